Source: an optimization exercise on an open RTL-to-GDS flow (aim: small area). Production flows keep margins and buffers that such runs may drop. Function was checked by simulation only, so behaviour that the tests miss may differ from the original. Order is by start time. A run may have started before the one above it ended, and the first run may already hold edits. Not every run is shown, and edits may drop behaviour that the tests do not exercise. In runs 19 to 24 the design's own scripts or RTL, not TritonCTS, make the clock network. The flow treats the clock pin as an ideal source. Dropping or thinning the clock tree relies on that and would not hold on a real chip.

**flow/config.mk**
```make
export PLATFORM = sky130hd
export DESIGN_NAME = Mips
export DESIGN_NICKNAME = Mips
export VERILOG_FILES = /design/flow/design.v
export SDC_FILE = /design/flow/constraint.sdc
export NUM_CORES = 8
export LEC_CHECK = 0
export CAP_MARGIN = 20
export CORE_MARGIN = 2
export CORE_UTILIZATION = 30
export SLEW_MARGIN = 20
```
**flow/constraint.sdc**
```tcl
create_clock -name core_clock -period 15.0 [get_ports {clock}]
set_input_delay 3.0000 -clock core_clock [delete_from_list [all_inputs] [get_ports {clock}]]
set_output_delay 3.0000 -clock core_clock [all_outputs]
set_load 0.01 [all_outputs]
```
**flow/design.v**
```verilog
module Control (
    input     [5:0]    op,
    input     [5:0]    fn,
    output             selwsource,
    output             selregdest,
    output             writereg,
    output             writeov,
    output             selimregb,
    output             selalushift,
    output    [2:0]    aluop,
    output    [1:0]    shiftop,
    output             readmem,
    output             writemem,
    output    [1:0]    selbrjumpz,
    output    [1:0]    selpctype,
    output    [2:0]    compop,
    output             unsig
);
    wire    [12:0]    sel;
    reg     [20:0]    out;
    assign sel = {op,fn};
    assign selimregb = out[20];
    assign selbrjumpz = out[19:18];
    assign selregdest = out[17];
    assign selwsource = out[16];
    assign writereg = out[15];
    assign writeov = out[14];
    assign unsig = out[13];
    assign shiftop = out[12:11];
    assign aluop = out[10:8];
    assign selalushift = out[7];
    assign compop = out[6:4];
    assign selpctype = out[3:2];
    assign readmem = out[1];
    assign writemem = out[0];
    always @(*) begin
        casex (sel)
            12'b000000000100: out <= 21'b000101101000010000000;
            12'b000000000110: out <= 21'b000101100000010000000;
            12'b000000000111: out <= 21'b000101100100010000000;
            12'b000000001000: out <= 21'b001000000000000000100;  
            12'b000000100000: out <= 21'b000101000001000000000;
            12'b000000100001: out <= 21'b000101110001000000000;
            12'b000000100010: out <= 21'b000101000011000000000;
            12'b000000100011: out <= 21'b000101110011000000000;
            12'b000000100100: out <= 21'b000101100000000000000;
            12'b000000100101: out <= 21'b000101100000100000000;
            12'b000000100110: out <= 21'b000101100010100000000;
            12'b000000100111: out <= 21'b000101100010000000000;
            12'b000010XXXXXX: out <= 21'b001000000000000001000;  
            12'b000100XXXXXX: out <= 21'b010000000000000000000;  
            12'b000101XXXXXX: out <= 21'b010000000000001010000;  
            12'b000110XXXXXX: out <= 21'b010000000000000100000;  
            12'b000111XXXXXX: out <= 21'b010000000000000110000;  
            12'b001000XXXXXX: out <= 21'b100001000001000000000;
            12'b001001XXXXXX: out <= 21'b100001110001000000000;
            12'b001100XXXXXX: out <= 21'b100001100000000000000;
            12'b001101XXXXXX: out <= 21'b100001100000100000000;
            12'b001110XXXXXX: out <= 21'b100001100010100000000;
            12'b100011XXXXXX: out <= 21'b100011100001000000010;
            12'b101011XXXXXX: out <= 21'b100100000001000000001;
            12'b000000011000: out <= 21'b000101000000000000000;
            default:          out <= 21'b000000000000000000000;
        endcase
    end
endmodule
module Comparator (
    input     [31:0]    a,
    input     [31:0]    b,
    input     [2:0]     op,
    output              compout
);
    reg compout_reg;
    assign compout = compout_reg;
    always @(*) begin
        case (op)
            3'b000:  compout_reg <= a == b;
            3'b001:  compout_reg <= $signed(a) >= $signed(b);
            3'b010:  compout_reg <= $signed(a) <= $signed(b);
            3'b011:  compout_reg <= $signed(a) > $signed(b);
            3'b100:  compout_reg <= $signed(a) < $signed(b);
            3'b101:  compout_reg <= a !=b;
            default: compout_reg <= 1'b0;
        endcase
    end
endmodule
module Fetch (
    input                   clock,
    input                   reset,
    input                   id_stall,
    output reg    [31:0]    if_id_nextpc,
    output reg    [31:0]    if_id_instruc,
    input                   id_if_selpcsource,
    input         [31:0]    id_if_rega,
    input         [31:0]    id_if_pcimd2ext,
    input         [31:0]    id_if_pcindex,
    input         [1:0]     id_if_selpctype,
    output        [9:0]     imem_addr,
    input         [31:0]    imem_data
);
    reg    [31:0]   pc;
    wire [31:0] instr_data;
    assign imem_addr = pc[11:2];
    assign instr_data = imem_data;
    always @(posedge clock or negedge reset) begin
        if (~reset) begin
            if_id_instruc <= 32'h0000_0000;
            pc <= 32'h0000_0000;
            if_id_nextpc <= 32'h0000_0000;
        end else begin
            if (id_stall) begin
                if_id_nextpc <= pc;
            end else begin
                if_id_instruc <= instr_data;
                if (id_if_selpcsource) begin
                    case (id_if_selpctype)
                        2'b00: pc <= id_if_pcimd2ext;
                        2'b01: pc <= id_if_rega;
                        2'b10: pc <= id_if_pcindex;
                        2'b11: pc <= 32'h0000_0040;
                        default: pc <= 32'h0000_0000;
                    endcase
                    case (id_if_selpctype)
                        2'b00: if_id_nextpc <= id_if_pcimd2ext;
                        2'b01: if_id_nextpc <= id_if_rega;
                        2'b10: if_id_nextpc <= id_if_pcindex;
                        2'b11: if_id_nextpc <= 32'h0000_0040;
                        default: if_id_nextpc <= 32'h0000_0000;
                    endcase
                end else begin
                    if_id_nextpc <= pc + 32'h0000_0004;
                    pc <= pc + 32'h0000_0004;
                end
            end
        end
    end
endmodule
module Decode (
    input                   clock,
    input                   reset,
    input         [31:0]    if_id_instruc,
    input         [31:0]    if_id_nextpc,
    output reg              id_if_selpcsource,
    output        [31:0]    id_if_rega,
    output        [31:0]    id_if_pcimd2ext,
    output        [31:0]    id_if_pcindex,
    output        [1:0]     id_if_selpctype,
    output reg              id_iss_selalushift,
    output reg              id_iss_selimregb,
    output reg    [2:0]     id_iss_aluop,
    output reg              id_iss_unsig,
    output reg    [1:0]     id_iss_shiftop,
    output reg              id_iss_readmem,
    output reg              id_iss_writemem,
    output reg    [31:0]    id_iss_imedext,
    output reg              id_iss_selwsource,
    output reg    [4:0]     id_iss_regdest,   
    output reg              id_iss_writereg,
    output reg              id_iss_writeov,
    output reg              id_iss_selregdest,  
    output reg [5:0] id_iss_op,
    output reg [5:0] id_iss_funct,
    input id_stall,
    input iss_stall,  
    output [4:0] id_reg_addra,
    output [4:0] id_reg_addrb,
    input [31:0] reg_id_ass_dataa,
    input [31:0] reg_id_ass_datab,
    output reg [4:0] id_iss_addra,
    output reg [4:0] id_iss_addrb,
    input wb_reg_en,
    input [4:0] wb_reg_addr,
    input [31:0] wb_reg_data,
    output [31:0] id_iss_dataa,
    output [31:0] id_iss_datab,
    output [4:0] id_hd_ass_addra,
    output id_hd_check_a,
    output [4:0] id_hd_ass_addrb,
    output id_hd_check_b,
    output [4:0] id_ass_waw_write_addr,
    output id_ass_waw_write_writereg
);
    wire    [1:0]    selbrjumpz;
    wire             compout;
    wire    [1:0]    selpctype;
    wire             selalushift;
    wire             selimregb;
    wire    [2:0]    aluop;
    wire             unsig;
    wire    [1:0]    shiftop;
    wire             readmem;
    wire             writemem;
    wire             selwsource;
    wire             selregdest;
    wire             writereg;
    wire             writeov;
    wire    [2:0]    compop;
    reg [31:0] opa_q;
    reg [31:0] opb_q;
    assign id_iss_dataa = (wb_reg_en && wb_reg_addr == id_iss_addra) ? wb_reg_data : opa_q;
    assign id_iss_datab = (wb_reg_en && wb_reg_addr == id_iss_addrb) ? wb_reg_data : opb_q;
    reg discard_instruction;  
    assign id_if_rega = reg_id_ass_dataa;
    assign id_reg_addra = if_id_instruc[25:21];
    assign id_reg_addrb = if_id_instruc[20:16];
    assign id_if_selpctype = selpctype;
    assign id_if_pcindex = {if_id_nextpc[31:28],if_id_instruc[25:0]<<2'b10};
    assign id_if_pcimd2ext = if_id_nextpc + $signed({{16{if_id_instruc[15]}},if_id_instruc[15:0]}<<2'b10);
    assign id_hd_ass_addra = id_reg_addra;
    assign id_hd_ass_addrb = id_reg_addrb;
    assign id_hd_check_a = ~discard_instruction && (selbrjumpz === 2'b10 ||
        selbrjumpz === 2'b01 && selpctype === 2'b01);
    assign id_hd_check_b = ~discard_instruction && selbrjumpz === 2'b10;
    assign id_ass_waw_write_addr = (selregdest) ? if_id_instruc[15:11] : if_id_instruc[20:16];
    assign id_ass_waw_write_writereg = writereg && ~discard_instruction;
    Comparator COMPARATOR(.a(reg_id_ass_dataa),.b(reg_id_ass_datab),.op(compop),.compout(compout));
    Control CONTROL(.op(if_id_instruc[31:26]),.fn(if_id_instruc[5:0]),
                    .selwsource(selwsource),.selregdest(selregdest),.writereg(writereg),
                    .writeov(writeov),.selimregb(selimregb),.selalushift(selalushift),
                    .aluop(aluop),.shiftop(shiftop),.readmem(readmem),.writemem(writemem),
                    .selbrjumpz(selbrjumpz),.selpctype(selpctype),.compop(compop),
                    .unsig(unsig));
    always @(*) begin
        if (discard_instruction)
            id_if_selpcsource <= 1'b0;
        else case (selbrjumpz)
            2'b00:   id_if_selpcsource <= 1'b0;
            2'b01:   id_if_selpcsource <= 1'b1;
            2'b10:   id_if_selpcsource <= compout;
            2'b11:   id_if_selpcsource <= 1'b0;
            default: id_if_selpcsource <= 1'b0;
        endcase
    end
    always @(posedge clock or negedge reset) begin
        if (~reset) begin
            id_iss_selalushift <= 1'b0;
            id_iss_selimregb <= 1'b0;
            id_iss_aluop <= 3'b000;
            id_iss_unsig <= 1'b0;
            id_iss_shiftop <= 2'b00;
            id_iss_readmem <= 1'b0;
            id_iss_writemem <= 1'b0;
            id_iss_selwsource <= 1'b0;
            id_iss_regdest <= 5'b00000;
            id_iss_writereg <= 1'b0;
            id_iss_writeov <= 1'b0;
            id_iss_imedext <= 32'h0000_0000;
            id_iss_selregdest <= 1'b0;
            id_iss_op <= 6'b000000;
            id_iss_funct <= 6'b000000;
            id_iss_addra <= 5'b00000;
            id_iss_addrb <= 5'b00000;
            opa_q <= 32'h0000_0000;
            opb_q <= 32'h0000_0000;
            discard_instruction <= 1'b0;
        end else begin
            if (~id_stall && ~discard_instruction) begin
                id_iss_selalushift <= selalushift;
                id_iss_selimregb <= selimregb;
                id_iss_aluop <= aluop;
                id_iss_unsig <= unsig;
                id_iss_shiftop <= shiftop;
                id_iss_readmem <= readmem;
                id_iss_writemem <= writemem;
                id_iss_selwsource <= selwsource;
                id_iss_regdest <= (selregdest) ? if_id_instruc[15:11] : if_id_instruc[20:16];
                id_iss_writereg <= writereg;
                id_iss_writeov <= writeov;
                id_iss_imedext <= $signed(if_id_instruc[15:0]);
                id_iss_selregdest <= selregdest;
                id_iss_op <= if_id_instruc[31:26];
                id_iss_funct <= if_id_instruc[5:0];
                id_iss_addra <= id_reg_addra;
                id_iss_addrb <= id_reg_addrb;
                opa_q <= reg_id_ass_dataa;
                opb_q <= reg_id_ass_datab;
            end else begin
                opa_q <= id_iss_dataa;
                opb_q <= id_iss_datab;
                if (~iss_stall) begin
                    id_iss_writereg <= 1'b0;
                    id_iss_readmem <= 1'b0;
                    id_iss_writemem <= 1'b0;
                    id_iss_selregdest <= 1'b0;
                    id_iss_op <= 6'b000000;
                    id_iss_funct <= 6'b000000;
                end
            end
            if (~id_stall) begin
                discard_instruction <= id_if_selpcsource;
            end
        end
    end
endmodule
module Scoreboard (
    input            clock,
    input            reset,
    input      [4:0] iss_ass_addr_a,       
    output           iss_ass_pending_a,    
    output     [1:0] iss_ass_unit_a,       
    output     [4:0] iss_ass_row_a,        
    input      [4:0] iss_ass_addr_b,       
    output           iss_ass_pending_b,    
    output     [1:0] iss_ass_unit_b,       
    output     [4:0] iss_ass_row_b,        
    input      [4:0] id_ass_addr_a,       
    output           id_ass_pending_a,    
    output     [1:0] id_ass_unit_a,       
    output     [4:0] id_ass_row_a,        
    input      [4:0] id_ass_addr_b,       
    output           id_ass_pending_b,    
    output     [1:0] id_ass_unit_b,       
    output     [4:0] id_ass_row_b,        
    input [4:0] id_ass_waw_write_addr,
    output           id_ass_waw_write_pending,
    output     [1:0] id_ass_waw_write_unit,
    output     [4:0] id_ass_waw_write_row,
    input      [4:0] writeaddr,      
    input      [1:0] registerunit,   
    input            enablewrite,   
    output [31:0] sb_haz_column
);
    reg [7:0] rows[31:0];
    reg [5:0] i;
    assign iss_ass_pending_a = rows[iss_ass_addr_a][7];
    assign iss_ass_unit_a    = rows[iss_ass_addr_a][6:5];
    assign iss_ass_row_a     = rows[iss_ass_addr_a][4:0];
    assign iss_ass_pending_b = rows[iss_ass_addr_b][7];
    assign iss_ass_unit_b    = rows[iss_ass_addr_b][6:5];
    assign iss_ass_row_b     = rows[iss_ass_addr_b][4:0];
    assign id_ass_pending_a = rows[id_ass_addr_a][7];
    assign id_ass_unit_a    = rows[id_ass_addr_a][6:5];
    assign id_ass_row_a     = rows[id_ass_addr_a][4:0];
    assign id_ass_pending_b = rows[id_ass_addr_b][7];
    assign id_ass_unit_b    = rows[id_ass_addr_b][6:5];
    assign id_ass_row_b     = rows[id_ass_addr_b][4:0];
    assign id_ass_waw_write_pending = rows[id_ass_waw_write_addr][7];
    assign id_ass_waw_write_unit    = rows[id_ass_waw_write_addr][6:5];
    assign id_ass_waw_write_row     = rows[id_ass_waw_write_addr][4:0];
    always @(posedge clock or negedge reset) begin
        if(~reset) begin
            for (i=0; i<32; i=i+1) begin
                rows[i] <= 8'b00000000;
            end
        end else begin
            for (i=0; i<32; i=i+1) begin
                rows[i][4:0] = rows[i][4:0] >> 1;
                if(rows[i][4:0] == 5'b00000) begin
                    rows[i][7:5] = 3'b000;
                end
            end
            if(enablewrite) begin
                rows[writeaddr][7] = 1'b1;
                rows[writeaddr][6:5] = registerunit;
                case (registerunit)
                    2'b00: rows[writeaddr][1] = 1'b1;  
                    2'b01: rows[writeaddr][2] = 1'b1;  
                    2'b10: rows[writeaddr][4] = 1'b1;  
                    2'b11: rows[writeaddr][4] = 1'b1;
                    default: rows[writeaddr][4] = 1'b1;
                endcase
            end
        end
    end
    assign sb_haz_column =
    registerunit === 2'b00 ?
    {
        rows[0][2],
        rows[1][2],
        rows[2][2],
        rows[3][2],
        rows[4][2],
        rows[5][2],
        rows[6][2],
        rows[7][2],
        rows[8][2],
        rows[9][2],
        rows[10][2],
        rows[11][2],
        rows[12][2],
        rows[13][2],
        rows[14][2],
        rows[15][2],
        rows[16][2],
        rows[17][2],
        rows[18][2],
        rows[19][2],
        rows[20][2],
        rows[21][2],
        rows[22][2],
        rows[23][2],
        rows[24][2],
        rows[25][2],
        rows[26][2],
        rows[27][2],
        rows[28][2],
        rows[29][2],
        rows[30][2],
        rows[31][2]
    }  
    : ( registerunit === 2'b01 ?
    {
        rows[0][3],
        rows[1][3],
        rows[2][3],
        rows[3][3],
        rows[4][3],
        rows[5][3],
        rows[6][3],
        rows[7][3],
        rows[8][3],
        rows[9][3],
        rows[10][3],
        rows[11][3],
        rows[12][3],
        rows[13][3],
        rows[14][3],
        rows[15][3],
        rows[16][3],
        rows[17][3],
        rows[18][3],
        rows[19][3],
        rows[20][3],
        rows[21][3],
        rows[22][3],
        rows[23][3],
        rows[24][3],
        rows[25][3],
        rows[26][3],
        rows[27][3],
        rows[28][3],
        rows[29][3],
        rows[30][3],
        rows[31][3]
    } : ( registerunit === 2'b10 ?
        32'h0000_0000 : 32'h0000_0000
    ));
endmodule
module HazardDetector (
    input iss_ass_pending_a,
    input [4:0] iss_ass_row_a,
    input iss_check_a,
    input iss_ass_pending_b,
    input [4:0] iss_ass_row_b,
    input iss_check_b,
    output iss_stalled,
    input [4:0] id_ass_addr_a,
    input id_ass_pending_a,
    input [4:0] id_ass_row_a,
    input id_check_a,  
    input [4:0] id_ass_addr_b,
    input id_ass_pending_b,
    input [4:0] id_ass_row_b,
    input id_check_b,
    input [4:0] iss_ass_writeaddr,
    input iss_ass_writereg,
    input iss_wants_write,  
    input [31:0] sb_haz_column,
    input id_ass_waw_write_pending,
    input [4:0] id_ass_waw_write_row,
    input id_ass_waw_write_check,
    input [4:0] id_ass_waw_write_addr,
    output id_stalled
);
assign iss_stalled =
    iss_check_a &&
    (iss_ass_pending_a && !(iss_ass_row_a[0]) || iss_ass_row_a[4:1] != 0) ||
    iss_check_b &&
    (iss_ass_pending_b && !(iss_ass_row_a[0]) || iss_ass_row_b[4:1] != 0) ||
    iss_wants_write && (sb_haz_column != 0);
assign id_stalled = iss_stalled || (
        iss_ass_writereg && (
            (id_check_a && id_ass_addr_a === iss_ass_writeaddr) ||
            (id_check_b && id_ass_addr_b === iss_ass_writeaddr)
        )
    ) || (
    id_check_a &&
    (id_ass_pending_a && !(id_ass_row_a[0]) || id_ass_row_a[4:1] != 0) ||
    id_check_b &&
    (id_ass_pending_b && !(id_ass_row_b[0]) || id_ass_row_b[4:1] != 0) ||
    id_ass_waw_write_check &&
    (id_ass_waw_write_pending && !(id_ass_waw_write_row[0]) ||
        id_ass_waw_write_row[4:1] != 0 ||
        iss_ass_writereg && id_ass_waw_write_addr === iss_ass_writeaddr)
);
endmodule
module Issue (
    input        clock,
    input        reset,
    input        id_iss_selalushift,
    input        id_iss_selimregb,
    input [2:0]  id_iss_aluop,
    input        id_iss_unsig,
    input [1:0]  id_iss_shiftop,
    input        id_iss_readmem,
    input        id_iss_writemem,
    input [31:0] id_iss_imedext,
    input        id_iss_selwsource,
    input [4:0]  id_iss_regdest,
    input        id_iss_writereg,
    input        id_iss_writeov,
    output reg iss_ex_selalushift,
    output reg iss_ex_selimregb,
    output reg [2:0] iss_ex_aluop,
    output reg iss_ex_unsig,
    output reg [1:0] iss_ex_shiftop,
    output reg [4:0] iss_ex_shiftamt,
    output reg iss_ex_readmem,
    output reg iss_ex_writemem,
    output reg [31:0] iss_ex_imedext,
    output reg iss_ex_selwsource,
    output reg [4:0] iss_ex_regdest,
    output reg iss_ex_writereg,
    output reg iss_ex_writeov,
    input [4:0] id_iss_addra,
    input [4:0] id_iss_addrb,
    output [4:0] iss_reg_addra,
    output [4:0] iss_reg_addrb,
    input [31:0] reg_iss_dataa,
    input [31:0] reg_iss_datab,
    output reg [31:0] iss_ex_rega,
    output reg [31:0] iss_ex_regb,
    input id_iss_selregdest,
    input [5:0] id_iss_op,
    input [5:0] id_iss_funct,
    output iss_am_oper,
    output iss_mem_oper,
    output iss_mul_oper,
    input [4:0] id_hd_ass_addra,
    input id_hd_check_a,
    input [4:0] id_hd_ass_addrb,
    input id_hd_check_b,
    input [4:0] id_ass_waw_write_addr,
    input id_ass_waw_write_writereg,
    output hd_id_stall,
    output iss_stall
);
    wire iss_ass_pending_a;
    wire [1:0] iss_ass_unit_a;
    wire [4:0] iss_ass_row_a;
    wire iss_ass_pending_b;
    wire [1:0] iss_ass_unit_b;
    wire [4:0] iss_ass_row_b;
    wire id_ass_pending_a;
    wire [1:0] id_ass_unit_a;  
    wire [4:0] id_ass_row_a;
    wire id_ass_pending_b;
    wire [1:0] id_ass_unit_b;  
    wire [4:0] id_ass_row_b;
    wire id_ass_waw_write_pending;
    wire [1:0] id_ass_waw_write_unit;
    wire [4:0] id_ass_waw_write_row;
    wire [1:0] registerunit;
    wire [4:0] writeaddr;
    wire       enablewrite;
    wire [31:0] sb_haz_column;
    Scoreboard SB (
        .clock(clock),
        .reset(reset),
        .iss_ass_addr_a(id_iss_addra),
        .iss_ass_pending_a(iss_ass_pending_a),
        .iss_ass_unit_a(iss_ass_unit_a),
        .iss_ass_row_a(iss_ass_row_a),
        .iss_ass_addr_b(id_iss_addrb),
        .iss_ass_pending_b(iss_ass_pending_b),
        .iss_ass_unit_b(iss_ass_unit_b),
        .iss_ass_row_b(iss_ass_row_b),
        .id_ass_addr_a(id_hd_ass_addra),
        .id_ass_pending_a(id_ass_pending_a),
        .id_ass_unit_a(id_ass_unit_a),
        .id_ass_row_a(id_ass_row_a),
        .id_ass_addr_b(id_hd_ass_addrb),
        .id_ass_pending_b(id_ass_pending_b),
        .id_ass_unit_b(id_ass_unit_b),
        .id_ass_row_b(id_ass_row_b),
        .id_ass_waw_write_addr(id_ass_waw_write_addr),
        .id_ass_waw_write_pending(id_ass_waw_write_pending),
        .id_ass_waw_write_unit(id_ass_waw_write_unit),
        .id_ass_waw_write_row(id_ass_waw_write_row),
        .writeaddr(writeaddr),
        .registerunit(registerunit),
        .enablewrite(enablewrite),
        .sb_haz_column(sb_haz_column)
    );
    HazardDetector HDETECTOR (
        .iss_ass_pending_a(iss_ass_pending_a),
        .iss_ass_row_a(iss_ass_row_a),
        .iss_check_a(1'b1),
        .iss_ass_pending_b(iss_ass_pending_b),
        .iss_ass_row_b(iss_ass_row_b),
        .iss_check_b(id_iss_selregdest),
        .iss_stalled(iss_stall),
        .id_ass_addr_a(id_hd_ass_addra),
        .id_ass_pending_a(id_ass_pending_a),
        .id_ass_row_a(id_ass_row_a),
        .id_check_a(id_hd_check_a),
        .id_ass_addr_b(id_hd_ass_addrb),
        .id_ass_pending_b(id_ass_pending_b),
        .id_ass_row_b(id_ass_row_b),
        .id_check_b(id_hd_check_b),
        .iss_ass_writeaddr(writeaddr),
        .iss_ass_writereg(enablewrite),
        .iss_wants_write(wants_write),
        .sb_haz_column(sb_haz_column),
        .id_ass_waw_write_pending(id_ass_waw_write_pending),
        .id_ass_waw_write_row(id_ass_waw_write_row),
        .id_ass_waw_write_check(id_ass_waw_write_writereg),
        .id_ass_waw_write_addr(id_ass_waw_write_addr),
        .id_stalled(hd_id_stall)
    );
    reg [1:0] functional_unit;
    reg prev_stall;
    assign iss_am_oper = functional_unit === 2'b00 && !prev_stall;
    assign iss_mem_oper = functional_unit === 2'b01 && !prev_stall;
    assign iss_mul_oper = functional_unit === 2'b10 && !prev_stall;
    assign iss_reg_addra = id_iss_addra;
    assign iss_reg_addrb = id_iss_addrb;
    assign writeaddr = id_iss_regdest;
    wire wants_write;
    assign wants_write = id_iss_writereg && registerunit !== 2'b11;
    assign enablewrite = wants_write && !iss_stall;
    assign registerunit = (id_iss_op === 6'b000000 && id_iss_funct === 6'b011000) ? 
        2'b10 : (id_iss_op === 6'b101011 || id_iss_op === 6'b100011 ? 2'b01 : (
        2'b00
    ));
    always @(posedge clock or negedge reset) begin
        if (~reset) begin
            iss_ex_selalushift <= 1'b0;
            iss_ex_selimregb <= 1'b0;
            iss_ex_aluop <= 3'b000;
            iss_ex_unsig <= 1'b0;
            iss_ex_shiftop <= 2'b00;
            iss_ex_shiftamt <= 5'b00000;
            iss_ex_readmem <= 1'b0;
            iss_ex_writemem <= 1'b0;
            iss_ex_imedext <= 32'h0000_0000;
            iss_ex_selwsource <= 1'b0;
            iss_ex_regdest <= 5'b00000;
            iss_ex_writereg <= 1'b0;
            iss_ex_writeov <= 1'b0;
            functional_unit <= 2'b11;
            iss_ex_rega <= 32'h0000_0000;
            iss_ex_regb <= 32'h0000_0000;
            prev_stall <= 1'b0;
        end else if (~iss_stall) begin
            iss_ex_selalushift <= id_iss_selalushift;
            iss_ex_selimregb <= id_iss_selimregb;
            iss_ex_aluop <= id_iss_aluop;
            iss_ex_unsig <= id_iss_unsig;
            iss_ex_shiftop <= id_iss_shiftop;
            iss_ex_readmem <= id_iss_readmem;
            iss_ex_writemem <= id_iss_writemem;
            iss_ex_imedext <= id_iss_imedext;
            iss_ex_selwsource <= id_iss_selwsource;
            iss_ex_regdest <= id_iss_regdest;
            iss_ex_writereg <= id_iss_writereg;
            iss_ex_writeov <= id_iss_writeov;
            iss_ex_shiftamt <= reg_iss_dataa;
            iss_ex_rega <= reg_iss_dataa;
            iss_ex_regb <= reg_iss_datab;
            prev_stall <= 1'b0;
            if (id_iss_op === 6'b101011 || id_iss_op === 6'b100011) begin
                functional_unit <= 2'b01;
            end else if (id_iss_op === 6'b000000 && id_iss_funct === 6'b011000) begin
                functional_unit <= 2'b10;
            end else begin
                functional_unit <= 2'b00;
            end
        end else begin
            prev_stall <= 1'b1;
        end
    end
endmodule
module Alu (
    input     [31:0]    a,
    input     [31:0]    b,
    output    [31:0]    aluout,
    input     [2:0]     op,
    input               unsig,
    output              overflow
);
    reg    [31:0]    aluout_reg;
    reg              overflow_reg;
    assign aluout = aluout_reg;
    assign overflow = overflow_reg;
    always @(*) begin
        case (op)
            3'b000:  aluout_reg = a & b;
            3'b001:  aluout_reg = a | b;
            3'b010:  aluout_reg = a + b;
            3'b100:  aluout_reg = ~(a | b);
            3'b101:  aluout_reg = a ^ b;
            3'b110:  aluout_reg = a - b;
            default: aluout_reg = 32'h0000_0000;
        endcase
        if ((op==3'b010 & a[31]==0 & b[31]==0 & aluout_reg[31]==1) ||
            (op==3'b010 & a[31]==1 & b[31]==1 & aluout_reg[31]==0) ||
            (op==3'b110 & a[31]==0 & b[31]==1 & aluout_reg[31]==1) ||
            (op==3'b110 & a[31]==1 & b[31]==0 & aluout_reg[31]==0)) begin
            overflow_reg <= 1'b1;
        end else begin
            overflow_reg <= 1'b0;
        end
    end
endmodule
module Shifter (
    input     [31:0]     in,
    input     [1:0]      shiftop,
    input     [4:0]      shiftamt,
    output    [31:0]     result
);
    reg    [31:0]    result_reg;
    assign result = result_reg;
    always @(*) begin
        case (shiftop)
            2'b00:   result_reg <= in >> shiftamt;
            2'b01:   result_reg <= $signed(in) >>> shiftamt;
            2'b10:   result_reg <= in << shiftamt;
            default: result_reg <= 32'h0000_0000;
        endcase
    end
endmodule
module AluMisc (
    input clock,
    input reset,
    input iss_am_oper,  
    input                   iss_am_selalushift,
    input                   iss_am_selimregb,
    input         [2:0]     iss_am_aluop,
    input                   iss_am_unsig,
    input         [1:0]     iss_am_shiftop,
    input         [4:0]     iss_am_shiftamt,
    input         [31:0]    iss_am_rega,
    input         [31:0]    iss_am_regb,
    input         [31:0]    iss_am_imedext,
    input         [4:0]     iss_am_regdest,
    input                   iss_am_writereg,
    input                   iss_am_writeov, 
    output reg    [4:0]     am_wb_regdest,
    output reg              am_wb_writereg,
    output reg    [31:0]    am_wb_wbvalue,
    output reg am_wb_oper
);
    wire    [31:0]    aluout;
    wire              aluov;
    wire    [31:0]    result;
    wire    [31:0]    mux_imregb;
    assign mux_imregb = (iss_am_selimregb) ? iss_am_imedext : iss_am_regb;
    Alu ALU(.a(iss_am_rega),.b(mux_imregb),.aluout(aluout),.op(iss_am_aluop),.unsig(iss_am_unsig),.overflow(aluov));
    Shifter SHIFTER(.in(iss_am_regb),.shiftop(iss_am_shiftop),.shiftamt(iss_am_shiftamt),.result(result));
    always @(posedge clock or negedge reset) begin
        if (~reset) begin
            am_wb_oper <= 1'b0;  
            am_wb_regdest <= 5'b00000;
            am_wb_writereg <= 1'b0;
            am_wb_wbvalue <= 32'h0000_0000;
        end else if (~iss_am_oper) begin
            am_wb_oper <= 1'b0;  
            am_wb_regdest <= 5'b00000;
            am_wb_writereg <= 1'b0;
            am_wb_wbvalue <= 32'h0000_0000;
        end else begin
            am_wb_oper <= 1'b1;
            am_wb_regdest <= iss_am_regdest;
            am_wb_writereg <= (!aluov | iss_am_writeov) & iss_am_writereg;
            am_wb_wbvalue <= (iss_am_selalushift) ? result : aluout;
        end
    end
endmodule
module Mem_0 (
    input clock,
    input reset,
    input mem_m0_oper,
    input mem_m0_readmem,
    input mem_m0_writemem,
    input [31:0] mem_m0_rega,
    input [31:0] mem_m0_imedext,
    input [31:0] mem_m0_regb,
    input [4:0] mem_m0_regdest,
    input mem_m0_writereg,
    output reg m0_m1_oper,
    output reg m0_m1_readmem,
    output reg m0_m1_writemem,
    output reg [31:0] m0_m1_data_addr,
    output reg [31:0] m0_m1_regb,
    output reg [4:0] m0_m1_regdest,
    output reg m0_m1_writereg
);
    always @(posedge clock or negedge reset) begin
        if (~reset) begin
            m0_m1_oper <= 1'b0;
            m0_m1_readmem <= 1'b0;
            m0_m1_writemem <= 1'b0;
            m0_m1_data_addr <= 32'h0000_0000;
            m0_m1_regb <= 32'h0000_0000;
            m0_m1_regdest <= 5'b00000;
            m0_m1_writereg <= 1'b0;
        end else if (~mem_m0_oper) begin
            m0_m1_oper <= 1'b0;
            m0_m1_readmem <= 1'b0;
            m0_m1_writemem <= 1'b0;
            m0_m1_data_addr <= 32'h0000_0000;
            m0_m1_regb <= 32'h0000_0000;
            m0_m1_regdest <= 5'b00000;
            m0_m1_writereg <= 1'b0;
        end else begin
            m0_m1_oper <= 1'b1;
            m0_m1_readmem <= mem_m0_readmem;
            m0_m1_writemem <= mem_m0_writemem;
            m0_m1_data_addr <= mem_m0_rega + mem_m0_imedext;
            m0_m1_regb <= mem_m0_regb;
            m0_m1_regdest <= mem_m0_regdest;
            m0_m1_writereg <= mem_m0_writereg;
        end
    end
endmodule
module Mem_1 (
    input clock,
    input reset,
    output [9:0] dmem_addr,
    output [31:0] dmem_wdata,
    output dmem_we,
    input [31:0] dmem_rdata,
    input m0_m1_oper,
    input m0_m1_readmem,
    input m0_m1_writemem,
    input [31:0] m0_m1_data_addr,
    input [31:0] m0_m1_regb,
    input [4:0] m0_m1_regdest,
    input m0_m1_writereg,
    output reg [4:0] m1_mem_regdest,
    output reg m1_mem_writereg,
    output reg [31:0] m1_mem_wbvalue
);
    wire [9:0] data_addr;
    assign data_addr = m0_m1_data_addr[11:2];
    wire data_wre;
    assign data_wre = !m0_m1_readmem & m0_m1_writemem;
    wire [31:0] data_data_out;
    assign dmem_addr = data_addr;
    assign dmem_wdata = m0_m1_regb;
    assign dmem_we = data_wre;
    assign data_data_out = dmem_rdata;
    always @(posedge clock or negedge reset) begin
        if (~reset) begin
            m1_mem_regdest <= 5'b00000;
            m1_mem_writereg <= 1'b0;
            m1_mem_wbvalue <= 32'h0000_0000;
        end else if (~m0_m1_oper) begin
            m1_mem_regdest <= 5'b00000;
            m1_mem_writereg <= 1'b0;
            m1_mem_wbvalue <= 32'h0000_0000;
        end else begin
            m1_mem_regdest <= m0_m1_regdest;
            m1_mem_writereg <= m0_m1_writereg;
            m1_mem_wbvalue <= data_data_out;
        end
    end
endmodule
module Mem (
    input clock,
    input reset,
    input iss_mem_oper,
    input iss_mem_readmem,
    input iss_mem_writemem,
    input [31:0] iss_mem_rega,
    input [31:0] iss_mem_imedext,
    input [31:0] iss_mem_regb,
    input [4:0] iss_mem_regdest,
    input iss_mem_writereg,
    output [4:0] mem_wb_regdest,
    output mem_wb_writereg,
    output [31:0] mem_wb_wbvalue,
    output [9:0] dmem_addr,
    output [31:0] dmem_wdata,
    output dmem_we,
    input [31:0] dmem_rdata,
    output mem_wb_oper
);
    assign mem_wb_oper = mem_wb_writereg;
    wire m0_m1_oper;
    wire m0_m1_readmem;
    wire m0_m1_writemem;
    wire m0_m1_writereg;
    wire [31:0] m0_m1_data_addr;
    wire [31:0] m0_m1_regb;
    wire [4:0] m0_m1_regdest;
    Mem_0 MEM_0 (
        .clock(clock),
        .reset(reset),
        .mem_m0_oper(iss_mem_oper),
        .mem_m0_readmem(iss_mem_readmem),
        .mem_m0_writemem(iss_mem_writemem),
        .mem_m0_rega(iss_mem_rega),
        .mem_m0_imedext(iss_mem_imedext),
        .mem_m0_regb(iss_mem_regb),
        .mem_m0_regdest(iss_mem_regdest),
        .mem_m0_writereg(iss_mem_writereg),
        .m0_m1_oper(m0_m1_oper),
        .m0_m1_readmem(m0_m1_readmem),
        .m0_m1_writemem(m0_m1_writemem),
        .m0_m1_data_addr(m0_m1_data_addr),
        .m0_m1_regb(m0_m1_regb),
        .m0_m1_regdest(m0_m1_regdest),
        .m0_m1_writereg(m0_m1_writereg)
    );
    Mem_1 MEM_1 (
        .clock(clock),
        .reset(reset),
        .dmem_addr(dmem_addr),
        .dmem_wdata(dmem_wdata),
        .dmem_we(dmem_we),
        .dmem_rdata(dmem_rdata),
        .m0_m1_oper(m0_m1_oper),
        .m0_m1_readmem(m0_m1_readmem),
        .m0_m1_writemem(m0_m1_writemem),
        .m0_m1_data_addr(m0_m1_data_addr),
        .m0_m1_regb(m0_m1_regb),
        .m0_m1_regdest(m0_m1_regdest),
        .m0_m1_writereg(m0_m1_writereg),
        .m1_mem_regdest(mem_wb_regdest),
        .m1_mem_writereg(mem_wb_writereg),
        .m1_mem_wbvalue(mem_wb_wbvalue)
    );
endmodule
module Mult_0 (
    input clock,
    input reset,
    input mul_m0_oper,
    input [31:0] mul_m0_rega,  
    input [31:0] mul_m0_regb,  
    input [4:0] mul_m0_regdest,
    output reg m0_m1_oper,
    output reg [31:0] m0_m1_rega,
    output reg [31:0] m0_m1_regb,
    output reg [4:0] m0_m1_regdest,
    output reg m0_m1_ispositive,
    output reg m0_m1_iszero
);
always @(posedge clock or negedge reset) begin
    if (~reset) begin
        m0_m1_oper <= 1'b0;
        m0_m1_rega <= 32'h0000_0000;
        m0_m1_regb <= 32'h0000_0000;
        m0_m1_regdest <= 5'b00000;
        m0_m1_ispositive <= 1'b0;
        m0_m1_iszero <= 1'b0;
    end else if (~mul_m0_oper) begin
        m0_m1_oper <= 1'b0;
        m0_m1_rega <= 32'h0000_0000;
        m0_m1_regb <= 32'h0000_0000;
        m0_m1_regdest <= 5'b00000;
        m0_m1_ispositive <= 1'b0;
        m0_m1_iszero <= 1'b0;
    end else begin
        m0_m1_oper <= 1'b1;
        m0_m1_rega <= mul_m0_rega;
        m0_m1_regb <= mul_m0_regb;
        m0_m1_regdest <= mul_m0_regdest;
        if (mul_m0_rega === 32'h0000_0000 || mul_m0_regb === 32'h0000_0000) begin
            m0_m1_iszero <= 1'b1;
        end else begin
            m0_m1_iszero <= 1'b0;
        end
        if (($signed(mul_m0_rega) < 32'sh0000_0000) != ($signed(mul_m0_regb) < 32'sh0000_0000)) begin
            m0_m1_ispositive <= 1'b0;
        end else begin
            m0_m1_ispositive <= 1'b1;
        end
    end
end
endmodule
module Mult_1 (
    input clock,
    input reset,
    input m0_m1_oper,
    input [31:0] m0_m1_rega,  
    input [31:0] m0_m1_regb,  
    input [4:0] m0_m1_regdest,
    input m0_m1_ispositive,
    input m0_m1_iszero,
    output reg m1_m2_oper,
    output reg [31:0] m1_m2_rega,
    output reg [31:0] m1_m2_regb,    
    output reg [4:0] m1_m2_regdest,
    output reg m1_m2_ispositive,
    output reg m1_m2_iszero
);
always @(posedge clock or negedge reset) begin
    if (~reset) begin
        m1_m2_oper <= 1'b0;
        m1_m2_rega <= 32'h0000_0000;
        m1_m2_regb <= 32'h0000_0000;
        m1_m2_regdest <= 5'b00000;
        m1_m2_ispositive <= 1'b0;
        m1_m2_iszero <= 1'b0;
    end else if (~m0_m1_oper) begin
        m1_m2_oper <= 1'b0;
        m1_m2_rega <= 32'h0000_0000;
        m1_m2_regb <= 32'h0000_0000;
        m1_m2_regdest <= 5'b00000;
        m1_m2_ispositive <= 1'b0;
        m1_m2_iszero <= 1'b0;
    end else begin
        m1_m2_oper <= 1'b1;
        m1_m2_regdest <= m0_m1_regdest;
        m1_m2_iszero <= m0_m1_iszero;
        m1_m2_ispositive <= m0_m1_ispositive;
        if ($signed(m0_m1_rega) < 32'sh0000_0000) begin
            m1_m2_rega <= ~m0_m1_rega + 32'h0000_0001;
        end else begin
            m1_m2_rega <= m0_m1_rega;
        end
        if ($signed(m0_m1_regb) < 32'sh0000_0000) begin
            m1_m2_regb <= ~m0_m1_regb + 32'h0000_0001;
        end else begin
            m1_m2_regb <= m0_m1_regb;
        end
    end
end
endmodule
module Mult_2 (
    input clock,
    input reset,
    input m1_m2_oper,
    input [31:0] m1_m2_rega,  
    input [31:0] m1_m2_regb,  
    input [4:0] m1_m2_regdest,
    input m1_m2_ispositive,
    input m1_m2_iszero,
    output reg m2_m3_oper,
    output reg [63:0] m2_m3_multres,
    output reg [4:0] m2_m3_regdest,
    output reg m2_m3_ispositive,
    output reg m2_m3_iszero
);
always @(posedge clock or negedge reset) begin
    if (~reset) begin
        m2_m3_oper <= 1'b0;
        m2_m3_multres <= 64'h00000000_00000000;
        m2_m3_regdest <= 5'b00000;
        m2_m3_ispositive <= 1'b0;
        m2_m3_iszero <= 1'b0;
    end else if (~m1_m2_oper) begin
        m2_m3_oper <= 1'b0;
        m2_m3_multres <= 64'h00000000_00000000;
        m2_m3_regdest <= 5'b00000;
        m2_m3_ispositive <= 1'b0;
        m2_m3_iszero <= 1'b0;
    end else begin
        m2_m3_oper <= 1'b1;
        m2_m3_multres <= m1_m2_rega * m1_m2_regb;
        m2_m3_regdest <= m1_m2_regdest;
        m2_m3_ispositive <= m1_m2_ispositive;
        m2_m3_iszero <= m1_m2_iszero;
    end
end
endmodule
module Mult_3 (
    input clock,
    input reset,
    input m2_m3_oper,
    input [63:0] m2_m3_multres,
    input [4:0] m2_m3_regdest,
    input m2_m3_ispositive,
    input m2_m3_iszero,
    output reg [4:0] m3_mul_regdest,
    output reg m3_mul_writereg,
    output reg [31:0] m3_mul_wbvalue
);
wire [32:0] upper_bits;
wire [31:0] lower_bits;
assign upper_bits = m2_m3_multres[63:31];
assign lower_bits = m2_m3_multres[31:0];
always @(posedge clock or negedge reset) begin
    if (~reset) begin
        m3_mul_regdest <= 5'b00000;
        m3_mul_writereg <= 1'b0;
        m3_mul_wbvalue <= 32'h0000_0000;
    end else if (~m2_m3_oper) begin
        m3_mul_regdest <= 5'b00000;
        m3_mul_writereg <= 1'b0;
        m3_mul_wbvalue <= 32'h0000_0000;
    end else begin
        m3_mul_regdest <= m2_m3_regdest;
        m3_mul_writereg <= 1'b1;
        if (!m2_m3_ispositive) begin
            m3_mul_wbvalue <= ~lower_bits + 1;
        end else begin
            m3_mul_wbvalue <= lower_bits;
        end
    end
end
endmodule
module Mult (
    input clock,
    input reset,
    input iss_mul_oper,  
    input [31:0] iss_mul_rega,  
    input [31:0] iss_mul_regb,  
    input [4:0] iss_mul_regdest,
    output [4:0] mul_wb_regdest,
    output mul_wb_writereg,
    output [31:0] mul_wb_wbvalue,
    output mul_wb_oper
);
assign mul_wb_oper = mul_wb_writereg;
wire m0_m1_oper;
wire m1_m2_oper;
wire m2_m3_oper;
wire m0_m1_ispositive;
wire m1_m2_ispositive;
wire m2_m3_ispositive;
wire m0_m1_iszero;
wire m1_m2_iszero;
wire m2_m3_iszero;
wire [31:0] m0_m1_rega;
wire [31:0] m1_m2_rega;
wire [31:0] m0_m1_regb;
wire [31:0] m1_m2_regb;
wire [4:0] m0_m1_regdest;
wire [4:0] m1_m2_regdest;
wire [4:0] m2_m3_regdest;
wire [63:0] m2_m3_multres;
Mult_0 MULT_0(
    .clock(clock),
    .reset(reset),
    .mul_m0_oper(iss_mul_oper),
    .mul_m0_rega(iss_mul_rega),
    .mul_m0_regb(iss_mul_regb),
    .mul_m0_regdest(iss_mul_regdest),
    .m0_m1_oper(m0_m1_oper),
    .m0_m1_rega(m0_m1_rega),
    .m0_m1_regb(m0_m1_regb),
    .m0_m1_regdest(m0_m1_regdest),
    .m0_m1_ispositive(m0_m1_ispositive),
    .m0_m1_iszero(m0_m1_iszero)
);
Mult_1 MULT_1(
    .clock(clock),
    .reset(reset),
    .m0_m1_oper(m0_m1_oper),
    .m0_m1_rega(m0_m1_rega),
    .m0_m1_regb(m0_m1_regb),
    .m0_m1_regdest(m0_m1_regdest),
    .m0_m1_ispositive(m0_m1_ispositive),
    .m0_m1_iszero(m0_m1_iszero),
    .m1_m2_oper(m1_m2_oper),
    .m1_m2_rega(m1_m2_rega),
    .m1_m2_regb(m1_m2_regb),    
    .m1_m2_regdest(m1_m2_regdest),
    .m1_m2_ispositive(m1_m2_ispositive),
    .m1_m2_iszero(m1_m2_iszero)
);
Mult_2 MULT_2(
    .clock(clock),
    .reset(reset),
    .m1_m2_oper(m1_m2_oper),
    .m1_m2_rega(m1_m2_rega),
    .m1_m2_regb(m1_m2_regb),
    .m1_m2_regdest(m1_m2_regdest),
    .m1_m2_ispositive(m1_m2_ispositive),
    .m1_m2_iszero(m1_m2_iszero),
    .m2_m3_oper(m2_m3_oper),
    .m2_m3_multres(m2_m3_multres),
    .m2_m3_regdest(m2_m3_regdest),
    .m2_m3_ispositive(m2_m3_ispositive),
    .m2_m3_iszero(m2_m3_iszero)
);
Mult_3 MULT_3(
    .clock(clock),
    .reset(reset),
    .m2_m3_oper(m2_m3_oper),
    .m2_m3_multres(m2_m3_multres),
    .m2_m3_regdest(m2_m3_regdest),
    .m2_m3_ispositive(m2_m3_ispositive),
    .m2_m3_iszero(m2_m3_iszero),
    .m3_mul_regdest(mul_wb_regdest),
    .m3_mul_writereg(mul_wb_writereg),
    .m3_mul_wbvalue(mul_wb_wbvalue)
);
endmodule
module Writeback (
    input clock,
    input reset,
    input mul_wb_oper,
    input [4:0] mul_wb_regdest,
    input mul_wb_writereg,
    input [31:0] mul_wb_wbvalue,
    input am_wb_oper,
    input [4:0] am_wb_regdest,
    input am_wb_writereg,
    input [31:0] am_wb_wbvalue,
    input [4:0] mem_wb_regdest,
    input mem_wb_writereg,
    input [31:0] mem_wb_wbvalue,
    input mem_wb_oper,
    output        wb_reg_en,
    output [4:0]  wb_reg_addr,
    output [31:0] wb_reg_data
);
    assign wb_reg_en = mem_wb_oper ? mem_wb_writereg : (
        am_wb_writereg ? am_wb_writereg : (
            mul_wb_oper ? mul_wb_writereg : 1'b0
        )
    );
    assign wb_reg_addr = mem_wb_oper ? mem_wb_regdest : (
        am_wb_writereg ? am_wb_regdest : (
            mul_wb_oper ? mul_wb_regdest : 5'b00000
        )
    );
    assign wb_reg_data = mem_wb_oper ? mem_wb_wbvalue : (
        am_wb_writereg ? am_wb_wbvalue : (
            mul_wb_oper ? mul_wb_wbvalue : 32'h0000_0000
        )
    );
endmodule
module Registers (
    input                   clock,
    input                   reset,
    input         [4:0]     addra,
    output reg    [31:0]    dataa,
    output        [31:0]    ass_dataa,
    input         [4:0]     addrb,
    output reg    [31:0]    datab,
    output        [31:0]    ass_datab,
    input                   enc,
    input         [4:0]     addrc,
    input         [31:0]    datac,
    input         [4:0]     addr_iss_a,
    input         [4:0]     addr_iss_b,
    output        [31:0]    ass_data_iss_a,
    output        [31:0]    ass_data_iss_b
);
    reg [31:0] registers [31:0];
    assign ass_dataa = registers[addra];
    assign ass_datab = registers[addrb];
    assign ass_data_iss_a = registers[addr_iss_a];
    assign ass_data_iss_b = registers[addr_iss_b];
    reg [5:0] i;
    generate
        always @(negedge clock or negedge reset) begin
            if (~reset) begin
                for (i=0; i<32; i=i+1) begin: Reg
                    registers[i] <= 32'h0000_0000;
                end
            end else begin
                dataa <= registers[addra];
                datab <= registers[addrb];
                if (enc) begin
                    registers[addrc] <= datac;
                end
            end
        end
    endgenerate
endmodule
module Mips (
    input clock,
    input reset,
    output [9:0] imem_addr,
    input [31:0] imem_data,
    output [9:0] dmem_addr,
    output [31:0] dmem_wdata,
    output dmem_we,
    input [31:0] dmem_rdata
);
    wire              id_stall;
    wire iss_stall;
    wire    [31:0]    if_id_nextpc;
    wire    [31:0]    if_id_instruc;
    wire              id_if_selpcsource;
    wire    [31:0]    id_if_rega;
    wire    [31:0]    id_if_pcimd2ext;
    wire    [31:0]    id_if_pcindex;
    wire    [1:0]     id_if_selpctype;
    Fetch FETCH(
        .clock(clock),
        .reset(reset),
        .id_stall(id_stall),
        .if_id_nextpc(if_id_nextpc),
        .if_id_instruc(if_id_instruc),
        .id_if_selpcsource(id_if_selpcsource),
        .id_if_rega(id_if_rega),
        .id_if_pcimd2ext(id_if_pcimd2ext),
        .id_if_pcindex(id_if_pcindex),
        .id_if_selpctype(id_if_selpctype),
        .imem_addr(imem_addr),
        .imem_data(imem_data)
    );
    wire id_iss_selalushift;
    wire id_iss_selimregb;
    wire [2:0] id_iss_aluop;
    wire id_iss_unsig;
    wire [1:0] id_iss_shiftop;
    wire id_iss_readmem;
    wire id_iss_writemem;
    wire [31:0] id_iss_imedext;
    wire id_iss_selwsource;
    wire [4:0] id_iss_regdest;
    wire id_iss_writereg;
    wire id_iss_writeov;
    wire id_iss_selregdest;
    wire [5:0] id_iss_op;
    wire [5:0] id_iss_funct;
    wire [4:0] id_reg_addra;
    wire [4:0] id_reg_addrb;
    wire [31:0] reg_id_dataa;
    wire [31:0] reg_id_datab;
    wire [31:0] reg_id_ass_dataa;
    wire [31:0] reg_id_ass_datab;
    wire [4:0] id_iss_addra;
    wire [4:0] id_iss_addrb;
    wire [4:0] id_hd_ass_addra;
    wire id_hd_check_a;
    wire [4:0] id_hd_ass_addrb;
    wire id_hd_check_b;
    wire [4:0] id_ass_waw_write_addr;
    wire id_ass_waw_write_writereg;
    wire wb_reg_en;
    wire [4:0] wb_reg_addr;
    wire [31:0] wb_reg_data;
    wire [31:0] id_iss_dataa;
    wire [31:0] id_iss_datab;
    Decode DECODE(
        .clock(clock),
        .reset(reset),
        .if_id_instruc(if_id_instruc),
        .if_id_nextpc(if_id_nextpc),
        .id_if_selpcsource(id_if_selpcsource),
        .id_if_rega(id_if_rega),
        .id_if_pcimd2ext(id_if_pcimd2ext),
        .id_if_pcindex(id_if_pcindex),
        .id_if_selpctype(id_if_selpctype),
        .id_iss_selalushift(id_iss_selalushift),
        .id_iss_selimregb(id_iss_selimregb),
        .id_iss_aluop(id_iss_aluop),
        .id_iss_unsig(id_iss_unsig),
        .id_iss_shiftop(id_iss_shiftop),
        .id_iss_readmem(id_iss_readmem),
        .id_iss_writemem(id_iss_writemem),
        .id_iss_imedext(id_iss_imedext),
        .id_iss_selwsource(id_iss_selwsource),
        .id_iss_regdest(id_iss_regdest),
        .id_iss_writereg(id_iss_writereg),
        .id_iss_writeov(id_iss_writeov),
        .id_iss_selregdest(id_iss_selregdest),
        .id_iss_op(id_iss_op),
        .id_iss_funct(id_iss_funct),
        .id_stall(id_stall),
        .iss_stall(iss_stall),
        .id_reg_addra(id_reg_addra),
        .id_reg_addrb(id_reg_addrb),
        .reg_id_ass_dataa(reg_id_ass_dataa),
        .reg_id_ass_datab(reg_id_ass_datab),
        .id_iss_addra(id_iss_addra),
        .id_iss_addrb(id_iss_addrb),
        .wb_reg_en(wb_reg_en),
        .wb_reg_addr(wb_reg_addr),
        .wb_reg_data(wb_reg_data),
        .id_iss_dataa(id_iss_dataa),
        .id_iss_datab(id_iss_datab),
        .id_hd_ass_addra(id_hd_ass_addra),
        .id_hd_check_a(id_hd_check_a),
        .id_hd_ass_addrb(id_hd_ass_addrb),
        .id_hd_check_b(id_hd_check_b),
        .id_ass_waw_write_addr(id_ass_waw_write_addr),
        .id_ass_waw_write_writereg(id_ass_waw_write_writereg)
    );
    wire iss_ex_selalushift;
    wire iss_ex_selimregb;
    wire [2:0] iss_ex_aluop;
    wire iss_ex_unsig;
    wire [1:0] iss_ex_shiftop;
    wire [4:0] iss_ex_shiftamt;
    wire iss_ex_readmem;
    wire iss_ex_writemem;
    wire [31:0] iss_ex_imedext;
    wire iss_ex_selwsource;
    wire [4:0] iss_ex_regdest;
    wire iss_ex_writereg;
    wire iss_ex_writeov;
    wire [31:0] iss_ex_rega;
    wire [31:0] iss_ex_regb;
    wire iss_am_oper;
    wire iss_mem_oper;
    wire iss_mul_oper;
    wire [4:0]  iss_reg_addra;
    wire [4:0]  iss_reg_addrb;
    wire [31:0] reg_iss_dataa;
    wire [31:0] reg_iss_datab;
    Issue ISSUE (
        .clock(clock),
        .reset(reset),
        .id_iss_selalushift(id_iss_selalushift),
        .id_iss_selimregb(id_iss_selimregb),
        .id_iss_aluop(id_iss_aluop),
        .id_iss_unsig(id_iss_unsig),
        .id_iss_shiftop(id_iss_shiftop),
        .id_iss_readmem(id_iss_readmem),
        .id_iss_writemem(id_iss_writemem),
        .id_iss_imedext(id_iss_imedext),
        .id_iss_selwsource(id_iss_selwsource),
        .id_iss_regdest(id_iss_regdest),
        .id_iss_writereg(id_iss_writereg),
        .id_iss_writeov(id_iss_writeov),
        .iss_ex_selalushift(iss_ex_selalushift),
        .iss_ex_selimregb(iss_ex_selimregb),
        .iss_ex_aluop(iss_ex_aluop),
        .iss_ex_unsig(iss_ex_unsig),
        .iss_ex_shiftop(iss_ex_shiftop),
        .iss_ex_shiftamt(iss_ex_shiftamt),
        .iss_ex_readmem(iss_ex_readmem),
        .iss_ex_writemem(iss_ex_writemem),
        .iss_ex_imedext(iss_ex_imedext),
        .iss_ex_selwsource(iss_ex_selwsource),
        .iss_ex_regdest(iss_ex_regdest),
        .iss_ex_writereg(iss_ex_writereg),
        .iss_ex_writeov(iss_ex_writeov),
        .id_iss_addra(id_iss_addra),
        .id_iss_addrb(id_iss_addrb),
        .iss_reg_addra(iss_reg_addra),
        .iss_reg_addrb(iss_reg_addrb),
        .reg_iss_dataa(id_iss_dataa),
        .reg_iss_datab(id_iss_datab),
        .iss_ex_rega(iss_ex_rega),
        .iss_ex_regb(iss_ex_regb),
        .id_iss_selregdest(id_iss_selregdest),
        .id_iss_op(id_iss_op),
        .id_iss_funct(id_iss_funct),
        .iss_am_oper(iss_am_oper),
        .iss_mem_oper(iss_mem_oper),
        .iss_mul_oper(iss_mul_oper),
        .id_hd_ass_addra(id_hd_ass_addra),
        .id_hd_check_a(id_hd_check_a),
        .id_hd_ass_addrb(id_hd_ass_addrb),
        .id_hd_check_b(id_hd_check_b),
        .id_ass_waw_write_addr(id_ass_waw_write_addr),
        .id_ass_waw_write_writereg(id_ass_waw_write_writereg),
        .hd_id_stall(id_stall),
        .iss_stall(iss_stall)
    );
    wire [4:0] am_wb_regdest;
    wire am_wb_writereg;
    wire [31:0] am_wb_wbvalue;
    wire am_wb_oper;
    AluMisc ALUMISC (
        .clock(clock),
        .reset(reset),
        .iss_am_oper(iss_am_oper),
        .iss_am_selalushift(iss_ex_selalushift),
        .iss_am_selimregb(iss_ex_selimregb),
        .iss_am_aluop(iss_ex_aluop),
        .iss_am_unsig(iss_ex_unsig),
        .iss_am_shiftop(iss_ex_shiftop),
        .iss_am_shiftamt(iss_ex_shiftamt),
        .iss_am_rega(iss_ex_rega),
        .iss_am_regb(iss_ex_regb),
        .iss_am_imedext(iss_ex_imedext),
        .iss_am_regdest(iss_ex_regdest),
        .iss_am_writereg(iss_ex_writereg),
        .iss_am_writeov(iss_ex_writeov),
        .am_wb_regdest(am_wb_regdest),
        .am_wb_writereg(am_wb_writereg),
        .am_wb_wbvalue(am_wb_wbvalue),
        .am_wb_oper(am_wb_oper)
    );
    wire [4:0] mem_wb_regdest;
    wire mem_wb_writereg;
    wire [31:0] mem_wb_wbvalue;
    wire mem_wb_oper;
    Mem MEM (
        .clock(clock),
        .reset(reset),
        .iss_mem_oper(iss_mem_oper),
        .iss_mem_readmem(iss_ex_readmem),
        .iss_mem_writemem(iss_ex_writemem),
        .iss_mem_rega(iss_ex_rega),
        .iss_mem_imedext(iss_ex_imedext),
        .iss_mem_regb(iss_ex_regb),
        .iss_mem_regdest(iss_ex_regdest),
        .iss_mem_writereg(iss_ex_writereg),
        .mem_wb_regdest(mem_wb_regdest),
        .mem_wb_writereg(mem_wb_writereg),
        .mem_wb_wbvalue(mem_wb_wbvalue),
        .dmem_addr(dmem_addr),
        .dmem_wdata(dmem_wdata),
        .dmem_we(dmem_we),
        .dmem_rdata(dmem_rdata),
        .mem_wb_oper(mem_wb_oper)
    );
    wire [4:0] mul_wb_regdest;
    wire mul_wb_writereg;
    wire [31:0] mul_wb_wbvalue;
    wire mul_wb_oper;
    Mult MULT (
        .clock(clock),
        .reset(reset),
        .iss_mul_oper(iss_mul_oper),
        .iss_mul_rega(iss_ex_rega),
        .iss_mul_regb(iss_ex_regb),
        .iss_mul_regdest(iss_ex_regdest),
        .mul_wb_regdest(mul_wb_regdest),
        .mul_wb_writereg(mul_wb_writereg),
        .mul_wb_wbvalue(mul_wb_wbvalue),
        .mul_wb_oper(mul_wb_oper)
    );
    Writeback WRITEBACK(
        .clock(clock),
        .reset(reset),
        .mul_wb_oper(mul_wb_oper),
        .mul_wb_regdest(mul_wb_regdest),
        .mul_wb_writereg(mul_wb_writereg),
        .mul_wb_wbvalue(mul_wb_wbvalue),
        .am_wb_oper(am_wb_oper),
        .am_wb_regdest(am_wb_regdest),
        .am_wb_writereg(am_wb_writereg),
        .am_wb_wbvalue(am_wb_wbvalue),
        .mem_wb_regdest(mem_wb_regdest),
        .mem_wb_writereg(mem_wb_writereg),
        .mem_wb_wbvalue(mem_wb_wbvalue),
        .mem_wb_oper(mem_wb_oper),
        .wb_reg_en(wb_reg_en),
        .wb_reg_addr(wb_reg_addr),
        .wb_reg_data(wb_reg_data)
    );
    Registers REGISTERS(
        .clock(clock),
        .reset(reset),
        .addra(id_reg_addra),
        .dataa(reg_id_dataa),
        .ass_dataa(reg_id_ass_dataa),
        .addrb(id_reg_addrb),
        .datab(reg_id_datab),
        .ass_datab(reg_id_ass_datab),
        .enc(wb_reg_en),
        .addrc(wb_reg_addr),
        .datac(wb_reg_data),
        .addr_iss_a(iss_reg_addra),
        .ass_data_iss_a(),
        .addr_iss_b(iss_reg_addrb),
        .ass_data_iss_b()
    );
endmodule
```
**flow/run.sh**
```bash
#!/bin/bash
# synth_recipe.tcl (not shown) runs the flow's synth.tcl, then flattens the netlist and writes it again
# the make line also repeats each setting of config.mk as NAME=value (left out here)
make -C /OpenROAD-flow-scripts/flow DESIGN_CONFIG=/design/flow/config.mk WORK_HOME=/design/flow/orfs CLKGATE_MAP_FILE= SYNTH_SCRIPT=/design/flow/synth_recipe.tcl finish
```
==> summary.txt, run 1 <==
Timing
  – Count of endpoints failing setup in the final report: 0
  – Count of endpoints failing hold in the final timing report: 0
  – Setup Total Neg Slack: 0 ns
  – Max Transition Viols Final: 0
  – Worst rel slew slack: 15.43%
  – Slew at the pin with the worst max-slew slack: 1.255 ns
  – Worst clock skew: 0.1094 ns
  – RSZ-0062 raised after global routing: no

Global route
  – First-pass GRT wire length: 825,900 um
  – Total congestion overflow: 0
  – Number of antenna violations at the first check in global routing: 66
  – Number of global-route vias before repair: 102,900
  – GRT Resource Usage Total: 30.42%
  – Largest net degree at the start of global routing: 169

Setup path
  – Cell with the biggest individual delay on the critical path: sky130_fd_sc_hd__o311a_1
  – End point of the critical path: FETCH.if_id_nextpc[10]
  – Maximum single-stage delay on the critical path: 0.84 ns
  – FF-to-FF Start: REGISTERS.registers[11][20]
  – Critical Path Start Type: register
  – Worst Setup End Kind: register
  – Worst setup path class: register to register
  – Highest net fanout along the worst path: 28
  – Launching instance or port of the critical path: REGISTERS.registers[11][20]
  – Cells along the critical path: a22oi_1 -> nand2_1 -> nor4_1 -> a21oi_1 -> ha_1 -> nand2_1 -> o21ai_0 -> nor2_1 -> and4b_1 -> or3_1 -> a21oi_1 -> o311a_1 -> nor2_1 -> nor3_1 -> o22a_1
  – Worst r2r dst: FETCH.if_id_nextpc[10]
  – Reg2reg path depth: 15
  – Slack of the worst reg-to-reg path: 2.29 ns
  – Data required time of the critical path: 15.84 ns
  – Worst path arrival time: 13.55 ns

Logic synthesis
  – Async set or reset register ratio after synthesis: 100.0%
  – Basic-gate share of the synthesized area counting and, or, nand and nor cells: 17.89%
  – Cell area after synthesis: 113,200 sq um
  – Register bit total from synthesis: 1,823
  – Synthesized-area fraction occupied by xor and xnor cells: 1.942%
  – Compound-cell area share of the yosys netlist: 20.40%
  – Yosys synthesis warning count: 18
  – Net count after synthesis: 13,510
  – Number of flops mapped to enable cells by yosys: 0
  – Syn Area/Cell: 8.873 sq um
  – Largest family of logic cells by synthesized area: compound AO/OA/AOI/OAI gates
  – Top_reg_cell synth: sky130_fd_sc_hd__dfrtn_1
  – Count of distinct cell types in the synthesized netlist: 97
  – Sequential cell area fraction in the yosys report: 40.30%
  – Arithmetic-cell share of the synthesized area counting full adders, half adders and majority gates: 10.30%
  – Cell count after synthesis: 12,760
  – Multiplexer area fraction after synthesis: 3.779%

Route
  – Detailed-route wire length: 596,300 um
  – Starting DRT DRC Count: 16,020
  – Vias: 107,700
  – Vias/cell: 6.081
  – Average wire per standard cell: 33.68 um
  – Initial DRT Pass Iterations: 13
  – Number of design rule violations left after detail routing: 0
  – Antenna-violating nets left: 0

Clock network
  – CTS tree: done
  – Worst skew pair latency: 0.96 ns
  – Buffers inserted during post-CTS setup optimization: 0
  – Number of H-tree levels: 4
  – Clock Tree Buf Depth: 4
  – Number of buffers added by the clock tree synthesis step: 204
  – Hold_buf cts: 0
  – Resized Gates After CTS: 0
  – Buffer cell driving the clock tree root: sky130_fd_sc_hd__clkbuf_16
  – Number of clock sinks: 1,823
  – Clock input transition at the sequential cells of the worst setup and hold paths: 0.06 ns

Die
  – Die width: 618.3 um
  – Core area: 375,500 sq um
  – Starting Density: 30.15%
  – Count of pins on the block boundary: 119
  – Vert. Die Dim: 618.3 um
  – Row count: 225
  – Area enclosed by the die boundary: 382,300 sq um

Cells and area
  – Area overhead of the layout relative to synthesis: 13.00%
  – Share of layout cells above drive strength 1: 8.965%
  – Number of nets in the layout: 13,240

Place
  – Number of input and output port buffers inserted: 118
  – DP Wirelength: 390,900 um
  – GPL Wtd Cong: 1.063

Min path
  – Startpoint of the worst hold path: ISSUE.SB.rows[0][4]
  – Class of the worst hold path: register to register

Outcome
  – Outcome: complete, no violations

Run
  – Total of max-cap violations: 0
==> sequential cells by signal, summed over array words and instances, names as in the netlist, 6 cells and up <==
| signal | count |
|---|---|
| REGISTERS.registers | 1024 |
| ISSUE.SB.rows | 192 |
| ALUMISC.am_wb_wbvalue | 32 |
| DECODE.opa_q | 32 |
| DECODE.opb_q | 32 |
| FETCH.if_id_instruc | 32 |
| ISSUE.iss_ex_rega | 32 |
| ISSUE.iss_ex_regb | 32 |
| MEM.MEM_0.m0_m1_regb | 32 |
| MEM.MEM_1.m1_mem_wbvalue | 32 |
| MULT.MULT_0.m0_m1_rega | 32 |
| MULT.MULT_0.m0_m1_regb | 32 |
| MULT.MULT_1.m1_m2_rega | 32 |
| MULT.MULT_1.m1_m2_regb | 32 |
| MULT.MULT_2.m2_m3_multres | 32 |
| MULT.MULT_3.m3_mul_wbvalue | 32 |
| DECODE.id_iss_imedext | 16 |
| ISSUE.iss_ex_imedext | 16 |
| FETCH.if_id_nextpc | 10 |
| MEM.MEM_0.m0_m1_data_addr | 10 |
| DECODE.id_iss_funct | 6 |
| DECODE.id_iss_op | 6 |
==> critical path: cells and delay by family (launching register included) <==
kind | cells | cell delay [ns]
DFF | 1 | 0.37
AOI/OAI and AO/OA | 6 | 2.36
and+or+nand+nor | 8 | 2.00
adders and majority gates | 1 | 0.42
==> worst min-delay path by stage <==
| stage | to | cells past startpoint |
|---|---|---|
| 2_1_floorplan | MULT.MULT_3.m3_mul_writereg | 0 |
| 3_3_place_gp | ISSUE.SB.rows[0][3] | 0 |
| 3_5_place_dp | ISSUE.SB.rows[0][3] | 0 |
| 4_1_cts | ISSUE.SB.rows[0][3] | 0 |
| 5_1_grt | ISSUE.SB.rows[29][0] | 0 |
| 6_report | ISSUE.SB.rows[0][3] | 0 |
==> synthesized netlist by cell type (25+ instances only) <==
master	number	share of area [%]
sky130_fd_sc_hd__a211oi_1	44	0.29
sky130_fd_sc_hd__a21o_1	97	0.64
sky130_fd_sc_hd__a21oi_1	439	1.9
sky130_fd_sc_hd__a221oi_1	64	0.50
sky130_fd_sc_hd__a22o_1	94	0.73
sky130_fd_sc_hd__a22oi_1	1009	6.7
sky130_fd_sc_hd__a31oi_1	47	0.26
sky130_fd_sc_hd__a32oi_1	27	0.21
sky130_fd_sc_hd__and2_1	556	3.1
sky130_fd_sc_hd__and3_1	95	0.52
sky130_fd_sc_hd__buf_1	89	0.30
sky130_fd_sc_hd__buf_2	34	0.15
sky130_fd_sc_hd__clkbuf_1	869	2.9
sky130_fd_sc_hd__dfrtn_1	1024	23
sky130_fd_sc_hd__dfrtp_1	797	18
sky130_fd_sc_hd__fa_1	410	7.3
sky130_fd_sc_hd__ha_1	276	3.1
sky130_fd_sc_hd__inv_1	583	1.9
sky130_fd_sc_hd__mux2_2	143	1.4
sky130_fd_sc_hd__mux2i_1	205	1.8
sky130_fd_sc_hd__nand2_1	2088	6.9
sky130_fd_sc_hd__nand2b_1	77	0.43
sky130_fd_sc_hd__nand3_1	170	0.75
sky130_fd_sc_hd__nand3b_1	25	0.17
sky130_fd_sc_hd__nand4_1	112	0.62
sky130_fd_sc_hd__nor2_1	639	2.1
sky130_fd_sc_hd__nor2b_1	73	0.40
sky130_fd_sc_hd__nor3_1	232	1.0
sky130_fd_sc_hd__nor4_1	120	0.66
sky130_fd_sc_hd__o211ai_1	34	0.23
sky130_fd_sc_hd__o21ai_0	1451	6.4
sky130_fd_sc_hd__o22ai_1	42	0.23
sky130_fd_sc_hd__o31ai_1	51	0.34
sky130_fd_sc_hd__or2_2	30	0.17
sky130_fd_sc_hd__or3_1	50	0.28
sky130_fd_sc_hd__xnor2_1	197	1.5
sky130_fd_sc_hd__xor2_1	54	0.42
==> per-stage QoR <==
stage / instances / worst slack (ns) / utilization, % / area, sq um / hold slack, ns
CTS: 17640 / 2.226 / 34.01 / 127700 / 0.4055
global route: 17650 / 2.205 / 34.03 / 127800 / 0.4278
detailed placement: 17270 / 2.188 / 32.19 / 120900 / 0.3916
global placement: 17270 / 1.946 / 32.19 / 120900 / 0.3985
floorplan: 12760 / 3.800 / - / 113200 / 0.3519
finish: 17700 / 2.289 / 34.06 / 127900 / 0.4088
==> kinds of logic (layout without fill, tap and decap cells) <==
family	after synthesis	count (layout)
simple gates	4370	4370
compound gates	3649	3649
flops	1823	1823
buf+inv	1597	1487
fa+ha+maj	686	686
mux	383	383
xor+xnor	251	251
other cells	0	60
==> metal layers <==
layer / wire length [um] / track usage, % / vias to the layer above
li1: - / - / 44120
met1: 220100 / 37.33 / 52700
met2: 246400 / 44.31 / 8150
met3: 76370 / 10.81 / 2654
met4: 53190 / 21.39 / 34
met5: 232 / 0.08838 / -
==> final cells by class <==
class                      instances  area, sq um
fill                           38820       247600
multi-input combinational       9339        62430
sequential                      1823        45640
tap                             4994         6248
clock buffer                     286         5921
timing repair buffer             527         4398
inverter                         591         2218
clock inverter                    83        914.6
antenna                           60        150.1
==> placed cells by master (no fill, tap or decap), types with 161 or more instances in the layout <==
cell type,netlist,routed
sky130_fd_sc_hd__dfrtp_1,797,786
sky130_fd_sc_hd__nand3_1,170,161
sky130_fd_sc_hd__nor3_1,232,227
sky130_fd_sc_hd__buf_4,7,398
sky130_fd_sc_hd__ha_1,276,276
sky130_fd_sc_hd__a22oi_1,1009,1009
sky130_fd_sc_hd__o21ai_0,1451,1448
sky130_fd_sc_hd__inv_1,583,583
sky130_fd_sc_hd__dfrtn_1,1024,1024
sky130_fd_sc_hd__nand2_1,2088,2068
sky130_fd_sc_hd__and2_1,556,556
sky130_fd_sc_hd__fa_1,410,410
sky130_fd_sc_hd__a21oi_1,439,407
sky130_fd_sc_hd__nor2_1,639,570
sky130_fd_sc_hd__xnor2_1,197,197
sky130_fd_sc_hd__clkbuf_16,0,210
sky130_fd_sc_hd__mux2i_1,205,205
Power of run 1 is not shown: the default activity estimate is doubtful for this run.
==> run 2: changes to the inputs <==
==> flow/design.v (replaced) <==
module Mips (
    input clock,
    input reset,
    output [9:0] imem_addr,
    input [31:0] imem_data,
    output [9:0] dmem_addr,
    output [31:0] dmem_wdata,
    output dmem_we,
    input [31:0] dmem_rdata
);
    reg [4:0] ph;
    wire last = &ph;
    wire first = ~|ph;
    always @(posedge clock or negedge reset)
        if (!reset) ph <= 5'd0;
        else ph <= ph + 5'd1;
    reg init;
    always @(posedge clock or negedge reset)
        if (!reset) init <= 1'b1;
        else if (last) init <= 1'b0;
    wire [31:0] ins = imem_data;
    wire [5:0] op = ins[31:26];
    wire [5:0] fn = ins[5:0];
    wire [4:0] rs = ins[25:21];
    wire [4:0] rt = ins[20:16];
    wire [4:0] rd = ins[15:11];
    wire is_r   = (op == 6'h00);
    wire r_sll  = is_r & (fn == 6'h04);
    wire r_srl  = is_r & (fn == 6'h06);
    wire r_sra  = is_r & (fn == 6'h07);
    wire r_jr   = is_r & (fn == 6'h08);
    wire r_mult = is_r & (fn == 6'h18);
    wire r_addt = is_r & (fn[5:2] == 4'b1000);    
    wire r_logic = is_r & (fn[5:2] == 4'b1001);   
    wire i_j    = (op == 6'h02);
    wire i_br   = (op[5:2] == 4'b0001);           
    wire i_addt = (op[5:1] == 5'b00100);          
    wire i_logic = (op[5:2] == 4'b0011) & ~(op[1] & op[0]);  
    wire i_lw   = (op == 6'h23);
    wire i_sw   = (op == 6'h2b);
    wire use_imm = i_addt | i_logic | i_lw | i_sw;
    wire do_sub  = (r_addt & fn[1]) | i_br;
    wire trap    = (r_addt & ~fn[0]) | (i_addt & ~op[0]);
    wire is_add  = r_addt | i_addt;
    wire alu_wr  = r_addt | r_logic | i_addt | i_logic;
    wire [1:0] lsel = is_r ? fn[1:0] : op[1:0];
    wire shift   = r_sll | r_srl | r_sra;
    wire sb = ph[4] ? ins[15] : ins[ph[3:0]];
    reg cwe;           
    reg [4:0] crd;
    reg cA, cB, cS;    
    reg [4:0] X;       
    reg pend_sw;
    wire C;            
    wire [31:0] rout;
    wire wbit = C & ~init;
    genvar r;
    generate
        for (r = 0; r < 32; r = r + 1) begin : g_rf
            reg [31:0] q;
            wire we = init | (cwe & (crd == r));
            always @(posedge clock)
                q <= {we ? wbit : q[0], q[31:1]};
            assign rout[r] = q[0];
        end
    endgenerate
    wire fwdA = cwe & (crd == rs);
    wire fwdB = cwe & (crd == rt);
    wire a = ~init & (fwdA ? C : rout[rs]);
    wire b = ~init & (fwdB ? C : rout[rt]);
    wire op2 = use_imm ? sb : b;
    wire op2x = op2 ^ do_sub;
    reg cy;
    wire cin = first ? do_sub : cy;
    wire sum = a ^ op2x ^ cin;
    wire cout = (a & op2x) | (a & cin) | (op2x & cin);
    always @(posedge clock) cy <= cout;
    reg lo;
    always @(*)
        case (lsel)
            2'b00: lo = a & op2;
            2'b01: lo = a | op2;
            2'b10: lo = a ^ op2;
            default: lo = ~(a | op2);
        endcase
    wire alu_out = is_add ? sum : lo;
    wire V = alu_wr ? alu_out : b;
    reg neq;
    always @(posedge clock) neq <= (~first & neq) | (a ^ b);
    wire eq = ~(neq | (a ^ b));
    wire lt = a ^ op2x ^ cout;
    wire taken = (op[1:0] == 2'b00) ? eq :
                 (op[1:0] == 2'b01) ? ~eq :
                 (op[1:0] == 2'b10) ? (lt | eq) : ~(lt | eq);
    wire ovf = (a == op2x) & (sum != a);
    reg [9:0] PC;
    reg [9:0] DA;
    wire px = i_br & PC[ph[3:0]];
    reg tc;
    wire tcin = first ? i_br : tc;
    wire tbit = px ^ sb ^ tcin;
    always @(posedge clock) tc <= (px & sb) | (px & tcin) | (sb & tcin);
    wire win_lo = (ph < 5'd10);
    wire win_hi = (ph >= 5'd2) & (ph < 5'd12);
    wire da_en = (win_lo & (i_br | i_j | shift)) | (win_hi & (r_jr | i_lw | i_sw));
    wire din = (i_br | i_j) ? tbit : (i_lw | i_sw) ? sum : a;
    always @(posedge clock)
        if (da_en) DA <= {din, DA[9:1]};
    wire redirect = i_j | r_jr | (i_br & taken);
    always @(posedge clock or negedge reset)
        if (!reset) PC <= 10'd0;
        else if (last) PC <= redirect ? DA : PC + 10'd1;
    reg [31:0] RD;
    always @(posedge clock)
        if (last & i_lw) RD <= dmem_rdata;
        else RD <= {V, RD[31:1]};
    always @(posedge clock or negedge reset)
        if (!reset) begin
            cwe <= 1'b0;
            pend_sw <= 1'b0;
        end else if (last) begin
            cwe <= (alu_wr & ~(trap & ovf)) | i_lw | r_mult | shift;
            pend_sw <= i_sw;
        end
    always @(posedge clock)
        if (last) begin
            crd <= is_r ? rd : rt;
            cA <= r_mult | r_sll;
            cB <= r_srl | r_sra;
            cS <= r_sll | r_sra;
            X <= r_mult ? rs : DA[4:0];
        end
    wire u = cS ? (ph == X) : rout[X];
    wire v = RD[0];
    reg [15:0] MA, MB, R;
    reg [15:0] MAn, MBn, xr, yr;
    integer m;
    always @(*)
        for (m = 0; m < 16; m = m + 1) begin
            MAn[m] = (ph == m) ? u : MA[m];
            MBn[m] = (ph == m) ? v : MB[m];
            xr[m] = u & MB[m] & (ph > m);
            yr[m] = v & MAn[m] & (ph >= m);
        end
    wire [15:0] Rm = first ? 16'd0 : R;
    wire [16:0] tot = {1'b0, Rm} + {1'b0, xr} + {1'b0, yr};
    always @(posedge clock) begin
        MA <= MAn;
        MB <= MBn;
        R <= tot[16:1];
    end
    wire mul_out = tot[0];
    wire inrange = (ph <= ~X);
    reg Cprev;
    wire sh_out = inrange ? RD[X] : (cS & Cprev);
    assign C = cA ? mul_out : cB ? sh_out : RD[0];
    always @(posedge clock) Cprev <= C;
    assign imem_addr = PC;
    assign dmem_addr = DA;
    assign dmem_wdata = RD;
    assign dmem_we = pend_sw & first;
endmodule
==> summary.txt, run 2 <==
Outcome
  – Outcome: complete, no violations

Die
  – Die width: 316.5 um (-49%)
  – Count of pins on the block boundary: 119 (unchanged)
  – Starting Density: 30.30% (+0.16 points)
  – Core area: 96,710 sq um (-74%)
  – Row count: 114 (-49%)
  – Area enclosed by the die boundary: 100,200 sq um (-74%)
  – Vert. Die Dim: 316.5 um (-49%)

Clock network
  – Buffer cell driving the clock tree root: sky130_fd_sc_hd__clkbuf_16
  – Hold_buf cts: 0 (unchanged)
  – Worst skew pair latency: 0.71 ns (-0.25 ns)
  – Resized Gates After CTS: 0 (unchanged)
  – Buffers inserted during post-CTS setup optimization: 0 (unchanged)
  – Clock input transition at the sequential cells of the worst setup and hold paths: 0.06 ns (about the same)
  – CTS tree: done
  – Number of buffers added by the clock tree synthesis step: 103 (-50%)
  – Clock Tree Buf Depth: 3 (-1)
  – Number of clock sinks: 1,149 (-37%)
  – Number of H-tree levels: 3 (-1)

Setup path
  – Worst setup path class: register to register
  – Worst path arrival time: 8.04 ns (-5.51 ns)
  – Worst r2r dst: PC[9]
  – Slack of the worst reg-to-reg path: 7.47 ns (+5.18 ns)
  – Data required time of the critical path: 15.51 ns (-0.33 ns)
  – Highest net fanout along the worst path: 36 (+29%)
  – Cells along the critical path: mux4_2 -> mux4_2 -> mux2i_1 -> o32a_1 -> inv_1 -> nand3_1 -> fa_1 -> nand2b_1 -> nand2_1 -> nor4_1 -> a32o_1 -> buf_4 -> a211o_1 -> mux2i_1 -> xor2_1 -> fa_1 -> a21boi_0 -> nor3b_1 -> a21oi_2 -> nand2_1 -> a311o_1
  – Maximum single-stage delay on the critical path: 0.79 ns (-0.05 ns)
  – Reg2reg path depth: 21 (+6)
  – Cell with the biggest individual delay on the critical path: sky130_fd_sc_hd__o32a_1
  – FF-to-FF Start: X[0]
  – Worst Setup End Kind: register
  – Critical Path Start Type: register

Timing
  – Slew at the pin with the worst max-slew slack: 1.037 ns (-0.2184 ns)
  – Final Critical Period: 7.534 ns
  – Count of endpoints failing hold in the final timing report: 0 (unchanged)
  – Max Transition Viols Final: 0 (unchanged)
  – Min setup slack post-route: 7.466 ns (+5.178 ns)
  – RSZ-0062 raised after global routing: no
  – Worst clock skew: 0.09581 ns (-0.01355 ns)
  – Final period util: 50.22%
  – Count of endpoints failing setup in the final report: 0 (unchanged)
  – Setup Total Neg Slack: 0 ns (unchanged)
  – Worst-case hold slack: 0.2646 ns (-0.1443 ns)
  – Achievable Freq: 132.7 MHz
  – Worst rel slew slack: 30.70% (+15 points)

Global route
  – Number of antenna violations at the first check in global routing: 4 (-94%)
  – Number of global-route vias before repair: 14,490 (-86%)
  – GRT Resource Usage Total: 10.02% (-20 points)
  – Total congestion overflow: 0 (unchanged)
  – First-pass GRT wire length: 79,390 um (-90%)
  – Largest net degree at the start of global routing: 39 (-77%)

Min path
  – Worst Hold Depth: 0 (unchanged)
  – Startpoint of the worst hold path: g_rf[10].q[8]
  – Class of the worst hold path: register to register
  – Hold Path Sink: g_rf[10].q[7]

Logic synthesis
  – Async set or reset register ratio after synthesis: 1.567% (-98 points)
  – Cell with the most instances after synthesis: sky130_fd_sc_hd__dfxtp_1
  – Portion of synthesized cell area occupied by the leading cell type: 74.60% (+52 points)
  – Cell count after synthesis: 1,961 (-85%)
  – Syn Area/Cell: 14.94 sq um (+68%)
  – Yosys synthesis warning count: 1 (-17)
  – Leading cell types by total area after synthesis: sky130_fd_sc_hd__dfxtp_1 (75%), sky130_fd_sc_hd__edfxtp_1 (4.0%), sky130_fd_sc_hd__mux4_2 (2.8%)
  – Cell area after synthesis: 29,300 sq um (-74%)
  – Commonest cells post-synth: sky130_fd_sc_hd__dfxtp_1 (1,092), sky130_fd_sc_hd__nand2_1 (100), sky130_fd_sc_hd__nor2_1 (81)
  – Net count after synthesis: 2,077 (-85%)
  – Sequential cell area fraction in the yosys report: 80.14% (+40 points)
  – Number of flops mapped to enable cells by yosys: 39 (+39)
  – Register bit total from synthesis: 1,149 (-37%)
  – Count of distinct cell types in the synthesized netlist: 73 (-25%)
  – Top_reg_cell synth: sky130_fd_sc_hd__dfxtp_1
  – Cell accounting for the most synthesized area: sky130_fd_sc_hd__dfxtp_1

Route
  – Number of design rule violations left after detail routing: 0 (unchanged)
  – Initial DRT Pass Iterations: 4 (-9)
  – Antenna-violating nets left: 0 (unchanged)
  – Vias/cell: 4.074 (-33%)
  – Average wire per standard cell: 14.35 um (-57%)
  – Detailed-route wire length: 50,220 um (-92%)
  – Vias: 14,250 (-87%)
  – Starting DRT DRC Count: 735 (-95%)

Cells and area
  – Share of layout cells above drive strength 1: 12.31% (+3.3 points)
  – Top library cells by usage in the layout, fill and taps aside: sky130_fd_sc_hd__dfxtp_1 (1,092), sky130_fd_sc_hd__clkdlybuf4s50_1 (117), sky130_fd_sc_hd__clkbuf_16 (106)
  – Area overhead of the layout relative to synthesis: 20.85%
  – End-of-flow core utilization: 36.62% (+2.6 points)
  – Fillers: 9,050 (-77%)
  – Largest Register: g_rf.q
  – Largest register FFs: 1,024 (unchanged)
  – Leading registers by flop count: g_rf.q x1024, RD x32
  – Commonest non-fill, non-tap cell in the layout: sky130_fd_sc_hd__dfxtp_1
  – Number of nets in the layout: 2,251 (-83%)

Place
  – DP Wirelength: 32,350 um (-92%)
  – GPL Wtd Cong: 0.8217 (-23%)
  – Number of input and output port buffers inserted: 118 (unchanged)
  – Setup slack at placement: 7.011 ns (+4.823 ns)

Run
  – Total of max-cap violations: 0 (unchanged)
-- run 2: cell types whose count changed after synthesis, moves of 558 or more --
cell                       before   now
sky130_fd_sc_hd__o21ai_0     1451    34
sky130_fd_sc_hd__nand2_1     2088   100
sky130_fd_sc_hd__nor2_1       639    81
sky130_fd_sc_hd__dfrtn_1     1024     0
sky130_fd_sc_hd__a22oi_1     1009     4
sky130_fd_sc_hd__clkbuf_1     869    39
sky130_fd_sc_hd__dfrtp_1      797    17
sky130_fd_sc_hd__dfxtp_1        0  1092
-- run 2: area by class of cell --
cell class	instances	area [sq um]	share of cell area [%]
clock inverter	38	513.0	1.449
tap	1276	1597	4.509
timing repair buffer	126	1244	3.512
clock buffer	149	3004	8.483
antenna	6	15.01	0.04240
multi-input combinational	686	5296	14.96
inverter	69	259.0	0.7314
sequential	1149	23480	66.32
-- run 2: cell families (layout without fill, tap and decap cells) --
kind of cell               Yosys count  count (layout)  share of synthesized area, %
adders and majority gates           50              50                         2.647
xor gates and xnor gates            29              29                        0.8668
buffers and inverters              126             382                         1.806
and+or+nand+nor                    342             342                         5.670
AOI/OAI and AO/OA                  174             174                         4.018
DFF                               1149            1149                         80.14
other                                0               6                             0
muxes                               91              91                         4.851
-- run 2: metrics by stage --
| step | instance area [sq um] | instances |
|---|---|---|
| after detailed placement | 31870 | 3305 |
| final | 35410 | 3499 |
| after global placement | 31870 | 3305 |
| after global routing | 35400 | 3493 |
| after CTS | 35390 | 3492 |
| after floorplan | 29300 | 1961 |
-- run 2: how the worst max path moves through the flow --
stage / depth (start not counted) / slack [ns] / start / to
4_1_cts: 21 / 6.91 / X[0] / PC[9]
2_1_floorplan: 15 / 8.33 / imem_data[16] / PC[8]
5_1_grt: 21 / 6.85 / X[0] / PC[9]
3_5_place_dp: 21 / 7.01 / X[0] / PC[0]
6_report: 21 / 7.47 / X[0] / PC[9]
3_3_place_gp: 14 / 7.13 / imem_data[16] / PC[9]
-- run 2: worst max-delay path, delay by kind of cell, from the launching register on --
kind	cells	cell delay, ns
buffers and inverters	2	0.63
flip-flops	1	0.73
adder cells (fa/ha/maj)	2	0.69
AO/OA/AOI/OAI	6	2.59
multiplexers	4	1.51
AND/OR/NAND/NOR	6	0.84
XOR/XNOR	1	0.33
-- run 2: layer usage --
metal	GRT usage, %	up-vias	routed length, um
met5	0	-	0
li1	-	6881	-
met1	13.63	6907	23920
met2	15.22	366	21540
met4	3.688	0	1288
met3	2.753	100	3464
Power of run 2 is not shown: the default activity estimate is doubtful for this run.
==> run 3: changes to the inputs <==
--- a/flow/config.mk
+++ b/flow/config.mk
@@ -7,5 +7,8 @@
 export LEC_CHECK = 0
 export CAP_MARGIN = 20
 export CORE_MARGIN = 2
-export CORE_UTILIZATION = 30
+export CORE_UTILIZATION = 55
+export CTS_BUF_LIST = sky130_fd_sc_hd__clkbuf_16
+export CTS_CLUSTER_DIAMETER = 60
+export CTS_CLUSTER_SIZE = 30
 export SLEW_MARGIN = 20
==> summary.txt, run 3 <==
Clock network
  – Hold_buf cts: 0 (unchanged)
  – Number of H-tree levels: 2 (-1)
  – Number of clock sinks: 1,149 (unchanged)
  – Buffers inserted during post-CTS setup optimization: 0 (unchanged)
  – Resized Gates After CTS: 0 (unchanged)
  – CTS tree: done
  – Clock Tree Buf Depth: 3 (unchanged)
  – Worst skew pair latency: 0.62 ns (-0.09 ns)
  – Clock input transition at the sequential cells of the worst setup and hold paths: 0.09 ns (+0.03 ns)
  – Buffer cell driving the clock tree root: sky130_fd_sc_hd__clkbuf_16
  – Number of buffers added by the clock tree synthesis step: 54 (-48%)

Logic synthesis
  – Number of flops mapped to enable cells by yosys: 39 (unchanged)
  – Top_reg_cell synth: sky130_fd_sc_hd__dfxtp_1
  – Net count after synthesis: 2,077 (unchanged)
  – Portion of synthesized cell area occupied by the leading cell type: 74.60% (unchanged)
  – Async set or reset register ratio after synthesis: 1.567% (unchanged)
  – Leading cell types by total area after synthesis: sky130_fd_sc_hd__dfxtp_1 (75%), sky130_fd_sc_hd__edfxtp_1 (4.0%), sky130_fd_sc_hd__mux4_2 (2.8%)
  – Syn Area/Cell: 14.94 sq um (unchanged)
  – Sequential cell area fraction in the yosys report: 80.14% (unchanged)
  – Cell count after synthesis: 1,961 (unchanged)
  – Cell area after synthesis: 29,300 sq um (unchanged)
  – Cell with the most instances after synthesis: sky130_fd_sc_hd__dfxtp_1
  – Yosys synthesis warning count: 1 (unchanged)
  – Count of distinct cell types in the synthesized netlist: 73 (unchanged)
  – Commonest cells post-synth: sky130_fd_sc_hd__dfxtp_1 (1,092), sky130_fd_sc_hd__nand2_1 (100), sky130_fd_sc_hd__nor2_1 (81)
  – Cell accounting for the most synthesized area: sky130_fd_sc_hd__dfxtp_1
  – Register bit total from synthesis: 1,149 (unchanged)

Timing
  – Min setup slack post-route: 7.629 ns (+0.1625 ns)
  – Slew at the pin with the worst max-slew slack: 1.018 ns (-0.01853 ns)
  – Max Transition Viols Final: 0 (unchanged)
  – Final Critical Period: 7.371 ns (-0.1625 ns)
  – Worst rel slew slack: 31.94% (+1.2 points)
  – Achievable Freq: 135.7 MHz (+2.2%)
  – RSZ-0062 raised after global routing: no
  – Worst clock skew: 0.04049 ns (-0.05532 ns)
  – Setup Total Neg Slack: 0 ns (unchanged)
  – Final period util: 49.14% (-1.1 points)
  – Count of endpoints failing setup in the final report: 0 (unchanged)
  – Count of endpoints failing hold in the final timing report: 0 (unchanged)

Min path
  – Startpoint of the worst hold path: g_rf[0].q[1]
  – Worst Hold Depth: 0 (unchanged)
  – Hold Path Sink: g_rf[0].q[0]
  – Class of the worst hold path: register to register

Setup path
  – Worst setup path class: register to register
  – Reg2reg path depth: 21 (unchanged)
  – Launching instance or port of the critical path: X[0]
  – Slack of the worst reg-to-reg path: 7.63 ns (+0.16 ns)
  – Worst r2r dst: PC[0]
  – Worst path arrival time: 7.83 ns (-0.21 ns)
  – Data required time of the critical path: 15.46 ns (-0.05 ns)
  – Critical Path Start Type: register
  – Worst Setup End Kind: register
  – Highest net fanout along the worst path: 36 (unchanged)
  – FF-to-FF Start: X[0]

Run
  – Total of max-cap violations: 0 (unchanged)

Global route
  – Number of global-route vias before repair: 13,430 (-7.3%)
  – GRT Resource Usage Total: 16.55% (+6.5 points)
  – First-pass GRT wire length: 72,740 um (-8.4%)
  – Number of antenna violations at the first check in global routing: 3 (-1)
  – Largest net degree at the start of global routing: 39 (unchanged)
  – Total congestion overflow: 0 (unchanged)

Die
  – Count of pins on the block boundary: 119 (unchanged)
  – Starting Density: 55.65% (+25 points)
  – Core area: 52,660 sq um (-46%)
  – Area enclosed by the die boundary: 55,140 sq um (-45%)
  – Die width: 234.8 um (-26%)
  – Row count: 84 (-26%)
  – Vert. Die Dim: 234.8 um (-26%)

Place
  – Number of input and output port buffers inserted: 118 (unchanged)
  – Cell area after placement: 31,140 sq um (-2.3%)
  – DP Wirelength: 29,940 um (-7.4%)
  – Setup slack at placement: 7.113 ns (+0.1026 ns)
  – GPL Wtd Cong: 0.8406 (+2.3%)

Cells and area
  – Area overhead of the layout relative to synthesis: 11.69%
  – Leading registers by flop count: g_rf.q x1024, RD x32
  – Top library cells by usage in the layout, fill and taps aside: sky130_fd_sc_hd__dfxtp_1 (1,092), sky130_fd_sc_hd__clkdlybuf4s50_1 (118), sky130_fd_sc_hd__nand2_1 (100)
  – Largest Register: g_rf.q
  – Number of nets in the layout: 2,202 (-2.2%)
  – End-of-flow core utilization: 62.15% (+26 points)
  – Commonest non-fill, non-tap cell in the layout: sky130_fd_sc_hd__dfxtp_1
  – Post-route standard cell area excluding fillers: 32,730 sq um (-7.6%)
  – Largest register FFs: 1,024 (unchanged)
  – Share of layout cells above drive strength 1: 8.681% (-3.6 points)

Route
  – Starting DRT DRC Count: 823 (+12%)
  – Initial DRT Pass Iterations: 5 (+1)
  – Number of design rule violations left after detail routing: 0 (unchanged)
  – Antenna-violating nets left: 0 (unchanged)
  – Vias/cell: 4.892 (+20%)
  – Vias: 13,680 (-4.0%)
  – Average wire per standard cell: 16.41 um (+14%)
  – Detailed-route wire length: 45,890 um (-8.6%)

Outcome
  – Outcome: complete, no violations
-- run 3: per-stage QoR --
stage          std cells  hold slack [ns]
2_1_floorplan       1961           0.3096
3_3_place_gp        2718           0.3098
3_5_place_dp        2718           0.3121
4_1_cts             2796           0.2942
5_1_grt             2797           0.2994
6_report            2797           0.2847
-- run 3: cells by family (layout without fill, tap and decap cells) --
group	Yosys count	after routing	share of synthesized area, %
flops	1149	1149	80.14
simple gates	342	342	5.670
compound gates	174	174	4.018
buf+inv	126	273	1.806
mux	91	91	4.851
fa+ha+maj	50	50	2.647
xor+xnor	29	29	0.8668
other cells	0	1	0
-- run 3: cell type report --
cell class / instances / area, sq um
Sequential cell: 1149 / 23480
Fill cell: 4007 / 19930
Multi-Input combinational cell: 686 / 5296
Clock buffer: 55 / 1376
Timing Repair Buffer: 126 / 1241
Tap cell: 688 / 860.8
Inverter: 69 / 259.0
Clock inverter: 23 / 207.7
Antenna cell: 1 / 2.502
-- run 3: worst max path at each step --
stage               endpoint  cells past startpoint
floorplan              PC[8]                     15
global placement       PC[9]                     14
detailed placement     PC[7]                     14
CTS                    PC[5]                     21
global route           PC[9]                     21
finish                 PC[0]                     21
-- run 3: critical path, stage by stage (launching register included) --
cell	delay [ns]
sky130_fd_sc_hd__edfxtp_1	0.66
sky130_fd_sc_hd__mux4_2	0.57
sky130_fd_sc_hd__mux4_2	0.49
sky130_fd_sc_hd__mux2i_1	0.17
sky130_fd_sc_hd__o32a_1	0.77
sky130_fd_sc_hd__inv_1	0.38
sky130_fd_sc_hd__nand3_1	0.22
sky130_fd_sc_hd__fa_1	0.43
sky130_fd_sc_hd__nand2b_1	0.16
sky130_fd_sc_hd__nand2_1	0.08
sky130_fd_sc_hd__nor4_1	0.05
sky130_fd_sc_hd__a32o_1	0.28
sky130_fd_sc_hd__buf_4	0.24
sky130_fd_sc_hd__a211o_1	0.39
sky130_fd_sc_hd__mux2i_1	0.28
sky130_fd_sc_hd__xor2_1	0.33
sky130_fd_sc_hd__fa_1	0.24
sky130_fd_sc_hd__a21boi_0	0.11
sky130_fd_sc_hd__nor3b_1	0.18
sky130_fd_sc_hd__a21oi_2	0.68
sky130_fd_sc_hd__and2_4	0.38
sky130_fd_sc_hd__o221ai_2	0.12
-- run 3: routing by layer --
metal,global-route usage [%],wire length [um]
met5,0,13
met4,5.562,1188
met3,3.301,2151
met2,25.04,20000
met1,23.99,22530
Power of run 3 is not shown: the default activity estimate is doubtful for this run.
==> run 4: changes to the inputs <==
--- a/flow/config.mk
+++ b/flow/config.mk
@@ -8,7 +8,7 @@
 export CAP_MARGIN = 20
 export CORE_MARGIN = 2
 export CORE_UTILIZATION = 55
-export CTS_BUF_LIST = sky130_fd_sc_hd__clkbuf_16
-export CTS_CLUSTER_DIAMETER = 60
-export CTS_CLUSTER_SIZE = 30
+export CTS_BUF_LIST = sky130_fd_sc_hd__clkbuf_8
+export CTS_CLUSTER_DIAMETER = 40
+export CTS_CLUSTER_SIZE = 18
 export SLEW_MARGIN = 20
==> summary.txt, run 4 <==
Logic synthesis
  – Cell area after synthesis: 29,300 sq um (unchanged)
  – Cell count after synthesis: 1,961 (unchanged)
  – Basic-gate share of the synthesized area counting and, or, nand and nor cells: 5.670% (unchanged)
  – Yosys synthesis warning count: 1 (unchanged)
  – Cell accounting for the most synthesized area: sky130_fd_sc_hd__dfxtp_1
  – Top_reg_cell synth: sky130_fd_sc_hd__dfxtp_1
  – Largest family of logic cells by synthesized area: simple AND/OR/NAND/NOR gates
  – Synthesized-area fraction occupied by xor and xnor cells: 0.8668% (unchanged)
  – Async set or reset register ratio after synthesis: 1.567% (unchanged)
  – Arithmetic-cell share of the synthesized area counting full adders, half adders and majority gates: 2.647% (unchanged)
  – Leading cell types by total area after synthesis: sky130_fd_sc_hd__dfxtp_1 (75%), sky130_fd_sc_hd__edfxtp_1 (4.0%), sky130_fd_sc_hd__mux4_2 (2.8%)
  – Count of distinct cell types in the synthesized netlist: 73 (unchanged)
  – Portion of synthesized cell area occupied by the leading cell type: 74.60% (unchanged)
  – Register bit total from synthesis: 1,149 (unchanged)
  – Commonest cells post-synth: sky130_fd_sc_hd__dfxtp_1 (1,092), sky130_fd_sc_hd__nand2_1 (100), sky130_fd_sc_hd__nor2_1 (81)
  – Number of flops mapped to enable cells by yosys: 39 (unchanged)
  – Multiplexer area fraction after synthesis: 4.851% (unchanged)
  – Cell with the most instances after synthesis: sky130_fd_sc_hd__dfxtp_1
  – Sequential cell area fraction in the yosys report: 80.14% (unchanged)
  – Syn Area/Cell: 14.94 sq um (unchanged)
  – Compound-cell area share of the yosys netlist: 4.018% (unchanged)
  – Net count after synthesis: 2,077 (unchanged)

Place
  – Number of input and output port buffers inserted: 118 (unchanged)
  – Setup slack at placement: 7.113 ns (unchanged)
  – GPL Wtd Cong: 0.8406 (unchanged)
  – DP Wirelength: 29,940 um (unchanged)

Global route
  – Number of global-route vias before repair: 14,100 (+5.1%)
  – GRT Resource Usage Total: 16.99% (+0.44 points)
  – Total congestion overflow: 0 (unchanged)
  – Number of antenna violations at the first check in global routing: 4 (+1)
  – First-pass GRT wire length: 74,400 um (+2.3%)
  – Largest net degree at the start of global routing: 39 (unchanged)

Clock network
  – Number of H-tree levels: 3 (+1)
  – Buffer cell driving the clock tree root: sky130_fd_sc_hd__clkbuf_8
  – Worst skew pair latency: 0.72 ns (+0.10 ns)
  – Hold_buf cts: 0 (unchanged)
  – Number of buffers added by the clock tree synthesis step: 106 (+96%)
  – Clock input transition at the sequential cells of the worst setup and hold paths: 0.09 ns (about the same)
  – CTS tree: done
  – Number of clock sinks: 1,149 (unchanged)
  – Clock Tree Buf Depth: 3 (unchanged)
  – Resized Gates After CTS: 0 (unchanged)
  – Buffers inserted during post-CTS setup optimization: 0 (unchanged)

Die
  – Die width: 234.8 um (unchanged)
  – Count of pins on the block boundary: 119 (unchanged)
  – Core area: 52,660 sq um (unchanged)
  – Starting Density: 55.65% (unchanged)
  – Vert. Die Dim: 234.8 um (unchanged)
  – Row count: 84 (unchanged)
  – Area enclosed by the die boundary: 55,140 sq um (unchanged)

Cells and area
  – Largest Register: g_rf.q
  – Commonest non-fill, non-tap cell in the layout: sky130_fd_sc_hd__dfxtp_1
  – Share of layout cells above drive strength 1: 13.40% (+4.7 points)
  – Area overhead of the layout relative to synthesis: 15.10%
  – Largest register FFs: 1,024 (unchanged)
  – Number of nets in the layout: 2,254 (+2.4%)
  – Leading registers by flop count: g_rf.q x1024, RD x32
  – Top library cells by usage in the layout, fill and taps aside: sky130_fd_sc_hd__dfxtp_1 (1,092), sky130_fd_sc_hd__clkdlybuf4s50_1 (118), sky130_fd_sc_hd__clkbuf_8 (115)

Route
  – Number of design rule violations left after detail routing: 0 (unchanged)
  – Starting DRT DRC Count: 866 (+5.2%)
  – Vias/cell: 4.870 (-0.44%)
  – Initial DRT Pass Iterations: 7 (+2)
  – Average wire per standard cell: 16.04 um (-2.2%)
  – Antenna-violating nets left: 0 (unchanged)
  – Vias: 14,200 (+3.8%)
  – Detailed-route wire length: 46,760 um (+1.9%)

Setup path
  – Maximum single-stage delay on the critical path: 0.79 ns (+0.02 ns)
  – Critical Path Start Type: register
  – Highest net fanout along the worst path: 36 (unchanged)
  – Cell family with most CP delay: compound AO/OA/AOI/OAI gates
  – Worst setup path class: register to register
  – Cell with the biggest individual delay on the critical path: sky130_fd_sc_hd__o32a_1
  – Worst path arrival time: 7.93 ns (+0.10 ns)
  – Data required time of the critical path: 15.54 ns (+0.08 ns)
  – Worst Setup End Kind: register
  – Buffer and inverter count on the worst path: 2 (unchanged)
  – Cells along the critical path: mux4_2 -> mux4_2 -> mux2i_1 -> o32a_1 -> inv_1 -> nand3_1 -> fa_1 -> nand2b_1 -> nand2_1 -> nor4_1 -> a32o_1 -> buf_4 -> a211o_1 -> mux2i_1 -> xor2_1 -> fa_1 -> a21boi_0 -> nor3b_1 -> a21oi_2 -> and2_4 -> o221ai_2

Timing
  – Max Transition Viols Final: 0 (unchanged)
  – Worst clock skew: 0.05144 ns (+0.01095 ns)
  – Count of endpoints failing hold in the final timing report: 0 (unchanged)
  – Slew at the pin with the worst max-slew slack: 1.046 ns (+0.02722 ns)
  – Worst rel slew slack: 30.12% (-1.8 points)
  – Achievable Freq: 135.4 MHz (-0.21%)
  – Min setup slack post-route: 7.613 ns (-0.01585 ns)
  – RSZ-0062 raised after global routing: no
  – Count of endpoints failing setup in the final report: 0 (unchanged)
  – Setup Total Neg Slack: 0 ns (unchanged)
  – Final period util: 49.25% (+0.11 points)
  – Final Critical Period: 7.387 ns (+0.01585 ns)

Min path
  – Class of the worst hold path: register to register

Run
  – Total of max-cap violations: 0 (unchanged)

Outcome
  – Outcome: complete, no violations
[run 4: cell counts after synthesis]
Identical to the previous run, type by type.
[run 4: cell families after synthesis]
kind of cell	after synthesis
XOR/XNOR	29
multiplexers	91
adder cells (fa/ha/maj)	50
AND/OR/NAND/NOR	342
AO/OA/AOI/OAI	174
flip-flops	1149
buffers and inverters	126
[run 4: through the flow]
stage / area [sq um] / util (%) / hold WS, ns / cells
5_1_grt: 33720 / 64.05 / 0.3121 / 2914
3_3_place_gp: 31140 / 59.14 / 0.3098 / 2718
4_1_cts: 33720 / 64.04 / 0.3261 / 2912
2_1_floorplan: 29300 / - / 0.3096 / 1961
3_5_place_dp: 31140 / 59.14 / 0.3121 / 2718
6_report: 33730 / 64.05 / 0.3196 / 2915
[run 4: metal layers]
metal	wire length, um	global-route usage (%)
met3	2667	4.500
met2	20160	25.29
met5	17	0
met4	1616	7.077
met1	22300	23.70
[run 4: final cells by class]
cell class / instances / area [sq um]
Sequential cell: 1149 / 23480
Fill cell: 3931 / 18930
Multi-Input combinational cell: 686 / 5296
Clock buffer: 115 / 1583
Timing Repair Buffer: 126 / 1241
Clock inverter: 79 / 996.0
Tap cell: 688 / 860.8
Inverter: 69 / 259.0
Antenna cell: 3 / 7.507
[run 4: final timing paths]
kind	endpoint	slack, ns	startpoint	cells after the start
min in group asynchronous	PC[8]	2.83	reset	1
worst max-delay path	PC[3]	7.61	X[0]	21
max in group asynchronous	ph[4]	11.53	reset	1
worst max register to register	PC[3]	7.61	X[0]	21
worst min register to register	g_rf[12].q[16]	0.32	g_rf[12].q[17]	0
worst min-delay path	g_rf[12].q[16]	0.32	g_rf[12].q[17]	0
Power of run 4 is not shown: the default activity estimate is doubtful for this run.
==> run 5: changes to the inputs <==
==> flow/config.mk (replaced) <==
export PLATFORM = sky130hd
export DESIGN_NAME = Mips
export DESIGN_NICKNAME = Mips
export VERILOG_FILES = /design/flow/design.v
export SDC_FILE = /design/flow/constraint.sdc
export NUM_CORES = 8
export LEC_CHECK = 0
export CAP_MARGIN = 20
export CORE_MARGIN = 2
export CORE_UTILIZATION = 60
export CTS_BUF_LIST = sky130_fd_sc_hd__clkbuf_16
export CTS_CLUSTER_DIAMETER = 60
export CTS_CLUSTER_SIZE = 36
export SLEW_MARGIN = 20
==> summary.txt, run 5 <==
Run
  – Total of max-cap violations: 0 (unchanged)

Min path
  – Class of the worst hold path: register to register
  – Worst Hold Depth: 0 (unchanged)

Die
  – Vert. Die Dim: 225.0 um (-4.2%)
  – Core area: 47,950 sq um (-8.9%)
  – Die width: 225.0 um (-4.2%)
  – Area enclosed by the die boundary: 50,620 sq um (-8.2%)
  – Count of pins on the block boundary: 119 (unchanged)
  – Row count: 80 (-4.8%)
  – Starting Density: 61.12% (+5.5 points)

Timing
  – RSZ-0062 raised after global routing: no
  – Max Transition Viols Final: 0 (unchanged)
  – Worst clock skew: 0.04869 ns (-0.002755 ns)
  – Worst rel slew slack: 28.64% (-1.5 points)
  – Worst-case hold slack: 0.3076 ns (-0.01205 ns)
  – Count of endpoints failing hold in the final timing report: 0 (unchanged)
  – Count of endpoints failing setup in the final report: 0 (unchanged)
  – Final Critical Period: 7.488 ns (+0.1011 ns)
  – Achievable Freq: 133.5 MHz (-1.4%)
  – Final period util: 49.92% (+0.67 points)
  – Slew at the pin with the worst max-slew slack: 1.068 ns (+0.02222 ns)
  – Setup Total Neg Slack: 0 ns (unchanged)

Setup path
  – Highest net fanout along the worst path: 36 (unchanged)
  – FF-to-FF Start: X[0]
  – Cells along the critical path: buf_8 -> mux4_2 -> mux4_2 -> mux2i_1 -> o32a_1 -> inv_1 -> nand3_1 -> fa_1 -> nand2b_1 -> nand2_1 -> nor4_1 -> a32o_1 -> buf_4 -> a211o_1 -> mux2i_1 -> xor2_1 -> fa_1 -> a21boi_0 -> nor3b_1 -> a21oi_2 -> and2_4 -> o221ai_2
  – Launching instance or port of the critical path: X[0]
  – Worst r2r dst: PC[3]
  – Reg2reg path depth: 22 (+4.8%)
  – Maximum single-stage delay on the critical path: 0.74 ns (-0.05 ns)
  – Cell with the biggest individual delay on the critical path: sky130_fd_sc_hd__o32a_1
  – Critical Path Start Type: register
  – Worst path arrival time: 7.95 ns (+0.02 ns)
  – End point of the critical path: PC[3]
  – Data required time of the critical path: 15.46 ns (-0.08 ns)
  – Worst setup path class: register to register
  – Slack of the worst reg-to-reg path: 7.51 ns (-0.10 ns)
  – Worst Setup End Kind: register

Route
  – Detailed-route wire length: 46,560 um (-0.43%)
  – Initial DRT Pass Iterations: 5 (-2)
  – Average wire per standard cell: 17.13 um (+6.8%)
  – Vias/cell: 5.025 (+3.2%)
  – Starting DRT DRC Count: 842 (-2.8%)
  – Number of design rule violations left after detail routing: 0 (unchanged)
  – Antenna-violating nets left: 0 (unchanged)
  – Vias: 13,660 (-3.8%)

Global route
  – Total congestion overflow: 0 (unchanged)
  – Number of antenna violations at the first check in global routing: 2 (-2)
  – GRT Resource Usage Total: 18.78% (+1.8 points)
  – Number of global-route vias before repair: 13,490 (-4.3%)
  – First-pass GRT wire length: 73,750 um (-0.88%)
  – Largest net degree at the start of global routing: 39 (unchanged)

Logic synthesis
  – Yosys synthesis warning count: 1 (unchanged)
  – Cell count after synthesis: 1,961 (unchanged)
  – Register bit total from synthesis: 1,149 (unchanged)
  – Leading cell types by total area after synthesis: sky130_fd_sc_hd__dfxtp_1 (75%), sky130_fd_sc_hd__edfxtp_1 (4.0%), sky130_fd_sc_hd__mux4_2 (2.8%)
  – Cell with the most instances after synthesis: sky130_fd_sc_hd__dfxtp_1
  – Sequential cell area fraction in the yosys report: 80.14% (unchanged)
  – Net count after synthesis: 2,077 (unchanged)
  – Count of distinct cell types in the synthesized netlist: 73 (unchanged)
  – Async set or reset register ratio after synthesis: 1.567% (unchanged)
  – Cell accounting for the most synthesized area: sky130_fd_sc_hd__dfxtp_1
  – Top_reg_cell synth: sky130_fd_sc_hd__dfxtp_1
  – Syn Area/Cell: 14.94 sq um (unchanged)
  – Portion of synthesized cell area occupied by the leading cell type: 74.60% (unchanged)
  – Commonest cells post-synth: sky130_fd_sc_hd__dfxtp_1 (1,092), sky130_fd_sc_hd__nand2_1 (100), sky130_fd_sc_hd__nor2_1 (81)
  – Number of flops mapped to enable cells by yosys: 39 (unchanged)
  – Cell area after synthesis: 29,300 sq um (unchanged)

Cells and area
  – Largest register FFs: 1,024 (unchanged)
  – Share of layout cells above drive strength 1: 8.567% (-4.8 points)
  – Top library cells by usage in the layout, fill and taps aside: sky130_fd_sc_hd__dfxtp_1 (1,092), sky130_fd_sc_hd__clkdlybuf4s50_1 (117), sky130_fd_sc_hd__nand2_1 (100)
  – Fillers: 3,277 (-17%)
  – Largest Register: g_rf.q
  – Non-Filler Instances: 2,718 (-6.8%)
  – Leading registers by flop count: g_rf.q x1024, RD x32
  – Commonest non-fill, non-tap cell in the layout: sky130_fd_sc_hd__dfxtp_1
  – Area overhead of the layout relative to synthesis: 11.40%
  – Number of nets in the layout: 2,196 (-2.6%)

Clock network
  – Number of buffers added by the clock tree synthesis step: 47 (-56%)
  – Clock Tree Buf Depth: 3 (unchanged)
  – Resized Gates After CTS: 0 (unchanged)
  – Buffer cell driving the clock tree root: sky130_fd_sc_hd__clkbuf_16
  – CTS tree: done
  – Hold_buf cts: 0 (unchanged)
  – Clock input transition at the sequential cells of the worst setup and hold paths: 0.10 ns (about the same)
  – Buffers inserted during post-CTS setup optimization: 0 (unchanged)
  – Worst skew pair latency: 0.64 ns (-0.08 ns)
  – Number of H-tree levels: 2 (-1)
  – Number of clock sinks: 1,149 (unchanged)

Outcome
  – Outcome: complete, no violations

Place
  – Post-Place Cells: 2,645 (-2.7%)
  – GPL Wtd Cong: 0.8328 (-0.93%)
  – Number of input and output port buffers inserted: 118 (unchanged)
  – DP Wirelength: 30,460 um (+1.7%)
## run 5: cell counts after synthesis
No cell type changed its count.
## run 5: worst max-delay path, delay by kind of cell, from the launching register on
kind | cells | cell delay (ns)
AOI/OAI and AO/OA | 6 | 2.36
xor gates and xnor gates | 1 | 0.34
adders and majority gates | 2 | 0.68
buffers and inverters | 3 | 0.83
DFF | 1 | 0.57
muxes | 4 | 1.47
and+or+nand+nor | 6 | 1.09
## run 5: logic make-up after synthesis
| family | after synthesis | share of synthesized area, % |
|---|---|---|
| buffers and inverters | 126 | 1.806 |
| AO/OA/AOI/OAI | 174 | 4.018 |
| adder cells (fa/ha/maj) | 50 | 2.647 |
| XOR/XNOR | 29 | 0.8668 |
| flip-flops | 1149 | 80.14 |
| AND/OR/NAND/NOR | 342 | 5.670 |
| multiplexers | 91 | 4.851 |
## run 5: metal layers
layer	share of wire [%]	routed length, um	GRT usage [%]	vias up
li1	-	-	-	6698
met4	2.6	1221	6.238	4
met2	44	20610	28.98	333
met5	0.056	26	0	-
met1	48	22200	27.11	6539
met3	5.4	2508	3.338	83
## run 5: final cells by class
class | instances | area (sq um) | share of cell area, %
Antenna cell | 2 | 5.005 | 0.01533
Clock buffer | 47 | 1176 | 3.603
Clock inverter | 23 | 404.1 | 1.238
Inverter | 69 | 259.0 | 0.7934
Multi-Input combinational cell | 686 | 5296 | 16.22
Sequential cell | 1149 | 23480 | 71.94
Tap cell | 615 | 769.5 | 2.357
Timing Repair Buffer | 127 | 1251 | 3.833
## run 5: worst min-delay path by stage
stage / startpoint / endpoint / slack [ns]
5_1_grt: g_rf[25].q[1] / g_rf[25].q[0] / 0.31
2_1_floorplan: g_rf[0].q[1] / g_rf[0].q[0] / 0.31
3_3_place_gp: g_rf[7].q[23] / g_rf[7].q[22] / 0.31
6_report: g_rf[25].q[1] / g_rf[25].q[0] / 0.31
3_5_place_dp: g_rf[0].q[1] / g_rf[0].q[0] / 0.31
4_1_cts: g_rf[25].q[1] / g_rf[25].q[0] / 0.31
## run 5: through the flow
step           worst slack (ns)  util [%]  instance area, sq um
2_1_floorplan             8.325         -                 29300
3_3_place_gp              7.071     64.76                 31050
3_5_place_dp              6.971     64.76                 31050
4_1_cts                   7.107     68.06                 32630
5_1_grt                   7.037     68.08                 32640
6_report                  7.512     68.09                 32650
Power of run 5 is not shown: the default activity estimate is doubtful for this run.
==> run 6: changes to the inputs <==
--- a/flow/config.mk
+++ b/flow/config.mk
@@ -9,6 +9,6 @@
 export CORE_MARGIN = 2
 export CORE_UTILIZATION = 60
 export CTS_BUF_LIST = sky130_fd_sc_hd__clkbuf_16
-export CTS_CLUSTER_DIAMETER = 60
-export CTS_CLUSTER_SIZE = 36
+export CTS_CLUSTER_DIAMETER = 50
+export CTS_CLUSTER_SIZE = 40
 export SLEW_MARGIN = 20
==> summary.txt, run 6 <==
Cells and area
  – Top library cells by usage in the layout, fill and taps aside: sky130_fd_sc_hd__dfxtp_1 (1,092), sky130_fd_sc_hd__clkdlybuf4s50_1 (117), sky130_fd_sc_hd__nand2_1 (100)
  – Fillers: 3,137 (-4.3%)
  – Non-Filler Instances: 2,766 (+1.8%)
  – Share of layout cells above drive strength 1: 10.51% (+1.9 points)
  – Largest register FFs: 1,024 (unchanged)
  – Largest Register: g_rf.q
  – Leading registers by flop count: g_rf.q x1024, RD x32
  – Area overhead of the layout relative to synthesis: 14.35%
  – End-of-flow core utilization: 69.89% (+1.8 points)
  – Number of nets in the layout: 2,215 (+0.87%)
  – Commonest non-fill, non-tap cell in the layout: sky130_fd_sc_hd__dfxtp_1

Route
  – Antenna-violating nets left: 0 (unchanged)
  – Initial DRT Pass Iterations: 5 (unchanged)
  – Starting DRT DRC Count: 808 (-4.0%)
  – Average wire per standard cell: 17.89 um (+4.4%)
  – Detailed-route wire length: 49,480 um (+6.3%)
  – Vias/cell: 5.027 (about the same)
  – Number of design rule violations left after detail routing: 0 (unchanged)
  – Vias: 13,910 (+1.8%)

Logic synthesis
  – Portion of synthesized cell area occupied by the leading cell type: 74.60% (unchanged)
  – Syn Area/Cell: 14.94 sq um (unchanged)
  – Commonest cells post-synth: sky130_fd_sc_hd__dfxtp_1 (1,092), sky130_fd_sc_hd__nand2_1 (100), sky130_fd_sc_hd__nor2_1 (81)
  – Cell count after synthesis: 1,961 (unchanged)
  – Yosys synthesis warning count: 1 (unchanged)
  – Net count after synthesis: 2,077 (unchanged)
  – Top_reg_cell synth: sky130_fd_sc_hd__dfxtp_1
  – Register bit total from synthesis: 1,149 (unchanged)
  – Number of flops mapped to enable cells by yosys: 39 (unchanged)
  – Async set or reset register ratio after synthesis: 1.567% (unchanged)
  – Cell with the most instances after synthesis: sky130_fd_sc_hd__dfxtp_1
  – Leading cell types by total area after synthesis: sky130_fd_sc_hd__dfxtp_1 (75%), sky130_fd_sc_hd__edfxtp_1 (4.0%), sky130_fd_sc_hd__mux4_2 (2.8%)
  – Cell area after synthesis: 29,300 sq um (unchanged)
  – Cell accounting for the most synthesized area: sky130_fd_sc_hd__dfxtp_1
  – Count of distinct cell types in the synthesized netlist: 73 (unchanged)
  – Sequential cell area fraction in the yosys report: 80.14% (unchanged)

Setup path
  – Highest net fanout along the worst path: 36 (unchanged)
  – Maximum single-stage delay on the critical path: 0.73 ns (about the same)
  – Worst setup path class: register to register
  – Cells along the critical path: buf_8 -> mux4_2 -> mux4_2 -> mux2i_1 -> o32a_1 -> inv_1 -> nand3_1 -> fa_1 -> nand2b_1 -> nand2_1 -> nor4_1 -> a32o_1 -> buf_4 -> a211o_1 -> mux2i_1 -> xor2_1 -> fa_1 -> a21boi_0 -> nor3b_1 -> a21oi_2 -> and2_4 -> o221ai_2
  – Data required time of the critical path: 15.43 ns (-0.03 ns)
  – Critical Path Start Type: register
  – Reg2reg path depth: 22 (unchanged)
  – FF-to-FF Start: X[0]
  – Worst Setup End Kind: register
  – Cell with the biggest individual delay on the critical path: sky130_fd_sc_hd__a21oi_2
  – Worst r2r dst: PC[3]
  – Slack of the worst reg-to-reg path: 7.51 ns (about the same)
  – Worst path arrival time: 7.92 ns (-0.03 ns)

Timing
  – Worst clock skew: 0.07885 ns (+0.03016 ns)
  – Final period util: 49.91% (about the same)
  – Min setup slack post-route: 7.513 ns (+0.001250 ns)
  – Slew at the pin with the worst max-slew slack: 1.095 ns (+0.02749 ns)
  – Count of endpoints failing hold in the final timing report: 0 (unchanged)
  – Count of endpoints failing setup in the final report: 0 (unchanged)
  – Achievable Freq: 133.6 MHz (about the same)
  – RSZ-0062 raised after global routing: no
  – Setup Total Neg Slack: 0 ns (unchanged)
  – Max Transition Viols Final: 0 (unchanged)
  – Final Critical Period: 7.487 ns (-0.001250 ns)
  – Worst rel slew slack: 26.80% (-1.8 points)

Global route
  – Number of global-route vias before repair: 14,200 (+5.2%)
  – Total congestion overflow: 0 (unchanged)
  – Number of antenna violations at the first check in global routing: 5 (+3)
  – Largest net degree at the start of global routing: 41 (+5.1%)
  – First-pass GRT wire length: 78,390 um (+6.3%)
  – GRT Resource Usage Total: 20.17% (+1.4 points)

Place
  – Number of input and output port buffers inserted: 118 (unchanged)
  – DP Wirelength: 30,460 um (unchanged)
  – GPL Wtd Cong: 0.8328 (unchanged)
  – Post-Place Cells: 2,645 (unchanged)
  – Setup slack at placement: 6.971 ns (unchanged)

Min path
  – Startpoint of the worst hold path: g_rf[13].q[2]
  – Worst Hold Depth: 0 (unchanged)
  – Class of the worst hold path: register to register
  – Hold Path Sink: g_rf[13].q[1]

Clock network
  – Number of H-tree levels: 3 (+1)
  – CTS tree: done
  – Worst skew pair latency: 0.64 ns (about the same)
  – Clock input transition at the sequential cells of the worst setup and hold paths: 0.12 ns (+0.02 ns)
  – Buffer cell driving the clock tree root: sky130_fd_sc_hd__clkbuf_16
  – Clock Tree Buf Depth: 3 (unchanged)
  – Number of clock sinks: 1,149 (unchanged)
  – Number of buffers added by the clock tree synthesis step: 66 (+40%)
  – Buffers inserted during post-CTS setup optimization: 0 (unchanged)
  – Resized Gates After CTS: 0 (unchanged)
  – Hold_buf cts: 0 (unchanged)

Die
  – Count of pins on the block boundary: 119 (unchanged)
  – Die width: 225.0 um (unchanged)
  – Vert. Die Dim: 225.0 um (unchanged)
  – Starting Density: 61.12% (unchanged)
  – Core area: 47,950 sq um (unchanged)
  – Area enclosed by the die boundary: 50,620 sq um (unchanged)
  – Row count: 80 (unchanged)

Outcome
  – Outcome: complete, no violations

Run
  – Total of max-cap violations: 0 (unchanged)
run 6: per-layer routing:
layer | up-vias | global-route usage, % | routed length [um]
met3 | 84 | 4.420 | 2728
met5 | - | 0 | 26
li1 | 6778 | - | -
met2 | 337 | 31.78 | 22530
met4 | 4 | 6.729 | 1277
met1 | 6703 | 27.95 | 22920
run 6: cell families (layout without fill, tap and decap cells):
| kind of cell | count (synthesis) | in the layout | synth area share, % |
|---|---|---|---|
| mux | 91 | 91 | 4.851 |
| xor+xnor | 29 | 29 | 0.8668 |
| simple gates | 342 | 342 | 5.670 |
| buf+inv | 126 | 315 | 1.806 |
| compound gates | 174 | 174 | 4.018 |
| fa+ha+maj | 50 | 50 | 2.647 |
| other cells | 0 | 1 | 0 |
| flops | 1149 | 1149 | 80.14 |
run 6: final cells by class:
class | instances | area, sq um | share of cell area (%)
antenna | 1 | 2.502 | 0.007468
clock buffer | 68 | 1702 | 5.078
clock inverter | 51 | 744.5 | 2.222
inverter | 69 | 259.0 | 0.7729
multi-input combinational | 686 | 5296 | 15.81
sequential | 1149 | 23480 | 70.08
tap | 615 | 769.5 | 2.296
timing repair buffer | 127 | 1251 | 3.734
run 6: stage by stage:
step	hold WS (ns)	area, sq um
2_1_floorplan	0.3096	29300
3_3_place_gp	0.3096	31050
3_5_place_dp	0.3121	31050
4_1_cts	0.2956	33500
5_1_grt	0.2998	33510
6_report	0.2897	33510
run 6: worst max-delay path by stage:
stage | start | end | slack, ns | cells after the start
floorplan | imem_data[16] | PC[8] | 8.33 | 15
global placement | imem_data[16] | PC[5] | 7.07 | 14
detailed placement | imem_data[16] | PC[7] | 6.97 | 14
CTS | X[0] | PC[3] | 7.12 | 21
global route | X[0] | PC[0] | 7.05 | 22
finish | X[0] | PC[3] | 7.51 | 22
run 6: critical path, delay by kind of cell, from the launching register on:
kind,cells,cell delay (ns)
AOI/OAI and AO/OA,6,2.35
buffers and inverters,3,0.84
DFF,1,0.57
xor gates and xnor gates,1,0.34
adders and majority gates,2,0.67
muxes,4,1.47
and+or+nand+nor,6,1.09
Power of run 6 is not shown: the default activity estimate is doubtful for this run.
==> run 7: changes to the inputs <==
==> flow/flow/run.sh (new file) <==
#!/bin/bash
set -euo pipefail
export BUFFER_PORTS_ARGS="-buffer_cell sky130_fd_sc_hd__buf_1"
export CTS_ARGS="-sink_clustering_enable -repair_clock_nets -sink_clustering_size 36 -sink_clustering_max_diameter 60 -buf_list sky130_fd_sc_hd__clkbuf_16 -dont_use_dummy_load"
bash standard.sh > standard.log 2>&1
==> flow/standard.sh (new file) <==
#!/bin/bash
# synth_recipe.tcl (not shown) runs the flow's synth.tcl, then flattens the netlist and writes it again
# the make line also repeats each setting of config.mk as NAME=value (left out here)
make -C /OpenROAD-flow-scripts/flow DESIGN_CONFIG=/design/flow/config.mk WORK_HOME=/design/flow/orfs CLKGATE_MAP_FILE= SYNTH_SCRIPT=/design/flow/synth_recipe.tcl "${@:-finish}"
--- a/flow/config.mk
+++ b/flow/config.mk
@@ -8,7 +8,4 @@
 export CAP_MARGIN = 20
 export CORE_MARGIN = 2
 export CORE_UTILIZATION = 60
-export CTS_BUF_LIST = sky130_fd_sc_hd__clkbuf_16
-export CTS_CLUSTER_DIAMETER = 50
-export CTS_CLUSTER_SIZE = 40
 export SLEW_MARGIN = 20
removed: flow/run.sh
==> summary.txt, run 7 <==
Min path
  – Startpoint of the worst hold path: g_rf[28].q[5]
  – Class of the worst hold path: register to register
  – Worst Hold Depth: 0 (unchanged)
  – Hold Path Sink: g_rf[28].q[4]

Die
  – Row count: 80 (unchanged)
  – Die width: 225.0 um (unchanged)
  – Area enclosed by the die boundary: 50,620 sq um (unchanged)
  – Count of pins on the block boundary: 119 (unchanged)
  – Vert. Die Dim: 225.0 um (unchanged)
  – Starting Density: 61.12% (unchanged)
  – Core area: 47,950 sq um (unchanged)

Logic synthesis
  – Yosys synthesis warning count: 1 (unchanged)
  – Count of distinct cell types in the synthesized netlist: 73 (unchanged)
  – Leading cell types by total area after synthesis: sky130_fd_sc_hd__dfxtp_1 (75%), sky130_fd_sc_hd__edfxtp_1 (4.0%), sky130_fd_sc_hd__mux4_2 (2.8%)
  – Portion of synthesized cell area occupied by the leading cell type: 74.60% (unchanged)
  – Register bit total from synthesis: 1,149 (unchanged)
  – Top_reg_cell synth: sky130_fd_sc_hd__dfxtp_1
  – Async set or reset register ratio after synthesis: 1.567% (unchanged)
  – Cell with the most instances after synthesis: sky130_fd_sc_hd__dfxtp_1
  – Cell count after synthesis: 1,961 (unchanged)
  – Cell accounting for the most synthesized area: sky130_fd_sc_hd__dfxtp_1
  – Cell area after synthesis: 29,300 sq um (unchanged)
  – Number of flops mapped to enable cells by yosys: 39 (unchanged)
  – Commonest cells post-synth: sky130_fd_sc_hd__dfxtp_1 (1,092), sky130_fd_sc_hd__nand2_1 (100), sky130_fd_sc_hd__nor2_1 (81)
  – Net count after synthesis: 2,077 (unchanged)
  – Syn Area/Cell: 14.94 sq um (unchanged)
  – Sequential cell area fraction in the yosys report: 80.14% (unchanged)

Route
  – Vias/cell: 5.030 (about the same)
  – Average wire per standard cell: 16.84 um (-5.9%)
  – Number of design rule violations left after detail routing: 0 (unchanged)
  – Detailed-route wire length: 45,400 um (-8.2%)
  – Antenna-violating nets left: 0 (unchanged)
  – Vias: 13,560 (-2.5%)
  – Starting DRT DRC Count: 835 (+3.3%)
  – Initial DRT Pass Iterations: 7 (+2)

Global route
  – GR met2 Demand/Resource: 27.34% (-4.4 points)
  – GRT Resource Usage Total: 18.08% (-2.1 points)
  – GR Layer Usage met1: 26.58% (-1.4 points)
  – Total congestion overflow: 0 (unchanged)
  – Number of antenna violations at the first check in global routing: 6 (+1)
  – Layer with the highest usage: met2
  – Fraction of met3 tracks used by global routing: 3.377% (-1.0 points)
  – First-pass GRT wire length: 71,250 um (-9.1%)
  – Largest net degree at the start of global routing: 39 (-4.9%)
  – Number of global-route vias before repair: 13,090 (-7.8%)

Clock network
  – Buffer cell driving the clock tree root: sky130_fd_sc_hd__clkbuf_16
  – Number of H-tree levels: 2 (-1)
  – CTS tree: done
  – Number of clock sinks: 1,149 (unchanged)
  – Clock input transition at the sequential cells of the worst setup and hold paths: 0.11 ns (about the same)
  – Number of buffers added by the clock tree synthesis step: 47 (-29%)
  – Hold_buf cts: 0 (unchanged)
  – Worst skew pair latency: 0.61 ns (-0.03 ns)
  – Resized Gates After CTS: 0 (unchanged)
  – Clock Tree Buf Depth: 3 (unchanged)
  – Buffers inserted during post-CTS setup optimization: 0 (unchanged)

Setup path
  – Cell with the biggest individual delay on the critical path: sky130_fd_sc_hd__o32a_1
  – Data required time of the critical path: 15.39 ns (-0.04 ns)
  – Buffer and inverter count on the worst path: 2 (-1)
  – Worst path arrival time: 7.77 ns (-0.15 ns)
  – Slack of the worst reg-to-reg path: 7.62 ns (+0.11 ns)
  – Worst setup path class: register to register
  – Worst r2r dst: PC[3]
  – Cells along the critical path: mux4_2 -> mux4_2 -> mux2i_1 -> o32a_1 -> inv_1 -> nand3_1 -> fa_1 -> nand2b_1 -> nand2_1 -> nor4_1 -> a32o_1 -> buf_4 -> a211o_1 -> mux2i_1 -> xor2_1 -> fa_1 -> a21boi_0 -> nor3b_1 -> a21oi_2 -> and2_4 -> o221ai_2
  – Maximum single-stage delay on the critical path: 0.71 ns (-0.02 ns)
  – Highest net fanout along the worst path: 36 (unchanged)
  – Critical Path Start Type: register
  – FF-to-FF Start: X[0]
  – Cell family with most CP delay: compound AO/OA/AOI/OAI gates
  – Reg2reg path depth: 21 (-4.5%)
  – Worst Setup End Kind: register

Cells and area
  – Footprint of the multi-input gates: 5296 sq um (unchanged)
  – Number of nets in the layout: 2,197 (-0.81%)
  – Top library cells by usage in the layout, fill and taps aside: sky130_fd_sc_hd__dfxtp_1 (1,092), sky130_fd_sc_hd__buf_1 (118), sky130_fd_sc_hd__nand2_1 (100)
  – Largest Register: g_rf.q
  – Register area: 23,480 sq um (unchanged)
  – Leading registers by flop count: g_rf.q x1024, RD x32
  – Largest register FFs: 1,024 (unchanged)
  – Share of layout cells above drive strength 1: 7.600% (-2.9 points)
  – Commonest non-fill, non-tap cell in the layout: sky130_fd_sc_hd__dfxtp_1
  – Fillers: 3,477 (+11%)
  – Area overhead of the layout relative to synthesis: 7.549%

Timing
  – Final Critical Period: 7.375 ns (-0.1116 ns)
  – Slew at the pin with the worst max-slew slack: 0.8512 ns (-0.2442 ns)
  – Final period util: 49.17% (-0.74 points)
  – Worst clock skew: 0.09079 ns (+0.01194 ns)
  – Worst rel slew slack: 43.25% (+16 points)
  – Count of endpoints failing setup in the final report: 0 (unchanged)
  – RSZ-0062 raised after global routing: no
  – Achievable Freq: 135.6 MHz (+1.5%)
  – Max Transition Viols Final: 0 (unchanged)
  – Count of endpoints failing hold in the final timing report: 0 (unchanged)
  – Setup Total Neg Slack: 0 ns (unchanged)

Place
  – DP Wirelength: 29,950 um (-1.7%)
  – Number of input and output port buffers inserted: 118 (unchanged)
  – GPL Wtd Cong: 0.8625 (+3.6%)

Outcome
  – Outcome: complete, no violations

Run
  – Total of max-cap violations: 0 (unchanged)
-- run 7: cell types whose count changed in the layout (fill, tap and decap cells not counted), sizes merged --
cell / delta
buf: +118
bufinv: -1
clkbuf: -21
clkdlybuf4s50: -117
clkinv: -18
clkinvlp: -1
diode: +1
inv: -31
-- run 7: layout make-up --
| type | instances | area share, % |
|---|---|---|
| Multi-Input combinational cell | 686 | 16.81 |
| Antenna cell | 2 | 0.01588 |
| Inverter | 69 | 0.8218 |
| Tap cell | 615 | 2.442 |
| Clock buffer | 47 | 3.732 |
| Sequential cell | 1149 | 74.52 |
| Timing Repair Buffer | 128 | 1.667 |
-- run 7: cell families after synthesis --
kind of cell | count (synthesis) | share of synthesized area (%)
compound gates | 174 | 4.018
xor+xnor | 29 | 0.8668
fa+ha+maj | 50 | 2.647
buf+inv | 126 | 1.806
flops | 1149 | 80.14
mux | 91 | 4.851
simple gates | 342 | 5.670
-- run 7: how the worst max path moves through the flow --
stage	start	to	slack, ns	cells after the start
finish	X[0]	PC[3]	7.62	21
global route	X[0]	PC[3]	7.07	21
CTS	X[0]	PC[3]	7.14	21
detailed placement	X[0]	PC[0]	7.22	21
global placement	X[0]	PC[0]	7.36	21
floorplan	imem_data[16]	PC[8]	8.33	15
-- run 7: stage by stage --
step / std cells / instance area [sq um] / setup WS, ns / hold WS [ns] / utilization [%]
CTS: 2693 / 31500 / 7.138 / 0.2675 / 65.69
detailed placement: 2646 / 30320 / 7.220 / 0.3121 / 63.24
global route: 2694 / 31510 / 7.070 / 0.2670 / 65.72
global placement: 2646 / 30320 / 7.360 / 0.3102 / 63.24
floorplan: 1961 / 29300 / 8.325 / 0.3096 / -
finish: 2696 / 31520 / 7.625 / 0.2666 / 65.73
-- run 7: routing by layer --
| metal | vias to the layer above | share of wire, % |
|---|---|---|
| met3 | 68 | 5.2 |
| met5 | - | 0.075 |
| li1 | 6690 | - |
| met1 | 6495 | 49 |
| met2 | 302 | 43 |
| met4 | 6 | 2.3 |
Power of run 7 is not shown: the default activity estimate is doubtful for this run.
==> run 8: changes to the inputs <==
==> flow/flow/run.sh (replaced) <==
#!/bin/bash
# Own layout flow: the standard ORFS flow (standard.sh) with
#  - the standard synthesis script, except that Yosys does not extract full
#    adders and ABC maps with an area-oriented script (flow/area.abc);
#    registers, their names and cells are those of the standard synthesis;
#  - port buffers of the smallest buffer cell;
#  - CTS without dummy loads, with larger sink clusters.
# Every tool's output goes to the ORFS logs under orfs/logs and to own_flow.log.
set -euo pipefail
HERE=$(pwd)
S=$FLOW_HOME/scripts/synth.tcl
sed -e 's|^  extract_fa {\*}\[dont_use_extract_fa_args\]$|  # extract_fa skipped|' \
    -e "s|^  log_cmd abc {\*}\$abc_args\$|  set abc_args [lreplace \$abc_args 1 1 $HERE/flow/area.abc]\n  log_cmd abc {*}\$abc_args|" \
    "$S" > own_synth.tcl
grep -q '# extract_fa skipped' own_synth.tcl
grep -q 'flow/area.abc' own_synth.tcl
sed "s|source \$::env(SCRIPTS_DIR)/synth.tcl|source $HERE/own_synth.tcl|" synth_recipe.tcl > own_synth_recipe.tcl
grep -q own_synth.tcl own_synth_recipe.tcl
sed "s|SYNTH_SCRIPT=[^ ]*|SYNTH_SCRIPT=$HERE/own_synth_recipe.tcl|" standard.sh > own_standard.sh
grep -q own_synth_recipe.tcl own_standard.sh
export BUFFER_PORTS_ARGS="-buffer_cell sky130_fd_sc_hd__buf_1"
export CTS_ARGS="-sink_clustering_enable -repair_clock_nets -sink_clustering_size 36 -sink_clustering_max_diameter 60 -buf_list sky130_fd_sc_hd__clkbuf_16 -dont_use_dummy_load"
bash own_standard.sh > own_flow.log 2>&1
==> flow/flow/area.abc (new file) <==
strash
dch -f
amap
topo
==> summary.txt, run 8 <==
Logic synthesis
  – Commonest cells post-synth: sky130_fd_sc_hd__dfxtp_1 (1,092), sky130_fd_sc_hd__o21ai_0 (133), sky130_fd_sc_hd__nor2_1 (132)
  – Net count after synthesis: 2,100 (+1.1%)
  – Sequential cell area fraction in the yosys report: 83.43% (+3.3 points)
  – Yosys synthesis warning count: 1 (unchanged)
  – Cell with the most instances after synthesis: sky130_fd_sc_hd__dfxtp_1
  – Cell count after synthesis: 2,034 (+3.7%)
  – Register bit total from synthesis: 1,149 (unchanged)
  – Cell area after synthesis: 28,150 sq um (-3.9%)
  – Cell accounting for the most synthesized area: sky130_fd_sc_hd__dfxtp_1
  – Top_reg_cell synth: sky130_fd_sc_hd__dfxtp_1
  – Async set or reset register ratio after synthesis: 1.567% (unchanged)
  – Count of distinct cell types in the synthesized netlist: 45 (-38%)
  – Syn Area/Cell: 13.84 sq um (-7.4%)
  – Portion of synthesized cell area occupied by the leading cell type: 77.67% (+3.1 points)
  – Number of flops mapped to enable cells by yosys: 39 (unchanged)
  – Leading cell types by total area after synthesis: sky130_fd_sc_hd__dfxtp_1 (78%), sky130_fd_sc_hd__edfxtp_1 (4.2%), sky130_fd_sc_hd__o21ai_0 (2.4%)

Setup path
  – Worst path arrival time: 9.00 ns (+1.23 ns)
  – Worst setup path class: register to register
  – Data required time of the critical path: 15.50 ns (+0.11 ns)
  – Slack of the worst reg-to-reg path: 6.50 ns (-1.12 ns)
  – Highest net fanout along the worst path: 35 (-2.8%)
  – Cell with the biggest individual delay on the critical path: sky130_fd_sc_hd__edfxtp_1
  – Worst r2r dst: PC[6]
  – Reg2reg path depth: 30 (+43%)
  – Crit path top cell by count: sky130_fd_sc_hd__a21oi_1
  – Maximum single-stage delay on the critical path: 1.06 ns (+0.35 ns)
  – Worst Setup End Kind: register
  – End point of the critical path: PC[6]
  – Launching instance or port of the critical path: X[0]
  – FF-to-FF Start: X[0]
  – Critical Path Start Type: register

Global route
  – Total congestion overflow: 0 (unchanged)
  – First-pass GRT wire length: 76,890 um (+7.9%)
  – Number of antenna violations at the first check in global routing: 2 (-4)
  – Largest net degree at the start of global routing: 66 (+69%)
  – Number of global-route vias before repair: 13,930 (+6.5%)
  – GRT Resource Usage Total: 20.57% (+2.5 points)

Clock network
  – Clock Tree Buf Depth: 3 (unchanged)
  – Clock input transition at the sequential cells of the worst setup and hold paths: 0.11 ns (about the same)
  – Number of buffers added by the clock tree synthesis step: 47 (unchanged)
  – Worst skew pair latency: 0.61 ns (about the same)
  – Buffers inserted during post-CTS setup optimization: 0 (unchanged)
  – Number of clock sinks: 1,149 (unchanged)
  – Buffer cell driving the clock tree root: sky130_fd_sc_hd__clkbuf_16
  – Hold_buf cts: 0 (unchanged)
  – Resized Gates After CTS: 0 (unchanged)
  – Number of H-tree levels: 2 (unchanged)
  – CTS tree: done

Cells and area
  – Share of layout cells above drive strength 1: 2.675% (-4.9 points)
  – Leading registers by flop count: g_rf.q x1024, RD x32
  – Top library cells by usage in the layout, fill and taps aside: sky130_fd_sc_hd__dfxtp_1 (1,092), sky130_fd_sc_hd__o21ai_0 (133), sky130_fd_sc_hd__nor2_1 (132)
  – Fillers: 3,383 (-2.7%)
  – Largest register FFs: 1,024 (unchanged)
  – Number of nets in the layout: 2,274 (+3.5%)
  – Area overhead of the layout relative to synthesis: 8.686%
  – Diodes inserted: 0 (-2)
  – Largest Register: g_rf.q
  – Commonest non-fill, non-tap cell in the layout: sky130_fd_sc_hd__dfxtp_1

Outcome
  – Outcome: complete, no violations

Run
  – Total of max-cap violations: 0 (unchanged)

Die
  – Die width: 220.6 um (-2.0%)
  – Row count: 79 (-1.3%)
  – Core area: 46,460 sq um (-3.1%)
  – Vert. Die Dim: 220.6 um (-2.0%)
  – Count of pins on the block boundary: 119 (unchanged)
  – Area enclosed by the die boundary: 48,660 sq um (-3.9%)
  – Starting Density: 60.59% (-0.53 points)

Place
  – GPL Wtd Cong: 0.8705 (+0.93%)
  – Number of input and output port buffers inserted: 118 (unchanged)
  – Setup slack at placement: 6.299 ns (-0.9215 ns)
  – DP Wirelength: 32,690 um (+9.1%)

Timing
  – Setup Total Neg Slack: 0 ns (unchanged)
  – Slew at the pin with the worst max-slew slack: 1.083 ns (+0.2319 ns)
  – Count of endpoints failing hold in the final timing report: 0 (unchanged)
  – Achievable Freq: 117.7 MHz (-13%)
  – Final period util: 56.66% (+7.5 points)
  – Worst rel slew slack: 27.79% (-15 points)
  – Count of endpoints failing setup in the final report: 0 (unchanged)
  – Max Transition Viols Final: 0 (unchanged)
  – RSZ-0062 raised after global routing: no
  – Worst clock skew: 0.06403 ns (-0.02675 ns)
  – Min setup slack post-route: 6.501 ns (-1.124 ns)
  – Final Critical Period: 8.499 ns (+1.124 ns)

Route
  – Initial DRT Pass Iterations: 6 (-1)
  – Vias/cell: 5.222 (+3.8%)
  – Starting DRT DRC Count: 1,069 (+28%)
  – Average wire per standard cell: 17.85 um (+6.0%)
  – Number of design rule violations left after detail routing: 0 (unchanged)
  – Vias: 14,690 (+8.3%)
  – Antenna-violating nets left: 0 (unchanged)
  – Detailed-route wire length: 50,200 um (+11%)

Min path
  – Class of the worst hold path: register to register
  – Startpoint of the worst hold path: g_rf[16].q[22]
==> run 8: worst min-delay path by stage <==
stage	end	slack [ns]	cells after the start
finish	g_rf[16].q[21]	0.26	0
global route	g_rf[16].q[21]	0.26	0
CTS	g_rf[16].q[21]	0.26	0
detailed placement	g_rf[24].q[9]	0.31	0
global placement	g_rf[21].q[22]	0.31	0
floorplan	g_rf[0].q[0]	0.31	0
==> run 8: final cells by class <==
cell class | count | area, sq um | share of cell area, %
Timing Repair Buffer | 126 | 503.0 | 1.644
Inverter | 108 | 405.4 | 1.325
Sequential cell | 1149 | 23480 | 76.77
Tap cell | 607 | 759.5 | 2.483
Clock buffer | 47 | 1176 | 3.845
Multi-Input combinational cell | 776 | 4264 | 13.94
==> run 8: cells by family after synthesis <==
| group | share of synthesized area, % |
|---|---|
| AOI/OAI and AO/OA | 9.886 |
| and+or+nand+nor | 5.214 |
| buffers and inverters | 1.467 |
| DFF | 83.43 |
==> run 8: metrics by stage <==
step                instance area [sq um]  hold slack (ns)  util, %  cells
finish                              30590           0.2576    65.85   2813
global route                        30590           0.2615    65.85   2813
CTS                                 30590           0.2574    65.84   2813
detailed placement                  29410           0.3121    63.31   2766
global placement                    29410           0.3098    63.31   2766
floorplan                           28150           0.3096        -   2034
==> run 8: critical path: cells and delay by family (launching register included) <==
kind	cells	cell delay, ns
compound gates	19	3.83
buf+inv	4	2.22
flops	1	1.06
simple gates	7	1.28
==> run 8: metal layers <==
metal | wire length [um] | track usage (%) | vias up | part of all wire [%]
li1 | - | - | 7296 | -
met1 | 24320 | 29.81 | 6948 | 48
met2 | 21900 | 31.36 | 349 | 44
met3 | 2443 | 3.491 | 93 | 4.9
met4 | 1518 | 7.467 | 4 | 3.0
met5 | 22 | 0 | - | 0.044
Power of run 8 is not shown: the default activity estimate is doubtful for this run.
==> run 9: changes to the inputs <==
--- a/flow/flow/run.sh
+++ b/flow/flow/run.sh
@@ -19,5 +19,5 @@
 sed "s|SYNTH_SCRIPT=[^ ]*|SYNTH_SCRIPT=$HERE/own_synth_recipe.tcl|" standard.sh > own_standard.sh
 grep -q own_synth_recipe.tcl own_standard.sh
 export BUFFER_PORTS_ARGS="-buffer_cell sky130_fd_sc_hd__buf_1"
-export CTS_ARGS="-sink_clustering_enable -repair_clock_nets -sink_clustering_size 36 -sink_clustering_max_diameter 60 -buf_list sky130_fd_sc_hd__clkbuf_16 -dont_use_dummy_load"
+export CTS_ARGS="-sink_clustering_enable -repair_clock_nets -sink_clustering_size 48 -sink_clustering_max_diameter 45 -buf_list sky130_fd_sc_hd__clkbuf_16 -dont_use_dummy_load"
 bash own_standard.sh > own_flow.log 2>&1
--- a/flow/config.mk
+++ b/flow/config.mk
@@ -7,5 +7,5 @@
 export LEC_CHECK = 0
 export CAP_MARGIN = 20
 export CORE_MARGIN = 2
-export CORE_UTILIZATION = 60
+export CORE_UTILIZATION = 65
 export SLEW_MARGIN = 20
==> summary.txt, run 9 <==
Die
  – Area enclosed by the die boundary: 44,980 sq um (-7.6%)
  – Die width: 212.1 um (-3.9%)
  – Vert. Die Dim: 212.1 um (-3.9%)
  – Row count: 76 (-3.8%)
  – Starting Density: 65.63% (+5.0 points)
  – Count of pins on the block boundary: 119 (unchanged)
  – Core area: 42,890 sq um (-7.7%)

Clock network
  – Number of clock sinks: 1,149 (unchanged)
  – Hold_buf cts: 0 (unchanged)
  – Buffers inserted during post-CTS setup optimization: 0 (unchanged)
  – Buffer cell driving the clock tree root: sky130_fd_sc_hd__clkbuf_16
  – Number of buffers added by the clock tree synthesis step: 71 (+51%)
  – Clock input transition at the sequential cells of the worst setup and hold paths: 0.10 ns (about the same)
  – Number of H-tree levels: 3 (+1)
  – Worst skew pair latency: 0.63 ns (+0.02 ns)
  – CTS tree: done
  – Clock Tree Buf Depth: 3 (unchanged)
  – Resized Gates After CTS: 0 (unchanged)

Place
  – GPL Wtd Cong: 0.9069 (+4.2%)
  – DP Wirelength: 34,060 um (+4.2%)
  – Number of input and output port buffers inserted: 118 (unchanged)

Global route
  – Total congestion overflow: 0 (unchanged)
  – Number of global-route vias before repair: 15,270 (+9.6%)
  – Number of antenna violations at the first check in global routing: 3 (+1)
  – First-pass GRT wire length: 86,920 um (+13%)
  – Largest net degree at the start of global routing: 66 (unchanged)
  – GRT Resource Usage Total: 25.62% (+5.0 points)

Min path
  – Class of the worst hold path: register to register

Setup path
  – Data required time of the critical path: 15.50 ns (about the same)
  – Maximum single-stage delay on the critical path: 1.05 ns (about the same)
  – Highest net fanout along the worst path: 35 (unchanged)
  – Cell family with most CP delay: compound AO/OA/AOI/OAI gates
  – Worst setup path class: register to register
  – Worst path arrival time: 9.27 ns (+0.27 ns)
  – Critical Path Start Type: register
  – Worst Setup End Kind: register
  – Buffer and inverter count on the worst path: 4 (unchanged)
  – Cell with the biggest individual delay on the critical path: sky130_fd_sc_hd__clkinv_1

Cells and area
  – Footprint of the multi-input gates: 4264 sq um (unchanged)
  – Fillers: 2,640 (-22%)
  – Top library cells by usage in the layout, fill and taps aside: sky130_fd_sc_hd__dfxtp_1 (1,092), sky130_fd_sc_hd__o21ai_0 (133), sky130_fd_sc_hd__nor2_1 (132)
  – Area overhead of the layout relative to synthesis: 10.74%
  – Largest Register: g_rf.q
  – Register area: 23,480 sq um (unchanged)
  – Share of layout cells above drive strength 1: 3.767% (+1.1 points)
  – Number of nets in the layout: 2,298 (+1.1%)
  – Leading registers by flop count: g_rf.q x1024, RD x32
  – Commonest non-fill, non-tap cell in the layout: sky130_fd_sc_hd__dfxtp_1
  – Largest register FFs: 1,024 (unchanged)

Logic synthesis
  – Cell accounting for the most synthesized area: sky130_fd_sc_hd__dfxtp_1
  – Number of flops mapped to enable cells by yosys: 39 (unchanged)
  – Commonest cells post-synth: sky130_fd_sc_hd__dfxtp_1 (1,092), sky130_fd_sc_hd__o21ai_0 (133), sky130_fd_sc_hd__nor2_1 (132)
  – Portion of synthesized cell area occupied by the leading cell type: 77.67% (unchanged)
  – Async set or reset register ratio after synthesis: 1.567% (unchanged)
  – Leading cell types by total area after synthesis: sky130_fd_sc_hd__dfxtp_1 (78%), sky130_fd_sc_hd__edfxtp_1 (4.2%), sky130_fd_sc_hd__o21ai_0 (2.4%)
  – Register bit total from synthesis: 1,149 (unchanged)
  – Cell with the most instances after synthesis: sky130_fd_sc_hd__dfxtp_1
  – Net count after synthesis: 2,100 (unchanged)
  – Count of distinct cell types in the synthesized netlist: 45 (unchanged)
  – Cell area after synthesis: 28,150 sq um (unchanged)
  – Syn Area/Cell: 13.84 sq um (unchanged)
  – Top_reg_cell synth: sky130_fd_sc_hd__dfxtp_1
  – Sequential cell area fraction in the yosys report: 83.43% (unchanged)
  – Yosys synthesis warning count: 1 (unchanged)
  – Cell count after synthesis: 2,034 (unchanged)

Timing
  – Worst clock skew: 0.08008 ns (+0.01604 ns)
  – Slew at the pin with the worst max-slew slack: 1.053 ns (-0.02983 ns)
  – Achievable Freq: 114.1 MHz (-3.1%)
  – Count of endpoints failing hold in the final timing report: 0 (unchanged)
  – Setup Total Neg Slack: 0 ns (unchanged)
  – RSZ-0062 raised after global routing: no
  – Count of endpoints failing setup in the final report: 0 (unchanged)
  – Final period util: 58.45% (+1.8 points)
  – Final Critical Period: 8.768 ns (+0.2682 ns)
  – Worst rel slew slack: 29.78% (+2.0 points)
  – Max Transition Viols Final: 0 (unchanged)

Route
  – Vias: 15,240 (+3.7%)
  – Antenna-violating nets left: 0 (unchanged)
  – Initial DRT Pass Iterations: 6 (unchanged)
  – Average wire per standard cell: 20.17 um (+13%)
  – Detailed-route wire length: 56,810 um (+13%)
  – Number of design rule violations left after detail routing: 0 (unchanged)
  – Starting DRT DRC Count: 1,339 (+25%)
  – Vias/cell: 5.409 (+3.6%)

Outcome
  – Outcome: complete, no violations

Run
  – Total of max-cap violations: 0 (unchanged)
run 9: final cells by class:
| class | instances | share of cell area (%) |
|---|---|---|
| flip-flops and latches | 1149 | 75.34 |
| multi-input cells | 776 | 13.68 |
| diodes | 2 | 0.01606 |
| clock buffers | 71 | 5.700 |
| well taps | 585 | 2.348 |
| inverters | 108 | 1.301 |
| repair buffers | 126 | 1.618 |
run 9: worst register-to-register path: cells and delay by family (launching register included):
family	cells	cell delay (ns)
buffers and inverters	4	2.46
AOI/OAI and AO/OA	18	4.06
DFF	1	1.04
and+or+nand+nor	6	1.12
run 9: path summary, 6_finish.rpt:
check	start	endpoint	slack [ns]	depth (start not counted)
hold reg to reg	g_rf[14].q[31]	g_rf[14].q[30]	0.27	0
hold / removal	g_rf[14].q[31]	g_rf[14].q[30]	0.27	0
setup reg to reg	X[0]	PC[5]	6.23	28
setup / recovery	X[0]	PC[5]	6.23	28
min in group asynchronous	reset	ph[0]	2.35	1
max in group asynchronous	reset	init	12.24	1
run 9: metal layers:
metal  global-route usage, %  up-vias  share of wire [%]
li1                        -     7346                  -
met1                   34.47     7253                 44
met2                   41.74      507                 47
met3                   5.495      128                6.1
met4                   8.305        4                3.0
met5                       0        -              0.037
run 9: through the flow:
stage	setup slack [ns]	instances	hold WS [ns]	cell area [sq um]	util [%]
6_report	6.232	2817	0.2689	31170	72.68
5_1_grt	5.458	2815	0.2678	31170	72.67
4_1_cts	6.467	2815	0.2698	31160	72.67
3_5_place_dp	6.373	2744	0.3121	29390	68.52
3_3_place_gp	6.590	2744	0.3099	29390	68.52
2_1_floorplan	6.715	2034	0.3096	28150	-
run 9: logic make-up after synthesis:
kind of cell | Yosys count | synth area share, %
buffers and inverters | 109 | 1.467
AO/OA/AOI/OAI | 443 | 9.886
flip-flops | 1149 | 83.43
AND/OR/NAND/NOR | 333 | 5.214
Power of run 9 is not shown: the default activity estimate is doubtful for this run.
==> run 10: changes to the inputs <==
--- a/flow/design.v
+++ b/flow/design.v
@@ -9,11 +9,12 @@
     input [31:0] dmem_rdata
 );
     reg [4:0] ph;
+    wire [4:0] ph_inc = ph ^ {&ph[3:0], &ph[2:0], &ph[1:0], ph[0], 1'b1};
     wire last = &ph;
     wire first = ~|ph;
     always @(posedge clock or negedge reset)
         if (!reset) ph <= 5'd0;
-        else ph <= ph + 5'd1;
+        else ph <= ph_inc;
     reg init;
     always @(posedge clock or negedge reset)
         if (!reset) init <= 1'b1;
@@ -52,22 +53,21 @@
     reg [4:0] X;       
     reg pend_sw;
     wire C;            
-    wire [31:0] rout;
+    wire [31:0] rout, rin;
     wire wbit = C & ~init;
     genvar r;
     generate
         for (r = 0; r < 32; r = r + 1) begin : g_rf
             reg [31:0] q;
             wire we = init | (cwe & (crd == r));
+            assign rin[r] = we ? wbit : q[0];
             always @(posedge clock)
-                q <= {we ? wbit : q[0], q[31:1]};
+                q <= {rin[r], q[31:1]};
             assign rout[r] = q[0];
         end
     endgenerate
-    wire fwdA = cwe & (crd == rs);
-    wire fwdB = cwe & (crd == rt);
-    wire a = ~init & (fwdA ? C : rout[rs]);
-    wire b = ~init & (fwdB ? C : rout[rt]);
+    wire a = rin[rs];
+    wire b = rin[rt];
     wire op2 = use_imm ? sb : b;
     wire op2x = op2 ^ do_sub;
     reg cy;
@@ -95,6 +95,15 @@
     wire ovf = (a == op2x) & (sum != a);
     reg [9:0] PC;
     reg [9:0] DA;
+    wire [10:0] pck;
+    assign pck[0] = 1'b1;
+    genvar gp;
+    generate
+        for (gp = 0; gp < 10; gp = gp + 1) begin : g_pcinc
+            assign pck[gp+1] = pck[gp] & PC[gp];
+        end
+    endgenerate
+    wire [9:0] pc_inc = PC ^ pck[9:0];
     wire px = i_br & PC[ph[3:0]];
     reg tc;
     wire tcin = first ? i_br : tc;
@@ -109,7 +118,7 @@
     wire redirect = i_j | r_jr | (i_br & taken);
     always @(posedge clock or negedge reset)
         if (!reset) PC <= 10'd0;
-        else if (last) PC <= redirect ? DA : PC + 10'd1;
+        else if (last) PC <= redirect ? DA : pc_inc;
     reg [31:0] RD;
     always @(posedge clock)
         if (last & i_lw) RD <= dmem_rdata;
@@ -139,15 +148,27 @@
         for (m = 0; m < 16; m = m + 1) begin
             MAn[m] = (ph == m) ? u : MA[m];
             MBn[m] = (ph == m) ? v : MB[m];
-            xr[m] = u & MB[m] & (ph > m);
-            yr[m] = v & MAn[m] & (ph >= m);
+            xr[m] = u & MB[m];
+            yr[m] = v & MAn[m];
         end
-    wire [15:0] Rm = first ? 16'd0 : R;
-    wire [16:0] tot = {1'b0, Rm} + {1'b0, xr} + {1'b0, yr};
+    wire [15:0] ms = R ^ xr ^ yr;
+    wire [15:0] mc = (R & xr) | (R & yr) | (xr & yr);
+    wire [16:0] tot;
+    wire [16:0] mk;
+    assign tot[0] = ms[0];
+    assign mk[1] = 1'b0;
+    genvar gi;
+    generate
+        for (gi = 1; gi < 16; gi = gi + 1) begin : g_mrip
+            assign tot[gi] = ms[gi] ^ mc[gi-1] ^ mk[gi];
+            assign mk[gi+1] = (ms[gi] & mc[gi-1]) | (ms[gi] & mk[gi]) | (mc[gi-1] & mk[gi]);
+        end
+    endgenerate
+    assign tot[16] = mc[15] ^ mk[16];
     always @(posedge clock) begin
-        MA <= MAn;
-        MB <= MBn;
-        R <= tot[16:1];
+        MA <= last ? 16'd0 : MAn;
+        MB <= last ? 16'd0 : MBn;
+        R <= last ? 16'd0 : tot[16:1];
     end
     wire mul_out = tot[0];
     wire inrange = (ph <= ~X);
==> flow/flow/run.sh (replaced) <==
#!/bin/bash
# Own layout flow: the standard ORFS flow (standard.sh) with
#  - the standard synthesis script, except that Yosys extracts only full
#    adders (no half adders) and ABC maps with an area-oriented script
#    (flow/area.abc);
#    registers, their names and cells are those of the standard synthesis;
#  - port buffers of the smallest buffer cell;
#  - CTS without dummy loads, with larger sink clusters.
# Every tool's output goes to the ORFS logs under orfs/logs and to own_flow.log.
set -euo pipefail
HERE=$(pwd)
S=$FLOW_HOME/scripts/synth.tcl
sed -e 's|^  extract_fa {\*}\[dont_use_extract_fa_args\]$|  extract_fa -fa|' \
    -e "s|^  log_cmd abc {\*}\$abc_args\$|  set abc_args [lreplace \$abc_args 1 1 $HERE/flow/area.abc]\n  log_cmd abc {*}\$abc_args|" \
    "$S" > own_synth.tcl
grep -q '^  extract_fa -fa$' own_synth.tcl
grep -q 'flow/area.abc' own_synth.tcl
sed "s|source \$::env(SCRIPTS_DIR)/synth.tcl|source $HERE/own_synth.tcl|" synth_recipe.tcl > own_synth_recipe.tcl
grep -q own_synth.tcl own_synth_recipe.tcl
sed "s|SYNTH_SCRIPT=[^ ]*|SYNTH_SCRIPT=$HERE/own_synth_recipe.tcl|" standard.sh > own_standard.sh
grep -q own_synth_recipe.tcl own_standard.sh
export BUFFER_PORTS_ARGS="-buffer_cell sky130_fd_sc_hd__buf_1"
export CTS_ARGS="-sink_clustering_enable -repair_clock_nets -sink_clustering_size 40 -sink_clustering_max_diameter 70 -buf_list sky130_fd_sc_hd__clkbuf_16 -dont_use_dummy_load"
bash own_standard.sh > own_flow.log 2>&1
--- a/flow/config.mk
+++ b/flow/config.mk
@@ -7,5 +7,5 @@
 export LEC_CHECK = 0
 export CAP_MARGIN = 20
 export CORE_MARGIN = 2
-export CORE_UTILIZATION = 65
+export CORE_UTILIZATION = 55
 export SLEW_MARGIN = 20
==> summary.txt, run 10 <==
Min path
  – Class of the worst hold path: register to register
  – Worst Hold Depth: 0 (unchanged)
  – Startpoint of the worst hold path: g_rf[17].q[29]
  – Hold Path Sink: g_rf[17].q[28]

Logic synthesis
  – Net count after synthesis: 1,989 (-5.3%)
  – Cell with the most instances after synthesis: sky130_fd_sc_hd__dfxtp_1
  – Commonest cells post-synth: sky130_fd_sc_hd__dfxtp_1 (1,108), sky130_fd_sc_hd__nor2_1 (154), sky130_fd_sc_hd__clkinv_1 (86)
  – Leading cell types by total area after synthesis: sky130_fd_sc_hd__dfxtp_1 (80%), sky130_fd_sc_hd__edfxtp_1 (2.5%), sky130_fd_sc_hd__fa_1 (2.4%)
  – Count of distinct cell types in the synthesized netlist: 43 (-4.4%)
  – Sequential cell area fraction in the yosys report: 83.87% (+0.43 points)
  – Top_reg_cell synth: sky130_fd_sc_hd__dfxtp_1
  – Async set or reset register ratio after synthesis: 1.567% (unchanged)
  – Yosys synthesis warning count: 1 (unchanged)
  – Cell area after synthesis: 27,810 sq um (-1.2%)
  – Number of flops mapped to enable cells by yosys: 23 (-41%)
  – Register bit total from synthesis: 1,149 (unchanged)
  – Portion of synthesized cell area occupied by the leading cell type: 79.76% (+2.1 points)
  – Cell count after synthesis: 1,890 (-7.1%)
  – Cell accounting for the most synthesized area: sky130_fd_sc_hd__dfxtp_1
  – Syn Area/Cell: 14.71 sq um (+6.3%)

Route
  – Average wire per standard cell: 16.69 um (-17%)
  – Vias: 13,520 (-11%)
  – Number of design rule violations left after detail routing: 0 (unchanged)
  – Antenna-violating nets left: 0 (unchanged)
  – Starting DRT DRC Count: 777 (-42%)
  – Vias/cell: 4.953 (-8.4%)
  – Initial DRT Pass Iterations: 5 (-1)
  – Detailed-route wire length: 45,580 um (-20%)

Die
  – Vert. Die Dim: 228.9 um (+7.9%)
  – Row count: 82 (+7.9%)
  – Core area: 50,070 sq um (+17%)
  – Area enclosed by the die boundary: 52,380 sq um (+16%)
  – Die width: 228.9 um (+7.9%)
  – Count of pins on the block boundary: 119 (unchanged)
  – Starting Density: 55.55% (-10 points)

Clock network
  – CTS tree: done
  – Number of buffers added by the clock tree synthesis step: 41 (-42%)
  – Clock Tree Buf Depth: 3 (unchanged)
  – Resized Gates After CTS: 0 (unchanged)
  – Number of H-tree levels: 2 (-1)
  – Worst skew pair latency: 0.62 ns (about the same)
  – Buffers inserted during post-CTS setup optimization: 0 (unchanged)
  – Clock input transition at the sequential cells of the worst setup and hold paths: 0.12 ns (+0.02 ns)
  – Hold_buf cts: 0 (unchanged)
  – Number of clock sinks: 1,149 (unchanged)
  – Buffer cell driving the clock tree root: sky130_fd_sc_hd__clkbuf_16

Timing
  – Final period util: 65.90% (+7.5 points)
  – Final Critical Period: 9.886 ns (+1.118 ns)
  – Achievable Freq: 101.2 MHz (-11%)
  – Count of endpoints failing setup in the final report: 0 (unchanged)
  – RSZ-0062 raised after global routing: no
  – Max Transition Viols Final: 0 (unchanged)
  – Setup Total Neg Slack: 0 ns (unchanged)
  – Worst clock skew: 0.08273 ns (+0.002658 ns)
  – Slew at the pin with the worst max-slew slack: 0.9145 ns (-0.1388 ns)
  – Count of endpoints failing hold in the final timing report: 0 (unchanged)
  – Worst rel slew slack: 38.66% (+8.9 points)
  – Min setup slack post-route: 5.114 ns (-1.118 ns)

Cells and area
  – Footprint of the multi-input gates: 4172 sq um (-2.2%)
  – Fillers: 4,039 (+53%)
  – Commonest non-fill, non-tap cell in the layout: sky130_fd_sc_hd__dfxtp_1
  – Area overhead of the layout relative to synthesis: 8.598%
  – Share of layout cells above drive strength 1: 2.578% (-1.2 points)
  – Top library cells by usage in the layout, fill and taps aside: sky130_fd_sc_hd__dfxtp_1 (1,108), sky130_fd_sc_hd__nor2_1 (153), sky130_fd_sc_hd__buf_1 (117)
  – Largest register FFs: 1,024 (unchanged)
  – Register area: 23,320 sq um (-0.68%)
  – Leading registers by flop count: g_rf.q x1024, RD x32
  – Largest Register: g_rf.q
  – Number of nets in the layout: 2,157 (-6.1%)

Setup path
  – Worst Setup End Kind: register
  – Data required time of the critical path: 15.39 ns (-0.11 ns)
  – Worst r2r dst: R[15]
  – Maximum single-stage delay on the critical path: 0.69 ns (-0.36 ns)
  – Crit path top cell by count: sky130_fd_sc_hd__fa_1
  – Highest net fanout along the worst path: 32 (-8.6%)
  – Worst path arrival time: 10.27 ns (+1.00 ns)
  – Worst setup path class: register to register
  – Slack of the worst reg-to-reg path: 5.11 ns (-1.12 ns)
  – Critical Path Start Type: register
  – Cell with the biggest individual delay on the critical path: sky130_fd_sc_hd__edfxtp_1
  – Reg2reg path depth: 30 (+7.1%)
  – Buffer and inverter count on the worst path: 3 (-1)
  – FF-to-FF Start: X[0]
  – Cell family with most CP delay: adder cells

Place
  – Number of input and output port buffers inserted: 118 (unchanged)
  – DP Wirelength: 29,630 um (-13%)
  – GPL Wtd Cong: 0.8840 (-2.5%)
  – Setup slack at placement: 4.564 ns (-1.809 ns)

Run
  – Total of max-cap violations: 0 (unchanged)

Global route
  – Largest net degree at the start of global routing: 74 (+12%)
  – First-pass GRT wire length: 72,120 um (-17%)
  – Number of global-route vias before repair: 13,240 (-13%)
  – GRT Resource Usage Total: 17.42% (-8.2 points)
  – Number of antenna violations at the first check in global routing: 6 (+3)
  – Total congestion overflow: 0 (unchanged)

Outcome
  – Outcome: complete, no violations
run 10: cell count changes after synthesis, sizes merged, moves of 7 or more:
cell	before	now
a22oi	15	42
o21ai	133	49
edfxtp	39	23
fa	0	33
nand2	98	41
nor2	132	154
nor3b	10	0
nand3	37	8
or3	0	7
dfxtp	1092	1108
clkinv	108	86
nor2b	5	32
o22ai	90	61
run 10: metal layers:
metal | GRT usage [%] | vias to the layer above | part of all wire, %
met4 | 6.230 | 4 | 3.3
li1 | - | 6660 | -
met2 | 26.31 | 284 | 43
met3 | 3.530 | 89 | 5.0
met5 | 0 | - | 0.050
met1 | 25.08 | 6484 | 49
run 10: area by class of cell:
class | instances | share of cell area (%)
Inverter | 86 | 1.069
Tap cell | 672 | 2.784
Clock buffer | 41 | 3.397
Antenna cell | 2 | 0.01657
Multi-Input combinational cell | 654 | 13.81
Sequential cell | 1149 | 77.23
Timing Repair Buffer | 126 | 1.694
run 10: through the flow:
stage	util, %	hold slack (ns)	cells	area (sq um)
2_1_floorplan	-	0.3096	1890	27810
4_1_cts	60.28	0.2464	2727	30180
6_report	60.32	0.2551	2730	30200
3_3_place_gp	58.23	0.3100	2686	29150
3_5_place_dp	58.23	0.3121	2686	29160
5_1_grt	60.31	0.2445	2728	30200
run 10: worst max path at each step:
stage                     cells after the start  from  slack, ns  endpoint
after floorplan                              28  X[0]       4.74     R[15]
after global placement                       29  X[0]       4.92     R[15]
after detailed placement                     28  X[0]       4.56     R[14]
after CTS                                    29  X[0]       4.52     R[15]
after global routing                         31  X[0]       4.08     PC[7]
final                                        30  X[0]       5.11     R[15]
run 10: cells by family (layout without fill, tap and decap cells):
logic type,after synthesis,in the layout,synth area share [%]
DFF,1149,1149,83.87
AOI/OAI and AO/OA,340,340,8.080
adders and majority gates,33,33,2.375
other,0,2,0
buffers and inverters,87,253,1.188
and+or+nand+nor,281,281,4.490
Power of run 10 is not shown: the default activity estimate is doubtful for this run.
==> run 11: changes to the inputs <==
--- a/flow/flow/run.sh
+++ b/flow/flow/run.sh
@@ -20,5 +20,5 @@
 sed "s|SYNTH_SCRIPT=[^ ]*|SYNTH_SCRIPT=$HERE/own_synth_recipe.tcl|" standard.sh > own_standard.sh
 grep -q own_synth_recipe.tcl own_standard.sh
 export BUFFER_PORTS_ARGS="-buffer_cell sky130_fd_sc_hd__buf_1"
-export CTS_ARGS="-sink_clustering_enable -repair_clock_nets -sink_clustering_size 40 -sink_clustering_max_diameter 70 -buf_list sky130_fd_sc_hd__clkbuf_16 -dont_use_dummy_load"
+export CTS_ARGS="-sink_clustering_enable -repair_clock_nets -sink_clustering_size 40 -sink_clustering_max_diameter 60 -buf_list sky130_fd_sc_hd__clkbuf_16 -dont_use_dummy_load"
 bash own_standard.sh > own_flow.log 2>&1
--- a/flow/config.mk
+++ b/flow/config.mk
@@ -7,5 +7,5 @@
 export LEC_CHECK = 0
 export CAP_MARGIN = 20
 export CORE_MARGIN = 2
-export CORE_UTILIZATION = 55
+export CORE_UTILIZATION = 50
 export SLEW_MARGIN = 20
==> summary.txt, run 11 <==
Outcome
  – Outcome: complete, no violations

Clock network
  – Number of clock sinks: 1,149 (unchanged)
  – Buffers inserted during post-CTS setup optimization: 0 (unchanged)
  – Number of buffers added by the clock tree synthesis step: 47 (+15%)
  – Buffer cell driving the clock tree root: sky130_fd_sc_hd__clkbuf_16
  – Number of H-tree levels: 2 (unchanged)
  – Clock Tree Buf Depth: 3 (unchanged)
  – Hold_buf cts: 0 (unchanged)
  – Worst skew pair latency: 0.64 ns (+0.02 ns)
  – Resized Gates After CTS: 0 (unchanged)
  – Clock input transition at the sequential cells of the worst setup and hold paths: 0.12 ns (about the same)
  – CTS tree: done

Global route
  – GRT Resource Usage Total: 16.26% (-1.2 points)
  – Total congestion overflow: 0 (unchanged)
  – First-pass GRT wire length: 72,570 um (+0.62%)
  – Number of global-route vias before repair: 13,240 (-0.038%)
  – Number of antenna violations at the first check in global routing: 10 (+4)
  – Largest net degree at the start of global routing: 75 (+1.4%)

Setup path
  – Cell family with most CP delay: adder cells
  – Crit path top cell by count: sky130_fd_sc_hd__fa_1
  – Worst Setup End Kind: register
  – Worst path arrival time: 10.89 ns (+0.62 ns)
  – Highest net fanout along the worst path: 35 (+9.4%)
  – Maximum single-stage delay on the critical path: 1.07 ns (+0.38 ns)
  – Worst setup path class: register to register
  – Critical Path Start Type: register
  – Buffer and inverter count on the worst path: 2 (-1)
  – Cell with the biggest individual delay on the critical path: sky130_fd_sc_hd__edfxtp_1
  – Data required time of the critical path: 15.42 ns (+0.03 ns)

Logic synthesis
  – Cell count after synthesis: 1,890 (unchanged)
  – Register bit total from synthesis: 1,149 (unchanged)
  – Arithmetic-cell share of the synthesized area counting full adders, half adders and majority gates: 2.375% (unchanged)
  – Synthesized-area fraction occupied by xor and xnor cells: 0% (unchanged)
  – Basic-gate share of the synthesized area counting and, or, nand and nor cells: 4.490% (unchanged)
  – Leading cell types by total area after synthesis: sky130_fd_sc_hd__dfxtp_1 (80%), sky130_fd_sc_hd__edfxtp_1 (2.5%), sky130_fd_sc_hd__fa_1 (2.4%)
  – Syn Area/Cell: 14.71 sq um (unchanged)
  – Net count after synthesis: 1,989 (unchanged)
  – Cell accounting for the most synthesized area: sky130_fd_sc_hd__dfxtp_1
  – Largest family of logic cells by synthesized area: compound AO/OA/AOI/OAI gates
  – Cell with the most instances after synthesis: sky130_fd_sc_hd__dfxtp_1
  – Cell area after synthesis: 27,810 sq um (unchanged)
  – Commonest cells post-synth: sky130_fd_sc_hd__dfxtp_1 (1,108), sky130_fd_sc_hd__nor2_1 (154), sky130_fd_sc_hd__clkinv_1 (86)
  – Async set or reset register ratio after synthesis: 1.567% (unchanged)
  – Compound-cell area share of the yosys netlist: 8.080% (unchanged)
  – Portion of synthesized cell area occupied by the leading cell type: 79.76% (unchanged)
  – Top_reg_cell synth: sky130_fd_sc_hd__dfxtp_1
  – Sequential cell area fraction in the yosys report: 83.87% (unchanged)
  – Yosys synthesis warning count: 1 (unchanged)
  – Multiplexer area fraction after synthesis: 0% (unchanged)
  – Number of flops mapped to enable cells by yosys: 23 (unchanged)
  – Count of distinct cell types in the synthesized netlist: 43 (unchanged)

Cells and area
  – Share of layout cells above drive strength 1: 2.766% (+0.19 points)
  – Commonest non-fill, non-tap cell in the layout: sky130_fd_sc_hd__dfxtp_1
  – Footprint of the multi-input gates: 4172 sq um (unchanged)
  – Largest Register: g_rf.q
  – Area overhead of the layout relative to synthesis: 9.421%
  – Leading registers by flop count: g_rf.q x1024, RD x32
  – Register area: 23,320 sq um (unchanged)
  – Fillers: 4,597 (+14%)
  – Number of nets in the layout: 2,162 (+0.23%)
  – Largest register FFs: 1,024 (unchanged)
  – Top library cells by usage in the layout, fill and taps aside: sky130_fd_sc_hd__dfxtp_1 (1,108), sky130_fd_sc_hd__nor2_1 (153), sky130_fd_sc_hd__buf_1 (118)

Timing
  – Max Transition Viols Final: 0 (unchanged)
  – RSZ-0062 raised after global routing: no
  – Count of endpoints failing hold in the final timing report: 0 (unchanged)
  – Slew at the pin with the worst max-slew slack: 1.090 ns (+0.1757 ns)
  – Count of endpoints failing setup in the final report: 0 (unchanged)
  – Worst rel slew slack: 27.32% (-11 points)
  – Final period util: 69.80% (+3.9 points)
  – Worst clock skew: 0.08681 ns (+0.004072 ns)
  – Achievable Freq: 95.52 MHz (-5.6%)
  – Setup Total Neg Slack: 0 ns (unchanged)
  – Final Critical Period: 10.47 ns (+0.5838 ns)

Die
  – Starting Density: 50.48% (-5.1 points)
  – Vert. Die Dim: 239.8 um (+4.8%)
  – Row count: 86 (+4.9%)
  – Area enclosed by the die boundary: 57,520 sq um (+9.8%)
  – Die width: 239.8 um (+4.8%)
  – Core area: 55,090 sq um (+10%)
  – Count of pins on the block boundary: 119 (unchanged)

Route
  – Average wire per standard cell: 16.41 um (-1.7%)
  – Vias: 13,630 (+0.84%)
  – Initial DRT Pass Iterations: 7 (+2)
  – Starting DRT DRC Count: 909 (+17%)
  – Detailed-route wire length: 46,120 um (+1.2%)
  – Number of design rule violations left after detail routing: 0 (unchanged)
  – Antenna-violating nets left: 0 (unchanged)
  – Vias/cell: 4.850 (-2.1%)

Min path
  – Class of the worst hold path: register to register

Place
  – DP Wirelength: 30,140 um (+1.7%)
  – Number of input and output port buffers inserted: 118 (unchanged)
  – GPL Wtd Cong: 0.8744 (-1.1%)

Run
  – Total of max-cap violations: 0 (unchanged)
run 11: cell families after synthesis:
kind of cell,count (synthesis)
simple gates,281
fa+ha+maj,33
flops,1149
compound gates,340
buf+inv,87
run 11: area by class of cell:
class | instances | share of cell area [%]
inverters | 86 | 1.061
repair buffers | 125 | 1.628
well taps | 748 | 3.076
clock buffers | 47 | 3.865
flip-flops and latches | 1149 | 76.65
multi-input cells | 654 | 13.71
diodes | 2 | 0.01645
run 11: per-layer routing:
metal / vias up / wire length, um / GRT usage, % / share of wire, %
li1: 6686 / - / - / -
met1: 6516 / 22550 / 23.63 / 49
met2: 322 / 19490 / 23.88 / 42
met3: 100 / 2665 / 3.619 / 5.8
met4: 10 / 1330 / 5.948 / 2.9
met5: - / 82 / 0 / 0.18
run 11: final timing paths:
check	end	start	cells after the start	slack, ns
min in group asynchronous	PC[2]	reset	2	2.32
worst min-delay path	g_rf[29].q[28]	g_rf[29].q[29]	0	0.26
worst min register to register	g_rf[29].q[28]	g_rf[29].q[29]	0	0.26
worst max-delay path	R[15]	X[0]	29	4.53
max in group asynchronous	init	reset	2	12.35
worst max register to register	R[15]	X[0]	29	4.53
run 11: metrics by stage:
stage               instances  instance area [sq um]  utilization, %  setup WS [ns]  hold WS (ns)
floorplan                1890                  27810               -          4.744        0.3096
CTS                      2809                  30430           55.23          4.528        0.2631
detailed placement       2762                  29250           53.09          4.537        0.3121
finish                   2811                  30430           55.23          4.531        0.2649
global route             2810                  30430           55.23          3.584        0.2638
global placement         2762                  29250           53.09          4.966        0.3095
Power of run 11 is not shown: the default activity estimate is doubtful for this run.
==> run 12: changes to the inputs <==
--- a/flow/flow/run.sh
+++ b/flow/flow/run.sh
@@ -20,5 +20,5 @@
 sed "s|SYNTH_SCRIPT=[^ ]*|SYNTH_SCRIPT=$HERE/own_synth_recipe.tcl|" standard.sh > own_standard.sh
 grep -q own_synth_recipe.tcl own_standard.sh
 export BUFFER_PORTS_ARGS="-buffer_cell sky130_fd_sc_hd__buf_1"
-export CTS_ARGS="-sink_clustering_enable -repair_clock_nets -sink_clustering_size 40 -sink_clustering_max_diameter 60 -buf_list sky130_fd_sc_hd__clkbuf_16 -dont_use_dummy_load"
+export CTS_ARGS="-sink_clustering_enable -repair_clock_nets -sink_clustering_size 36 -sink_clustering_max_diameter 60 -buf_list sky130_fd_sc_hd__clkbuf_16 -dont_use_dummy_load"
 bash own_standard.sh > own_flow.log 2>&1
--- a/flow/config.mk
+++ b/flow/config.mk
@@ -7,5 +7,5 @@
 export LEC_CHECK = 0
 export CAP_MARGIN = 20
 export CORE_MARGIN = 2
-export CORE_UTILIZATION = 50
+export CORE_UTILIZATION = 60
 export SLEW_MARGIN = 20
==> summary.txt, run 12 <==
Clock network
  – Resized Gates After CTS: 0 (unchanged)
  – Buffers inserted during post-CTS setup optimization: 0 (unchanged)
  – CTS tree: done
  – Number of clock sinks: 1,149 (unchanged)
  – Worst skew pair latency: 0.63 ns (about the same)
  – Number of H-tree levels: 2 (unchanged)
  – Buffer cell driving the clock tree root: sky130_fd_sc_hd__clkbuf_16
  – Hold_buf cts: 0 (unchanged)
  – Clock Tree Buf Depth: 3 (unchanged)
  – Clock input transition at the sequential cells of the worst setup and hold paths: 0.07 ns (-0.05 ns)
  – Number of buffers added by the clock tree synthesis step: 48 (+2.1%)

Die
  – Count of pins on the block boundary: 119 (unchanged)
  – Starting Density: 61.02% (+11 points)
  – Vert. Die Dim: 219.3 um (-8.6%)
  – Die width: 219.3 um (-8.6%)
  – Area enclosed by the die boundary: 48,090 sq um (-16%)
  – Core area: 45,580 sq um (-17%)
  – Row count: 78 (-9.3%)

Min path
  – Class of the worst hold path: register to register

Setup path
  – FF-to-FF Start: X[0]
  – Worst path depth: 31 (+6.9%)
  – Cell with the biggest individual delay on the critical path: sky130_fd_sc_hd__o31ai_1
  – Cell family with most CP delay: compound AO/OA/AOI/OAI gates
  – Critical Path Start Type: register
  – Worst r2r dst: PC[4]
  – Worst path arrival time: 10.38 ns (-0.51 ns)
  – Data required time of the critical path: 15.45 ns (+0.03 ns)
  – Reg2reg path depth: 31 (+6.9%)
  – Maximum single-stage delay on the critical path: 0.84 ns (-0.23 ns)
  – End point of the critical path: PC[4]
  – Buffer and inverter count on the worst path: 5 (+3)
  – Crit path top cell by count: sky130_fd_sc_hd__a21oi_1
  – Launching instance or port of the critical path: X[0]
  – Slack of the worst reg-to-reg path: 5.07 ns (+0.54 ns)
  – Worst Setup End Kind: register
  – Highest net fanout along the worst path: 32 (-8.6%)
  – Worst setup path class: register to register

Global route
  – Largest net degree at the start of global routing: 74 (-1.3%)
  – GRT Resource Usage Total: 19.25% (+3.0 points)
  – Number of antenna violations at the first check in global routing: 8 (-2)
  – Total congestion overflow: 0 (unchanged)
  – Number of global-route vias before repair: 13,230 (-0.0076%)
  – First-pass GRT wire length: 71,500 um (-1.5%)

Logic synthesis
  – Count of distinct cell types in the synthesized netlist: 43 (unchanged)
  – Net count after synthesis: 1,989 (unchanged)
  – Leading cell types by total area after synthesis: sky130_fd_sc_hd__dfxtp_1 (80%), sky130_fd_sc_hd__edfxtp_1 (2.5%), sky130_fd_sc_hd__fa_1 (2.4%)
  – Yosys synthesis warning count: 1 (unchanged)
  – Cell area after synthesis: 27,810 sq um (unchanged)
  – Cell with the most instances after synthesis: sky130_fd_sc_hd__dfxtp_1
  – Async set or reset register ratio after synthesis: 1.567% (unchanged)
  – Syn Area/Cell: 14.71 sq um (unchanged)
  – Cell accounting for the most synthesized area: sky130_fd_sc_hd__dfxtp_1
  – Top_reg_cell synth: sky130_fd_sc_hd__dfxtp_1
  – Cell count after synthesis: 1,890 (unchanged)
  – Sequential cell area fraction in the yosys report: 83.87% (unchanged)
  – Register bit total from synthesis: 1,149 (unchanged)
  – Portion of synthesized cell area occupied by the leading cell type: 79.76% (unchanged)
  – Number of flops mapped to enable cells by yosys: 23 (unchanged)
  – Commonest cells post-synth: sky130_fd_sc_hd__dfxtp_1 (1,108), sky130_fd_sc_hd__nor2_1 (154), sky130_fd_sc_hd__clkinv_1 (86)

Route
  – Detailed-route wire length: 46,310 um (+0.42%)
  – Starting DRT DRC Count: 910 (+0.11%)
  – Average wire per standard cell: 17.37 um (+5.9%)
  – Number of design rule violations left after detail routing: 0 (unchanged)
  – Post-Route M1 WL: 22,320 um (-1.0%)
  – Highest routed layer: met5
  – Met2 wire length: 20,190 um (+3.6%)
  – Initial DRT Pass Iterations: 5 (-2)
  – Vias/cell: 5.108 (+5.3%)
  – Antenna-violating nets left: 0 (unchanged)
  – Vias: 13,620 (-0.12%)
  – Routed length on met3: 2568 um (-3.6%)

Run
  – Total of max-cap violations: 0 (unchanged)

Timing
  – Final Critical Period: 9.926 ns (-0.5437 ns)
  – Count of endpoints failing hold in the final timing report: 0 (unchanged)
  – Final period util: 66.17% (-3.6 points)
  – Slew at the pin with the worst max-slew slack: 1.090 ns (+0.0001466 ns)
  – Worst clock skew: 0.08718 ns (+0.0003722 ns)
  – Worst-case hold slack: 0.2801 ns (+0.01518 ns)
  – Worst rel slew slack: 27.31% (about the same)
  – RSZ-0062 raised after global routing: no
  – Achievable Freq: 100.8 MHz (+5.5%)
  – Count of endpoints failing setup in the final report: 0 (unchanged)
  – Setup Total Neg Slack: 0 ns (unchanged)
  – Max Transition Viols Final: 0 (unchanged)

Cells and area
  – End-of-flow core utilization: 66.46% (+11 points)
  – Leading registers by flop count: g_rf.q x1024, RD x32
  – Largest Register: g_rf.q
  – Area overhead of the layout relative to synthesis: 8.908%
  – Largest register FFs: 1,024 (unchanged)
  – Top library cells by usage in the layout, fill and taps aside: sky130_fd_sc_hd__dfxtp_1 (1,108), sky130_fd_sc_hd__nor2_1 (153), sky130_fd_sc_hd__buf_1 (118)
  – Number of nets in the layout: 2,164 (+0.093%)
  – Share of layout cells above drive strength 1: 2.860% (+0.094 points)
  – Commonest non-fill, non-tap cell in the layout: sky130_fd_sc_hd__dfxtp_1

Place
  – Number of input and output port buffers inserted: 118 (unchanged)
  – GPL Wtd Cong: 0.8971 (+2.6%)
  – DP Wirelength: 30,100 um (-0.11%)

Outcome
  – Outcome: complete, no violations
[run 12: changes by cell type in the layout (fill, tap and decap cells not counted), sizes merged]
cell    change
clkbuf      +1
diode       +1
buf         +1
[run 12: how the worst min path moves through the flow]
stage,start,to,slack [ns],depth (start not counted)
after floorplan,g_rf[0].q[1],g_rf[0].q[0],0.31,0
after global placement,g_rf[20].q[30],g_rf[20].q[29],0.31,0
after detailed placement,g_rf[0].q[28],g_rf[0].q[27],0.31,0
after CTS,g_rf[21].q[31],g_rf[21].q[30],0.27,0
after global routing,g_rf[31].q[30],g_rf[31].q[29],0.27,0
final,g_rf[21].q[31],g_rf[21].q[30],0.28,0
[run 12: cell type report]
| class | count | area, sq um |
|---|---|---|
| Antenna cell | 3 | 7.507 |
| Clock buffer | 48 | 1201 |
| Fill cell | 3323 | 15290 |
| Inverter | 86 | 322.8 |
| Multi-Input combinational cell | 654 | 4172 |
| Sequential cell | 1149 | 23320 |
| Tap cell | 600 | 750.7 |
| Timing Repair Buffer | 126 | 510.5 |
[run 12: worst reg2reg max path: cells and delay by family (launching register included)]
family	cells	cell delay (ns)
compound gates	20	5.30
buf+inv	5	2.65
fa+ha+maj	2	0.87
flops	1	0.55
simple gates	4	0.48
[run 12: kinds of logic (layout without fill, tap and decap cells)]
kind of cell / after synthesis / after routing / synth area share, %
compound gates: 340 / 340 / 8.080
fa+ha+maj: 33 / 33 / 2.375
simple gates: 281 / 281 / 4.490
other cells: 0 / 3 / 0
buf+inv: 87 / 260 / 1.188
flops: 1149 / 1149 / 83.87
[run 12: layer usage]
layer | vias up | global-route usage (%)
li1 | 6688 | -
met1 | 6514 | 27.40
met2 | 324 | 29.46
met3 | 84 | 3.992
met4 | 8 | 6.667
met5 | - | 0
[run 12: stage by stage]
| stage | instances | worst slack, ns | area, sq um |
|---|---|---|---|
| floorplan | 1890 | 4.744 | 27810 |
| global placement | 2614 | 4.967 | 29060 |
| detailed placement | 2614 | 4.483 | 29060 |
| CTS | 2662 | 4.501 | 30270 |
| global route | 2663 | 4.122 | 30280 |
| finish | 2666 | 5.074 | 30290 |
Power of run 12 is not shown: the default activity estimate is doubtful for this run.
==> run 13: changes to the inputs <==
--- a/flow/flow/run.sh
+++ b/flow/flow/run.sh
@@ -20,5 +20,5 @@
 sed "s|SYNTH_SCRIPT=[^ ]*|SYNTH_SCRIPT=$HERE/own_synth_recipe.tcl|" standard.sh > own_standard.sh
 grep -q own_synth_recipe.tcl own_standard.sh
 export BUFFER_PORTS_ARGS="-buffer_cell sky130_fd_sc_hd__buf_1"
-export CTS_ARGS="-sink_clustering_enable -repair_clock_nets -sink_clustering_size 36 -sink_clustering_max_diameter 60 -buf_list sky130_fd_sc_hd__clkbuf_16 -dont_use_dummy_load"
+export CTS_ARGS="-sink_clustering_enable -repair_clock_nets -sink_clustering_size 38 -sink_clustering_max_diameter 62 -buf_list sky130_fd_sc_hd__clkbuf_16 -dont_use_dummy_load"
 bash own_standard.sh > own_flow.log 2>&1
--- a/flow/config.mk
+++ b/flow/config.mk
@@ -7,5 +7,5 @@
 export LEC_CHECK = 0
 export CAP_MARGIN = 20
 export CORE_MARGIN = 2
-export CORE_UTILIZATION = 60
+export CORE_UTILIZATION = 58
 export SLEW_MARGIN = 20
==> summary.txt, run 13 <==
Outcome
  – Outcome: complete, no violations

Route
  – Detailed-route wire length: 45,120 um (-2.6%)
  – Routed length on met3: 2250 um (-12%)
  – Post-Route M1 WL: 21,800 um (-2.3%)
  – Average wire per standard cell: 16.87 um (-2.9%)
  – Met2 wire length: 19,170 um (-5.0%)
  – Initial DRT Pass Iterations: 5 (unchanged)
  – Antenna-violating nets left: 0 (unchanged)
  – Number of design rule violations left after detail routing: 0 (unchanged)
  – Vias/cell: 5.090 (-0.36%)
  – Starting DRT DRC Count: 857 (-5.8%)
  – Vias: 13,620 (-0.022%)
  – Highest routed layer: met5

Setup path
  – Worst setup path class: register to register
  – Data required time of the critical path: 15.41 ns (-0.04 ns)
  – Worst path arrival time: 10.86 ns (+0.48 ns)
  – Cell with the biggest individual delay on the critical path: sky130_fd_sc_hd__edfxtp_1
  – Worst Setup End Kind: register
  – Maximum single-stage delay on the critical path: 1.06 ns (+0.22 ns)
  – Crit path top cell by count: sky130_fd_sc_hd__fa_1
  – Highest net fanout along the worst path: 35 (+9.4%)
  – Critical Path Start Type: register

Cells and area
  – Non-Filler Instances: 2,675 (+0.34%)
  – Top library cells by usage in the layout, fill and taps aside: sky130_fd_sc_hd__dfxtp_1 (1,108), sky130_fd_sc_hd__nor2_1 (153), sky130_fd_sc_hd__buf_1 (118)
  – Number of nets in the layout: 2,161 (-0.14%)
  – Fillers: 3,625 (+9.1%)
  – Area overhead of the layout relative to synthesis: 8.715%
  – Largest Register: g_rf.q
  – Share of layout cells above drive strength 1: 2.718% (-0.14 points)
  – Commonest non-fill, non-tap cell in the layout: sky130_fd_sc_hd__dfxtp_1
  – Diodes inserted: 0 (-3)
  – Largest register FFs: 1,024 (unchanged)
  – Leading registers by flop count: g_rf.q x1024, RD x32

Global route
  – Largest net degree at the start of global routing: 74 (unchanged)
  – GRT Resource Usage Total: 18.27% (-0.98 points)
  – Number of antenna violations at the first check in global routing: 1 (-7)
  – Number of global-route vias before repair: 13,270 (+0.29%)
  – First-pass GRT wire length: 71,200 um (-0.42%)
  – Total congestion overflow: 0 (unchanged)

Logic synthesis
  – Count of distinct cell types in the synthesized netlist: 43 (unchanged)
  – Cell count after synthesis: 1,890 (unchanged)
  – Leading cell types by total area after synthesis: sky130_fd_sc_hd__dfxtp_1 (80%), sky130_fd_sc_hd__edfxtp_1 (2.5%), sky130_fd_sc_hd__fa_1 (2.4%)
  – Cell with the most instances after synthesis: sky130_fd_sc_hd__dfxtp_1
  – Number of flops mapped to enable cells by yosys: 23 (unchanged)
  – Sequential cell area fraction in the yosys report: 83.87% (unchanged)
  – Cell area after synthesis: 27,810 sq um (unchanged)
  – Syn Area/Cell: 14.71 sq um (unchanged)
  – Register bit total from synthesis: 1,149 (unchanged)
  – Top_reg_cell synth: sky130_fd_sc_hd__dfxtp_1
  – Net count after synthesis: 1,989 (unchanged)
  – Portion of synthesized cell area occupied by the leading cell type: 79.76% (unchanged)
  – Cell accounting for the most synthesized area: sky130_fd_sc_hd__dfxtp_1
  – Commonest cells post-synth: sky130_fd_sc_hd__dfxtp_1 (1,108), sky130_fd_sc_hd__nor2_1 (154), sky130_fd_sc_hd__clkinv_1 (86)
  – Async set or reset register ratio after synthesis: 1.567% (unchanged)
  – Yosys synthesis warning count: 1 (unchanged)

Die
  – Area enclosed by the die boundary: 49,720 sq um (+3.4%)
  – Count of pins on the block boundary: 119 (unchanged)
  – Die width: 223.0 um (+1.7%)
  – Starting Density: 58.49% (-2.5 points)
  – Row count: 80 (+2.6%)
  – Core area: 47,550 sq um (+4.3%)
  – Vert. Die Dim: 223.0 um (+1.7%)

Clock network
  – Clock input transition at the sequential cells of the worst setup and hold paths: 0.12 ns (+0.05 ns)
  – Number of H-tree levels: 2 (unchanged)
  – Worst skew pair latency: 0.63 ns (about the same)
  – Buffer cell driving the clock tree root: sky130_fd_sc_hd__clkbuf_16
  – Buffers inserted during post-CTS setup optimization: 0 (unchanged)
  – Clock Tree Buf Depth: 3 (unchanged)
  – Number of clock sinks: 1,149 (unchanged)
  – Hold_buf cts: 0 (unchanged)
  – CTS tree: done
  – Resized Gates After CTS: 0 (unchanged)
  – Number of buffers added by the clock tree synthesis step: 46 (-4.2%)

Min path
  – Class of the worst hold path: register to register

Timing
  – Final period util: 69.65% (+3.5 points)
  – Slew at the pin with the worst max-slew slack: 1.073 ns (-0.01730 ns)
  – Final Critical Period: 10.45 ns (+0.5220 ns)
  – RSZ-0062 raised after global routing: no
  – Worst rel slew slack: 28.47% (+1.2 points)
  – Worst clock skew: 0.08510 ns (-0.002076 ns)
  – Count of endpoints failing setup in the final report: 0 (unchanged)
  – Achievable Freq: 95.72 MHz (-5.0%)
  – Count of endpoints failing hold in the final timing report: 0 (unchanged)
  – Setup Total Neg Slack: 0 ns (unchanged)
  – Max Transition Viols Final: 0 (unchanged)
  – Min setup slack post-route: 4.552 ns (-0.5220 ns)

Run
  – Total of max-cap violations: 0 (unchanged)

Place
  – DP Wirelength: 29,450 um (-2.2%)
  – GPL Wtd Cong: 0.8993 (+0.25%)
  – Number of input and output port buffers inserted: 118 (unchanged)
  – Post-Place Cells: 2,629 (+0.57%)
  – Setup slack at placement: 4.630 ns (+0.1476 ns)
==> run 13: cell counts after synthesis <==
No cell type changed its count.
==> run 13: metal layers <==
metal	vias up	global-route usage, %
li1	6683	-
met1	6487	26.09
met2	326	27.29
met3	117	3.411
met4	2	8.378
met5	-	0
==> run 13: worst paths after layout <==
kind / from / endpoint / slack, ns / depth (start not counted)
max in group asynchronous: reset / init / 12.32 / 2
hold reg to reg: g_rf[17].q[29] / g_rf[17].q[28] / 0.27 / 0
setup reg to reg: X[0] / R[14] / 4.55 / 28
setup / recovery: X[0] / R[14] / 4.55 / 28
min in group asynchronous: reset / PC[5] / 2.38 / 2
hold / removal: g_rf[17].q[29] / g_rf[17].q[28] / 0.27 / 0
==> run 13: critical path, delay by kind of cell (launching register included) <==
kind	cells	cell delay, ns
adder cells (fa/ha/maj)	15	5.95
AND/OR/NAND/NOR	4	0.47
flip-flops	1	1.06
buffers and inverters	2	1.40
AO/OA/AOI/OAI	7	1.40
==> run 13: kinds of logic after synthesis <==
kind of cell    after synthesis  synth area share (%)
simple gates                281                 4.490
compound gates              340                 8.080
fa+ha+maj                    33                 2.375
flops                      1149                 83.87
buf+inv                      87                 1.188
==> run 13: area by class of cell <==
cell class	count	area, sq um	share of cell area, %
inverter	86	322.8	1.068
sequential	1149	23320	77.14
timing repair buffer	125	495.5	1.639
clock buffer	46	1151	3.807
tap	615	769.5	2.545
multi-input combinational	654	4172	13.80
==> run 13: per-stage QoR <==
stage | hold WS [ns] | area [sq um] | utilization [%]
floorplan | 0.3096 | 27810 | -
global placement | 0.3098 | 29080 | 61.17
detailed placement | 0.3121 | 29080 | 61.17
CTS | 0.2703 | 30230 | 63.59
global route | 0.2615 | 30230 | 63.59
finish | 0.2671 | 30230 | 63.59
Power of run 13 is not shown: the default activity estimate is doubtful for this run.
==> run 14: changes to the inputs <==
--- a/flow/flow/run.sh
+++ b/flow/flow/run.sh
@@ -20,5 +20,5 @@
 sed "s|SYNTH_SCRIPT=[^ ]*|SYNTH_SCRIPT=$HERE/own_synth_recipe.tcl|" standard.sh > own_standard.sh
 grep -q own_synth_recipe.tcl own_standard.sh
 export BUFFER_PORTS_ARGS="-buffer_cell sky130_fd_sc_hd__buf_1"
-export CTS_ARGS="-sink_clustering_enable -repair_clock_nets -sink_clustering_size 38 -sink_clustering_max_diameter 62 -buf_list sky130_fd_sc_hd__clkbuf_16 -dont_use_dummy_load"
+export CTS_ARGS="-sink_clustering_enable -repair_clock_nets -sink_clustering_size 40 -sink_clustering_max_diameter 60 -buf_list sky130_fd_sc_hd__clkbuf_16 -dont_use_dummy_load"
 bash own_standard.sh > own_flow.log 2>&1
--- a/flow/config.mk
+++ b/flow/config.mk
@@ -7,5 +7,6 @@
 export LEC_CHECK = 0
 export CAP_MARGIN = 20
 export CORE_MARGIN = 2
-export CORE_UTILIZATION = 58
+export CORE_UTILIZATION = 60
+export GPL_TIMING_DRIVEN = 0
 export SLEW_MARGIN = 20
==> summary.txt, run 14 <==
Outcome
  – Outcome: complete, no violations

Clock network
  – Number of clock sinks: 1,149 (unchanged)
  – Buffer cell driving the clock tree root: sky130_fd_sc_hd__clkbuf_16
  – CTS tree: done
  – Resized Gates After CTS: 0 (unchanged)
  – Buffers inserted during post-CTS setup optimization: 0 (unchanged)
  – Hold_buf cts: 0 (unchanged)
  – Clock Tree Buf Depth: 3 (unchanged)
  – Worst skew pair latency: 0.63 ns (about the same)
  – Number of H-tree levels: 2 (unchanged)
  – Number of buffers added by the clock tree synthesis step: 45 (-2.2%)
  – Clock input transition at the sequential cells of the worst setup and hold paths: 0.11 ns (about the same)

Setup path
  – Worst setup path class: register to register
  – Worst path arrival time: 11.69 ns (+0.83 ns)
  – Critical Path Start Type: register
  – Worst r2r dst: PC[7]
  – Maximum single-stage delay on the critical path: 0.94 ns (-0.12 ns)
  – Worst Setup End Kind: register
  – Crit path top cell by count: sky130_fd_sc_hd__a21oi_1
  – Slack of the worst reg-to-reg path: 3.75 ns (-0.80 ns)
  – FF-to-FF Start: X[0]
  – Cell with the biggest individual delay on the critical path: sky130_fd_sc_hd__o31ai_1
  – Reg2reg path depth: 30 (+7.1%)
  – Data required time of the critical path: 15.44 ns (+0.03 ns)
  – Highest net fanout along the worst path: 32 (-8.6%)

Timing
  – Slew at the pin with the worst max-slew slack: 1.134 ns (+0.06138 ns)
  – Worst clock skew: 0.1076 ns (+0.02246 ns)
  – Max Transition Viols Final: 0 (unchanged)
  – Worst rel slew slack: 23.73% (-4.7 points)
  – Final period util: 75.00% (+5.3 points)
  – Count of endpoints failing setup in the final report: 0 (unchanged)
  – Min setup slack post-route: 3.750 ns (-0.8020 ns)
  – Setup Total Neg Slack: 0 ns (unchanged)
  – RSZ-0062 raised after global routing: no
  – Count of endpoints failing hold in the final timing report: 0 (unchanged)
  – Achievable Freq: 88.89 MHz (-7.1%)
  – Final Critical Period: 11.25 ns (+0.8020 ns)

Die
  – Area enclosed by the die boundary: 48,090 sq um (-3.3%)
  – Count of pins on the block boundary: 119 (unchanged)
  – Core area: 45,580 sq um (-4.1%)
  – Vert. Die Dim: 219.3 um (-1.7%)
  – Row count: 78 (-2.5%)
  – Die width: 219.3 um (-1.7%)
  – Starting Density: 61.02% (+2.5 points)

Min path
  – Hold Path Sink: g_rf[16].q[25]
  – Startpoint of the worst hold path: g_rf[16].q[26]
  – Class of the worst hold path: register to register
  – Worst Hold Depth: 0 (unchanged)

Route
  – Detailed-route wire length: 43,930 um (-2.6%)
  – Antenna-violating nets left: 0 (unchanged)
  – Starting DRT DRC Count: 858 (+0.12%)
  – Number of design rule violations left after detail routing: 0 (unchanged)
  – Vias: 13,660 (+0.35%)
  – Initial DRT Pass Iterations: 6 (+1)
  – Vias/cell: 5.136 (+0.91%)
  – Average wire per standard cell: 16.51 um (-2.1%)

Cells and area
  – Post-route standard cell area excluding fillers: 30,290 sq um (+0.17%)
  – Top library cells by usage in the layout, fill and taps aside: sky130_fd_sc_hd__dfxtp_1 (1,108), sky130_fd_sc_hd__nor2_1 (153), sky130_fd_sc_hd__buf_1 (117)
  – Fillers: 3,301 (-8.9%)
  – Non-Filler Instances: 2,660 (-0.56%)
  – Commonest non-fill, non-tap cell in the layout: sky130_fd_sc_hd__dfxtp_1
  – Leading registers by flop count: g_rf.q x1024, RD x32
  – Largest register FFs: 1,024 (unchanged)
  – Number of nets in the layout: 2,159 (-0.093%)
  – Largest Register: g_rf.q
  – Area overhead of the layout relative to synthesis: 8.899%
  – Share of layout cells above drive strength 1: 2.818% (+0.10 points)

Logic synthesis
  – Portion of synthesized cell area occupied by the leading cell type: 79.76% (unchanged)
  – Register bit total from synthesis: 1,149 (unchanged)
  – Syn Area/Cell: 14.71 sq um (unchanged)
  – Cell with the most instances after synthesis: sky130_fd_sc_hd__dfxtp_1
  – Leading cell types by total area after synthesis: sky130_fd_sc_hd__dfxtp_1 (80%), sky130_fd_sc_hd__edfxtp_1 (2.5%), sky130_fd_sc_hd__fa_1 (2.4%)
  – Sequential cell area fraction in the yosys report: 83.87% (unchanged)
  – Cell count after synthesis: 1,890 (unchanged)
  – Cell area after synthesis: 27,810 sq um (unchanged)
  – Count of distinct cell types in the synthesized netlist: 43 (unchanged)
  – Top_reg_cell synth: sky130_fd_sc_hd__dfxtp_1
  – Yosys synthesis warning count: 1 (unchanged)
  – Number of flops mapped to enable cells by yosys: 23 (unchanged)
  – Commonest cells post-synth: sky130_fd_sc_hd__dfxtp_1 (1,108), sky130_fd_sc_hd__nor2_1 (154), sky130_fd_sc_hd__clkinv_1 (86)
  – Net count after synthesis: 1,989 (unchanged)
  – Async set or reset register ratio after synthesis: 1.567% (unchanged)
  – Cell accounting for the most synthesized area: sky130_fd_sc_hd__dfxtp_1

Global route
  – Number of global-route vias before repair: 13,050 (-1.7%)
  – Total congestion overflow: 0 (unchanged)
  – First-pass GRT wire length: 67,980 um (-4.5%)
  – Largest net degree at the start of global routing: 41 (-45%)
  – Number of antenna violations at the first check in global routing: 4 (+3)
  – GRT Resource Usage Total: 18.27% (about the same)

Run
  – Total of max-cap violations: 0 (unchanged)

Place
  – Setup slack at placement: 3.781 ns (-0.8495 ns)
  – Cell area after placement: 29,150 sq um (+0.24%)
  – GPL Wtd Cong: 0.9093 (+1.1%)
  – Post-Place Cells: 2,613 (-0.61%)
  – DP Wirelength: 29,170 um (-0.94%)
  – Number of input and output port buffers inserted: 118 (unchanged)
-- run 14: cell counts after synthesis --
Identical to the previous run, type by type.
-- run 14: metal layers --
metal | vias up | track usage [%] | part of all wire [%]
met2 | 360 | 27.08 | 43
met5 | - | 0 | 0.059
met4 | 4 | 7.072 | 2.9
li1 | 6671 | - | -
met1 | 6548 | 26.07 | 48
met3 | 79 | 4.394 | 6.5
-- run 14: layout make-up --
| class | instances | area [sq um] | share of cell area (%) |
|---|---|---|---|
| sequential | 1149 | 23320 | 77.01 |
| multi-input combinational | 654 | 4198 | 13.86 |
| clock buffer | 45 | 1126 | 3.718 |
| tap | 600 | 750.7 | 2.479 |
| timing repair buffer | 123 | 551.8 | 1.822 |
| inverter | 86 | 322.8 | 1.066 |
| buffer | 1 | 7.507 | 0.02479 |
| antenna | 2 | 5.005 | 0.01653 |
-- run 14: metrics by stage --
| stage | hold WS [ns] | util [%] |
|---|---|---|
| floorplan | 0.3096 | - |
| global placement | 0.3098 | 63.64 |
| detailed placement | 0.3121 | 63.96 |
| CTS | 0.2418 | 66.43 |
| global route | 0.2373 | 66.44 |
| finish | 0.2507 | 66.45 |
-- run 14: critical path, delay by kind of cell (launching register included) --
kind,cells,cell delay [ns]
compound gates,18,6.12
fa+ha+maj,2,0.88
buf+inv,5,2.65
flops,1,0.87
simple gates,5,0.57
-- run 14: cell families (layout without fill, tap and decap cells) --
logic type               after synthesis  after routing  share of synthesized area (%)
AND/OR/NAND/NOR                      281            281                          4.490
AO/OA/AOI/OAI                        340            340                          8.080
buffers and inverters                 87            255                          1.188
flip-flops                          1149           1149                          83.87
other                                  0              2                              0
adder cells (fa/ha/maj)               33             33                          2.375
-- run 14: how the worst max path moves through the flow --
| stage | from | endpoint | cells after the start |
|---|---|---|---|
| 6_report | X[0] | PC[7] | 30 |
| 5_1_grt | X[0] | PC[7] | 30 |
| 4_1_cts | X[0] | PC[7] | 31 |
| 3_5_place_dp | X[0] | PC[4] | 31 |
| 3_3_place_gp | X[0] | PC[8] | 27 |
| 2_1_floorplan | X[0] | R[15] | 28 |
Power of run 14 is not shown: the default activity estimate is doubtful for this run.
==> run 15: changes to the inputs <==
--- a/flow/flow/run.sh
+++ b/flow/flow/run.sh
@@ -20,5 +20,5 @@
 sed "s|SYNTH_SCRIPT=[^ ]*|SYNTH_SCRIPT=$HERE/own_synth_recipe.tcl|" standard.sh > own_standard.sh
 grep -q own_synth_recipe.tcl own_standard.sh
 export BUFFER_PORTS_ARGS="-buffer_cell sky130_fd_sc_hd__buf_1"
-export CTS_ARGS="-sink_clustering_enable -repair_clock_nets -sink_clustering_size 40 -sink_clustering_max_diameter 60 -buf_list sky130_fd_sc_hd__clkbuf_16 -dont_use_dummy_load"
+export CTS_ARGS='-sink_clustering_enable -repair_clock_nets -sink_clustering_size 36 -sink_clustering_max_diameter 60 -buf_list {sky130_fd_sc_hd__clkbuf_8 sky130_fd_sc_hd__clkbuf_16} -dont_use_dummy_load'
 bash own_standard.sh > own_flow.log 2>&1
--- a/flow/config.mk
+++ b/flow/config.mk
@@ -8,5 +8,4 @@
 export CAP_MARGIN = 20
 export CORE_MARGIN = 2
 export CORE_UTILIZATION = 60
-export GPL_TIMING_DRIVEN = 0
 export SLEW_MARGIN = 20
==> summary.txt, run 15 <==
Outcome
  – Outcome: complete, no violations

Timing
  – Setup Total Neg Slack: 0 ns (unchanged)
  – Worst rel slew slack: 27.31% (+3.6 points)
  – Worst clock skew: 0.08718 ns (-0.02039 ns)
  – Final Critical Period: 9.926 ns (-1.324 ns)
  – Final period util: 66.17% (-8.8 points)
  – Count of endpoints failing hold in the final timing report: 0 (unchanged)
  – Count of endpoints failing setup in the final report: 0 (unchanged)
  – Slew at the pin with the worst max-slew slack: 1.090 ns (-0.04408 ns)
  – Max Transition Viols Final: 0 (unchanged)
  – Achievable Freq: 100.8 MHz (+13%)
  – RSZ-0062 raised after global routing: no

Die
  – Core area: 45,580 sq um (unchanged)
  – Vert. Die Dim: 219.3 um (unchanged)
  – Starting Density: 61.02% (unchanged)
  – Area enclosed by the die boundary: 48,090 sq um (unchanged)
  – Die width: 219.3 um (unchanged)
  – Row count: 78 (unchanged)
  – Count of pins on the block boundary: 119 (unchanged)

Setup path
  – Highest net fanout along the worst path: 32 (unchanged)
  – Cell with the biggest individual delay on the critical path: sky130_fd_sc_hd__o31ai_1
  – Maximum single-stage delay on the critical path: 0.84 ns (-0.10 ns)
  – Critical Path Start Type: register
  – Worst path arrival time: 10.38 ns (-1.31 ns)
  – Worst setup path class: register to register
  – Worst Setup End Kind: register
  – Crit path top cell by count: sky130_fd_sc_hd__a21oi_1
  – Data required time of the critical path: 15.45 ns (about the same)

Clock network
  – Number of H-tree levels: 2 (unchanged)
  – Clock input transition at the sequential cells of the worst setup and hold paths: 0.07 ns (-0.04 ns)
  – Buffer cell driving the clock tree root: sky130_fd_sc_hd__clkbuf_16
  – Number of clock sinks: 1,149 (unchanged)
  – Hold_buf cts: 0 (unchanged)
  – CTS tree: done
  – Worst skew pair latency: 0.63 ns (about the same)
  – Clock Tree Buf Depth: 3 (unchanged)
  – Resized Gates After CTS: 0 (unchanged)
  – Number of buffers added by the clock tree synthesis step: 48 (+6.7%)
  – Buffers inserted during post-CTS setup optimization: 0 (unchanged)

Min path
  – Class of the worst hold path: register to register

Cells and area
  – End-of-flow core utilization: 66.46% (about the same)
  – Leading registers by flop count: g_rf.q x1024, RD x32
  – Area overhead of the layout relative to synthesis: 8.908% (about the same)
  – Commonest non-fill, non-tap cell in the layout: sky130_fd_sc_hd__dfxtp_1
  – Top library cells by usage in the layout, fill and taps aside: sky130_fd_sc_hd__dfxtp_1 (1,108), sky130_fd_sc_hd__nor2_1 (153), sky130_fd_sc_hd__buf_1 (118)
  – Largest register FFs: 1,024 (unchanged)
  – Largest Register: g_rf.q
  – Share of layout cells above drive strength 1: 2.860% (+0.042 points)
  – Number of nets in the layout: 2,164 (+0.23%)
  – Post-route standard cell area excluding fillers: 30,290 sq um (about the same)

Route
  – Antenna-violating nets left: 0 (unchanged)
  – Vias: 13,620 (-0.32%)
  – Initial DRT Pass Iterations: 5 (-1)
  – Vias/cell: 5.108 (-0.55%)
  – Number of design rule violations left after detail routing: 0 (unchanged)
  – Detailed-route wire length: 46,310 um (+5.4%)
  – Starting DRT DRC Count: 910 (+6.1%)
  – Average wire per standard cell: 17.37 um (+5.2%)

Logic synthesis
  – Register bit total from synthesis: 1,149 (unchanged)
  – Net count after synthesis: 1,989 (unchanged)
  – Leading cell types by total area after synthesis: sky130_fd_sc_hd__dfxtp_1 (80%), sky130_fd_sc_hd__edfxtp_1 (2.5%), sky130_fd_sc_hd__fa_1 (2.4%)
  – Syn Area/Cell: 14.71 sq um (unchanged)
  – Cell count after synthesis: 1,890 (unchanged)
  – Commonest cells post-synth: sky130_fd_sc_hd__dfxtp_1 (1,108), sky130_fd_sc_hd__nor2_1 (154), sky130_fd_sc_hd__clkinv_1 (86)
  – Sequential cell area fraction in the yosys report: 83.87% (unchanged)
  – Cell with the most instances after synthesis: sky130_fd_sc_hd__dfxtp_1
  – Cell area after synthesis: 27,810 sq um (unchanged)
  – Portion of synthesized cell area occupied by the leading cell type: 79.76% (unchanged)
  – Number of flops mapped to enable cells by yosys: 23 (unchanged)
  – Top_reg_cell synth: sky130_fd_sc_hd__dfxtp_1
  – Count of distinct cell types in the synthesized netlist: 43 (unchanged)
  – Yosys synthesis warning count: 1 (unchanged)
  – Cell accounting for the most synthesized area: sky130_fd_sc_hd__dfxtp_1
  – Async set or reset register ratio after synthesis: 1.567% (unchanged)

Global route
  – Number of global-route vias before repair: 13,230 (+1.4%)
  – Number of antenna violations at the first check in global routing: 8 (+4)
  – GRT Resource Usage Total: 19.25% (+0.98 points)
  – Total congestion overflow: 0 (unchanged)
  – First-pass GRT wire length: 71,500 um (+5.2%)
  – Largest net degree at the start of global routing: 74 (+80%)

Run
  – Total of max-cap violations: 0 (unchanged)

Place
  – Number of input and output port buffers inserted: 118 (unchanged)
  – Cell area after placement: 29,060 sq um (-0.30%)
  – GPL Wtd Cong: 0.8971 (-1.3%)
  – DP Wirelength: 30,100 um (+3.2%)
[run 15: worst paths after layout]
path	start	end	slack (ns)	cells past startpoint
max	X[0]	PC[4]	5.07	31
min	g_rf[21].q[31]	g_rf[21].q[30]	0.28	0
max reg2reg	X[0]	PC[4]	5.07	31
min reg2reg	g_rf[21].q[31]	g_rf[21].q[30]	0.28	0
max in group asynchronous	reset	init	12.35	2
min in group asynchronous	reset	PC[6]	2.35	2
[run 15: worst max-delay path: cells and delay by family (launching register included)]
kind            cells  cell delay [ns]
compound gates     20             5.29
fa+ha+maj           2             0.87
buf+inv             5             2.64
flops               1             0.55
simple gates        4             0.47
[run 15: stage by stage]
step	setup WS (ns)	hold WS [ns]	cells
floorplan	4.744	0.3096	1890
global placement	4.967	0.3096	2614
detailed placement	4.483	0.3121	2614
CTS	4.501	0.2730	2662
global route	4.122	0.2695	2663
finish	5.074	0.2801	2666
[run 15: logic make-up (layout without fill, tap and decap cells)]
kind of cell	Yosys count	after routing	synth area share [%]
fa+ha+maj	33	33	2.375
buf+inv	87	260	1.188
flops	1149	1149	83.87
other cells	0	3	0
compound gates	340	340	8.080
simple gates	281	281	4.490
[run 15: final cells by class]
class | count | area (sq um)
Tap cell | 600 | 750.7
Timing Repair Buffer | 126 | 510.5
Antenna cell | 3 | 7.507
Sequential cell | 1149 | 23320
Multi-Input combinational cell | 654 | 4172
Fill cell | 3323 | 15290
Inverter | 86 | 322.8
Clock buffer | 48 | 1201
[run 15: routing by layer]
layer	up-vias	GRT usage [%]	share of wire (%)
met4	8	6.667	2.6
met3	84	3.992	5.5
met1	6514	27.40	48
met5	-	0	0.10
met2	324	29.46	44
li1	6688	-	-
Power of run 15 is not shown: the default activity estimate is doubtful for this run.
==> run 16: changes to the inputs <==
--- a/flow/flow/run.sh
+++ b/flow/flow/run.sh
@@ -20,5 +20,5 @@
 sed "s|SYNTH_SCRIPT=[^ ]*|SYNTH_SCRIPT=$HERE/own_synth_recipe.tcl|" standard.sh > own_standard.sh
 grep -q own_synth_recipe.tcl own_standard.sh
 export BUFFER_PORTS_ARGS="-buffer_cell sky130_fd_sc_hd__buf_1"
-export CTS_ARGS='-sink_clustering_enable -repair_clock_nets -sink_clustering_size 36 -sink_clustering_max_diameter 60 -buf_list {sky130_fd_sc_hd__clkbuf_8 sky130_fd_sc_hd__clkbuf_16} -dont_use_dummy_load'
+export CTS_ARGS='-sink_clustering_enable -repair_clock_nets -sink_clustering_size 36 -sink_clustering_max_diameter 60 -buf_list {sky130_fd_sc_hd__clkbuf_4 sky130_fd_sc_hd__clkbuf_8 sky130_fd_sc_hd__clkbuf_16} -dont_use_dummy_load'
 bash own_standard.sh > own_flow.log 2>&1
==> summary.txt, run 16 <==
Setup path
  – Worst r2r dst: PC[4]
  – Maximum single-stage delay on the critical path: 0.84 ns (about the same)
  – Critical Path Start Type: register
  – Data required time of the critical path: 15.45 ns (about the same)
  – End point of the critical path: PC[4]
  – Worst path arrival time: 10.38 ns (about the same)
  – Crit path top cell by count: sky130_fd_sc_hd__a21oi_1
  – Highest net fanout along the worst path: 32 (unchanged)
  – Slack of the worst reg-to-reg path: 5.07 ns (about the same)
  – Worst Setup End Kind: register
  – Cell with the biggest individual delay on the critical path: sky130_fd_sc_hd__o31ai_1
  – FF-to-FF Start: X[0]
  – Launching instance or port of the critical path: X[0]
  – Worst setup path class: register to register
  – Reg2reg path depth: 31 (unchanged)

Route
  – Routed length on met3: 2568 um (unchanged)
  – Met2 wire length: 20,190 um (unchanged)
  – Average wire per standard cell: 17.37 um (unchanged)
  – Highest routed layer: met5
  – Initial DRT Pass Iterations: 5 (unchanged)
  – Vias: 13,620 (unchanged)
  – Number of design rule violations left after detail routing: 0 (unchanged)
  – Starting DRT DRC Count: 910 (unchanged)
  – Antenna-violating nets left: 0 (unchanged)
  – Vias/cell: 5.108 (unchanged)
  – Detailed-route wire length: 46,310 um (unchanged)
  – Post-Route M1 WL: 22,320 um (unchanged)

Logic synthesis
  – Portion of synthesized cell area occupied by the leading cell type: 79.76% (unchanged)
  – Async set or reset register ratio after synthesis: 1.567% (unchanged)
  – Number of flops mapped to enable cells by yosys: 23 (unchanged)
  – Cell area after synthesis: 27,810 sq um (unchanged)
  – Net count after synthesis: 1,989 (unchanged)
  – Register bit total from synthesis: 1,149 (unchanged)
  – Sequential cell area fraction in the yosys report: 83.87% (unchanged)
  – Leading cell types by total area after synthesis: sky130_fd_sc_hd__dfxtp_1 (80%), sky130_fd_sc_hd__edfxtp_1 (2.5%), sky130_fd_sc_hd__fa_1 (2.4%)
  – Top_reg_cell synth: sky130_fd_sc_hd__dfxtp_1
  – Count of distinct cell types in the synthesized netlist: 43 (unchanged)
  – Commonest cells post-synth: sky130_fd_sc_hd__dfxtp_1 (1,108), sky130_fd_sc_hd__nor2_1 (154), sky130_fd_sc_hd__clkinv_1 (86)
  – Cell count after synthesis: 1,890 (unchanged)
  – Cell with the most instances after synthesis: sky130_fd_sc_hd__dfxtp_1
  – Cell accounting for the most synthesized area: sky130_fd_sc_hd__dfxtp_1
  – Syn Area/Cell: 14.71 sq um (unchanged)
  – Yosys synthesis warning count: 1 (unchanged)

Die
  – Area enclosed by the die boundary: 48,090 sq um (unchanged)
  – Count of pins on the block boundary: 119 (unchanged)
  – Vert. Die Dim: 219.3 um (unchanged)
  – Core area: 45,580 sq um (unchanged)
  – Starting Density: 61.02% (unchanged)
  – Row count: 78 (unchanged)
  – Die width: 219.3 um (unchanged)

Min path
  – Worst Hold Depth: 0 (unchanged)
  – Class of the worst hold path: register to register

Run
  – Total of max-cap violations: 0 (unchanged)

Cells and area
  – Share of layout cells above drive strength 1: 2.860% (unchanged)
  – Largest register FFs: 1,024 (unchanged)
  – Fillers: 3,323 (unchanged)
  – Post-route standard cell area excluding fillers: 30,290 sq um (unchanged)
  – Top library cells by usage in the layout, fill and taps aside: sky130_fd_sc_hd__dfxtp_1 (1,108), sky130_fd_sc_hd__nor2_1 (153), sky130_fd_sc_hd__buf_1 (118)
  – Register area: 23,320 sq um (unchanged)
  – Footprint of the multi-input gates: 4172 sq um (unchanged)
  – Commonest non-fill, non-tap cell in the layout: sky130_fd_sc_hd__dfxtp_1
  – Leading registers by flop count: g_rf.q x1024, RD x32
  – Area overhead of the layout relative to synthesis: 8.908% (unchanged)
  – Number of nets in the layout: 2,164 (unchanged)
  – Largest Register: g_rf.q

Global route
  – Total congestion overflow: 0 (unchanged)
  – Number of antenna violations at the first check in global routing: 8 (unchanged)
  – Largest net degree at the start of global routing: 74 (unchanged)
  – GRT Resource Usage Total: 19.25% (unchanged)
  – First-pass GRT wire length: 71,500 um (unchanged)
  – Number of global-route vias before repair: 13,230 (unchanged)

Clock network
  – Number of H-tree levels: 2 (unchanged)
  – Number of buffers added by the clock tree synthesis step: 48 (unchanged)
  – Worst skew pair latency: 0.63 ns (about the same)
  – Number of clock sinks: 1,149 (unchanged)
  – Clock Tree Buf Depth: 3 (unchanged)
  – Buffer cell driving the clock tree root: sky130_fd_sc_hd__clkbuf_16
  – CTS tree: done
  – Clock input transition at the sequential cells of the worst setup and hold paths: 0.07 ns (about the same)
  – Resized Gates After CTS: 0 (unchanged)
  – Hold_buf cts: 0 (unchanged)
  – Buffers inserted during post-CTS setup optimization: 0 (unchanged)

Timing
  – Achievable Freq: 100.8 MHz (unchanged)
  – Slew at the pin with the worst max-slew slack: 1.090 ns (unchanged)
  – Final Critical Period: 9.926 ns (unchanged)
  – Count of endpoints failing hold in the final timing report: 0 (unchanged)
  – Setup Total Neg Slack: 0 ns (unchanged)
  – RSZ-0062 raised after global routing: no
  – Worst clock skew: 0.08718 ns (unchanged)
  – Count of endpoints failing setup in the final report: 0 (unchanged)
  – Final period util: 66.17% (unchanged)
  – Max Transition Viols Final: 0 (unchanged)
  – Worst rel slew slack: 27.31% (unchanged)

Outcome
  – Outcome: complete, no violations

Place
  – DP Wirelength: 30,100 um (unchanged)
  – Cell area after placement: 29,060 sq um (unchanged)
  – GPL Wtd Cong: 0.8971 (unchanged)
  – Number of input and output port buffers inserted: 118 (unchanged)
## run 16: cell counts in the layout (fill, tap and decap cells not counted)
Identical to the previous run, type by type.
## run 16: through the flow
stage               utilization (%)  worst slack [ns]  cells  hold WS, ns
global placement              63.77             4.967   2614       0.3096
floorplan                         -             4.744   1890       0.3096
global route                  66.44             4.122   2663       0.2695
finish                        66.46             5.074   2666       0.2801
CTS                           66.41             4.501   2662       0.2730
detailed placement            63.77             4.483   2614       0.3121
## run 16: kinds of logic after synthesis
family / after synthesis / share of synthesized area [%]
simple gates: 281 / 4.490
fa+ha+maj: 33 / 2.375
buf+inv: 87 / 1.188
flops: 1149 / 83.87
compound gates: 340 / 8.080
## run 16: layer usage
layer / global-route usage (%) / up-vias
met1: 27.40 / 6514
met5: 0 / -
li1: - / 6688
met3: 3.992 / 84
met2: 29.46 / 324
met4: 6.667 / 8
## run 16: worst max-delay path, delay by kind of cell, from the launching register on
| family | cells | cell delay (ns) |
|---|---|---|
| AND/OR/NAND/NOR | 4 | 0.47 |
| AO/OA/AOI/OAI | 20 | 5.29 |
| flip-flops | 1 | 0.55 |
| adder cells (fa/ha/maj) | 2 | 0.87 |
| buffers and inverters | 5 | 2.64 |
## run 16: cell type report
type | count | area share, %
antenna | 3 | 0.02479
timing repair buffer | 126 | 1.685
sequential | 1149 | 77.01
multi-input combinational | 654 | 13.77
clock buffer | 48 | 3.966
inverter | 86 | 1.066
tap | 600 | 2.479
## run 16: worst min-delay path by stage
stage                     endpoint  slack, ns      startpoint
floorplan             g_rf[0].q[0]       0.31    g_rf[0].q[1]
global placement    g_rf[20].q[29]       0.31  g_rf[20].q[30]
detailed placement   g_rf[0].q[27]       0.31   g_rf[0].q[28]
finish              g_rf[21].q[30]       0.28  g_rf[21].q[31]
CTS                 g_rf[21].q[30]       0.27  g_rf[21].q[31]
global route        g_rf[31].q[29]       0.27  g_rf[31].q[30]
Power of run 16 is not shown: the default activity estimate is doubtful for this run.
==> run 17: changes to the inputs <==
--- a/flow/flow/run.sh
+++ b/flow/flow/run.sh
@@ -5,7 +5,8 @@
 #    (flow/area.abc);
 #    registers, their names and cells are those of the standard synthesis;
 #  - port buffers of the smallest buffer cell;
-#  - CTS without dummy loads, with larger sink clusters.
+#  - CTS without dummy loads, with larger sink clusters, and lightly loaded
+#    leaf clock buffers downsized afterwards (flow/post_cts.tcl).
 # Every tool's output goes to the ORFS logs under orfs/logs and to own_flow.log.
 set -euo pipefail
 HERE=$(pwd)
@@ -20,5 +21,6 @@
 sed "s|SYNTH_SCRIPT=[^ ]*|SYNTH_SCRIPT=$HERE/own_synth_recipe.tcl|" standard.sh > own_standard.sh
 grep -q own_synth_recipe.tcl own_standard.sh
 export BUFFER_PORTS_ARGS="-buffer_cell sky130_fd_sc_hd__buf_1"
-export CTS_ARGS='-sink_clustering_enable -repair_clock_nets -sink_clustering_size 36 -sink_clustering_max_diameter 60 -buf_list {sky130_fd_sc_hd__clkbuf_4 sky130_fd_sc_hd__clkbuf_8 sky130_fd_sc_hd__clkbuf_16} -dont_use_dummy_load'
+export CTS_ARGS="-sink_clustering_enable -repair_clock_nets -sink_clustering_size 36 -sink_clustering_max_diameter 60 -buf_list sky130_fd_sc_hd__clkbuf_16 -dont_use_dummy_load"
+export POST_CTS_TCL=$HERE/flow/post_cts.tcl
 bash own_standard.sh > own_flow.log 2>&1
==> flow/flow/post_cts.tcl (new file) <==
set slew_limit 0.095
proc leaf_worst_slew { loads } {
  estimate_parasitics -placement
  set worst 0.0
  foreach p $loads {
    set s [get_property $p slew_max]
    if { $s > $worst } { set worst $s }
  }
  return $worst
}
set saved 0
foreach inst [get_cells -hierarchical clkbuf_leaf_*] {
  if { [get_property $inst ref_name] ne "sky130_fd_sc_hd__clkbuf_16" } { continue }
  set out [get_pins -of_objects $inst -filter "direction == output"]
  set loads [get_pins -of_objects [get_nets -of_objects $out] -filter "direction == input"]
  foreach cand { sky130_fd_sc_hd__clkbuf_4 sky130_fd_sc_hd__clkbuf_8 } {
    replace_cell $inst $cand
    set w [leaf_worst_slew $loads]
    if { $w <= $slew_limit } {
      puts "post_cts: [get_full_name $inst] ([llength $loads] sinks) -> $cand, slew [format %.3f $w] ns"
      incr saved
      break
    }
    replace_cell $inst sky130_fd_sc_hd__clkbuf_16
  }
}
estimate_parasitics -placement
puts "post_cts: downsized $saved leaf clock buffers"
==> summary.txt, run 17 <==
Logic synthesis
  – Syn Area/Cell: 14.71 sq um (unchanged)
  – Number of flops mapped to enable cells by yosys: 23 (unchanged)
  – Leading cell types by total area after synthesis: sky130_fd_sc_hd__dfxtp_1 (80%), sky130_fd_sc_hd__edfxtp_1 (2.5%), sky130_fd_sc_hd__fa_1 (2.4%)
  – Basic-gate share of the synthesized area counting and, or, nand and nor cells: 4.490% (unchanged)
  – Synthesized-area fraction occupied by xor and xnor cells: 0% (unchanged)
  – Async set or reset register ratio after synthesis: 1.567% (unchanged)
  – Arithmetic-cell share of the synthesized area counting full adders, half adders and majority gates: 2.375% (unchanged)
  – Top_reg_cell synth: sky130_fd_sc_hd__dfxtp_1
  – Portion of synthesized cell area occupied by the leading cell type: 79.76% (unchanged)
  – Register bit total from synthesis: 1,149 (unchanged)
  – Count of distinct cell types in the synthesized netlist: 43 (unchanged)
  – Multiplexer area fraction after synthesis: 0% (unchanged)
  – Cell accounting for the most synthesized area: sky130_fd_sc_hd__dfxtp_1
  – Largest family of logic cells by synthesized area: compound AO/OA/AOI/OAI gates
  – Compound-cell area share of the yosys netlist: 8.080% (unchanged)
  – Sequential cell area fraction in the yosys report: 83.87% (unchanged)
  – Cell count after synthesis: 1,890 (unchanged)
  – Cell with the most instances after synthesis: sky130_fd_sc_hd__dfxtp_1
  – Net count after synthesis: 1,989 (unchanged)
  – Commonest cells post-synth: sky130_fd_sc_hd__dfxtp_1 (1,108), sky130_fd_sc_hd__nor2_1 (154), sky130_fd_sc_hd__clkinv_1 (86)
  – Yosys synthesis warning count: 1 (unchanged)
  – Cell area after synthesis: 27,810 sq um (unchanged)

Cells and area
  – Area overhead of the layout relative to synthesis: 8.490%
  – Leading registers by flop count: g_rf.q x1024, RD x32
  – Largest register FFs: 1,024 (unchanged)
  – End-of-flow core utilization: 66.20% (-0.26 points)
  – Number of nets in the layout: 2,164 (unchanged)
  – Commonest non-fill, non-tap cell in the layout: sky130_fd_sc_hd__dfxtp_1
  – Share of layout cells above drive strength 1: 2.860% (unchanged)
  – Top library cells by usage in the layout, fill and taps aside: sky130_fd_sc_hd__dfxtp_1 (1,108), sky130_fd_sc_hd__nor2_1 (153), sky130_fd_sc_hd__buf_1 (118)
  – Largest Register: g_rf.q

Global route
  – GRT Resource Usage Total: 19.24% (about the same)
  – Total congestion overflow: 0 (unchanged)
  – Number of antenna violations at the first check in global routing: 9 (+1)
  – Number of global-route vias before repair: 13,230 (-0.068%)
  – Largest net degree at the start of global routing: 74 (unchanged)
  – First-pass GRT wire length: 71,410 um (-0.13%)

Setup path
  – Cell with the biggest individual delay on the critical path: sky130_fd_sc_hd__o31ai_1
  – Highest net fanout along the worst path: 32 (unchanged)
  – Critical Path Start Type: register
  – Worst Setup End Kind: register
  – Worst path arrival time: 10.46 ns (+0.08 ns)
  – Worst setup path class: register to register
  – Crit path top cell by count: sky130_fd_sc_hd__a21oi_1
  – Maximum single-stage delay on the critical path: 0.89 ns (+0.05 ns)
  – Data required time of the critical path: 15.44 ns (about the same)

Clock network
  – Number of clock sinks: 1,149 (unchanged)
  – CTS tree: done
  – Clock input transition at the sequential cells of the worst setup and hold paths: 0.11 ns (+0.04 ns)
  – Worst skew pair latency: 0.63 ns (about the same)

Die
  – Row count: 78 (unchanged)
  – Vert. Die Dim: 219.3 um (unchanged)
  – Die width: 219.3 um (unchanged)
  – Count of pins on the block boundary: 119 (unchanged)
  – Area enclosed by the die boundary: 48,090 sq um (unchanged)
  – Starting Density: 61.02% (unchanged)
  – Core area: 45,580 sq um (unchanged)

Outcome
  – Outcome: complete, no violations

Route
  – Vias: 13,610 (-0.029%)
  – Antenna-violating nets left: 0 (unchanged)
  – Detailed-route wire length: 46,270 um (about the same)
  – Vias/cell: 5.108 (about the same)
  – Number of design rule violations left after detail routing: 0 (unchanged)
  – Starting DRT DRC Count: 1,032 (+13%)
  – Initial DRT Pass Iterations: 5 (unchanged)
  – Average wire per standard cell: 17.36 um (about the same)

Timing
  – Setup Total Neg Slack: 0 ns (unchanged)
  – Worst clock skew: 0.1024 ns (+0.01518 ns)
  – Worst rel slew slack: 27.84% (+0.53 points)
  – RSZ-0062 raised after global routing: no
  – Count of endpoints failing hold in the final timing report: 0 (unchanged)
  – Max Transition Viols Final: 0 (unchanged)
  – Slew at the pin with the worst max-slew slack: 1.082 ns (-0.007964 ns)
  – Final period util: 66.79% (+0.62 points)
  – Count of endpoints failing setup in the final report: 0 (unchanged)
  – Final Critical Period: 10.02 ns (+0.09248 ns)
  – Achievable Freq: 99.82 MHz (-0.92%)

Place
  – GPL Wtd Cong: 0.8971 (unchanged)
  – DP Wirelength: 30,100 um (unchanged)
  – Number of input and output port buffers inserted: 118 (unchanged)

Min path
  – Class of the worst hold path: register to register

Run
  – Total of max-cap violations: 0 (unchanged)
-- run 17: cell types whose count changed in the layout (fill, tap and decap cells not counted), sizes merged --
cell,before,now
diode,3,2
-- run 17: cell families (layout without fill, tap and decap cells) --
kind of cell / Yosys count / count (layout)
buffers and inverters: 87 / 260
adder cells (fa/ha/maj): 33 / 33
other: 0 / 2
AND/OR/NAND/NOR: 281 / 281
AO/OA/AOI/OAI: 340 / 340
flip-flops: 1149 / 1149
-- run 17: through the flow --
stage               cells  area [sq um]  hold WS, ns  setup WS, ns
global route         2663         30170       0.2833         4.062
finish               2665         30170       0.2834         4.982
detailed placement   2614         29060       0.3121         4.483
global placement     2614         29060       0.3096         4.967
floorplan            1890         27810       0.3096         4.744
-- run 17: layout make-up --
type / count / area, sq um
inverters: 86 / 322.8
multi-input cells: 654 / 4172
fillers: 3335 / 15400
well taps: 600 / 750.7
diodes: 2 / 5.005
flip-flops and latches: 1149 / 23320
clock buffers: 48 / 1087
repair buffers: 126 / 510.5
-- run 17: routing by layer --
layer	share of wire [%]	track usage [%]
met2	43	29.38
met1	48	27.33
met3	5.8	4.061
met5	0.12	0
met4	2.8	6.824
-- run 17: path summary, 6_finish.rpt --
check / start / endpoint / slack (ns) / cells after the start
worst max-delay path: X[0] / PC[4] / 4.98 / 31
worst min-delay path: g_rf[26].q[28] / g_rf[26].q[27] / 0.28 / 0
worst max register to register: X[0] / PC[4] / 4.98 / 31
worst min register to register: g_rf[26].q[28] / g_rf[26].q[27] / 0.28 / 0
max in group asynchronous: reset / init / 12.32 / 2
min in group asynchronous: reset / PC[3] / 2.35 / 2
-- run 17: worst max-delay path: cells and delay by family (launching register included) --
family | cells | cell delay, ns
fa+ha+maj | 2 | 0.87
flops | 1 | 0.56
compound gates | 20 | 5.32
buf+inv | 5 | 2.65
simple gates | 4 | 0.47
Power of run 17 is not shown: the default activity estimate is doubtful for this run.
==> run 18: changes to the inputs <==
--- a/flow/flow/post_cts.tcl
+++ b/flow/flow/post_cts.tcl
@@ -24,5 +24,26 @@
     replace_cell $inst sky130_fd_sc_hd__clkbuf_16
   }
 }
+# Then the buffers above the leaves, as long as no flip-flop clock pin gets
+# a slower estimated slew than the worst one the leaves already have.
+set all_loads {}
+foreach inst [get_cells -hierarchical clkbuf_leaf_*] {
+  set out [get_pins -of_objects $inst -filter "direction == output"]
+  foreach p [get_pins -of_objects [get_nets -of_objects $out] -filter "direction == input"] { lappend all_loads $p }
+}
+set base [leaf_worst_slew $all_loads]
+foreach inst [get_cells -hierarchical clkbuf_*] {
+  set name [get_full_name $inst]
+  if { [string match clkbuf_leaf_* $name] } { continue }
+  if { [get_property $inst ref_name] ne "sky130_fd_sc_hd__clkbuf_16" } { continue }
+  replace_cell $inst sky130_fd_sc_hd__clkbuf_8
+  set w [leaf_worst_slew $all_loads]
+  if { $w <= $base + 0.002 } {
+    puts "post_cts: $name -> sky130_fd_sc_hd__clkbuf_8, worst sink slew [format %.3f $w] ns"
+    incr saved
+  } else {
+    replace_cell $inst sky130_fd_sc_hd__clkbuf_16
+  }
+}
 estimate_parasitics -placement
-puts "post_cts: downsized $saved leaf clock buffers"
+puts "post_cts: downsized $saved clock buffers"
==> summary.txt, run 18 <==
Outcome
  – Outcome: complete, no violations

Route
  – Starting DRT DRC Count: 1,004 (-2.7%)
  – Antenna-violating nets left: 0 (unchanged)
  – Initial DRT Pass Iterations: 5 (unchanged)
  – Vias: 13,610 (-0.0073%)
  – Met2 wire length: 20,120 um (about the same)
  – Post-Route M1 WL: 22,110 um (about the same)
  – Highest routed layer: met5
  – Routed length on met3: 2685 um (-0.56%)
  – Vias/cell: 5.108 (about the same)
  – Average wire per standard cell: 17.36 um (about the same)
  – Number of design rule violations left after detail routing: 0 (unchanged)
  – Detailed-route wire length: 46,270 um (about the same)

Logic synthesis
  – Portion of synthesized cell area occupied by the leading cell type: 79.76% (unchanged)
  – Register bit total from synthesis: 1,149 (unchanged)
  – Cell count after synthesis: 1,890 (unchanged)
  – Count of distinct cell types in the synthesized netlist: 43 (unchanged)
  – Top_reg_cell synth: sky130_fd_sc_hd__dfxtp_1
  – Leading cell types by total area after synthesis: sky130_fd_sc_hd__dfxtp_1 (80%), sky130_fd_sc_hd__edfxtp_1 (2.5%), sky130_fd_sc_hd__fa_1 (2.4%)
  – Async set or reset register ratio after synthesis: 1.567% (unchanged)
  – Cell area after synthesis: 27,810 sq um (unchanged)
  – Cell with the most instances after synthesis: sky130_fd_sc_hd__dfxtp_1
  – Number of flops mapped to enable cells by yosys: 23 (unchanged)
  – Sequential cell area fraction in the yosys report: 83.87% (unchanged)
  – Cell accounting for the most synthesized area: sky130_fd_sc_hd__dfxtp_1
  – Commonest cells post-synth: sky130_fd_sc_hd__dfxtp_1 (1,108), sky130_fd_sc_hd__nor2_1 (154), sky130_fd_sc_hd__clkinv_1 (86)
  – Yosys synthesis warning count: 1 (unchanged)
  – Net count after synthesis: 1,989 (unchanged)
  – Syn Area/Cell: 14.71 sq um (unchanged)

Die
  – Core area: 45,580 sq um (unchanged)
  – Row count: 78 (unchanged)
  – Count of pins on the block boundary: 119 (unchanged)
  – Area enclosed by the die boundary: 48,090 sq um (unchanged)
  – Starting Density: 61.02% (unchanged)
  – Vert. Die Dim: 219.3 um (unchanged)
  – Die width: 219.3 um (unchanged)

Timing
  – Final period util: 67.03% (+0.25 points)
  – Final Critical Period: 10.05 ns (+0.03687 ns)
  – Worst clock skew: 0.1404 ns (+0.03809 ns)
  – Achievable Freq: 99.45 MHz (-0.37%)
  – RSZ-0062 raised after global routing: no
  – Count of endpoints failing hold in the final timing report: 0 (unchanged)
  – Setup Total Neg Slack: 0 ns (unchanged)
  – Worst rel slew slack: 27.73% (-0.12 points)
  – Slew at the pin with the worst max-slew slack: 1.084 ns (+0.001783 ns)
  – Count of endpoints failing setup in the final report: 0 (unchanged)
  – Max Transition Viols Final: 0 (unchanged)
  – Worst-case hold slack: 0.2584 ns (-0.02507 ns)

Setup path
  – Highest net fanout along the worst path: 32 (unchanged)
  – Worst Setup End Kind: register
  – Data required time of the critical path: 15.52 ns (+0.08 ns)
  – Maximum single-stage delay on the critical path: 0.89 ns (about the same)
  – Worst r2r dst: PC[4]
  – FF-to-FF Start: X[0]
  – Cell with the biggest individual delay on the critical path: sky130_fd_sc_hd__o31ai_1
  – Worst setup path class: register to register
  – Critical Path Start Type: register
  – Slack of the worst reg-to-reg path: 4.95 ns (-0.04 ns)
  – Worst path arrival time: 10.58 ns (+0.12 ns)
  – Reg2reg path depth: 31 (unchanged)
  – Crit path top cell by count: sky130_fd_sc_hd__a21oi_1

Global route
  – First-pass GRT wire length: 71,390 um (about the same)
  – Total congestion overflow: 0 (unchanged)
  – Largest net degree at the start of global routing: 74 (unchanged)
  – Number of global-route vias before repair: 13,220 (-0.030%)
  – Number of antenna violations at the first check in global routing: 9 (unchanged)
  – GRT Resource Usage Total: 19.24% (unchanged)

Clock network
  – Number of clock sinks: 1,149 (unchanged)
  – Clock input transition at the sequential cells of the worst setup and hold paths: 0.09 ns (-0.02 ns)
  – CTS tree: done
  – Worst skew pair latency: 0.75 ns (+0.12 ns)

Cells and area
  – Leading registers by flop count: g_rf.q x1024, RD x32
  – Number of nets in the layout: 2,164 (unchanged)
  – Top library cells by usage in the layout, fill and taps aside: sky130_fd_sc_hd__dfxtp_1 (1,108), sky130_fd_sc_hd__nor2_1 (153), sky130_fd_sc_hd__buf_1 (118)
  – Post-route standard cell area excluding fillers: 30,120 sq um (-0.19%)
  – Largest Register: g_rf.q
  – Area overhead of the layout relative to synthesis: 8.287%
  – Largest register FFs: 1,024 (unchanged)
  – Commonest non-fill, non-tap cell in the layout: sky130_fd_sc_hd__dfxtp_1
  – Share of layout cells above drive strength 1: 2.860% (unchanged)

Min path
  – Hold Path Sink: g_rf[16].q[29]
  – Class of the worst hold path: register to register
  – Worst Hold Depth: 0 (unchanged)
  – Startpoint of the worst hold path: g_rf[16].q[30]

Place
  – GPL Wtd Cong: 0.8971 (unchanged)
  – DP Wirelength: 30,100 um (unchanged)
  – Number of input and output port buffers inserted: 118 (unchanged)
  – Cell area after placement: 29,060 sq um (unchanged)

Run
  – Total of max-cap violations: 0 (unchanged)
## run 18: metrics by stage
step	setup WS (ns)	cells	utilization, %
floorplan	4.744	1890	-
global placement	4.967	2614	63.77
detailed placement	4.483	2614	63.77
global route	4.062	2663	66.07
finish	4.945	2665	66.08
## run 18: per-layer routing
metal,track usage [%],vias up
met1,27.33,6482
met2,29.38,336
met5,0,-
met4,6.824,10
met3,4.061,102
li1,-,6683
## run 18: critical path: cells and delay by family (launching register included)
| family | cells | cell delay (ns) |
|---|---|---|
| AO/OA/AOI/OAI | 20 | 5.33 |
| adder cells (fa/ha/maj) | 2 | 0.87 |
| buffers and inverters | 5 | 2.66 |
| flip-flops | 1 | 0.56 |
| AND/OR/NAND/NOR | 4 | 0.47 |
## run 18: how the worst max path moves through the flow
stage                     startpoint    end  slack [ns]  cells after the start
after global routing            X[0]  PC[5]        4.06                     31
final                           X[0]  PC[4]        4.95                     31
after detailed placement        X[0]  PC[7]        4.48                     30
after floorplan                 X[0]  R[15]        4.74                     28
after global placement          X[0]  R[15]        4.97                     29
## run 18: cell families (layout without fill, tap and decap cells)
logic type      after synthesis  count (layout)  synth area share, %
buf+inv                      87             260                1.188
compound gates              340             340                8.080
other cells                   0               2                    0
simple gates                281             281                4.490
fa+ha+maj                    33              33                2.375
flops                      1149            1149                83.87
## run 18: area by class of cell
| cell class | count | area, sq um |
|---|---|---|
| repair buffers | 126 | 510.5 |
| flip-flops and latches | 1149 | 23320 |
| multi-input cells | 654 | 4172 |
| well taps | 600 | 750.7 |
| fillers | 3345 | 15460 |
| clock buffers | 48 | 1031 |
| inverters | 86 | 322.8 |
| diodes | 2 | 5.005 |
Power of run 18 is not shown: the default activity estimate is doubtful for this run.
==> run 19: changes to the inputs <==
--- a/flow/flow/run.sh
+++ b/flow/flow/run.sh
@@ -6,7 +6,8 @@
 #    registers, their names and cells are those of the standard synthesis;
 #  - port buffers of the smallest buffer cell;
 #  - CTS without dummy loads, with larger sink clusters, and lightly loaded
-#    leaf clock buffers downsized afterwards (flow/post_cts.tcl).
+#    leaf clock buffers downsized afterwards, and the two lowest levels of
+#    clock buffers turned into inverters (flow/post_cts.tcl).
 # Every tool's output goes to the ORFS logs under orfs/logs and to own_flow.log.
 set -euo pipefail
 HERE=$(pwd)
--- a/flow/flow/post_cts.tcl
+++ b/flow/flow/post_cts.tcl
@@ -45,5 +45,64 @@
     replace_cell $inst sky130_fd_sc_hd__clkbuf_16
   }
 }
+puts "post_cts: downsized $saved clock buffers"
+
+# Turn each clock buffer whose loads are all leaf clock buffers, and those
+# leaves, into inverters of the same drive: every flip-flop still sees an
+# even number of inversions.
+proc sink_slews { } {
+  estimate_parasitics -placement
+  set worst 0.0
+  foreach inst [get_cells -hierarchical clkbuf_leaf_*] {
+    set out [get_pins -of_objects $inst -filter "direction == output"]
+    foreach p [get_pins -of_objects [get_nets -of_objects $out] -filter "direction == input"] {
+      set s [get_property $p slew_max]
+      if { $s > $worst } { set worst $s }
+    }
+  }
+  return $worst
+}
+proc to_inverter { name } {
+  set block [ord::get_db_block]
+  set inst [$block findInst $name]
+  set m [[$inst getMaster] getName]
+  set inv [string map {clkbuf_ inv_} $m]
+  if {![string match clkbuf_leaf_* $name]} { set inv sky130_fd_sc_hd__inv_16 }
+  set master [[ord::get_db] findMaster $inv]
+  set loc [$inst getLocation]
+  set orient [$inst getOrient]
+  set status [$inst getPlacementStatus]
+  set in_net [[$inst findITerm A] getNet]
+  set out_net [[$inst findITerm X] getNet]
+  odb::dbInst_destroy $inst
+  set new [odb::dbInst_create $block $master $name]
+  [$new findITerm A] connect $in_net
+  [$new findITerm Y] connect $out_net
+  $new setOrient $orient
+  $new setLocation [lindex $loc 0] [lindex $loc 1]
+  $new setPlacementStatus $status
+  return "$m -> $inv"
+}
+set groups {}
+foreach inst [get_cells -hierarchical clkbuf_*] {
+  set name [get_full_name $inst]
+  if { [string match clkbuf_leaf_* $name] } { continue }
+  set out [get_pins -of_objects $inst -filter "direction == output"]
+  set loads [get_pins -of_objects [get_nets -of_objects $out] -filter "direction == input"]
+  set leaves {}
+  set ok 1
+  foreach p $loads {
+    set li [get_full_name [get_cells -of_objects $p]]
+    if { ![string match clkbuf_leaf_* $li] } { set ok 0 }
+    lappend leaves $li
+  }
+  if { $ok } { lappend groups [list $name $leaves] }
+}
+set n 0
+foreach g $groups {
+  puts "invert: [lindex $g 0] [to_inverter [lindex $g 0]]"
+  foreach l [lindex $g 1] { puts "invert: $l [to_inverter $l]"; incr n }
+}
+global_connect
+puts "post_cts: $n leaf clock buffers made inverters, worst estimated sink slew [format %.3f [sink_slews]] ns"
 estimate_parasitics -placement
-puts "post_cts: downsized $saved clock buffers"
==> summary.txt, run 19 <==
Outcome
  – Outcome: complete, no violations

Global route
  – GR Layer Usage met1: 27.44% (+0.10 points)
  – GR met2 Demand/Resource: 29.24% (-0.14 points)
  – Fraction of met3 tracks used by global routing: 4.047% (-0.014 points)
  – Number of global-route vias before repair: 13,210 (-0.068%)
  – Layer with the highest usage: met2
  – Largest net degree at the start of global routing: 74 (unchanged)
  – GRT Resource Usage Total: 19.25% (about the same)
  – First-pass GRT wire length: 71,450 um (about the same)
  – Total congestion overflow: 0 (unchanged)
  – Number of antenna violations at the first check in global routing: 9 (unchanged)

Timing
  – Slew at the pin with the worst max-slew slack: 1.079 ns (-0.004924 ns)
  – Max Transition Viols Final: 0 (unchanged)
  – Count of endpoints failing setup in the final report: 0 (unchanged)
  – Min setup slack post-route: 5.084 ns (+0.1385 ns)
  – Final Critical Period: 9.916 ns (-0.1385 ns)
  – Achievable Freq: 100.8 MHz (+1.4%)
  – Setup Total Neg Slack: 0 ns (unchanged)
  – Worst clock skew: 0.1478 ns (+0.007346 ns)
  – RSZ-0062 raised after global routing: no
  – Count of endpoints failing hold in the final timing report: 0 (unchanged)
  – Worst rel slew slack: 28.05% (+0.33 points)
  – Final period util: 66.11% (-0.92 points)

Setup path
  – Crit path top cell by count: sky130_fd_sc_hd__a21oi_1
  – Highest net fanout along the worst path: 32 (unchanged)
  – End point of the critical path: PC[4]
  – FF-to-FF Start: X[0]
  – Cell with the biggest individual delay on the critical path: sky130_fd_sc_hd__o31ai_1
  – Worst r2r dst: PC[4]
  – Data required time of the critical path: 15.49 ns (-0.03 ns)
  – Worst path depth: 31 (unchanged)
  – Cell family with most CP delay: compound AO/OA/AOI/OAI gates
  – Slack of the worst reg-to-reg path: 5.08 ns (+0.14 ns)
  – Reg2reg path depth: 31 (unchanged)
  – Launching instance or port of the critical path: X[0]
  – Worst Setup End Kind: register
  – Worst path arrival time: 10.41 ns (-0.17 ns)
  – Maximum single-stage delay on the critical path: 0.82 ns (-0.07 ns)
  – Buffer and inverter count on the worst path: 5 (unchanged)
  – Critical Path Start Type: register
  – Worst setup path class: register to register

Logic synthesis
  – Sequential cell area fraction in the yosys report: 83.87% (unchanged)
  – Syn Area/Cell: 14.71 sq um (unchanged)
  – Cell count after synthesis: 1,890 (unchanged)
  – Cell area after synthesis: 27,810 sq um (unchanged)
  – Portion of synthesized cell area occupied by the leading cell type: 79.76% (unchanged)
  – Commonest cells post-synth: sky130_fd_sc_hd__dfxtp_1 (1,108), sky130_fd_sc_hd__nor2_1 (154), sky130_fd_sc_hd__clkinv_1 (86)
  – Net count after synthesis: 1,989 (unchanged)
  – Leading cell types by total area after synthesis: sky130_fd_sc_hd__dfxtp_1 (80%), sky130_fd_sc_hd__edfxtp_1 (2.5%), sky130_fd_sc_hd__fa_1 (2.4%)
  – Cell with the most instances after synthesis: sky130_fd_sc_hd__dfxtp_1
  – Count of distinct cell types in the synthesized netlist: 43 (unchanged)
  – Number of flops mapped to enable cells by yosys: 23 (unchanged)
  – Top_reg_cell synth: sky130_fd_sc_hd__dfxtp_1
  – Async set or reset register ratio after synthesis: 1.567% (unchanged)
  – Cell accounting for the most synthesized area: sky130_fd_sc_hd__dfxtp_1
  – Register bit total from synthesis: 1,149 (unchanged)
  – Yosys synthesis warning count: 1 (unchanged)

Die
  – Row count: 78 (unchanged)
  – Area enclosed by the die boundary: 48,090 sq um (unchanged)
  – Core area: 45,580 sq um (unchanged)
  – Vert. Die Dim: 219.3 um (unchanged)
  – Starting Density: 61.02% (unchanged)
  – Count of pins on the block boundary: 119 (unchanged)
  – Die width: 219.3 um (unchanged)

Route
  – Detailed-route wire length: 46,060 um (-0.46%)
  – Number of design rule violations left after detail routing: 0 (unchanged)
  – Vias: 13,650 (+0.29%)
  – Antenna-violating nets left: 0 (unchanged)
  – Initial DRT Pass Iterations: 7 (+2)
  – Vias/cell: 5.123 (+0.29%)
  – Average wire per standard cell: 17.28 um (-0.46%)
  – Starting DRT DRC Count: 898 (-11%)

Cells and area
  – Top library cells by usage in the layout, fill and taps aside: sky130_fd_sc_hd__dfxtp_1 (1,108), sky130_fd_sc_hd__nor2_1 (153), sky130_fd_sc_hd__buf_1 (118)
  – Leading registers by flop count: g_rf.q x1024, RD x32
  – Largest register FFs: 1,024 (unchanged)
  – Area overhead of the layout relative to synthesis: 7.693%
  – Share of layout cells above drive strength 1: 2.860% (unchanged)
  – Commonest non-fill, non-tap cell in the layout: sky130_fd_sc_hd__dfxtp_1
  – Number of nets in the layout: 2,164 (unchanged)
  – Non-Filler Instances: 2,665 (unchanged)
  – Largest Register: g_rf.q

Run
  – Total of max-cap violations: 0 (unchanged)

Clock network
  – Number of clock sinks: 1,149 (unchanged)
  – Worst skew pair latency: 0.73 ns (-0.02 ns)
  – Clock input transition at the sequential cells of the worst setup and hold paths: 0.08 ns (about the same)

Place
  – Post-Place Cells: 2,614 (unchanged)
  – DP Wirelength: 30,100 um (unchanged)
  – GPL Wtd Cong: 0.8971 (unchanged)
  – Setup slack at placement: 4.483 ns (unchanged)
  – Number of input and output port buffers inserted: 118 (unchanged)

Min path
  – Class of the worst hold path: register to register
==> run 19: cell count changes in the layout (fill, tap and decap cells not counted) <==
cell	previous run	this run
sky130_fd_sc_hd__inv_8	0	7
sky130_fd_sc_hd__clkbuf_4	2	0
sky130_fd_sc_hd__inv_16	0	38
sky130_fd_sc_hd__inv_4	0	2
sky130_fd_sc_hd__clkbuf_8	12	1
sky130_fd_sc_hd__clkbuf_16	34	0
==> run 19: cell type report, without the clock buffers <==
class                           count  area, sq um
Fill cell                        3369        15630
Timing Repair Buffer              126        510.5
Multi-Input combinational cell    654         4172
Sequential cell                  1149        23320
Tap cell                          600        750.7
Antenna cell                        2        5.005
Inverter                          133         1175
==> run 19: worst register-to-register path, delay by kind of cell (launching register included) <==
kind | cells | cell delay [ns]
and+or+nand+nor | 4 | 0.49
adders and majority gates | 2 | 0.87
DFF | 1 | 0.56
AOI/OAI and AO/OA | 20 | 5.22
buffers and inverters | 5 | 2.67
==> run 19: worst min-delay path by stage <==
stage	to	depth (start not counted)	start
after global routing	g_rf[16].q[29]	0	g_rf[16].q[30]
final	g_rf[16].q[29]	0	g_rf[16].q[30]
after detailed placement	g_rf[0].q[27]	0	g_rf[0].q[28]
after global placement	g_rf[20].q[29]	0	g_rf[20].q[30]
after floorplan	g_rf[0].q[0]	0	g_rf[0].q[1]
==> run 19: routing by layer <==
layer  vias to the layer above  wire (um)
li1                       6702          -
met1                      6510      22030
met2                       334      20060
met3                        97       2586
met4                        10       1321
met5                         -         55
==> run 19: metrics by stage <==
step / cell area [sq um] / hold slack, ns / util [%]
final: 29950 / 0.2399 / 65.71
after global placement: 29060 / 0.3096 / 63.77
after global routing: 29950 / 0.2516 / 65.70
after detailed placement: 29060 / 0.3121 / 63.77
after floorplan: 27810 / 0.3096 / -
==> run 19: cells by family after synthesis <==
kind of cell,synth area share (%)
fa+ha+maj,2.375
flops,83.87
compound gates,8.080
simple gates,4.490
buf+inv,1.188
Power of run 19 is not shown: the default activity estimate is doubtful for this run.
==> run 20: changes to the inputs <==
--- a/flow/flow/post_cts.tcl
+++ b/flow/flow/post_cts.tcl
@@ -106,3 +106,28 @@
 global_connect
 puts "post_cts: $n leaf clock buffers made inverters, worst estimated sink slew [format %.3f [sink_slews]] ns"
 estimate_parasitics -placement
+
+# Finally give each leaf inverter the smallest size that keeps its sinks'
+# estimated slew within slew_limit (or the slew it has now, if larger).
+set resized 0
+foreach inst [get_cells -hierarchical clkbuf_leaf_*] {
+  set m [get_property $inst ref_name]
+  if { ![string match sky130_fd_sc_hd__inv_* $m] } { continue }
+  set out [get_pins -of_objects $inst -filter "direction == output"]
+  set loads [get_pins -of_objects [get_nets -of_objects $out] -filter "direction == input"]
+  set now [leaf_worst_slew $loads]
+  set lim [expr { max($slew_limit, $now) }]
+  foreach cand { sky130_fd_sc_hd__inv_2 sky130_fd_sc_hd__inv_4 sky130_fd_sc_hd__inv_6 sky130_fd_sc_hd__inv_8 sky130_fd_sc_hd__inv_12 sky130_fd_sc_hd__inv_16 } {
+    if { $cand eq $m } { break }
+    replace_cell $inst $cand
+    set w [leaf_worst_slew $loads]
+    if { $w <= $lim && [sink_slews] <= [expr { max(0.120, $now) }] } {
+      puts "post_cts: [get_full_name $inst] $m -> $cand, slew [format %.3f $w] ns"
+      incr resized
+      break
+    }
+    replace_cell $inst $m
+  }
+}
+estimate_parasitics -placement
+puts "post_cts: resized $resized leaf inverters, worst estimated sink slew [format %.3f [sink_slews]] ns"
--- a/flow/config.mk
+++ b/flow/config.mk
@@ -5,7 +5,7 @@
 export SDC_FILE = /design/flow/constraint.sdc
 export NUM_CORES = 8
 export LEC_CHECK = 0
-export CAP_MARGIN = 20
+export CAP_MARGIN = 0
 export CORE_MARGIN = 2
 export CORE_UTILIZATION = 60
-export SLEW_MARGIN = 20
+export SLEW_MARGIN = 0
==> summary.txt, run 20 <==
Global route
  – Fraction of met3 tracks used by global routing: 4.033% (-0.014 points)
  – Number of antenna violations at the first check in global routing: 9 (unchanged)
  – GRT Resource Usage Total: 19.24% (about the same)
  – Total congestion overflow: 0 (unchanged)
  – GR met2 Demand/Resource: 29.28% (+0.042 points)
  – Largest net degree at the start of global routing: 74 (unchanged)
  – Number of global-route vias before repair: 13,210 (+0.0076%)
  – First-pass GRT wire length: 71,390 um (about the same)
  – Layer with the highest usage: met2
  – GR Layer Usage met1: 27.39% (-0.047 points)

Timing
  – Worst clock skew: 0.1558 ns (+0.007977 ns)
  – Final period util: 70.59% (+4.5 points)
  – Worst rel slew slack: 26.00% (-2.1 points)
  – Final Critical Period: 10.59 ns (+0.6717 ns)
  – Setup Total Neg Slack: 0 ns (unchanged)
  – Max Transition Viols Final: 0 (unchanged)
  – Min setup slack post-route: 4.412 ns (-0.6717 ns)
  – Count of endpoints failing setup in the final report: 0 (unchanged)
  – Count of endpoints failing hold in the final timing report: 0 (unchanged)
  – RSZ-0062 raised after global routing: no
  – Slew at the pin with the worst max-slew slack: 1.110 ns (+0.03085 ns)
  – Achievable Freq: 94.45 MHz (-6.3%)

Die
  – Area enclosed by the die boundary: 48,090 sq um (unchanged)
  – Core area: 45,580 sq um (unchanged)
  – Vert. Die Dim: 219.3 um (unchanged)
  – Count of pins on the block boundary: 119 (unchanged)
  – Starting Density: 61.02% (unchanged)
  – Row count: 78 (unchanged)
  – Die width: 219.3 um (unchanged)

Logic synthesis
  – Compound-cell area share of the yosys netlist: 8.080% (unchanged)
  – Register bit total from synthesis: 1,149 (unchanged)
  – Arithmetic-cell share of the synthesized area counting full adders, half adders and majority gates: 2.375% (unchanged)
  – Synthesized-area fraction occupied by xor and xnor cells: 0% (unchanged)
  – Cell with the most instances after synthesis: sky130_fd_sc_hd__dfxtp_1
  – Portion of synthesized cell area occupied by the leading cell type: 79.76% (unchanged)
  – Cell accounting for the most synthesized area: sky130_fd_sc_hd__dfxtp_1
  – Net count after synthesis: 1,989 (unchanged)
  – Async set or reset register ratio after synthesis: 1.567% (unchanged)
  – Yosys synthesis warning count: 1 (unchanged)
  – Syn Area/Cell: 14.71 sq um (unchanged)
  – Number of flops mapped to enable cells by yosys: 23 (unchanged)
  – Cell count after synthesis: 1,890 (unchanged)
  – Count of distinct cell types in the synthesized netlist: 43 (unchanged)
  – Largest family of logic cells by synthesized area: compound AO/OA/AOI/OAI gates
  – Top_reg_cell synth: sky130_fd_sc_hd__dfxtp_1
  – Cell area after synthesis: 27,810 sq um (unchanged)
  – Multiplexer area fraction after synthesis: 0% (unchanged)
  – Commonest cells post-synth: sky130_fd_sc_hd__dfxtp_1 (1,108), sky130_fd_sc_hd__nor2_1 (154), sky130_fd_sc_hd__clkinv_1 (86)
  – Sequential cell area fraction in the yosys report: 83.87% (unchanged)
  – Leading cell types by total area after synthesis: sky130_fd_sc_hd__dfxtp_1 (80%), sky130_fd_sc_hd__edfxtp_1 (2.5%), sky130_fd_sc_hd__fa_1 (2.4%)
  – Basic-gate share of the synthesized area counting and, or, nand and nor cells: 4.490% (unchanged)

Setup path
  – Reg2reg path depth: 30 (-3.2%)
  – Data required time of the critical path: 15.50 ns (about the same)
  – FF-to-FF Start: X[0]
  – Buffer and inverter count on the worst path: 4 (-1)
  – Cell with the biggest individual delay on the critical path: sky130_fd_sc_hd__edfxtp_1
  – Crit path top cell by count: sky130_fd_sc_hd__a21oi_1
  – Cell family with most CP delay: compound AO/OA/AOI/OAI gates
  – Maximum single-stage delay on the critical path: 1.09 ns (+0.27 ns)
  – Slack of the worst reg-to-reg path: 4.41 ns (-0.67 ns)
  – Critical Path Start Type: register
  – Worst path depth: 30 (-3.2%)
  – Worst r2r dst: PC[1]
  – Highest net fanout along the worst path: 35 (+9.4%)
  – Worst setup path class: register to register
  – Worst Setup End Kind: register
  – Worst path arrival time: 11.09 ns (+0.68 ns)

Cells and area
  – Largest register FFs: 1,024 (unchanged)
  – Fillers: 3,372 (+0.089%)
  – Area overhead of the layout relative to synthesis: 7.540%
  – Leading registers by flop count: g_rf.q x1024, RD x32
  – Share of layout cells above drive strength 1: 2.813% (-0.047 points)
  – Top library cells by usage in the layout, fill and taps aside: sky130_fd_sc_hd__dfxtp_1 (1,108), sky130_fd_sc_hd__nor2_1 (153), sky130_fd_sc_hd__buf_1 (118)
  – Number of nets in the layout: 2,163 (-0.046%)
  – Post-route standard cell area excluding fillers: 29,910 sq um (-0.14%)
  – Largest Register: g_rf.q
  – Commonest non-fill, non-tap cell in the layout: sky130_fd_sc_hd__dfxtp_1

Place
  – Cell area after placement: 29,060 sq um (unchanged)
  – DP Wirelength: 30,100 um (unchanged)
  – GPL Wtd Cong: 0.8971 (unchanged)
  – Number of input and output port buffers inserted: 118 (unchanged)
  – Setup slack at placement: 4.483 ns (unchanged)

Route
  – Antenna-violating nets left: 0 (unchanged)
  – Initial DRT Pass Iterations: 5 (-2)
  – Starting DRT DRC Count: 977 (+8.8%)
  – Vias/cell: 5.107 (-0.31%)
  – Detailed-route wire length: 46,120 um (+0.13%)
  – Average wire per standard cell: 17.31 um (+0.17%)
  – Number of design rule violations left after detail routing: 0 (unchanged)
  – Vias: 13,610 (-0.34%)

Min path
  – Hold Path Sink: g_rf[16].q[29]
  – Class of the worst hold path: register to register
  – Worst Hold Depth: 0 (unchanged)
  – Startpoint of the worst hold path: g_rf[16].q[30]

Clock network
  – Clock input transition at the sequential cells of the worst setup and hold paths: 0.09 ns (about the same)
  – Number of clock sinks: 1,149 (unchanged)
  – Worst skew pair latency: 0.73 ns (about the same)

Outcome
  – Outcome: complete, no violations

Run
  – Total of max-cap violations: 0 (unchanged)
==> run 20: cell types whose count changed in the layout (fill, tap and decap cells not counted), sizes merged <==
cell,previous run,this run
buf,126,125
==> run 20: kinds of logic (layout without fill, tap and decap cells) <==
logic type | Yosys count | count (layout)
flip-flops | 1149 | 1149
AND/OR/NAND/NOR | 281 | 281
other | 0 | 2
adder cells (fa/ha/maj) | 33 | 33
AO/OA/AOI/OAI | 340 | 340
buffers and inverters | 87 | 259
==> run 20: per-stage QoR <==
stage,hold WS [ns],std cells,utilization [%]
after floorplan,0.3096,1890,-
after global placement,0.3096,2614,63.77
after detailed placement,0.3121,2614,63.77
after global routing,0.2409,2662,65.61
final,0.2333,2664,65.62
==> run 20: worst max-delay path by stage <==
stage	end	slack [ns]	startpoint
2_1_floorplan	R[15]	4.74	X[0]
3_3_place_gp	R[15]	4.97	X[0]
3_5_place_dp	PC[7]	4.48	X[0]
5_1_grt	PC[5]	3.31	X[0]
6_report	PC[1]	4.41	X[0]
==> run 20: worst register-to-register path, delay by kind of cell (launching register included) <==
kind	cells	cell delay, ns
simple gates	4	0.48
buf+inv	4	2.79
compound gates	20	5.30
fa+ha+maj	2	0.87
flops	1	1.09
==> run 20: final cells by class, without the clock buffers <==
| type | instances | area, sq um | share of cell area [%] |
|---|---|---|---|
| tap | 600 | 750.7 | 2.510 |
| antenna | 2 | 5.005 | 0.01673 |
| sequential | 1149 | 23320 | 77.99 |
| multi-input combinational | 654 | 4172 | 13.95 |
| timing repair buffer | 125 | 495.5 | 1.657 |
| inverter | 133 | 1147 | 3.836 |
==> run 20: metal layers <==
layer | wire length [um] | share of wire [%]
met1 | 22180 | 48
met2 | 20070 | 44
met3 | 2473 | 5.4
met5 | 57 | 0.12
met4 | 1336 | 2.9
Power of run 20 is not shown: the default activity estimate is doubtful for this run.
==> run 21: changes to the inputs <==
--- a/flow/config.mk
+++ b/flow/config.mk
@@ -5,7 +5,7 @@
 export SDC_FILE = /design/flow/constraint.sdc
 export NUM_CORES = 8
 export LEC_CHECK = 0
-export CAP_MARGIN = 0
+export CAP_MARGIN = 20
 export CORE_MARGIN = 2
 export CORE_UTILIZATION = 60
-export SLEW_MARGIN = 0
+export SLEW_MARGIN = 20
==> summary.txt, run 21 <==
Min path
  – Class of the worst hold path: register to register
  – Hold Path Sink: g_rf[16].q[29]
  – Worst Hold Depth: 0 (unchanged)
  – Startpoint of the worst hold path: g_rf[16].q[30]

Die
  – Count of pins on the block boundary: 119 (unchanged)
  – Vert. Die Dim: 219.3 um (unchanged)
  – Core area: 45,580 sq um (unchanged)
  – Area enclosed by the die boundary: 48,090 sq um (unchanged)
  – Starting Density: 61.02% (unchanged)
  – Die width: 219.3 um (unchanged)
  – Row count: 78 (unchanged)

Route
  – Highest routed layer: met5
  – Vias: 13,610 (+0.044%)
  – Met2 wire length: 20,010 um (-0.33%)
  – Starting DRT DRC Count: 962 (-1.5%)
  – Initial DRT Pass Iterations: 7 (+2)
  – Vias/cell: 5.108 (about the same)
  – Average wire per standard cell: 17.29 um (-0.13%)
  – Detailed-route wire length: 46,080 um (about the same)
  – Antenna-violating nets left: 0 (unchanged)
  – Routed length on met3: 2493 um (+0.81%)
  – Number of design rule violations left after detail routing: 0 (unchanged)
  – Post-Route M1 WL: 22,190 um (about the same)

Cells and area
  – Area overhead of the layout relative to synthesis: 7.594% (about the same)
  – Largest Register: g_rf.q
  – Post-route standard cell area excluding fillers: 29,920 sq um (about the same)
  – Leading registers by flop count: g_rf.q x1024, RD x32
  – Non-Filler Instances: 2,665 (+0.038%)
  – Number of nets in the layout: 2,164 (+0.046%)
  – Commonest non-fill, non-tap cell in the layout: sky130_fd_sc_hd__dfxtp_1
  – Largest register FFs: 1,024 (unchanged)
  – Share of layout cells above drive strength 1: 2.860% (+0.047 points)
  – Fillers: 3,373 (+0.030%)
  – Top library cells by usage in the layout, fill and taps aside: sky130_fd_sc_hd__dfxtp_1 (1,108), sky130_fd_sc_hd__nor2_1 (153), sky130_fd_sc_hd__buf_1 (118)

Setup path
  – Crit path top cell by count: sky130_fd_sc_hd__a21oi_1
  – Slack of the worst reg-to-reg path: 5.09 ns (+0.68 ns)
  – Worst path arrival time: 10.40 ns (-0.69 ns)
  – Data required time of the critical path: 15.49 ns (about the same)
  – Critical Path Start Type: register
  – Highest net fanout along the worst path: 32 (-8.6%)
  – FF-to-FF Start: X[0]
  – Worst setup path class: register to register
  – Worst r2r dst: PC[7]
  – Maximum single-stage delay on the critical path: 0.81 ns (-0.28 ns)
  – Reg2reg path depth: 31 (+3.3%)
  – Cell with the biggest individual delay on the critical path: sky130_fd_sc_hd__o31ai_1
  – Worst Setup End Kind: register

Place
  – GPL Wtd Cong: 0.8971 (unchanged)
  – Cell area after placement: 29,060 sq um (unchanged)
  – DP Wirelength: 30,100 um (unchanged)
  – Number of input and output port buffers inserted: 118 (unchanged)
  – Post-Place Cells: 2,614 (unchanged)
  – Setup slack at placement: 4.483 ns (unchanged)

Global route
  – Number of global-route vias before repair: 13,210 (unchanged)
  – First-pass GRT wire length: 71,390 um (unchanged)
  – Number of antenna violations at the first check in global routing: 9 (unchanged)
  – Largest net degree at the start of global routing: 74 (unchanged)
  – GRT Resource Usage Total: 19.24% (unchanged)
  – Total congestion overflow: 0 (unchanged)

Timing
  – Max Transition Viols Final: 0 (unchanged)
  – Final period util: 66.06% (-4.5 points)
  – Count of endpoints failing hold in the final timing report: 0 (unchanged)
  – Count of endpoints failing setup in the final report: 0 (unchanged)
  – RSZ-0062 raised after global routing: no
  – Setup Total Neg Slack: 0 ns (unchanged)
  – Min setup slack post-route: 5.091 ns (+0.6796 ns)
  – Worst rel slew slack: 29.41% (+3.4 points)
  – Final Critical Period: 9.909 ns (-0.6796 ns)
  – Achievable Freq: 100.9 MHz (+6.9%)
  – Worst clock skew: 0.1557 ns (-0.00002500 ns)
  – Slew at the pin with the worst max-slew slack: 1.059 ns (-0.05122 ns)

Logic synthesis
  – Count of distinct cell types in the synthesized netlist: 43 (unchanged)
  – Yosys synthesis warning count: 1 (unchanged)
  – Net count after synthesis: 1,989 (unchanged)
  – Top_reg_cell synth: sky130_fd_sc_hd__dfxtp_1
  – Number of flops mapped to enable cells by yosys: 23 (unchanged)
  – Syn Area/Cell: 14.71 sq um (unchanged)
  – Cell accounting for the most synthesized area: sky130_fd_sc_hd__dfxtp_1
  – Cell count after synthesis: 1,890 (unchanged)
  – Register bit total from synthesis: 1,149 (unchanged)
  – Cell with the most instances after synthesis: sky130_fd_sc_hd__dfxtp_1
  – Async set or reset register ratio after synthesis: 1.567% (unchanged)
  – Cell area after synthesis: 27,810 sq um (unchanged)
  – Sequential cell area fraction in the yosys report: 83.87% (unchanged)
  – Leading cell types by total area after synthesis: sky130_fd_sc_hd__dfxtp_1 (80%), sky130_fd_sc_hd__edfxtp_1 (2.5%), sky130_fd_sc_hd__fa_1 (2.4%)
  – Commonest cells post-synth: sky130_fd_sc_hd__dfxtp_1 (1,108), sky130_fd_sc_hd__nor2_1 (154), sky130_fd_sc_hd__clkinv_1 (86)
  – Portion of synthesized cell area occupied by the leading cell type: 79.76% (unchanged)

Outcome
  – Outcome: complete, no violations

Clock network
  – Number of clock sinks: 1,149 (unchanged)
  – Worst skew pair latency: 0.73 ns (about the same)
  – Clock input transition at the sequential cells of the worst setup and hold paths: 0.09 ns (about the same)

Run
  – Total of max-cap violations: 0 (unchanged)
## run 21: layout make-up, without the clock buffers
type,instances,area [sq um],share of cell area [%]
timing repair buffer,126,510.5,1.706
sequential,1149,23320,77.95
tap,600,750.7,2.509
multi-input combinational,654,4172,13.94
inverter,133,1147,3.834
antenna,2,5.005,0.01673
## run 21: worst max-delay path: cells and delay by family, from the launching register on
kind	cells	cell delay, ns
AOI/OAI and AO/OA	20	5.22
buffers and inverters	5	2.68
adders and majority gates	2	0.87
DFF	1	0.55
and+or+nand+nor	4	0.47
## run 21: worst max path at each step
stage,startpoint,to,slack [ns],depth (start not counted)
2_1_floorplan,X[0],R[15],4.74,28
3_3_place_gp,X[0],R[15],4.97,29
3_5_place_dp,X[0],PC[7],4.48,30
5_1_grt,X[0],PC[5],4.07,31
6_report,X[0],PC[7],5.09,31
## run 21: metal layers
| metal | GRT usage, % | up-vias |
|---|---|---|
| met3 | 4.033 | 97 |
| met2 | 29.28 | 333 |
| met1 | 27.39 | 6482 |
| met4 | 6.914 | 10 |
| li1 | - | 6690 |
| met5 | 0 | - |
## run 21: cells by family (layout without fill, tap and decap cells)
kind of cell / Yosys count / count (layout) / synth area share (%)
buffers and inverters: 87 / 260 / 1.188
and+or+nand+nor: 281 / 281 / 4.490
adders and majority gates: 33 / 33 / 2.375
AOI/OAI and AO/OA: 340 / 340 / 8.080
other: 0 / 2 / 0
DFF: 1149 / 1149 / 83.87
## run 21: through the flow
step,hold WS [ns],utilization (%)
final,0.2373,65.65
after global routing,0.2409,65.64
after detailed placement,0.3121,63.77
after global placement,0.3096,63.77
after floorplan,0.3096,-
Power of run 21 is not shown: the default activity estimate is doubtful for this run.
==> run 22: changes to the inputs <==
--- a/flow/flow/run.sh
+++ b/flow/flow/run.sh
@@ -22,6 +22,6 @@
 sed "s|SYNTH_SCRIPT=[^ ]*|SYNTH_SCRIPT=$HERE/own_synth_recipe.tcl|" standard.sh > own_standard.sh
 grep -q own_synth_recipe.tcl own_standard.sh
 export BUFFER_PORTS_ARGS="-buffer_cell sky130_fd_sc_hd__buf_1"
-export CTS_ARGS="-sink_clustering_enable -repair_clock_nets -sink_clustering_size 36 -sink_clustering_max_diameter 60 -buf_list sky130_fd_sc_hd__clkbuf_16 -dont_use_dummy_load"
+export CTS_ARGS="-sink_clustering_enable -repair_clock_nets -sink_clustering_size 36 -sink_clustering_max_diameter 50 -buf_list sky130_fd_sc_hd__clkbuf_16 -dont_use_dummy_load"
 export POST_CTS_TCL=$HERE/flow/post_cts.tcl
 bash own_standard.sh > own_flow.log 2>&1
==> summary.txt, run 22 <==
Global route
  – Number of global-route vias before repair: 13,420 (+1.6%)
  – Total congestion overflow: 0 (unchanged)
  – First-pass GRT wire length: 72,520 um (+1.6%)
  – GRT Resource Usage Total: 19.52% (+0.28 points)
  – Number of antenna violations at the first check in global routing: 9 (unchanged)
  – Largest net degree at the start of global routing: 74 (unchanged)

Die
  – Core area: 45,580 sq um (unchanged)
  – Vert. Die Dim: 219.3 um (unchanged)
  – Count of pins on the block boundary: 119 (unchanged)
  – Row count: 78 (unchanged)
  – Area enclosed by the die boundary: 48,090 sq um (unchanged)
  – Die width: 219.3 um (unchanged)
  – Starting Density: 61.02% (unchanged)

Setup path
  – Reg2reg path depth: 31 (unchanged)
  – Worst path depth: 31 (unchanged)
  – Worst Setup End Kind: register
  – End point of the critical path: PC[5]
  – Cell with the biggest individual delay on the critical path: sky130_fd_sc_hd__o31ai_1
  – Data required time of the critical path: 15.49 ns (about the same)
  – Worst setup path class: register to register
  – Crit path top cell by count: sky130_fd_sc_hd__a21oi_1
  – FF-to-FF Start: X[0]
  – Worst r2r dst: PC[5]
  – Maximum single-stage delay on the critical path: 0.82 ns (about the same)
  – Critical Path Start Type: register
  – Highest net fanout along the worst path: 32 (unchanged)
  – Buffer and inverter count on the worst path: 5 (unchanged)
  – Slack of the worst reg-to-reg path: 5.14 ns (+0.05 ns)
  – Launching instance or port of the critical path: X[0]
  – Cell family with most CP delay: compound AO/OA/AOI/OAI gates
  – Worst path arrival time: 10.35 ns (-0.05 ns)

Cells and area
  – Largest Register: g_rf.q
  – Leading registers by flop count: g_rf.q x1024, RD x32
  – Share of layout cells above drive strength 1: 3.375% (+0.52 points)
  – Top library cells by usage in the layout, fill and taps aside: sky130_fd_sc_hd__dfxtp_1 (1,108), sky130_fd_sc_hd__nor2_1 (153), sky130_fd_sc_hd__buf_1 (118)
  – Largest register FFs: 1,024 (unchanged)
  – Number of nets in the layout: 2,175 (+0.51%)
  – Commonest non-fill, non-tap cell in the layout: sky130_fd_sc_hd__dfxtp_1
  – Area overhead of the layout relative to synthesis: 8.193%
  – End-of-flow core utilization: 66.02% (+0.37 points)

Timing
  – Worst rel slew slack: 30.30% (+0.89 points)
  – Setup Total Neg Slack: 0 ns (unchanged)
  – RSZ-0062 raised after global routing: no
  – Worst clock skew: 0.1923 ns (+0.03653 ns)
  – Slew at the pin with the worst max-slew slack: 1.045 ns (-0.01338 ns)
  – Achievable Freq: 101.5 MHz (+0.52%)
  – Count of endpoints failing setup in the final report: 0 (unchanged)
  – Final Critical Period: 9.857 ns (-0.05149 ns)
  – Final period util: 65.71% (-0.34 points)
  – Max Transition Viols Final: 0 (unchanged)
  – Worst-case hold slack: 0.2077 ns (-0.02959 ns)
  – Count of endpoints failing hold in the final timing report: 0 (unchanged)

Clock network
  – Clock input transition at the sequential cells of the worst setup and hold paths: 0.09 ns (about the same)
  – Worst skew pair latency: 0.76 ns (+0.03 ns)
  – Number of clock sinks: 1,149 (unchanged)

Logic synthesis
  – Cell accounting for the most synthesized area: sky130_fd_sc_hd__dfxtp_1
  – Yosys synthesis warning count: 1 (unchanged)
  – Cell area after synthesis: 27,810 sq um (unchanged)
  – Net count after synthesis: 1,989 (unchanged)
  – Register bit total from synthesis: 1,149 (unchanged)
  – Leading cell types by total area after synthesis: sky130_fd_sc_hd__dfxtp_1 (80%), sky130_fd_sc_hd__edfxtp_1 (2.5%), sky130_fd_sc_hd__fa_1 (2.4%)
  – Sequential cell area fraction in the yosys report: 83.87% (unchanged)
  – Cell with the most instances after synthesis: sky130_fd_sc_hd__dfxtp_1
  – Syn Area/Cell: 14.71 sq um (unchanged)
  – Async set or reset register ratio after synthesis: 1.567% (unchanged)
  – Top_reg_cell synth: sky130_fd_sc_hd__dfxtp_1
  – Portion of synthesized cell area occupied by the leading cell type: 79.76% (unchanged)
  – Commonest cells post-synth: sky130_fd_sc_hd__dfxtp_1 (1,108), sky130_fd_sc_hd__nor2_1 (154), sky130_fd_sc_hd__clkinv_1 (86)
  – Number of flops mapped to enable cells by yosys: 23 (unchanged)
  – Cell count after synthesis: 1,890 (unchanged)
  – Count of distinct cell types in the synthesized netlist: 43 (unchanged)

Run
  – Total of max-cap violations: 0 (unchanged)

Place
  – Number of input and output port buffers inserted: 118 (unchanged)
  – DP Wirelength: 30,100 um (unchanged)
  – GPL Wtd Cong: 0.8971 (unchanged)

Route
  – Average wire per standard cell: 17.35 um (+0.34%)
  – Detailed-route wire length: 46,430 um (+0.75%)
  – Vias/cell: 5.115 (+0.14%)
  – Initial DRT Pass Iterations: 5 (-2)
  – Starting DRT DRC Count: 1,035 (+7.6%)
  – Vias: 13,690 (+0.55%)
  – Number of design rule violations left after detail routing: 0 (unchanged)
  – Antenna-violating nets left: 0 (unchanged)

Outcome
  – Outcome: complete, no violations

Min path
  – Class of the worst hold path: register to register
[run 22: worst min-delay path by stage]
stage              startpoint        endpoint  slack (ns)  cells past startpoint
2_1_floorplan    g_rf[0].q[1]    g_rf[0].q[0]        0.31                      0
3_3_place_gp   g_rf[20].q[30]  g_rf[20].q[29]        0.31                      0
3_5_place_dp    g_rf[0].q[28]   g_rf[0].q[27]        0.31                      0
5_1_grt         g_rf[0].q[29]   g_rf[0].q[28]        0.22                      0
6_report       g_rf[16].q[30]  g_rf[16].q[29]        0.21                      0
[run 22: layout make-up, without the clock buffers]
cell class,instances,area [sq um]
timing repair buffer,126,510.5
inverter,144,1314
sequential,1149,23320
tap,600,750.7
fill,3363,15490
multi-input combinational,654,4172
antenna,2,5.005
[run 22: metal layers]
metal | vias to the layer above | part of all wire (%) | track usage [%]
li1 | 6728 | - | -
met1 | 6519 | 48 | 27.77
met2 | 326 | 44 | 29.76
met3 | 104 | 4.9 | 3.950
met4 | 10 | 2.8 | 7.185
met5 | - | 0.14 | 0
[run 22: cell families (layout without fill, tap and decap cells)]
family          count (synthesis)  after routing  share of synthesized area, %
simple gates                  281            281                         4.490
other cells                     0              2                             0
flops                        1149           1149                         83.87
fa+ha+maj                      33             33                         2.375
compound gates                340            340                         8.080
buf+inv                        87            271                         1.188
[run 22: through the flow]
stage                     setup WS, ns  cell area (sq um)  std cells
after floorplan                  4.744              27810       1890
after global placement           4.967              29060       2614
after detailed placement         4.483              29060       2614
after global routing             4.116              30080       2674
final                            5.143              30090       2676
Power of run 22 is not shown: the default activity estimate is doubtful for this run.
==> run 23: changes to the inputs <==
--- a/flow/flow/run.sh
+++ b/flow/flow/run.sh
@@ -22,6 +22,6 @@
 sed "s|SYNTH_SCRIPT=[^ ]*|SYNTH_SCRIPT=$HERE/own_synth_recipe.tcl|" standard.sh > own_standard.sh
 grep -q own_synth_recipe.tcl own_standard.sh
 export BUFFER_PORTS_ARGS="-buffer_cell sky130_fd_sc_hd__buf_1"
-export CTS_ARGS="-sink_clustering_enable -repair_clock_nets -sink_clustering_size 36 -sink_clustering_max_diameter 50 -buf_list sky130_fd_sc_hd__clkbuf_16 -dont_use_dummy_load"
+export CTS_ARGS="-sink_clustering_enable -repair_clock_nets -sink_clustering_size 32 -sink_clustering_max_diameter 60 -buf_list sky130_fd_sc_hd__clkbuf_16 -dont_use_dummy_load"
 export POST_CTS_TCL=$HERE/flow/post_cts.tcl
 bash own_standard.sh > own_flow.log 2>&1
==> summary.txt, run 23 <==
Outcome
  – Outcome: complete, no violations

Clock network
  – Number of clock sinks: 1,149 (unchanged)
  – Worst skew pair latency: 0.73 ns (-0.03 ns)
  – Clock input transition at the sequential cells of the worst setup and hold paths: 0.09 ns (about the same)

Min path
  – Class of the worst hold path: register to register

Cells and area
  – Largest Register: g_rf.q
  – Top library cells by usage in the layout, fill and taps aside: sky130_fd_sc_hd__dfxtp_1 (1,108), sky130_fd_sc_hd__nor2_1 (153), sky130_fd_sc_hd__buf_1 (118)
  – Commonest non-fill, non-tap cell in the layout: sky130_fd_sc_hd__dfxtp_1
  – Number of nets in the layout: 2,166 (-0.41%)
  – Leading registers by flop count: g_rf.q x1024, RD x32
  – Largest register FFs: 1,024 (unchanged)
  – Area overhead of the layout relative to synthesis: 7.752%
  – Fillers: 3,376 (+0.39%)
  – Non-Filler Instances: 2,667 (-0.34%)
  – Share of layout cells above drive strength 1: 2.954% (-0.42 points)

Setup path
  – Worst path arrival time: 10.38 ns (+0.03 ns)
  – Worst Setup End Kind: register
  – Highest net fanout along the worst path: 32 (unchanged)
  – Maximum single-stage delay on the critical path: 0.80 ns (-0.02 ns)
  – Data required time of the critical path: 15.49 ns (about the same)
  – Worst setup path class: register to register
  – Cell with the biggest individual delay on the critical path: sky130_fd_sc_hd__o31ai_1
  – End point of the critical path: PC[5]
  – FF-to-FF Start: X[0]
  – Critical Path Start Type: register
  – Reg2reg path depth: 31 (unchanged)
  – Worst r2r dst: PC[5]
  – Slack of the worst reg-to-reg path: 5.11 ns (-0.03 ns)
  – Crit path top cell by count: sky130_fd_sc_hd__a21oi_1
  – Launching instance or port of the critical path: X[0]

Logic synthesis
  – Number of flops mapped to enable cells by yosys: 23 (unchanged)
  – Cell with the most instances after synthesis: sky130_fd_sc_hd__dfxtp_1
  – Count of distinct cell types in the synthesized netlist: 43 (unchanged)
  – Leading cell types by total area after synthesis: sky130_fd_sc_hd__dfxtp_1 (80%), sky130_fd_sc_hd__edfxtp_1 (2.5%), sky130_fd_sc_hd__fa_1 (2.4%)
  – Register bit total from synthesis: 1,149 (unchanged)
  – Cell area after synthesis: 27,810 sq um (unchanged)
  – Commonest cells post-synth: sky130_fd_sc_hd__dfxtp_1 (1,108), sky130_fd_sc_hd__nor2_1 (154), sky130_fd_sc_hd__clkinv_1 (86)
  – Async set or reset register ratio after synthesis: 1.567% (unchanged)
  – Portion of synthesized cell area occupied by the leading cell type: 79.76% (unchanged)
  – Sequential cell area fraction in the yosys report: 83.87% (unchanged)
  – Top_reg_cell synth: sky130_fd_sc_hd__dfxtp_1
  – Syn Area/Cell: 14.71 sq um (unchanged)
  – Cell count after synthesis: 1,890 (unchanged)
  – Yosys synthesis warning count: 1 (unchanged)
  – Cell accounting for the most synthesized area: sky130_fd_sc_hd__dfxtp_1
  – Net count after synthesis: 1,989 (unchanged)

Route
  – Vias: 13,640 (-0.38%)
  – Vias/cell: 5.112 (about the same)
  – Initial DRT Pass Iterations: 5 (unchanged)
  – Starting DRT DRC Count: 950 (-8.2%)
  – Number of design rule violations left after detail routing: 0 (unchanged)
  – Average wire per standard cell: 17.36 um (about the same)
  – Antenna-violating nets left: 0 (unchanged)
  – Detailed-route wire length: 46,300 um (-0.27%)

Die
  – Starting Density: 61.02% (unchanged)
  – Area enclosed by the die boundary: 48,090 sq um (unchanged)
  – Vert. Die Dim: 219.3 um (unchanged)
  – Count of pins on the block boundary: 119 (unchanged)
  – Core area: 45,580 sq um (unchanged)
  – Row count: 78 (unchanged)
  – Die width: 219.3 um (unchanged)

Timing
  – Count of endpoints failing hold in the final timing report: 0 (unchanged)
  – Achievable Freq: 101.1 MHz (-0.32%)
  – Slew at the pin with the worst max-slew slack: 1.059 ns (+0.01309 ns)
  – Setup Total Neg Slack: 0 ns (unchanged)
  – Max Transition Viols Final: 0 (unchanged)
  – Count of endpoints failing setup in the final report: 0 (unchanged)
  – RSZ-0062 raised after global routing: no
  – Worst clock skew: 0.1491 ns (-0.04319 ns)
  – Worst rel slew slack: 29.43% (-0.87 points)
  – Final Critical Period: 9.889 ns (+0.03201 ns)
  – Final period util: 65.93% (+0.21 points)

Run
  – Total of max-cap violations: 0 (unchanged)

Global route
  – Number of global-route vias before repair: 13,220 (-1.5%)
  – Number of antenna violations at the first check in global routing: 9 (unchanged)
  – GRT Resource Usage Total: 19.30% (-0.22 points)
  – GR Layer Usage met1: 27.45% (-0.32 points)
  – Total congestion overflow: 0 (unchanged)
  – Largest net degree at the start of global routing: 74 (unchanged)
  – Fraction of met3 tracks used by global routing: 4.061% (+0.11 points)
  – GR met2 Demand/Resource: 29.47% (-0.28 points)
  – Layer with the highest usage: met2
  – First-pass GRT wire length: 71,600 um (-1.3%)

Place
  – DP Wirelength: 30,100 um (unchanged)
  – Post-Place Cells: 2,614 (unchanged)
  – GPL Wtd Cong: 0.8971 (unchanged)
  – Number of input and output port buffers inserted: 118 (unchanged)
-- run 23: cell counts after synthesis --
No cell type changed its count.
-- run 23: worst min-delay path by stage --
stage,endpoint,startpoint,cells after the start
after floorplan,g_rf[0].q[0],g_rf[0].q[1],0
after global placement,g_rf[20].q[29],g_rf[20].q[30],0
after detailed placement,g_rf[0].q[27],g_rf[0].q[28],0
after global routing,g_rf[0].q[30],g_rf[0].q[31],0
final,g_rf[16].q[29],g_rf[16].q[30],0
-- run 23: cells by family after synthesis --
logic type | Yosys count | share of synthesized area, %
adder cells (fa/ha/maj) | 33 | 2.375
buffers and inverters | 87 | 1.188
AO/OA/AOI/OAI | 340 | 8.080
flip-flops | 1149 | 83.87
AND/OR/NAND/NOR | 281 | 4.490
-- run 23: layout make-up, without the clock buffers --
cell class	count	area, sq um	share of cell area (%)
diodes	2	5.005	0.01670
inverters	135	1191	3.975
multi-input cells	654	4172	13.92
flip-flops and latches	1149	23320	77.83
well taps	600	750.7	2.505
repair buffers	126	510.5	1.704
-- run 23: through the flow --
step / hold slack [ns] / setup slack [ns] / utilization [%] / cell area [sq um]
2_1_floorplan: 0.3096 / 4.744 / - / 27810
3_3_place_gp: 0.3096 / 4.967 / 63.77 / 29060
3_5_place_dp: 0.3121 / 4.483 / 63.77 / 29060
5_1_grt: 0.2243 / 4.053 / 65.74 / 29960
6_report: 0.2159 / 5.111 / 65.75 / 29970
-- run 23: metal layers --
layer	routed length, um	share of wire (%)	up-vias
li1	-	-	6706
met1	22280	48	6492
met2	20150	44	320
met3	2529	5.5	107
met4	1281	2.8	10
met5	55	0.12	-
-- run 23: critical path, delay by kind of cell (launching register included) --
| kind | cells | cell delay (ns) |
|---|---|---|
| AO/OA/AOI/OAI | 20 | 5.23 |
| flip-flops | 1 | 0.56 |
| adder cells (fa/ha/maj) | 2 | 0.87 |
| buffers and inverters | 5 | 2.66 |
| AND/OR/NAND/NOR | 4 | 0.48 |
Power of run 23 is not shown: the default activity estimate is doubtful for this run.
==> run 24: changes to the inputs <==
--- a/flow/design.v
+++ b/flow/design.v
@@ -54,12 +54,21 @@
     reg pend_sw;
     wire C;            
     wire [31:0] rout, rin;
+    wire [3:0] wP;
+    wire [7:0] wQ;
+    genvar pj;
+    generate for (pj = 0; pj < 8; pj = pj + 1) begin : g_pd
+        if (pj < 4) begin : g_p
+            assign wP[pj] = init | (cwe & (crd[1:0] == pj));
+        end
+        assign wQ[pj] = init | (crd[4:2] == pj);
+    end endgenerate
     wire wbit = C & ~init;
     genvar r;
     generate
         for (r = 0; r < 32; r = r + 1) begin : g_rf
             reg [31:0] q;
-            wire we = init | (cwe & (crd == r));
+            wire we = wP[r % 4] & wQ[r / 4];
             assign rin[r] = we ? wbit : q[0];
             always @(posedge clock)
                 q <= {rin[r], q[31:1]};
@@ -143,11 +152,18 @@
     wire v = RD[0];
     reg [15:0] MA, MB, R;
     reg [15:0] MAn, MBn, xr, yr;
+    wire [3:0] phl = {ph[1:0] == 2'd3, ph[1:0] == 2'd2, ph[1:0] == 2'd1, ph[1:0] == 2'd0};
+    wire [3:0] phh = {ph[3:2] == 2'd3, ph[3:2] == 2'd2, ph[3:2] == 2'd1, ph[3:2] == 2'd0} & {4{~ph[4]}};
+    wire [15:0] Em;
+    genvar ge;
+    generate for (ge = 0; ge < 16; ge = ge + 1) begin : g_em
+        assign Em[ge] = phl[ge % 4] & phh[ge / 4];
+    end endgenerate
     integer m;
     always @(*)
         for (m = 0; m < 16; m = m + 1) begin
-            MAn[m] = (ph == m) ? u : MA[m];
-            MBn[m] = (ph == m) ? v : MB[m];
+            MAn[m] = Em[m] ? u : MA[m];
+            MBn[m] = Em[m] ? v : MB[m];
             xr[m] = u & MB[m];
             yr[m] = v & MAn[m];
         end
--- a/flow/flow/run.sh
+++ b/flow/flow/run.sh
@@ -22,6 +22,6 @@
 sed "s|SYNTH_SCRIPT=[^ ]*|SYNTH_SCRIPT=$HERE/own_synth_recipe.tcl|" standard.sh > own_standard.sh
 grep -q own_synth_recipe.tcl own_standard.sh
 export BUFFER_PORTS_ARGS="-buffer_cell sky130_fd_sc_hd__buf_1"
-export CTS_ARGS="-sink_clustering_enable -repair_clock_nets -sink_clustering_size 32 -sink_clustering_max_diameter 60 -buf_list sky130_fd_sc_hd__clkbuf_16 -dont_use_dummy_load"
+export CTS_ARGS="-sink_clustering_enable -repair_clock_nets -sink_clustering_size 36 -sink_clustering_max_diameter 60 -buf_list sky130_fd_sc_hd__clkbuf_16 -dont_use_dummy_load"
 export POST_CTS_TCL=$HERE/flow/post_cts.tcl
 bash own_standard.sh > own_flow.log 2>&1
==> summary.txt, run 24 <==
Min path
  – Class of the worst hold path: register to register

Logic synthesis
  – Arithmetic-cell share of the synthesized area counting full adders, half adders and majority gates: 2.382% (+0.0070 points)
  – Synthesized-area fraction occupied by xor and xnor cells: 0% (unchanged)
  – Cell count after synthesis: 1,879 (-0.58%)
  – Multiplexer area fraction after synthesis: 0% (unchanged)
  – Cell area after synthesis: 27,730 sq um (-0.29%)
  – Portion of synthesized cell area occupied by the leading cell type: 79.99% (+0.23 points)
  – Leading cell types by total area after synthesis: sky130_fd_sc_hd__dfxtp_1 (80%), sky130_fd_sc_hd__nor2_1 (2.6%), sky130_fd_sc_hd__edfxtp_1 (2.5%)
  – Net count after synthesis: 1,978 (-0.55%)
  – Commonest cells post-synth: sky130_fd_sc_hd__dfxtp_1 (1,108), sky130_fd_sc_hd__nor2_1 (191), sky130_fd_sc_hd__clkinv_1 (97)
  – Sequential cell area fraction in the yosys report: 84.11% (+0.25 points)
  – Compound-cell area share of the yosys netlist: 7.775% (-0.31 points)
  – Async set or reset register ratio after synthesis: 1.567% (unchanged)
  – Number of flops mapped to enable cells by yosys: 23 (unchanged)
  – Cell accounting for the most synthesized area: sky130_fd_sc_hd__dfxtp_1
  – Register bit total from synthesis: 1,149 (unchanged)
  – Syn Area/Cell: 14.76 sq um (+0.29%)
  – Top_reg_cell synth: sky130_fd_sc_hd__dfxtp_1
  – Largest family of logic cells by synthesized area: compound AO/OA/AOI/OAI gates
  – Yosys synthesis warning count: 1 (unchanged)
  – Cell with the most instances after synthesis: sky130_fd_sc_hd__dfxtp_1
  – Count of distinct cell types in the synthesized netlist: 42 (-2.3%)
  – Basic-gate share of the synthesized area counting and, or, nand and nor cells: 4.390% (-0.10 points)

Global route
  – Number of global-route vias before repair: 13,230 (+0.12%)
  – GRT Resource Usage Total: 20.06% (+0.76 points)
  – First-pass GRT wire length: 73,850 um (+3.1%)
  – Largest net degree at the start of global routing: 75 (+1.4%)
  – Total congestion overflow: 0 (unchanged)
  – Number of antenna violations at the first check in global routing: 3 (-6)

Route
  – Number of design rule violations left after detail routing: 0 (unchanged)
  – Vias/cell: 5.066 (-0.91%)
  – Detailed-route wire length: 47,190 um (+1.9%)
  – Starting DRT DRC Count: 911 (-4.1%)
  – Average wire per standard cell: 17.82 um (+2.6%)
  – Vias: 13,420 (-1.6%)
  – Antenna-violating nets left: 0 (unchanged)
  – Initial DRT Pass Iterations: 5 (unchanged)

Die
  – Die width: 219.0 um (-0.14%)
  – Starting Density: 60.97% (about the same)
  – Count of pins on the block boundary: 119 (unchanged)
  – Area enclosed by the die boundary: 47,950 sq um (-0.29%)
  – Core area: 45,480 sq um (-0.21%)
  – Row count: 78 (unchanged)
  – Vert. Die Dim: 219.0 um (-0.14%)

Timing
  – Count of endpoints failing setup in the final report: 0 (unchanged)
  – Slew at the pin with the worst max-slew slack: 1.077 ns (+0.01890 ns)
  – Setup Total Neg Slack: 0 ns (unchanged)
  – Achievable Freq: 101.7 MHz (+0.55%)
  – Worst clock skew: 0.1310 ns (-0.01812 ns)
  – Final Critical Period: 9.835 ns (-0.05404 ns)
  – Count of endpoints failing hold in the final timing report: 0 (unchanged)
  – Final period util: 65.57% (-0.36 points)
  – RSZ-0062 raised after global routing: no
  – Max Transition Viols Final: 0 (unchanged)
  – Worst rel slew slack: 27.84% (-1.6 points)
  – Worst-case hold slack: 0.2562 ns (+0.04033 ns)

Cells and area
  – Number of nets in the layout: 2,149 (-0.78%)
  – Fillers: 3,241 (-4.0%)
  – Area overhead of the layout relative to synthesis: 7.653% (about the same)
  – End-of-flow core utilization: 65.64% (-0.11 points)
  – Non-Filler Instances: 2,649 (-0.67%)
  – Leading registers by flop count: g_rf.q x1024, RD x32
  – Footprint of the multi-input gates: 4056 sq um (-2.8%)
  – Commonest non-fill, non-tap cell in the layout: sky130_fd_sc_hd__dfxtp_1
  – Top library cells by usage in the layout, fill and taps aside: sky130_fd_sc_hd__dfxtp_1 (1,108), sky130_fd_sc_hd__nor2_1 (190), sky130_fd_sc_hd__buf_1 (117)
  – Share of layout cells above drive strength 1: 2.832% (-0.12 points)
  – Register area: 23,320 sq um (unchanged)
  – Largest register FFs: 1,024 (unchanged)
  – Largest Register: g_rf.q

Run
  – Total of max-cap violations: 0 (unchanged)

Clock network
  – Clock input transition at the sequential cells of the worst setup and hold paths: 0.08 ns (about the same)
  – Number of clock sinks: 1,149 (unchanged)
  – Worst skew pair latency: 0.71 ns (-0.02 ns)

Place
  – Number of input and output port buffers inserted: 118 (unchanged)
  – Post-Place Cells: 2,600 (-0.54%)
  – GPL Wtd Cong: 0.8821 (-1.7%)
  – DP Wirelength: 29,610 um (-1.6%)

Setup path
  – Cell family with most CP delay: adder cells
  – Buffer and inverter count on the worst path: 4 (-1)
  – Critical Path Start Type: register
  – Maximum single-stage delay on the critical path: 0.72 ns (-0.08 ns)
  – Highest net fanout along the worst path: 32 (unchanged)
  – Cell with the biggest individual delay on the critical path: sky130_fd_sc_hd__clkinv_1
  – Data required time of the critical path: 15.45 ns (-0.04 ns)
  – Worst path arrival time: 10.29 ns (-0.09 ns)
  – Crit path top cell by count: sky130_fd_sc_hd__fa_1
  – Worst Setup End Kind: register
  – Worst setup path class: register to register

Outcome
  – Outcome: complete, no violations
[run 24: changes by cell type after synthesis, moves of 3 or more]
cell | before | now
sky130_fd_sc_hd__a21oi_1 | 85 | 88
sky130_fd_sc_hd__a221oi_1 | 15 | 19
sky130_fd_sc_hd__a22o_1 | 1 | 5
sky130_fd_sc_hd__a22oi_1 | 42 | 37
sky130_fd_sc_hd__a31oi_1 | 4 | 16
sky130_fd_sc_hd__clkinv_1 | 86 | 97
sky130_fd_sc_hd__nand2_1 | 41 | 23
sky130_fd_sc_hd__nand4_1 | 12 | 4
sky130_fd_sc_hd__nor2_1 | 154 | 191
sky130_fd_sc_hd__o21ai_0 | 49 | 15
sky130_fd_sc_hd__o221ai_1 | 13 | 21
sky130_fd_sc_hd__o22ai_1 | 61 | 53
sky130_fd_sc_hd__or3_1 | 7 | 2
[run 24: worst paths after layout]
check | start | endpoint | slack [ns] | cells past startpoint
min in group asynchronous | reset | PC[5] | 2.28 | 1
max in group asynchronous | reset | init | 12.26 | 1
min reg2reg | g_rf[0].q[30] | g_rf[0].q[29] | 0.26 | 0
max reg2reg | X[0] | R[14] | 5.17 | 30
min | g_rf[0].q[30] | g_rf[0].q[29] | 0.26 | 0
max | X[0] | R[14] | 5.17 | 30
[run 24: metal layers]
layer,wire (um),vias up,GRT usage [%]
li1,-,6617,-
met1,22550,6390,29.05
met2,20710,300,30.12
met3,2160,109,3.423
met4,1750,4,8.356
met5,23,-,0
[run 24: kinds of logic after synthesis]
kind of cell,count (synthesis)
compound gates,316
simple gates,283
buf+inv,98
flops,1149
fa+ha+maj,33
[run 24: final cells by class, without the clock buffers]
| type | instances | area share, % |
|---|---|---|
| Antenna cell | 1 | 0.008383 |
| Inverter | 143 | 4.070 |
| Multi-Input combinational cell | 632 | 13.59 |
| Sequential cell | 1149 | 78.13 |
| Tap cell | 600 | 2.515 |
| Timing Repair Buffer | 123 | 1.639 |
[run 24: stage by stage]
stage                     setup WS (ns)  instance area (sq um)
after floorplan                   4.625                  27730
after global placement            5.426                  28960
after detailed placement          5.188                  28970
after global routing              4.532                  29850
final                             5.165                  29850
Power of run 24 is not shown: the default activity estimate is doubtful for this run.

==> port drivers added, routing unchanged <==
In the flow no input, the clock included, has a driving cell. The finished layouts below were timed again as built, in two steps.
Step 1: set_driving_cell puts a clkbuf_16 on clock and a buf_2 on each other input, an assumption about the parent block.
Step 2 adds t to the input delays and takes it off the output delays; t is the mean of the earliest and latest rising clock arrival at the registers after step 1. Input paths then give back, and output paths get back, about the clock's delay inside the block.
Three values: ideal ports, drivers, drivers and shift; two values: the first two.
run	shift t [ns]	setup WS [ns]	clock arrival spread, ns	slew at the worst register clock pin (ns)	cell pins on the clock port's net
run 2	0.718	7.466 / 7.466 / 6.883	0.100 / 0.101	0.07 / 0.07	1
run 3	0.659	7.629 / 7.629 / 6.987	0.041 / 0.041	0.10 / 0.10	1
run 4	0.750	7.613 / 7.613 / 7.009	0.052 / 0.051	0.10 / 0.10	1
run 5	0.668	7.512 / 7.512 / 6.898	0.053 / 0.054	0.12 / 0.12	1
run 6	0.656	7.513 / 7.513 / 6.870	0.079 / 0.080	0.12 / 0.12	1
run 7	0.629	7.625 / 7.625 / 7.170	0.094 / 0.095	0.12 / 0.12	1
run 8	0.645	6.501 / 6.501 / 6.082	0.065 / 0.065	0.12 / 0.12	1
run 9	0.648	6.232 / 6.232 / 5.866	0.081 / 0.082	0.11 / 0.11	1
run 10	0.639	5.114 / 5.114 / 5.114	0.084 / 0.084	0.13 / 0.13	1
run 11	0.652	4.531 / 4.531 / 4.531	0.088 / 0.089	0.13 / 0.13	1
run 12	0.643	5.074 / 5.074 / 5.074	0.091 / 0.090	0.12 / 0.12	1
run 13	0.646	4.552 / 4.552 / 4.552	0.086 / 0.086	0.12 / 0.12	1
run 14	0.635	3.750 / 3.750 / 3.750	0.108 / 0.108	0.13 / 0.13	1
run 15	0.643	5.074 / 5.074 / 5.074	0.091 / 0.090	0.12 / 0.12	1
run 16	0.643	5.074 / 5.074 / 5.074	0.091 / 0.090	0.12 / 0.12	1
run 17	0.636	4.982 / 4.982 / 4.982	0.105 / 0.106	0.12 / 0.12	1
run 18	0.731	4.945 / 4.945 / 4.945	0.143 / 0.142	0.12 / 0.12	1
run 19	0.710	5.084 / 5.083 / 5.083	0.149 / 0.149	0.12 / 0.12	1
run 20	0.708	4.412 / 4.412 / 4.412	0.157 / 0.156	0.12 / 0.12	1
run 21	0.707	5.091 / 5.091 / 5.091	0.156 / 0.156	0.12 / 0.12	1
run 22	0.724	5.143 / 5.143 / 5.143	0.193 / 0.193	0.12 / 0.12	1
run 23	0.709	5.111 / 5.111 / 5.111	0.151 / 0.151	0.11 / 0.11	1
run 24	0.709	5.165 / 5.165 / 5.165	0.134 / 0.135	0.12 / 0.12	1
After both steps every run listed still meets setup and hold. The setup slack of run 6, which loses most, moves by 0.000 ns with the drivers and by -0.643 ns with both steps.
